Context: an optimization exercise on an open-source flow, tuned for small area. The choices shown serve that exercise and are no tape-out recipe. Only simulation tests tie the RTL to the original design; equivalence was not proved. The runs stand in the order in which they began. Some may have run side by side, so a run need not build on the results above it, and the first need not be the original design. Some runs may be left out. An edit can pass the tests and still lose a function that they never use. Power figures rest on the tool's default switching activity, not on a simulated workload.

==> flow/design.v <==
module primitive_srlatch (
    input   wire            i_S,
    input   wire            i_R,
    output  reg             o_Q
);
always @(*) begin
    case({i_S, i_R})
        2'b00: o_Q = o_Q;
        2'b01: o_Q = 1'b0;
        2'b10: o_Q = 1'b1;
        2'b11: o_Q = 1'b0;  
    endcase
end
endmodule
module primitive_dlatch #(parameter WIDTH = 8 ) (
    input   wire                    i_EN,
    input   wire    [WIDTH-1:0]     i_D,
    output  reg     [WIDTH-1:0]     o_Q
);
always @(*) begin
    if(i_EN) o_Q = i_D;
    else o_Q = o_Q;
end
endmodule
module primitive_syncsrlatch (
    input   wire            i_EMUCLK,
    input   wire            i_RST_n,
    input   wire            i_S,
    input   wire            i_R,
    output  reg             o_Q
);
always @(posedge i_EMUCLK) begin
    if(!i_RST_n) o_Q <= 1'b0;
    else begin
        case({i_S, i_R})
            2'b00: o_Q <= o_Q;
            2'b01: o_Q <= 1'b0;
            2'b10: o_Q <= 1'b1;
            2'b11: o_Q <= 1'b0;  
        endcase
    end
end
endmodule
module primitive_syncdlatch #(parameter WIDTH = 8 ) (
    input   wire                    i_EMUCLK,
    input   wire                    i_RST_n,
    input   wire                    i_EN,
    input   wire    [WIDTH-1:0]     i_D,
    output  reg     [WIDTH-1:0]     o_Q
);
always @(posedge i_EMUCLK) begin
    if(!i_RST_n) o_Q <= {WIDTH{1'b0}};
    else begin
        if(i_EN) o_Q <= i_D;
        else o_Q <= o_Q;
    end
end
endmodule
module primitive_counter #(parameter WIDTH = 4 ) (
    input   wire                    i_EMUCLK,
    input   wire                    i_PCEN_n,
    input   wire                    i_NCEN_n,
    input   wire                    i_CNT,
    input   wire                    i_LD,
    input   wire                    i_RST,
    input   wire    [WIDTH-1:0]     i_D,
    output  wire    [WIDTH-1:0]     o_Q,
    output  wire                    o_CO
);
localparam COUNTER_MAX = (2**WIDTH) - 1;
reg     [WIDTH-1:0]     counter;
reg                     counter_full;
always @(posedge i_EMUCLK) begin
    if(!i_PCEN_n) begin
        if(i_RST) counter <= {WIDTH{1'b0}};
        else begin
            if(i_LD) counter <= i_D;
            else begin
                if(i_CNT) begin
                    counter <= (counter == COUNTER_MAX) ? {WIDTH{1'b0}} : counter + {{(WIDTH - 1){1'b0}}, 1'b1};
                end
            end
        end
    end
    if(!i_NCEN_n) begin
        counter_full <= counter == COUNTER_MAX;
    end
end
assign  o_CO = counter_full & i_CNT;
assign  o_Q = counter;
endmodule
module primitive_sr #(parameter WIDTH = 1, parameter LENGTH = 32, parameter TAP = 32 ) (
    input   wire                    i_EMUCLK,
    input   wire                    i_CEN_n, 
    input   wire    [WIDTH-1:0]     i_D,
    output  wire    [WIDTH-1:0]     o_Q_TAP,
    output  wire    [WIDTH-1:0]     o_Q_LAST
);
reg     [WIDTH-1:0]     sr[0:LENGTH-1];
always @(posedge i_EMUCLK) begin
    if(!i_CEN_n) begin
        sr[0] <= i_D;
    end
end
genvar stage;
generate
for(stage = 0; stage < LENGTH-1; stage = stage + 1) begin : primitive_sr
    always @(posedge i_EMUCLK) if(!i_CEN_n) begin
        sr[stage + 1] <= sr[stage];
    end
end
endgenerate
assign  o_Q_LAST = sr[LENGTH-1];
assign  o_Q_TAP = (TAP == 0) ? i_D : sr[TAP-1];
endmodule
module primitive_sr_bram #(parameter WIDTH = 1, parameter LENGTH = 32, parameter TAP = 32 ) (
    input   wire                    i_EMUCLK,
    input   wire                    i_CEN_n,
    input   wire                    i_CNTRRST,
    input   wire                    i_WR,
    input   wire    [WIDTH-1:0]     i_D,
    output  reg     [WIDTH-1:0]     o_Q_TAP
);
function integer length_bin (input integer length); 
    integer iter;
begin
    iter = 0;
    while(2**iter < length) begin
        iter = iter + 1;
    end
    length_bin = iter;
end
endfunction
localparam  LENGTH_BIN = length_bin(LENGTH);
localparam  WRCNTR_INIT = 0;
localparam  RDCNTR_INIT = {LENGTH - (TAP - 1)};
reg     [LENGTH_BIN-1:0]    wrcntr;
reg     [LENGTH_BIN-1:0]    rdcntr;
always @(posedge i_EMUCLK) if(!i_CEN_n) begin
    if(i_CNTRRST) begin
        wrcntr <= WRCNTR_INIT[LENGTH_BIN-1:0];
        rdcntr <= RDCNTR_INIT[LENGTH_BIN-1:0];
    end
    else begin
        wrcntr <= (wrcntr < LENGTH - 1) ? wrcntr + {{(LENGTH_BIN - 1){1'b0}}, 1'b1} : {LENGTH_BIN{1'b0}};  
        rdcntr <= (rdcntr < LENGTH - 1) ? rdcntr + {{(LENGTH_BIN - 1){1'b0}}, 1'b1} : {LENGTH_BIN{1'b0}};
    end
end
reg     [WIDTH-1:0]     sr_bram[0:LENGTH-1];
always @(posedge i_EMUCLK) if(!i_CEN_n) begin
    if(i_WR) sr_bram[wrcntr] <= i_D;
end
always @(posedge i_EMUCLK) if(!i_CEN_n) begin
    o_Q_TAP <= sr_bram[rdcntr];
end
endmodule
module IKAOPM_timinggen #(parameter FULLY_SYNCHRONOUS = 1, parameter FAST_RESET = 0) (
    input   wire            i_EMUCLK,  
    input   wire            i_IC_n,
    output  wire            o_MRST_n,  
    input   wire            i_phiM_PCEN_n,  
    output  wire            o_phi1,  
    output  wire            o_phi1_PCEN_n,  
    output  wire            o_phi1_NCEN_n,  
    output  reg             o_SH1,
    output  reg             o_SH2,
    output  reg             o_CYCLE_01,
    output  reg             o_CYCLE_31,
    output  reg             o_CYCLE_12_28,
    output  reg             o_CYCLE_05_21,
    output  reg             o_CYCLE_BYTE,
    output  reg             o_CYCLE_05,
    output  reg             o_CYCLE_10,
    output  reg             o_CYCLE_03,
    output  reg             o_CYCLE_00_16,
    output  reg             o_CYCLE_01_TO_16,
    output  reg             o_CYCLE_04_12_20_28,
    output  reg             o_CYCLE_12,
    output  reg             o_CYCLE_15_31,
    output  reg             o_CYCLE_29,
    output  reg             o_CYCLE_06_22
);
wire            phi1ncen_n = o_phi1_NCEN_n;
wire            mrst_n = o_MRST_n;
reg             ic_n_negedge;  
reg             synced_mrst_n;  
wire            phi1_init;
generate
if(FAST_RESET == 0) begin : FAST_RESET_0_clock_and_global_rst
    assign  o_MRST_n = synced_mrst_n;
    assign  phi1_init = ic_n_negedge;
end
else begin : FAST_RESET_1_clock_and_global_rst
    assign  o_MRST_n = synced_mrst_n & i_IC_n;
    assign  phi1_init = ic_n_negedge | ~i_IC_n;
end
endgenerate
generate
if(FULLY_SYNCHRONOUS == 0) begin : FULLY_SYNCHRONOUS_0_reset_syncchain
    reg     [1:0]   ic_n_internal;
    always @(posedge i_EMUCLK) if(!i_phiM_PCEN_n) begin 
        ic_n_internal[0] <= i_IC_n; 
        ic_n_internal[1] <= ic_n_internal[0];  
    end
    always @(posedge i_EMUCLK) if(!i_phiM_PCEN_n) begin
        ic_n_negedge <= ~ic_n_internal[0] & ic_n_internal[1];
    end
    always @(posedge i_EMUCLK) if(!phi1ncen_n) begin
        synced_mrst_n <= ic_n_internal[0];
    end
end
else begin : FULLY_SYNCHRONOUS_1_reset_syncchain
    reg     [3:0]   ic_n_internal;
    always @(posedge i_EMUCLK) if(!i_phiM_PCEN_n) begin 
        ic_n_internal[0] <= i_IC_n; 
        ic_n_internal[3:1] <= ic_n_internal[2:0];  
    end
    always @(posedge i_EMUCLK) if(!i_phiM_PCEN_n) begin
        ic_n_negedge <= ~ic_n_internal[2] & ic_n_internal[3];
    end
    always @(posedge i_EMUCLK) if(!phi1ncen_n) begin
        synced_mrst_n <= ic_n_internal[2];
    end
end
endgenerate
reg             phi1p, phi1n;
generate
if(FAST_RESET == 0) begin : FAST_RESET_0_phi1gen
    always @(posedge i_EMUCLK) if(!i_phiM_PCEN_n) begin
        if(phi1_init)   begin phi1p <= 1'b1;   phi1n <= 1'b1;  end  
        else            begin phi1p <= ~phi1p; phi1n <= phi1p; end  
    end
end
else begin : FAST_RESET_1_phi1gen
    always @(posedge i_EMUCLK) if(!(i_phiM_PCEN_n & i_IC_n)) begin
        if(phi1_init)   begin phi1p <= 1'b1;   phi1n <= 1'b1;  end  
        else            begin phi1p <= ~phi1p; phi1n <= phi1p; end  
    end
end
endgenerate
assign  o_phi1 = phi1p;
generate
if(FAST_RESET == 0) begin : FAST_RESET_0_cenout
    assign  o_phi1_PCEN_n = phi1p | i_phiM_PCEN_n;  
    assign  o_phi1_NCEN_n = phi1n | i_phiM_PCEN_n;
end
else begin : FAST_RESET_1_cenout
    assign  o_phi1_PCEN_n = (phi1p | i_phiM_PCEN_n) & i_IC_n;  
    assign  o_phi1_NCEN_n = (phi1n | i_phiM_PCEN_n) & i_IC_n;
end
endgenerate
reg     [4:0]   timinggen_cntr;
always @(posedge i_EMUCLK) if(!phi1ncen_n) begin
    if(!mrst_n) begin
        timinggen_cntr <= 5'h0;
    end
    else begin
        if(timinggen_cntr == 5'h1F) timinggen_cntr <= 5'h0;
        else                        timinggen_cntr <= timinggen_cntr + 5'h1;
    end
end
always @(posedge i_EMUCLK) if(!phi1ncen_n) begin
    o_CYCLE_01          <= timinggen_cntr == 5'd0;
    o_CYCLE_31          <= timinggen_cntr == 5'd30;
    o_CYCLE_12_28 <= (timinggen_cntr == 5'd11) | (timinggen_cntr == 5'd27);
    o_CYCLE_05_21 <= (timinggen_cntr == 5'd4) | (timinggen_cntr == 5'd20);
    o_CYCLE_BYTE  <= (timinggen_cntr[3:1] == 3'b111) |
                     (timinggen_cntr[3:1] == 3'b010) |
                     (timinggen_cntr[3:2] == 2'b00);
    o_CYCLE_05          <= timinggen_cntr == 5'd4;
    o_CYCLE_10          <= timinggen_cntr == 5'd9;
    o_CYCLE_03          <= timinggen_cntr == 5'd2;
    o_CYCLE_00_16       <= (timinggen_cntr == 5'd31) | (timinggen_cntr == 5'd15);
    o_CYCLE_01_TO_16    <= ~timinggen_cntr[4];
    o_CYCLE_04_12_20_28 <= (timinggen_cntr == 5'd3) | (timinggen_cntr == 5'd11) | (timinggen_cntr == 5'd19) | (timinggen_cntr == 5'd27);
    o_CYCLE_29          <= timinggen_cntr == 5'd28;
    o_CYCLE_06_22       <= (timinggen_cntr == 5'd05) | (timinggen_cntr == 5'd21);
    o_CYCLE_12          <= timinggen_cntr == 5'd11;
    o_CYCLE_15_31       <= (timinggen_cntr == 5'd14) | (timinggen_cntr == 5'd30);
end
wire            sh1 = timinggen_cntr[4:3] == 2'b01;  
wire            sh2 = timinggen_cntr[4:3] == 2'b11;  
reg     [4:0]   sh1_sr, sh2_sr;
always @(posedge i_EMUCLK) if(!phi1ncen_n) begin
    sh1_sr[0] <= sh1;
    sh2_sr[0] <= sh2;
    sh1_sr[4:1] <= sh1_sr[3:0];
    sh2_sr[4:1] <= sh2_sr[3:0];
    o_SH1 <= sh1_sr[4] & mrst_n;
    o_SH2 <= sh2_sr[4] & mrst_n;
end
endmodule
module IKAOPM_reg #(parameter USE_BRAM_FOR_D32REG = 0, parameter FULLY_SYNCHRONOUS = 1) (
    input   wire            i_EMUCLK,  
    input   wire            i_MRST_n,
    input   wire            i_phi1_PCEN_n,  
    input   wire            i_phi1_NCEN_n,  
    input   wire            i_CYCLE_01,
    input   wire            i_CYCLE_31,
    input   wire            i_CS_n,
    input   wire            i_RD_n,
    input   wire            i_WR_n,
    input   wire            i_A0,
    input   wire    [7:0]   i_D,
    output  wire    [7:0]   o_D,   
    output  wire            o_D_OE,   
    input   wire            i_TIMERA_OVFL,
    input   wire            i_TIMERA_FLAG,
    input   wire            i_TIMERB_FLAG,
    output  reg     [7:0]   o_TEST,      
    output  reg             o_CT1,
    output  reg             o_CT2,
    output  reg             o_NE,        
    output  reg     [4:0]   o_NFRQ,      
    output  reg     [7:0]   o_CLKA1,         
    output  reg     [1:0]   o_CLKA2,         
    output  reg     [7:0]   o_CLKB,          
    output  wire            o_TIMERA_FRST,   
    output  wire            o_TIMERB_FRST,   
    output  reg             o_TIMERA_RUN,    
    output  reg             o_TIMERB_RUN,    
    output  reg             o_TIMERA_IRQ_EN, 
    output  reg             o_TIMERB_IRQ_EN, 
    output  reg     [7:0]   o_LFRQ,      
    output  reg     [6:0]   o_PMD,       
    output  reg     [6:0]   o_AMD,       
    output  reg     [1:0]   o_W,         
    output  wire            o_LFRQ_UPDATE,
    output  wire    [6:0]   o_KC, 
    output  wire    [5:0]   o_KF, 
    output  wire    [2:0]   o_PMS,
    output  wire    [1:0]   o_DT2,
    output  wire    [2:0]   o_DT1,
    output  wire    [3:0]   o_MUL,
    output  wire            o_KON,
    output  wire    [1:0]   o_KS,
    output  wire    [4:0]   o_AR,
    output  wire    [4:0]   o_D1R,
    output  wire    [4:0]   o_D2R,
    output  wire    [3:0]   o_RR,
    output  wire    [3:0]   o_D1L,
    output  wire    [6:0]   o_TL,
    output  wire    [1:0]   o_AMS,
    output  wire    [2:0]   o_ALG,
    output  wire    [2:0]   o_FL,
    output  wire    [1:0]   o_RL,
    input   wire            i_REG_LFO_CLK,
    input   wire            i_REG_PHASE_CH6_C2,
    input   wire            i_REG_ATTENLEVEL_CH8_C2,
    input   wire    [13:0]  i_REG_OPDATA
);
wire            phi1pcen_n = i_phi1_PCEN_n;
wire            phi1ncen_n = i_phi1_NCEN_n;
wire            mrst_n = i_MRST_n;
reg             cycle_02;
always @(posedge i_EMUCLK) if(!phi1ncen_n) begin
    cycle_02 <= i_CYCLE_01;
end
wire    [7:0]   dbus_inlatch_temp;
wire            dreg_rq_inlatch, areg_rq_inlatch;
reg             dreg_rq_synced0, dreg_rq_synced1, dreg_rq_synced2;
reg             areg_rq_synced0, areg_rq_synced1, areg_rq_synced2;
wire            data_ld = dreg_rq_synced2;
wire            addr_ld = areg_rq_synced2;
always @(posedge i_EMUCLK) begin
    if(!phi1ncen_n) begin
        if(!mrst_n) begin
            dreg_rq_synced0 <= 1'b0;
            dreg_rq_synced2 <= 1'b0;
            areg_rq_synced0 <= 1'b0;
            areg_rq_synced2 <= 1'b0;
        end
        else begin
            dreg_rq_synced0 <= dreg_rq_inlatch;
            dreg_rq_synced2 <= dreg_rq_synced1;
            areg_rq_synced0 <= areg_rq_inlatch;
            areg_rq_synced2 <= areg_rq_synced1;
        end
    end
    if(!phi1pcen_n) begin
        if(!mrst_n) begin
            dreg_rq_synced1 <= 1'b0;
            areg_rq_synced1 <= 1'b0;
        end
        else begin
            dreg_rq_synced1 <= dreg_rq_synced0;
            areg_rq_synced1 <= areg_rq_synced0;
        end
    end
end
reg     [7:0]   dbus_inlatch; 
always @(posedge i_EMUCLK) begin
    if(!phi1ncen_n) begin
        if(!i_MRST_n) begin
            dbus_inlatch <= 8'h00;
        end
        else begin
            if(areg_rq_synced1 | dreg_rq_synced1) dbus_inlatch <= dbus_inlatch_temp;
        end
    end
end
generate
if(FULLY_SYNCHRONOUS == 0) begin : FULLY_SYNCHRONOUS_0_busctrl
    wire            dbus_inlatch_temp_en = ~|{i_CS_n, i_WR_n};
    wire            dreg_req_inlatch_set = ~(|{i_CS_n, i_WR_n, ~i_A0, ~mrst_n} | dreg_rq_synced1);
    wire            dreg_req_inlatch_rst = dreg_rq_synced1 | ~mrst_n;
    wire            areg_req_inlatch_set = ~(|{i_CS_n, i_WR_n,  i_A0, ~mrst_n} | areg_rq_synced1);
    wire            areg_req_inlatch_rst = areg_rq_synced1 | ~mrst_n;
    primitive_dlatch #(.WIDTH(8)) u_dbus_inlatch_temp (
        .i_EN(dbus_inlatch_temp_en), .i_D(i_D), .o_Q(dbus_inlatch_temp)
    );
    primitive_srlatch u_dreg_req_inlatch (
        .i_S(dreg_req_inlatch_set), .i_R(dreg_req_inlatch_rst), .o_Q(dreg_rq_inlatch)
    );
    primitive_srlatch u_areg_req_inlatch (
        .i_S(areg_req_inlatch_set), .i_R(areg_req_inlatch_rst), .o_Q(areg_rq_inlatch)
    );
end
else begin : FULLY_SYNCHRONOUS_1_busctrl
    reg     [7:0]   din_syncchain[0:1];
    reg     [1:0]   cs_n_syncchain, rd_n_syncchain, wr_n_syncchain, a0_syncchain;
    always @(posedge i_EMUCLK) begin
        din_syncchain[0] <= i_D;
        din_syncchain[1] <= din_syncchain[0];
        cs_n_syncchain[0] <= i_CS_n;
        cs_n_syncchain[1] <= cs_n_syncchain[0];
        wr_n_syncchain[0] <= i_WR_n;
        wr_n_syncchain[1] <= wr_n_syncchain[0];
        a0_syncchain[0] <= i_A0;
        a0_syncchain[1] <= a0_syncchain[0];
    end
    wire            cs_n = cs_n_syncchain[1];
    wire            wr_n = wr_n_syncchain[1];
    wire            a0 = a0_syncchain[1];
    wire    [7:0]   din = din_syncchain[1];
    wire            dbus_inlatch_temp_en = ~|{cs_n, wr_n};
    wire            dreg_req_inlatch_set = ~(|{cs_n, wr_n, ~a0, ~mrst_n} | dreg_rq_synced1);
    wire            dreg_req_inlatch_rst = dreg_rq_synced1 | ~mrst_n;
    wire            areg_req_inlatch_set = ~(|{cs_n, wr_n, a0, ~mrst_n} | areg_rq_synced1);
    wire            areg_req_inlatch_rst = areg_rq_synced1 | ~mrst_n;
    primitive_syncdlatch #(.WIDTH(8)) u_dbus_inlatch_temp (
        .i_EMUCLK(i_EMUCLK), .i_RST_n(i_MRST_n),
        .i_EN(dbus_inlatch_temp_en), .i_D(din), .o_Q(dbus_inlatch_temp)
    );
    primitive_syncsrlatch u_dreg_req_inlatch (
        .i_EMUCLK(i_EMUCLK), .i_RST_n(i_MRST_n),
        .i_S(dreg_req_inlatch_set), .i_R(dreg_req_inlatch_rst), .o_Q(dreg_rq_inlatch)
    );
    primitive_syncsrlatch u_areg_req_inlatch (
        .i_EMUCLK(i_EMUCLK), .i_RST_n(i_MRST_n),
        .i_S(areg_req_inlatch_set), .i_R(areg_req_inlatch_rst), .o_Q(areg_rq_inlatch)
    );
end
endgenerate
wire            reg10_en, reg11_en, reg12_en, reg14_en;  
wire            reg01_en;  
wire            reg0f_en;  
wire            reg19_en;  
wire            reg18_en;  
wire            reg1b_en;  
wire            reg08_en;  
assign  o_LFRQ_UPDATE = reg18_en;  
reg_submdl_loreg_decoder #(.TARGET_ADDR(8'h10)) u_reg10 (
    .i_EMUCLK(i_EMUCLK), .i_phi1_NCEN_n(phi1ncen_n),
    .i_ADDR(dbus_inlatch), .i_ADDR_LD(addr_ld), .i_DATA_LD(data_ld), .o_REG_LD(reg10_en)
);
reg_submdl_loreg_decoder #(.TARGET_ADDR(8'h11)) u_reg11 (
    .i_EMUCLK(i_EMUCLK), .i_phi1_NCEN_n(phi1ncen_n),
    .i_ADDR(dbus_inlatch), .i_ADDR_LD(addr_ld), .i_DATA_LD(data_ld), .o_REG_LD(reg11_en)
);
reg_submdl_loreg_decoder #(.TARGET_ADDR(8'h12)) u_reg12 (
    .i_EMUCLK(i_EMUCLK), .i_phi1_NCEN_n(phi1ncen_n),
    .i_ADDR(dbus_inlatch), .i_ADDR_LD(addr_ld), .i_DATA_LD(data_ld), .o_REG_LD(reg12_en)
);
reg_submdl_loreg_decoder #(.TARGET_ADDR(8'h14)) u_reg14 (
    .i_EMUCLK(i_EMUCLK), .i_phi1_NCEN_n(phi1ncen_n),
    .i_ADDR(dbus_inlatch), .i_ADDR_LD(addr_ld), .i_DATA_LD(data_ld), .o_REG_LD(reg14_en)
);
reg_submdl_loreg_decoder #(.TARGET_ADDR(8'h01)) u_reg01 (
    .i_EMUCLK(i_EMUCLK), .i_phi1_NCEN_n(phi1ncen_n),
    .i_ADDR(dbus_inlatch), .i_ADDR_LD(addr_ld), .i_DATA_LD(data_ld), .o_REG_LD(reg01_en)
);
reg_submdl_loreg_decoder #(.TARGET_ADDR(8'h0f)) u_reg0f (
    .i_EMUCLK(i_EMUCLK), .i_phi1_NCEN_n(phi1ncen_n),
    .i_ADDR(dbus_inlatch), .i_ADDR_LD(addr_ld), .i_DATA_LD(data_ld), .o_REG_LD(reg0f_en)
);
reg_submdl_loreg_decoder #(.TARGET_ADDR(8'h19)) u_reg19 (
    .i_EMUCLK(i_EMUCLK), .i_phi1_NCEN_n(phi1ncen_n),
    .i_ADDR(dbus_inlatch), .i_ADDR_LD(addr_ld), .i_DATA_LD(data_ld), .o_REG_LD(reg19_en)
);
reg_submdl_loreg_decoder #(.TARGET_ADDR(8'h18)) u_reg18 (
    .i_EMUCLK(i_EMUCLK), .i_phi1_NCEN_n(phi1ncen_n),
    .i_ADDR(dbus_inlatch), .i_ADDR_LD(addr_ld), .i_DATA_LD(data_ld), .o_REG_LD(reg18_en)
);
reg_submdl_loreg_decoder #(.TARGET_ADDR(8'h1B)) u_reg1b (
    .i_EMUCLK(i_EMUCLK), .i_phi1_NCEN_n(phi1ncen_n),
    .i_ADDR(dbus_inlatch), .i_ADDR_LD(addr_ld), .i_DATA_LD(data_ld), .o_REG_LD(reg1b_en)
);
reg_submdl_loreg_decoder #(.TARGET_ADDR(8'h08)) u_reg08 (
    .i_EMUCLK(i_EMUCLK), .i_phi1_NCEN_n(phi1ncen_n),
    .i_ADDR(dbus_inlatch), .i_ADDR_LD(addr_ld), .i_DATA_LD(data_ld), .o_REG_LD(reg08_en)
);
wire            hireg_addrreg_en = (addr_ld & (dbus_inlatch[7:5] != 3'b000));  
reg     [7:0]   hireg_addr;
always @(posedge i_EMUCLK or negedge mrst_n) begin
    if(!mrst_n) begin
        hireg_addr <= 8'hFF;
    end
    else begin
        if(!phi1pcen_n) begin
            if(hireg_addrreg_en) hireg_addr <= dbus_inlatch;
        end
    end
end
reg             hireg_addr_valid;
always @(posedge i_EMUCLK) begin
    if(!phi1ncen_n) begin
        if(!mrst_n) hireg_addr_valid <= 1'b0;
        else hireg_addr_valid <= hireg_addrreg_en | (hireg_addr_valid & ~addr_ld);
    end
end
wire            hireg_datareg_en = data_ld & hireg_addr_valid;
reg     [7:0]   hireg_data;
always @(posedge i_EMUCLK or negedge mrst_n) begin
    if(!mrst_n) begin
        hireg_data <= 8'hFF;
    end
    else begin
        if(!phi1ncen_n) begin
            if(hireg_datareg_en) hireg_data <= dbus_inlatch;
        end
    end
end
reg             hireg_data_valid;
always @(posedge i_EMUCLK) begin
    if(!phi1pcen_n) begin
        if(!mrst_n) hireg_data_valid <= 1'b0;
        else hireg_data_valid <= hireg_datareg_en | (hireg_data_valid & ~addr_ld);
    end
end
wire    [4:0]   hireg_addrcntr;
primitive_counter #(.WIDTH(5)) u_hireg_addrcntr (
    .i_EMUCLK(i_EMUCLK), .i_PCEN_n(phi1pcen_n), .i_NCEN_n(phi1ncen_n),
    .i_CNT(1'b1), .i_LD(1'b0), .i_RST(i_CYCLE_31 | ~mrst_n),
    .i_D(5'd0), .o_Q(hireg_addrcntr), .o_CO()
);
reg             reg38_3f_en;  
reg             reg30_37_en;  
reg             reg28_2f_en;  
reg             reg20_27_en;  
reg             rege0_ff_en;  
reg             regc0_df_en;  
reg             rega0_bf_en;  
reg             reg80_9f_en;  
reg             reg60_7f_en;  
reg             reg40_5f_en;  
always @(posedge i_EMUCLK) begin
    if(!phi1ncen_n) begin
        reg38_3f_en <= (hireg_addr[7:3] == 5'b00111) & (hireg_addr[2:0] == hireg_addrcntr[2:0]) & hireg_data_valid;
        reg30_37_en <= (hireg_addr[7:3] == 5'b00110) & (hireg_addr[2:0] == hireg_addrcntr[2:0]) & hireg_data_valid;
        reg28_2f_en <= (hireg_addr[7:3] == 5'b00101) & (hireg_addr[2:0] == hireg_addrcntr[2:0]) & hireg_data_valid;
        reg20_27_en <= (hireg_addr[7:3] == 5'b00100) & (hireg_addr[2:0] == hireg_addrcntr[2:0]) & hireg_data_valid;
        rege0_ff_en <= (hireg_addr[7:5] == 3'b111)   & (hireg_addr[4:0] == hireg_addrcntr)      & hireg_data_valid;
        regc0_df_en <= (hireg_addr[7:5] == 3'b110)   & (hireg_addr[4:0] == hireg_addrcntr)      & hireg_data_valid;
        rega0_bf_en <= (hireg_addr[7:5] == 3'b101)   & (hireg_addr[4:0] == hireg_addrcntr)      & hireg_data_valid;
        reg80_9f_en <= (hireg_addr[7:5] == 3'b100)   & (hireg_addr[4:0] == hireg_addrcntr)      & hireg_data_valid;
        reg60_7f_en <= (hireg_addr[7:5] == 3'b011)   & (hireg_addr[4:0] == hireg_addrcntr)      & hireg_data_valid;
        reg40_5f_en <= (hireg_addr[7:5] == 3'b010)   & (hireg_addr[4:0] == hireg_addrcntr)      & hireg_data_valid;
    end
end
reg     [1:0]   ct_reg;  
always @(posedge i_EMUCLK) if(!phi1ncen_n) begin
    o_CT1 <= o_TEST[3] ? i_REG_LFO_CLK : ct_reg[0];   
    o_CT2 <= ct_reg[1];
end
reg             csm_reg;
reg     [6:0]   kon_temp_reg;
assign  o_TIMERA_FRST = (reg14_en & dbus_inlatch[4]) | ~mrst_n;
assign  o_TIMERB_FRST = (reg14_en & dbus_inlatch[5]) | ~mrst_n;
always @(posedge i_EMUCLK) begin
    if(!phi1pcen_n) begin  
        if(!mrst_n) begin
            o_TEST          <= 8'h0;
            ct_reg          <= 2'b00;
            o_NE            <= 1'b0;
            o_NFRQ          <= 5'h00;
            o_CLKA1         <= 8'h0;
            o_CLKA2         <= 2'h0;
            o_CLKB          <= 8'h0;
            o_TIMERA_RUN    <= 1'b0;
            o_TIMERB_RUN    <= 1'b0;
            o_TIMERA_IRQ_EN <= 1'b0;
            o_TIMERB_IRQ_EN <= 1'b0;
            o_LFRQ          <= 8'h00;
            o_PMD           <= 7'h00;
            o_AMD           <= 7'h00;
            o_W             <= 2'd0;
            csm_reg         <= 1'b0;
            kon_temp_reg    <= 7'b0000_000;
        end
        else begin
            o_TEST          <= reg01_en ? dbus_inlatch      : o_TEST;
            ct_reg          <= reg1b_en ? dbus_inlatch[7:6] : ct_reg;
            o_NE            <= reg0f_en ? dbus_inlatch[7]   : o_NE;
            o_NFRQ          <= reg0f_en ? dbus_inlatch[4:0] : o_NFRQ;
            o_CLKA1         <= reg10_en ? dbus_inlatch      : o_CLKA1;
            o_CLKA2         <= reg11_en ? dbus_inlatch[1:0] : o_CLKA2;
            o_CLKB          <= reg12_en ? dbus_inlatch      : o_CLKB;
            o_TIMERA_RUN    <= reg14_en ? dbus_inlatch[0]   : o_TIMERA_RUN;
            o_TIMERB_RUN    <= reg14_en ? dbus_inlatch[1]   : o_TIMERB_RUN;
            o_TIMERA_IRQ_EN <= reg14_en ? dbus_inlatch[2]   : o_TIMERA_IRQ_EN;
            o_TIMERB_IRQ_EN <= reg14_en ? dbus_inlatch[3]   : o_TIMERB_IRQ_EN;
            o_LFRQ          <= reg18_en ? dbus_inlatch      : o_LFRQ;
            o_PMD           <= reg19_en ? (dbus_inlatch[7] == 1'b1) ? dbus_inlatch[6:0] : o_PMD :
                                          o_PMD;
            o_AMD           <= reg19_en ? (dbus_inlatch[7] == 1'b0) ? dbus_inlatch[6:0] : o_AMD :
                                          o_AMD;
            o_W             <= reg1b_en ? dbus_inlatch[1:0] : o_W;
            csm_reg         <= reg14_en ? dbus_inlatch[7]   : csm_reg;
            kon_temp_reg    <= reg08_en ? dbus_inlatch[6:0] : kon_temp_reg;
        end
    end
end
reg             ch_equal, force_kon;
always @(posedge i_EMUCLK) begin
    if(!phi1ncen_n) begin
        ch_equal <= hireg_addrcntr == {2'b00, kon_temp_reg[2:0]};  
        if(!mrst_n) force_kon <= 1'b0;
        else begin if(cycle_02) force_kon <= i_TIMERA_OVFL & csm_reg; end
    end
end
reg             kon_m1, kon_m2, kon_c1, kon_c2;
reg     [7:0]   kon_sr_0_7, kon_sr_8_15, kon_sr_16_23, kon_sr_24_31;
always @(posedge i_EMUCLK) begin
    if(!phi1ncen_n) begin
        kon_m1 <= kon_temp_reg[3]; kon_m2 <= kon_temp_reg[5];
        kon_c1 <= kon_temp_reg[4]; kon_c2 <= kon_temp_reg[6];
        kon_sr_0_7[0] <= ch_equal ? kon_m1 : (kon_sr_24_31[7] & mrst_n);
        kon_sr_0_7[7:1] <= kon_sr_0_7[6:0];
        kon_sr_8_15[0] <= ch_equal ? kon_c2 : kon_sr_0_7[7];
        kon_sr_8_15[7:1] <= kon_sr_8_15[6:0];
        kon_sr_16_23[0] <= ch_equal ? kon_c1 : kon_sr_8_15[7];
        kon_sr_16_23[7:1] <= kon_sr_16_23[6:0];
        kon_sr_24_31[0] <= ch_equal ? kon_m2 : kon_sr_16_23[7];
        kon_sr_24_31[7:1] <= kon_sr_24_31[6:0];
    end
end
assign  o_KON = kon_sr_24_31[5] | force_kon;
wire    [2:0]   pms_out;     
wire    [1:0]   ams_out;     
wire    [5:0]   kf_out;      
wire    [6:0]   kc_out;      
wire    [2:0]   fl_out;      
wire    [2:0]   alg_out;     
wire    [1:0]   rl_out;      
wire    [2:0]   pms_in  = !mrst_n ? 3'd0  : reg38_3f_en ? hireg_data[6:4] : pms_out;
wire    [1:0]   ams_in  = !mrst_n ? 2'd0  : reg38_3f_en ? hireg_data[1:0] : ams_out;
wire    [5:0]   kf_in   = !mrst_n ? 6'd0  : reg30_37_en ? hireg_data[7:2] : kf_out;
wire    [6:0]   kc_in   = !mrst_n ? 7'd0  : reg28_2f_en ? hireg_data[6:0] : kc_out;
wire    [2:0]   fl_in   = !mrst_n ? 3'd0  : reg20_27_en ? hireg_data[5:3] : fl_out;
wire    [2:0]   alg_in  = !mrst_n ? 3'd0  : reg20_27_en ? hireg_data[2:0] : alg_out;
wire    [1:0]   rl_in   = !mrst_n ? 2'b00 : reg20_27_en ? hireg_data[7:6] : rl_out;
primitive_sr #(.WIDTH(3), .LENGTH(8), .TAP(0)) u_pms_reg 
(.i_EMUCLK(i_EMUCLK), .i_CEN_n(phi1ncen_n), .i_D(pms_in), .o_Q_TAP(o_PMS), .o_Q_LAST(pms_out));
primitive_sr #(.WIDTH(2), .LENGTH(8), .TAP(8)) u_ams_reg 
(.i_EMUCLK(i_EMUCLK), .i_CEN_n(phi1ncen_n), .i_D(ams_in), .o_Q_TAP(), .o_Q_LAST(ams_out));
primitive_sr #(.WIDTH(6), .LENGTH(8), .TAP(1)) u_kf_reg 
(.i_EMUCLK(i_EMUCLK), .i_CEN_n(phi1ncen_n), .i_D(kf_in), .o_Q_TAP(o_KF), .o_Q_LAST(kf_out));
primitive_sr #(.WIDTH(7), .LENGTH(8), .TAP(1)) u_kc_reg 
(.i_EMUCLK(i_EMUCLK), .i_CEN_n(phi1ncen_n), .i_D(kc_in), .o_Q_TAP(o_KC), .o_Q_LAST(kc_out));
primitive_sr #(.WIDTH(3), .LENGTH(8), .TAP(7)) u_fl_reg 
(.i_EMUCLK(i_EMUCLK), .i_CEN_n(phi1ncen_n), .i_D(fl_in), .o_Q_TAP(o_FL), .o_Q_LAST(fl_out));
primitive_sr #(.WIDTH(3), .LENGTH(8), .TAP(4)) u_alg_reg 
(.i_EMUCLK(i_EMUCLK), .i_CEN_n(phi1ncen_n), .i_D(alg_in), .o_Q_TAP(o_ALG), .o_Q_LAST(alg_out));
primitive_sr #(.WIDTH(2), .LENGTH(8), .TAP(5)) u_rl_reg 
(.i_EMUCLK(i_EMUCLK), .i_CEN_n(phi1ncen_n), .i_D(rl_in), .o_Q_TAP(o_RL), .o_Q_LAST(rl_out));
wire    [1:0]   dt2_out;     
wire    [2:0]   dt1_out;     
wire    [3:0]   mul_out;     
wire    [4:0]   ar_out;      
wire    [4:0]   d2r_out;     
wire    [4:0]   d1r_out;     
wire    [3:0]   rr_out;      
wire    [3:0]   d1l_out;     
wire            amen_out;    
wire    [1:0]   ks_out;      
wire    [6:0]   tl_out;      
generate
if(USE_BRAM_FOR_D32REG == 0) begin: d32reg_mode_sr
    wire    [1:0]   dt2_in  = !mrst_n ? 2'd0 : regc0_df_en ? hireg_data[7:6] : dt2_out;
    wire    [2:0]   dt1_in  = !mrst_n ? 3'd0 : reg40_5f_en ? hireg_data[6:4] : dt1_out;
    wire    [3:0]   mul_in  = !mrst_n ? 4'd0 : reg40_5f_en ? hireg_data[3:0] : mul_out;
    wire    [4:0]   ar_in   = !mrst_n ? 5'd0 : reg80_9f_en ? hireg_data[4:0] : ar_out;
    wire    [4:0]   d1r_in  = !mrst_n ? 5'd0 : rega0_bf_en ? hireg_data[4:0] : d1r_out;
    wire    [4:0]   d2r_in  = !mrst_n ? 5'd0 : regc0_df_en ? hireg_data[4:0] : d2r_out;
    wire    [3:0]   rr_in   = !mrst_n ? 4'd0 : rege0_ff_en ? hireg_data[3:0] : rr_out;
    wire    [3:0]   d1l_in  = !mrst_n ? 4'd0 : rege0_ff_en ? hireg_data[7:4] : d1l_out;
    wire            amen_in = !mrst_n ? 1'b0 : rega0_bf_en ? hireg_data[7]   : amen_out;
    wire    [1:0]   ks_in   = !mrst_n ? 2'd0 : reg80_9f_en ? hireg_data[7:6] : ks_out; 
    wire    [6:0]   tl_in   = !mrst_n ? 7'd0 : reg60_7f_en ? hireg_data[6:0] : tl_out; 
    primitive_sr #(.WIDTH(2), .LENGTH(32), .TAP(27)) u_dt2_reg 
    (.i_EMUCLK(i_EMUCLK), .i_CEN_n(phi1ncen_n), .i_D(dt2_in), .o_Q_TAP(o_DT2), .o_Q_LAST(dt2_out));
    primitive_sr #(.WIDTH(3), .LENGTH(32), .TAP(32)) u_dt1_reg 
    (.i_EMUCLK(i_EMUCLK), .i_CEN_n(phi1ncen_n), .i_D(dt1_in), .o_Q_TAP(o_DT1), .o_Q_LAST(dt1_out));
    primitive_sr #(.WIDTH(4), .LENGTH(32), .TAP(32)) u_mul_reg 
    (.i_EMUCLK(i_EMUCLK), .i_CEN_n(phi1ncen_n), .i_D(mul_in), .o_Q_TAP(o_MUL), .o_Q_LAST(mul_out));
    primitive_sr #(.WIDTH(5), .LENGTH(32), .TAP(32)) u_ar_reg 
    (.i_EMUCLK(i_EMUCLK), .i_CEN_n(phi1ncen_n), .i_D(ar_in), .o_Q_TAP(o_AR), .o_Q_LAST(ar_out));
    primitive_sr #(.WIDTH(5), .LENGTH(32), .TAP(32)) u_d1r_reg 
    (.i_EMUCLK(i_EMUCLK), .i_CEN_n(phi1ncen_n), .i_D(d1r_in), .o_Q_TAP(o_D1R), .o_Q_LAST(d1r_out));
    primitive_sr #(.WIDTH(5), .LENGTH(32), .TAP(32)) u_d2r_reg 
    (.i_EMUCLK(i_EMUCLK), .i_CEN_n(phi1ncen_n), .i_D(d2r_in), .o_Q_TAP(o_D2R), .o_Q_LAST(d2r_out));
    primitive_sr #(.WIDTH(4), .LENGTH(32), .TAP(32)) u_rr_reg 
    (.i_EMUCLK(i_EMUCLK), .i_CEN_n(phi1ncen_n), .i_D(rr_in), .o_Q_TAP(o_RR), .o_Q_LAST(rr_out));
    primitive_sr #(.WIDTH(4), .LENGTH(32), .TAP(32)) u_d1l_reg 
    (.i_EMUCLK(i_EMUCLK), .i_CEN_n(phi1ncen_n), .i_D(d1l_in), .o_Q_TAP(o_D1L), .o_Q_LAST(d1l_out));
    primitive_sr #(.WIDTH(1), .LENGTH(32), .TAP(32)) u_amen_reg 
    (.i_EMUCLK(i_EMUCLK), .i_CEN_n(phi1ncen_n), .i_D(amen_in), .o_Q_TAP(), .o_Q_LAST(amen_out));
    primitive_sr #(.WIDTH(2), .LENGTH(32), .TAP(32)) u_ks_reg 
    (.i_EMUCLK(i_EMUCLK), .i_CEN_n(phi1ncen_n), .i_D(ks_in), .o_Q_TAP(o_KS), .o_Q_LAST(ks_out));
    primitive_sr #(.WIDTH(7), .LENGTH(32), .TAP(32)) u_tl_reg 
    (.i_EMUCLK(i_EMUCLK), .i_CEN_n(phi1ncen_n), .i_D(tl_in), .o_Q_TAP(o_TL), .o_Q_LAST(tl_out));
    assign  o_AMS = ams_out & {2{amen_out}};
end
else begin: d32reg_mode_bram
    wire    [1:0]   dt2_in  = !mrst_n ? 2'd0 : regc0_df_en ? hireg_data[7:6] : dt2_out;
    wire    [2:0]   dt1_in  = !mrst_n ? 3'd0 : hireg_data[6:4];
    wire    [3:0]   mul_in  = !mrst_n ? 4'd0 : hireg_data[3:0];
    wire    [4:0]   ar_in   = !mrst_n ? 5'd0 : hireg_data[4:0];
    wire    [4:0]   d1r_in  = !mrst_n ? 5'd0 : hireg_data[4:0];
    wire    [4:0]   d2r_in  = !mrst_n ? 5'd0 : hireg_data[4:0];
    wire    [3:0]   rr_in   = !mrst_n ? 4'd0 : hireg_data[3:0];
    wire    [3:0]   d1l_in  = !mrst_n ? 4'd0 : hireg_data[7:4];
    wire            amen_in = !mrst_n ? 1'b0 : hireg_data[7]  ;
    wire    [1:0]   ks_in   = !mrst_n ? 2'd0 : hireg_data[7:6];
    wire    [6:0]   tl_in   = !mrst_n ? 7'd0 : hireg_data[6:0];
    wire            d32reg_cntr_rst = i_CYCLE_31 | ~mrst_n;
    primitive_sr #(.WIDTH(2), .LENGTH(32), .TAP(27)) u_dt2_reg 
    (.i_EMUCLK(i_EMUCLK), .i_CEN_n(phi1ncen_n), .i_D(dt2_in), .o_Q_TAP(o_DT2), .o_Q_LAST(dt2_out));
    primitive_sr_bram #(.WIDTH(3), .LENGTH(32), .TAP(32)) u_dt1_reg 
    (.i_EMUCLK(i_EMUCLK), .i_CEN_n(phi1ncen_n), .i_CNTRRST(d32reg_cntr_rst), .i_WR(reg40_5f_en), .i_D(dt1_in), .o_Q_TAP(o_DT1));
    primitive_sr_bram #(.WIDTH(4), .LENGTH(32), .TAP(32)) u_mul_reg 
    (.i_EMUCLK(i_EMUCLK), .i_CEN_n(phi1ncen_n), .i_CNTRRST(d32reg_cntr_rst), .i_WR(reg40_5f_en), .i_D(mul_in), .o_Q_TAP(o_MUL));
    primitive_sr_bram #(.WIDTH(5), .LENGTH(32), .TAP(32)) u_ar_reg 
    (.i_EMUCLK(i_EMUCLK), .i_CEN_n(phi1ncen_n), .i_CNTRRST(d32reg_cntr_rst), .i_WR(reg80_9f_en), .i_D(ar_in), .o_Q_TAP(o_AR));
    primitive_sr_bram #(.WIDTH(5), .LENGTH(32), .TAP(32)) u_d1r_reg 
    (.i_EMUCLK(i_EMUCLK), .i_CEN_n(phi1ncen_n), .i_CNTRRST(d32reg_cntr_rst), .i_WR(rega0_bf_en), .i_D(d1r_in), .o_Q_TAP(o_D1R));
    primitive_sr_bram #(.WIDTH(5), .LENGTH(32), .TAP(32)) u_d2r_reg 
    (.i_EMUCLK(i_EMUCLK), .i_CEN_n(phi1ncen_n), .i_CNTRRST(d32reg_cntr_rst), .i_WR(regc0_df_en), .i_D(d2r_in), .o_Q_TAP(o_D2R));
    primitive_sr_bram #(.WIDTH(4), .LENGTH(32), .TAP(32)) u_rr_reg 
    (.i_EMUCLK(i_EMUCLK), .i_CEN_n(phi1ncen_n), .i_CNTRRST(d32reg_cntr_rst), .i_WR(rege0_ff_en), .i_D(rr_in), .o_Q_TAP(o_RR));
    primitive_sr_bram #(.WIDTH(4), .LENGTH(32), .TAP(32)) u_d1l_reg 
    (.i_EMUCLK(i_EMUCLK), .i_CEN_n(phi1ncen_n), .i_CNTRRST(d32reg_cntr_rst), .i_WR(rege0_ff_en), .i_D(d1l_in), .o_Q_TAP(o_D1L));
    primitive_sr_bram #(.WIDTH(1), .LENGTH(32), .TAP(32)) u_amen_reg 
    (.i_EMUCLK(i_EMUCLK), .i_CEN_n(phi1ncen_n), .i_CNTRRST(d32reg_cntr_rst), .i_WR(rega0_bf_en), .i_D(amen_in), .o_Q_TAP());
    primitive_sr_bram #(.WIDTH(2), .LENGTH(32), .TAP(32)) u_ks_reg 
    (.i_EMUCLK(i_EMUCLK), .i_CEN_n(phi1ncen_n), .i_CNTRRST(d32reg_cntr_rst), .i_WR(reg80_9f_en), .i_D(ks_in), .o_Q_TAP(o_KS));
    primitive_sr_bram #(.WIDTH(7), .LENGTH(32), .TAP(32)) u_tl_reg 
    (.i_EMUCLK(i_EMUCLK), .i_CEN_n(phi1ncen_n), .i_CNTRRST(d32reg_cntr_rst), .i_WR(reg60_7f_en), .i_D(tl_in), .o_Q_TAP(o_TL));
end
endgenerate
reg             busycntr_cnt;
wire            busycntr_ovfl;
primitive_counter #(.WIDTH(5)) u_busycntr (
    .i_EMUCLK(i_EMUCLK), .i_PCEN_n(phi1pcen_n), .i_NCEN_n(phi1ncen_n),
    .i_CNT(busycntr_cnt), .i_LD(1'b0), .i_RST(~mrst_n),
    .i_D(5'd0), .o_Q(), .o_CO(busycntr_ovfl)
);
reg             write_busy;
always @(posedge i_EMUCLK) begin
    if(!phi1pcen_n) write_busy <= (write_busy & ~(~mrst_n | busycntr_ovfl)) | data_ld;
    if(!phi1ncen_n) busycntr_cnt <= write_busy;
end
wire        [7:0]   internal_data = o_TEST[7] ? {i_REG_PHASE_CH6_C2, i_REG_ATTENLEVEL_CH8_C2, i_REG_OPDATA[13:8]} : i_REG_OPDATA[7:0];
assign  o_D = o_TEST[6] ? internal_data : {write_busy, 5'b00000, i_TIMERB_FLAG, i_TIMERA_FLAG};
assign  o_D_OE = ~|{~mrst_n, i_A0, i_RD_n, i_CS_n};
endmodule
module reg_submdl_loreg_decoder #(parameter TARGET_ADDR = 8'h00 ) (
    input   wire            i_EMUCLK,  
    input   wire            i_phi1_NCEN_n,  
    input   wire    [7:0]   i_ADDR,
    input   wire            i_ADDR_LD,
    input   wire            i_DATA_LD,
    output  wire            o_REG_LD
);
reg             loreg_addr_valid;
always @(posedge i_EMUCLK) begin
    if(!i_phi1_NCEN_n) begin
        loreg_addr_valid <= ((TARGET_ADDR == i_ADDR) & i_ADDR_LD) | (loreg_addr_valid & ~i_ADDR_LD);
    end
end
assign  o_REG_LD = loreg_addr_valid & i_DATA_LD;
endmodule
module IKAOPM_noise (
    input   wire            i_EMUCLK,  
    input   wire            i_MRST_n,
    input   wire            i_phi1_PCEN_n,  
    input   wire            i_phi1_NCEN_n,  
    input   wire            i_CYCLE_12,
    input   wire            i_CYCLE_15_31,
    input   wire    [4:0]   i_NFRQ,
    input   wire            i_NOISE_ATTENLEVEL,
    output  wire    [13:0]  o_ACC_NOISE,
    output  wire            o_LFO_NOISE
);
wire            phi1pcen_n = i_phi1_PCEN_n;
wire            phi1ncen_n = i_phi1_NCEN_n;
wire            mrst_n = i_MRST_n;
wire    [4:0]   noise_freqgen_value;
reg             noise_update, noise_update_z;
always @(posedge i_EMUCLK) if(!phi1ncen_n) begin
    noise_update <= (noise_freqgen_value == ~i_NFRQ);
    noise_update_z <= noise_update;
end
primitive_counter #(.WIDTH(5)) u_noise_freqgen (
    .i_EMUCLK(i_EMUCLK), .i_PCEN_n(phi1pcen_n), .i_NCEN_n(phi1ncen_n),
    .i_CNT(i_CYCLE_15_31), .i_LD(1'b0), .i_RST(~mrst_n | (noise_update & i_CYCLE_15_31)),
    .i_D(5'd0), .o_Q(noise_freqgen_value), .o_CO()
);
reg     [15:0]  noise_lfsr;
reg             xor_flag;
wire            xor_fdbk = (xor_flag ^ noise_lfsr[2]) | (noise_lfsr == 16'h0000 && xor_flag == 1'b0);
always @(posedge i_EMUCLK) if(!phi1ncen_n) begin
    noise_lfsr[15] <= !mrst_n ? 1'b0 : 
                                noise_update_z ? xor_fdbk : noise_lfsr[0];
    noise_lfsr[14:0] <= noise_lfsr[15:1];
    xor_flag  <= !mrst_n ? noise_lfsr[0] :
                           noise_update_z ? noise_lfsr[0] : xor_flag;
end
wire            noise_serial = noise_lfsr[1];
assign  o_LFO_NOISE = noise_serial;
reg             is_attenlevel_max;  
always @(posedge i_EMUCLK) if(!phi1ncen_n) begin
    is_attenlevel_max <= i_CYCLE_12 ? 1'b1 : (i_NOISE_ATTENLEVEL & is_attenlevel_max);
end
reg             noise_sign_z, noise_sign_zz;
reg     [8:0]   noise_sipo_sr;
reg             noise_mute;
reg             noise_sign;
reg             noise_redundant_bit;
reg     [8:0]   noise_parallel;
always @(posedge i_EMUCLK) begin
    if(!phi1ncen_n) begin
        noise_sign_z <= noise_sign;
        noise_sign_zz <= noise_sign_z;
        noise_sipo_sr[0] <= noise_sign_zz ^ ~i_NOISE_ATTENLEVEL;
        noise_sipo_sr[8:1] <= noise_sipo_sr[7:0];
    end
    if(!phi1pcen_n) begin
        if(i_CYCLE_12) begin
            noise_mute <= is_attenlevel_max;  
            noise_sign <= noise_serial;  
            noise_redundant_bit <= noise_sign_z;  
            noise_parallel <= noise_sipo_sr;  
        end
    end    
end
assign  o_ACC_NOISE = noise_mute ? 14'd0 : {{2{noise_redundant_bit}},
                                             noise_parallel,
                                            {3{noise_redundant_bit}}};
endmodule
module IKAOPM_lfo (
    input   wire            i_EMUCLK,  
    input   wire            i_MRST_n,
    input   wire            i_phi1_PCEN_n,  
    input   wire            i_phi1_NCEN_n,  
    input   wire            i_CYCLE_12_28,
    input   wire            i_CYCLE_05_21,
    input   wire            i_CYCLE_BYTE,
    input   wire    [7:0]   i_LFRQ,  
    input   wire    [6:0]   i_AMD,   
    input   wire    [6:0]   i_PMD,   
    input   wire    [1:0]   i_W,     
    input   wire            i_TEST_D1,  
    input   wire            i_TEST_D2,
    input   wire            i_TEST_D3,
    input   wire            i_LFRQ_UPDATE,
    input   wire            i_LFO_NOISE,
    output  wire    [7:0]   o_LFP,
    output  wire    [7:0]   o_LFA,
    output  wire            o_REG_LFO_CLK
);
wire            phi1pcen_n = i_phi1_PCEN_n;
wire            phi1ncen_n = i_phi1_NCEN_n;
wire            mrst_n = i_MRST_n;
reg             cycle_06_22, cycle_13_29, cycle_14_30, cycle_15_31;
always @(posedge i_EMUCLK) if(!phi1ncen_n) begin
    cycle_06_22 <= i_CYCLE_05_21;
    cycle_13_29 <= i_CYCLE_12_28;
    cycle_14_30 <= cycle_13_29;
    cycle_15_31 <= cycle_14_30;
end
wire    [3:0]   prescaler_value;
wire            prescaler_cout;
primitive_counter #(.WIDTH(4)) u_lfo_prescaler (
    .i_EMUCLK(i_EMUCLK), .i_PCEN_n(phi1pcen_n), .i_NCEN_n(phi1ncen_n),
    .i_CNT(i_CYCLE_12_28), .i_LD(1'b0), .i_RST(~mrst_n),
    .i_D(4'd0), .o_Q(prescaler_value), .o_CO(prescaler_cout)
);
reg             prescaler_cycle_2, prescaler_cout_z;
always @(posedge i_EMUCLK) begin
    if(!phi1ncen_n) prescaler_cycle_2 <= prescaler_value == 4'd2;
    if(!phi1ncen_n) prescaler_cout_z <= prescaler_cout;
end
reg     [14:0]  lfolut_dout;
always @(posedge i_EMUCLK) if(!phi1ncen_n) begin
    case(i_LFRQ[7:4])
        4'hF: lfolut_dout <= 15'h7FFF;
        4'hE: lfolut_dout <= 15'h7FFE;
        4'hD: lfolut_dout <= 15'h7FFC;
        4'hC: lfolut_dout <= 15'h7FF8;
        4'hB: lfolut_dout <= 15'h7FF0;
        4'hA: lfolut_dout <= 15'h7FE0;
        4'h9: lfolut_dout <= 15'h7FC0;
        4'h8: lfolut_dout <= 15'h7F80;
        4'h7: lfolut_dout <= 15'h7F00;
        4'h6: lfolut_dout <= 15'h7E00;
        4'h5: lfolut_dout <= 15'h7C00;
        4'h4: lfolut_dout <= 15'h7800;
        4'h3: lfolut_dout <= 15'h7000;
        4'h2: lfolut_dout <= 15'h6000;
        4'h1: lfolut_dout <= 15'h4000;
        4'h0: lfolut_dout <= 15'h1000;
    endcase
end
reg             locntr_cnt;
always @(posedge i_EMUCLK) if(!phi1ncen_n) begin
    locntr_cnt <= prescaler_cout_z | i_TEST_D3;  
end
wire            locntr_cout;
reg             locntr_cout_z, freq_update;
reg             locntr_ld;
always @(posedge i_EMUCLK) if(!phi1ncen_n) begin
    locntr_cout_z <= locntr_cout;
    freq_update <= i_LFRQ_UPDATE;
    locntr_ld <= (locntr_cout_z | freq_update);
end
primitive_counter #(.WIDTH(15)) u_lfo_locntr (
    .i_EMUCLK(i_EMUCLK), .i_PCEN_n(phi1pcen_n), .i_NCEN_n(phi1ncen_n),
    .i_CNT(locntr_cnt), .i_LD(locntr_ld), .i_RST(~mrst_n),
    .i_D(lfolut_dout), .o_Q(), .o_CO(locntr_cout)
);
reg             locntr_cout_step1, locntr_cout_step2;
always @(posedge i_EMUCLK) begin
    if(!phi1pcen_n) begin
        if(!mrst_n) begin
            locntr_cout_step1 <= 1'b0;
            locntr_cout_step2 <= 1'b0;
        end
        else begin
            if(cycle_15_31) locntr_cout_step1 <= locntr_cout_z;
            if(i_CYCLE_05_21) locntr_cout_step2 <= locntr_cout_step1;  
        end
    end
end
reg             hicntr_cnt;
wire            hicntr_decode_en = (cycle_13_29 & locntr_cout_step2);  
always @(posedge i_EMUCLK) if(!phi1ncen_n) begin
    hicntr_cnt <= hicntr_decode_en;
end
wire    [3:0]  hicntr_value;
primitive_counter #(.WIDTH(4)) u_lfo_hicntr (
    .i_EMUCLK(i_EMUCLK), .i_PCEN_n(phi1pcen_n), .i_NCEN_n(phi1ncen_n),
    .i_CNT(hicntr_cnt), .i_LD(1'b0), .i_RST(~mrst_n),
    .i_D(4'd0), .o_Q(hicntr_value), .o_CO()
);
reg             hicntr_complete;  
always @(posedge i_EMUCLK) if(!phi1ncen_n) begin
    if(hicntr_decode_en) begin  
        casez(hicntr_value)
            4'b???0: hicntr_complete <= i_LFRQ[3];
            4'b??01: hicntr_complete <= i_LFRQ[2];
            4'b?011: hicntr_complete <= i_LFRQ[1];
            4'b0111: hicntr_complete <= i_LFRQ[0];
            default: hicntr_complete <= 1'b0;
        endcase
    end
    else hicntr_complete <= 1'b0;  
end
reg             lfo_clk;
assign  o_REG_LFO_CLK = lfo_clk;
always @(posedge i_EMUCLK) if(!phi1ncen_n) begin
    lfo_clk <= |{locntr_cout, hicntr_complete, i_TEST_D2};
end
reg             lfo_clk_latched;  
always @(posedge i_EMUCLK) if(!phi1ncen_n) begin
    if(cycle_14_30) lfo_clk_latched <= |{locntr_cout, hicntr_complete, i_TEST_D2};
end
reg     [1:0]   wfsel;
wire            wfsel_noise = (wfsel == 2'd3);
wire            wfsel_tri   = (wfsel == 2'd2);
always @(posedge i_EMUCLK) if(!phi1ncen_n) begin
    wfsel <= i_W;
end
reg             tst_bit1_latched;
always @(posedge i_EMUCLK) if(!phi1ncen_n) begin
    tst_bit1_latched <= i_TEST_D1;
end
reg     [15:0]  phase_acc;  
wire            phase_acc_lsb = phase_acc[0];
wire    [1:0]   phase_acc_fa;
reg             phase_acc_fa_prev_carry;
always @(posedge i_EMUCLK or negedge mrst_n) begin  
    if(!mrst_n) phase_acc_fa_prev_carry <= 1'b0;
    else begin
        if(!phi1ncen_n) phase_acc_fa_prev_carry <= phase_acc_fa[1];  
    end
end
wire            phase_acc_fa_a   =  &{cycle_15_31, lfo_clk, ~wfsel_noise} &
                                    wfsel_tri;
wire            phase_acc_fa_b   =  mrst_n &
                                   ~tst_bit1_latched &
                                    phase_acc_lsb &
                                   ~(lfo_clk_latched & wfsel_noise);
wire            phase_acc_fa_cin = ~(|{cycle_15_31, ~phase_acc_fa_prev_carry, wfsel_noise} &
                                     ~&{cycle_15_31, lfo_clk, ~wfsel_noise});
assign  phase_acc_fa = phase_acc_fa_a + phase_acc_fa_b + phase_acc_fa_cin;
reg             noise_input_z, noise_stream;
always @(posedge i_EMUCLK) if(!phi1ncen_n) begin
    noise_input_z <= i_LFO_NOISE;
    noise_stream <= lfo_clk_latched & noise_input_z;  
end
wire            phase_acc_input = phase_acc_fa[0] | (wfsel_noise & noise_stream);
always @(posedge i_EMUCLK or negedge mrst_n) begin  
    if(!mrst_n) phase_acc <= 16'h0;
    else begin
        if(!phi1ncen_n) begin
            phase_acc[15] <= phase_acc_input;
            phase_acc[14:0] <= phase_acc[15:1];
        end
    end
end
wire    [3:0]   multiplier_bitselcntr_value;
primitive_counter #(.WIDTH(4)) u_lfo_multiplier_bitselcntr (
    .i_EMUCLK(i_EMUCLK), .i_PCEN_n(phi1pcen_n), .i_NCEN_n(phi1ncen_n),
    .i_CNT(cycle_14_30), .i_LD(1'b0), .i_RST(~mrst_n | (prescaler_cycle_2 & i_CYCLE_12_28)),
    .i_D(4'd0), .o_Q(multiplier_bitselcntr_value), .o_CO()
);
reg     [2:0]   multiplier_bitsel;
always @(posedge i_EMUCLK) if(!phi1ncen_n) begin
    multiplier_bitsel <= multiplier_bitselcntr_value[2:0];  
end
wire            a_np_sel = ~multiplier_bitselcntr_value[3];  
wire            multiplier_bitselcntr_cycle_0_8 = multiplier_bitselcntr_value == 4'd0 | multiplier_bitselcntr_value == 4'd8;
wire            multiplier_bitsel_0 = multiplier_bitsel == 3'd0;
wire            multiplier_bitsel_7 = multiplier_bitsel == 3'd7;
reg             wf_tri_sign, wf_saw_sign;
always @(posedge i_EMUCLK) if(!phi1pcen_n) begin
    if(!mrst_n) begin
        wf_tri_sign <= 1'b0;
        wf_saw_sign <= 1'b0;
    end
    else if(cycle_15_31 & multiplier_bitselcntr_cycle_0_8) begin
        wf_tri_sign <= phase_acc[8];
        wf_saw_sign <= phase_acc[7];
    end
end
reg             a_np_sel_latched;
always @(posedge i_EMUCLK) if(!phi1ncen_n) begin
    a_np_sel_latched <= a_np_sel;
end
wire            noise_value_stream = a_np_sel_latched ? phase_acc_fa_b ^ 1'b1         : (phase_acc_fa_b ^ wf_saw_sign);
wire            tri_value_stream   = a_np_sel_latched ? phase_acc_fa_b ^ ~wf_tri_sign : (phase_acc_fa_b ^ wf_saw_sign);
wire            sq_value_stream    = a_np_sel_latched ?         ~wf_saw_sign          :          cycle_06_22          ;
wire            saw_value_stream   = a_np_sel_latched ? phase_acc_fa_b ^ 1'b1         : (phase_acc_fa_b ^ wf_saw_sign);
reg             base_value_input;
always @(*) begin
    if(i_CYCLE_BYTE) begin
        case(wfsel)
            2'd3: base_value_input = noise_value_stream;
            2'd2: base_value_input = tri_value_stream;  
            2'd1: base_value_input = sq_value_stream;
            2'd0: base_value_input = saw_value_stream;
        endcase
    end
    else base_value_input = 1'b0;
end
reg     [6:0]   base_value_sr;
always @(posedge i_EMUCLK or negedge mrst_n) begin
    if(!mrst_n) base_value_sr <= 7'h00;
    else begin
        if(!phi1ncen_n) begin
            base_value_sr[6] <= base_value_input;
            base_value_sr[5:0] <= base_value_sr[6:1];
        end
    end
end
reg     [6:0]   ap_muxed;
always @(posedge i_EMUCLK) if(!phi1ncen_n) begin
    ap_muxed <= a_np_sel ? i_AMD : i_PMD;
end
reg             multiplier_fa_b;
always @(*) begin
    case(multiplier_bitsel)
        3'b000: multiplier_fa_b = base_value_sr[0] & ap_muxed[6];
        3'b001: multiplier_fa_b = base_value_sr[1] & ap_muxed[5];
        3'b010: multiplier_fa_b = base_value_sr[2] & ap_muxed[4];
        3'b011: multiplier_fa_b = base_value_sr[3] & ap_muxed[3];
        3'b100: multiplier_fa_b = base_value_sr[4] & ap_muxed[2];
        3'b101: multiplier_fa_b = base_value_sr[5] & ap_muxed[1];
        3'b110: multiplier_fa_b = base_value_sr[6] & ap_muxed[0];
        3'b111: multiplier_fa_b = 1'b0;
    endcase 
end
wire    [1:0]   multiplier_fa;
reg     [15:0]  multiplier_sr;
always @(posedge i_EMUCLK or negedge mrst_n) begin
    if(!mrst_n) multiplier_sr <= 16'h0;  
    else begin
        if(!phi1ncen_n) begin
            multiplier_sr[15] <= multiplier_fa[0];
            multiplier_sr[14:0] <= multiplier_sr[15:1];
        end
    end
end
reg             multiplier_prev_carry;
always @(posedge i_EMUCLK or negedge mrst_n) begin
    if(!mrst_n) multiplier_prev_carry <= 1'b0;  
    else begin
        if(!phi1ncen_n) multiplier_prev_carry <= multiplier_fa[1];
    end
end
wire            multiplier_fa_a = ~(~multiplier_sr[0] | multiplier_bitsel_0);
wire            multiplier_fa_cin = multiplier_prev_carry & ~cycle_15_31;
assign  multiplier_fa = multiplier_fa_a + multiplier_fa_b + multiplier_fa_cin;
wire            lfa_reg_ld = &{cycle_15_31, multiplier_bitsel_7, a_np_sel};
wire            lfp_reg_ld = &{cycle_15_31, multiplier_bitsel_7, ~a_np_sel};
reg     [7:0]   lfa_reg, lfp_reg;
assign  o_LFA = lfa_reg;
assign  o_LFP = lfp_reg;
wire            pmd_zero = i_PMD == 7'h00;
wire            lfp_sign_ctrl = wfsel_tri ? wf_tri_sign : wf_saw_sign;  
always @(posedge i_EMUCLK) begin
    if(!phi1ncen_n) begin
        if(!mrst_n) lfa_reg <= 8'd0; 
        else begin
            if(lfa_reg_ld) lfa_reg <= multiplier_sr[15:8];
        end
    end
    if(!phi1pcen_n) begin
        if(!mrst_n) lfp_reg <= 8'd0;
        else begin
            if(lfp_reg_ld) lfp_reg <= (pmd_zero == 1'b1) ? 8'h00 : {~(multiplier_sr[15] ^ ~lfp_sign_ctrl), multiplier_sr[14:8]};
        end
    end
end
endmodule
module IKAOPM_pg #(parameter USE_BRAM_FOR_PHASEREG = 0) (
    input   wire            i_EMUCLK,  
    input   wire            i_MRST_n,
    input   wire            i_phi1_PCEN_n,  
    input   wire            i_phi1_NCEN_n,  
    input   wire            i_CYCLE_05,  
    input   wire            i_CYCLE_10,
    input   wire    [6:0]   i_KC,  
    input   wire    [5:0]   i_KF,  
    input   wire    [2:0]   i_PMS,  
    input   wire    [1:0]   i_DT2,  
    input   wire    [2:0]   i_DT1,  
    input   wire    [3:0]   i_MUL,
    input   wire            i_TEST_D3,  
    input   wire    [7:0]   i_LFP,
    input   wire            i_PG_PHASE_RST,  
    output  wire    [4:0]   o_EG_PDELTA_SHIFT_AMOUNT,  
    output  wire    [9:0]   o_OP_PHASEDATA,  
    output  wire            o_REG_PHASE_CH6_C2  
);
wire            phi1ncen_n = i_phi1_NCEN_n;
wire            mrst_n = i_MRST_n;
wire    [2:0]   cyc0c_ex_lfp_weight0 = (i_PMS == 3'd7) ? i_LFP[6:4]        : {1'b0, i_LFP[6:5]};
wire    [2:0]   cyc0c_ex_lfp_weight1 = (i_PMS == 3'd7) ? {2'b00, i_LFP[6]} : 3'b000;
wire            cyc0c_ex_lfp_weight2 = (i_PMS == 3'd7) ? ((i_LFP[6] & i_LFP[5]) | (i_LFP[5] & i_LFP[4])) : 
                                       (i_PMS == 3'd6) ? (i_LFP[6] & i_LFP[5]) : 1'b0;
wire    [3:0]   cyc0c_ex_lfp_weightsum = cyc0c_ex_lfp_weight0 + cyc0c_ex_lfp_weight1 + cyc0c_ex_lfp_weight2;
reg     [2:0]   cyc0r_pms_level;
reg     [7:0]   cyc0r_ex_lfp;
reg             cyc0r_ex_lfp_sign;
always @(posedge i_EMUCLK) if(!phi1ncen_n) begin
    cyc0r_pms_level <= i_PMS;
    if(i_PMS == 3'd7) cyc0r_ex_lfp <= {cyc0c_ex_lfp_weightsum,      i_LFP[3:0]};
    else              cyc0r_ex_lfp <= {cyc0c_ex_lfp_weightsum[2:0], i_LFP[4:0]};
    cyc0r_ex_lfp_sign <= (i_PMS > 3'd0) & i_LFP[7];
end
reg     [12:0]  cyc1c_lfp_deviance;
always @(*) begin
    case(cyc0r_pms_level)
        3'd0: cyc1c_lfp_deviance = 13'b0;
        3'd1: cyc1c_lfp_deviance = {11'b0, cyc0r_ex_lfp[6:5]      };
        3'd2: cyc1c_lfp_deviance = {10'b0, cyc0r_ex_lfp[6:4]      };
        3'd3: cyc1c_lfp_deviance = {9'b0,  cyc0r_ex_lfp[6:3]      };
        3'd4: cyc1c_lfp_deviance = {8'b0,  cyc0r_ex_lfp[6:2]      };
        3'd5: cyc1c_lfp_deviance = {7'b0,  cyc0r_ex_lfp[6:1]      };
        3'd6: cyc1c_lfp_deviance = {4'b0,  cyc0r_ex_lfp[7:0], 1'b0};
        3'd7: cyc1c_lfp_deviance = {3'b0,  cyc0r_ex_lfp[7:0], 2'b0};
    endcase
end
wire    [6:0]   cyc1c_frac_adder      = i_KF      + (cyc1c_lfp_deviance[5:0]  ^ {6{cyc0r_ex_lfp_sign}}) + cyc0r_ex_lfp_sign; 
wire    [7:0]   cyc1c_int_adder       = i_KC      + (cyc1c_lfp_deviance[12:6] ^ {7{cyc0r_ex_lfp_sign}}) + cyc1c_frac_adder[6];
wire    [2:0]   cyc1c_notegroup_adder = i_KC[1:0] + (cyc1c_lfp_deviance[7:6]  ^ {2{cyc0r_ex_lfp_sign}}) + cyc1c_frac_adder[6];
reg     [12:0]  cyc1r_modded_pitchval;  
reg             cyc1r_modded_pitchval_ovfl;
reg             cyc1r_notegroup_nopitchmod;  
reg             cyc1r_notegroup_ovfl;  
reg             cyc1r_lfp_sign;
always @(posedge i_EMUCLK) if(!phi1ncen_n) begin
    cyc1r_modded_pitchval      <= {cyc1c_int_adder[6:0], cyc1c_frac_adder[5:0]};
    cyc1r_modded_pitchval_ovfl <= cyc1c_int_adder[7];
    cyc1r_notegroup_nopitchmod <= (cyc1c_lfp_deviance[7:6] ^ {2{cyc0r_ex_lfp_sign}}) == 2'b00;
    cyc1r_notegroup_ovfl <= cyc1c_notegroup_adder[2];
    cyc1r_lfp_sign <= cyc0r_ex_lfp_sign; 
end
reg     [7:0]   cyc2c_int_adder;
always @(*) begin
    case({(cyc1r_modded_pitchval[7:6] == 2'd3), cyc1r_notegroup_nopitchmod, cyc1r_notegroup_ovfl, cyc1r_lfp_sign})
        4'b0_0_0_0: cyc2c_int_adder = cyc1r_modded_pitchval[12:6]        ; 
        4'b0_0_0_1: cyc2c_int_adder = cyc1r_modded_pitchval[12:6] + 7'h7F; 
        4'b0_0_1_0: cyc2c_int_adder = cyc1r_modded_pitchval[12:6] + 7'h01; 
        4'b0_0_1_1: cyc2c_int_adder = cyc1r_modded_pitchval[12:6]        ; 
        4'b0_1_0_0: cyc2c_int_adder = cyc1r_modded_pitchval[12:6]        ; 
        4'b0_1_0_1: cyc2c_int_adder = cyc1r_modded_pitchval[12:6]        ; 
        4'b0_1_1_0: cyc2c_int_adder = cyc1r_modded_pitchval[12:6] + 7'h01; 
        4'b0_1_1_1: cyc2c_int_adder = cyc1r_modded_pitchval[12:6]        ; 
        4'b1_0_0_0: cyc2c_int_adder = cyc1r_modded_pitchval[12:6] + 7'h01; 
        4'b1_0_0_1: cyc2c_int_adder = cyc1r_modded_pitchval[12:6] + 7'h7F; 
        4'b1_0_1_0: cyc2c_int_adder = cyc1r_modded_pitchval[12:6] + 7'h01; 
        4'b1_0_1_1: cyc2c_int_adder = cyc1r_modded_pitchval[12:6]        ; 
        4'b1_1_0_0: cyc2c_int_adder = cyc1r_modded_pitchval[12:6] + 7'h01; 
        4'b1_1_0_1: cyc2c_int_adder = cyc1r_modded_pitchval[12:6]        ; 
        4'b1_1_1_0: cyc2c_int_adder = cyc1r_modded_pitchval[12:6] + 7'h01; 
        4'b1_1_1_1: cyc2c_int_adder = cyc1r_modded_pitchval[12:6]        ; 
    endcase
end
reg     [12:0]  cyc2r_rearranged_pitchval;
reg             cyc2r_rearranged_pitchval_ovfl;
reg             cyc2r_modded_pitchval_ovfl;
reg             cyc2r_int_sub1;
reg             cyc2r_lfp_sign;
always @(posedge i_EMUCLK) if(!phi1ncen_n) begin
    cyc2r_rearranged_pitchval <= {cyc2c_int_adder[6:0], cyc1r_modded_pitchval[5:0]};
    cyc2r_rearranged_pitchval_ovfl <= cyc2c_int_adder[7];
    cyc2r_int_sub1 <= ~(cyc1r_notegroup_nopitchmod | cyc1r_notegroup_ovfl | ~cyc1r_lfp_sign);
    cyc2r_modded_pitchval_ovfl <= cyc1r_modded_pitchval_ovfl;
    cyc2r_lfp_sign <= cyc1r_lfp_sign;
end
reg     [12:0]  cyc3r_saturated_pitchval;
reg     [1:0]   cyc3r_dt2;  
always @(posedge i_EMUCLK) if(!phi1ncen_n) begin
    casez({cyc2r_lfp_sign, cyc2r_modded_pitchval_ovfl, cyc2r_int_sub1, cyc2r_rearranged_pitchval_ovfl})
        4'b0000: cyc3r_saturated_pitchval <= cyc2r_rearranged_pitchval;
        4'b00?1: cyc3r_saturated_pitchval <= 13'b111_1110_111111;  
        4'b01?0: cyc3r_saturated_pitchval <= 13'b111_1110_111111;
        4'b01?1: cyc3r_saturated_pitchval <= 13'b111_1110_111111;
        4'b0010: cyc3r_saturated_pitchval <= 13'b000_0000_000000;  
        4'b1000: cyc3r_saturated_pitchval <= 13'b000_0000_000000;  
        4'b1001: cyc3r_saturated_pitchval <= 13'b000_0000_000000;
        4'b1010: cyc3r_saturated_pitchval <= 13'b000_0000_000000;
        4'b1011: cyc3r_saturated_pitchval <= 13'b000_0000_000000;
        4'b1100: cyc3r_saturated_pitchval <= cyc2r_rearranged_pitchval;
        4'b1101: cyc3r_saturated_pitchval <= cyc2r_rearranged_pitchval;
        4'b1110: cyc3r_saturated_pitchval <= 13'b000_0000_000000;
        4'b1111: cyc3r_saturated_pitchval <= cyc2r_rearranged_pitchval;
    endcase
    cyc3r_dt2 <= i_DT2;
end
reg     [6:0]   cyc4r_frac_detuned_pitchval;  
reg     [6:0]   cyc4r_int_pitchval;
reg     [1:0]   cyc4r_dt2;
always @(posedge i_EMUCLK) if(!phi1ncen_n) begin
    case(cyc3r_dt2)
        2'd0: cyc4r_frac_detuned_pitchval <= cyc3r_saturated_pitchval[5:0] + 6'd0  + 1'd0;
        2'd1: cyc4r_frac_detuned_pitchval <= cyc3r_saturated_pitchval[5:0] + 6'd0  + 1'd0;
        2'd2: cyc4r_frac_detuned_pitchval <= cyc3r_saturated_pitchval[5:0] + 6'd52 + 1'd0;  
        2'd3: cyc4r_frac_detuned_pitchval <= cyc3r_saturated_pitchval[5:0] + 6'd32 + 1'd0;  
    endcase
    cyc4r_int_pitchval <= cyc3r_saturated_pitchval[12:6];
    cyc4r_dt2 <= cyc3r_dt2;
end
reg     [5:0]   cyc5r_frac_detuned_pitchval;  
reg     [7:0]   cyc5r_int_detuned_pitchval;  
always @(posedge i_EMUCLK) if(!phi1ncen_n) begin
    casez({cyc4r_dt2, cyc4r_frac_detuned_pitchval[6], cyc4r_int_pitchval[1:0]})
        5'b00_0_00: cyc5r_int_detuned_pitchval <= cyc4r_int_pitchval + 7'd0;
        5'b00_0_01: cyc5r_int_detuned_pitchval <= cyc4r_int_pitchval + 7'd0;
        5'b00_0_10: cyc5r_int_detuned_pitchval <= cyc4r_int_pitchval + 7'd0;
        5'b00_0_11: cyc5r_int_detuned_pitchval <= cyc4r_int_pitchval + 7'd0;
        5'b00_1_00: cyc5r_int_detuned_pitchval <= cyc4r_int_pitchval + 7'd0 + 7'd1;
        5'b00_1_01: cyc5r_int_detuned_pitchval <= cyc4r_int_pitchval + 7'd0 + 7'd1;
        5'b00_1_10: cyc5r_int_detuned_pitchval <= cyc4r_int_pitchval + 7'd0 + 7'd2;
        5'b00_1_11: cyc5r_int_detuned_pitchval <= cyc4r_int_pitchval + 7'd0 + 7'd2;
        5'b01_0_00: cyc5r_int_detuned_pitchval <= cyc4r_int_pitchval + 7'd8;
        5'b01_0_01: cyc5r_int_detuned_pitchval <= cyc4r_int_pitchval + 7'd8;
        5'b01_0_10: cyc5r_int_detuned_pitchval <= cyc4r_int_pitchval + 7'd8;
        5'b01_0_11: cyc5r_int_detuned_pitchval <= cyc4r_int_pitchval + 7'd8;
        5'b01_1_00: cyc5r_int_detuned_pitchval <= cyc4r_int_pitchval + 7'd8 + 7'd1;
        5'b01_1_01: cyc5r_int_detuned_pitchval <= cyc4r_int_pitchval + 7'd8 + 7'd1;
        5'b01_1_10: cyc5r_int_detuned_pitchval <= cyc4r_int_pitchval + 7'd8 + 7'd2;
        5'b01_1_11: cyc5r_int_detuned_pitchval <= cyc4r_int_pitchval + 7'd8 + 7'd2;
        5'b10_0_00: cyc5r_int_detuned_pitchval <= cyc4r_int_pitchval + 7'd9;
        5'b10_0_01: cyc5r_int_detuned_pitchval <= cyc4r_int_pitchval + 7'd9;
        5'b10_0_10: cyc5r_int_detuned_pitchval <= cyc4r_int_pitchval + 7'd9 + 7'd1;
        5'b10_0_11: cyc5r_int_detuned_pitchval <= cyc4r_int_pitchval + 7'd9 + 7'd1;
        5'b10_1_00: cyc5r_int_detuned_pitchval <= cyc4r_int_pitchval + 7'd9 + 7'd1;
        5'b10_1_01: cyc5r_int_detuned_pitchval <= cyc4r_int_pitchval + 7'd9 + 7'd2;
        5'b10_1_10: cyc5r_int_detuned_pitchval <= cyc4r_int_pitchval + 7'd9 + 7'd2;
        5'b10_1_11: cyc5r_int_detuned_pitchval <= cyc4r_int_pitchval + 7'd9 + 7'd2;
        5'b11_0_00: cyc5r_int_detuned_pitchval <= cyc4r_int_pitchval + 7'd12;
        5'b11_0_01: cyc5r_int_detuned_pitchval <= cyc4r_int_pitchval + 7'd12;
        5'b11_0_10: cyc5r_int_detuned_pitchval <= cyc4r_int_pitchval + 7'd12;
        5'b11_0_11: cyc5r_int_detuned_pitchval <= cyc4r_int_pitchval + 7'd12;
        5'b11_1_00: cyc5r_int_detuned_pitchval <= cyc4r_int_pitchval + 7'd12 + 7'd1;
        5'b11_1_01: cyc5r_int_detuned_pitchval <= cyc4r_int_pitchval + 7'd12 + 7'd1;
        5'b11_1_10: cyc5r_int_detuned_pitchval <= cyc4r_int_pitchval + 7'd12 + 7'd2;
        5'b11_1_11: cyc5r_int_detuned_pitchval <= cyc4r_int_pitchval + 7'd12 + 7'd2;
    endcase
    cyc5r_frac_detuned_pitchval <= cyc4r_frac_detuned_pitchval[5:0];  
end
wire   [12:0]  cyc6c_final_pitchval = (cyc5r_int_detuned_pitchval[7] == 1'b1) ? 13'b111_1110_111111 : {cyc5r_int_detuned_pitchval[6:0], cyc5r_frac_detuned_pitchval};
reg     [4:0]   cyc6r_pdelta_shift_amount;
wire    [11:0]  cyc6r_pdelta_base;
wire    [3:0]   cyc6r_pdelta_increment_multiplicand;
reg     [3:0]   cyc6r_pdelta_increment_multiplier;
wire            cyc6r_pdelta_calcmode;
pg_submdl_fnumrom u_cyc6r_fnumrom (
    .i_EMUCLK(i_EMUCLK), .i_CEN_n(phi1ncen_n), .i_ADDR(cyc6c_final_pitchval[9:4]),
    .o_DATA({cyc6r_pdelta_base, cyc6r_pdelta_increment_multiplicand[0], cyc6r_pdelta_increment_multiplicand[3:1], cyc6r_pdelta_calcmode})
);
always @(posedge i_EMUCLK) if(!phi1ncen_n) begin
    cyc6r_pdelta_shift_amount <= cyc6c_final_pitchval[12:8];
    cyc6r_pdelta_increment_multiplier <= cyc6c_final_pitchval[3:0];
end
reg     [4:0]   cyc7r_pdelta_shift_amount;
reg     [11:0]  cyc7r_pdelta_base;
reg     [6:0]   cyc7r_multiplied_increment;
assign  o_EG_PDELTA_SHIFT_AMOUNT = cyc7r_pdelta_shift_amount;
always @(posedge i_EMUCLK) if(!phi1ncen_n) begin
    cyc7r_pdelta_shift_amount <= cyc6r_pdelta_shift_amount;
    cyc7r_pdelta_base <= cyc6r_pdelta_base;
    if(cyc6r_pdelta_calcmode) begin
        cyc7r_multiplied_increment <= ({{1'b1, cyc6r_pdelta_increment_multiplicand} >> 0} & {5{cyc6r_pdelta_increment_multiplier[3]}}) +
                                        ({{1'b1, cyc6r_pdelta_increment_multiplicand} >> 1} & {5{cyc6r_pdelta_increment_multiplier[2]}}) +
                                        ({{1'b1, cyc6r_pdelta_increment_multiplicand} >> 2} & {5{cyc6r_pdelta_increment_multiplier[1]}}) +
                                        ({{1'b1, cyc6r_pdelta_increment_multiplicand} >> 3} & {5{cyc6r_pdelta_increment_multiplier[0]}});
    end
    else begin
        cyc7r_multiplied_increment <= ({{1'b1, cyc6r_pdelta_increment_multiplicand[3:1], 1'b1} >> 0} & {5{cyc6r_pdelta_increment_multiplier[3]}}) +
                                        ({{1'b1, cyc6r_pdelta_increment_multiplicand[3:1], 1'b1} >> 1} & {5{cyc6r_pdelta_increment_multiplier[2]}}) +
                                        ({{1'b1, cyc6r_pdelta_increment_multiplicand[3:1], 1'b1} >> 3} & {5{cyc6r_pdelta_increment_multiplier[0]}}) +
                                        (5'd4 & {5{&{cyc6r_pdelta_increment_multiplier[3:2], ~cyc6r_pdelta_increment_multiplicand[0]}}}) + 
                                        (5'd1 & {5{cyc6r_pdelta_increment_multiplier[3]}}) + 
                                        (5'd8 & {5{cyc6r_pdelta_increment_multiplier[1]}}) + 
                                        (5'd2 & {5{cyc6r_pdelta_increment_multiplier[0]}});
    end
end
reg     [4:0]   cyc8r_pdelta_shift_amount;
reg     [11:0]  cyc8r_pdelta_base;
reg     [2:0]   cyc8r_dt1;
reg     [3:0]   cyc8r_mul;
always @(posedge i_EMUCLK) if(!phi1ncen_n) begin
    cyc8r_pdelta_shift_amount <= cyc7r_pdelta_shift_amount;
    cyc8r_pdelta_base <= cyc7r_pdelta_base + {6'b0, cyc7r_multiplied_increment[6:1]};
    cyc8r_dt1 <= i_DT1;
    cyc8r_mul <= i_MUL;
end
reg     [4:0]   cyc9c_dt1_intensity;  
always @(*) begin
    case(cyc8r_dt1[1:0])
        2'd0: cyc9c_dt1_intensity = {1'b0, cyc8r_pdelta_shift_amount[4:2]} + 4'd0  + 1'd1;  
        2'd1: cyc9c_dt1_intensity = {1'b0, cyc8r_pdelta_shift_amount[4:2]} + 4'd8  + 1'd1;
        2'd2: cyc9c_dt1_intensity = {1'b0, cyc8r_pdelta_shift_amount[4:2]} + 4'd10 + 1'd1;
        2'd3: cyc9c_dt1_intensity = {1'b0, cyc8r_pdelta_shift_amount[4:2]} + 4'd11 + 1'd1;
    endcase
end
wire    [1:0]   cyc9c_dt1_base_sel = (cyc8r_pdelta_shift_amount >= 5'd28) ? 2'd0 : cyc8r_pdelta_shift_amount[1:0];  
reg     [4:0]   cyc9c_dt1_base;
always @(*) begin
    case({cyc9c_dt1_intensity[0], cyc9c_dt1_base_sel})
        3'b0_00: cyc9c_dt1_base = 5'b10000;  
        3'b0_01: cyc9c_dt1_base = 5'b10001;  
        3'b0_10: cyc9c_dt1_base = 5'b10011;  
        3'b0_11: cyc9c_dt1_base = 5'b10100;  
        3'b1_00: cyc9c_dt1_base = 5'b10110;  
        3'b1_01: cyc9c_dt1_base = 5'b11000;  
        3'b1_10: cyc9c_dt1_base = 5'b11011;  
        3'b1_11: cyc9c_dt1_base = 5'b11101;  
    endcase
end
wire    [19:0]  cyc40r_phase_sr_out;  
reg     [19:0]  cyc9r_previous_phase;
reg     [16:0]  cyc9r_shifted_pdelta;
reg     [16:0]  cyc9r_pdelta_detuning_value;
reg     [3:0]   cyc9r_mul;
always @(posedge i_EMUCLK) if(!phi1ncen_n) begin
    case(cyc8r_pdelta_shift_amount[4:2])
        3'd0: cyc9r_shifted_pdelta <= {7'b0000000, cyc8r_pdelta_base[11:2]};  
        3'd1: cyc9r_shifted_pdelta <= {6'b000000, cyc8r_pdelta_base[11:1] };  
        3'd2: cyc9r_shifted_pdelta <= {5'b00000, cyc8r_pdelta_base        };  
        3'd3: cyc9r_shifted_pdelta <= {4'b0000, cyc8r_pdelta_base, 1'b0   };  
        3'd4: cyc9r_shifted_pdelta <= {3'b000, cyc8r_pdelta_base, 2'b00   };  
        3'd5: cyc9r_shifted_pdelta <= {2'b00, cyc8r_pdelta_base, 3'b000   };  
        3'd6: cyc9r_shifted_pdelta <= {1'b0, cyc8r_pdelta_base, 4'b0000   };  
        3'd7: cyc9r_shifted_pdelta <= {     cyc8r_pdelta_base, 5'b00000   };  
    endcase
    case(cyc9c_dt1_intensity[4:1])
        4'b0101: cyc9r_pdelta_detuning_value <= (cyc8r_dt1[2] == 1'b0) ? {16'd0, cyc9c_dt1_base[4]}   : ~{16'd0, cyc9c_dt1_base[4]}   + 1'd1;  
        4'b0110: cyc9r_pdelta_detuning_value <= (cyc8r_dt1[2] == 1'b0) ? {15'd0, cyc9c_dt1_base[4:3]} : ~{15'd0, cyc9c_dt1_base[4:3]} + 1'd1;  
        4'b0111: cyc9r_pdelta_detuning_value <= (cyc8r_dt1[2] == 1'b0) ? {14'd0, cyc9c_dt1_base[4:2]} : ~{14'd0, cyc9c_dt1_base[4:2]} + 1'd1;  
        4'b1000: cyc9r_pdelta_detuning_value <= (cyc8r_dt1[2] == 1'b0) ? {13'd0, cyc9c_dt1_base[4:1]} : ~{13'd0, cyc9c_dt1_base[4:1]} + 1'd1;  
        4'b1001: cyc9r_pdelta_detuning_value <= (cyc8r_dt1[2] == 1'b0) ? {12'd0, cyc9c_dt1_base}      : ~{12'd0, cyc9c_dt1_base}      + 1'd1;  
        default: cyc9r_pdelta_detuning_value <= 17'd0;                                                                                     
    endcase
    cyc9r_mul <= cyc8r_mul;
    cyc9r_previous_phase <= mrst_n ? cyc40r_phase_sr_out : 20'd0;  
end
reg     [19:0]  cyc10r_previous_phase;
reg     [16:0]  cyc10r_detuned_pdelta;  
reg     [3:0]   cyc10r_mul;
reg             cyc10r_phase_rst;
always @(posedge i_EMUCLK) if(!phi1ncen_n) begin
    cyc10r_detuned_pdelta <= cyc9r_shifted_pdelta + cyc9r_pdelta_detuning_value;
    cyc10r_mul <= cyc9r_mul;
    cyc10r_previous_phase <= cyc9r_previous_phase;
    cyc10r_phase_rst <= i_PG_PHASE_RST;
end
reg     [19:0]  cyc11r_previous_phase;
reg     [16:0]  cyc11r_detuned_pdelta;
reg     [3:0]   cyc11r_mul;
reg             cyc11r_phase_rst;
always @(posedge i_EMUCLK) if(!phi1ncen_n) begin
    cyc11r_detuned_pdelta <= cyc10r_detuned_pdelta;
    cyc11r_mul <= cyc10r_mul;
    cyc11r_previous_phase <= cyc10r_previous_phase;
    cyc11r_phase_rst <= cyc10r_phase_rst;
end
reg     [19:0]  cyc12r_previous_phase;
reg     [19:0]  cyc12r_multiplied_pdelta;  
reg             cyc12r_phase_rst;
always @(posedge i_EMUCLK) if(!phi1ncen_n) begin
    if(cyc11r_mul == 4'b0) cyc12r_multiplied_pdelta <= {4'b0000, cyc11r_detuned_pdelta[16:1]};  
    else begin
        cyc12r_multiplied_pdelta <= cyc11r_detuned_pdelta * cyc11r_mul;
    end
    cyc12r_previous_phase <= cyc11r_previous_phase;
    cyc12r_phase_rst <= cyc11r_phase_rst;
end
reg     [19:0]  cyc13r_previous_phase;
reg     [19:0]  cyc13r_multiplied_pdelta;  
reg             cyc13r_phase_rst;
always @(posedge i_EMUCLK) if(!phi1ncen_n) begin
    cyc13r_multiplied_pdelta <= cyc12r_multiplied_pdelta[19:0];
    cyc13r_previous_phase <= cyc12r_previous_phase;
    cyc13r_phase_rst <= cyc12r_phase_rst;
end
reg     [19:0]  cyc14r_previous_phase;
reg     [19:0]  cyc14r_final_pdelta; 
reg             cyc14r_phase_rst;
always @(posedge i_EMUCLK) if(!phi1ncen_n) begin
    cyc14r_final_pdelta <= (cyc13r_phase_rst) ? 20'd0 : cyc13r_multiplied_pdelta;
    cyc14r_previous_phase <= cyc13r_previous_phase;
    cyc14r_phase_rst <= cyc13r_phase_rst;
end
reg     [19:0]  cyc15r_previous_phase;
reg     [19:0]  cyc15r_final_pdelta; 
reg             cyc15r_phase_rst;
always @(posedge i_EMUCLK) if(!phi1ncen_n) begin
    cyc15r_final_pdelta <= cyc14r_final_pdelta;
    cyc15r_previous_phase <= cyc14r_previous_phase;
    cyc15r_phase_rst <= cyc14r_phase_rst;
end
reg     [19:0]  cyc16r_final_pdelta; 
reg     [19:0]  cyc16r_previous_phase;
always @(posedge i_EMUCLK) if(!phi1ncen_n) begin
    cyc16r_final_pdelta <= cyc15r_final_pdelta;
    cyc16r_previous_phase <= (cyc15r_phase_rst | i_TEST_D3) ? 20'd0 : cyc15r_previous_phase;
end
reg     [19:0]  cyc17r_current_phase;  
always @(posedge i_EMUCLK) if(!phi1ncen_n) begin
    cyc17r_current_phase <= cyc16r_previous_phase + cyc16r_final_pdelta;
end
reg     [19:0]  cyc18r_current_phase;
always @(posedge i_EMUCLK) if(!phi1ncen_n) begin
    cyc18r_current_phase <= mrst_n ? cyc17r_current_phase : 20'd0;  
end
generate
if(USE_BRAM_FOR_PHASEREG == 0) begin: phasesr_mode_sr
    primitive_sr #(.WIDTH(20), .LENGTH(22), .TAP(22)) u_cyc19r_cyc40r_phase_sr
    (.i_EMUCLK(i_EMUCLK), .i_CEN_n(phi1ncen_n), .i_D(cyc18r_current_phase), .o_Q_TAP(), .o_Q_LAST(cyc40r_phase_sr_out));
end
else begin: phasesr_mode_bram
    primitive_sr_bram #(.WIDTH(20), .LENGTH(32), .TAP(22)) u_cyc19r_cyc40r_phase_sr
    (.i_EMUCLK(i_EMUCLK), .i_CEN_n(phi1ncen_n), .i_CNTRRST(i_CYCLE_10 | ~mrst_n), .i_WR(1'b1), .i_D(cyc18r_current_phase), .o_Q_TAP(cyc40r_phase_sr_out));
end
endgenerate
assign  o_OP_PHASEDATA = cyc40r_phase_sr_out[19:10];
reg     [8:0]   phase_ch6_c2;
assign  o_REG_PHASE_CH6_C2 = phase_ch6_c2[0];
always @(posedge i_EMUCLK) if(!phi1ncen_n) begin
    if(i_CYCLE_05) phase_ch6_c2 <= cyc15r_previous_phase[8:0];
    else begin 
        phase_ch6_c2[7:0] <= phase_ch6_c2[8:1];
        phase_ch6_c2[8] <= 1'b0;
    end
end
endmodule
module pg_submdl_fnumrom (
    input   wire            i_EMUCLK,  
    input   wire            i_CEN_n,  
    input   wire    [5:0]   i_ADDR,
    output  reg     [16:0]  o_DATA
);
always @(posedge i_EMUCLK) if(!i_CEN_n) begin
    case(i_ADDR)
        6'h00: o_DATA <= 17'b010100_010011_1001_1;
        6'h01: o_DATA <= 17'b010100_100110_1001_1;
        6'h02: o_DATA <= 17'b010100_111001_1001_1;
        6'h03: o_DATA <= 17'b010101_001100_0010_1;
        6'h04: o_DATA <= 17'b010101_100000_0010_1;
        6'h05: o_DATA <= 17'b010101_110100_0010_1;
        6'h06: o_DATA <= 17'b010110_001000_1010_1;
        6'h07: o_DATA <= 17'b010110_011101_0010_1;
        6'h08: o_DATA <= 17'b010110_110010_1010_1;
        6'h09: o_DATA <= 17'b010111_000111_1010_1;
        6'h0A: o_DATA <= 17'b010111_011101_0011_1;
        6'h0B: o_DATA <= 17'b010111_110011_0011_1;
        6'h0C: o_DATA <= 17'b000000_000000_0000_0;
        6'h0D: o_DATA <= 17'b000000_000000_0000_0;
        6'h0E: o_DATA <= 17'b000000_000000_0000_0;
        6'h0F: o_DATA <= 17'b000000_000000_0000_0;
        6'h10: o_DATA <= 17'b011000_001001_0011_1;
        6'h11: o_DATA <= 17'b011000_011111_0011_1;
        6'h12: o_DATA <= 17'b011000_110110_1011_1;
        6'h13: o_DATA <= 17'b011001_001101_1011_1;
        6'h14: o_DATA <= 17'b011001_100101_1011_1;
        6'h15: o_DATA <= 17'b011001_111100_0100_1;
        6'h16: o_DATA <= 17'b011010_010101_0100_1;
        6'h17: o_DATA <= 17'b011010_101101_0100_1;
        6'h18: o_DATA <= 17'b011011_000110_1100_1;
        6'h19: o_DATA <= 17'b011011_011111_1100_1;
        6'h1A: o_DATA <= 17'b011011_111001_0101_1;
        6'h1B: o_DATA <= 17'b011100_010011_0101_1;
        6'h1C: o_DATA <= 17'b000000_000000_0000_0;
        6'h1D: o_DATA <= 17'b000000_000000_0000_0;
        6'h1E: o_DATA <= 17'b000000_000000_0000_0;
        6'h1F: o_DATA <= 17'b000000_000000_0000_0;
        6'h20: o_DATA <= 17'b011100_101101_0101_1;
        6'h21: o_DATA <= 17'b011101_001000_1101_1;
        6'h22: o_DATA <= 17'b011101_100011_1101_1;
        6'h23: o_DATA <= 17'b011101_111110_0110_1;
        6'h24: o_DATA <= 17'b011110_011010_0110_1;
        6'h25: o_DATA <= 17'b011110_110111_0110_1;
        6'h26: o_DATA <= 17'b011111_010011_1110_1;
        6'h27: o_DATA <= 17'b011111_110000_0111_1;
        6'h28: o_DATA <= 17'b100000_001110_0111_1;
        6'h29: o_DATA <= 17'b100000_101100_0111_1;
        6'h2A: o_DATA <= 17'b100001_001010_1111_1;
        6'h2B: o_DATA <= 17'b100001_101001_1111_1;
        6'h2C: o_DATA <= 17'b000000_000000_0000_0;
        6'h2D: o_DATA <= 17'b000000_000000_0000_0;
        6'h2E: o_DATA <= 17'b000000_000000_0000_0;
        6'h2F: o_DATA <= 17'b000000_000000_0000_0;
        6'h30: o_DATA <= 17'b100010_001001_1111_1;
        6'h31: o_DATA <= 17'b100010_101000_1111_0;
        6'h32: o_DATA <= 17'b100011_001001_1111_0;
        6'h33: o_DATA <= 17'b100011_101001_1111_0;
        6'h34: o_DATA <= 17'b100100_001011_1111_0;
        6'h35: o_DATA <= 17'b100100_101100_1111_0;
        6'h36: o_DATA <= 17'b100101_001110_0111_0;
        6'h37: o_DATA <= 17'b100101_110001_0111_0;
        6'h38: o_DATA <= 17'b100110_010100_0111_0;
        6'h39: o_DATA <= 17'b100110_111000_0111_0;
        6'h3A: o_DATA <= 17'b100111_011100_0111_0;
        6'h3B: o_DATA <= 17'b101000_000001_0111_0;
        6'h3C: o_DATA <= 17'b000000_000000_0000_0;
        6'h3D: o_DATA <= 17'b000000_000000_0000_0;
        6'h3E: o_DATA <= 17'b000000_000000_0000_0;
        6'h3F: o_DATA <= 17'b000000_000000_0000_0;
    endcase
end
endmodule
module IKAOPM_eg (
    input   wire            i_EMUCLK,  
    input   wire            i_MRST_n,
    input   wire            i_phi1_PCEN_n,  
    input   wire            i_phi1_NCEN_n,  
    input   wire            i_CYCLE_03,
    input   wire            i_CYCLE_31,
    input   wire            i_CYCLE_00_16,
    input   wire            i_CYCLE_01_TO_16,
    input   wire            i_KON,  
    input   wire    [1:0]   i_KS,   
    input   wire    [4:0]   i_AR,   
    input   wire    [4:0]   i_D1R,  
    input   wire    [4:0]   i_D2R,  
    input   wire    [3:0]   i_RR,   
    input   wire    [3:0]   i_D1L,  
    input   wire    [6:0]   i_TL,   
    input   wire    [1:0]   i_AMS,  
    input   wire    [7:0]   i_LFA,  
    input   wire            i_TEST_D0,  
    input   wire            i_TEST_D5,
    input   wire    [4:0]   i_EG_PDELTA_SHIFT_AMOUNT,
    output  wire            o_PG_PHASE_RST,
    output  wire    [9:0]   o_OP_ATTENLEVEL,  
    output  wire            o_NOISE_ATTENLEVEL,  
    output  wire            o_REG_ATTENLEVEL_CH8_C2  
);
wire            phi1pcen_n = i_phi1_PCEN_n;
wire            phi1ncen_n = i_phi1_NCEN_n;
wire            mrst_n = i_MRST_n;
reg             cycle_01_17;
always @(posedge i_EMUCLK) if(!phi1ncen_n) begin
    cycle_01_17 <= i_CYCLE_00_16;
end
reg             samplecntr_rst;
wire    [1:0]   samplecntr_q;
reg             third_sample;
always @(posedge i_EMUCLK) if(!phi1ncen_n) begin
    samplecntr_rst <= samplecntr_q[1];
    third_sample <= samplecntr_q[1] | i_TEST_D0;
end
primitive_counter #(.WIDTH(2)) u_samplecntr (
    .i_EMUCLK(i_EMUCLK), .i_PCEN_n(phi1pcen_n), .i_NCEN_n(phi1ncen_n),
    .i_CNT(i_CYCLE_31), .i_LD(1'b0), .i_RST((samplecntr_rst & i_CYCLE_31) | ~mrst_n),
    .i_D(2'd0), .o_Q(samplecntr_q), .o_CO()
);
reg             mrst_z;
reg     [1:0]   timecntr_adder;
reg     [14:0]  timecntr_sr;  
reg             onebit_det, mrst_dlyd;
reg     [3:0]   conseczerobitcntr;
always @(posedge i_EMUCLK) if(!phi1ncen_n) begin
    timecntr_adder <= mrst_n ? (((third_sample & i_CYCLE_01_TO_16) & (cycle_01_17 | timecntr_adder[1])) + timecntr_sr[0]) :
                                2'd0;
    timecntr_sr[14] <= timecntr_adder[0];
    timecntr_sr[13:0] <= timecntr_sr[14:1];
    mrst_z <= ~mrst_n;  
    if(mrst_z | cycle_01_17) begin
        onebit_det <= 1'b0;
        conseczerobitcntr <= 4'd1;  
    end
    else begin
        if(!onebit_det) begin
            if(timecntr_adder[0]) begin
                onebit_det <= 1'b1;
                conseczerobitcntr <= conseczerobitcntr;
            end
            else begin
                onebit_det <= 1'b0;
                conseczerobitcntr <= (conseczerobitcntr == 4'd14) ? 4'd0 : conseczerobitcntr + 4'd1;  
            end
        end
    end
end
reg     [1:0]   envcntr;
reg     [3:0]   attenrate;
always @(posedge i_EMUCLK) if(!phi1pcen_n) begin  
    if(third_sample & ~i_CYCLE_01_TO_16 & cycle_01_17) begin
        envcntr <= timecntr_sr[2:1];
        attenrate <= conseczerobitcntr;
    end
end
reg     [3:0]   cyc6r_cyc9r_kon_current_dlyline;  
reg     [27:0]  cyc10r_cyc37r_kon_previous;  
reg     [3:0]   cyc6r_cyc9r_kon_previous;  
wire            cyc9r_kon_current = cyc6r_cyc9r_kon_current_dlyline[3];  
wire            cyc9r_kon_detected = ~cyc6r_cyc9r_kon_previous[3] & cyc9r_kon_current;  
assign  o_PG_PHASE_RST = cyc9r_kon_detected;
always @(posedge i_EMUCLK) if(!phi1ncen_n) begin
    cyc6r_cyc9r_kon_current_dlyline[0] <= i_KON;
    cyc6r_cyc9r_kon_current_dlyline[3:1] <= cyc6r_cyc9r_kon_current_dlyline[2:0];
    cyc10r_cyc37r_kon_previous[0] <= cyc6r_cyc9r_kon_current_dlyline[3];
    cyc10r_cyc37r_kon_previous[27:1] <= cyc10r_cyc37r_kon_previous[26:0];
    cyc6r_cyc9r_kon_previous[0] <= cyc10r_cyc37r_kon_previous[27];
    cyc6r_cyc9r_kon_previous[3:1] <= cyc6r_cyc9r_kon_previous[2:0];
end
localparam ATTACK = 2'd0;
localparam FIRST_DECAY = 2'd1;
localparam SECOND_DECAY = 2'd2;
localparam RELEASE = 2'd3;
wire            cyc10c_first_decay_end;
wire            cyc10c_prevatten_min;
wire            cyc10c_prevatten_max;
reg     [1:0]   cyc6r_cyc9r_envstate_previous[0:3];  
reg     [1:0]   cyc10r_envstate_current;  
wire    [1:0]   cyc37r_envstate_previous;  
wire    [1:0]   cyc9r_envstate_previous = cyc6r_cyc9r_envstate_previous[3];
always @(posedge i_EMUCLK) if(!phi1ncen_n) begin
    cyc6r_cyc9r_envstate_previous[0] <= (~cyc10r_cyc37r_kon_previous[27] & i_KON) ? ATTACK : cyc37r_envstate_previous;
    cyc6r_cyc9r_envstate_previous[1] <= cyc6r_cyc9r_envstate_previous[0];
    cyc6r_cyc9r_envstate_previous[2] <= cyc6r_cyc9r_envstate_previous[1];
    cyc6r_cyc9r_envstate_previous[3] <= cyc6r_cyc9r_envstate_previous[2];
end
primitive_sr #(.WIDTH(2), .LENGTH(27), .TAP(27)) u_cyc11r_cyc37r_envstate_sr
(.i_EMUCLK(i_EMUCLK), .i_CEN_n(phi1ncen_n), .i_D(cyc10r_envstate_current), .o_Q_TAP(), .o_Q_LAST(cyc37r_envstate_previous));
always @(posedge i_EMUCLK) if(!phi1ncen_n) begin
    if(!mrst_n) begin
        cyc10r_envstate_current <= RELEASE;
    end
    else begin
        if(cyc9r_kon_detected) begin
            cyc10r_envstate_current <= ATTACK;  
        end
        else begin
            if(cyc9r_kon_current) begin
                case(cyc9r_envstate_previous)
                    2'd0: begin
                        if(cyc10c_prevatten_min) begin
                            cyc10r_envstate_current <= FIRST_DECAY;  
                        end
                        else begin
                            cyc10r_envstate_current <= ATTACK;  
                        end
                    end
                    2'd1: begin
                        if(cyc10c_prevatten_max) begin
                            cyc10r_envstate_current <= RELEASE;  
                        end
                        else begin
                            if(cyc10c_first_decay_end) begin
                                cyc10r_envstate_current <= SECOND_DECAY;  
                            end
                            else begin
                                cyc10r_envstate_current <= FIRST_DECAY;  
                            end
                        end
                    end 
                    2'd2: begin
                        if(cyc10c_prevatten_max) begin
                            cyc10r_envstate_current <= RELEASE;  
                        end
                        else begin
                            cyc10r_envstate_current <= SECOND_DECAY;  
                        end
                    end
                    2'd3: begin
                        cyc10r_envstate_current <= RELEASE;  
                    end
                endcase                    
            end
            else begin
                cyc10r_envstate_current <= RELEASE;  
            end
        end
    end
end
reg     [4:0]   cyc8c_egparam;
always @(*) begin
    if(!mrst_n) begin
        cyc8c_egparam = 5'd31;
    end
    else begin
        case(cyc6r_cyc9r_envstate_previous[1])
            ATTACK:         cyc8c_egparam = i_AR;
            FIRST_DECAY:    cyc8c_egparam = i_D1R;
            SECOND_DECAY:   cyc8c_egparam = i_D2R;
            RELEASE:        cyc8c_egparam = {i_RR, 1'b1};
        endcase
    end
end
reg     [4:0]   cyc8r_egparam;
reg             cyc8r_egparam_zero;
reg     [3:0]   cyc8r_d1l;
reg     [4:0]   cyc8r_keyscale;
always @(posedge i_EMUCLK) if(!phi1ncen_n) begin
    cyc8r_egparam <= cyc8c_egparam;
    cyc8r_egparam_zero <= cyc8c_egparam == 5'd0;
    cyc8r_d1l <= i_D1L;
    case(i_KS)
        2'd0: cyc8r_keyscale <= (cyc8c_egparam == 5'd0) ? 5'd0 : {3'b000, i_EG_PDELTA_SHIFT_AMOUNT[4:3]};
        2'd1: cyc8r_keyscale <= {2'b00, i_EG_PDELTA_SHIFT_AMOUNT[4:2]};
        2'd2: cyc8r_keyscale <= {1'b0, i_EG_PDELTA_SHIFT_AMOUNT[4:1]};
        2'd3: cyc8r_keyscale <= i_EG_PDELTA_SHIFT_AMOUNT;
    endcase
end
wire    [6:0]   cyc9c_egparam_scaled_adder = {cyc8r_egparam, 1'b0} + {1'b0, cyc8r_keyscale};
wire    [9:0]   cyc40r_attenlevel_previous;  
reg             cyc9r_egparam_zero;
reg     [5:0]   cyc9r_egparam_scaled;
reg             cyc9r_egparam_scaled_fullrate;
reg     [3:0]   cyc9r_d1l;
reg             cyc9r_third_sample;
reg     [1:0]   cyc9r_envcntr;
reg     [3:0]   cyc9r_attenrate;
reg     [9:0]   cyc9r_attenlevel_previous;
always @(posedge i_EMUCLK) if(!phi1ncen_n) begin
    cyc9r_egparam_zero <= cyc8r_egparam_zero;
    cyc9r_egparam_scaled <= cyc9c_egparam_scaled_adder[6] ? 6'd63 : cyc9c_egparam_scaled_adder[5:0];  
    cyc9r_egparam_scaled_fullrate <= cyc9c_egparam_scaled_adder[5:1] == 5'b11111;  
    cyc9r_d1l <= cyc8r_d1l;
    cyc9r_third_sample <= third_sample;
    cyc9r_envcntr <= envcntr;
    cyc9r_attenrate <= attenrate;
    cyc9r_attenlevel_previous <= cyc40r_attenlevel_previous;
end
reg             cyc10c_envdeltaweight_intensity;  
always @(*) begin
    case({cyc9r_egparam_scaled[1:0], cyc9r_envcntr})
        4'b00_00: cyc10c_envdeltaweight_intensity = 1'b0;
        4'b00_01: cyc10c_envdeltaweight_intensity = 1'b0;
        4'b00_10: cyc10c_envdeltaweight_intensity = 1'b0;
        4'b00_11: cyc10c_envdeltaweight_intensity = 1'b0;
        4'b01_00: cyc10c_envdeltaweight_intensity = 1'b1;
        4'b01_01: cyc10c_envdeltaweight_intensity = 1'b0;
        4'b01_10: cyc10c_envdeltaweight_intensity = 1'b0;
        4'b01_11: cyc10c_envdeltaweight_intensity = 1'b0;
        4'b10_00: cyc10c_envdeltaweight_intensity = 1'b1;
        4'b10_01: cyc10c_envdeltaweight_intensity = 1'b0;
        4'b10_10: cyc10c_envdeltaweight_intensity = 1'b1;
        4'b10_11: cyc10c_envdeltaweight_intensity = 1'b0;
        4'b11_00: cyc10c_envdeltaweight_intensity = 1'b1;
        4'b11_01: cyc10c_envdeltaweight_intensity = 1'b1;
        4'b11_10: cyc10c_envdeltaweight_intensity = 1'b1;
        4'b11_11: cyc10c_envdeltaweight_intensity = 1'b0;
    endcase
end
wire    [5:0]   cyc10c_egparam_rateapplied = cyc9r_egparam_scaled + {cyc9r_attenrate, 2'b00};  
assign  cyc10c_first_decay_end =  cyc9r_attenlevel_previous[9:4] == {(cyc9r_d1l == 4'd15), cyc9r_d1l, 1'b0};  
assign  cyc10c_prevatten_min = cyc9r_attenlevel_previous == 10'd0;
assign  cyc10c_prevatten_max = cyc9r_attenlevel_previous >= 10'd1008;  
reg     [3:0]   cyc10r_envdeltaweight;  
always @(posedge i_EMUCLK) if(!phi1ncen_n) begin
    if(cyc9r_third_sample) begin
        if     (cyc9r_egparam_scaled[5:2] == 4'b1111) cyc10r_envdeltaweight <= cyc10c_envdeltaweight_intensity ? 4'b1000 : 4'b1000;
        else if(cyc9r_egparam_scaled[5:2] == 4'b1110) cyc10r_envdeltaweight <= cyc10c_envdeltaweight_intensity ? 4'b1000 : 4'b0100;
        else if(cyc9r_egparam_scaled[5:2] == 4'b1101) cyc10r_envdeltaweight <= cyc10c_envdeltaweight_intensity ? 4'b0100 : 4'b0010;
        else if(cyc9r_egparam_scaled[5:2] == 4'b1100) cyc10r_envdeltaweight <= cyc10c_envdeltaweight_intensity ? 4'b0010 : 4'b0001;
        else begin
            if(cyc9r_egparam_zero) begin
                cyc10r_envdeltaweight <= 4'b0000;
            end
            else begin
                if(cyc9r_egparam_scaled != 6'd0 & 
                    |{cyc10c_egparam_rateapplied == 6'd59, cyc10c_egparam_rateapplied == 6'd57,
                        cyc10c_egparam_rateapplied == 6'd55, cyc10c_egparam_rateapplied == 6'd54,
                        cyc10c_egparam_rateapplied == 6'd51, cyc10c_egparam_rateapplied == 6'd50,
                        cyc10c_egparam_rateapplied == 6'd49, cyc10c_egparam_rateapplied == 6'd48}) begin
                    cyc10r_envdeltaweight <= 4'b0001;
                end
                else begin
                    cyc10r_envdeltaweight <= 4'b0000;
                end
            end
        end
    end
    else begin
        cyc10r_envdeltaweight <= 4'b0000;
    end
end
reg             cyc10r_atten_inc;  
reg             cyc10r_atten_dec;  
reg             cyc10r_fix_prevatten_max;  
reg             cyc10r_enable_prevatten;  
always @(posedge i_EMUCLK) if(!phi1ncen_n) begin
    if(!mrst_n) begin
        cyc10r_atten_inc <= 1'b0;
        cyc10r_atten_dec <= 1'b0;
    end
    else begin
        cyc10r_atten_inc     <= ( cyc9r_envstate_previous == FIRST_DECAY &
                                ~cyc9r_kon_detected &
                                ~cyc10c_first_decay_end &
                                ~cyc10c_prevatten_max ) |
                                ((cyc9r_envstate_previous == SECOND_DECAY | cyc9r_envstate_previous == RELEASE) &
                                ~cyc9r_kon_detected &
                                ~cyc10c_prevatten_max );
        cyc10r_atten_dec      <= ( cyc9r_envstate_previous == ATTACK &
                                cyc9r_kon_current &
                                ~cyc10c_prevatten_min &
                                ~cyc9r_egparam_scaled_fullrate );
    end
    cyc10r_fix_prevatten_max <= ( cyc9r_envstate_previous != ATTACK ) & ~cyc9r_kon_detected & cyc10c_prevatten_max;
    cyc10r_enable_prevatten  <= (~cyc9r_kon_detected &
                                    cyc9r_egparam_scaled_fullrate) |
                                    ~cyc9r_egparam_scaled_fullrate;
end
reg     [9:0]   cyc10r_attenlevel_previous;
always @(posedge i_EMUCLK) if(!phi1ncen_n) begin
    cyc10r_attenlevel_previous <= cyc9r_attenlevel_previous;
end
reg     [9:0]   cyc11r_attenlevel_previous_gated;  
reg     [9:0]   cyc11r_attenlevel_weighted_delta;
always @(posedge i_EMUCLK) if(!phi1ncen_n) begin
    if(cyc10r_fix_prevatten_max | ~mrst_n) cyc11r_attenlevel_previous_gated <= 10'd1023;
    else begin
        if(cyc10r_enable_prevatten) cyc11r_attenlevel_previous_gated <= cyc10r_attenlevel_previous;
        else                        cyc11r_attenlevel_previous_gated <= 10'd0;
    end
    case({cyc10r_atten_dec, cyc10r_atten_inc})
        2'b00: cyc11r_attenlevel_weighted_delta <= 10'd0;
        2'b01: cyc11r_attenlevel_weighted_delta <= {6'b000000, cyc10r_envdeltaweight};
        2'b10: begin
            case(cyc10r_envdeltaweight)
                4'b0001: cyc11r_attenlevel_weighted_delta <= {4'b1111, ~cyc10r_attenlevel_previous[9:5], ~cyc10r_attenlevel_previous[3]};
                4'b0010: cyc11r_attenlevel_weighted_delta <= {3'b111, ~cyc10r_attenlevel_previous[9:5], ~cyc10r_attenlevel_previous[3], ~cyc10r_attenlevel_previous[1]};
                4'b0100: cyc11r_attenlevel_weighted_delta <= {2'b11, ~cyc10r_attenlevel_previous[9:5], ~cyc10r_attenlevel_previous[3], {2{~cyc10r_attenlevel_previous[2]}}};
                4'b1000: cyc11r_attenlevel_weighted_delta <= {1'b1, ~cyc10r_attenlevel_previous[9:5], {4{~cyc10r_attenlevel_previous[4]}}};
                default: cyc11r_attenlevel_weighted_delta <= 10'd0;
            endcase
        end
        2'b11: cyc11r_attenlevel_weighted_delta <= 10'd1023;
    endcase
end
reg     [9:0]   cyc12r_attenlevel_current;
always @(posedge i_EMUCLK) if(!phi1ncen_n) begin
    cyc12r_attenlevel_current <= cyc11r_attenlevel_previous_gated + cyc11r_attenlevel_weighted_delta;  
end
primitive_sr #(.WIDTH(10), .LENGTH(28), .TAP(28)) u_cyc13r_cyc40r_attenlevel_sr
(.i_EMUCLK(i_EMUCLK), .i_CEN_n(phi1ncen_n), .i_D(cyc12r_attenlevel_current), .o_Q_TAP(), .o_Q_LAST(cyc40r_attenlevel_previous));
reg     [9:0]   cyc40r_lfa_shifted;
reg             cyc40r_force_no_atten;
reg     [6:0]   cyc40r_tl;
always @(posedge i_EMUCLK) if(!phi1ncen_n) begin
    case(i_AMS)
        2'd0: cyc40r_lfa_shifted <= {10'd0};
        2'd1: cyc40r_lfa_shifted <= {2'b00, i_LFA};
        2'd2: cyc40r_lfa_shifted <= {1'b0, i_LFA, 1'b0};
        2'd3: cyc40r_lfa_shifted <= {i_LFA, 2'b00};
    endcase
    cyc40r_force_no_atten <= i_TEST_D5;
    cyc40r_tl <= i_TL;
end
wire    [10:0]  cyc41c_attenlevel_mod_adder = cyc40r_attenlevel_previous + cyc40r_lfa_shifted;
reg     [9:0]   cyc41r_attenlevel_mod;
reg             cyc41r_force_no_atten;
reg     [6:0]   cyc41r_tl;
always @(posedge i_EMUCLK) if(!phi1ncen_n) begin
    cyc41r_attenlevel_mod <= cyc41c_attenlevel_mod_adder[10] ? 10'd1023 : cyc41c_attenlevel_mod_adder[9:0];  
    cyc41r_force_no_atten <= cyc40r_force_no_atten;
    cyc41r_tl <= cyc40r_tl;
end
wire    [10:0]  cyc42c_attenlevel_tl_adder = cyc41r_attenlevel_mod + {cyc41r_tl, 3'b000};  
reg     [9:0]   cyc42r_attenlevel_tl;
reg             cyc42r_force_no_atten;
always @(posedge i_EMUCLK) if(!phi1ncen_n) begin
    cyc42r_attenlevel_tl <= cyc42c_attenlevel_tl_adder[10] ? 10'd1023 : cyc42c_attenlevel_tl_adder[9:0];  
    cyc42r_force_no_atten <= cyc41r_force_no_atten;
end
reg     [9:0]   cyc43r_attenlevel_final;
always @(posedge i_EMUCLK) if(!phi1ncen_n) begin
    cyc43r_attenlevel_final <= cyc42r_force_no_atten ? 10'd0 : cyc42r_attenlevel_tl;  
end
assign  o_OP_ATTENLEVEL = cyc43r_attenlevel_final;
reg     [9:0]   noise_attenlevel;
assign  o_NOISE_ATTENLEVEL = noise_attenlevel[9];
assign  o_REG_ATTENLEVEL_CH8_C2 = noise_attenlevel[9];
always @(posedge i_EMUCLK) if(!phi1ncen_n) begin
    if(i_CYCLE_03) noise_attenlevel <= cyc43r_attenlevel_final;
    else begin 
        noise_attenlevel[9:1] <= noise_attenlevel[8:0];
        noise_attenlevel[0] <= 1'b1;
    end
end
endmodule
module IKAOPM_op (
    input   wire            i_EMUCLK,  
    input   wire            i_MRST_n,
    input   wire            i_phi1_PCEN_n,  
    input   wire            i_phi1_NCEN_n,  
    input   wire            i_CYCLE_03,
    input   wire            i_CYCLE_12,
    input   wire            i_CYCLE_04_12_20_28,
    input   wire    [2:0]   i_ALG,
    input   wire    [2:0]   i_FL,
    input   wire            i_TEST_D4,  
    input   wire    [9:0]   i_OP_PHASEDATA,
    input   wire    [9:0]   i_OP_ATTENLEVEL,
    output  wire            o_ACC_SNDADD,
    output  wire    [13:0]  o_ACC_OPDATA
);
wire            phi1pcen_n = i_phi1_PCEN_n;
wire            phi1ncen_n = i_phi1_NCEN_n;
wire            mrst_n = i_MRST_n;
wire    [1:0]   algst_cntr;
primitive_counter #(.WIDTH(2)) u_op_algst_cntr (
    .i_EMUCLK(i_EMUCLK), .i_PCEN_n(phi1pcen_n), .i_NCEN_n(phi1ncen_n),
    .i_CNT(i_CYCLE_04_12_20_28), .i_LD(1'b0), .i_RST(i_CYCLE_12 | ~mrst_n),
    .i_D(2'd0), .o_Q(algst_cntr), .o_CO()
);
reg     [9:0]   cyc56r_phasemod_value;  
wire    [10:0]  cyc41c_modded_phase_adder = !mrst_n ? 10'd0 : i_OP_PHASEDATA + cyc56r_phasemod_value;
reg     [7:0]   cyc41r_logsinrom_phase;
reg             cyc41r_level_fp_sign;
always @(posedge i_EMUCLK) if(!phi1ncen_n) begin
    cyc41r_logsinrom_phase <= cyc41c_modded_phase_adder[8] ?  cyc41c_modded_phase_adder[7:0] : 
                                                             ~cyc41c_modded_phase_adder[7:0];
    cyc41r_level_fp_sign <= cyc41c_modded_phase_adder[9];  
end
wire    [45:0]  cyc42r_logsinrom_out;
op_submdl_logsinrom u_cyc42r_logsinrom (
    .i_EMUCLK(i_EMUCLK), .i_CEN_n(phi1ncen_n), .i_ADDR(cyc41r_logsinrom_phase[5:1]), .o_DATA(cyc42r_logsinrom_out)
);
reg             cyc42r_logsinrom_phase_odd;
reg     [1:0]   cyc42r_logsinrom_bitsel;
reg             cyc42r_level_fp_sign;
always @(posedge i_EMUCLK) if(!phi1ncen_n) begin
    cyc42r_logsinrom_phase_odd <= cyc41r_logsinrom_phase[0];
    cyc42r_logsinrom_bitsel <= cyc41r_logsinrom_phase[7:6];
    cyc42r_level_fp_sign <= cyc41r_level_fp_sign;
end
wire    [45:0]  ls = cyc42r_logsinrom_out;  
wire            odd = cyc42r_logsinrom_phase_odd;  
reg     [10:0]  cyc43c_logsinrom_addend0, cyc43c_logsinrom_addend1;
always @(*) begin
    case(cyc42r_logsinrom_bitsel)
        2'd0: cyc43c_logsinrom_addend0 = {  1'b0,   1'b0,   1'b0,   1'b0,   1'b0,   1'b0, ls[29], ls[25], ls[18], ls[14],  ls[3]};
        2'd1: cyc43c_logsinrom_addend0 = {  1'b0,   1'b0,   1'b0,   1'b0, ls[37], ls[34], ls[28], ls[24], ls[17], ls[13],  ls[2]};
        2'd2: cyc43c_logsinrom_addend0 = {  1'b0,   1'b0, ls[43], ls[41], ls[36], ls[33], ls[27], ls[23], ls[16], ls[12],  ls[1]};
        2'd3: cyc43c_logsinrom_addend0 = {ls[45], ls[44], ls[42], ls[40], ls[35], ls[32], ls[26], ls[22], ls[15], ls[11],  ls[0]};
    endcase
    case(cyc42r_logsinrom_bitsel)
        2'd0: cyc43c_logsinrom_addend1 = {  1'b0,   1'b0,   1'b0,   1'b0,   1'b0,   1'b0,   1'b0,   1'b0,   1'b0,   1'b0,  ls[7]} & {2'b00, {9{odd}}};
        2'd1: cyc43c_logsinrom_addend1 = {  1'b0,   1'b0,   1'b0,   1'b0,   1'b0,   1'b0,   1'b0,   1'b0,   1'b0, ls[10],  ls[6]} & {2'b00, {9{odd}}};
        2'd2: cyc43c_logsinrom_addend1 = {  1'b0,   1'b0,   1'b0,   1'b0,   1'b0,   1'b0,   1'b0,   1'b0, ls[20],  ls[9],  ls[5]} & {2'b00, {9{odd}}};
        2'd3: cyc43c_logsinrom_addend1 = {  1'b0,   1'b0, ls[39], ls[39], ls[38], ls[31], ls[30], ls[21], ls[19],  ls[8],  ls[4]} & {2'b00, {9{odd}}};
    endcase 
end
reg     [11:0]  cyc43r_logsin_raw;
reg             cyc43r_level_fp_sign;
always @(posedge i_EMUCLK) if(!phi1ncen_n) begin
    cyc43r_logsin_raw <= cyc43c_logsinrom_addend0 + cyc43c_logsinrom_addend1;
    cyc43r_level_fp_sign <= cyc42r_level_fp_sign;
end
reg     [12:0]  cyc44r_logsin_attenuated;
reg             cyc44r_level_fp_sign;
always @(posedge i_EMUCLK) if(!phi1ncen_n) begin
    cyc44r_logsin_attenuated <= cyc43r_logsin_raw + {i_OP_ATTENLEVEL, 2'b00};
    cyc44r_level_fp_sign <= cyc43r_level_fp_sign;
end
reg     [11:0]  cyc45r_logsin_saturated;
reg             cyc45r_level_fp_sign;
always @(posedge i_EMUCLK) if(!phi1ncen_n) begin
    cyc45r_logsin_saturated <= cyc44r_logsin_attenuated[12] ? 12'd4095 : cyc44r_logsin_attenuated[11:0];  
    cyc45r_level_fp_sign <= cyc44r_level_fp_sign;
end
wire    [44:0]  cyc46r_exprom_out;
op_submdl_exprom u_cyc46r_exprom (
    .i_EMUCLK(i_EMUCLK), .i_CEN_n(phi1ncen_n), .i_ADDR(cyc45r_logsin_saturated[5:1]), .o_DATA(cyc46r_exprom_out)
);
reg             cyc46r_logsin_even;
reg     [1:0]   cyc46r_exprom_bitsel;
reg     [3:0]   cyc46r_level_fp_exp;
reg             cyc46r_level_fp_sign;
always @(posedge i_EMUCLK) if(!phi1ncen_n) begin
    cyc46r_logsin_even <= ~cyc45r_logsin_saturated[0];  
    cyc46r_exprom_bitsel <= cyc45r_logsin_saturated[7:6];
    cyc46r_level_fp_exp <= ~cyc45r_logsin_saturated[11:8];  
    cyc46r_level_fp_sign <= cyc45r_level_fp_sign;
end
wire    [44:0]  e = cyc46r_exprom_out;  
wire            even = cyc46r_logsin_even;  
reg     [9:0]  cyc47c_exprom_addend0, cyc47c_exprom_addend1;
always @(*) begin
    case(cyc46r_exprom_bitsel)
        2'd0: cyc47c_exprom_addend0 = {  1'b1,  e[43],  e[40],  e[36],  e[32],  e[28],  e[24],  e[18],  e[14],   e[3]};
        2'd1: cyc47c_exprom_addend0 = { e[44],  e[42],  e[39],  e[35],  e[31],  e[27],  e[23],  e[17],  e[13],   e[2]};
        2'd2: cyc47c_exprom_addend0 = {  1'b0,  e[41],  e[38],  e[34],  e[30],  e[26],  e[22],  e[16],  e[12],   e[1]};
        2'd3: cyc47c_exprom_addend0 = {  1'b0,   1'b0,  e[37],  e[33],  e[29],  e[25],  e[21],  e[15],  e[11],   e[0]};
    endcase
    case(cyc46r_exprom_bitsel)
        2'd0: cyc47c_exprom_addend1 = {  1'b0,   1'b0,   1'b0,   1'b0,   1'b0,   1'b0,   1'b0,   1'b1,  e[10],   e[7]} & {7'b0000000, {3{even}}};
        2'd1: cyc47c_exprom_addend1 = {  1'b0,   1'b0,   1'b0,   1'b0,   1'b0,   1'b0,   1'b0,   1'b1,   1'b0,   e[6]} & {7'b0000000, {3{even}}};
        2'd2: cyc47c_exprom_addend1 = {  1'b0,   1'b0,   1'b0,   1'b0,   1'b0,   1'b0,   1'b0,  e[19],   e[9],   e[5]} & {7'b0000000, {3{even}}};
        2'd3: cyc47c_exprom_addend1 = {  1'b0,   1'b0,   1'b0,   1'b0,   1'b0,   1'b0,   1'b0,  e[20],   e[8],   e[4]} & {7'b0000000, {3{even}}};
    endcase 
end
reg     [9:0]   cyc47r_level_fp_mant;
reg     [3:0]   cyc47r_level_fp_exp;
reg             cyc47r_level_fp_sign;
reg             cyc47r_level_negate;
always @(posedge i_EMUCLK) if(!phi1ncen_n) begin
    cyc47r_level_fp_mant <= cyc47c_exprom_addend0 + cyc47c_exprom_addend1;  
    cyc47r_level_fp_exp <= cyc46r_level_fp_exp;
    cyc47r_level_fp_sign <= cyc46r_level_fp_sign;
    cyc47r_level_negate <= i_TEST_D4;
end
reg     [12:0]  cyc48c_shifter0, cyc48c_shifter1;
always @(*) begin
    case(cyc47r_level_fp_exp[1:0])
        2'b00: cyc48c_shifter0 = {3'b000, 1'b1, cyc47r_level_fp_mant[9:1]};
        2'b01: cyc48c_shifter0 = {2'b00, 1'b1, cyc47r_level_fp_mant      };
        2'b10: cyc48c_shifter0 = {1'b0, 1'b1, cyc47r_level_fp_mant, 1'b0 };
        2'b11: cyc48c_shifter0 = {     1'b1, cyc47r_level_fp_mant, 2'b00 };
    endcase
    case(cyc47r_level_fp_exp[3:2])
        2'b00: cyc48c_shifter1 = {12'b0, cyc48c_shifter0[12]  };
        2'b01: cyc48c_shifter1 = { 8'b0, cyc48c_shifter0[12:8]};
        2'b10: cyc48c_shifter1 = { 4'b0, cyc48c_shifter0[12:4]};
        2'b11: cyc48c_shifter1 = cyc48c_shifter0;
    endcase
end
reg             cyc48r_level_negate;
reg             cyc48r_level_sign;
reg     [12:0]  cyc48r_level_magnitude;
always @(posedge i_EMUCLK) if(!phi1ncen_n) begin
    cyc48r_level_negate <= cyc47r_level_negate;
    cyc48r_level_sign <= cyc47r_level_fp_sign;
    cyc48r_level_magnitude <= cyc48c_shifter1;
end
reg     [13:0]  cyc49r_level_signed;
always @(posedge i_EMUCLK) if(!phi1ncen_n) begin
    cyc49r_level_signed <= cyc48r_level_sign ? (~{cyc48r_level_negate, cyc48r_level_magnitude} + 14'd1) : 
                                                 {cyc48r_level_negate, cyc48r_level_magnitude};
end
reg     [13:0]  cyc50r_level_signed;
always @(posedge i_EMUCLK) if(!phi1ncen_n) begin
    cyc50r_level_signed <= cyc49r_level_signed;
end
reg     [13:0]  cyc51r_level_signed;
always @(posedge i_EMUCLK) if(!phi1ncen_n) begin
    cyc51r_level_signed <= cyc50r_level_signed;
end
reg     [1:0]   cyc52r_algst;
reg     [2:0]   cyc52r_algtype;
reg     [13:0]  cyc52r_level_signed;
always @(posedge i_EMUCLK) if(!phi1ncen_n) begin
    cyc52r_algst <= algst_cntr;  
    cyc52r_algtype <= i_ALG;  
    cyc52r_level_signed <= cyc51r_level_signed;
end
assign  o_ACC_OPDATA = cyc52r_level_signed;  
reg             cyc53c_accumulation_en;
assign  o_ACC_SNDADD = cyc53c_accumulation_en;
always @(*) begin
    case(cyc52r_algst)
        2'd0: cyc53c_accumulation_en = cyc52r_algtype == 3'd7;  
        2'd1: cyc53c_accumulation_en = cyc52r_algtype == 3'd7 || cyc52r_algtype == 3'd6 || cyc52r_algtype == 3'd5;  
        2'd2: cyc53c_accumulation_en = cyc52r_algtype == 3'd7 || cyc52r_algtype == 3'd6 || cyc52r_algtype == 3'd5 || cyc52r_algtype == 3'd4;  
        2'd3: cyc53c_accumulation_en = 1'b1;  
    endcase
end
reg     [1:0]   cyc53r_algst;
reg     [2:0]   cyc53r_algtype;
reg     [13:0]  cyc53r_OP_current;
always @(posedge i_EMUCLK) if(!phi1ncen_n) begin
    cyc53r_algst <= cyc52r_algst;
    cyc53r_algtype <= cyc52r_algtype;
    cyc53r_OP_current <= cyc52r_level_signed;
end
reg             cyc53r_M1_z_ld, cyc53r_M1_zz_ld;  
reg             cyc53r_C1_z_ld;  
always @(posedge i_EMUCLK) if(!phi1ncen_n) begin
    cyc53r_M1_z_ld <= cyc52r_algst == 2'd0;
    cyc53r_M1_zz_ld <= cyc52r_algst == 2'd0;
    cyc53r_C1_z_ld <= cyc52r_algst == 2'd2;
end
wire    [13:0]  cyc53r_M1_z_reg_out, cyc53r_M1_zz_reg_out, cyc53r_C1_z_reg_out;
wire    [13:0]  cyc46c_M1_z_reg_in  = !mrst_n ? 14'd0 : 
                                                cyc53r_M1_z_ld ? cyc53r_OP_current: cyc53r_M1_z_reg_out;
wire    [13:0]  cyc46c_M1_zz_reg_in = !mrst_n ? 14'd0 : 
                                                cyc53r_M1_zz_ld ? cyc53r_M1_z_reg_out : cyc53r_M1_zz_reg_out;
wire    [13:0]  cyc46c_C1_z_reg_in  = !mrst_n ? 14'd0 : 
                                                cyc53r_C1_z_ld ? cyc53r_OP_current : cyc53r_C1_z_reg_out;
primitive_sr #(.WIDTH(14), .LENGTH(8), .TAP(8)) u_cyc46r_cyc53r_M1_z
(.i_EMUCLK(i_EMUCLK), .i_CEN_n(phi1ncen_n), .i_D(cyc46c_M1_z_reg_in), .o_Q_TAP(), .o_Q_LAST(cyc53r_M1_z_reg_out));
primitive_sr #(.WIDTH(14), .LENGTH(8), .TAP(8)) u_cyc46r_cyc53r_M1_zz
(.i_EMUCLK(i_EMUCLK), .i_CEN_n(phi1ncen_n), .i_D(cyc46c_M1_zz_reg_in), .o_Q_TAP(), .o_Q_LAST(cyc53r_M1_zz_reg_out));
primitive_sr #(.WIDTH(14), .LENGTH(8), .TAP(8)) u_cyc46r_cyc53r_C1_z
(.i_EMUCLK(i_EMUCLK), .i_CEN_n(phi1ncen_n), .i_D(cyc46c_C1_z_reg_in), .o_Q_TAP(), .o_Q_LAST(cyc53r_C1_z_reg_out));
reg             cyc53r_self_fdbk_en;
always @(posedge i_EMUCLK) if(!phi1ncen_n) begin
    cyc53r_self_fdbk_en <= cyc52r_algst == 2'd2;
end
wire    [13:0]  M1    = cyc53r_OP_current;
wire    [13:0]  M2    = cyc53r_OP_current;
wire    [13:0]  M1_z  = cyc53r_M1_z_reg_out;
wire    [13:0]  M1_zz = cyc53r_M1_zz_reg_out;
wire    [13:0]  C1_z  = cyc53r_C1_z_reg_out;
reg     [13:0]  cyc54r_op_addend0, cyc54r_op_addend1;
reg             cyc54r_self_fdbk_en;
always @(posedge i_EMUCLK) if(!phi1ncen_n) begin
    case({cyc53r_algtype, cyc53r_algst})
        5'b000_10: begin cyc54r_op_addend0 <= M1_z ; cyc54r_op_addend1 <= M1_zz; end  
        5'b000_11: begin cyc54r_op_addend0 <= 14'd0; cyc54r_op_addend1 <= C1_z ; end  
        5'b000_00: begin cyc54r_op_addend0 <= M1   ; cyc54r_op_addend1 <= 14'd0; end  
        5'b000_01: begin cyc54r_op_addend0 <= M2   ; cyc54r_op_addend1 <= 14'd0; end  
        5'b001_10: begin cyc54r_op_addend0 <= M1_z ; cyc54r_op_addend1 <= M1_zz; end  
        5'b001_11: begin cyc54r_op_addend0 <= M1_z ; cyc54r_op_addend1 <= C1_z ; end  
        5'b001_00: begin cyc54r_op_addend0 <= 14'd0; cyc54r_op_addend1 <= 14'd0; end  
        5'b001_01: begin cyc54r_op_addend0 <= M2   ; cyc54r_op_addend1 <= 14'd0; end  
        5'b010_10: begin cyc54r_op_addend0 <= M1_z ; cyc54r_op_addend1 <= M1_zz; end  
        5'b010_11: begin cyc54r_op_addend0 <= 14'd0; cyc54r_op_addend1 <= C1_z ; end  
        5'b010_00: begin cyc54r_op_addend0 <= 14'd0; cyc54r_op_addend1 <= 14'd0; end  
        5'b010_01: begin cyc54r_op_addend0 <= M1_z ; cyc54r_op_addend1 <= M2   ; end  
        5'b011_10: begin cyc54r_op_addend0 <= M1_z ; cyc54r_op_addend1 <= M1_zz; end  
        5'b011_11: begin cyc54r_op_addend0 <= 14'd0; cyc54r_op_addend1 <= 14'd0; end  
        5'b011_00: begin cyc54r_op_addend0 <= M1   ; cyc54r_op_addend1 <= 14'd0; end  
        5'b011_01: begin cyc54r_op_addend0 <= M2   ; cyc54r_op_addend1 <= C1_z ; end  
        5'b100_10: begin cyc54r_op_addend0 <= M1_z ; cyc54r_op_addend1 <= M1_zz; end  
        5'b100_11: begin cyc54r_op_addend0 <= 14'd0; cyc54r_op_addend1 <= 14'd0; end  
        5'b100_00: begin cyc54r_op_addend0 <= M1   ; cyc54r_op_addend1 <= 14'd0; end  
        5'b100_01: begin cyc54r_op_addend0 <= M2   ; cyc54r_op_addend1 <= 14'd0; end  
        5'b101_10: begin cyc54r_op_addend0 <= M1_z ; cyc54r_op_addend1 <= M1_zz; end  
        5'b101_11: begin cyc54r_op_addend0 <= M1_z ; cyc54r_op_addend1 <= 14'd0; end  
        5'b101_00: begin cyc54r_op_addend0 <= M1   ; cyc54r_op_addend1 <= 14'd0; end  
        5'b101_01: begin cyc54r_op_addend0 <= M1_z ; cyc54r_op_addend1 <= 14'd0; end  
        5'b110_10: begin cyc54r_op_addend0 <= M1_z ; cyc54r_op_addend1 <= M1_zz; end  
        5'b110_11: begin cyc54r_op_addend0 <= 14'd0; cyc54r_op_addend1 <= 14'd0; end  
        5'b110_00: begin cyc54r_op_addend0 <= M1   ; cyc54r_op_addend1 <= 14'd0; end  
        5'b110_01: begin cyc54r_op_addend0 <= 14'd0; cyc54r_op_addend1 <= 14'd0; end  
        5'b111_10: begin cyc54r_op_addend0 <= M1_z ; cyc54r_op_addend1 <= M1_zz; end  
        5'b111_11: begin cyc54r_op_addend0 <= 14'd0; cyc54r_op_addend1 <= 14'd0; end  
        5'b111_00: begin cyc54r_op_addend0 <= 14'd0; cyc54r_op_addend1 <= 14'd0; end  
        5'b111_01: begin cyc54r_op_addend0 <= 14'd0; cyc54r_op_addend1 <= 14'd0; end  
    endcase
    cyc54r_self_fdbk_en <= cyc53r_self_fdbk_en;
end
reg             cyc55r_self_fdbk_en;
reg     [2:0]   cyc55r_fl;
reg     [14:0]  cyc55r_op_sum;
always @(posedge i_EMUCLK) if(!phi1ncen_n) begin
    cyc55r_self_fdbk_en <= cyc54r_self_fdbk_en;
    cyc55r_fl <= cyc54r_self_fdbk_en ? i_FL : 3'd0;
    cyc55r_op_sum <= {cyc54r_op_addend0[13], cyc54r_op_addend0} + {cyc54r_op_addend1[13], cyc54r_op_addend1};  
end
always @(posedge i_EMUCLK) if(!phi1ncen_n) begin
    if(cyc55r_self_fdbk_en) begin
        case(cyc55r_fl)
            3'd0: cyc56r_phasemod_value <= 10'd0;
            3'd1: cyc56r_phasemod_value <= {{4{cyc55r_op_sum[14]}}, cyc55r_op_sum[14:9]};
            3'd2: cyc56r_phasemod_value <= {{3{cyc55r_op_sum[14]}}, cyc55r_op_sum[14:8]};
            3'd3: cyc56r_phasemod_value <= {{2{cyc55r_op_sum[14]}}, cyc55r_op_sum[14:7]};
            3'd4: cyc56r_phasemod_value <= {{1{cyc55r_op_sum[14]}}, cyc55r_op_sum[14:6]};
            3'd5: cyc56r_phasemod_value <= cyc55r_op_sum[14:5];
            3'd6: cyc56r_phasemod_value <= cyc55r_op_sum[13:4];
            3'd7: cyc56r_phasemod_value <= cyc55r_op_sum[12:3];
        endcase
    end
    else cyc56r_phasemod_value <= cyc55r_op_sum[10:1];
end
endmodule
module op_submdl_logsinrom (
    input   wire            i_EMUCLK,  
    input   wire            i_CEN_n,  
    input   wire    [4:0]   i_ADDR,
    output  reg     [45:0]  o_DATA
);
always @(posedge i_EMUCLK) if(!i_CEN_n) begin
    case(i_ADDR)
        5'd0 : o_DATA <= 46'b000110000010010001000100_0010101010101001010010;
        5'd1 : o_DATA <= 46'b000110000011010000010000_0010010001001101000001;
        5'd2 : o_DATA <= 46'b000110000011010000010011_0010001011001101100000;
        5'd3 : o_DATA <= 46'b000111000001000000000011_0010110001001101110010;
        5'd4 : o_DATA <= 46'b000111000001000000110000_0010111010001101101001;
        5'd5 : o_DATA <= 46'b000111000001010000100110_0010000000101101111010;
        5'd6 : o_DATA <= 46'b000111000001010000110110_0010010011001101011010;
        5'd7 : o_DATA <= 46'b000111000001110000010101_0010111000101111111100;
        5'd8 : o_DATA <= 46'b000111000011100000000111_0010101110001101110111;
        5'd9 : o_DATA <= 46'b000111000011100001010011_1000011101011010100110;
        5'd10: o_DATA <= 46'b000111000011110001100001_1000111100001001111010;
        5'd11: o_DATA <= 46'b000111000011110001110011_1001101011001001110111;
        5'd12: o_DATA <= 46'b010010000101000001000101_1001001000111010110111;
        5'd13: o_DATA <= 46'b010010000101010001000100_1001110001111100101010;
        5'd14: o_DATA <= 46'b010010000101010001010110_1101111110100101000110;
        5'd15: o_DATA <= 46'b010010001110000000100001_1001010110101101111001;
        5'd16: o_DATA <= 46'b010010001110010000100010_1011100101001011101111;
        5'd17: o_DATA <= 46'b010010001110110000011101_1010000001011010110001;
        5'd18: o_DATA <= 46'b010011001100100000011110_1010000010111010111111;
        5'd19: o_DATA <= 46'b010011001100110000101101_1110101110110110000001;
        5'd20: o_DATA <= 46'b010011001110100001101011_1011001010001101110001;
        5'd21: o_DATA <= 46'b010011001110110101101011_0101111001010100001111;
        5'd22: o_DATA <= 46'b011100001000000101011100_0101010101010110010111;
        5'd23: o_DATA <= 46'b011100001000010101011111_0111110101010010111011;
        5'd24: o_DATA <= 46'b011100001011010110100010_1100001000010000011001;
        5'd25: o_DATA <= 46'b011101001001100110010001_1110100100010010010010;
        5'd26: o_DATA <= 46'b011101001011101010010110_0101000000110100100011;
        5'd27: o_DATA <= 46'b101000001001101010110101_1101100001110010011010;
        5'd28: o_DATA <= 46'b101000001011111111110010_0111010100010000111001;
        5'd29: o_DATA <= 46'b101001011111010011001000_1100111001010110100000;
        5'd30: o_DATA <= 46'b101101011101001111101101_1110000100110010100001;
        5'd31: o_DATA <= 46'b111001101111000111101110_0111100001110110100111;
    endcase
end
endmodule
module op_submdl_exprom (
    input   wire            i_EMUCLK,  
    input   wire            i_CEN_n,  
    input   wire    [4:0]   i_ADDR,
    output  reg     [44:0]  o_DATA
);
always @(posedge i_EMUCLK) if(!i_CEN_n) begin
    case(i_ADDR)
        5'd0 : o_DATA <= 45'b110111111000111111010001_011000000100110011101;
        5'd1 : o_DATA <= 45'b110111111000110100111110_000001100001110110011;
        5'd2 : o_DATA <= 45'b110111111000000111101101_011101110100111011010;
        5'd3 : o_DATA <= 45'b110111111000000111000011_011100000010101010110;
        5'd4 : o_DATA <= 45'b110111111000000100001100_010100000010101011011;
        5'd5 : o_DATA <= 45'b110111010010101010111011_011000111100111011101;
        5'd6 : o_DATA <= 45'b110110010110111011110100_111001011000011000000;
        5'd7 : o_DATA <= 45'b110110010110111001001011_010001001100111011110;
        5'd8 : o_DATA <= 45'b110110010110011010001101_011000101000111011010;
        5'd9 : o_DATA <= 45'b110110010110000011100110_011110010100111010100;
        5'd10: o_DATA <= 45'b110110000111000101111001_010110110100110010101;
        5'd11: o_DATA <= 45'b110100001111100110011110_011111110000110011011;
        5'd12: o_DATA <= 45'b110100001111100110000001_001111001101110111101;
        5'd13: o_DATA <= 45'b110100001001111101101111_010110101010101010001;
        5'd14: o_DATA <= 45'b110100001001111101100000_010110001100110010011;
        5'd15: o_DATA <= 45'b110100001001011010110101_011001110000111010101;
        5'd16: o_DATA <= 45'b110100001001011000011010_001001010101110110111;
        5'd17: o_DATA <= 45'b110100001001001001010100_000000111001110110001;
        5'd18: o_DATA <= 45'b110100000001100011101011_000000011101110110011;
        5'd19: o_DATA <= 45'b110100000001100000101100_001011100001111110101;
        5'd20: o_DATA <= 45'b110100000000100100010011_011011000100110010101;
        5'd21: o_DATA <= 45'b011101000100010111011101_000010101001110110101;
        5'd22: o_DATA <= 45'b011001100110011111110010_000010001101111110011;
        5'd23: o_DATA <= 45'b011001100110011100100111_001001100001110110001;
        5'd24: o_DATA <= 45'b001011101110111110101001_001000000001110101010;
        5'd25: o_DATA <= 45'b001011101110101111000110_000000101101110111000;
        5'd26: o_DATA <= 45'b001011101110101001011001_010001001000110011010;
        5'd27: o_DATA <= 45'b001011101110100000110110_010011000100110010000;
        5'd28: o_DATA <= 45'b001011101110000010110000_001010101001110110001;
        5'd29: o_DATA <= 45'b001011101010010001001111_001010001101110111011;
        5'd30: o_DATA <= 45'b001011101010010001000010_011001000100100000000;
        5'd31: o_DATA <= 45'b001011100010110010001100_000000101001110110000;
    endcase
end
endmodule
module IKAOPM_acc (
    input   wire            i_EMUCLK,  
    input   wire            i_MRST_n,
    input   wire            i_phi1_PCEN_n,  
    input   wire            i_phi1_NCEN_n,  
    input   wire            i_CYCLE_12,
    input   wire            i_CYCLE_29,
    input   wire            i_CYCLE_00_16,
    input   wire            i_CYCLE_06_22,
    input   wire            i_CYCLE_01_TO_16,
    input   wire            i_NE,
    input   wire    [1:0]   i_RL,
    input   wire            i_ACC_SNDADD,
    input   wire    [13:0]  i_ACC_OPDATA,
    input   wire    [13:0]  i_ACC_NOISE,
    output  reg             o_SO,
    output  reg             o_EMU_R_SAMPLE, o_EMU_L_SAMPLE,
    output  reg signed      [15:0]  o_EMU_R_EX, o_EMU_L_EX,
    output  reg signed      [15:0]  o_EMU_R, o_EMU_L
);
wire            phi1ncen_n = i_phi1_NCEN_n;
wire            mrst_n = i_MRST_n;
reg             cycle_13, cycle_01_17, cycle_02_to_17;
always @(posedge i_EMUCLK) if(!phi1ncen_n) begin
    cycle_13 <= i_CYCLE_12;
    cycle_01_17 <= i_CYCLE_00_16;
    cycle_02_to_17 <= i_CYCLE_01_TO_16;
end
reg     [13:0]  sound_inlatch;
reg             r_add, l_add;
always @(posedge i_EMUCLK) if(!phi1ncen_n) begin
    sound_inlatch <= (i_NE & i_CYCLE_12) ? i_ACC_NOISE : i_ACC_OPDATA;
    r_add <= i_ACC_SNDADD & i_RL[1];
    l_add <= i_ACC_SNDADD & i_RL[0];
end
reg     [17:0]  r_accumulator, l_accumulator;
always @(posedge i_EMUCLK) if(!phi1ncen_n) begin
    if(!mrst_n) begin
        r_accumulator <= 18'd0;  
        l_accumulator <= 18'd0;
    end
    else begin
        if(cycle_13)   r_accumulator <= r_add ? {{4{sound_inlatch[13]}}, sound_inlatch}                 : 17'd0;          
        else           r_accumulator <= r_add ? {{4{sound_inlatch[13]}}, sound_inlatch} + r_accumulator : r_accumulator;  
        if(i_CYCLE_29) l_accumulator <= l_add ? {{4{sound_inlatch[13]}}, sound_inlatch}                 : 17'd0;          
        else           l_accumulator <= l_add ? {{4{sound_inlatch[13]}}, sound_inlatch} + l_accumulator : l_accumulator;  
    end
end
reg     [15:0]  mcyc14_r_piso, mcyc30_l_piso;
reg     [2:0]   mcyc14_r_saturation_ctrl, mcyc30_l_saturation_ctrl;
always @(posedge i_EMUCLK) if(!phi1ncen_n) begin
    if(cycle_13) begin
        mcyc14_r_piso <= {~r_accumulator[17], r_accumulator[14:0]};  
        mcyc14_r_saturation_ctrl <= r_accumulator[17:15];
    end
    else begin
        mcyc14_r_piso[14:0] <= mcyc14_r_piso[15:1];  
    end
    if(i_CYCLE_29) begin
        mcyc30_l_piso <= {~l_accumulator[17], l_accumulator[14:0]};  
        mcyc30_l_saturation_ctrl <= l_accumulator[17:15];
    end
    else begin
        mcyc30_l_piso[14:0] <= mcyc30_l_piso[15:1];  
    end
end
localparam  SAMPLE_STROBE_LENGTH = 1;  
reg     [SAMPLE_STROBE_LENGTH+1:0]   r_sample_det, l_sample_det;
always @(posedge i_EMUCLK) begin
    if(!i_MRST_n) begin
        r_sample_det[0] <= 1'b0;
        l_sample_det[0] <= 1'b0;
    end
    else begin
        r_sample_det[0] <= cycle_13;
        l_sample_det[0] <= i_CYCLE_29;
    end
    r_sample_det[SAMPLE_STROBE_LENGTH+1:1] <= r_sample_det[SAMPLE_STROBE_LENGTH:0];
    l_sample_det[SAMPLE_STROBE_LENGTH+1:1] <= l_sample_det[SAMPLE_STROBE_LENGTH:0];
    o_EMU_R_SAMPLE <= {|{r_sample_det[SAMPLE_STROBE_LENGTH+1:2]}, r_sample_det[1]} == 2'b10;
    o_EMU_L_SAMPLE <= {|{l_sample_det[SAMPLE_STROBE_LENGTH+1:2]}, l_sample_det[1]} == 2'b10;
end
reg signed  [15:0]  r_parallel, l_parallel, r_parallel_extended, l_parallel_extended;  
reg         [2:0]   r_parallel_saturation_ctrl, l_parallel_saturation_ctrl;  
always @(posedge i_EMUCLK) if(!phi1ncen_n) begin
    if(!i_MRST_n) begin
        r_parallel_saturation_ctrl <= 3'b000;
        r_parallel_extended <= 16'sd0;
        r_parallel <= 16'sd0;
        l_parallel_saturation_ctrl <= 3'b000;
        l_parallel_extended <= 16'sd0;
        l_parallel <= 16'sd0;
    end
    else begin
        if(cycle_13) begin
            r_parallel_saturation_ctrl <= r_accumulator[17:15];
            r_parallel_extended <= {r_accumulator[17], r_accumulator[14:0]};  
            casez(r_accumulator[14:9] ^ {6{r_accumulator[17]}})
                6'b000000: r_parallel <= {r_accumulator[17], r_accumulator[14:6], r_accumulator[5:0]};  
                6'b000001: r_parallel <= {r_accumulator[17], r_accumulator[14:6], r_accumulator[17] ? r_accumulator[5:0] | 6'b000001 : r_accumulator[5:0] & 6'b111110};
                6'b00001?: r_parallel <= {r_accumulator[17], r_accumulator[14:6], r_accumulator[17] ? r_accumulator[5:0] | 6'b000011 : r_accumulator[5:0] & 6'b111100};
                6'b0001??: r_parallel <= {r_accumulator[17], r_accumulator[14:6], r_accumulator[17] ? r_accumulator[5:0] | 6'b000111 : r_accumulator[5:0] & 6'b111000};
                6'b001???: r_parallel <= {r_accumulator[17], r_accumulator[14:6], r_accumulator[17] ? r_accumulator[5:0] | 6'b001111 : r_accumulator[5:0] & 6'b110000};
                6'b01????: r_parallel <= {r_accumulator[17], r_accumulator[14:6], r_accumulator[17] ? r_accumulator[5:0] | 6'b011111 : r_accumulator[5:0] & 6'b100000};
                6'b1?????: r_parallel <= {r_accumulator[17], r_accumulator[14:6], r_accumulator[17] ? r_accumulator[5:0] | 6'b111111 : r_accumulator[5:0] & 6'b000000};  
                default:   r_parallel <= {r_accumulator[17], r_accumulator[14:6], r_accumulator[5:0]};
            endcase
        end
        if(i_CYCLE_29) begin
            l_parallel_saturation_ctrl <= l_accumulator[17:15];
            l_parallel_extended <= {l_accumulator[17], l_accumulator[14:0]};  
            casez(l_accumulator[14:9] ^ {6{l_accumulator[17]}})
                6'b000000: l_parallel <= {l_accumulator[17], l_accumulator[14:6], l_accumulator[5:0]};  
                6'b000001: l_parallel <= {l_accumulator[17], l_accumulator[14:6], l_accumulator[17] ? l_accumulator[5:0] | 6'b000001 : l_accumulator[5:0] & 6'b111110};
                6'b00001?: l_parallel <= {l_accumulator[17], l_accumulator[14:6], l_accumulator[17] ? l_accumulator[5:0] | 6'b000011 : l_accumulator[5:0] & 6'b111100};
                6'b0001??: l_parallel <= {l_accumulator[17], l_accumulator[14:6], l_accumulator[17] ? l_accumulator[5:0] | 6'b000111 : l_accumulator[5:0] & 6'b111000};
                6'b001???: l_parallel <= {l_accumulator[17], l_accumulator[14:6], l_accumulator[17] ? l_accumulator[5:0] | 6'b001111 : l_accumulator[5:0] & 6'b110000};
                6'b01????: l_parallel <= {l_accumulator[17], l_accumulator[14:6], l_accumulator[17] ? l_accumulator[5:0] | 6'b011111 : l_accumulator[5:0] & 6'b100000};
                6'b1?????: l_parallel <= {l_accumulator[17], l_accumulator[14:6], l_accumulator[17] ? l_accumulator[5:0] | 6'b111111 : l_accumulator[5:0] & 6'b000000};  
                default:   l_parallel <= {l_accumulator[17], l_accumulator[14:6], l_accumulator[5:0]};
            endcase
        end
    end
end
always @(posedge i_EMUCLK) begin
    if(!i_MRST_n) begin
        o_EMU_R <= 16'sd0;
        o_EMU_R_EX <= 16'sd0;
        o_EMU_L <= 16'sd0;
        o_EMU_L_EX <= 16'sd0;
    end
    else begin
        case(r_parallel_saturation_ctrl)
            3'b000: begin o_EMU_R <= r_parallel; o_EMU_R_EX <= r_parallel_extended; end
            3'b001: begin o_EMU_R <= 16'h7FFF;   o_EMU_R_EX <= 16'h7FFF; end  
            3'b010: begin o_EMU_R <= 16'h7FFF;   o_EMU_R_EX <= 16'h7FFF; end
            3'b011: begin o_EMU_R <= 16'h7FFF;   o_EMU_R_EX <= 16'h7FFF; end
            3'b100: begin o_EMU_R <= 16'h8000;   o_EMU_R_EX <= 16'h8000; end  
            3'b101: begin o_EMU_R <= 16'h8000;   o_EMU_R_EX <= 16'h8000; end
            3'b110: begin o_EMU_R <= 16'h8000;   o_EMU_R_EX <= 16'h8000; end
            3'b111: begin o_EMU_R <= r_parallel; o_EMU_R_EX <= r_parallel_extended; end
        endcase
        case(l_parallel_saturation_ctrl)
            3'b000: begin o_EMU_L <= l_parallel; o_EMU_L_EX <= l_parallel_extended; end
            3'b001: begin o_EMU_L <= 16'h7FFF;   o_EMU_L_EX <= 16'h7FFF; end  
            3'b010: begin o_EMU_L <= 16'h7FFF;   o_EMU_L_EX <= 16'h7FFF; end
            3'b011: begin o_EMU_L <= 16'h7FFF;   o_EMU_L_EX <= 16'h7FFF; end
            3'b100: begin o_EMU_L <= 16'h8000;   o_EMU_L_EX <= 16'h8000; end  
            3'b101: begin o_EMU_L <= 16'h8000;   o_EMU_L_EX <= 16'h8000; end
            3'b110: begin o_EMU_L <= 16'h8000;   o_EMU_L_EX <= 16'h8000; end
            3'b111: begin o_EMU_L <= l_parallel; o_EMU_L_EX <= l_parallel_extended; end
        endcase
    end
end
reg             mcyc15_r_stream, mcyc31_l_stream;
always @(posedge i_EMUCLK) if(!phi1ncen_n) begin
    case(mcyc14_r_saturation_ctrl)
        3'b000: mcyc15_r_stream <= mcyc14_r_piso[0];
        3'b001: mcyc15_r_stream <= 1'b1;  
        3'b010: mcyc15_r_stream <= 1'b1;
        3'b011: mcyc15_r_stream <= 1'b1;
        3'b100: mcyc15_r_stream <= 1'b0;  
        3'b101: mcyc15_r_stream <= 1'b0;
        3'b110: mcyc15_r_stream <= 1'b0;
        3'b111: mcyc15_r_stream <= mcyc14_r_piso[0];
    endcase
    case(mcyc30_l_saturation_ctrl)
        3'b000: mcyc31_l_stream <= mcyc30_l_piso[0];
        3'b001: mcyc31_l_stream <= 1'b1;  
        3'b010: mcyc31_l_stream <= 1'b1;
        3'b011: mcyc31_l_stream <= 1'b1;
        3'b100: mcyc31_l_stream <= 1'b0;  
        3'b101: mcyc31_l_stream <= 1'b0;
        3'b110: mcyc31_l_stream <= 1'b0;
        3'b111: mcyc31_l_stream <= mcyc30_l_piso[0];
    endcase
end
reg             mcyc16_r_stream_z, mcyc17_r_stream_zz, mcyc18_r_stream_zzz;
reg             mcyc00_l_stream_z, mcyc01_l_stream_zz, mcyc02_l_stream_zzz;
always @(posedge i_EMUCLK) if(!phi1ncen_n) begin
    mcyc16_r_stream_z <= mcyc15_r_stream;
    mcyc00_l_stream_z <= mcyc31_l_stream;
    mcyc17_r_stream_zz <= mcyc16_r_stream_z;
    mcyc01_l_stream_zz <= mcyc00_l_stream_z;
    mcyc18_r_stream_zzz <= mcyc17_r_stream_zz;
    mcyc02_l_stream_zzz <= mcyc01_l_stream_zz;
end
wire            sound_data_lookaround_register_input_stream = cycle_02_to_17 ? mcyc02_l_stream_zzz : mcyc18_r_stream_zzz;
reg     [20:0]  sound_data_lookaround_register;
reg     [6:0]   sound_data_bit_15_9;
always @(posedge i_EMUCLK) if(!phi1ncen_n) begin
    sound_data_lookaround_register[20] <= sound_data_lookaround_register_input_stream;  
    sound_data_lookaround_register[19:0] <= sound_data_lookaround_register[20:1];
    if(cycle_01_17) sound_data_bit_15_9 <= {sound_data_lookaround_register_input_stream, sound_data_lookaround_register[20:15]};
end
reg     [3:0]   outmux_sel_cntr;
always @(posedge i_EMUCLK) if(!phi1ncen_n) begin
    if(i_CYCLE_06_22) outmux_sel_cntr <= 4'd1;
    else outmux_sel_cntr <= (outmux_sel_cntr == 4'd15) ? 4'd0 : outmux_sel_cntr + 4'd1;
end
wire    [5:0]   sound_data_magnitude = sound_data_bit_15_9[6] ? sound_data_bit_15_9[5:0] : ~sound_data_bit_15_9[5:0];
reg             sound_data_sign;
reg     [2:0]   sound_data_shift_amount;
reg     [4:0]   sound_data_output_tap;
always @(posedge i_EMUCLK) if(!phi1ncen_n) begin
    if(i_CYCLE_06_22) begin
        sound_data_sign <= sound_data_bit_15_9[6];
        casez(sound_data_magnitude)
            6'b000000: begin sound_data_output_tap <= 5'd0; sound_data_shift_amount <= 3'd1; end  
            6'b000001: begin sound_data_output_tap <= 5'd1; sound_data_shift_amount <= 3'd2; end
            6'b00001?: begin sound_data_output_tap <= 5'd2; sound_data_shift_amount <= 3'd3; end
            6'b0001??: begin sound_data_output_tap <= 5'd3; sound_data_shift_amount <= 3'd4; end
            6'b001???: begin sound_data_output_tap <= 5'd4; sound_data_shift_amount <= 3'd5; end
            6'b01????: begin sound_data_output_tap <= 5'd5; sound_data_shift_amount <= 3'd6; end
            6'b1?????: begin sound_data_output_tap <= 5'd6; sound_data_shift_amount <= 3'd7; end  
            default:   begin sound_data_output_tap <= 5'd0; sound_data_shift_amount <= 3'd1; end
        endcase
    end
end
reg             floating_sound_data;
always @(posedge i_EMUCLK) if(!phi1ncen_n) begin
    if(outmux_sel_cntr >= 4'd1 && outmux_sel_cntr < 4'd10)  floating_sound_data <= sound_data_lookaround_register[sound_data_output_tap];
    else if(outmux_sel_cntr == 4'd10)                       floating_sound_data <= sound_data_sign;
    else if(outmux_sel_cntr == 4'd11)                       floating_sound_data <= sound_data_shift_amount[0];
    else if(outmux_sel_cntr == 4'd12)                       floating_sound_data <= sound_data_shift_amount[1];
    else if(outmux_sel_cntr == 4'd13)                       floating_sound_data <= sound_data_shift_amount[2];
    else                                                    floating_sound_data <= sound_data_lookaround_register[sound_data_output_tap];
    o_SO <= floating_sound_data;
end
endmodule
module IKAOPM_timer (
    input   wire            i_EMUCLK,  
    input   wire            i_MRST_n,
    input   wire            i_phi1_PCEN_n,  
    input   wire            i_phi1_NCEN_n,  
    input   wire            i_CYCLE_31,
    input   wire    [7:0]   i_CLKA1,
    input   wire    [1:0]   i_CLKA2,
    input   wire    [7:0]   i_CLKB,
    input   wire            i_TIMERA_RUN,
    input   wire            i_TIMERB_RUN,
    input   wire            i_TIMERA_IRQ_EN,
    input   wire            i_TIMERB_IRQ_EN,
    input   wire            i_TIMERA_FRST,
    input   wire            i_TIMERB_FRST,
    input   wire            i_TEST_D2,  
    output  wire            o_TIMERA_OVFL,
    output  reg             o_TIMERA_FLAG,
    output  reg             o_TIMERB_FLAG,
    output  reg             o_IRQ_n
);
wire            phi1pcen_n = i_phi1_PCEN_n;
wire            phi1ncen_n = i_phi1_NCEN_n;
wire            mrst_n = i_MRST_n;
reg             timera_cnt, timera_ld, timera_rst, timera_ovfl_z;
wire            timera_ovfl;
always @(posedge i_EMUCLK) if(!phi1ncen_n) begin
    timera_cnt <= (i_CYCLE_31 & i_TIMERA_RUN) | i_TEST_D2;
    timera_ld  <= (i_TIMERA_RUN & timera_rst) | timera_ovfl_z;  
    timera_rst <= ~i_TIMERA_RUN;
    timera_ovfl_z <= timera_ovfl;
end
primitive_counter #(.WIDTH(10)) u_timera (
    .i_EMUCLK(i_EMUCLK), .i_PCEN_n(phi1pcen_n), .i_NCEN_n(phi1ncen_n),
    .i_CNT(timera_cnt), .i_LD(timera_ld), .i_RST(~mrst_n | timera_rst),
    .i_D({i_CLKA1, i_CLKA2}), .o_Q(), .o_CO(timera_ovfl)
);
assign  o_TIMERA_OVFL = timera_ld;  
reg             timerb_prescaler_cnt, timerb_prescaler_ovfl_z;
wire            timerb_prescaler_ovfl;
always @(posedge i_EMUCLK) if(!phi1ncen_n) begin
    timerb_prescaler_ovfl_z <= timerb_prescaler_ovfl;  
    timerb_prescaler_cnt <= i_CYCLE_31;
end
primitive_counter #(.WIDTH(4)) u_timerb_prescaler (
    .i_EMUCLK(i_EMUCLK), .i_PCEN_n(phi1pcen_n), .i_NCEN_n(phi1ncen_n),
    .i_CNT(timerb_prescaler_cnt), .i_LD(1'b0), .i_RST(~mrst_n),
    .i_D(4'd0), .o_Q(), .o_CO(timerb_prescaler_ovfl)
);
reg             timerb_cnt, timerb_ld, timerb_rst, timerb_ovfl_z;
wire            timerb_ovfl;
always @(posedge i_EMUCLK) if(!phi1ncen_n) begin
    timerb_cnt <= (timerb_prescaler_ovfl_z & i_TIMERB_RUN) | i_TEST_D2;
    timerb_ld  <= (i_TIMERB_RUN & timerb_rst) | timerb_ovfl_z;  
    timerb_rst <= ~i_TIMERB_RUN;
    timerb_ovfl_z <= timerb_ovfl;
end
primitive_counter #(.WIDTH(8)) u_timerb (
    .i_EMUCLK(i_EMUCLK), .i_PCEN_n(phi1pcen_n), .i_NCEN_n(phi1ncen_n),
    .i_CNT(timerb_cnt), .i_LD(timerb_ld), .i_RST(~mrst_n | timerb_rst),
    .i_D(i_CLKB), .o_Q(), .o_CO(timerb_ovfl)
);
always @(posedge i_EMUCLK) if(!phi1ncen_n) begin
    if(~mrst_n || i_TIMERA_FRST) begin
        o_TIMERA_FLAG <= 1'b0;
    end
    else begin
        if(i_TIMERA_IRQ_EN) o_TIMERA_FLAG <= timera_ovfl_z | o_TIMERA_FLAG;
        else o_TIMERA_FLAG <= 1'b0;
    end
    if(~mrst_n || i_TIMERB_FRST) begin
        o_TIMERB_FLAG <= 1'b0;
    end
    else begin
        if(i_TIMERB_IRQ_EN) o_TIMERB_FLAG <= timerb_ovfl_z | o_TIMERB_FLAG;
        else o_TIMERB_FLAG <= 1'b0;
    end
    o_IRQ_n <= ~(o_TIMERA_FLAG | o_TIMERB_FLAG);
end
endmodule
module IKAOPM #(parameter FULLY_SYNCHRONOUS = 1, parameter FAST_RESET = 0) (
    input   wire            i_EMUCLK,  
    input   wire            i_phiM_PCEN_n,  
    input   wire            i_IC_n,    
    output  wire            o_phi1,
    input   wire            i_CS_n,
    input   wire            i_RD_n,
    input   wire            i_WR_n,
    input   wire            i_A0,
    input   wire    [7:0]   i_D,
    output  wire    [7:0]   o_D,
    output  wire            o_D_OE,
    output  wire            o_CT2,  
    output  wire            o_CT1,  
    output  wire            o_IRQ_n,
    output  wire            o_SH1,
    output  wire            o_SH2,
    output  wire            o_SO,
    output  wire            o_EMU_R_SAMPLE, o_EMU_L_SAMPLE,
    output  wire signed     [15:0]  o_EMU_R_EX, o_EMU_L_EX,
    output  wire signed     [15:0]  o_EMU_R, o_EMU_L
);
wire            phi1pcen_n, phi1ncen_n;
wire            mrst_n;
wire            cycle_31, cycle_01;                      
wire            cycle_12_28, cycle_05_21, cycle_byte;    
wire            cycle_05, cycle_10;                      
wire            cycle_03, cycle_00_16, cycle_01_to_16;   
wire            cycle_04_12_20_28;                       
wire            cycle_29, cycle_06_22;                   
wire            cycle_12, cycle_15_31;                   
wire    [4:0]   nfrq;
wire            lfo_noise;
wire            noise_attenlevel;
wire    [7:0]   lfrq;
wire    [6:0]   pmd, amd;
wire    [1:0]   w;
wire            lfrq_update;
wire    [7:0]   lfa, lfp;
wire    [6:0]   kc;
wire    [5:0]   kf;
wire    [2:0]   pms;
wire    [1:0]   dt2;
wire    [2:0]   dt1;
wire    [3:0]   mul;
wire    [4:0]   pdelta_shamt;
wire            phase_rst;
wire            kon;
wire    [1:0]   ks;
wire    [4:0]   ar;
wire    [4:0]   d1r;
wire    [4:0]   d2r;
wire    [3:0]   rr;
wire    [3:0]   d1l;
wire    [6:0]   tl;
wire    [1:0]   ams;
wire    [9:0]   op_attenlevel, op_phasedata;
wire    [2:0]   alg, fl;
wire            ne;
wire    [1:0]   rl;
wire            acc_snd_add;
wire    [13:0]  acc_noise;
wire    [13:0]  acc_opdata;
wire    [7:0]   clka1, clkb;
wire    [1:0]   clka2;
wire    [5:0]   timerctrl;
wire            timera_flag, timerb_flag, timera_ovfl;
wire    [7:0]   test;
wire            reg_phase_ch6_c2, reg_attenlevel_ch8_c2, reg_lfo_clk;
IKAOPM_timinggen #(
    .FULLY_SYNCHRONOUS          (FULLY_SYNCHRONOUS          ),
    .FAST_RESET                 (FAST_RESET                 )
) TIMINGGEN (
    .i_EMUCLK                   (i_EMUCLK                   ),
    .i_IC_n                     (i_IC_n                     ),
    .o_MRST_n                   (mrst_n                     ),
    .i_phiM_PCEN_n              (i_phiM_PCEN_n              ),
    .o_phi1                     (o_phi1                     ),
    .o_phi1_PCEN_n              (phi1pcen_n                 ),
    .o_phi1_NCEN_n              (phi1ncen_n                 ),
    .o_SH1                      (o_SH1                      ),
    .o_SH2                      (o_SH2                      ),
    .o_CYCLE_01                 (cycle_01                   ),
    .o_CYCLE_31                 (cycle_31                   ),
    .o_CYCLE_12_28              (cycle_12_28                ),
    .o_CYCLE_05_21              (cycle_05_21                ),
    .o_CYCLE_BYTE               (cycle_byte                 ),
    .o_CYCLE_05                 (cycle_05                   ),
    .o_CYCLE_10                 (cycle_10                   ),
    .o_CYCLE_03                 (cycle_03                   ),
    .o_CYCLE_00_16              (cycle_00_16                ),
    .o_CYCLE_01_TO_16           (cycle_01_to_16             ),
    .o_CYCLE_04_12_20_28        (cycle_04_12_20_28          ),
    .o_CYCLE_12                 (cycle_12                   ),
    .o_CYCLE_15_31              (cycle_15_31                ),
    .o_CYCLE_29                 (cycle_29                   ),
    .o_CYCLE_06_22              (cycle_06_22                )
);
IKAOPM_reg #(
    .USE_BRAM_FOR_D32REG        (0                          ),
    .FULLY_SYNCHRONOUS          (FULLY_SYNCHRONOUS          )
) REG (
    .i_EMUCLK                   (i_EMUCLK                   ),
    .i_MRST_n                   (mrst_n                     ),
    .i_phi1_PCEN_n              (phi1pcen_n                 ),
    .i_phi1_NCEN_n              (phi1ncen_n                 ),
    .i_CYCLE_01                 (cycle_01                   ),
    .i_CYCLE_31                 (cycle_31                   ),
    .i_CS_n                     (i_CS_n                     ),
    .i_RD_n                     (i_RD_n                     ),
    .i_WR_n                     (i_WR_n                     ),
    .i_A0                       (i_A0                       ),
    .i_D                        (i_D                        ),
    .o_D                        (o_D                        ),
    .o_D_OE                     (o_D_OE                     ),
    .i_TIMERA_OVFL              (timera_ovfl                ),
    .i_TIMERA_FLAG              (timera_flag                ),
    .i_TIMERB_FLAG              (timerb_flag                ),
    .o_TEST                     (test                       ),
    .o_CT1                      (o_CT1                      ),
    .o_CT2                      (o_CT2                      ),
    .o_NE                       (ne                         ),
    .o_NFRQ                     (nfrq                       ),
    .o_CLKA1                    (clka1                      ),
    .o_CLKA2                    (clka2                      ),
    .o_CLKB                     (clkb                       ),       
    .o_TIMERA_RUN               (timerctrl[0]               ),
    .o_TIMERB_RUN               (timerctrl[1]               ),
    .o_TIMERA_IRQ_EN            (timerctrl[2]               ),
    .o_TIMERB_IRQ_EN            (timerctrl[3]               ),
    .o_TIMERA_FRST              (timerctrl[4]               ),
    .o_TIMERB_FRST              (timerctrl[5]               ),
    .o_LFRQ                     (lfrq                       ),
    .o_PMD                      (pmd                        ),
    .o_AMD                      (amd                        ),
    .o_W                        (w                          ),
    .o_LFRQ_UPDATE              (lfrq_update                ),
    .o_KC                       (kc                         ),
    .o_KF                       (kf                         ),
    .o_PMS                      (pms                        ),
    .o_DT2                      (dt2                        ),
    .o_DT1                      (dt1                        ),
    .o_MUL                      (mul                        ),
    .o_KON                      (kon                        ),
    .o_KS                       (ks                         ),
    .o_AR                       (ar                         ),
    .o_D1R                      (d1r                        ),
    .o_D2R                      (d2r                        ),
    .o_RR                       (rr                         ),
    .o_D1L                      (d1l                        ),
    .o_TL                       (tl                         ),
    .o_AMS                      (ams                        ),
    .o_ALG                      (alg                        ),
    .o_FL                       (fl                         ),
    .o_RL                       (rl                         ),
    .i_REG_LFO_CLK              (reg_lfo_clk                ),
    .i_REG_PHASE_CH6_C2         (reg_phase_ch6_c2           ),
    .i_REG_ATTENLEVEL_CH8_C2    (reg_attenlevel_ch8_c2      ),
    .i_REG_OPDATA               (acc_opdata                 )
);
IKAOPM_noise NOISE (
    .i_EMUCLK                   (i_EMUCLK                   ),
    .i_MRST_n                   (mrst_n                     ),
    .i_phi1_PCEN_n              (phi1pcen_n                 ),
    .i_phi1_NCEN_n              (phi1ncen_n                 ),
    .i_CYCLE_12                 (cycle_12                   ),
    .i_CYCLE_15_31              (cycle_15_31                ),
    .i_NFRQ                     (nfrq                       ),
    .i_NOISE_ATTENLEVEL         (noise_attenlevel           ),
    .o_ACC_NOISE                (acc_noise                  ),
    .o_LFO_NOISE                (lfo_noise                  )
);
IKAOPM_lfo LFO (
    .i_EMUCLK                   (i_EMUCLK                   ),
    .i_MRST_n                   (mrst_n                     ),
    .i_phi1_PCEN_n              (phi1pcen_n                 ),
    .i_phi1_NCEN_n              (phi1ncen_n                 ),
    .i_CYCLE_12_28              (cycle_12_28                ),
    .i_CYCLE_05_21              (cycle_05_21                ),
    .i_CYCLE_BYTE               (cycle_byte                 ),
    .i_LFRQ                     (lfrq                       ),
    .i_PMD                      (pmd                        ),
    .i_AMD                      (amd                        ),
    .i_W                        (w                          ),
    .i_TEST_D1                  (test[1]                    ),
    .i_TEST_D2                  (test[2]                    ),
    .i_TEST_D3                  (test[3]                    ),
    .i_LFRQ_UPDATE              (lfrq_update                ),
    .i_LFO_NOISE                (lfo_noise                  ),
    .o_LFA                      (lfa                        ),
    .o_LFP                      (lfp                        ),
    .o_REG_LFO_CLK              (reg_lfo_clk                )
);
IKAOPM_pg #(
    .USE_BRAM_FOR_PHASEREG      (0                          )
) PG (
    .i_EMUCLK                   (i_EMUCLK                   ),
    .i_MRST_n                   (mrst_n                     ),
    .i_phi1_PCEN_n              (phi1pcen_n                 ),
    .i_phi1_NCEN_n              (phi1ncen_n                 ),
    .i_CYCLE_05                 (cycle_05                   ),
    .i_CYCLE_10                 (cycle_10                   ),
    .i_KC                       (kc                         ),
    .i_KF                       (kf                         ),
    .i_PMS                      (pms                        ),
    .i_DT2                      (dt2                        ),
    .i_DT1                      (dt1                        ),
    .i_MUL                      (mul                        ),
    .i_TEST_D3                  (test[3]                    ),
    .i_LFP                      (lfp                        ),
    .i_PG_PHASE_RST             (phase_rst                  ),
    .o_EG_PDELTA_SHIFT_AMOUNT   (pdelta_shamt               ),
    .o_OP_PHASEDATA             (op_phasedata               ),
    .o_REG_PHASE_CH6_C2         (reg_phase_ch6_c2           )
);
IKAOPM_eg EG (
    .i_EMUCLK                   (i_EMUCLK                   ),
    .i_MRST_n                   (mrst_n                     ),
    .i_phi1_PCEN_n              (phi1pcen_n                 ),
    .i_phi1_NCEN_n              (phi1ncen_n                 ),
    .i_CYCLE_03                 (cycle_03                   ),
    .i_CYCLE_31                 (cycle_31                   ),
    .i_CYCLE_00_16              (cycle_00_16                ),
    .i_CYCLE_01_TO_16           (cycle_01_to_16             ),
    .i_KON                      (kon                        ),
    .i_KS                       (ks                         ),
    .i_AR                       (ar                         ),
    .i_D1R                      (d1r                        ),
    .i_D2R                      (d2r                        ),
    .i_RR                       (rr                         ),
    .i_D1L                      (d1l                        ),
    .i_TL                       (tl                         ),
    .i_AMS                      (ams                        ),
    .i_LFA                      (lfa                        ),
    .i_TEST_D0                  (test[0]                    ),
    .i_TEST_D5                  (test[5]                    ),
    .i_EG_PDELTA_SHIFT_AMOUNT   (pdelta_shamt               ),
    .o_PG_PHASE_RST             (phase_rst                  ),
    .o_OP_ATTENLEVEL            (op_attenlevel              ),
    .o_NOISE_ATTENLEVEL         (noise_attenlevel           ),
    .o_REG_ATTENLEVEL_CH8_C2    (reg_attenlevel_ch8_c2      )
);
IKAOPM_op OP (
    .i_EMUCLK                   (i_EMUCLK                   ),
    .i_MRST_n                   (mrst_n                     ),
    .i_phi1_PCEN_n              (phi1pcen_n                 ),
    .i_phi1_NCEN_n              (phi1ncen_n                 ),
    .i_CYCLE_03                 (cycle_03                   ),
    .i_CYCLE_12                 (cycle_12                   ),
    .i_CYCLE_04_12_20_28        (cycle_04_12_20_28          ),
    .i_ALG                      (alg                        ),
    .i_FL                       (fl                         ),
    .i_TEST_D4                  (test[4]                    ),
    .i_OP_PHASEDATA             (op_phasedata               ),
    .i_OP_ATTENLEVEL            (op_attenlevel              ),
    .o_ACC_SNDADD               (acc_snd_add                ),
    .o_ACC_OPDATA               (acc_opdata                 )
);
IKAOPM_acc ACC (
    .i_EMUCLK                   (i_EMUCLK                   ),
    .i_MRST_n                   (mrst_n                     ),
    .i_phi1_PCEN_n              (phi1pcen_n                 ),
    .i_phi1_NCEN_n              (phi1ncen_n                 ),
    .i_CYCLE_12                 (cycle_12                   ),
    .i_CYCLE_29                 (cycle_29                   ),
    .i_CYCLE_00_16              (cycle_00_16                ),
    .i_CYCLE_06_22              (cycle_06_22                ),
    .i_CYCLE_01_TO_16           (cycle_01_to_16             ),
    .i_NE                       (ne                         ),
    .i_RL                       (rl                         ),
    .i_ACC_SNDADD               (acc_snd_add                ),
    .i_ACC_OPDATA               (acc_opdata                 ),
    .i_ACC_NOISE                (acc_noise                  ),
    .o_SO                       (o_SO                       ),
    .o_EMU_R_SAMPLE             (o_EMU_R_SAMPLE             ),
    .o_EMU_R_EX                 (o_EMU_R_EX                 ),
    .o_EMU_R                    (o_EMU_R                    ),
    .o_EMU_L_SAMPLE             (o_EMU_L_SAMPLE             ),
    .o_EMU_L_EX                 (o_EMU_L_EX                 ),
    .o_EMU_L                    (o_EMU_L                    )
);
IKAOPM_timer TIMER (
    .i_EMUCLK                   (i_EMUCLK                   ),
    .i_MRST_n                   (mrst_n                     ),
    .i_phi1_PCEN_n              (phi1pcen_n                 ),
    .i_phi1_NCEN_n              (phi1ncen_n                 ),
    .i_CYCLE_31                 (cycle_31                   ),
    .i_CLKA1                    (clka1                      ),
    .i_CLKA2                    (clka2                      ),
    .i_CLKB                     (clkb                       ),
    .i_TIMERA_RUN               (timerctrl[0]               ),
    .i_TIMERB_RUN               (timerctrl[1]               ),
    .i_TIMERA_IRQ_EN            (timerctrl[2]               ),
    .i_TIMERB_IRQ_EN            (timerctrl[3]               ),
    .i_TIMERA_FRST              (timerctrl[4]               ),
    .i_TIMERB_FRST              (timerctrl[5]               ),
    .i_TEST_D2                  (test[2]                    ),
    .o_TIMERA_OVFL              (timera_ovfl                ),
    .o_TIMERA_FLAG              (timera_flag                ),
    .o_TIMERB_FLAG              (timerb_flag                ),
    .o_IRQ_n                    (o_IRQ_n                    )
);
endmodule 
==> flow/run.sh <==
#!/bin/bash
# synth_recipe.tcl (not shown) runs the flow's synth.tcl, then flattens the netlist and writes it again
# the make line also repeats each setting of config.mk as NAME=value (left out here)
make -C /OpenROAD-flow-scripts/flow DESIGN_CONFIG=/design/flow/config.mk WORK_HOME=/design/flow/orfs CLKGATE_MAP_FILE= SYNTH_SCRIPT=/design/flow/synth_recipe.tcl finish
==> flow/config.mk <==
export PLATFORM = sky130hd
export DESIGN_NAME = IKAOPM
export DESIGN_NICKNAME = IKAOPM
export VERILOG_FILES = /design/flow/design.v
export SDC_FILE = /design/flow/constraint.sdc
export NUM_CORES = 4
export LEC_CHECK = 0
export CAP_MARGIN = 20
export CORE_MARGIN = 2
export CORE_UTILIZATION = 40
export PLACE_DENSITY = 0.6
export SLEW_MARGIN = 20
==> flow/constraint.sdc <==
create_clock -name core_clock -period 10.0 [get_ports {i_EMUCLK}]
set_input_delay 2.0000 -clock core_clock [delete_from_list [all_inputs] [get_ports {i_EMUCLK}]]
set_output_delay 2.0000 -clock core_clock [all_outputs]
set_load 0.01 [all_outputs]
==> results of run 1 <==
## worst max path at each step
stage	slack, ns	endpoint	start	cells past startpoint
floorplan	-2.72	NOISE.xor_flag	i_phiM_PCEN_n	5
global route	4.65	o_D_OE	i_CS_n	3
CTS	4.70	o_D_OE	i_CS_n	3
finish	4.72	o_D_OE	i_CS_n	3
detailed placement	4.44	REG.d32reg_mode_sr.u_d1l_reg.sr[1][3]	i_phiM_PCEN_n	5
global placement	4.54	REG.d32reg_mode_sr.u_d1l_reg.sr[5][2]	i_phiM_PCEN_n	5
## placed cells by master (no fill, tap or decap), types with 44 or more instances in the layout
master	instances
sky130_fd_sc_hd__mux2_2	108
sky130_fd_sc_hd__a21oi_1	388
sky130_fd_sc_hd__clkdlybuf4s50_1	96
sky130_fd_sc_hd__nand2_1	580
sky130_fd_sc_hd__nor2_1	627
sky130_fd_sc_hd__a31oi_1	45
sky130_fd_sc_hd__xor2_1	113
sky130_fd_sc_hd__buf_4	44
sky130_fd_sc_hd__fa_1	62
sky130_fd_sc_hd__mux2i_1	186
sky130_fd_sc_hd__clkbuf_16	421
sky130_fd_sc_hd__ha_1	314
sky130_fd_sc_hd__a21o_1	87
sky130_fd_sc_hd__xnor2_1	172
sky130_fd_sc_hd__o21a_1	55
sky130_fd_sc_hd__o21ai_0	270
sky130_fd_sc_hd__nor2b_1	108
sky130_fd_sc_hd__and2_1	214
sky130_fd_sc_hd__nand3_1	85
sky130_fd_sc_hd__nand2b_1	93
sky130_fd_sc_hd__inv_1	258
sky130_fd_sc_hd__nor3_1	73
sky130_fd_sc_hd__clkbuf_1	95
sky130_fd_sc_hd__dfxtp_1	84
sky130_fd_sc_hd__clkinv_1	77
sky130_fd_sc_hd__edfxtp_1	4326
sky130_fd_sc_hd__clkinv_2	83
## per-layer routing
| metal | GRT usage | wire, um | vias up |
|---|---|---|---|
| met2 | 0.197 | 126000 | 1757 |
| met4 | 0.0441 | 8460 | 2 |
| met1 | 0.203 | 137000 | 38398 |
| met5 | 0 | 13 | - |
| met3 | 0.0212 | 14300 | 517 |
| li1 | - | - | 35494 |
## worst reg2reg max path, stage by stage, from the launching register on
cell,delay [ns]
sky130_fd_sc_hd__edfxtp_1,0.70
sky130_fd_sc_hd__nand3b_1,0.19
sky130_fd_sc_hd__o21ai_0,0.13
sky130_fd_sc_hd__o21ai_0,0.27
sky130_fd_sc_hd__o21ai_0,0.20
sky130_fd_sc_hd__xor2_1,0.19
sky130_fd_sc_hd__ha_1,0.37
sky130_fd_sc_hd__a21oi_1,0.17
sky130_fd_sc_hd__o21bai_1,0.11
sky130_fd_sc_hd__a21o_1,0.19
sky130_fd_sc_hd__a21o_1,0.19
sky130_fd_sc_hd__fa_1,0.44
sky130_fd_sc_hd__fa_1,0.46
sky130_fd_sc_hd__a21oi_1,0.16
sky130_fd_sc_hd__nor2_1,0.05
sky130_fd_sc_hd__nor2_1,0.15
sky130_fd_sc_hd__o21bai_1,0.09
sky130_fd_sc_hd__a21oi_1,0.18
sky130_fd_sc_hd__xnor2_1,0.09
## per-stage QoR
stage / instance area (sq um) / std cells / power (mW) / setup slack [ns] / hold WS (ns)
2_1_floorplan: 164000 / 9248 / 22.7 / -2.72 / 0.310
3_3_place_gp: 171000 / 14546 / 22.9 / 4.54 / 0.268
3_5_place_dp: 171000 / 14548 / 23.0 / 4.44 / 0.265
4_1_cts: 185000 / 15323 / 38.8 / 4.70 / 0.280
5_1_grt: 185000 / 15326 / 39.7 / 4.65 / 0.285
6_report: 185000 / 15328 / 38.4 / 4.72 / 0.278
## cell families (layout without fill, tap and decap cells)
family                     count (synthesis)  in the layout  share of synthesized area
DFF                                     4467           4467                      0.812
adders and majority gates                377            377                     0.0316
other                                      0              3                          0
and+or+nand+nor                         1989           1989                     0.0572
muxes                                    321            321                     0.0225
AOI/OAI and AO/OA                       1230           1230                     0.0475
buffers and inverters                    577           1203                     0.0140
xor gates and xnor gates                 287            287                     0.0154
## power by group through the flow
stage / Combinational [mW] / Sequential, mW / Clock (mW)
2_1_floorplan: 0.885 / 21.9 / 0
3_3_place_gp: 1.14 / 21.8 / 0
3_5_place_dp: 1.17 / 21.8 / 0
4_1_cts: 1.18 / 21.4 / 16.2
5_1_grt: 1.31 / 21.5 / 17.0
6_report: 1.17 / 21.4 / 15.8
## cell type report
| type | count | area (sq um) | area share |
|---|---|---|---|
| Clock buffer | 528 | 11100 | 0.0598 |
| Inverter | 266 | 1020 | 0.00551 |
| Tap cell | 5451 | 6820 | 0.0369 |
| Sequential cell | 4467 | 133000 | 0.719 |
| Antenna cell | 3 | 7.51 | 0.0000406 |
| Multi-Input combinational cell | 4204 | 28600 | 0.155 |
| Timing Repair Buffer | 162 | 1740 | 0.00940 |
| Clock inverter | 247 | 2690 | 0.0145 |
==> results.toml, run 1 <==
[synth]
async_reset_ff_frac = 0.0128
synth_largest_type_area_fraction = 0.793
synth-main-ff-cell = "sky130_fd_sc_hd__edfxtp_1"
ys_types = 103
synthesis.yosys.warnings = 68
post-synth-top-count-cell = "sky130_fd_sc_hd__edfxtp_1"
synth.ff_latch_count = 4467
synth_common_cells = "sky130_fd_sc_hd__edfxtp_1 (4326), sky130_fd_sc_hd__nor2_1 (628), sky130_fd_sc_hd__nand2_1 (580)"
synthesis.area_per_instance_sq_um = 17.7
synth_area_leaders = "sky130_fd_sc_hd__edfxtp_1 (79%), sky130_fd_sc_hd__ha_1 (2.4%), sky130_fd_sc_hd__nor2_1 (1.4%)"
synthesis.area_sq_mm = 0.164
synth_top_area_cell = "sky130_fd_sc_hd__edfxtp_1"
synth_seq_area_share = 0.812
synth_edf_count = 4326
synth_nets = 9639
synthCells = 9248

[finish]
largest_register_ff_count = 440
drive_above_1_share = 0.0921
final_util = 0.453
design.final.nets = 9910
largest_reg_by_ff_count = "PG.phasesr_mode_sr.u_cyc19r_cyc40r_phase_sr.sr"
layout_stage_area_growth_over_the_synthesis_result_pct = 12.9
biggestRegsByFlops = "PG.phasesr_mode_sr.u_cyc19r_cyc40r_phase_sr.sr x440, EG.u_cyc13r_cyc40r_attenlevel_sr.sr x280, REG.d32reg_mode_sr.u_tl_reg.sr x224"
fillCellCount = 34695

[clock_tree]
cts_root_buffer = "sky130_fd_sc_hd__clkbuf_16"
cts_tree = "done"
cts_max_level = 5
cts-buffers-inserted = 418
postCtsSetupRepairBufs = 0
clkTransAtPathRegs_ns = 0.06
clock_latency_ns = 0.98
clkSinkCount = 4467
post_cts_hold_buffer_count = 0
post_cts.resized_instances = 0
cts_max_path_buffers = 4

[sta]
setup_viol = 0
final_hold_viol_count = 0
fin_crit_ns = 5.28
post-route-period-util = 0.528
fin_worst_skew_ns = 0.0670
slew_violations = 0
fmax_mhz = 189
fin_tns_setup_ns = 0
slew_headroom = 0.241
max_slew.worst_pin.slew_ns = 1.14
grt_setup_unrepaired = "no"

[global_routing]
grt.total_usage = 0.134
grt-ovfl-total = 0
global_route_wire_length_before_repair_mm = 441
grt_pass1_vias = 74653
initial_antenna_violation_count = 12
grt_start_max_net_pins = 229

[setup_path]
critical_path.endpoint_type = "output port"
critical_path_required_ns = 8.00
critPathMaxStageDelay_ns = 0.58
setup.worst_path.start_class = "input port"
cpMostUsedCell = "sky130_fd_sc_hd__clkdlybuf4s50_1"
cell_with_the_largest_stage_delay_on_the_worst_path = "sky130_fd_sc_hd__clkdlybuf4s50_1"
crit-reg2reg-capture = "PG.cyc1r_modded_pitchval[12]"
arrival_ns = 3.28
r2r.worst_path.cells = 18
timing_worst_setup_path_type = "in -> out"
worstReg2RegStart = "PG.cyc0r_pms_level[1]"
r2r_setup_slack_ns = 5.42
critical_path.n_buffers_inverters = 2
critical_path.cell_chain = "clkdlybuf4s50_1 > nor4_1 > clkdlybuf4s50_1"
path_delay_family = "buffers and inverters"
worst-path-max-fanout = 2

[outcome]
run_status = "complete, no violations"

[floorplan]
die_h_um = 644
starting_density = 0.401
rows = 235
core_area_sq_mm = 0.409
fp.dieW_um = 644
ios = 97
fp.dieArea_sq_mm = 0.415

[power_and_ir_drop]
pwr_density_cell_mw_per_mm2 = 207
power.net_switching_mw = 7.94
power_frac_seq = 0.558
power_switching_share = 0.207
pwr-share-clk = 0.411
comb_power_share = 0.031
peak_supply_drop_mv = 0.157
power.static_leakage_nw = 62.7
intPower_mw = 30.4

[route]
antenna_violating_nets_post_route = 0
remaining_drc_errors = 0
via_count = 76168
first_iter_violations = 7539
wl_mm = 286
route.detailed.vias_per_inst = 4.97
wire_per_inst_um = 18.7
detail_route.first_pass.iterations = 8

[placed_design]
place_congestion = 0.852
dp_hpwl_mm = 174
port-buffer-count = 96

[run]
maxCapViolations = 0

[min_path]
min-delay-path-class = "reg -> async"
==> inputs of run 2 (changes only) <==
--- a/flow/config.mk
+++ b/flow/config.mk
@@ -7,6 +7,9 @@
 export LEC_CHECK = 0
 export CAP_MARGIN = 20
 export CORE_MARGIN = 2
-export CORE_UTILIZATION = 40
-export PLACE_DENSITY = 0.6
+export CORE_UTILIZATION = 65
+export CTS_BUF_LIST = sky130_fd_sc_hd__clkbuf_16
+export CTS_CLUSTER_DIAMETER = 50
+export CTS_CLUSTER_SIZE = 30
+export PLACE_DENSITY = 0.75
 export SLEW_MARGIN = 20
==> results.toml, run 2 <==
[sta]
fin_tns_setup_ns = 0
fmax_mhz = 188
post-route-period-util = 0.533
max_slew.worst_pin.slew_ns = 1.24
slew_headroom = 0.176
grt_setup_unrepaired = "no"
fin_worst_skew_ns = 0.0946
slew_violations = 0
final_hold_viol_count = 0
fin_crit_ns = 5.33
setup_viol = 0

[global_routing]
grt_pass1_vias = 75506
grt_start_max_net_pins = 212
grt.total_usage = 0.223
grt-ovfl-total = 0
initial_antenna_violation_count = 4
global_route_wire_length_before_repair_mm = 441

[route]
antenna_violating_nets_post_route = 0
remaining_drc_errors = 0
wire_per_inst_um = 21.9
detail_route.first_pass.iterations = 8
wl_mm = 287
via_count = 76689
first_iter_violations = 8642
route.detailed.vias_per_inst = 5.86

[synth]
synth_area_leaders = "sky130_fd_sc_hd__edfxtp_1 (79%), sky130_fd_sc_hd__ha_1 (2.4%), sky130_fd_sc_hd__nor2_1 (1.4%)"
synth_common_cells = "sky130_fd_sc_hd__edfxtp_1 (4326), sky130_fd_sc_hd__nor2_1 (628), sky130_fd_sc_hd__nand2_1 (580)"
async_reset_ff_frac = 0.0128
synth_edf_count = 4326
synthesis.yosys.warnings = 68
post-synth-top-count-cell = "sky130_fd_sc_hd__edfxtp_1"
synth_nets = 9639
synthesis.area_sq_mm = 0.164
synth_top_area_cell = "sky130_fd_sc_hd__edfxtp_1"
synth.ff_latch_count = 4467
ys_types = 103
synth_largest_type_area_fraction = 0.793
synth-main-ff-cell = "sky130_fd_sc_hd__edfxtp_1"
synth_seq_area_share = 0.812
synthesis.area_per_instance_sq_um = 17.7
synthCells = 9248

[clock_tree]
cts_root_buffer = "sky130_fd_sc_hd__clkbuf_16"
cts_max_path_buffers = 4
post_cts.resized_instances = 0
post_cts_hold_buffer_count = 0
cts-buffers-inserted = 363
cts_tree = "done"
clkSinkCount = 4467
postCtsSetupRepairBufs = 0
clkTransAtPathRegs_ns = 0.08
clock_latency_ns = 1.00
cts_max_level = 5

[finish]
layout.cell_area.non_filler_sq_mm = 0.182
layout_stage_area_growth_over_the_synthesis_result_pct = 10.9
drive_above_1_share = 0.0956
biggestRegsByFlops = "PG.phasesr_mode_sr.u_cyc19r_cyc40r_phase_sr.sr x440, EG.u_cyc13r_cyc40r_attenlevel_sr.sr x280, REG.d32reg_mode_sr.u_tl_reg.sr x224"
largest_reg_by_ff_count = "PG.phasesr_mode_sr.u_cyc19r_cyc40r_phase_sr.sr"
mostFrequentLayoutCells = "sky130_fd_sc_hd__edfxtp_1 (4326), sky130_fd_sc_hd__nor2_1 (624), sky130_fd_sc_hd__nand2_1 (580), sky130_fd_sc_hd__a21oi_1 (388), sky130_fd_sc_hd__clkbuf_16 (366)"
fin_cells = 13094
largest_register_ff_count = 440
design.final.nets = 9846
final_common_cell = "sky130_fd_sc_hd__edfxtp_1"

[setup_path]
setup.worst_path.start_class = "input port"
cpMostUsedCell = "sky130_fd_sc_hd__clkdlybuf4s50_1"
critical_path.endpoint_type = "output port"
critPathMaxStageDelay_ns = 0.59
worstReg2RegStart = "PG.cyc0r_pms_level[0]"
critical_path.n_buffers_inverters = 2
critical_path.cell_chain = "clkdlybuf4s50_1 > nor4_1 > clkdlybuf4s50_1"
cell_with_the_largest_stage_delay_on_the_worst_path = "sky130_fd_sc_hd__clkdlybuf4s50_1"
timing_worst_setup_path_type = "in -> out"
crit_start = "i_CS_n"
path_delay_family = "buffers and inverters"
critical_path_required_ns = 8.00
worst-path-max-fanout = 2
arrival_ns = 3.33

[placed_design]
place_congestion = 0.860
dp_cells = 12437
port-buffer-count = 96
place_area_sq_mm = 0.168
dp_hpwl_mm = 166

[floorplan]
core_area_sq_mm = 0.251
ios = 97
starting_density = 0.653
die_h_um = 506
fp.dieW_um = 506
fp.dieArea_sq_mm = 0.256
rows = 184

[min_path]
min-delay-path-class = "reg -> reg"
worstHoldStart = "ACC.l_sample_det[0]"

[power_and_ir_drop]
power.static_leakage_nw = 62.3
pwr_density_cell_mw_per_mm2 = 209
overall_power_consumption_mw = 38.0
peak_supply_drop_mv = 0.217

[run]
maxCapViolations = 0

[outcome]
run_status = "complete, no violations"
## run 2: cell types whose count changed in the layout (fill, tap and decap cells not counted), moves of 29 or more
cell	change
sky130_fd_sc_hd__bufinv_16	-29
sky130_fd_sc_hd__clkbuf_1	-95
sky130_fd_sc_hd__clkbuf_16	-55
sky130_fd_sc_hd__clkinv_1	-63
sky130_fd_sc_hd__clkinv_2	-72
sky130_fd_sc_hd__clkinv_8	+49
sky130_fd_sc_hd__inv_12	+48
sky130_fd_sc_hd__inv_16	+35
sky130_fd_sc_hd__inv_8	+45
## run 2: stage by stage
step	setup WS, ns	hold slack, ns	utilization
final	4.67	0.333	0.724
after global routing	4.63	0.338	0.724
after CTS	4.67	0.334	0.724
after detailed placement	4.42	0.312	0.671
after global placement	4.54	0.313	0.671
after floorplan	-2.72	0.310	-
## run 2: final cells by class
cell class / instances / area [sq um]
Multi-Input combinational cell: 4204 / 28600
Clock inverter: 286 / 4090
Antenna cell: 4 / 10.0
Tap cell: 3348 / 4190
Inverter: 266 / 1020
Sequential cell: 4467 / 133000
Fill cell: 14613 / 69200
Timing Repair Buffer: 153 / 1670
Clock buffer: 366 / 9160
## run 2: kinds of logic after synthesis
family / Yosys count / synth area share
buffers and inverters: 577 / 0.0140
XOR/XNOR: 287 / 0.0154
adder cells (fa/ha/maj): 377 / 0.0316
AND/OR/NAND/NOR: 1989 / 0.0572
flip-flops: 4467 / 0.812
AO/OA/AOI/OAI: 1230 / 0.0475
multiplexers: 321 / 0.0225
## run 2: layer usage
layer | routed length (um) | up-vias | GRT usage | part of all wire
li1 | - | 35336 | - | -
met1 | 124000 | 38412 | 0.329 | 0.43
met2 | 139000 | 2457 | 0.356 | 0.48
met3 | 17400 | 482 | 0.0346 | 0.061
met4 | 6390 | 2 | 0.0555 | 0.022
met5 | 13 | - | 0 | 0.000045
## run 2: worst register-to-register path, delay by kind of cell, from the launching register on
family,cells,cell delay (ns)
AO/OA/AOI/OAI,8,1.31
buffers and inverters,1,0.05
flip-flops,1,0.77
multiplexers,3,0.80
adder cells (fa/ha/maj),3,1.19
XOR/XNOR,1,0.09
AND/OR/NAND/NOR,2,0.22
## run 2: worst paths after layout
path	end	slack, ns	cells past startpoint
setup / recovery	o_D_OE	4.67	3
hold / removal	ACC.l_sample_det[1]	0.33	0
setup reg to reg	PG.cyc1r_modded_pitchval[12]	5.35	18
hold reg to reg	ACC.l_sample_det[1]	0.33	0
max in group asynchronous	REG.hireg_addr[6]	8.22	3
min in group asynchronous	LFO.phase_acc[3]	0.39	1
## run 2: power breakdown
group          switching (mW)  internal (mW)
logic                   0.761          0.410
clock network            7.76           7.69
registers               0.324           21.1
==> inputs of run 3 (changes only) <==
--- a/flow/config.mk
+++ b/flow/config.mk
@@ -8,8 +8,8 @@
 export CAP_MARGIN = 20
 export CORE_MARGIN = 2
 export CORE_UTILIZATION = 65
-export CTS_BUF_LIST = sky130_fd_sc_hd__clkbuf_16
-export CTS_CLUSTER_DIAMETER = 50
-export CTS_CLUSTER_SIZE = 30
+export CTS_BUF_LIST = sky130_fd_sc_hd__clkbuf_8
+export CTS_CLUSTER_DIAMETER = 40
+export CTS_CLUSTER_SIZE = 18
 export PLACE_DENSITY = 0.75
 export SLEW_MARGIN = 20
==> results.toml, run 3 <==
[outcome]
run_status = "complete, no violations"

[placed_design]
port-buffer-count = 96
dp_hpwl_mm = 166
dp_cells = 12437
place_area_sq_mm = 0.168
place_ws_ns = 4.42
place_congestion = 0.860

[clock_tree]
cts_max_path_buffers = 4
cts_max_level = 5
clkTransAtPathRegs_ns = 0.10
post_cts.resized_instances = 0
cts-buffers-inserted = 485
cts_tree = "done"
clkSinkCount = 4467
clock_latency_ns = 1.11
cts_root_buffer = "sky130_fd_sc_hd__clkbuf_8"
post_cts_hold_buffer_count = 0
postCtsSetupRepairBufs = 0

[power_and_ir_drop]
pwr-share-clk = 0.373
power.net_switching_mw = 8.12
overall_power_consumption_mw = 35.9
power_frac_seq = 0.595
intPower_mw = 27.8
power.static_leakage_nw = 61.7
comb_power_share = 0.032
peak_supply_drop_mv = 0.208
pwr_density_cell_mw_per_mm2 = 200
power_switching_share = 0.226

[sta]
fmax_mhz = 189
fin_tns_setup_ns = 0
slew_violations = 0
setup_viol = 0
fin_crit_ns = 5.30
max_slew.worst_pin.slew_ns = 1.09
hold_ws_ns = 0.314
post-route-period-util = 0.530
layout_setup_ws_ns = 4.70
fin_worst_skew_ns = 0.0832
slew_headroom = 0.273
grt_setup_unrepaired = "no"
final_hold_viol_count = 0

[finish]
mostFrequentLayoutCells = "sky130_fd_sc_hd__edfxtp_1 (4326), sky130_fd_sc_hd__nor2_1 (624), sky130_fd_sc_hd__nand2_1 (580), sky130_fd_sc_hd__clkbuf_8 (499), sky130_fd_sc_hd__a21oi_1 (388)"
largest_register_ff_count = 440
largest_reg_by_ff_count = "PG.phasesr_mode_sr.u_cyc19r_cyc40r_phase_sr.sr"
layout.cell_area.non_filler_sq_mm = 0.180
final_common_cell = "sky130_fd_sc_hd__edfxtp_1"
final_util = 0.717
design.final.nets = 9968
layout_stage_area_growth_over_the_synthesis_result_pct = 9.74
fillCellCount = 14782
drive_above_1_share = 0.114
biggestRegsByFlops = "PG.phasesr_mode_sr.u_cyc19r_cyc40r_phase_sr.sr x440, EG.u_cyc13r_cyc40r_attenlevel_sr.sr x280, REG.d32reg_mode_sr.u_tl_reg.sr x224"
fin_cells = 13339

[synth]
synth.ff_latch_count = 4467
ys_types = 103
synth_edf_count = 4326
synth_nets = 9639
synth_seq_area_share = 0.812
synth-main-ff-cell = "sky130_fd_sc_hd__edfxtp_1"
synth_top_area_cell = "sky130_fd_sc_hd__edfxtp_1"
synthCells = 9248
synthesis.area_sq_mm = 0.164
synthesis.yosys.warnings = 68
async_reset_ff_frac = 0.0128
post-synth-top-count-cell = "sky130_fd_sc_hd__edfxtp_1"
synth_common_cells = "sky130_fd_sc_hd__edfxtp_1 (4326), sky130_fd_sc_hd__nor2_1 (628), sky130_fd_sc_hd__nand2_1 (580)"
synth_largest_type_area_fraction = 0.793
synthesis.area_per_instance_sq_um = 17.7
synth_area_leaders = "sky130_fd_sc_hd__edfxtp_1 (79%), sky130_fd_sc_hd__ha_1 (2.4%), sky130_fd_sc_hd__nor2_1 (1.4%)"

[setup_path]
setup.worst_path.start_class = "input port"
r2r.worst_path.cells = 18
timing_worst_setup_path_type = "in -> out"
worst-path-max-fanout = 2
crit-reg2reg-capture = "PG.cyc1r_modded_pitchval[12]"
worstReg2RegStart = "PG.cyc0r_pms_level[0]"
cpMostUsedCell = "sky130_fd_sc_hd__clkdlybuf4s50_1"
critical_path.cell_chain = "clkdlybuf4s50_1 > nor4_1 > clkdlybuf4s50_1"
critPathMaxStageDelay_ns = 0.59
r2r_setup_slack_ns = 5.42
cell_with_the_largest_stage_delay_on_the_worst_path = "sky130_fd_sc_hd__clkdlybuf4s50_1"
arrival_ns = 3.30
critical_path.endpoint_type = "output port"
critical_path_required_ns = 8.00

[run]
maxCapViolations = 0

[route]
via_count = 76848
wire_per_inst_um = 20.8
antenna_violating_nets_post_route = 0
first_iter_violations = 8621
remaining_drc_errors = 0
route.detailed.vias_per_inst = 5.76
wl_mm = 277
detail_route.first_pass.iterations = 9

[floorplan]
core_area_sq_mm = 0.251
starting_density = 0.653
rows = 184
ios = 97
fp.dieArea_sq_mm = 0.256
fp.dieW_um = 506
die_h_um = 506

[min_path]
worstHoldStart = "REG.FULLY_SYNCHRONOUS_1_busctrl.cs_n_syncchain[0]"
min-delay-path-class = "reg -> reg"
min_delay_path_depth = 0
worstHoldEndpoint = "REG.FULLY_SYNCHRONOUS_1_busctrl.cs_n_syncchain[1]"

[global_routing]
grt_pass1_vias = 75108
grt_start_max_net_pins = 212
global_route_wire_length_before_repair_mm = 427
grt.total_usage = 0.214
grt-ovfl-total = 0
initial_antenna_violation_count = 7
-- run 3: cells by family (layout without fill, tap and decap cells) --
logic type,count (synthesis),after routing,synth area share
xor gates and xnor gates,287,287,0.0154
DFF,4467,4467,0.812
AOI/OAI and AO/OA,1230,1230,0.0475
and+or+nand+nor,1989,1989,0.0572
muxes,321,321,0.0225
other,0,3,0
buffers and inverters,577,1317,0.0140
adders and majority gates,377,377,0.0316
-- run 3: cell type report --
| cell class | count | area (sq um) | area share |
|---|---|---|---|
| sequential | 4467 | 133000 | 0.740 |
| multi-input combinational | 4204 | 28600 | 0.159 |
| clock buffer | 499 | 6870 | 0.0382 |
| clock inverter | 399 | 4460 | 0.0248 |
| tap | 3348 | 4190 | 0.0233 |
| timing repair buffer | 153 | 1670 | 0.00929 |
| inverter | 266 | 1020 | 0.00568 |
| antenna | 3 | 7.51 | 0.0000417 |
-- run 3: worst max path at each step --
stage,startpoint,cells after the start,slack (ns),to
final,i_CS_n,3,4.70,o_D_OE
after global routing,i_CS_n,3,4.66,o_D_OE
after CTS,i_CS_n,3,4.69,o_D_OE
after detailed placement,i_phiM_PCEN_n,5,4.42,PG.cyc15r_previous_phase[17]
after global placement,i_phiM_PCEN_n,5,4.54,flop
after floorplan,i_phiM_PCEN_n,5,-2.72,NOISE.xor_flag
-- run 3: worst max-delay path, delay by kind of cell --
kind | cells | cell delay [ns]
buf+inv | 2 | 1.01
simple gates | 1 | 0.29
-- run 3: routing by layer --
| metal | share of wire | GRT usage | up-vias |
|---|---|---|---|
| met5 | 0.000047 | 0 | - |
| met4 | 0.025 | 0.0618 | 2 |
| met3 | 0.058 | 0.0327 | 540 |
| met2 | 0.47 | 0.330 | 2352 |
| met1 | 0.45 | 0.325 | 38330 |
| li1 | - | - | 35624 |
-- run 3: power groups by stage --
| stage | Combinational, mW | Sequential (mW) | Clock (mW) |
|---|---|---|---|
| 2_1_floorplan | 0.885 | 21.9 | 0 |
| 4_1_cts | 1.16 | 21.4 | 13.7 |
| 6_report | 1.17 | 21.4 | 13.4 |
| 3_3_place_gp | 1.12 | 21.8 | 0 |
| 3_5_place_dp | 1.16 | 21.8 | 0 |
| 5_1_grt | 1.30 | 21.4 | 14.4 |
==> inputs of run 4 (changes only) <==
--- a/flow/design.v
+++ b/flow/design.v
@@ -164,21 +164,21 @@
     output  wire            o_phi1_NCEN_n,  
     output  reg             o_SH1,
     output  reg             o_SH2,
-    output  reg             o_CYCLE_01,
-    output  reg             o_CYCLE_31,
-    output  reg             o_CYCLE_12_28,
-    output  reg             o_CYCLE_05_21,
-    output  reg             o_CYCLE_BYTE,
-    output  reg             o_CYCLE_05,
-    output  reg             o_CYCLE_10,
-    output  reg             o_CYCLE_03,
-    output  reg             o_CYCLE_00_16,
-    output  reg             o_CYCLE_01_TO_16,
-    output  reg             o_CYCLE_04_12_20_28,
-    output  reg             o_CYCLE_12,
-    output  reg             o_CYCLE_15_31,
-    output  reg             o_CYCLE_29,
-    output  reg             o_CYCLE_06_22
+    output  wire            o_CYCLE_01,
+    output  wire            o_CYCLE_31,
+    output  wire            o_CYCLE_12_28,
+    output  wire            o_CYCLE_05_21,
+    output  wire            o_CYCLE_BYTE,
+    output  wire            o_CYCLE_05,
+    output  wire            o_CYCLE_10,
+    output  wire            o_CYCLE_03,
+    output  wire            o_CYCLE_00_16,
+    output  wire            o_CYCLE_01_TO_16,
+    output  wire            o_CYCLE_04_12_20_28,
+    output  wire            o_CYCLE_12,
+    output  wire            o_CYCLE_15_31,
+    output  wire            o_CYCLE_29,
+    output  wire            o_CYCLE_06_22
 );
 wire            phi1ncen_n = o_phi1_NCEN_n;
 wire            mrst_n = o_MRST_n;
@@ -249,43 +249,37 @@
     assign  o_phi1_NCEN_n = (phi1n | i_phiM_PCEN_n) & i_IC_n;
 end
 endgenerate
-reg     [4:0]   timinggen_cntr;
+reg     [4:0]   timinggen_cntr_prev;
+reg             timinggen_cntr_run;
+wire    [4:0]   timinggen_cntr = timinggen_cntr_run ? timinggen_cntr_prev + 5'h1 : 5'h0;
+always @(posedge i_EMUCLK) if(!phi1ncen_n) begin
+    timinggen_cntr_prev <= timinggen_cntr;
+    timinggen_cntr_run <= mrst_n;
+end
+wire    [4:0]   pc = timinggen_cntr_prev;
+assign  o_CYCLE_01          = pc == 5'd0;
+assign  o_CYCLE_31          = pc == 5'd30;
+assign  o_CYCLE_12_28       = (pc == 5'd11) | (pc == 5'd27);
+assign  o_CYCLE_05_21       = (pc == 5'd4) | (pc == 5'd20);
+assign  o_CYCLE_BYTE        = (pc[3:1] == 3'b111) |
+                              (pc[3:1] == 3'b010) |
+                              (pc[3:2] == 2'b00);
+assign  o_CYCLE_05          = pc == 5'd4;
+assign  o_CYCLE_10          = pc == 5'd9;
+assign  o_CYCLE_03          = pc == 5'd2;
+assign  o_CYCLE_00_16       = (pc == 5'd31) | (pc == 5'd15);
+assign  o_CYCLE_01_TO_16    = ~pc[4];
+assign  o_CYCLE_04_12_20_28 = (pc == 5'd3) | (pc == 5'd11) | (pc == 5'd19) | (pc == 5'd27);
+assign  o_CYCLE_29          = pc == 5'd28;
+assign  o_CYCLE_06_22       = (pc == 5'd05) | (pc == 5'd21);
+assign  o_CYCLE_12          = pc == 5'd11;
+assign  o_CYCLE_15_31       = (pc == 5'd14) | (pc == 5'd30);
+wire            sh1_sr0 = pc[4:3] == 2'b01;  
+wire            sh2_sr0 = pc[4:3] == 2'b11;  
+reg     [4:1]   sh1_sr, sh2_sr;
 always @(posedge i_EMUCLK) if(!phi1ncen_n) begin
-    if(!mrst_n) begin
-        timinggen_cntr <= 5'h0;
-    end
-    else begin
-        if(timinggen_cntr == 5'h1F) timinggen_cntr <= 5'h0;
-        else                        timinggen_cntr <= timinggen_cntr + 5'h1;
-    end
-end
-always @(posedge i_EMUCLK) if(!phi1ncen_n) begin
-    o_CYCLE_01          <= timinggen_cntr == 5'd0;
-    o_CYCLE_31          <= timinggen_cntr == 5'd30;
-    o_CYCLE_12_28 <= (timinggen_cntr == 5'd11) | (timinggen_cntr == 5'd27);
-    o_CYCLE_05_21 <= (timinggen_cntr == 5'd4) | (timinggen_cntr == 5'd20);
-    o_CYCLE_BYTE  <= (timinggen_cntr[3:1] == 3'b111) |
-                     (timinggen_cntr[3:1] == 3'b010) |
-                     (timinggen_cntr[3:2] == 2'b00);
-    o_CYCLE_05          <= timinggen_cntr == 5'd4;
-    o_CYCLE_10          <= timinggen_cntr == 5'd9;
-    o_CYCLE_03          <= timinggen_cntr == 5'd2;
-    o_CYCLE_00_16       <= (timinggen_cntr == 5'd31) | (timinggen_cntr == 5'd15);
-    o_CYCLE_01_TO_16    <= ~timinggen_cntr[4];
-    o_CYCLE_04_12_20_28 <= (timinggen_cntr == 5'd3) | (timinggen_cntr == 5'd11) | (timinggen_cntr == 5'd19) | (timinggen_cntr == 5'd27);
-    o_CYCLE_29          <= timinggen_cntr == 5'd28;
-    o_CYCLE_06_22       <= (timinggen_cntr == 5'd05) | (timinggen_cntr == 5'd21);
-    o_CYCLE_12          <= timinggen_cntr == 5'd11;
-    o_CYCLE_15_31       <= (timinggen_cntr == 5'd14) | (timinggen_cntr == 5'd30);
-end
-wire            sh1 = timinggen_cntr[4:3] == 2'b01;  
-wire            sh2 = timinggen_cntr[4:3] == 2'b11;  
-reg     [4:0]   sh1_sr, sh2_sr;
-always @(posedge i_EMUCLK) if(!phi1ncen_n) begin
-    sh1_sr[0] <= sh1;
-    sh2_sr[0] <= sh2;
-    sh1_sr[4:1] <= sh1_sr[3:0];
-    sh2_sr[4:1] <= sh2_sr[3:0];
+    sh1_sr[4:1] <= {sh1_sr[3:1], sh1_sr0};
+    sh2_sr[4:1] <= {sh2_sr[3:1], sh2_sr0};
     o_SH1 <= sh1_sr[4] & mrst_n;
     o_SH2 <= sh2_sr[4] & mrst_n;
 end
@@ -902,27 +896,10 @@
     if(!phi1ncen_n) prescaler_cycle_2 <= prescaler_value == 4'd2;
     if(!phi1ncen_n) prescaler_cout_z <= prescaler_cout;
 end
-reg     [14:0]  lfolut_dout;
-always @(posedge i_EMUCLK) if(!phi1ncen_n) begin
-    case(i_LFRQ[7:4])
-        4'hF: lfolut_dout <= 15'h7FFF;
-        4'hE: lfolut_dout <= 15'h7FFE;
-        4'hD: lfolut_dout <= 15'h7FFC;
-        4'hC: lfolut_dout <= 15'h7FF8;
-        4'hB: lfolut_dout <= 15'h7FF0;
-        4'hA: lfolut_dout <= 15'h7FE0;
-        4'h9: lfolut_dout <= 15'h7FC0;
-        4'h8: lfolut_dout <= 15'h7F80;
-        4'h7: lfolut_dout <= 15'h7F00;
-        4'h6: lfolut_dout <= 15'h7E00;
-        4'h5: lfolut_dout <= 15'h7C00;
-        4'h4: lfolut_dout <= 15'h7800;
-        4'h3: lfolut_dout <= 15'h7000;
-        4'h2: lfolut_dout <= 15'h6000;
-        4'h1: lfolut_dout <= 15'h4000;
-        4'h0: lfolut_dout <= 15'h1000;
-    endcase
-end
+reg     [3:0]   lfolut_addr;
+always @(posedge i_EMUCLK) if(!phi1ncen_n) lfolut_addr <= i_LFRQ[7:4];
+localparam [239:0] LFOLUT_DATA = 240'hfffffffbffe7ff8ffe1ff83fe07f80fe01f803e007800e00180020001000;
+wire    [14:0]  lfolut_dout = LFOLUT_DATA[lfolut_addr*15 +: 15];
 reg             locntr_cnt;
 always @(posedge i_EMUCLK) if(!phi1ncen_n) begin
     locntr_cnt <= prescaler_cout_z | i_TEST_D3;  
@@ -1316,39 +1293,45 @@
 end
 wire   [12:0]  cyc6c_final_pitchval = (cyc5r_int_detuned_pitchval[7] == 1'b1) ? 13'b111_1110_111111 : {cyc5r_int_detuned_pitchval[6:0], cyc5r_frac_detuned_pitchval};
 reg     [4:0]   cyc6r_pdelta_shift_amount;
-wire    [11:0]  cyc6r_pdelta_base;
-wire    [3:0]   cyc6r_pdelta_increment_multiplicand;
+reg     [5:0]   cyc6r_fnumrom_addr;
 reg     [3:0]   cyc6r_pdelta_increment_multiplier;
-wire            cyc6r_pdelta_calcmode;
-pg_submdl_fnumrom u_cyc6r_fnumrom (
-    .i_EMUCLK(i_EMUCLK), .i_CEN_n(phi1ncen_n), .i_ADDR(cyc6c_final_pitchval[9:4]),
-    .o_DATA({cyc6r_pdelta_base, cyc6r_pdelta_increment_multiplicand[0], cyc6r_pdelta_increment_multiplicand[3:1], cyc6r_pdelta_calcmode})
-);
 always @(posedge i_EMUCLK) if(!phi1ncen_n) begin
     cyc6r_pdelta_shift_amount <= cyc6c_final_pitchval[12:8];
+    cyc6r_fnumrom_addr <= cyc6c_final_pitchval[9:4];
     cyc6r_pdelta_increment_multiplier <= cyc6c_final_pitchval[3:0];
 end
 reg     [4:0]   cyc7r_pdelta_shift_amount;
-reg     [11:0]  cyc7r_pdelta_base;
-reg     [6:0]   cyc7r_multiplied_increment;
+reg     [5:0]   cyc7r_fnumrom_addr;
+reg     [3:0]   cyc7r_pdelta_increment_multiplier;
 assign  o_EG_PDELTA_SHIFT_AMOUNT = cyc7r_pdelta_shift_amount;
 always @(posedge i_EMUCLK) if(!phi1ncen_n) begin
     cyc7r_pdelta_shift_amount <= cyc6r_pdelta_shift_amount;
-    cyc7r_pdelta_base <= cyc6r_pdelta_base;
-    if(cyc6r_pdelta_calcmode) begin
-        cyc7r_multiplied_increment <= ({{1'b1, cyc6r_pdelta_increment_multiplicand} >> 0} & {5{cyc6r_pdelta_increment_multiplier[3]}}) +
-                                        ({{1'b1, cyc6r_pdelta_increment_multiplicand} >> 1} & {5{cyc6r_pdelta_increment_multiplier[2]}}) +
-                                        ({{1'b1, cyc6r_pdelta_increment_multiplicand} >> 2} & {5{cyc6r_pdelta_increment_multiplier[1]}}) +
-                                        ({{1'b1, cyc6r_pdelta_increment_multiplicand} >> 3} & {5{cyc6r_pdelta_increment_multiplier[0]}});
+    cyc7r_fnumrom_addr <= cyc6r_fnumrom_addr;
+    cyc7r_pdelta_increment_multiplier <= cyc6r_pdelta_increment_multiplier;
+end
+wire    [11:0]  cyc7c_pdelta_base;
+wire    [3:0]   cyc7c_pdelta_increment_multiplicand;
+wire            cyc7c_pdelta_calcmode;
+pg_submdl_fnumrom u_cyc7c_fnumrom (
+    .i_ADDR(cyc7r_fnumrom_addr),
+    .o_DATA({cyc7c_pdelta_base, cyc7c_pdelta_increment_multiplicand[0], cyc7c_pdelta_increment_multiplicand[3:1], cyc7c_pdelta_calcmode})
+);
+reg     [6:0]   cyc7c_multiplied_increment;
+always @(*) begin
+    if(cyc7c_pdelta_calcmode) begin
+        cyc7c_multiplied_increment = ({{1'b1, cyc7c_pdelta_increment_multiplicand} >> 0} & {5{cyc7r_pdelta_increment_multiplier[3]}}) +
+                                        ({{1'b1, cyc7c_pdelta_increment_multiplicand} >> 1} & {5{cyc7r_pdelta_increment_multiplier[2]}}) +
+                                        ({{1'b1, cyc7c_pdelta_increment_multiplicand} >> 2} & {5{cyc7r_pdelta_increment_multiplier[1]}}) +
+                                        ({{1'b1, cyc7c_pdelta_increment_multiplicand} >> 3} & {5{cyc7r_pdelta_increment_multiplier[0]}});
     end
     else begin
-        cyc7r_multiplied_increment <= ({{1'b1, cyc6r_pdelta_increment_multiplicand[3:1], 1'b1} >> 0} & {5{cyc6r_pdelta_increment_multiplier[3]}}) +
-                                        ({{1'b1, cyc6r_pdelta_increment_multiplicand[3:1], 1'b1} >> 1} & {5{cyc6r_pdelta_increment_multiplier[2]}}) +
-                                        ({{1'b1, cyc6r_pdelta_increment_multiplicand[3:1], 1'b1} >> 3} & {5{cyc6r_pdelta_increment_multiplier[0]}}) +
-                                        (5'd4 & {5{&{cyc6r_pdelta_increment_multiplier[3:2], ~cyc6r_pdelta_increment_multiplicand[0]}}}) + 
-                                        (5'd1 & {5{cyc6r_pdelta_increment_multiplier[3]}}) + 
-                                        (5'd8 & {5{cyc6r_pdelta_increment_multiplier[1]}}) + 
-                                        (5'd2 & {5{cyc6r_pdelta_increment_multiplier[0]}});
+        cyc7c_multiplied_increment = ({{1'b1, cyc7c_pdelta_increment_multiplicand[3:1], 1'b1} >> 0} & {5{cyc7r_pdelta_increment_multiplier[3]}}) +
+                                        ({{1'b1, cyc7c_pdelta_increment_multiplicand[3:1], 1'b1} >> 1} & {5{cyc7r_pdelta_increment_multiplier[2]}}) +
+                                        ({{1'b1, cyc7c_pdelta_increment_multiplicand[3:1], 1'b1} >> 3} & {5{cyc7r_pdelta_increment_multiplier[0]}}) +
+                                        (5'd4 & {5{&{cyc7r_pdelta_increment_multiplier[3:2], ~cyc7c_pdelta_increment_multiplicand[0]}}}) + 
+                                        (5'd1 & {5{cyc7r_pdelta_increment_multiplier[3]}}) + 
+                                        (5'd8 & {5{cyc7r_pdelta_increment_multiplier[1]}}) + 
+                                        (5'd2 & {5{cyc7r_pdelta_increment_multiplier[0]}});
     end
 end
 reg     [4:0]   cyc8r_pdelta_shift_amount;
@@ -1357,7 +1340,7 @@
 reg     [3:0]   cyc8r_mul;
 always @(posedge i_EMUCLK) if(!phi1ncen_n) begin
     cyc8r_pdelta_shift_amount <= cyc7r_pdelta_shift_amount;
-    cyc8r_pdelta_base <= cyc7r_pdelta_base + {6'b0, cyc7r_multiplied_increment[6:1]};
+    cyc8r_pdelta_base <= cyc7c_pdelta_base + {6'b0, cyc7c_multiplied_increment[6:1]};
     cyc8r_dt1 <= i_DT1;
     cyc8r_mul <= i_MUL;
 end
@@ -1502,78 +1485,12 @@
 end
 endmodule
 module pg_submdl_fnumrom (
-    input   wire            i_EMUCLK,  
-    input   wire            i_CEN_n,  
     input   wire    [5:0]   i_ADDR,
     output  reg     [16:0]  o_DATA
 );
-always @(posedge i_EMUCLK) if(!i_CEN_n) begin
-    case(i_ADDR)
-        6'h00: o_DATA <= 17'b010100_010011_1001_1;
-        6'h01: o_DATA <= 17'b010100_100110_1001_1;
-        6'h02: o_DATA <= 17'b010100_111001_1001_1;
-        6'h03: o_DATA <= 17'b010101_001100_0010_1;
-        6'h04: o_DATA <= 17'b010101_100000_0010_1;
-        6'h05: o_DATA <= 17'b010101_110100_0010_1;
-        6'h06: o_DATA <= 17'b010110_001000_1010_1;
-        6'h07: o_DATA <= 17'b010110_011101_0010_1;
-        6'h08: o_DATA <= 17'b010110_110010_1010_1;
-        6'h09: o_DATA <= 17'b010111_000111_1010_1;
-        6'h0A: o_DATA <= 17'b010111_011101_0011_1;
-        6'h0B: o_DATA <= 17'b010111_110011_0011_1;
-        6'h0C: o_DATA <= 17'b000000_000000_0000_0;
-        6'h0D: o_DATA <= 17'b000000_000000_0000_0;
-        6'h0E: o_DATA <= 17'b000000_000000_0000_0;
-        6'h0F: o_DATA <= 17'b000000_000000_0000_0;
-        6'h10: o_DATA <= 17'b011000_001001_0011_1;
-        6'h11: o_DATA <= 17'b011000_011111_0011_1;
-        6'h12: o_DATA <= 17'b011000_110110_1011_1;
-        6'h13: o_DATA <= 17'b011001_001101_1011_1;
-        6'h14: o_DATA <= 17'b011001_100101_1011_1;
-        6'h15: o_DATA <= 17'b011001_111100_0100_1;
-        6'h16: o_DATA <= 17'b011010_010101_0100_1;
-        6'h17: o_DATA <= 17'b011010_101101_0100_1;
-        6'h18: o_DATA <= 17'b011011_000110_1100_1;
-        6'h19: o_DATA <= 17'b011011_011111_1100_1;
-        6'h1A: o_DATA <= 17'b011011_111001_0101_1;
-        6'h1B: o_DATA <= 17'b011100_010011_0101_1;
-        6'h1C: o_DATA <= 17'b000000_000000_0000_0;
-        6'h1D: o_DATA <= 17'b000000_000000_0000_0;
-        6'h1E: o_DATA <= 17'b000000_000000_0000_0;
-        6'h1F: o_DATA <= 17'b000000_000000_0000_0;
-        6'h20: o_DATA <= 17'b011100_101101_0101_1;
-        6'h21: o_DATA <= 17'b011101_001000_1101_1;
-        6'h22: o_DATA <= 17'b011101_100011_1101_1;
-        6'h23: o_DATA <= 17'b011101_111110_0110_1;
-        6'h24: o_DATA <= 17'b011110_011010_0110_1;
-        6'h25: o_DATA <= 17'b011110_110111_0110_1;
-        6'h26: o_DATA <= 17'b011111_010011_1110_1;
-        6'h27: o_DATA <= 17'b011111_110000_0111_1;
-        6'h28: o_DATA <= 17'b100000_001110_0111_1;
-        6'h29: o_DATA <= 17'b100000_101100_0111_1;
-        6'h2A: o_DATA <= 17'b100001_001010_1111_1;
-        6'h2B: o_DATA <= 17'b100001_101001_1111_1;
-        6'h2C: o_DATA <= 17'b000000_000000_0000_0;
-        6'h2D: o_DATA <= 17'b000000_000000_0000_0;
-        6'h2E: o_DATA <= 17'b000000_000000_0000_0;
-        6'h2F: o_DATA <= 17'b000000_000000_0000_0;
-        6'h30: o_DATA <= 17'b100010_001001_1111_1;
-        6'h31: o_DATA <= 17'b100010_101000_1111_0;
-        6'h32: o_DATA <= 17'b100011_001001_1111_0;
-        6'h33: o_DATA <= 17'b100011_101001_1111_0;
-        6'h34: o_DATA <= 17'b100100_001011_1111_0;
-        6'h35: o_DATA <= 17'b100100_101100_1111_0;
-        6'h36: o_DATA <= 17'b100101_001110_0111_0;
-        6'h37: o_DATA <= 17'b100101_110001_0111_0;
-        6'h38: o_DATA <= 17'b100110_010100_0111_0;
-        6'h39: o_DATA <= 17'b100110_111000_0111_0;
-        6'h3A: o_DATA <= 17'b100111_011100_0111_0;
-        6'h3B: o_DATA <= 17'b101000_000001_0111_0;
-        6'h3C: o_DATA <= 17'b000000_000000_0000_0;
-        6'h3D: o_DATA <= 17'b000000_000000_0000_0;
-        6'h3E: o_DATA <= 17'b000000_000000_0000_0;
-        6'h3F: o_DATA <= 17'b000000_000000_0000_0;
-    endcase
+localparam [1087:0] ROM_DATA = 1088'ha0174ee3a6e1d328e97174a73a4b3d217e8e9f464fa2a3d113f00000000000000000869fc257e0b1f01cf7f07be9f5eddaf34d77e6bb1edd236e5ab000000000000000007135b7cadb7f2d8d96ad4b4aa59f12ccb764dbb1b5d87cec127000000000000000005f33aee9d71eab65559d2ac4555d0aac0554c2a9ccd49a6a273;
+always @(*) begin
+    o_DATA = ROM_DATA[i_ADDR*17 +: 17];
 end
 endmodule
 module IKAOPM_eg (
@@ -2135,13 +2052,9 @@
     cyc53r_algtype <= cyc52r_algtype;
     cyc53r_OP_current <= cyc52r_level_signed;
 end
-reg             cyc53r_M1_z_ld, cyc53r_M1_zz_ld;  
-reg             cyc53r_C1_z_ld;  
-always @(posedge i_EMUCLK) if(!phi1ncen_n) begin
-    cyc53r_M1_z_ld <= cyc52r_algst == 2'd0;
-    cyc53r_M1_zz_ld <= cyc52r_algst == 2'd0;
-    cyc53r_C1_z_ld <= cyc52r_algst == 2'd2;
-end
+wire            cyc53r_M1_z_ld = cyc53r_algst == 2'd0;
+wire            cyc53r_M1_zz_ld = cyc53r_algst == 2'd0;
+wire            cyc53r_C1_z_ld = cyc53r_algst == 2'd2;
 wire    [13:0]  cyc53r_M1_z_reg_out, cyc53r_M1_zz_reg_out, cyc53r_C1_z_reg_out;
 wire    [13:0]  cyc46c_M1_z_reg_in  = !mrst_n ? 14'd0 : 
                                                 cyc53r_M1_z_ld ? cyc53r_OP_current: cyc53r_M1_z_reg_out;
@@ -2155,10 +2068,7 @@
 (.i_EMUCLK(i_EMUCLK), .i_CEN_n(phi1ncen_n), .i_D(cyc46c_M1_zz_reg_in), .o_Q_TAP(), .o_Q_LAST(cyc53r_M1_zz_reg_out));
 primitive_sr #(.WIDTH(14), .LENGTH(8), .TAP(8)) u_cyc46r_cyc53r_C1_z
 (.i_EMUCLK(i_EMUCLK), .i_CEN_n(phi1ncen_n), .i_D(cyc46c_C1_z_reg_in), .o_Q_TAP(), .o_Q_LAST(cyc53r_C1_z_reg_out));
-reg             cyc53r_self_fdbk_en;
-always @(posedge i_EMUCLK) if(!phi1ncen_n) begin
-    cyc53r_self_fdbk_en <= cyc52r_algst == 2'd2;
-end
+wire            cyc53r_self_fdbk_en = cyc53r_algst == 2'd2;
 wire    [13:0]  M1    = cyc53r_OP_current;
 wire    [13:0]  M2    = cyc53r_OP_current;
 wire    [13:0]  M1_z  = cyc53r_M1_z_reg_out;
@@ -2233,41 +2143,11 @@
     input   wire    [4:0]   i_ADDR,
     output  reg     [45:0]  o_DATA
 );
-always @(posedge i_EMUCLK) if(!i_CEN_n) begin
-    case(i_ADDR)
-        5'd0 : o_DATA <= 46'b000110000010010001000100_0010101010101001010010;
-        5'd1 : o_DATA <= 46'b000110000011010000010000_0010010001001101000001;
-        5'd2 : o_DATA <= 46'b000110000011010000010011_0010001011001101100000;
-        5'd3 : o_DATA <= 46'b000111000001000000000011_0010110001001101110010;
-        5'd4 : o_DATA <= 46'b000111000001000000110000_0010111010001101101001;
-        5'd5 : o_DATA <= 46'b000111000001010000100110_0010000000101101111010;
-        5'd6 : o_DATA <= 46'b000111000001010000110110_0010010011001101011010;
-        5'd7 : o_DATA <= 46'b000111000001110000010101_0010111000101111111100;
-        5'd8 : o_DATA <= 46'b000111000011100000000111_0010101110001101110111;
-        5'd9 : o_DATA <= 46'b000111000011100001010011_1000011101011010100110;
-        5'd10: o_DATA <= 46'b000111000011110001100001_1000111100001001111010;
-        5'd11: o_DATA <= 46'b000111000011110001110011_1001101011001001110111;
-        5'd12: o_DATA <= 46'b010010000101000001000101_1001001000111010110111;
-        5'd13: o_DATA <= 46'b010010000101010001000100_1001110001111100101010;
-        5'd14: o_DATA <= 46'b010010000101010001010110_1101111110100101000110;
-        5'd15: o_DATA <= 46'b010010001110000000100001_1001010110101101111001;
-        5'd16: o_DATA <= 46'b010010001110010000100010_1011100101001011101111;
-        5'd17: o_DATA <= 46'b010010001110110000011101_1010000001011010110001;
-        5'd18: o_DATA <= 46'b010011001100100000011110_1010000010111010111111;
-        5'd19: o_DATA <= 46'b010011001100110000101101_1110101110110110000001;
-        5'd20: o_DATA <= 46'b010011001110100001101011_1011001010001101110001;
-        5'd21: o_DATA <= 46'b010011001110110101101011_0101111001010100001111;
-        5'd22: o_DATA <= 46'b011100001000000101011100_0101010101010110010111;
-        5'd23: o_DATA <= 46'b011100001000010101011111_0111110101010010111011;
-        5'd24: o_DATA <= 46'b011100001011010110100010_1100001000010000011001;
-        5'd25: o_DATA <= 46'b011101001001100110010001_1110100100010010010010;
-        5'd26: o_DATA <= 46'b011101001011101010010110_0101000000110100100011;
-        5'd27: o_DATA <= 46'b101000001001101010110101_1101100001110010011010;
-        5'd28: o_DATA <= 46'b101000001011111111110010_0111010100010000111001;
-        5'd29: o_DATA <= 46'b101001011111010011001000_1100111001010110100000;
-        5'd30: o_DATA <= 46'b101101011101001111101101_1110000100110010100001;
-        5'd31: o_DATA <= 46'b111001101111000111101110_0111100001110110100111;
-    endcase
+reg     [4:0]   addr_r;
+always @(posedge i_EMUCLK) if(!i_CEN_n) addr_r <= i_ADDR;
+localparam [1471:0] ROM_DATA = 1472'he6f1ee78769ed74fb784ca1a5f4c8ce568282ffc9d4439a09ab5d87269d2ea5940d23749991e91249c2d68b0841970855f7d52edc20571555974ced6b5e543d33a1aeca3714ccc2debb60533207a82ebf48ec1da05ac523908ae52ef48e02195ade521515b7e9464854449c7ca921411648eb71c3c739ac9dc70f1863c27a1c3853875a9870e01cae3771c1c152e2ff07050d89335a1c1426202de87040c0ba3691c10032c4dc860d04c8b360183410244d04609110aaa52;
+always @(*) begin
+    o_DATA = ROM_DATA[addr_r*46 +: 46];
 end
 endmodule
 module op_submdl_exprom (
@@ -2276,41 +2156,11 @@
     input   wire    [4:0]   i_ADDR,
     output  reg     [44:0]  o_DATA
 );
-always @(posedge i_EMUCLK) if(!i_CEN_n) begin
-    case(i_ADDR)
-        5'd0 : o_DATA <= 45'b110111111000111111010001_011000000100110011101;
-        5'd1 : o_DATA <= 45'b110111111000110100111110_000001100001110110011;
-        5'd2 : o_DATA <= 45'b110111111000000111101101_011101110100111011010;
-        5'd3 : o_DATA <= 45'b110111111000000111000011_011100000010101010110;
-        5'd4 : o_DATA <= 45'b110111111000000100001100_010100000010101011011;
-        5'd5 : o_DATA <= 45'b110111010010101010111011_011000111100111011101;
-        5'd6 : o_DATA <= 45'b110110010110111011110100_111001011000011000000;
-        5'd7 : o_DATA <= 45'b110110010110111001001011_010001001100111011110;
-        5'd8 : o_DATA <= 45'b110110010110011010001101_011000101000111011010;
-        5'd9 : o_DATA <= 45'b110110010110000011100110_011110010100111010100;
-        5'd10: o_DATA <= 45'b110110000111000101111001_010110110100110010101;
-        5'd11: o_DATA <= 45'b110100001111100110011110_011111110000110011011;
-        5'd12: o_DATA <= 45'b110100001111100110000001_001111001101110111101;
-        5'd13: o_DATA <= 45'b110100001001111101101111_010110101010101010001;
-        5'd14: o_DATA <= 45'b110100001001111101100000_010110001100110010011;
-        5'd15: o_DATA <= 45'b110100001001011010110101_011001110000111010101;
-        5'd16: o_DATA <= 45'b110100001001011000011010_001001010101110110111;
-        5'd17: o_DATA <= 45'b110100001001001001010100_000000111001110110001;
-        5'd18: o_DATA <= 45'b110100000001100011101011_000000011101110110011;
-        5'd19: o_DATA <= 45'b110100000001100000101100_001011100001111110101;
-        5'd20: o_DATA <= 45'b110100000000100100010011_011011000100110010101;
-        5'd21: o_DATA <= 45'b011101000100010111011101_000010101001110110101;
-        5'd22: o_DATA <= 45'b011001100110011111110010_000010001101111110011;
-        5'd23: o_DATA <= 45'b011001100110011100100111_001001100001110110001;
-        5'd24: o_DATA <= 45'b001011101110111110101001_001000000001110101010;
-        5'd25: o_DATA <= 45'b001011101110101111000110_000000101101110111000;
-        5'd26: o_DATA <= 45'b001011101110101001011001_010001001000110011010;
-        5'd27: o_DATA <= 45'b001011101110100000110110_010011000100110010000;
-        5'd28: o_DATA <= 45'b001011101110000010110000_001010101001110110001;
-        5'd29: o_DATA <= 45'b001011101010010001001111_001010001101110111011;
-        5'd30: o_DATA <= 45'b001011101010010001000010_011001000100100000000;
-        5'd31: o_DATA <= 45'b001011100010110010001100_000000101001110110000;
-    endcase
+reg     [4:0]   addr_r;
+always @(posedge i_EMUCLK) if(!i_CEN_n) addr_r <= i_ADDR;
+localparam [1439:0] ROM_DATA = 1440'h2e2c8c029d8175221322400ba913ca37765dc160553b12ee8364c4c817752ca24668bbaf180b7705ddf52403aa666727261d8b333f9046fcdd117742a76ba01226d8995d0182c2e1fae80c7580eecf4249500e763a12c344abb7d096b5670eae84fb02c664f427dbd6aaa3a1f30279bbdd0f99e7f0cdec38bcada657658399e53a9b2cd1ac51dad96e4b44cef6cb77a72c30374aaed8f3bbbf0218a055bdf81c3702ab6fc0f6bba76b7e34f818767bf1fa2c099d;
+always @(*) begin
+    o_DATA = ROM_DATA[addr_r*45 +: 45];
 end
 endmodule
 module IKAOPM_acc (
@@ -2331,7 +2181,7 @@
     output  reg             o_SO,
     output  reg             o_EMU_R_SAMPLE, o_EMU_L_SAMPLE,
     output  reg signed      [15:0]  o_EMU_R_EX, o_EMU_L_EX,
-    output  reg signed      [15:0]  o_EMU_R, o_EMU_L
+    output  wire signed     [15:0]  o_EMU_R, o_EMU_L
 );
 wire            phi1ncen_n = i_phi1_NCEN_n;
 wire            mrst_n = i_MRST_n;
@@ -2362,18 +2212,18 @@
     end
 end
 reg     [15:0]  mcyc14_r_piso, mcyc30_l_piso;
-reg     [2:0]   mcyc14_r_saturation_ctrl, mcyc30_l_saturation_ctrl;
+reg     [1:0]   mcyc14_r_saturation_ctrl, mcyc30_l_saturation_ctrl;  
 always @(posedge i_EMUCLK) if(!phi1ncen_n) begin
     if(cycle_13) begin
         mcyc14_r_piso <= {~r_accumulator[17], r_accumulator[14:0]};  
-        mcyc14_r_saturation_ctrl <= r_accumulator[17:15];
+        mcyc14_r_saturation_ctrl <= {(r_accumulator[17:15] != 3'b000) & (r_accumulator[17:15] != 3'b111), r_accumulator[17]};
     end
     else begin
         mcyc14_r_piso[14:0] <= mcyc14_r_piso[15:1];  
     end
     if(i_CYCLE_29) begin
         mcyc30_l_piso <= {~l_accumulator[17], l_accumulator[14:0]};  
-        mcyc30_l_saturation_ctrl <= l_accumulator[17:15];
+        mcyc30_l_saturation_ctrl <= {(l_accumulator[17:15] != 3'b000) & (l_accumulator[17:15] != 3'b111), l_accumulator[17]};
     end
     else begin
         mcyc30_l_piso[14:0] <= mcyc30_l_piso[15:1];  
@@ -2395,100 +2245,65 @@
     o_EMU_R_SAMPLE <= {|{r_sample_det[SAMPLE_STROBE_LENGTH+1:2]}, r_sample_det[1]} == 2'b10;
     o_EMU_L_SAMPLE <= {|{l_sample_det[SAMPLE_STROBE_LENGTH+1:2]}, l_sample_det[1]} == 2'b10;
 end
-reg signed  [15:0]  r_parallel, l_parallel, r_parallel_extended, l_parallel_extended;  
-reg         [2:0]   r_parallel_saturation_ctrl, l_parallel_saturation_ctrl;  
+reg signed  [15:0]  r_parallel_extended, l_parallel_extended;  
+reg                 r_parallel_saturated, l_parallel_saturated;  
 always @(posedge i_EMUCLK) if(!phi1ncen_n) begin
     if(!i_MRST_n) begin
-        r_parallel_saturation_ctrl <= 3'b000;
+        r_parallel_saturated <= 1'b0;
         r_parallel_extended <= 16'sd0;
-        r_parallel <= 16'sd0;
-        l_parallel_saturation_ctrl <= 3'b000;
+        l_parallel_saturated <= 1'b0;
         l_parallel_extended <= 16'sd0;
-        l_parallel <= 16'sd0;
     end
     else begin
         if(cycle_13) begin
-            r_parallel_saturation_ctrl <= r_accumulator[17:15];
+            r_parallel_saturated <= (r_accumulator[17:15] != 3'b000) & (r_accumulator[17:15] != 3'b111);
             r_parallel_extended <= {r_accumulator[17], r_accumulator[14:0]};  
-            casez(r_accumulator[14:9] ^ {6{r_accumulator[17]}})
-                6'b000000: r_parallel <= {r_accumulator[17], r_accumulator[14:6], r_accumulator[5:0]};  
-                6'b000001: r_parallel <= {r_accumulator[17], r_accumulator[14:6], r_accumulator[17] ? r_accumulator[5:0] | 6'b000001 : r_accumulator[5:0] & 6'b111110};
-                6'b00001?: r_parallel <= {r_accumulator[17], r_accumulator[14:6], r_accumulator[17] ? r_accumulator[5:0] | 6'b000011 : r_accumulator[5:0] & 6'b111100};
-                6'b0001??: r_parallel <= {r_accumulator[17], r_accumulator[14:6], r_accumulator[17] ? r_accumulator[5:0] | 6'b000111 : r_accumulator[5:0] & 6'b111000};
-                6'b001???: r_parallel <= {r_accumulator[17], r_accumulator[14:6], r_accumulator[17] ? r_accumulator[5:0] | 6'b001111 : r_accumulator[5:0] & 6'b110000};
-                6'b01????: r_parallel <= {r_accumulator[17], r_accumulator[14:6], r_accumulator[17] ? r_accumulator[5:0] | 6'b011111 : r_accumulator[5:0] & 6'b100000};
-                6'b1?????: r_parallel <= {r_accumulator[17], r_accumulator[14:6], r_accumulator[17] ? r_accumulator[5:0] | 6'b111111 : r_accumulator[5:0] & 6'b000000};  
-                default:   r_parallel <= {r_accumulator[17], r_accumulator[14:6], r_accumulator[5:0]};
-            endcase
         end
         if(i_CYCLE_29) begin
-            l_parallel_saturation_ctrl <= l_accumulator[17:15];
-            l_parallel_extended <= {l_accumulator[17], l_accumulator[14:0]};  
-            casez(l_accumulator[14:9] ^ {6{l_accumulator[17]}})
-                6'b000000: l_parallel <= {l_accumulator[17], l_accumulator[14:6], l_accumulator[5:0]};  
-                6'b000001: l_parallel <= {l_accumulator[17], l_accumulator[14:6], l_accumulator[17] ? l_accumulator[5:0] | 6'b000001 : l_accumulator[5:0] & 6'b111110};
-                6'b00001?: l_parallel <= {l_accumulator[17], l_accumulator[14:6], l_accumulator[17] ? l_accumulator[5:0] | 6'b000011 : l_accumulator[5:0] & 6'b111100};
-                6'b0001??: l_parallel <= {l_accumulator[17], l_accumulator[14:6], l_accumulator[17] ? l_accumulator[5:0] | 6'b000111 : l_accumulator[5:0] & 6'b111000};
-                6'b001???: l_parallel <= {l_accumulator[17], l_accumulator[14:6], l_accumulator[17] ? l_accumulator[5:0] | 6'b001111 : l_accumulator[5:0] & 6'b110000};
-                6'b01????: l_parallel <= {l_accumulator[17], l_accumulator[14:6], l_accumulator[17] ? l_accumulator[5:0] | 6'b011111 : l_accumulator[5:0] & 6'b100000};
-                6'b1?????: l_parallel <= {l_accumulator[17], l_accumulator[14:6], l_accumulator[17] ? l_accumulator[5:0] | 6'b111111 : l_accumulator[5:0] & 6'b000000};  
-                default:   l_parallel <= {l_accumulator[17], l_accumulator[14:6], l_accumulator[5:0]};
-            endcase
+            l_parallel_saturated <= (l_accumulator[17:15] != 3'b000) & (l_accumulator[17:15] != 3'b111);
+            l_parallel_extended <= {l_accumulator[17], l_accumulator[14:0]};
         end
     end
 end
+function [5:0] acc_lowbits;
+    input   [15:0]  x;
+    reg     [5:0]   mag;
+    reg     [5:0]   m;
+    begin
+        mag = x[14:9] ^ {6{x[15]}};
+        casez(mag)
+            6'b000000: m = 6'b000000;
+            6'b000001: m = 6'b000001;
+            6'b00001?: m = 6'b000011;
+            6'b0001??: m = 6'b000111;
+            6'b001???: m = 6'b001111;
+            6'b01????: m = 6'b011111;
+            default:   m = 6'b111111;
+        endcase
+        acc_lowbits = x[15] ? (x[5:0] | m) : (x[5:0] & ~m);
+    end
+endfunction
+reg                 r_out_saturated, l_out_saturated;
 always @(posedge i_EMUCLK) begin
     if(!i_MRST_n) begin
-        o_EMU_R <= 16'sd0;
         o_EMU_R_EX <= 16'sd0;
-        o_EMU_L <= 16'sd0;
         o_EMU_L_EX <= 16'sd0;
+        r_out_saturated <= 1'b0;
+        l_out_saturated <= 1'b0;
     end
     else begin
-        case(r_parallel_saturation_ctrl)
-            3'b000: begin o_EMU_R <= r_parallel; o_EMU_R_EX <= r_parallel_extended; end
-            3'b001: begin o_EMU_R <= 16'h7FFF;   o_EMU_R_EX <= 16'h7FFF; end  
-            3'b010: begin o_EMU_R <= 16'h7FFF;   o_EMU_R_EX <= 16'h7FFF; end
-            3'b011: begin o_EMU_R <= 16'h7FFF;   o_EMU_R_EX <= 16'h7FFF; end
-            3'b100: begin o_EMU_R <= 16'h8000;   o_EMU_R_EX <= 16'h8000; end  
-            3'b101: begin o_EMU_R <= 16'h8000;   o_EMU_R_EX <= 16'h8000; end
-            3'b110: begin o_EMU_R <= 16'h8000;   o_EMU_R_EX <= 16'h8000; end
-            3'b111: begin o_EMU_R <= r_parallel; o_EMU_R_EX <= r_parallel_extended; end
-        endcase
-        case(l_parallel_saturation_ctrl)
-            3'b000: begin o_EMU_L <= l_parallel; o_EMU_L_EX <= l_parallel_extended; end
-            3'b001: begin o_EMU_L <= 16'h7FFF;   o_EMU_L_EX <= 16'h7FFF; end  
-            3'b010: begin o_EMU_L <= 16'h7FFF;   o_EMU_L_EX <= 16'h7FFF; end
-            3'b011: begin o_EMU_L <= 16'h7FFF;   o_EMU_L_EX <= 16'h7FFF; end
-            3'b100: begin o_EMU_L <= 16'h8000;   o_EMU_L_EX <= 16'h8000; end  
-            3'b101: begin o_EMU_L <= 16'h8000;   o_EMU_L_EX <= 16'h8000; end
-            3'b110: begin o_EMU_L <= 16'h8000;   o_EMU_L_EX <= 16'h8000; end
-            3'b111: begin o_EMU_L <= l_parallel; o_EMU_L_EX <= l_parallel_extended; end
-        endcase
+        r_out_saturated <= r_parallel_saturated;
+        l_out_saturated <= l_parallel_saturated;
+        o_EMU_R_EX <= r_parallel_saturated ? (r_parallel_extended[15] ? 16'h8000 : 16'h7FFF) : r_parallel_extended;
+        o_EMU_L_EX <= l_parallel_saturated ? (l_parallel_extended[15] ? 16'h8000 : 16'h7FFF) : l_parallel_extended;
     end
 end
+assign  o_EMU_R = {o_EMU_R_EX[15:6], r_out_saturated ? o_EMU_R_EX[5:0] : acc_lowbits(o_EMU_R_EX)};
+assign  o_EMU_L = {o_EMU_L_EX[15:6], l_out_saturated ? o_EMU_L_EX[5:0] : acc_lowbits(o_EMU_L_EX)};
 reg             mcyc15_r_stream, mcyc31_l_stream;
 always @(posedge i_EMUCLK) if(!phi1ncen_n) begin
-    case(mcyc14_r_saturation_ctrl)
-        3'b000: mcyc15_r_stream <= mcyc14_r_piso[0];
-        3'b001: mcyc15_r_stream <= 1'b1;  
-        3'b010: mcyc15_r_stream <= 1'b1;
-        3'b011: mcyc15_r_stream <= 1'b1;
-        3'b100: mcyc15_r_stream <= 1'b0;  
-        3'b101: mcyc15_r_stream <= 1'b0;
-        3'b110: mcyc15_r_stream <= 1'b0;
-        3'b111: mcyc15_r_stream <= mcyc14_r_piso[0];
-    endcase
-    case(mcyc30_l_saturation_ctrl)
-        3'b000: mcyc31_l_stream <= mcyc30_l_piso[0];
-        3'b001: mcyc31_l_stream <= 1'b1;  
-        3'b010: mcyc31_l_stream <= 1'b1;
-        3'b011: mcyc31_l_stream <= 1'b1;
-        3'b100: mcyc31_l_stream <= 1'b0;  
-        3'b101: mcyc31_l_stream <= 1'b0;
-        3'b110: mcyc31_l_stream <= 1'b0;
-        3'b111: mcyc31_l_stream <= mcyc30_l_piso[0];
-    endcase
+    mcyc15_r_stream <= mcyc14_r_saturation_ctrl[1] ? ~mcyc14_r_saturation_ctrl[0] : mcyc14_r_piso[0];
+    mcyc31_l_stream <= mcyc30_l_saturation_ctrl[1] ? ~mcyc30_l_saturation_ctrl[0] : mcyc30_l_piso[0];
 end
 reg             mcyc16_r_stream_z, mcyc17_r_stream_zz, mcyc18_r_stream_zzz;
 reg             mcyc00_l_stream_z, mcyc01_l_stream_zz, mcyc02_l_stream_zzz;
--- a/flow/config.mk
+++ b/flow/config.mk
@@ -8,8 +8,8 @@
 export CAP_MARGIN = 20
 export CORE_MARGIN = 2
 export CORE_UTILIZATION = 65
-export CTS_BUF_LIST = sky130_fd_sc_hd__clkbuf_8
-export CTS_CLUSTER_DIAMETER = 40
-export CTS_CLUSTER_SIZE = 18
+export CTS_BUF_LIST = sky130_fd_sc_hd__clkbuf_16
+export CTS_CLUSTER_DIAMETER = 100
+export CTS_CLUSTER_SIZE = 26
 export PLACE_DENSITY = 0.75
 export SLEW_MARGIN = 20
==> results.toml, run 4 <==
[power_and_ir_drop]
intPower_mw = 24.3
peak_supply_drop_mv = 0.200
pwr_density_cell_mw_per_mm2 = 181
power.net_switching_mw = 6.25
comb_power_share = 0.037
power.static_leakage_nw = 57.2
pwr-share-clk = 0.287
power_frac_seq = 0.676
power_switching_share = 0.205

[sta]
final_hold_viol_count = 0
setup_viol = 0
post-route-period-util = 0.656
fmax_mhz = 152
fin_crit_ns = 6.56
grt_setup_unrepaired = "no"
fin_worst_skew_ns = 0.0523
max_slew.worst_pin.slew_ns = 1.17
slew_violations = 0
slew_headroom = 0.220
layout_setup_ws_ns = 3.44

[synth]
synth_nets = 9481
synth_edf_count = 4179
synthesis.yosys.warnings = 68
synth_common_cells = "sky130_fd_sc_hd__edfxtp_1 (4179), sky130_fd_sc_hd__nand2_1 (681), sky130_fd_sc_hd__nor2_1 (502)"
synth_area_leaders = "sky130_fd_sc_hd__edfxtp_1 (79%), sky130_fd_sc_hd__ha_1 (2.4%), sky130_fd_sc_hd__nand2_1 (1.6%)"
synthesis.area_sq_mm = 0.159
ys_types = 102
post-synth-top-count-cell = "sky130_fd_sc_hd__edfxtp_1"
synth-main-ff-cell = "sky130_fd_sc_hd__edfxtp_1"
synthesis.area_per_instance_sq_um = 17.4
synth_top_area_cell = "sky130_fd_sc_hd__edfxtp_1"
async_reset_ff_frac = 0.0132
synth.ff_latch_count = 4310
synthCells = 9103
synth_seq_area_share = 0.809
synth_largest_type_area_fraction = 0.791

[global_routing]
grt.total_usage = 0.215
grt_start_max_net_pins = 255
grt-ovfl-total = 0
global_route_wire_length_before_repair_mm = 412
initial_antenna_violation_count = 3
grt_pass1_vias = 70507

[route]
via_count = 73243
first_iter_violations = 7938
wire_per_inst_um = 21.7
route.detailed.vias_per_inst = 5.88
antenna_violating_nets_post_route = 0
detail_route.first_pass.iterations = 14
remaining_drc_errors = 0
wl_mm = 270

[clock_tree]
post_cts.resized_instances = 0
cts_max_level = 4
cts_tree = "done"
cts-buffers-inserted = 187
post_cts_hold_buffer_count = 0
clkSinkCount = 4310
cts_max_path_buffers = 3
cts_root_buffer = "sky130_fd_sc_hd__clkbuf_16"
postCtsSetupRepairBufs = 0
clkTransAtPathRegs_ns = 0.10
clock_latency_ns = 0.87

[outcome]
run_status = "complete, no violations"

[placed_design]
place_ws_ns = 3.48
port-buffer-count = 96
dp_hpwl_mm = 166
dp_cells = 12165
place_congestion = 0.868

[finish]
biggestRegsByFlops = "PG.phasesr_mode_sr.u_cyc19r_cyc40r_phase_sr.sr x440, EG.u_cyc13r_cyc40r_attenlevel_sr.sr x280, REG.d32reg_mode_sr.u_tl_reg.sr x224"
design.final.nets = 9534
largest_reg_by_ff_count = "PG.phasesr_mode_sr.u_cyc19r_cyc40r_phase_sr.sr"
mostFrequentLayoutCells = "sky130_fd_sc_hd__edfxtp_1 (4179), sky130_fd_sc_hd__nand2_1 (681), sky130_fd_sc_hd__nor2_1 (499), sky130_fd_sc_hd__a21oi_1 (444), sky130_fd_sc_hd__inv_1 (346)"
layout_stage_area_growth_over_the_synthesis_result_pct = 6.34
largest_register_ff_count = 440
drive_above_1_share = 0.0535
fin_cells = 12453
final_common_cell = "sky130_fd_sc_hd__edfxtp_1"

[setup_path]
critical_path.n_buffers_inverters = 5
critPathMaxStageDelay_ns = 0.61
cpMostUsedCell = "sky130_fd_sc_hd__inv_1"
setup.worst_path.start_class = "flop"
crit-reg2reg-capture = "PG.cyc8r_pdelta_base[10]"
arrival_ns = 7.15
worst-path-max-fanout = 12
timing_worst_setup_path_type = "reg -> reg"
critical_path_required_ns = 10.59
r2r.worst_path.cells = 27
critical_path.endpoint_type = "flop"
worstReg2RegStart = "PG.cyc7r_fnumrom_addr[1]"
path_delay_family = "adder cells"
r2r_setup_slack_ns = 3.44
cell_with_the_largest_stage_delay_on_the_worst_path = "sky130_fd_sc_hd__edfxtp_1"

[floorplan]
starting_density = 0.653
rows = 181
ios = 97
fp.dieArea_sq_mm = 0.248
fp.dieW_um = 498
die_h_um = 498
core_area_sq_mm = 0.243

[run]
maxCapViolations = 0

[min_path]
worstHoldStart = "REG.FULLY_SYNCHRONOUS_1_busctrl.wr_n_syncchain[0]"
min-delay-path-class = "reg -> reg"
min_delay_path_depth = 0
worstHoldEndpoint = "REG.FULLY_SYNCHRONOUS_1_busctrl.wr_n_syncchain[1]"
[run 4: kinds of logic (layout without fill, tap and decap cells)]
kind of cell,Yosys count,count (layout),synth area share
flops,4310,4310,0.809
xor+xnor,279,279,0.0154
mux,236,236,0.0170
simple gates,2006,2006,0.0600
compound gates,1319,1319,0.0523
fa+ha+maj,363,363,0.0315
buf+inv,590,735,0.0147
other cells,0,3,0
[run 4: area by class of cell]
class	count	area, sq um
repair buffers	167	1770
flip-flops and latches	4310	128000
diodes	3	7.51
fillers	15083	74200
well taps	3202	4010
inverters	287	1110
multi-input cells	4203	28000
clock buffers	190	4750
clock inverters	91	728
[run 4: worst max-delay path by stage]
stage | startpoint | to | slack, ns | cells past startpoint
final | PG.cyc7r_fnumrom_addr[1] | PG.cyc8r_pdelta_base[10] | 3.44 | 27
after global routing | PG.cyc7r_fnumrom_addr[1] | PG.cyc8r_pdelta_base[10] | 2.92 | 27
after CTS | PG.cyc7r_fnumrom_addr[1] | PG.cyc8r_pdelta_base[10] | 3.44 | 27
after detailed placement | PG.cyc7r_fnumrom_addr[1] | PG.cyc8r_pdelta_base[10] | 3.48 | 27
after global placement | PG.cyc7r_fnumrom_addr[1] | PG.cyc8r_pdelta_base[10] | 3.44 | 27
after floorplan | i_phiM_PCEN_n | NOISE.xor_flag | -2.42 | 5
[run 4: metal layers]
| layer | share of wire | global-route usage | vias to the layer above | wire length [um] |
|---|---|---|---|---|
| li1 | - | - | 34159 | - |
| met1 | 0.45 | 0.325 | 36783 | 122000 |
| met2 | 0.47 | 0.335 | 1898 | 127000 |
| met3 | 0.047 | 0.0265 | 401 | 12700 |
| met4 | 0.030 | 0.0634 | 2 | 8100 |
| met5 | 0.000059 | 0 | - | 16 |
[run 4: power groups by stage]
stage | sequential (mW) | clock [mW] | combinational, mW
after floorplan | 21.1 | 0 | 0.864
after global placement | 21.0 | 0 | 1.10
after detailed placement | 21.0 | 0 | 1.13
after CTS | 20.6 | 9.00 | 1.14
after global routing | 20.7 | 9.52 | 1.28
final | 20.6 | 8.75 | 1.14
[run 4: stage by stage]
step                      setup TNS, ns  utilization  power (mW)  area, sq um  hold slack, ns
after detailed placement              0        0.672        22.2       163000           0.315
after global placement                0        0.672        22.1       163000           0.310
after CTS                             0        0.694        30.8       169000           0.337
after floorplan                -8817.42            -        21.9       159000           0.310
after global routing                  0        0.695        31.5       169000           0.341
final                                 0        0.695        30.5       169000           0.336
==> inputs of run 5 (changes only) <==
--- a/flow/config.mk
+++ b/flow/config.mk
@@ -8,8 +8,8 @@
 export CAP_MARGIN = 20
 export CORE_MARGIN = 2
 export CORE_UTILIZATION = 65
-export CTS_BUF_LIST = sky130_fd_sc_hd__clkbuf_16
-export CTS_CLUSTER_DIAMETER = 100
-export CTS_CLUSTER_SIZE = 26
+export CTS_BUF_LIST = sky130_fd_sc_hd__clkbuf_8
+export CTS_CLUSTER_DIAMETER = 60
+export CTS_CLUSTER_SIZE = 15
 export PLACE_DENSITY = 0.75
 export SLEW_MARGIN = 20
==> results.toml, run 5 <==
[synth]
synth_nets = 9481
synthesis.yosys.warnings = 68
synthCells = 9103
async_reset_ff_frac = 0.0132
synth_seq_area_share = 0.809
synth-main-ff-cell = "sky130_fd_sc_hd__edfxtp_1"
synth_top_area_cell = "sky130_fd_sc_hd__edfxtp_1"
synth_area_leaders = "sky130_fd_sc_hd__edfxtp_1 (79%), sky130_fd_sc_hd__ha_1 (2.4%), sky130_fd_sc_hd__nand2_1 (1.6%)"
synth.ff_latch_count = 4310
synth_edf_count = 4179
synth_largest_type_area_fraction = 0.791
ys_types = 102
synth_common_cells = "sky130_fd_sc_hd__edfxtp_1 (4179), sky130_fd_sc_hd__nand2_1 (681), sky130_fd_sc_hd__nor2_1 (502)"
synthesis.area_per_instance_sq_um = 17.4
post-synth-top-count-cell = "sky130_fd_sc_hd__edfxtp_1"
synthesis.area_sq_mm = 0.159

[sta]
max_slew.worst_pin.slew_ns = 1.10
post-route-period-util = 0.650
slew_violations = 0
setup_viol = 0
final_hold_viol_count = 0
fmax_mhz = 154
fin_worst_skew_ns = 0.114
hold_ws_ns = 0.335
fin_crit_ns = 6.50
slew_headroom = 0.267
grt_setup_unrepaired = "no"

[setup_path]
critical_path.endpoint_type = "flop"
r2r_setup_slack_ns = 3.50
critical_path_required_ns = 10.83
timing_worst_setup_path_type = "reg -> reg"
worst-path-max-fanout = 12
critPathMaxStageDelay_ns = 0.62
critical_path.n_buffers_inverters = 5
cell_with_the_largest_stage_delay_on_the_worst_path = "sky130_fd_sc_hd__edfxtp_1"
cpMostUsedCell = "sky130_fd_sc_hd__inv_1"
arrival_ns = 7.33
path_delay_family = "adder cells"
setup.worst_path.start_class = "flop"

[power_and_ir_drop]
pwr_density_cell_mw_per_mm2 = 180
peak_supply_drop_mv = 0.138
overall_power_consumption_mw = 30.3
power.static_leakage_nw = 57.4

[finish]
largest_reg_by_ff_count = "PG.phasesr_mode_sr.u_cyc19r_cyc40r_phase_sr.sr"
fin_cells = 12644
largest_register_ff_count = 440
drive_above_1_share = 0.0700
layout_stage_area_growth_over_the_synthesis_result_pct = 6.35
fillCellCount = 14987
final_common_cell = "sky130_fd_sc_hd__edfxtp_1"
design.final.nets = 9693
biggestRegsByFlops = "PG.phasesr_mode_sr.u_cyc19r_cyc40r_phase_sr.sr x440, EG.u_cyc13r_cyc40r_attenlevel_sr.sr x280, REG.d32reg_mode_sr.u_tl_reg.sr x224"
multi_input_comb_area_sq_mm = 0.0280
mostFrequentLayoutCells = "sky130_fd_sc_hd__edfxtp_1 (4179), sky130_fd_sc_hd__nand2_1 (681), sky130_fd_sc_hd__nor2_1 (499), sky130_fd_sc_hd__a21oi_1 (444), sky130_fd_sc_hd__inv_1 (366)"
seq_area_sq_mm = 0.128

[clock_tree]
cts_max_level = 5
post_cts.resized_instances = 0
cts_max_path_buffers = 4
post_cts_hold_buffer_count = 0
cts_root_buffer = "sky130_fd_sc_hd__clkbuf_8"
clkSinkCount = 4310
clkTransAtPathRegs_ns = 0.08
postCtsSetupRepairBufs = 0
cts-buffers-inserted = 346
clock_latency_ns = 1.16
cts_tree = "done"

[global_routing]
grt-ovfl-total = 0
global_route_wire_length_before_repair_mm = 413
grt_start_max_net_pins = 255
grt_pass1_vias = 71707
initial_antenna_violation_count = 4
grt.total_usage = 0.215

[floorplan]
fp.dieArea_sq_mm = 0.248
core_area_sq_mm = 0.243
die_h_um = 498
fp.dieW_um = 498
rows = 181
starting_density = 0.653
ios = 97

[placed_design]
dp_cells = 12165
place_congestion = 0.868
port-buffer-count = 96
dp_hpwl_mm = 166

[route]
wl_mm = 269
route.detailed.vias_per_inst = 5.85
detail_route.first_pass.iterations = 8
antenna_violating_nets_post_route = 0
first_iter_violations = 7085
via_count = 73998
remaining_drc_errors = 0
wire_per_inst_um = 21.3

[outcome]
run_status = "complete, no violations"

[min_path]
min-delay-path-class = "reg -> reg"

[run]
maxCapViolations = 0
run 5: final timing paths:
kind                                     startpoint                       end  cells after the start
setup / recovery           PG.cyc7r_fnumrom_addr[1]  PG.cyc8r_pdelta_base[10]                     27
hold / removal                  ACC.l_sample_det[0]       ACC.l_sample_det[1]                      0
setup reg to reg           PG.cyc7r_fnumrom_addr[1]  PG.cyc8r_pdelta_base[10]                     27
hold reg to reg                 ACC.l_sample_det[0]       ACC.l_sample_det[1]                      0
max in group asynchronous   TIMINGGEN.synced_mrst_n         LFO.phase_acc[10]                      2
min in group asynchronous   TIMINGGEN.synced_mrst_n         REG.hireg_addr[2]                      1
run 5: per-layer routing:
layer | GRT usage | part of all wire | vias to the layer above
li1 | - | - | 34467
met1 | 0.326 | 0.45 | 36905
met2 | 0.328 | 0.47 | 2164
met3 | 0.0348 | 0.056 | 462
met4 | 0.0643 | 0.027 | 0
met5 | 0 | 0 | -
run 5: kinds of logic (layout without fill, tap and decap cells):
logic type | Yosys count | count (layout) | share of synthesized area
adders and majority gates | 363 | 363 | 0.0315
buffers and inverters | 590 | 920 | 0.0147
other | 0 | 9 | 0
AOI/OAI and AO/OA | 1319 | 1319 | 0.0523
muxes | 236 | 236 | 0.0170
xor gates and xnor gates | 279 | 279 | 0.0154
DFF | 4310 | 4310 | 0.809
and+or+nand+nor | 2006 | 2006 | 0.0600
run 5: where the power goes:
part | internal, mW | total, mW | switching, mW
clock | 3.32 | 8.57 | 5.25
sequential | 20.3 | 20.6 | 0.304
combinational | 0.403 | 1.14 | 0.736
total | 24.0 | 30.3 | 6.29
run 5: final cells by class:
| class | count | share of cell area |
|---|---|---|
| Clock inverter | 115 | 0.00385 |
| Tap cell | 3202 | 0.0237 |
| Antenna cell | 9 | 0.000133 |
| Timing Repair Buffer | 167 | 0.0105 |
| Multi-Input combinational cell | 4203 | 0.166 |
| Sequential cell | 4310 | 0.761 |
| Clock buffer | 351 | 0.0286 |
| Inverter | 287 | 0.00658 |
run 5: stage by stage:
step / TNS (ns) / utilization / worst slack [ns] / area [sq um]
2_1_floorplan: -8817.42 / - / -2.42 / 159000
3_3_place_gp: 0 / 0.672 / 3.44 / 163000
3_5_place_dp: 0 / 0.672 / 3.48 / 163000
4_1_cts: 0 / 0.694 / 3.51 / 169000
5_1_grt: 0 / 0.695 / 2.99 / 169000
6_report: 0 / 0.695 / 3.50 / 169000
==> inputs of run 6 (changes only) <==
--- a/flow/design.v
+++ b/flow/design.v
@@ -89,11 +89,12 @@
 assign  o_CO = counter_full & i_CNT;
 assign  o_Q = counter;
 endmodule
-module primitive_sr #(parameter WIDTH = 1, parameter LENGTH = 32, parameter TAP = 32 ) (
+module primitive_sr #(parameter WIDTH = 1, parameter LENGTH = 32, parameter TAP = 32, parameter TAP2 = 32 ) (
     input   wire                    i_EMUCLK,
     input   wire                    i_CEN_n, 
     input   wire    [WIDTH-1:0]     i_D,
     output  wire    [WIDTH-1:0]     o_Q_TAP,
+    output  wire    [WIDTH-1:0]     o_Q_TAP2,
     output  wire    [WIDTH-1:0]     o_Q_LAST
 );
 reg     [WIDTH-1:0]     sr[0:LENGTH-1];
@@ -112,6 +113,7 @@
 endgenerate
 assign  o_Q_LAST = sr[LENGTH-1];
 assign  o_Q_TAP = (TAP == 0) ? i_D : sr[TAP-1];
+assign  o_Q_TAP2 = (TAP2 == 0) ? i_D : sr[TAP2-1];
 endmodule
 module primitive_sr_bram #(parameter WIDTH = 1, parameter LENGTH = 32, parameter TAP = 32 ) (
     input   wire                    i_EMUCLK,
@@ -323,7 +325,9 @@
     output  wire    [6:0]   o_KC, 
     output  wire    [5:0]   o_KF, 
     output  wire    [2:0]   o_PMS,
-    output  wire    [1:0]   o_DT2,
+    output  wire    [2:0]   o_PMS_T1,   
+    output  wire    [1:0]   o_DT2_T28,  
+    output  wire    [1:0]   o_DT2_T29,  
     output  wire    [2:0]   o_DT1,
     output  wire    [3:0]   o_MUL,
     output  wire            o_KON,
@@ -335,7 +339,8 @@
     output  wire    [3:0]   o_D1L,
     output  wire    [6:0]   o_TL,
     output  wire    [1:0]   o_AMS,
-    output  wire    [2:0]   o_ALG,
+    output  wire    [2:0]   o_ALG_T5,
+    output  wire    [2:0]   o_ALG_T6,
     output  wire    [2:0]   o_FL,
     output  wire    [1:0]   o_RL,
     input   wire            i_REG_LFO_CLK,
@@ -654,18 +659,30 @@
 wire    [2:0]   fl_in   = !mrst_n ? 3'd0  : reg20_27_en ? hireg_data[5:3] : fl_out;
 wire    [2:0]   alg_in  = !mrst_n ? 3'd0  : reg20_27_en ? hireg_data[2:0] : alg_out;
 wire    [1:0]   rl_in   = !mrst_n ? 2'b00 : reg20_27_en ? hireg_data[7:6] : rl_out;
-primitive_sr #(.WIDTH(3), .LENGTH(8), .TAP(0)) u_pms_reg 
-(.i_EMUCLK(i_EMUCLK), .i_CEN_n(phi1ncen_n), .i_D(pms_in), .o_Q_TAP(o_PMS), .o_Q_LAST(pms_out));
+primitive_sr #(.WIDTH(3), .LENGTH(8), .TAP(0), .TAP2(1)) u_pms_reg 
+(.i_EMUCLK(i_EMUCLK), .i_CEN_n(phi1ncen_n), .i_D(pms_in), .o_Q_TAP(o_PMS), .o_Q_TAP2(o_PMS_T1), .o_Q_LAST(pms_out));
 primitive_sr #(.WIDTH(2), .LENGTH(8), .TAP(8)) u_ams_reg 
 (.i_EMUCLK(i_EMUCLK), .i_CEN_n(phi1ncen_n), .i_D(ams_in), .o_Q_TAP(), .o_Q_LAST(ams_out));
 primitive_sr #(.WIDTH(6), .LENGTH(8), .TAP(1)) u_kf_reg 
 (.i_EMUCLK(i_EMUCLK), .i_CEN_n(phi1ncen_n), .i_D(kf_in), .o_Q_TAP(o_KF), .o_Q_LAST(kf_out));
 primitive_sr #(.WIDTH(7), .LENGTH(8), .TAP(1)) u_kc_reg 
 (.i_EMUCLK(i_EMUCLK), .i_CEN_n(phi1ncen_n), .i_D(kc_in), .o_Q_TAP(o_KC), .o_Q_LAST(kc_out));
-primitive_sr #(.WIDTH(3), .LENGTH(8), .TAP(7)) u_fl_reg 
+primitive_sr #(.WIDTH(3), .LENGTH(8), .TAP(6)) u_fl_reg 
 (.i_EMUCLK(i_EMUCLK), .i_CEN_n(phi1ncen_n), .i_D(fl_in), .o_Q_TAP(o_FL), .o_Q_LAST(fl_out));
-primitive_sr #(.WIDTH(3), .LENGTH(8), .TAP(4)) u_alg_reg 
-(.i_EMUCLK(i_EMUCLK), .i_CEN_n(phi1ncen_n), .i_D(alg_in), .o_Q_TAP(o_ALG), .o_Q_LAST(alg_out));
+reg     [2:0]   alg_sr[0:7];
+always @(posedge i_EMUCLK) if(!phi1ncen_n) begin
+    alg_sr[0] <= alg_in;
+    alg_sr[1] <= alg_sr[0];
+    alg_sr[2] <= alg_sr[1];
+    alg_sr[3] <= alg_sr[2];
+    alg_sr[4] <= alg_sr[3];
+    alg_sr[5] <= alg_sr[4];
+    alg_sr[6] <= alg_sr[5];
+    alg_sr[7] <= alg_sr[6];
+end
+assign  alg_out = alg_sr[7];
+assign  o_ALG_T5 = alg_sr[4];
+assign  o_ALG_T6 = alg_sr[5];
 primitive_sr #(.WIDTH(2), .LENGTH(8), .TAP(5)) u_rl_reg 
 (.i_EMUCLK(i_EMUCLK), .i_CEN_n(phi1ncen_n), .i_D(rl_in), .o_Q_TAP(o_RL), .o_Q_LAST(rl_out));
 wire    [1:0]   dt2_out;     
@@ -692,8 +709,8 @@
     wire            amen_in = !mrst_n ? 1'b0 : rega0_bf_en ? hireg_data[7]   : amen_out;
     wire    [1:0]   ks_in   = !mrst_n ? 2'd0 : reg80_9f_en ? hireg_data[7:6] : ks_out; 
     wire    [6:0]   tl_in   = !mrst_n ? 7'd0 : reg60_7f_en ? hireg_data[6:0] : tl_out; 
-    primitive_sr #(.WIDTH(2), .LENGTH(32), .TAP(27)) u_dt2_reg 
-    (.i_EMUCLK(i_EMUCLK), .i_CEN_n(phi1ncen_n), .i_D(dt2_in), .o_Q_TAP(o_DT2), .o_Q_LAST(dt2_out));
+    primitive_sr #(.WIDTH(2), .LENGTH(32), .TAP(28), .TAP2(29)) u_dt2_reg 
+    (.i_EMUCLK(i_EMUCLK), .i_CEN_n(phi1ncen_n), .i_D(dt2_in), .o_Q_TAP(o_DT2_T28), .o_Q_TAP2(o_DT2_T29), .o_Q_LAST(dt2_out));
     primitive_sr #(.WIDTH(3), .LENGTH(32), .TAP(32)) u_dt1_reg 
     (.i_EMUCLK(i_EMUCLK), .i_CEN_n(phi1ncen_n), .i_D(dt1_in), .o_Q_TAP(o_DT1), .o_Q_LAST(dt1_out));
     primitive_sr #(.WIDTH(4), .LENGTH(32), .TAP(32)) u_mul_reg 
@@ -729,8 +746,8 @@
     wire    [1:0]   ks_in   = !mrst_n ? 2'd0 : hireg_data[7:6];
     wire    [6:0]   tl_in   = !mrst_n ? 7'd0 : hireg_data[6:0];
     wire            d32reg_cntr_rst = i_CYCLE_31 | ~mrst_n;
-    primitive_sr #(.WIDTH(2), .LENGTH(32), .TAP(27)) u_dt2_reg 
-    (.i_EMUCLK(i_EMUCLK), .i_CEN_n(phi1ncen_n), .i_D(dt2_in), .o_Q_TAP(o_DT2), .o_Q_LAST(dt2_out));
+    primitive_sr #(.WIDTH(2), .LENGTH(32), .TAP(28), .TAP2(29)) u_dt2_reg 
+    (.i_EMUCLK(i_EMUCLK), .i_CEN_n(phi1ncen_n), .i_D(dt2_in), .o_Q_TAP(o_DT2_T28), .o_Q_TAP2(o_DT2_T29), .o_Q_LAST(dt2_out));
     primitive_sr_bram #(.WIDTH(3), .LENGTH(32), .TAP(32)) u_dt1_reg 
     (.i_EMUCLK(i_EMUCLK), .i_CEN_n(phi1ncen_n), .i_CNTRRST(d32reg_cntr_rst), .i_WR(reg40_5f_en), .i_D(dt1_in), .o_Q_TAP(o_DT1));
     primitive_sr_bram #(.WIDTH(4), .LENGTH(32), .TAP(32)) u_mul_reg 
@@ -1132,7 +1149,9 @@
     input   wire    [6:0]   i_KC,  
     input   wire    [5:0]   i_KF,  
     input   wire    [2:0]   i_PMS,  
-    input   wire    [1:0]   i_DT2,  
+    input   wire    [2:0]   i_PMS_T1,  
+    input   wire    [1:0]   i_DT2_T28,  
+    input   wire    [1:0]   i_DT2_T29,  
     input   wire    [2:0]   i_DT1,  
     input   wire    [3:0]   i_MUL,
     input   wire            i_TEST_D3,  
@@ -1149,11 +1168,10 @@
 wire            cyc0c_ex_lfp_weight2 = (i_PMS == 3'd7) ? ((i_LFP[6] & i_LFP[5]) | (i_LFP[5] & i_LFP[4])) : 
                                        (i_PMS == 3'd6) ? (i_LFP[6] & i_LFP[5]) : 1'b0;
 wire    [3:0]   cyc0c_ex_lfp_weightsum = cyc0c_ex_lfp_weight0 + cyc0c_ex_lfp_weight1 + cyc0c_ex_lfp_weight2;
-reg     [2:0]   cyc0r_pms_level;
+wire    [2:0]   cyc0r_pms_level = i_PMS_T1;  
 reg     [7:0]   cyc0r_ex_lfp;
 reg             cyc0r_ex_lfp_sign;
 always @(posedge i_EMUCLK) if(!phi1ncen_n) begin
-    cyc0r_pms_level <= i_PMS;
     if(i_PMS == 3'd7) cyc0r_ex_lfp <= {cyc0c_ex_lfp_weightsum,      i_LFP[3:0]};
     else              cyc0r_ex_lfp <= {cyc0c_ex_lfp_weightsum[2:0], i_LFP[4:0]};
     cyc0r_ex_lfp_sign <= (i_PMS > 3'd0) & i_LFP[7];
@@ -1174,74 +1192,79 @@
 wire    [6:0]   cyc1c_frac_adder      = i_KF      + (cyc1c_lfp_deviance[5:0]  ^ {6{cyc0r_ex_lfp_sign}}) + cyc0r_ex_lfp_sign; 
 wire    [7:0]   cyc1c_int_adder       = i_KC      + (cyc1c_lfp_deviance[12:6] ^ {7{cyc0r_ex_lfp_sign}}) + cyc1c_frac_adder[6];
 wire    [2:0]   cyc1c_notegroup_adder = i_KC[1:0] + (cyc1c_lfp_deviance[7:6]  ^ {2{cyc0r_ex_lfp_sign}}) + cyc1c_frac_adder[6];
-reg     [12:0]  cyc1r_modded_pitchval;  
-reg             cyc1r_modded_pitchval_ovfl;
-reg             cyc1r_notegroup_nopitchmod;  
-reg             cyc1r_notegroup_ovfl;  
-reg             cyc1r_lfp_sign;
-always @(posedge i_EMUCLK) if(!phi1ncen_n) begin
-    cyc1r_modded_pitchval      <= {cyc1c_int_adder[6:0], cyc1c_frac_adder[5:0]};
-    cyc1r_modded_pitchval_ovfl <= cyc1c_int_adder[7];
-    cyc1r_notegroup_nopitchmod <= (cyc1c_lfp_deviance[7:6] ^ {2{cyc0r_ex_lfp_sign}}) == 2'b00;
-    cyc1r_notegroup_ovfl <= cyc1c_notegroup_adder[2];
-    cyc1r_lfp_sign <= cyc0r_ex_lfp_sign; 
+reg     [12:0]  cyc1q_modded_pitchval;  
+reg             cyc1q_modded_pitchval_ovfl;
+reg             cyc1q_notegroup_nopitchmod;  
+reg             cyc1q_notegroup_ovfl;  
+reg             cyc1q_lfp_sign;
+always @(*) begin
+    cyc1q_modded_pitchval      = {cyc1c_int_adder[6:0], cyc1c_frac_adder[5:0]};
+    cyc1q_modded_pitchval_ovfl = cyc1c_int_adder[7];
+    cyc1q_notegroup_nopitchmod = (cyc1c_lfp_deviance[7:6] ^ {2{cyc0r_ex_lfp_sign}}) == 2'b00;
+    cyc1q_notegroup_ovfl = cyc1c_notegroup_adder[2];
+    cyc1q_lfp_sign = cyc0r_ex_lfp_sign; 
 end
 reg     [7:0]   cyc2c_int_adder;
 always @(*) begin
-    case({(cyc1r_modded_pitchval[7:6] == 2'd3), cyc1r_notegroup_nopitchmod, cyc1r_notegroup_ovfl, cyc1r_lfp_sign})
-        4'b0_0_0_0: cyc2c_int_adder = cyc1r_modded_pitchval[12:6]        ; 
-        4'b0_0_0_1: cyc2c_int_adder = cyc1r_modded_pitchval[12:6] + 7'h7F; 
-        4'b0_0_1_0: cyc2c_int_adder = cyc1r_modded_pitchval[12:6] + 7'h01; 
-        4'b0_0_1_1: cyc2c_int_adder = cyc1r_modded_pitchval[12:6]        ; 
-        4'b0_1_0_0: cyc2c_int_adder = cyc1r_modded_pitchval[12:6]        ; 
-        4'b0_1_0_1: cyc2c_int_adder = cyc1r_modded_pitchval[12:6]        ; 
-        4'b0_1_1_0: cyc2c_int_adder = cyc1r_modded_pitchval[12:6] + 7'h01; 
-        4'b0_1_1_1: cyc2c_int_adder = cyc1r_modded_pitchval[12:6]        ; 
-        4'b1_0_0_0: cyc2c_int_adder = cyc1r_modded_pitchval[12:6] + 7'h01; 
-        4'b1_0_0_1: cyc2c_int_adder = cyc1r_modded_pitchval[12:6] + 7'h7F; 
-        4'b1_0_1_0: cyc2c_int_adder = cyc1r_modded_pitchval[12:6] + 7'h01; 
-        4'b1_0_1_1: cyc2c_int_adder = cyc1r_modded_pitchval[12:6]        ; 
-        4'b1_1_0_0: cyc2c_int_adder = cyc1r_modded_pitchval[12:6] + 7'h01; 
-        4'b1_1_0_1: cyc2c_int_adder = cyc1r_modded_pitchval[12:6]        ; 
-        4'b1_1_1_0: cyc2c_int_adder = cyc1r_modded_pitchval[12:6] + 7'h01; 
-        4'b1_1_1_1: cyc2c_int_adder = cyc1r_modded_pitchval[12:6]        ; 
+    case({(cyc1q_modded_pitchval[7:6] == 2'd3), cyc1q_notegroup_nopitchmod, cyc1q_notegroup_ovfl, cyc1q_lfp_sign})
+        4'b0_0_0_0: cyc2c_int_adder = cyc1q_modded_pitchval[12:6]        ; 
+        4'b0_0_0_1: cyc2c_int_adder = cyc1q_modded_pitchval[12:6] + 7'h7F; 
+        4'b0_0_1_0: cyc2c_int_adder = cyc1q_modded_pitchval[12:6] + 7'h01; 
+        4'b0_0_1_1: cyc2c_int_adder = cyc1q_modded_pitchval[12:6]        ; 
+        4'b0_1_0_0: cyc2c_int_adder = cyc1q_modded_pitchval[12:6]        ; 
+        4'b0_1_0_1: cyc2c_int_adder = cyc1q_modded_pitchval[12:6]        ; 
+        4'b0_1_1_0: cyc2c_int_adder = cyc1q_modded_pitchval[12:6] + 7'h01; 
+        4'b0_1_1_1: cyc2c_int_adder = cyc1q_modded_pitchval[12:6]        ; 
+        4'b1_0_0_0: cyc2c_int_adder = cyc1q_modded_pitchval[12:6] + 7'h01; 
+        4'b1_0_0_1: cyc2c_int_adder = cyc1q_modded_pitchval[12:6] + 7'h7F; 
+        4'b1_0_1_0: cyc2c_int_adder = cyc1q_modded_pitchval[12:6] + 7'h01; 
+        4'b1_0_1_1: cyc2c_int_adder = cyc1q_modded_pitchval[12:6]        ; 
+        4'b1_1_0_0: cyc2c_int_adder = cyc1q_modded_pitchval[12:6] + 7'h01; 
+        4'b1_1_0_1: cyc2c_int_adder = cyc1q_modded_pitchval[12:6]        ; 
+        4'b1_1_1_0: cyc2c_int_adder = cyc1q_modded_pitchval[12:6] + 7'h01; 
+        4'b1_1_1_1: cyc2c_int_adder = cyc1q_modded_pitchval[12:6]        ; 
     endcase
 end
-reg     [12:0]  cyc2r_rearranged_pitchval;
-reg             cyc2r_rearranged_pitchval_ovfl;
-reg             cyc2r_modded_pitchval_ovfl;
-reg             cyc2r_int_sub1;
-reg             cyc2r_lfp_sign;
-always @(posedge i_EMUCLK) if(!phi1ncen_n) begin
-    cyc2r_rearranged_pitchval <= {cyc2c_int_adder[6:0], cyc1r_modded_pitchval[5:0]};
-    cyc2r_rearranged_pitchval_ovfl <= cyc2c_int_adder[7];
-    cyc2r_int_sub1 <= ~(cyc1r_notegroup_nopitchmod | cyc1r_notegroup_ovfl | ~cyc1r_lfp_sign);
-    cyc2r_modded_pitchval_ovfl <= cyc1r_modded_pitchval_ovfl;
-    cyc2r_lfp_sign <= cyc1r_lfp_sign;
+reg     [12:0]  cyc2q_rearranged_pitchval;
+reg             cyc2q_rearranged_pitchval_ovfl;
+reg             cyc2q_modded_pitchval_ovfl;
+reg             cyc2q_int_sub1;
+reg             cyc2q_lfp_sign;
+always @(*) begin
+    cyc2q_rearranged_pitchval = {cyc2c_int_adder[6:0], cyc1q_modded_pitchval[5:0]};
+    cyc2q_rearranged_pitchval_ovfl = cyc2c_int_adder[7];
+    cyc2q_int_sub1 = ~(cyc1q_notegroup_nopitchmod | cyc1q_notegroup_ovfl | ~cyc1q_lfp_sign);
+    cyc2q_modded_pitchval_ovfl = cyc1q_modded_pitchval_ovfl;
+    cyc2q_lfp_sign = cyc1q_lfp_sign;
+end
+reg     [12:0]  cyc1r_saturated_pitchval;  
+wire    [1:0]   cyc3r_dt2 = i_DT2_T28;  
+always @(posedge i_EMUCLK) if(!phi1ncen_n) begin
+    casez({cyc2q_lfp_sign, cyc2q_modded_pitchval_ovfl, cyc2q_int_sub1, cyc2q_rearranged_pitchval_ovfl})
+        4'b0000: cyc1r_saturated_pitchval <= cyc2q_rearranged_pitchval;
+        4'b00?1: cyc1r_saturated_pitchval <= 13'b111_1110_111111;  
+        4'b01?0: cyc1r_saturated_pitchval <= 13'b111_1110_111111;
+        4'b01?1: cyc1r_saturated_pitchval <= 13'b111_1110_111111;
+        4'b0010: cyc1r_saturated_pitchval <= 13'b000_0000_000000;  
+        4'b1000: cyc1r_saturated_pitchval <= 13'b000_0000_000000;  
+        4'b1001: cyc1r_saturated_pitchval <= 13'b000_0000_000000;
+        4'b1010: cyc1r_saturated_pitchval <= 13'b000_0000_000000;
+        4'b1011: cyc1r_saturated_pitchval <= 13'b000_0000_000000;
+        4'b1100: cyc1r_saturated_pitchval <= cyc2q_rearranged_pitchval;
+        4'b1101: cyc1r_saturated_pitchval <= cyc2q_rearranged_pitchval;
+        4'b1110: cyc1r_saturated_pitchval <= 13'b000_0000_000000;
+        4'b1111: cyc1r_saturated_pitchval <= cyc2q_rearranged_pitchval;
+    endcase
 end
+reg     [12:0]  cyc2r_saturated_pitchval;
 reg     [12:0]  cyc3r_saturated_pitchval;
-reg     [1:0]   cyc3r_dt2;  
 always @(posedge i_EMUCLK) if(!phi1ncen_n) begin
-    casez({cyc2r_lfp_sign, cyc2r_modded_pitchval_ovfl, cyc2r_int_sub1, cyc2r_rearranged_pitchval_ovfl})
-        4'b0000: cyc3r_saturated_pitchval <= cyc2r_rearranged_pitchval;
-        4'b00?1: cyc3r_saturated_pitchval <= 13'b111_1110_111111;  
-        4'b01?0: cyc3r_saturated_pitchval <= 13'b111_1110_111111;
-        4'b01?1: cyc3r_saturated_pitchval <= 13'b111_1110_111111;
-        4'b0010: cyc3r_saturated_pitchval <= 13'b000_0000_000000;  
-        4'b1000: cyc3r_saturated_pitchval <= 13'b000_0000_000000;  
-        4'b1001: cyc3r_saturated_pitchval <= 13'b000_0000_000000;
-        4'b1010: cyc3r_saturated_pitchval <= 13'b000_0000_000000;
-        4'b1011: cyc3r_saturated_pitchval <= 13'b000_0000_000000;
-        4'b1100: cyc3r_saturated_pitchval <= cyc2r_rearranged_pitchval;
-        4'b1101: cyc3r_saturated_pitchval <= cyc2r_rearranged_pitchval;
-        4'b1110: cyc3r_saturated_pitchval <= 13'b000_0000_000000;
-        4'b1111: cyc3r_saturated_pitchval <= cyc2r_rearranged_pitchval;
-    endcase
-    cyc3r_dt2 <= i_DT2;
+    cyc2r_saturated_pitchval <= cyc1r_saturated_pitchval;
+    cyc3r_saturated_pitchval <= cyc2r_saturated_pitchval;
 end
 reg     [6:0]   cyc4r_frac_detuned_pitchval;  
 reg     [6:0]   cyc4r_int_pitchval;
-reg     [1:0]   cyc4r_dt2;
+wire    [1:0]   cyc4r_dt2 = i_DT2_T29;
 always @(posedge i_EMUCLK) if(!phi1ncen_n) begin
     case(cyc3r_dt2)
         2'd0: cyc4r_frac_detuned_pitchval <= cyc3r_saturated_pitchval[5:0] + 6'd0  + 1'd0;
@@ -1250,7 +1273,6 @@
         2'd3: cyc4r_frac_detuned_pitchval <= cyc3r_saturated_pitchval[5:0] + 6'd32 + 1'd0;  
     endcase
     cyc4r_int_pitchval <= cyc3r_saturated_pitchval[12:6];
-    cyc4r_dt2 <= cyc3r_dt2;
 end
 reg     [5:0]   cyc5r_frac_detuned_pitchval;  
 reg     [7:0]   cyc5r_int_detuned_pitchval;  
@@ -1369,28 +1391,32 @@
 end
 wire    [19:0]  cyc40r_phase_sr_out;  
 reg     [19:0]  cyc9r_previous_phase;
-reg     [16:0]  cyc9r_shifted_pdelta;
-reg     [16:0]  cyc9r_pdelta_detuning_value;
-reg     [3:0]   cyc9r_mul;
-always @(posedge i_EMUCLK) if(!phi1ncen_n) begin
+reg     [16:0]  cyc9c_shifted_pdelta;
+reg     [16:0]  cyc9c_pdelta_detuning_value;
+always @(*) begin
     case(cyc8r_pdelta_shift_amount[4:2])
-        3'd0: cyc9r_shifted_pdelta <= {7'b0000000, cyc8r_pdelta_base[11:2]};  
-        3'd1: cyc9r_shifted_pdelta <= {6'b000000, cyc8r_pdelta_base[11:1] };  
-        3'd2: cyc9r_shifted_pdelta <= {5'b00000, cyc8r_pdelta_base        };  
-        3'd3: cyc9r_shifted_pdelta <= {4'b0000, cyc8r_pdelta_base, 1'b0   };  
-        3'd4: cyc9r_shifted_pdelta <= {3'b000, cyc8r_pdelta_base, 2'b00   };  
-        3'd5: cyc9r_shifted_pdelta <= {2'b00, cyc8r_pdelta_base, 3'b000   };  
-        3'd6: cyc9r_shifted_pdelta <= {1'b0, cyc8r_pdelta_base, 4'b0000   };  
-        3'd7: cyc9r_shifted_pdelta <= {     cyc8r_pdelta_base, 5'b00000   };  
+        3'd0: cyc9c_shifted_pdelta = {7'b0000000, cyc8r_pdelta_base[11:2]};  
+        3'd1: cyc9c_shifted_pdelta = {6'b000000, cyc8r_pdelta_base[11:1] };  
+        3'd2: cyc9c_shifted_pdelta = {5'b00000, cyc8r_pdelta_base        };  
+        3'd3: cyc9c_shifted_pdelta = {4'b0000, cyc8r_pdelta_base, 1'b0   };  
+        3'd4: cyc9c_shifted_pdelta = {3'b000, cyc8r_pdelta_base, 2'b00   };  
+        3'd5: cyc9c_shifted_pdelta = {2'b00, cyc8r_pdelta_base, 3'b000   };  
+        3'd6: cyc9c_shifted_pdelta = {1'b0, cyc8r_pdelta_base, 4'b0000   };  
+        3'd7: cyc9c_shifted_pdelta = {     cyc8r_pdelta_base, 5'b00000   };  
     endcase
     case(cyc9c_dt1_intensity[4:1])
-        4'b0101: cyc9r_pdelta_detuning_value <= (cyc8r_dt1[2] == 1'b0) ? {16'd0, cyc9c_dt1_base[4]}   : ~{16'd0, cyc9c_dt1_base[4]}   + 1'd1;  
-        4'b0110: cyc9r_pdelta_detuning_value <= (cyc8r_dt1[2] == 1'b0) ? {15'd0, cyc9c_dt1_base[4:3]} : ~{15'd0, cyc9c_dt1_base[4:3]} + 1'd1;  
-        4'b0111: cyc9r_pdelta_detuning_value <= (cyc8r_dt1[2] == 1'b0) ? {14'd0, cyc9c_dt1_base[4:2]} : ~{14'd0, cyc9c_dt1_base[4:2]} + 1'd1;  
-        4'b1000: cyc9r_pdelta_detuning_value <= (cyc8r_dt1[2] == 1'b0) ? {13'd0, cyc9c_dt1_base[4:1]} : ~{13'd0, cyc9c_dt1_base[4:1]} + 1'd1;  
-        4'b1001: cyc9r_pdelta_detuning_value <= (cyc8r_dt1[2] == 1'b0) ? {12'd0, cyc9c_dt1_base}      : ~{12'd0, cyc9c_dt1_base}      + 1'd1;  
-        default: cyc9r_pdelta_detuning_value <= 17'd0;                                                                                     
+        4'b0101: cyc9c_pdelta_detuning_value = (cyc8r_dt1[2] == 1'b0) ? {16'd0, cyc9c_dt1_base[4]}   : ~{16'd0, cyc9c_dt1_base[4]}   + 1'd1;  
+        4'b0110: cyc9c_pdelta_detuning_value = (cyc8r_dt1[2] == 1'b0) ? {15'd0, cyc9c_dt1_base[4:3]} : ~{15'd0, cyc9c_dt1_base[4:3]} + 1'd1;  
+        4'b0111: cyc9c_pdelta_detuning_value = (cyc8r_dt1[2] == 1'b0) ? {14'd0, cyc9c_dt1_base[4:2]} : ~{14'd0, cyc9c_dt1_base[4:2]} + 1'd1;  
+        4'b1000: cyc9c_pdelta_detuning_value = (cyc8r_dt1[2] == 1'b0) ? {13'd0, cyc9c_dt1_base[4:1]} : ~{13'd0, cyc9c_dt1_base[4:1]} + 1'd1;  
+        4'b1001: cyc9c_pdelta_detuning_value = (cyc8r_dt1[2] == 1'b0) ? {12'd0, cyc9c_dt1_base}      : ~{12'd0, cyc9c_dt1_base}      + 1'd1;  
+        default: cyc9c_pdelta_detuning_value = 17'd0;                                                                                     
     endcase
+end
+reg     [16:0]  cyc9r_detuned_pdelta;  
+reg     [3:0]   cyc9r_mul;
+always @(posedge i_EMUCLK) if(!phi1ncen_n) begin
+    cyc9r_detuned_pdelta <= cyc9c_shifted_pdelta + cyc9c_pdelta_detuning_value;
     cyc9r_mul <= cyc8r_mul;
     cyc9r_previous_phase <= mrst_n ? cyc40r_phase_sr_out : 20'd0;  
 end
@@ -1399,7 +1425,7 @@
 reg     [3:0]   cyc10r_mul;
 reg             cyc10r_phase_rst;
 always @(posedge i_EMUCLK) if(!phi1ncen_n) begin
-    cyc10r_detuned_pdelta <= cyc9r_shifted_pdelta + cyc9r_pdelta_detuning_value;
+    cyc10r_detuned_pdelta <= cyc9r_detuned_pdelta;
     cyc10r_mul <= cyc9r_mul;
     cyc10r_previous_phase <= cyc9r_previous_phase;
     cyc10r_phase_rst <= i_PG_PHASE_RST;
@@ -1793,67 +1819,62 @@
 always @(posedge i_EMUCLK) if(!phi1ncen_n) begin
     cyc10r_attenlevel_previous <= cyc9r_attenlevel_previous;
 end
-reg     [9:0]   cyc11r_attenlevel_previous_gated;  
-reg     [9:0]   cyc11r_attenlevel_weighted_delta;
-always @(posedge i_EMUCLK) if(!phi1ncen_n) begin
-    if(cyc10r_fix_prevatten_max | ~mrst_n) cyc11r_attenlevel_previous_gated <= 10'd1023;
+reg     [9:0]   cyc11c_attenlevel_previous_gated;  
+reg     [9:0]   cyc11c_attenlevel_weighted_delta;
+always @(*) begin
+    if(cyc10r_fix_prevatten_max | ~mrst_n) cyc11c_attenlevel_previous_gated = 10'd1023;
     else begin
-        if(cyc10r_enable_prevatten) cyc11r_attenlevel_previous_gated <= cyc10r_attenlevel_previous;
-        else                        cyc11r_attenlevel_previous_gated <= 10'd0;
+        if(cyc10r_enable_prevatten) cyc11c_attenlevel_previous_gated = cyc10r_attenlevel_previous;
+        else                        cyc11c_attenlevel_previous_gated = 10'd0;
     end
     case({cyc10r_atten_dec, cyc10r_atten_inc})
-        2'b00: cyc11r_attenlevel_weighted_delta <= 10'd0;
-        2'b01: cyc11r_attenlevel_weighted_delta <= {6'b000000, cyc10r_envdeltaweight};
+        2'b00: cyc11c_attenlevel_weighted_delta = 10'd0;
+        2'b01: cyc11c_attenlevel_weighted_delta = {6'b000000, cyc10r_envdeltaweight};
         2'b10: begin
             case(cyc10r_envdeltaweight)
-                4'b0001: cyc11r_attenlevel_weighted_delta <= {4'b1111, ~cyc10r_attenlevel_previous[9:5], ~cyc10r_attenlevel_previous[3]};
-                4'b0010: cyc11r_attenlevel_weighted_delta <= {3'b111, ~cyc10r_attenlevel_previous[9:5], ~cyc10r_attenlevel_previous[3], ~cyc10r_attenlevel_previous[1]};
-                4'b0100: cyc11r_attenlevel_weighted_delta <= {2'b11, ~cyc10r_attenlevel_previous[9:5], ~cyc10r_attenlevel_previous[3], {2{~cyc10r_attenlevel_previous[2]}}};
-                4'b1000: cyc11r_attenlevel_weighted_delta <= {1'b1, ~cyc10r_attenlevel_previous[9:5], {4{~cyc10r_attenlevel_previous[4]}}};
-                default: cyc11r_attenlevel_weighted_delta <= 10'd0;
+                4'b0001: cyc11c_attenlevel_weighted_delta = {4'b1111, ~cyc10r_attenlevel_previous[9:5], ~cyc10r_attenlevel_previous[3]};
+                4'b0010: cyc11c_attenlevel_weighted_delta = {3'b111, ~cyc10r_attenlevel_previous[9:5], ~cyc10r_attenlevel_previous[3], ~cyc10r_attenlevel_previous[1]};
+                4'b0100: cyc11c_attenlevel_weighted_delta = {2'b11, ~cyc10r_attenlevel_previous[9:5], ~cyc10r_attenlevel_previous[3], {2{~cyc10r_attenlevel_previous[2]}}};
+                4'b1000: cyc11c_attenlevel_weighted_delta = {1'b1, ~cyc10r_attenlevel_previous[9:5], {4{~cyc10r_attenlevel_previous[4]}}};
+                default: cyc11c_attenlevel_weighted_delta = 10'd0;
             endcase
         end
-        2'b11: cyc11r_attenlevel_weighted_delta <= 10'd1023;
+        2'b11: cyc11c_attenlevel_weighted_delta = 10'd1023;
     endcase
 end
-reg     [9:0]   cyc12r_attenlevel_current;
+reg     [9:0]   cyc11r_attenlevel_current;
 always @(posedge i_EMUCLK) if(!phi1ncen_n) begin
-    cyc12r_attenlevel_current <= cyc11r_attenlevel_previous_gated + cyc11r_attenlevel_weighted_delta;  
+    cyc11r_attenlevel_current <= cyc11c_attenlevel_previous_gated + cyc11c_attenlevel_weighted_delta;  
 end
-primitive_sr #(.WIDTH(10), .LENGTH(28), .TAP(28)) u_cyc13r_cyc40r_attenlevel_sr
-(.i_EMUCLK(i_EMUCLK), .i_CEN_n(phi1ncen_n), .i_D(cyc12r_attenlevel_current), .o_Q_TAP(), .o_Q_LAST(cyc40r_attenlevel_previous));
-reg     [9:0]   cyc40r_lfa_shifted;
-reg             cyc40r_force_no_atten;
-reg     [6:0]   cyc40r_tl;
+reg     [9:0]   cyc12r_attenlevel_current;
 always @(posedge i_EMUCLK) if(!phi1ncen_n) begin
+    cyc12r_attenlevel_current <= cyc11r_attenlevel_current;
+end
+wire    [9:0]   cyc39r_attenlevel_previous;  
+primitive_sr #(.WIDTH(10), .LENGTH(28), .TAP(27)) u_cyc13r_cyc40r_attenlevel_sr
+(.i_EMUCLK(i_EMUCLK), .i_CEN_n(phi1ncen_n), .i_D(cyc12r_attenlevel_current), .o_Q_TAP(cyc39r_attenlevel_previous), .o_Q_LAST(cyc40r_attenlevel_previous));
+reg     [9:0]   cyc40c_lfa_shifted;
+always @(*) begin
     case(i_AMS)
-        2'd0: cyc40r_lfa_shifted <= {10'd0};
-        2'd1: cyc40r_lfa_shifted <= {2'b00, i_LFA};
-        2'd2: cyc40r_lfa_shifted <= {1'b0, i_LFA, 1'b0};
-        2'd3: cyc40r_lfa_shifted <= {i_LFA, 2'b00};
+        2'd0: cyc40c_lfa_shifted = {10'd0};
+        2'd1: cyc40c_lfa_shifted = {2'b00, i_LFA};
+        2'd2: cyc40c_lfa_shifted = {1'b0, i_LFA, 1'b0};
+        2'd3: cyc40c_lfa_shifted = {i_LFA, 2'b00};
     endcase
-    cyc40r_force_no_atten <= i_TEST_D5;
-    cyc40r_tl <= i_TL;
-end
-wire    [10:0]  cyc41c_attenlevel_mod_adder = cyc40r_attenlevel_previous + cyc40r_lfa_shifted;
-reg     [9:0]   cyc41r_attenlevel_mod;
-reg             cyc41r_force_no_atten;
-reg     [6:0]   cyc41r_tl;
-always @(posedge i_EMUCLK) if(!phi1ncen_n) begin
-    cyc41r_attenlevel_mod <= cyc41c_attenlevel_mod_adder[10] ? 10'd1023 : cyc41c_attenlevel_mod_adder[9:0];  
-    cyc41r_force_no_atten <= cyc40r_force_no_atten;
-    cyc41r_tl <= cyc40r_tl;
-end
-wire    [10:0]  cyc42c_attenlevel_tl_adder = cyc41r_attenlevel_mod + {cyc41r_tl, 3'b000};  
-reg     [9:0]   cyc42r_attenlevel_tl;
-reg             cyc42r_force_no_atten;
-always @(posedge i_EMUCLK) if(!phi1ncen_n) begin
-    cyc42r_attenlevel_tl <= cyc42c_attenlevel_tl_adder[10] ? 10'd1023 : cyc42c_attenlevel_tl_adder[9:0];  
-    cyc42r_force_no_atten <= cyc41r_force_no_atten;
 end
+wire    [10:0]  cyc40c_attenlevel_mod_adder = cyc39r_attenlevel_previous + cyc40c_lfa_shifted;
+wire    [9:0]   cyc40c_attenlevel_mod = cyc40c_attenlevel_mod_adder[10] ? 10'd1023 : cyc40c_attenlevel_mod_adder[9:0];  
+wire    [10:0]  cyc40c_attenlevel_tl_adder = cyc40c_attenlevel_mod + {i_TL, 3'b000};  
+wire    [9:0]   cyc40c_attenlevel_tl = cyc40c_attenlevel_tl_adder[10] ? 10'd1023 : cyc40c_attenlevel_tl_adder[9:0];  
+reg     [9:0]   cyc40r_attenlevel_final;
+reg     [9:0]   cyc41r_attenlevel_final;
+reg     [9:0]   cyc42r_attenlevel_final;
 reg     [9:0]   cyc43r_attenlevel_final;
 always @(posedge i_EMUCLK) if(!phi1ncen_n) begin
-    cyc43r_attenlevel_final <= cyc42r_force_no_atten ? 10'd0 : cyc42r_attenlevel_tl;  
+    cyc40r_attenlevel_final <= i_TEST_D5 ? 10'd0 : cyc40c_attenlevel_tl;  
+    cyc41r_attenlevel_final <= cyc40r_attenlevel_final;
+    cyc42r_attenlevel_final <= cyc41r_attenlevel_final;
+    cyc43r_attenlevel_final <= cyc42r_attenlevel_final;
 end
 assign  o_OP_ATTENLEVEL = cyc43r_attenlevel_final;
 reg     [9:0]   noise_attenlevel;
@@ -1875,8 +1896,9 @@
     input   wire            i_CYCLE_03,
     input   wire            i_CYCLE_12,
     input   wire            i_CYCLE_04_12_20_28,
-    input   wire    [2:0]   i_ALG,
-    input   wire    [2:0]   i_FL,
+    input   wire    [2:0]   i_ALG_T5,  
+    input   wire    [2:0]   i_ALG_T6,  
+    input   wire    [2:0]   i_FL_T6,  
     input   wire            i_TEST_D4,  
     input   wire    [9:0]   i_OP_PHASEDATA,
     input   wire    [9:0]   i_OP_ATTENLEVEL,
@@ -2026,11 +2048,10 @@
     cyc51r_level_signed <= cyc50r_level_signed;
 end
 reg     [1:0]   cyc52r_algst;
-reg     [2:0]   cyc52r_algtype;
+wire    [2:0]   cyc52r_algtype = i_ALG_T5;  
 reg     [13:0]  cyc52r_level_signed;
 always @(posedge i_EMUCLK) if(!phi1ncen_n) begin
     cyc52r_algst <= algst_cntr;  
-    cyc52r_algtype <= i_ALG;  
     cyc52r_level_signed <= cyc51r_level_signed;
 end
 assign  o_ACC_OPDATA = cyc52r_level_signed;  
@@ -2045,11 +2066,10 @@
     endcase
 end
 reg     [1:0]   cyc53r_algst;
-reg     [2:0]   cyc53r_algtype;
+wire    [2:0]   cyc53r_algtype = i_ALG_T6;
 reg     [13:0]  cyc53r_OP_current;
 always @(posedge i_EMUCLK) if(!phi1ncen_n) begin
     cyc53r_algst <= cyc52r_algst;
-    cyc53r_algtype <= cyc52r_algtype;
     cyc53r_OP_current <= cyc52r_level_signed;
 end
 wire            cyc53r_M1_z_ld = cyc53r_algst == 2'd0;
@@ -2074,67 +2094,65 @@
 wire    [13:0]  M1_z  = cyc53r_M1_z_reg_out;
 wire    [13:0]  M1_zz = cyc53r_M1_zz_reg_out;
 wire    [13:0]  C1_z  = cyc53r_C1_z_reg_out;
-reg     [13:0]  cyc54r_op_addend0, cyc54r_op_addend1;
-reg             cyc54r_self_fdbk_en;
-always @(posedge i_EMUCLK) if(!phi1ncen_n) begin
+reg     [13:0]  cyc53c_op_addend0, cyc53c_op_addend1;
+always @(*) begin
     case({cyc53r_algtype, cyc53r_algst})
-        5'b000_10: begin cyc54r_op_addend0 <= M1_z ; cyc54r_op_addend1 <= M1_zz; end  
-        5'b000_11: begin cyc54r_op_addend0 <= 14'd0; cyc54r_op_addend1 <= C1_z ; end  
-        5'b000_00: begin cyc54r_op_addend0 <= M1   ; cyc54r_op_addend1 <= 14'd0; end  
-        5'b000_01: begin cyc54r_op_addend0 <= M2   ; cyc54r_op_addend1 <= 14'd0; end  
-        5'b001_10: begin cyc54r_op_addend0 <= M1_z ; cyc54r_op_addend1 <= M1_zz; end  
-        5'b001_11: begin cyc54r_op_addend0 <= M1_z ; cyc54r_op_addend1 <= C1_z ; end  
-        5'b001_00: begin cyc54r_op_addend0 <= 14'd0; cyc54r_op_addend1 <= 14'd0; end  
-        5'b001_01: begin cyc54r_op_addend0 <= M2   ; cyc54r_op_addend1 <= 14'd0; end  
-        5'b010_10: begin cyc54r_op_addend0 <= M1_z ; cyc54r_op_addend1 <= M1_zz; end  
-        5'b010_11: begin cyc54r_op_addend0 <= 14'd0; cyc54r_op_addend1 <= C1_z ; end  
-        5'b010_00: begin cyc54r_op_addend0 <= 14'd0; cyc54r_op_addend1 <= 14'd0; end  
-        5'b010_01: begin cyc54r_op_addend0 <= M1_z ; cyc54r_op_addend1 <= M2   ; end  
-        5'b011_10: begin cyc54r_op_addend0 <= M1_z ; cyc54r_op_addend1 <= M1_zz; end  
-        5'b011_11: begin cyc54r_op_addend0 <= 14'd0; cyc54r_op_addend1 <= 14'd0; end  
-        5'b011_00: begin cyc54r_op_addend0 <= M1   ; cyc54r_op_addend1 <= 14'd0; end  
-        5'b011_01: begin cyc54r_op_addend0 <= M2   ; cyc54r_op_addend1 <= C1_z ; end  
-        5'b100_10: begin cyc54r_op_addend0 <= M1_z ; cyc54r_op_addend1 <= M1_zz; end  
-        5'b100_11: begin cyc54r_op_addend0 <= 14'd0; cyc54r_op_addend1 <= 14'd0; end  
-        5'b100_00: begin cyc54r_op_addend0 <= M1   ; cyc54r_op_addend1 <= 14'd0; end  
-        5'b100_01: begin cyc54r_op_addend0 <= M2   ; cyc54r_op_addend1 <= 14'd0; end  
-        5'b101_10: begin cyc54r_op_addend0 <= M1_z ; cyc54r_op_addend1 <= M1_zz; end  
-        5'b101_11: begin cyc54r_op_addend0 <= M1_z ; cyc54r_op_addend1 <= 14'd0; end  
-        5'b101_00: begin cyc54r_op_addend0 <= M1   ; cyc54r_op_addend1 <= 14'd0; end  
-        5'b101_01: begin cyc54r_op_addend0 <= M1_z ; cyc54r_op_addend1 <= 14'd0; end  
-        5'b110_10: begin cyc54r_op_addend0 <= M1_z ; cyc54r_op_addend1 <= M1_zz; end  
-        5'b110_11: begin cyc54r_op_addend0 <= 14'd0; cyc54r_op_addend1 <= 14'd0; end  
-        5'b110_00: begin cyc54r_op_addend0 <= M1   ; cyc54r_op_addend1 <= 14'd0; end  
-        5'b110_01: begin cyc54r_op_addend0 <= 14'd0; cyc54r_op_addend1 <= 14'd0; end  
-        5'b111_10: begin cyc54r_op_addend0 <= M1_z ; cyc54r_op_addend1 <= M1_zz; end  
-        5'b111_11: begin cyc54r_op_addend0 <= 14'd0; cyc54r_op_addend1 <= 14'd0; end  
-        5'b111_00: begin cyc54r_op_addend0 <= 14'd0; cyc54r_op_addend1 <= 14'd0; end  
-        5'b111_01: begin cyc54r_op_addend0 <= 14'd0; cyc54r_op_addend1 <= 14'd0; end  
+        5'b000_10: begin cyc53c_op_addend0 = M1_z ; cyc53c_op_addend1 = M1_zz; end  
+        5'b000_11: begin cyc53c_op_addend0 = 14'd0; cyc53c_op_addend1 = C1_z ; end  
+        5'b000_00: begin cyc53c_op_addend0 = M1   ; cyc53c_op_addend1 = 14'd0; end  
+        5'b000_01: begin cyc53c_op_addend0 = M2   ; cyc53c_op_addend1 = 14'd0; end  
+        5'b001_10: begin cyc53c_op_addend0 = M1_z ; cyc53c_op_addend1 = M1_zz; end  
+        5'b001_11: begin cyc53c_op_addend0 = M1_z ; cyc53c_op_addend1 = C1_z ; end  
+        5'b001_00: begin cyc53c_op_addend0 = 14'd0; cyc53c_op_addend1 = 14'd0; end  
+        5'b001_01: begin cyc53c_op_addend0 = M2   ; cyc53c_op_addend1 = 14'd0; end  
+        5'b010_10: begin cyc53c_op_addend0 = M1_z ; cyc53c_op_addend1 = M1_zz; end  
+        5'b010_11: begin cyc53c_op_addend0 = 14'd0; cyc53c_op_addend1 = C1_z ; end  
+        5'b010_00: begin cyc53c_op_addend0 = 14'd0; cyc53c_op_addend1 = 14'd0; end  
+        5'b010_01: begin cyc53c_op_addend0 = M1_z ; cyc53c_op_addend1 = M2   ; end  
+        5'b011_10: begin cyc53c_op_addend0 = M1_z ; cyc53c_op_addend1 = M1_zz; end  
+        5'b011_11: begin cyc53c_op_addend0 = 14'd0; cyc53c_op_addend1 = 14'd0; end  
+        5'b011_00: begin cyc53c_op_addend0 = M1   ; cyc53c_op_addend1 = 14'd0; end  
+        5'b011_01: begin cyc53c_op_addend0 = M2   ; cyc53c_op_addend1 = C1_z ; end  
+        5'b100_10: begin cyc53c_op_addend0 = M1_z ; cyc53c_op_addend1 = M1_zz; end  
+        5'b100_11: begin cyc53c_op_addend0 = 14'd0; cyc53c_op_addend1 = 14'd0; end  
+        5'b100_00: begin cyc53c_op_addend0 = M1   ; cyc53c_op_addend1 = 14'd0; end  
+        5'b100_01: begin cyc53c_op_addend0 = M2   ; cyc53c_op_addend1 = 14'd0; end  
+        5'b101_10: begin cyc53c_op_addend0 = M1_z ; cyc53c_op_addend1 = M1_zz; end  
+        5'b101_11: begin cyc53c_op_addend0 = M1_z ; cyc53c_op_addend1 = 14'd0; end  
+        5'b101_00: begin cyc53c_op_addend0 = M1   ; cyc53c_op_addend1 = 14'd0; end  
+        5'b101_01: begin cyc53c_op_addend0 = M1_z ; cyc53c_op_addend1 = 14'd0; end  
+        5'b110_10: begin cyc53c_op_addend0 = M1_z ; cyc53c_op_addend1 = M1_zz; end  
+        5'b110_11: begin cyc53c_op_addend0 = 14'd0; cyc53c_op_addend1 = 14'd0; end  
+        5'b110_00: begin cyc53c_op_addend0 = M1   ; cyc53c_op_addend1 = 14'd0; end  
+        5'b110_01: begin cyc53c_op_addend0 = 14'd0; cyc53c_op_addend1 = 14'd0; end  
+        5'b111_10: begin cyc53c_op_addend0 = M1_z ; cyc53c_op_addend1 = M1_zz; end  
+        5'b111_11: begin cyc53c_op_addend0 = 14'd0; cyc53c_op_addend1 = 14'd0; end  
+        5'b111_00: begin cyc53c_op_addend0 = 14'd0; cyc53c_op_addend1 = 14'd0; end  
+        5'b111_01: begin cyc53c_op_addend0 = 14'd0; cyc53c_op_addend1 = 14'd0; end  
     endcase
-    cyc54r_self_fdbk_en <= cyc53r_self_fdbk_en;
 end
-reg             cyc55r_self_fdbk_en;
-reg     [2:0]   cyc55r_fl;
-reg     [14:0]  cyc55r_op_sum;
-always @(posedge i_EMUCLK) if(!phi1ncen_n) begin
-    cyc55r_self_fdbk_en <= cyc54r_self_fdbk_en;
-    cyc55r_fl <= cyc54r_self_fdbk_en ? i_FL : 3'd0;
-    cyc55r_op_sum <= {cyc54r_op_addend0[13], cyc54r_op_addend0} + {cyc54r_op_addend1[13], cyc54r_op_addend1};  
-end
-always @(posedge i_EMUCLK) if(!phi1ncen_n) begin
-    if(cyc55r_self_fdbk_en) begin
-        case(cyc55r_fl)
-            3'd0: cyc56r_phasemod_value <= 10'd0;
-            3'd1: cyc56r_phasemod_value <= {{4{cyc55r_op_sum[14]}}, cyc55r_op_sum[14:9]};
-            3'd2: cyc56r_phasemod_value <= {{3{cyc55r_op_sum[14]}}, cyc55r_op_sum[14:8]};
-            3'd3: cyc56r_phasemod_value <= {{2{cyc55r_op_sum[14]}}, cyc55r_op_sum[14:7]};
-            3'd4: cyc56r_phasemod_value <= {{1{cyc55r_op_sum[14]}}, cyc55r_op_sum[14:6]};
-            3'd5: cyc56r_phasemod_value <= cyc55r_op_sum[14:5];
-            3'd6: cyc56r_phasemod_value <= cyc55r_op_sum[13:4];
-            3'd7: cyc56r_phasemod_value <= cyc55r_op_sum[12:3];
+wire    [14:0]  cyc53c_op_sum = {cyc53c_op_addend0[13], cyc53c_op_addend0} + {cyc53c_op_addend1[13], cyc53c_op_addend1};  
+reg     [9:0]   cyc53c_phasemod_value;
+always @(*) begin
+    if(cyc53r_self_fdbk_en) begin
+        case(i_FL_T6)
+            3'd0: cyc53c_phasemod_value = 10'd0;
+            3'd1: cyc53c_phasemod_value = {{4{cyc53c_op_sum[14]}}, cyc53c_op_sum[14:9]};
+            3'd2: cyc53c_phasemod_value = {{3{cyc53c_op_sum[14]}}, cyc53c_op_sum[14:8]};
+            3'd3: cyc53c_phasemod_value = {{2{cyc53c_op_sum[14]}}, cyc53c_op_sum[14:7]};
+            3'd4: cyc53c_phasemod_value = {{1{cyc53c_op_sum[14]}}, cyc53c_op_sum[14:6]};
+            3'd5: cyc53c_phasemod_value = cyc53c_op_sum[14:5];
+            3'd6: cyc53c_phasemod_value = cyc53c_op_sum[13:4];
+            3'd7: cyc53c_phasemod_value = cyc53c_op_sum[12:3];
         endcase
     end
-    else cyc56r_phasemod_value <= cyc55r_op_sum[10:1];
+    else cyc53c_phasemod_value = cyc53c_op_sum[10:1];
+end
+reg     [9:0]   cyc54r_phasemod_value, cyc55r_phasemod_value;
+always @(posedge i_EMUCLK) if(!phi1ncen_n) begin
+    cyc54r_phasemod_value <= cyc53c_phasemod_value;
+    cyc55r_phasemod_value <= cyc54r_phasemod_value;
+    cyc56r_phasemod_value <= cyc55r_phasemod_value;
 end
 endmodule
 module op_submdl_logsinrom (
@@ -2479,8 +2497,8 @@
 wire    [7:0]   lfa, lfp;
 wire    [6:0]   kc;
 wire    [5:0]   kf;
-wire    [2:0]   pms;
-wire    [1:0]   dt2;
+wire    [2:0]   pms, pms_t1;
+wire    [1:0]   dt2_t28, dt2_t29;
 wire    [2:0]   dt1;
 wire    [3:0]   mul;
 wire    [4:0]   pdelta_shamt;
@@ -2495,7 +2513,7 @@
 wire    [6:0]   tl;
 wire    [1:0]   ams;
 wire    [9:0]   op_attenlevel, op_phasedata;
-wire    [2:0]   alg, fl;
+wire    [2:0]   alg_t5, alg_t6, fl_t6;
 wire            ne;
 wire    [1:0]   rl;
 wire            acc_snd_add;
@@ -2578,7 +2596,9 @@
     .o_KC                       (kc                         ),
     .o_KF                       (kf                         ),
     .o_PMS                      (pms                        ),
-    .o_DT2                      (dt2                        ),
+    .o_PMS_T1                   (pms_t1                     ),
+    .o_DT2_T28                  (dt2_t28                    ),
+    .o_DT2_T29                  (dt2_t29                    ),
     .o_DT1                      (dt1                        ),
     .o_MUL                      (mul                        ),
     .o_KON                      (kon                        ),
@@ -2590,8 +2610,9 @@
     .o_D1L                      (d1l                        ),
     .o_TL                       (tl                         ),
     .o_AMS                      (ams                        ),
-    .o_ALG                      (alg                        ),
-    .o_FL                       (fl                         ),
+    .o_ALG_T5                   (alg_t5                     ),
+    .o_ALG_T6                   (alg_t6                     ),
+    .o_FL                       (fl_t6                      ),
     .o_RL                       (rl                         ),
     .i_REG_LFO_CLK              (reg_lfo_clk                ),
     .i_REG_PHASE_CH6_C2         (reg_phase_ch6_c2           ),
@@ -2643,7 +2664,9 @@
     .i_KC                       (kc                         ),
     .i_KF                       (kf                         ),
     .i_PMS                      (pms                        ),
-    .i_DT2                      (dt2                        ),
+    .i_PMS_T1                   (pms_t1                     ),
+    .i_DT2_T28                  (dt2_t28                    ),
+    .i_DT2_T29                  (dt2_t29                    ),
     .i_DT1                      (dt1                        ),
     .i_MUL                      (mul                        ),
     .i_TEST_D3                  (test[3]                    ),
@@ -2688,8 +2711,9 @@
     .i_CYCLE_03                 (cycle_03                   ),
     .i_CYCLE_12                 (cycle_12                   ),
     .i_CYCLE_04_12_20_28        (cycle_04_12_20_28          ),
-    .i_ALG                      (alg                        ),
-    .i_FL                       (fl                         ),
+    .i_ALG_T5                   (alg_t5                     ),
+    .i_ALG_T6                   (alg_t6                     ),
+    .i_FL_T6                    (fl_t6                      ),
     .i_TEST_D4                  (test[4]                    ),
     .i_OP_PHASEDATA             (op_phasedata               ),
     .i_OP_ATTENLEVEL            (op_attenlevel              ),
--- a/flow/config.mk
+++ b/flow/config.mk
@@ -7,9 +7,9 @@
 export LEC_CHECK = 0
 export CAP_MARGIN = 20
 export CORE_MARGIN = 2
-export CORE_UTILIZATION = 65
+export CORE_UTILIZATION = 72
 export CTS_BUF_LIST = sky130_fd_sc_hd__clkbuf_8
 export CTS_CLUSTER_DIAMETER = 60
 export CTS_CLUSTER_SIZE = 15
-export PLACE_DENSITY = 0.75
+export PLACE_DENSITY = 0.82
 export SLEW_MARGIN = 20
==> results.toml, run 6 <==
[route]
route.detailed.vias_per_inst = 6.12
detail_route.first_pass.iterations = 9
first_iter_violations = 8294
wl_mm = 282
wire_per_inst_um = 23.0
via_count = 74914
antenna_violating_nets_post_route = 0
remaining_drc_errors = 0

[sta]
setup_viol = 0
fin_worst_skew_ns = 0.0916
max_slew.worst_pin.slew_ns = 1.15
slew_violations = 0
grt_setup_unrepaired = "no"
hold_ws_ns = 0.300
post-route-period-util = 0.693
fin_crit_ns = 6.93
layout_setup_ws_ns = 3.07
fmax_mhz = 144
slew_headroom = 0.235
final_hold_viol_count = 0

[synth]
post-synth-top-count-cell = "sky130_fd_sc_hd__edfxtp_1"
synth_common_cells = "sky130_fd_sc_hd__edfxtp_1 (4111), sky130_fd_sc_hd__nand2_1 (693), sky130_fd_sc_hd__nor2_1 (484)"
synth_seq_area_share = 0.806
synth_edf_count = 4111
synthCells = 9049
synthesis.yosys.warnings = 67
synth_nets = 9426
synth.ff_latch_count = 4242
async_reset_ff_frac = 0.0134
synth_area_leaders = "sky130_fd_sc_hd__edfxtp_1 (79%), sky130_fd_sc_hd__ha_1 (2.4%), sky130_fd_sc_hd__nand2_1 (1.7%)"
synthesis.area_per_instance_sq_um = 17.3
synth_top_area_cell = "sky130_fd_sc_hd__edfxtp_1"
synth_largest_type_area_fraction = 0.788
ys_types = 95
synthesis.area_sq_mm = 0.157
synth-main-ff-cell = "sky130_fd_sc_hd__edfxtp_1"

[finish]
biggestRegsByFlops = "PG.phasesr_mode_sr.u_cyc19r_cyc40r_phase_sr.sr x440, EG.u_cyc13r_cyc40r_attenlevel_sr.sr x280, REG.d32reg_mode_sr.u_tl_reg.sr x224"
fin_cells = 12238
layout_stage_area_growth_over_the_synthesis_result_pct = 6.04
largest_register_ff_count = 440
design.final.nets = 9620
mostFrequentLayoutCells = "sky130_fd_sc_hd__edfxtp_1 (4111), sky130_fd_sc_hd__nand2_1 (693), sky130_fd_sc_hd__nor2_1 (482), sky130_fd_sc_hd__a21oi_1 (438), sky130_fd_sc_hd__inv_1 (346)"
largest_reg_by_ff_count = "PG.phasesr_mode_sr.u_cyc19r_cyc40r_phase_sr.sr"
drive_above_1_share = 0.0689
final_common_cell = "sky130_fd_sc_hd__edfxtp_1"

[clock_tree]
clock_latency_ns = 1.11
post_cts_hold_buffer_count = 0
post_cts.resized_instances = 0
cts_max_level = 5
clkSinkCount = 4242
cts_max_path_buffers = 4
cts-buffers-inserted = 339
cts_root_buffer = "sky130_fd_sc_hd__clkbuf_8"
cts_tree = "done"
postCtsSetupRepairBufs = 0
clkTransAtPathRegs_ns = 0.11

[setup_path]
path_delay_family = "compound AO/OA/AOI/OAI gates"
critical_path_required_ns = 10.76
critical_path_cell_count = 27
worst-path-max-fanout = 20
critPathMaxStageDelay_ns = 0.81
critical_path.n_buffers_inverters = 2
timing_worst_setup_path_type = "reg -> reg"
arrival_ns = 7.69
cell_with_the_largest_stage_delay_on_the_worst_path = "sky130_fd_sc_hd__edfxtp_1"
setup.worst_path.start_class = "flop"
r2r.worst_path.cells = 27
cpMostUsedCell = "sky130_fd_sc_hd__a21oi_1"
critical_path.endpoint_type = "flop"

[global_routing]
grt.total_usage = 0.253
initial_antenna_violation_count = 8
grt_pass1_vias = 72976
grt_start_max_net_pins = 224
global_route_wire_length_before_repair_mm = 428
grt-ovfl-total = 0

[floorplan]
fp.dieArea_sq_mm = 0.221
die_h_um = 471
fp.dieW_um = 471
rows = 171
ios = 97
starting_density = 0.723
core_area_sq_mm = 0.217

[placed_design]
place_congestion = 0.854
dp_hpwl_mm = 175
dp_cells = 11756
port-buffer-count = 96
place_ws_ns = 2.80

[min_path]
min_delay_path_depth = 0
min-delay-path-class = "reg -> reg"

[run]
maxCapViolations = 0

[power_and_ir_drop]
power.static_leakage_nw = 56.6
overall_power_consumption_mw = 29.9
pwr_density_cell_mw_per_mm2 = 180
peak_supply_drop_mv = 0.158

[outcome]
run_status = "complete, no violations"
run 6: changes by cell type in the layout (fill, tap and decap cells not counted), moves of 12 or more:
cell	delta
sky130_fd_sc_hd__buf_4	+15
sky130_fd_sc_hd__edfxtp_1	-68
sky130_fd_sc_hd__a221oi_1	-12
sky130_fd_sc_hd__nand2_1	+12
sky130_fd_sc_hd__nor3_1	+19
sky130_fd_sc_hd__inv_1	-20
sky130_fd_sc_hd__nor2_1	-17
run 6: logic make-up (layout without fill, tap and decap cells):
family | count (synthesis) | in the layout | share of synthesized area
buffers and inverters | 574 | 901 | 0.0144
flip-flops | 4242 | 4242 | 0.806
adder cells (fa/ha/maj) | 362 | 362 | 0.0319
other | 0 | 8 | 0
multiplexers | 236 | 236 | 0.0167
AND/OR/NAND/NOR | 2027 | 2027 | 0.0612
AO/OA/AOI/OAI | 1331 | 1331 | 0.0542
XOR/XNOR | 277 | 277 | 0.0155
run 6: through the flow:
stage | cell area [sq um] | utilization | TNS [ns]
CTS | 166000 | 0.767 | 0
global route | 166000 | 0.767 | 0
finish | 166000 | 0.767 | 0
detailed placement | 161000 | 0.742 | 0
floorplan | 157000 | - | -8036.98
global placement | 161000 | 0.742 | 0
run 6: worst register-to-register path: stages (launching register included):
cell                       delay [ns]
sky130_fd_sc_hd__edfxtp_1        0.81
sky130_fd_sc_hd__mux2i_1         0.26
sky130_fd_sc_hd__a211oi_1        0.10
sky130_fd_sc_hd__a21oi_1         0.28
sky130_fd_sc_hd__mux2_2          0.41
sky130_fd_sc_hd__fa_1            0.42
sky130_fd_sc_hd__a21oi_1         0.18
sky130_fd_sc_hd__nor2_1          0.06
sky130_fd_sc_hd__nor2_1          0.16
sky130_fd_sc_hd__nor2b_1         0.07
sky130_fd_sc_hd__o21ai_0         0.19
sky130_fd_sc_hd__nand2b_1        0.10
sky130_fd_sc_hd__fa_1            0.42
sky130_fd_sc_hd__inv_1           0.09
sky130_fd_sc_hd__fa_1            0.44
sky130_fd_sc_hd__inv_1           0.13
sky130_fd_sc_hd__nand2_1         0.06
sky130_fd_sc_hd__a21o_1          0.29
sky130_fd_sc_hd__ha_1            0.32
sky130_fd_sc_hd__a21o_1          0.18
sky130_fd_sc_hd__a21oi_1         0.23
sky130_fd_sc_hd__o21bai_1        0.10
sky130_fd_sc_hd__a21oi_1         0.23
sky130_fd_sc_hd__nor2b_1         0.07
sky130_fd_sc_hd__o21ai_0         0.19
sky130_fd_sc_hd__nand2b_1        0.12
sky130_fd_sc_hd__o21ai_1         0.54
sky130_fd_sc_hd__o21ai_0         0.22
run 6: area by class of cell:
cell class	count	area (sq um)
inverters	251	976
multi-input cells	4233	28200
fillers	11256	50500
clock inverters	131	641
repair buffers	176	1750
clock buffers	343	4720
flip-flops and latches	4242	126000
well taps	2854	3570
diodes	8	20.0
run 6: worst paths after layout:
check	startpoint	to	slack [ns]
worst min register to register	REG.FULLY_SYNCHRONOUS_1_busctrl.din_syncchain[0][1]	REG.FULLY_SYNCHRONOUS_1_busctrl.din_syncchain[1][1]	0.30
worst min-delay path	REG.FULLY_SYNCHRONOUS_1_busctrl.din_syncchain[0][1]	REG.FULLY_SYNCHRONOUS_1_busctrl.din_syncchain[1][1]	0.30
worst max register to register	REG.u_pms_reg.sr[0][0]	PG.cyc1r_saturated_pitchval[2]	3.07
max in group asynchronous	TIMINGGEN.synced_mrst_n	LFO.multiplier_sr[13]	8.26
min in group asynchronous	TIMINGGEN.synced_mrst_n	REG.hireg_addr[3]	0.78
worst max-delay path	REG.u_pms_reg.sr[0][0]	PG.cyc1r_saturated_pitchval[2]	3.07
run 6: report_power, final:
group | internal [mW] | switching (mW)
Clock | 3.20 | 5.20
Combinational | 0.430 | 0.805
Sequential | 20.0 | 0.311
Total | 23.6 | 6.31
run 6: metal layers:
| layer | share of wire | vias to the layer above | global-route usage |
|---|---|---|---|
| met4 | 0.032 | 2 | 0.0792 |
| met2 | 0.48 | 2787 | 0.403 |
| met3 | 0.060 | 555 | 0.0330 |
| met5 | 0.000046 | - | 0 |
| li1 | - | 34334 | - |
| met1 | 0.42 | 37236 | 0.373 |
==> inputs of run 7 (changes only) <==
--- a/flow/design.v
+++ b/flow/design.v
@@ -1699,22 +1699,26 @@
         endcase
     end
 end
-reg     [4:0]   cyc8r_egparam;
+reg     [4:0]   cyc8c_keyscale;
+always @(*) begin
+    case(i_KS)
+        2'd0: cyc8c_keyscale = (cyc8c_egparam == 5'd0) ? 5'd0 : {3'b000, i_EG_PDELTA_SHIFT_AMOUNT[4:3]};
+        2'd1: cyc8c_keyscale = {2'b00, i_EG_PDELTA_SHIFT_AMOUNT[4:2]};
+        2'd2: cyc8c_keyscale = {1'b0, i_EG_PDELTA_SHIFT_AMOUNT[4:1]};
+        2'd3: cyc8c_keyscale = i_EG_PDELTA_SHIFT_AMOUNT;
+    endcase
+end
+wire    [6:0]   cyc8c_egparam_scaled_adder = {cyc8c_egparam, 1'b0} + {1'b0, cyc8c_keyscale};
 reg             cyc8r_egparam_zero;
+reg     [5:0]   cyc8r_egparam_scaled;
+reg             cyc8r_egparam_scaled_fullrate;
 reg     [3:0]   cyc8r_d1l;
-reg     [4:0]   cyc8r_keyscale;
 always @(posedge i_EMUCLK) if(!phi1ncen_n) begin
-    cyc8r_egparam <= cyc8c_egparam;
     cyc8r_egparam_zero <= cyc8c_egparam == 5'd0;
+    cyc8r_egparam_scaled <= cyc8c_egparam_scaled_adder[6] ? 6'd63 : cyc8c_egparam_scaled_adder[5:0];  
+    cyc8r_egparam_scaled_fullrate <= cyc8c_egparam_scaled_adder[5:1] == 5'b11111;  
     cyc8r_d1l <= i_D1L;
-    case(i_KS)
-        2'd0: cyc8r_keyscale <= (cyc8c_egparam == 5'd0) ? 5'd0 : {3'b000, i_EG_PDELTA_SHIFT_AMOUNT[4:3]};
-        2'd1: cyc8r_keyscale <= {2'b00, i_EG_PDELTA_SHIFT_AMOUNT[4:2]};
-        2'd2: cyc8r_keyscale <= {1'b0, i_EG_PDELTA_SHIFT_AMOUNT[4:1]};
-        2'd3: cyc8r_keyscale <= i_EG_PDELTA_SHIFT_AMOUNT;
-    endcase
 end
-wire    [6:0]   cyc9c_egparam_scaled_adder = {cyc8r_egparam, 1'b0} + {1'b0, cyc8r_keyscale};
 wire    [9:0]   cyc40r_attenlevel_previous;  
 reg             cyc9r_egparam_zero;
 reg     [5:0]   cyc9r_egparam_scaled;
@@ -1726,8 +1730,8 @@
 reg     [9:0]   cyc9r_attenlevel_previous;
 always @(posedge i_EMUCLK) if(!phi1ncen_n) begin
     cyc9r_egparam_zero <= cyc8r_egparam_zero;
-    cyc9r_egparam_scaled <= cyc9c_egparam_scaled_adder[6] ? 6'd63 : cyc9c_egparam_scaled_adder[5:0];  
-    cyc9r_egparam_scaled_fullrate <= cyc9c_egparam_scaled_adder[5:1] == 5'b11111;  
+    cyc9r_egparam_scaled <= cyc8r_egparam_scaled;
+    cyc9r_egparam_scaled_fullrate <= cyc8r_egparam_scaled_fullrate;
     cyc9r_d1l <= cyc8r_d1l;
     cyc9r_third_sample <= third_sample;
     cyc9r_envcntr <= envcntr;
@@ -1903,6 +1907,7 @@
     input   wire    [9:0]   i_OP_PHASEDATA,
     input   wire    [9:0]   i_OP_ATTENLEVEL,
     output  wire            o_ACC_SNDADD,
+    output  wire    [13:0]  o_ACC_OPDATA_Z,
     output  wire    [13:0]  o_ACC_OPDATA
 );
 wire            phi1pcen_n = i_phi1_PCEN_n;
@@ -1923,20 +1928,20 @@
                                                              ~cyc41c_modded_phase_adder[7:0];
     cyc41r_level_fp_sign <= cyc41c_modded_phase_adder[9];  
 end
-wire    [45:0]  cyc42r_logsinrom_out;
-op_submdl_logsinrom u_cyc42r_logsinrom (
-    .i_EMUCLK(i_EMUCLK), .i_CEN_n(phi1ncen_n), .i_ADDR(cyc41r_logsinrom_phase[5:1]), .o_DATA(cyc42r_logsinrom_out)
-);
-reg             cyc42r_logsinrom_phase_odd;
-reg     [1:0]   cyc42r_logsinrom_bitsel;
+reg     [7:0]   cyc42r_logsinrom_phase, cyc43r_logsinrom_phase;
 reg             cyc42r_level_fp_sign;
 always @(posedge i_EMUCLK) if(!phi1ncen_n) begin
-    cyc42r_logsinrom_phase_odd <= cyc41r_logsinrom_phase[0];
-    cyc42r_logsinrom_bitsel <= cyc41r_logsinrom_phase[7:6];
+    cyc42r_logsinrom_phase <= cyc41r_logsinrom_phase;
+    cyc43r_logsinrom_phase <= cyc42r_logsinrom_phase;
     cyc42r_level_fp_sign <= cyc41r_level_fp_sign;
 end
-wire    [45:0]  ls = cyc42r_logsinrom_out;  
-wire            odd = cyc42r_logsinrom_phase_odd;  
+wire    [45:0]  cyc43c_logsinrom_out;
+op_submdl_logsinrom u_cyc43c_logsinrom (
+    .i_ADDR(cyc43r_logsinrom_phase[5:1]), .o_DATA(cyc43c_logsinrom_out)
+);
+wire    [45:0]  ls = cyc43c_logsinrom_out;  
+wire            odd = cyc43r_logsinrom_phase[0];  
+wire    [1:0]   cyc42r_logsinrom_bitsel = cyc43r_logsinrom_phase[7:6];  
 reg     [10:0]  cyc43c_logsinrom_addend0, cyc43c_logsinrom_addend1;
 always @(*) begin
     case(cyc42r_logsinrom_bitsel)
@@ -1952,22 +1957,18 @@
         2'd3: cyc43c_logsinrom_addend1 = {  1'b0,   1'b0, ls[39], ls[39], ls[38], ls[31], ls[30], ls[21], ls[19],  ls[8],  ls[4]} & {2'b00, {9{odd}}};
     endcase 
 end
-reg     [11:0]  cyc43r_logsin_raw;
+wire    [11:0]  cyc43c_logsin_raw = cyc43c_logsinrom_addend0 + cyc43c_logsinrom_addend1;
+wire    [12:0]  cyc43c_logsin_attenuated = cyc43c_logsin_raw + {i_OP_ATTENLEVEL, 2'b00};
 reg             cyc43r_level_fp_sign;
-always @(posedge i_EMUCLK) if(!phi1ncen_n) begin
-    cyc43r_logsin_raw <= cyc43c_logsinrom_addend0 + cyc43c_logsinrom_addend1;
-    cyc43r_level_fp_sign <= cyc42r_level_fp_sign;
-end
-reg     [12:0]  cyc44r_logsin_attenuated;
+reg     [11:0]  cyc44r_logsin_saturated;
 reg             cyc44r_level_fp_sign;
-always @(posedge i_EMUCLK) if(!phi1ncen_n) begin
-    cyc44r_logsin_attenuated <= cyc43r_logsin_raw + {i_OP_ATTENLEVEL, 2'b00};
-    cyc44r_level_fp_sign <= cyc43r_level_fp_sign;
-end
 reg     [11:0]  cyc45r_logsin_saturated;
 reg             cyc45r_level_fp_sign;
 always @(posedge i_EMUCLK) if(!phi1ncen_n) begin
-    cyc45r_logsin_saturated <= cyc44r_logsin_attenuated[12] ? 12'd4095 : cyc44r_logsin_attenuated[11:0];  
+    cyc43r_level_fp_sign <= cyc42r_level_fp_sign;
+    cyc44r_logsin_saturated <= cyc43c_logsin_attenuated[12] ? 12'd4095 : cyc43c_logsin_attenuated[11:0];  
+    cyc44r_level_fp_sign <= cyc43r_level_fp_sign;
+    cyc45r_logsin_saturated <= cyc44r_logsin_saturated;
     cyc45r_level_fp_sign <= cyc44r_level_fp_sign;
 end
 wire    [44:0]  cyc46r_exprom_out;
@@ -2068,6 +2069,7 @@
 reg     [1:0]   cyc53r_algst;
 wire    [2:0]   cyc53r_algtype = i_ALG_T6;
 reg     [13:0]  cyc53r_OP_current;
+assign  o_ACC_OPDATA_Z = cyc53r_OP_current;
 always @(posedge i_EMUCLK) if(!phi1ncen_n) begin
     cyc53r_algst <= cyc52r_algst;
     cyc53r_OP_current <= cyc52r_level_signed;
@@ -2156,16 +2158,12 @@
 end
 endmodule
 module op_submdl_logsinrom (
-    input   wire            i_EMUCLK,  
-    input   wire            i_CEN_n,  
     input   wire    [4:0]   i_ADDR,
     output  reg     [45:0]  o_DATA
 );
-reg     [4:0]   addr_r;
-always @(posedge i_EMUCLK) if(!i_CEN_n) addr_r <= i_ADDR;
 localparam [1471:0] ROM_DATA = 1472'he6f1ee78769ed74fb784ca1a5f4c8ce568282ffc9d4439a09ab5d87269d2ea5940d23749991e91249c2d68b0841970855f7d52edc20571555974ced6b5e543d33a1aeca3714ccc2debb60533207a82ebf48ec1da05ac523908ae52ef48e02195ade521515b7e9464854449c7ca921411648eb71c3c739ac9dc70f1863c27a1c3853875a9870e01cae3771c1c152e2ff07050d89335a1c1426202de87040c0ba3691c10032c4dc860d04c8b360183410244d04609110aaa52;
 always @(*) begin
-    o_DATA = ROM_DATA[addr_r*46 +: 46];
+    o_DATA = ROM_DATA[i_ADDR*46 +: 46];
 end
 endmodule
 module op_submdl_exprom (
@@ -2195,6 +2193,7 @@
     input   wire    [1:0]   i_RL,
     input   wire            i_ACC_SNDADD,
     input   wire    [13:0]  i_ACC_OPDATA,
+    input   wire    [13:0]  i_ACC_OPDATA_Z,  
     input   wire    [13:0]  i_ACC_NOISE,
     output  reg             o_SO,
     output  reg             o_EMU_R_SAMPLE, o_EMU_L_SAMPLE,
@@ -2209,10 +2208,11 @@
     cycle_01_17 <= i_CYCLE_00_16;
     cycle_02_to_17 <= i_CYCLE_01_TO_16;
 end
-reg     [13:0]  sound_inlatch;
+reg             sound_inlatch_noise_sel;
+wire    [13:0]  sound_inlatch = sound_inlatch_noise_sel ? i_ACC_NOISE : i_ACC_OPDATA_Z;
 reg             r_add, l_add;
 always @(posedge i_EMUCLK) if(!phi1ncen_n) begin
-    sound_inlatch <= (i_NE & i_CYCLE_12) ? i_ACC_NOISE : i_ACC_OPDATA;
+    sound_inlatch_noise_sel <= i_NE & i_CYCLE_12;
     r_add <= i_ACC_SNDADD & i_RL[1];
     l_add <= i_ACC_SNDADD & i_RL[0];
 end
@@ -2518,7 +2518,7 @@
 wire    [1:0]   rl;
 wire            acc_snd_add;
 wire    [13:0]  acc_noise;
-wire    [13:0]  acc_opdata;
+wire    [13:0]  acc_opdata, acc_opdata_z;
 wire    [7:0]   clka1, clkb;
 wire    [1:0]   clka2;
 wire    [5:0]   timerctrl;
@@ -2718,6 +2718,7 @@
     .i_OP_PHASEDATA             (op_phasedata               ),
     .i_OP_ATTENLEVEL            (op_attenlevel              ),
     .o_ACC_SNDADD               (acc_snd_add                ),
+    .o_ACC_OPDATA_Z             (acc_opdata_z               ),
     .o_ACC_OPDATA               (acc_opdata                 )
 );
 IKAOPM_acc ACC (
@@ -2734,6 +2735,7 @@
     .i_RL                       (rl                         ),
     .i_ACC_SNDADD               (acc_snd_add                ),
     .i_ACC_OPDATA               (acc_opdata                 ),
+    .i_ACC_OPDATA_Z             (acc_opdata_z               ),
     .i_ACC_NOISE                (acc_noise                  ),
     .o_SO                       (o_SO                       ),
     .o_EMU_R_SAMPLE             (o_EMU_R_SAMPLE             ),
==> results.toml, run 7 <==
[outcome]
run_status = "complete, no violations"

[finish]
design.final.nets = 9584
fillCellCount = 11113
largest_register_ff_count = 440
largest_reg_by_ff_count = "PG.phasesr_mode_sr.u_cyc19r_cyc40r_phase_sr.sr"
layout_stage_area_growth_over_the_synthesis_result_pct = 6.25
final_common_cell = "sky130_fd_sc_hd__edfxtp_1"
biggestRegsByFlops = "PG.phasesr_mode_sr.u_cyc19r_cyc40r_phase_sr.sr x440, EG.u_cyc13r_cyc40r_attenlevel_sr.sr x280, REG.d32reg_mode_sr.u_tl_reg.sr x224"
seq_area_sq_mm = 0.126
drive_above_1_share = 0.0697
multi_input_comb_area_sq_mm = 0.0280
final_util = 0.771
mostFrequentLayoutCells = "sky130_fd_sc_hd__edfxtp_1 (4090), sky130_fd_sc_hd__nand2_1 (686), sky130_fd_sc_hd__nor2_1 (505), sky130_fd_sc_hd__a21oi_1 (447), sky130_fd_sc_hd__inv_1 (359)"

[placed_design]
dp_hpwl_mm = 180
place_congestion = 0.885
port-buffer-count = 96

[synth]
synthesis.area_per_instance_sq_um = 17.4
synthesis.yosys.warnings = 67
async_reset_ff_frac = 0.0135
synth-main-ff-cell = "sky130_fd_sc_hd__edfxtp_1"
synth_common_cells = "sky130_fd_sc_hd__edfxtp_1 (4090), sky130_fd_sc_hd__nand2_1 (686), sky130_fd_sc_hd__nor2_1 (506)"
synth.ff_latch_count = 4222
post-synth-top-count-cell = "sky130_fd_sc_hd__edfxtp_1"
ys_types = 97
synthesis.area_sq_mm = 0.156
synth_top_area_cell = "sky130_fd_sc_hd__edfxtp_1"
synth_area_leaders = "sky130_fd_sc_hd__edfxtp_1 (79%), sky130_fd_sc_hd__ha_1 (2.5%), sky130_fd_sc_hd__nand2_1 (1.7%)"
synth_nets = 9362
synth_largest_type_area_fraction = 0.787
synth_seq_area_share = 0.806
synth_edf_count = 4090
synthCells = 8968

[floorplan]
core_area_sq_mm = 0.215
starting_density = 0.725
fp.dieW_um = 469
fp.dieArea_sq_mm = 0.220
rows = 170
ios = 97
die_h_um = 469

[clock_tree]
cts_max_level = 5
post_cts.resized_instances = 0
cts_root_buffer = "sky130_fd_sc_hd__clkbuf_8"
cts-buffers-inserted = 341
cts_max_path_buffers = 4
postCtsSetupRepairBufs = 0
clkTransAtPathRegs_ns = 0.10
clkSinkCount = 4222
post_cts_hold_buffer_count = 0
cts_tree = "done"
clock_latency_ns = 1.12

[setup_path]
setup.worst_path.start_class = "flop"
critPathMaxStageDelay_ns = 0.83
cell_with_the_largest_stage_delay_on_the_worst_path = "sky130_fd_sc_hd__edfxtp_1"
arrival_ns = 7.98
timing_worst_setup_path_type = "reg -> reg"
critical_path.endpoint_type = "flop"
worst-path-max-fanout = 20
critical_path_required_ns = 10.72

[power_and_ir_drop]
power.static_leakage_nw = 56.7
pwr-share-clk = 0.285
power_frac_seq = 0.674
peak_supply_drop_mv = 0.201
intPower_mw = 23.6
pwr_density_cell_mw_per_mm2 = 181
power.net_switching_mw = 6.42
power_switching_share = 0.214
comb_power_share = 0.041
overall_power_consumption_mw = 30.0

[route]
remaining_drc_errors = 0
wl_mm = 289
route.detailed.vias_per_inst = 6.15
wire_per_inst_um = 23.8
via_count = 74923
first_iter_violations = 7968
antenna_violating_nets_post_route = 0
detail_route.first_pass.iterations = 6

[global_routing]
global_route_wire_length_before_repair_mm = 436
initial_antenna_violation_count = 7
grt.total_usage = 0.260
grt-ovfl-total = 0
grt_pass1_vias = 74147
grt_start_max_net_pins = 269

[min_path]
min-delay-path-class = "reg -> reg"

[sta]
post-route-period-util = 0.726
fmax_mhz = 138
fin_crit_ns = 7.26
setup_viol = 0
final_hold_viol_count = 0
fin_worst_skew_ns = 0.135
max_slew.worst_pin.slew_ns = 1.13
slew_headroom = 0.246
slew_violations = 0
grt_setup_unrepaired = "no"
hold_ws_ns = 0.306

[run]
maxCapViolations = 0
[run 7: per-stage QoR]
stage                     instance area [sq um]  std cells  worst slack, ns  setup TNS (ns)
after CTS                                166000      12170             2.77               0
after detailed placement                 160000      11683             2.80               0
after global routing                     166000      12176             2.21               0
final                                    166000      12176             2.74               0
after global placement                   160000      11683             2.63               0
after floorplan                          156000       8968            -2.19        -7717.36
[run 7: cells by family (layout without fill, tap and decap cells)]
| logic type | Yosys count | count (layout) | synth area share |
|---|---|---|---|
| DFF | 4222 | 4222 | 0.806 |
| other | 0 | 4 | 0 |
| AOI/OAI and AO/OA | 1287 | 1287 | 0.0525 |
| xor gates and xnor gates | 287 | 287 | 0.0162 |
| and+or+nand+nor | 1984 | 1984 | 0.0598 |
| muxes | 237 | 237 | 0.0170 |
| buffers and inverters | 568 | 934 | 0.0142 |
| adders and majority gates | 383 | 383 | 0.0339 |
[run 7: cell type report]
class                      count  area share
clock inverter               142     0.00456
antenna                        4   0.0000604
inverter                     260     0.00609
timing repair buffer         187      0.0113
sequential                  4222       0.759
clock buffer                 345      0.0287
multi-input combinational   4178       0.169
tap                         2838      0.0214
[run 7: routing by layer]
metal / vias to the layer above / track usage / share of wire
met5: - / 0 / 0.000038
met4: 2 / 0.0872 / 0.034
met3: 596 / 0.0319 / 0.057
met2: 2899 / 0.429 / 0.50
met1: 37380 / 0.369 / 0.41
li1: 34046 / - / -
[run 7: worst max-delay path: cells and delay by family (launching register included)]
kind	cells	cell delay [ns]
AO/OA/AOI/OAI	9	2.20
adder cells (fa/ha/maj)	5	1.98
flip-flops	1	0.83
multiplexers	3	0.78
AND/OR/NAND/NOR	7	0.64
buffers and inverters	3	0.54
[run 7: worst paths after layout]
| path | slack (ns) | endpoint | depth (start not counted) | from |
|---|---|---|---|---|
| max | 2.74 | PG.cyc1r_saturated_pitchval[2] | 27 | REG.u_pms_reg.sr[0][0] |
| min | 0.31 | REG.FULLY_SYNCHRONOUS_1_busctrl.a0_syncchain[1] | 0 | REG.FULLY_SYNCHRONOUS_1_busctrl.a0_syncchain[0] |
| max reg2reg | 2.74 | PG.cyc1r_saturated_pitchval[2] | 27 | REG.u_pms_reg.sr[0][0] |
| min reg2reg | 0.31 | REG.FULLY_SYNCHRONOUS_1_busctrl.a0_syncchain[1] | 0 | REG.FULLY_SYNCHRONOUS_1_busctrl.a0_syncchain[0] |
| max in group asynchronous | 6.81 | LFO.phase_acc[10] | 4 | TIMINGGEN.synced_mrst_n |
| min in group asynchronous | 0.73 | REG.hireg_addr[6] | 0 | TIMINGGEN.synced_mrst_n |
[run 7: power by group through the flow]
stage	registers [mW]	logic, mW	clock network (mW)
floorplan	20.6	0.924	0
global placement	20.6	1.18	0
detailed placement	20.6	1.23	0
CTS	20.2	1.24	8.70
global route	20.3	1.38	9.27
finish	20.2	1.24	8.55
==> inputs of run 8 (changes only) <==
--- a/flow/design.v
+++ b/flow/design.v
@@ -89,7 +89,7 @@
 assign  o_CO = counter_full & i_CNT;
 assign  o_Q = counter;
 endmodule
-module primitive_sr #(parameter WIDTH = 1, parameter LENGTH = 32, parameter TAP = 32, parameter TAP2 = 32 ) (
+module primitive_sr #(parameter WIDTH = 1, parameter LENGTH = 32, parameter TAP = 32, parameter TAP2 = 0 ) (
     input   wire                    i_EMUCLK,
     input   wire                    i_CEN_n, 
     input   wire    [WIDTH-1:0]     i_D,
@@ -113,7 +113,14 @@
 endgenerate
 assign  o_Q_LAST = sr[LENGTH-1];
 assign  o_Q_TAP = (TAP == 0) ? i_D : sr[TAP-1];
-assign  o_Q_TAP2 = (TAP2 == 0) ? i_D : sr[TAP2-1];
+generate
+if(TAP2 == 0) begin : tap2_input
+    assign  o_Q_TAP2 = i_D;
+end
+else begin : tap2_stage
+    assign  o_Q_TAP2 = sr[TAP2-1];
+end
+endgenerate
 endmodule
 module primitive_sr_bram #(parameter WIDTH = 1, parameter LENGTH = 32, parameter TAP = 32 ) (
     input   wire                    i_EMUCLK,
@@ -459,46 +466,36 @@
 wire            reg1b_en;  
 wire            reg08_en;  
 assign  o_LFRQ_UPDATE = reg18_en;  
-reg_submdl_loreg_decoder #(.TARGET_ADDR(8'h10)) u_reg10 (
-    .i_EMUCLK(i_EMUCLK), .i_phi1_NCEN_n(phi1ncen_n),
-    .i_ADDR(dbus_inlatch), .i_ADDR_LD(addr_ld), .i_DATA_LD(data_ld), .o_REG_LD(reg10_en)
-);
-reg_submdl_loreg_decoder #(.TARGET_ADDR(8'h11)) u_reg11 (
-    .i_EMUCLK(i_EMUCLK), .i_phi1_NCEN_n(phi1ncen_n),
-    .i_ADDR(dbus_inlatch), .i_ADDR_LD(addr_ld), .i_DATA_LD(data_ld), .o_REG_LD(reg11_en)
-);
-reg_submdl_loreg_decoder #(.TARGET_ADDR(8'h12)) u_reg12 (
-    .i_EMUCLK(i_EMUCLK), .i_phi1_NCEN_n(phi1ncen_n),
-    .i_ADDR(dbus_inlatch), .i_ADDR_LD(addr_ld), .i_DATA_LD(data_ld), .o_REG_LD(reg12_en)
-);
-reg_submdl_loreg_decoder #(.TARGET_ADDR(8'h14)) u_reg14 (
-    .i_EMUCLK(i_EMUCLK), .i_phi1_NCEN_n(phi1ncen_n),
-    .i_ADDR(dbus_inlatch), .i_ADDR_LD(addr_ld), .i_DATA_LD(data_ld), .o_REG_LD(reg14_en)
-);
-reg_submdl_loreg_decoder #(.TARGET_ADDR(8'h01)) u_reg01 (
-    .i_EMUCLK(i_EMUCLK), .i_phi1_NCEN_n(phi1ncen_n),
-    .i_ADDR(dbus_inlatch), .i_ADDR_LD(addr_ld), .i_DATA_LD(data_ld), .o_REG_LD(reg01_en)
-);
-reg_submdl_loreg_decoder #(.TARGET_ADDR(8'h0f)) u_reg0f (
-    .i_EMUCLK(i_EMUCLK), .i_phi1_NCEN_n(phi1ncen_n),
-    .i_ADDR(dbus_inlatch), .i_ADDR_LD(addr_ld), .i_DATA_LD(data_ld), .o_REG_LD(reg0f_en)
-);
-reg_submdl_loreg_decoder #(.TARGET_ADDR(8'h19)) u_reg19 (
-    .i_EMUCLK(i_EMUCLK), .i_phi1_NCEN_n(phi1ncen_n),
-    .i_ADDR(dbus_inlatch), .i_ADDR_LD(addr_ld), .i_DATA_LD(data_ld), .o_REG_LD(reg19_en)
-);
-reg_submdl_loreg_decoder #(.TARGET_ADDR(8'h18)) u_reg18 (
-    .i_EMUCLK(i_EMUCLK), .i_phi1_NCEN_n(phi1ncen_n),
-    .i_ADDR(dbus_inlatch), .i_ADDR_LD(addr_ld), .i_DATA_LD(data_ld), .o_REG_LD(reg18_en)
-);
-reg_submdl_loreg_decoder #(.TARGET_ADDR(8'h1B)) u_reg1b (
-    .i_EMUCLK(i_EMUCLK), .i_phi1_NCEN_n(phi1ncen_n),
-    .i_ADDR(dbus_inlatch), .i_ADDR_LD(addr_ld), .i_DATA_LD(data_ld), .o_REG_LD(reg1b_en)
-);
-reg_submdl_loreg_decoder #(.TARGET_ADDR(8'h08)) u_reg08 (
-    .i_EMUCLK(i_EMUCLK), .i_phi1_NCEN_n(phi1ncen_n),
-    .i_ADDR(dbus_inlatch), .i_ADDR_LD(addr_ld), .i_DATA_LD(data_ld), .o_REG_LD(reg08_en)
-);
+reg     [3:0]   loreg_addr_code;
+always @(posedge i_EMUCLK) begin
+    if(!phi1ncen_n) begin
+        if(addr_ld) begin
+            case(dbus_inlatch)
+                8'h10: loreg_addr_code <= 4'd1;
+                8'h11: loreg_addr_code <= 4'd2;
+                8'h12: loreg_addr_code <= 4'd3;
+                8'h14: loreg_addr_code <= 4'd4;
+                8'h01: loreg_addr_code <= 4'd5;
+                8'h0f: loreg_addr_code <= 4'd6;
+                8'h19: loreg_addr_code <= 4'd7;
+                8'h18: loreg_addr_code <= 4'd8;
+                8'h1B: loreg_addr_code <= 4'd9;
+                8'h08: loreg_addr_code <= 4'd10;
+                default: loreg_addr_code <= 4'd0;
+            endcase
+        end
+    end
+end
+assign  reg10_en = (loreg_addr_code == 4'd1) & data_ld;
+assign  reg11_en = (loreg_addr_code == 4'd2) & data_ld;
+assign  reg12_en = (loreg_addr_code == 4'd3) & data_ld;
+assign  reg14_en = (loreg_addr_code == 4'd4) & data_ld;
+assign  reg01_en = (loreg_addr_code == 4'd5) & data_ld;
+assign  reg0f_en = (loreg_addr_code == 4'd6) & data_ld;
+assign  reg19_en = (loreg_addr_code == 4'd7) & data_ld;
+assign  reg18_en = (loreg_addr_code == 4'd8) & data_ld;
+assign  reg1b_en = (loreg_addr_code == 4'd9) & data_ld;
+assign  reg08_en = (loreg_addr_code == 4'd10) & data_ld;
 wire            hireg_addrreg_en = (addr_ld & (dbus_inlatch[7:5] != 3'b000));  
 reg     [7:0]   hireg_addr;
 always @(posedge i_EMUCLK or negedge mrst_n) begin
==> results.toml, run 8 <==
[placed_design]
dp_hpwl_mm = 176
dp_cells = 11745
place_congestion = 0.880
port-buffer-count = 96
place_ws_ns = 3.13

[power_and_ir_drop]
intPower_mw = 23.5
pwr-share-clk = 0.282
power.net_switching_mw = 6.28
pwr_density_cell_mw_per_mm2 = 180
power_frac_seq = 0.676
power_switching_share = 0.210
comb_power_share = 0.042
peak_supply_drop_mv = 0.157
power.static_leakage_nw = 56.6

[synth]
synth_edf_count = 4084
synth_area_leaders = "sky130_fd_sc_hd__edfxtp_1 (79%), sky130_fd_sc_hd__ha_1 (2.4%), sky130_fd_sc_hd__nand2_1 (1.7%)"
synth.ff_latch_count = 4216
post-synth-top-count-cell = "sky130_fd_sc_hd__edfxtp_1"
synthesis.yosys.warnings = 57
synth_top_area_cell = "sky130_fd_sc_hd__edfxtp_1"
synth_largest_type_area_fraction = 0.786
synth_seq_area_share = 0.805
synthesis.area_per_instance_sq_um = 17.2
synthCells = 9052
ys_types = 95
async_reset_ff_frac = 0.0135
synth_common_cells = "sky130_fd_sc_hd__edfxtp_1 (4084), sky130_fd_sc_hd__nand2_1 (688), sky130_fd_sc_hd__nor2_1 (537)"
synth-main-ff-cell = "sky130_fd_sc_hd__edfxtp_1"
synthesis.area_sq_mm = 0.156
synth_nets = 9436

[finish]
multi_input_comb_area_sq_mm = 0.0282
largest_reg_by_ff_count = "PG.phasesr_mode_sr.u_cyc19r_cyc40r_phase_sr.sr"
final_common_cell = "sky130_fd_sc_hd__edfxtp_1"
biggestRegsByFlops = "PG.phasesr_mode_sr.u_cyc19r_cyc40r_phase_sr.sr x440, EG.u_cyc13r_cyc40r_attenlevel_sr.sr x280, REG.d32reg_mode_sr.u_tl_reg.sr x224"
final_util = 0.770
design.final.nets = 9635
largest_register_ff_count = 440
fillCellCount = 11140
mostFrequentLayoutCells = "sky130_fd_sc_hd__edfxtp_1 (4084), sky130_fd_sc_hd__nand2_1 (688), sky130_fd_sc_hd__nor2_1 (533), sky130_fd_sc_hd__a21oi_1 (476), sky130_fd_sc_hd__inv_1 (360)"
drive_above_1_share = 0.0678
fin_cells = 12227
seq_area_sq_mm = 0.126
layout_stage_area_growth_over_the_synthesis_result_pct = 6.15

[clock_tree]
post_cts_hold_buffer_count = 0
cts_max_level = 5
post_cts.resized_instances = 0
clkSinkCount = 4216
cts_max_path_buffers = 4
cts_tree = "done"
cts-buffers-inserted = 342
clock_latency_ns = 1.10
postCtsSetupRepairBufs = 0
cts_root_buffer = "sky130_fd_sc_hd__clkbuf_8"
clkTransAtPathRegs_ns = 0.11

[global_routing]
initial_antenna_violation_count = 6
grt.total_usage = 0.250
grt_pass1_vias = 73432
grt_start_max_net_pins = 279
grt-ovfl-total = 0
global_route_wire_length_before_repair_mm = 424

[outcome]
run_status = "complete, no violations"

[sta]
post-route-period-util = 0.688
fin_worst_skew_ns = 0.107
slew_violations = 0
hold_ws_ns = 0.341
fmax_mhz = 145
grt_setup_unrepaired = "no"
fin_crit_ns = 6.88
max_slew.worst_pin.slew_ns = 1.15
final_hold_viol_count = 0
layout_setup_ws_ns = 3.12
slew_headroom = 0.231
setup_viol = 0

[min_path]
min-delay-path-class = "reg -> reg"
min_delay_path_depth = 0
worstHoldEndpoint = "REG.FULLY_SYNCHRONOUS_1_busctrl.din_syncchain[1][1]"
worstHoldStart = "REG.FULLY_SYNCHRONOUS_1_busctrl.din_syncchain[0][1]"

[setup_path]
worstReg2RegStart = "REG.u_pms_reg.sr[0][0]"
critical_path.endpoint_type = "flop"
timing_worst_setup_path_type = "reg -> reg"
crit-reg2reg-capture = "PG.cyc1r_saturated_pitchval[4]"
critPathMaxStageDelay_ns = 0.83
worst-path-max-fanout = 22
setup.worst_path.start_class = "flop"
cpMostUsedCell = "sky130_fd_sc_hd__a21o_1"
r2r_setup_slack_ns = 3.12
critical_path_required_ns = 10.76
crit_start = "REG.u_pms_reg.sr[0][0]"
r2r.worst_path.cells = 25
cell_with_the_largest_stage_delay_on_the_worst_path = "sky130_fd_sc_hd__edfxtp_1"
arrival_ns = 7.64

[route]
via_count = 75028
wl_mm = 277
remaining_drc_errors = 0
wire_per_inst_um = 22.7
antenna_violating_nets_post_route = 0
detail_route.first_pass.iterations = 7
route.detailed.vias_per_inst = 6.14
first_iter_violations = 8644

[floorplan]
die_h_um = 470
fp.dieW_um = 470
core_area_sq_mm = 0.215
rows = 170
ios = 97
starting_density = 0.726
fp.dieArea_sq_mm = 0.221

[run]
maxCapViolations = 0
==> run 8: changes by cell type after synthesis, moves of 9 or more <==
cell,delta
sky130_fd_sc_hd__a31oi_1,-13
sky130_fd_sc_hd__inv_1,+12
sky130_fd_sc_hd__o22ai_1,-10
sky130_fd_sc_hd__a21oi_1,+29
sky130_fd_sc_hd__o21ai_0,+25
sky130_fd_sc_hd__a21o_1,+10
sky130_fd_sc_hd__a211oi_1,+13
sky130_fd_sc_hd__nor2_1,+31
sky130_fd_sc_hd__nor4_1,-9
sky130_fd_sc_hd__ha_1,-10
sky130_fd_sc_hd__a22oi_1,-10
sky130_fd_sc_hd__buf_1,+10
==> run 8: layout make-up <==
class,instances,area share
diodes,5,0.0000755
clock buffers,347,0.0288
clock inverters,130,0.00428
inverters,268,0.00628
multi-input cells,4249,0.170
flip-flops and latches,4216,0.758
well taps,2838,0.0214
repair buffers,174,0.0107
==> run 8: routing by layer <==
metal	vias up	GRT usage	routed length (um)
met5	-	0	13
met2	2798	0.400	134000
met3	591	0.0333	16000
li1	34300	-	-
met1	37337	0.367	118000
met4	2	0.0817	8980
==> run 8: logic make-up (layout without fill, tap and decap cells) <==
logic type | after synthesis | after routing | share of synthesized area
flip-flops | 4216 | 4216 | 0.805
AND/OR/NAND/NOR | 2008 | 2008 | 0.0602
AO/OA/AOI/OAI | 1345 | 1345 | 0.0547
buffers and inverters | 587 | 919 | 0.0148
adder cells (fa/ha/maj) | 372 | 372 | 0.0330
XOR/XNOR | 287 | 287 | 0.0162
multiplexers | 237 | 237 | 0.0165
other | 0 | 5 | 0
==> run 8: how the worst max path moves through the flow <==
| stage | to | slack (ns) |
|---|---|---|
| detailed placement | PG.cyc1r_saturated_pitchval[4] | 3.13 |
| CTS | PG.cyc1r_saturated_pitchval[4] | 3.12 |
| finish | PG.cyc1r_saturated_pitchval[4] | 3.12 |
| floorplan | NOISE.xor_flag | -2.19 |
| global placement | PG.cyc1r_saturated_pitchval[7] | 3.21 |
| global route | PG.cyc1r_saturated_pitchval[4] | 2.50 |
==> run 8: per-stage QoR <==
stage               setup TNS [ns]  area (sq um)  power [mW]
CTS                              0        166000        30.0
detailed placement               0        160000        21.8
floorplan                 -7717.36        156000        21.5
global route                     0        166000        30.8
global placement                 0        160000        21.7
finish                           0        166000        29.8
==> run 8: power groups by stage <==
stage               Sequential [mW]  Combinational [mW]  Clock [mW]
floorplan                      20.6               0.930           0
global placement               20.5                1.19           0
detailed placement             20.6                1.23           0
CTS                            20.2                1.24        8.62
global route                   20.2                1.38        9.19
finish                         20.2                1.24        8.42
==> run 8: worst max-delay path: cells and delay by family, from the launching register on <==
| family | cells | cell delay, ns |
|---|---|---|
| flip-flops | 1 | 0.83 |
| adder cells (fa/ha/maj) | 4 | 1.57 |
| AND/OR/NAND/NOR | 6 | 0.70 |
| multiplexers | 2 | 0.81 |
| buffers and inverters | 2 | 0.23 |
| AO/OA/AOI/OAI | 11 | 2.47 |
==> inputs of run 9 (changes only) <==
--- a/flow/design.v
+++ b/flow/design.v
@@ -2226,24 +2226,31 @@
         else           l_accumulator <= l_add ? {{4{sound_inlatch[13]}}, sound_inlatch} + l_accumulator : l_accumulator;  
     end
 end
-reg     [15:0]  mcyc14_r_piso, mcyc30_l_piso;
+reg     [15:0]  mcyc_piso;
 reg     [1:0]   mcyc14_r_saturation_ctrl, mcyc30_l_saturation_ctrl;  
+reg             mcyc_piso_holds_r;
+reg             mcyc_r_loaded_z;
+reg             mcyc_l_next;
 always @(posedge i_EMUCLK) if(!phi1ncen_n) begin
     if(cycle_13) begin
-        mcyc14_r_piso <= {~r_accumulator[17], r_accumulator[14:0]};  
+        mcyc_piso <= {~r_accumulator[17], r_accumulator[14:0]};  
         mcyc14_r_saturation_ctrl <= {(r_accumulator[17:15] != 3'b000) & (r_accumulator[17:15] != 3'b111), r_accumulator[17]};
+        mcyc_piso_holds_r <= 1'b1;
+        mcyc_l_next <= mcyc_piso_holds_r ? ~mcyc30_l_saturation_ctrl[0] : mcyc_piso[1];
     end
-    else begin
-        mcyc14_r_piso[14:0] <= mcyc14_r_piso[15:1];  
-    end
-    if(i_CYCLE_29) begin
-        mcyc30_l_piso <= {~l_accumulator[17], l_accumulator[14:0]};  
+    else if(i_CYCLE_29) begin
+        mcyc_piso <= {~l_accumulator[17], l_accumulator[14:0]};  
         mcyc30_l_saturation_ctrl <= {(l_accumulator[17:15] != 3'b000) & (l_accumulator[17:15] != 3'b111), l_accumulator[17]};
+        mcyc_piso_holds_r <= 1'b0;
     end
     else begin
-        mcyc30_l_piso[14:0] <= mcyc30_l_piso[15:1];  
+        mcyc_piso[14:0] <= mcyc_piso[15:1];  
     end
+    mcyc_r_loaded_z <= cycle_13;
 end
+wire            mcyc14_r_piso_0 = mcyc_piso_holds_r ? mcyc_piso[0] : ~mcyc14_r_saturation_ctrl[0];
+wire            mcyc30_l_piso_0 = ~mcyc_piso_holds_r ? mcyc_piso[0] :
+                                  mcyc_r_loaded_z ? mcyc_l_next : ~mcyc30_l_saturation_ctrl[0];
 localparam  SAMPLE_STROBE_LENGTH = 1;  
 reg     [SAMPLE_STROBE_LENGTH+1:0]   r_sample_det, l_sample_det;
 always @(posedge i_EMUCLK) begin
@@ -2317,8 +2324,8 @@
 assign  o_EMU_L = {o_EMU_L_EX[15:6], l_out_saturated ? o_EMU_L_EX[5:0] : acc_lowbits(o_EMU_L_EX)};
 reg             mcyc15_r_stream, mcyc31_l_stream;
 always @(posedge i_EMUCLK) if(!phi1ncen_n) begin
-    mcyc15_r_stream <= mcyc14_r_saturation_ctrl[1] ? ~mcyc14_r_saturation_ctrl[0] : mcyc14_r_piso[0];
-    mcyc31_l_stream <= mcyc30_l_saturation_ctrl[1] ? ~mcyc30_l_saturation_ctrl[0] : mcyc30_l_piso[0];
+    mcyc15_r_stream <= mcyc14_r_saturation_ctrl[1] ? ~mcyc14_r_saturation_ctrl[0] : mcyc14_r_piso_0;
+    mcyc31_l_stream <= mcyc30_l_saturation_ctrl[1] ? ~mcyc30_l_saturation_ctrl[0] : mcyc30_l_piso_0;
 end
 reg             mcyc16_r_stream_z, mcyc17_r_stream_zz, mcyc18_r_stream_zzz;
 reg             mcyc00_l_stream_z, mcyc01_l_stream_zz, mcyc02_l_stream_zzz;
==> results.toml, run 9 <==
[clock_tree]
post_cts_hold_buffer_count = 0
clkSinkCount = 4203
postCtsSetupRepairBufs = 0
cts_root_buffer = "sky130_fd_sc_hd__clkbuf_8"
cts_max_path_buffers = 4
clock_latency_ns = 1.11
cts-buffers-inserted = 338
post_cts.resized_instances = 0
cts_tree = "done"
clkTransAtPathRegs_ns = 0.10
cts_max_level = 5

[power_and_ir_drop]
peak_supply_drop_mv = 0.156
power.static_leakage_nw = 56.2
pwr_density_cell_mw_per_mm2 = 180

[placed_design]
place_congestion = 0.909
dp_hpwl_mm = 178
port-buffer-count = 96

[synth]
async_reset_ff_frac = 0.0136
synthesis.area_per_instance_sq_um = 17.3
synth_top_area_cell = "sky130_fd_sc_hd__edfxtp_1"
ys_types = 101
synth_compound_gate_area_share = 0.0544
synth_largest_type_area_fraction = 0.786
synth-main-ff-cell = "sky130_fd_sc_hd__edfxtp_1"
synthMuxAreaShare = 0.0164
post-synth-top-count-cell = "sky130_fd_sc_hd__edfxtp_1"
synth.ff_latch_count = 4203
synthesis.area_sq_mm = 0.156
synth_edf_count = 4071
synthCells = 8965
synth_simple_gate_area_frac = 0.0602
synth_top_family_by_area = "simple AND/OR/NAND/NOR gates"
synthesized_area_fraction_occupied_by_adder_cells = 0.0334
synthesis.yosys.warnings = 57
synth_seq_area_share = 0.805
synth_xor_xnor_area_share = 0.0164
synth_common_cells = "sky130_fd_sc_hd__edfxtp_1 (4071), sky130_fd_sc_hd__nand2_1 (651), sky130_fd_sc_hd__nor2_1 (496)"
synth_nets = 9353
synth_area_leaders = "sky130_fd_sc_hd__edfxtp_1 (79%), sky130_fd_sc_hd__ha_1 (2.5%), sky130_fd_sc_hd__nand2_1 (1.6%)"

[finish]
layout_stage_area_growth_over_the_synthesis_result_pct = 6.11
largest_reg_by_ff_count = "PG.phasesr_mode_sr.u_cyc19r_cyc40r_phase_sr.sr"
drive_above_1_share = 0.0661
mostFrequentLayoutCells = "sky130_fd_sc_hd__edfxtp_1 (4071), sky130_fd_sc_hd__nand2_1 (651), sky130_fd_sc_hd__nor2_1 (493), sky130_fd_sc_hd__a21oi_1 (455), sky130_fd_sc_hd__clkbuf_8 (345)"
final_common_cell = "sky130_fd_sc_hd__edfxtp_1"
final_util = 0.769
largest_register_ff_count = 440
biggestRegsByFlops = "PG.phasesr_mode_sr.u_cyc19r_cyc40r_phase_sr.sr x440, EG.u_cyc13r_cyc40r_attenlevel_sr.sr x280, REG.d32reg_mode_sr.u_tl_reg.sr x224"
design.final.nets = 9545

[outcome]
run_status = "complete, but fails checks"
violations = "antenna rules"

[sta]
post-route-period-util = 0.746
fmax_mhz = 134
max_slew.worst_pin.slew_ns = 1.16
fin_worst_skew_ns = 0.0783
slew_headroom = 0.226
final_hold_viol_count = 0
slew_violations = 0
grt_setup_unrepaired = "no"
fin_crit_ns = 7.46
setup_viol = 0
hold_ws_ns = 0.266

[setup_path]
timing_worst_setup_path_type = "reg -> reg"
setup.worst_path.start_class = "flop"
critical_path_required_ns = 10.91
worst-path-max-fanout = 23
arrival_ns = 8.36
critical_path.endpoint_type = "flop"

[floorplan]
ios = 97
starting_density = 0.725
rows = 170
fp.dieArea_sq_mm = 0.220
core_area_sq_mm = 0.215
fp.dieW_um = 469
die_h_um = 469

[route]
first_iter_violations = 8454
route.detailed.vias_per_inst = 6.14
antenna_violating_nets_post_route = 1
wire_per_inst_um = 23.3
wl_mm = 282
detail_route.first_pass.iterations = 8
remaining_drc_errors = 0
via_count = 74558

[global_routing]
grt_start_max_net_pins = 271
grt.total_usage = 0.255
grt_pass1_vias = 72115
grt-ovfl-total = 0
initial_antenna_violation_count = 14
global_route_wire_length_before_repair_mm = 423

[min_path]
min-delay-path-class = "reg -> reg"

[run]
maxCapViolations = 0
-- run 9: cells by family (layout without fill, tap and decap cells) --
kind of cell,Yosys count,after routing
AO/OA/AOI/OAI,1334,1334
buffers and inverters,561,882
flip-flops,4203,4203
XOR/XNOR,290,290
multiplexers,232,232
other,0,15
AND/OR/NAND/NOR,1971,1971
adder cells (fa/ha/maj),374,374
-- run 9: per-layer routing --
metal,global-route usage,vias up,routed length (um)
met5,0,-,0
met4,0.0937,0,10700
met3,0.0308,602,16400
met2,0.405,2825,136000
met1,0.372,37105,119000
li1,-,34026,-
-- run 9: cell type report --
cell class | count | area [sq um]
inverter | 244 | 950
antenna | 15 | 37.5
clock buffer | 345 | 4750
clock inverter | 124 | 647
tap | 2838 | 3550
fill | 11100 | 49600
multi-input combinational | 4201 | 28100
sequential | 4203 | 125000
timing repair buffer | 169 | 1760
-- run 9: final timing paths --
path	start	endpoint	slack, ns	cells after the start
max reg2reg	REG.u_pms_reg.sr[0][0]	PG.cyc1r_saturated_pitchval[1]	2.54	25
max in group asynchronous	TIMINGGEN.synced_mrst_n	LFO.phase_acc[10]	8.47	2
min reg2reg	REG.FULLY_SYNCHRONOUS_1_busctrl.wr_n_syncchain[0]	REG.FULLY_SYNCHRONOUS_1_busctrl.wr_n_syncchain[1]	0.27	0
min	REG.FULLY_SYNCHRONOUS_1_busctrl.wr_n_syncchain[0]	REG.FULLY_SYNCHRONOUS_1_busctrl.wr_n_syncchain[1]	0.27	0
min in group asynchronous	TIMINGGEN.synced_mrst_n	LFO.multiplier_sr[9]	0.59	1
max	REG.u_pms_reg.sr[0][0]	PG.cyc1r_saturated_pitchval[1]	2.54	25
-- run 9: report_power, final --
part           switching (mW)  leakage [nW]  total, mW  internal, mW
Clock                    5.12          3.12       8.36          3.24
Sequential              0.316          39.1       20.1          19.8
Combinational           0.817          13.9       1.25         0.435
Total                    6.25          56.2       29.7          23.5
-- run 9: per-stage QoR --
stage / std cells / setup slack [ns] / cell area (sq um) / power (mW) / TNS, ns
6_report: 12139 / 2.54 / 165000 / 29.7 / 0
5_1_grt: 12129 / 1.96 / 165000 / 30.7 / 0
4_1_cts: 12122 / 2.56 / 165000 / 29.9 / 0
3_5_place_dp: 11653 / 2.60 / 160000 / 21.8 / 0
3_3_place_gp: 11653 / 2.58 / 160000 / 21.7 / 0
2_1_floorplan: 8965 / -2.16 / 156000 / 21.5 / -7571.11
-- run 9: worst max-delay path, cell delays in order (launching register included) --
cell                       delay (ns)
sky130_fd_sc_hd__edfxtp_1        0.86
sky130_fd_sc_hd__mux2i_1         0.27
sky130_fd_sc_hd__mux2i_1         0.09
sky130_fd_sc_hd__o21ai_1         0.26
sky130_fd_sc_hd__mux2_1          0.40
sky130_fd_sc_hd__fa_1            0.45
sky130_fd_sc_hd__a21o_1          0.18
sky130_fd_sc_hd__a21oi_1         0.22
sky130_fd_sc_hd__nor2b_1         0.07
sky130_fd_sc_hd__o21ai_0         0.14
sky130_fd_sc_hd__nand2b_1        0.10
sky130_fd_sc_hd__fa_1            0.42
sky130_fd_sc_hd__inv_1           0.09
sky130_fd_sc_hd__fa_1            0.45
sky130_fd_sc_hd__o21ai_0         0.23
sky130_fd_sc_hd__nand2b_1        0.28
sky130_fd_sc_hd__ha_1            0.37
sky130_fd_sc_hd__a21o_1          0.18
sky130_fd_sc_hd__a21o_1          0.20
sky130_fd_sc_hd__a21o_1          0.17
sky130_fd_sc_hd__a21oi_1         0.26
sky130_fd_sc_hd__o21ai_0         0.16
sky130_fd_sc_hd__nor2b_1         0.15
sky130_fd_sc_hd__o21bai_1        0.56
sky130_fd_sc_hd__nand2_1         0.40
sky130_fd_sc_hd__o21ai_0         0.32
==> inputs of run 10 (changes only) <==
--- a/flow/config.mk
+++ b/flow/config.mk
@@ -7,7 +7,7 @@
 export LEC_CHECK = 0
 export CAP_MARGIN = 20
 export CORE_MARGIN = 2
-export CORE_UTILIZATION = 72
+export CORE_UTILIZATION = 70
 export CTS_BUF_LIST = sky130_fd_sc_hd__clkbuf_8
 export CTS_CLUSTER_DIAMETER = 60
 export CTS_CLUSTER_SIZE = 15
==> results.toml, run 10 <==
[outcome]
run_status = "complete, no violations"

[synth]
synth_seq_area_share = 0.805
synth_top_area_cell = "sky130_fd_sc_hd__edfxtp_1"
synthesis.yosys.warnings = 57
synth_largest_type_area_fraction = 0.786
synth-main-ff-cell = "sky130_fd_sc_hd__edfxtp_1"
synth_area_leaders = "sky130_fd_sc_hd__edfxtp_1 (79%), sky130_fd_sc_hd__ha_1 (2.5%), sky130_fd_sc_hd__nand2_1 (1.6%)"
synth_nets = 9353
synth_common_cells = "sky130_fd_sc_hd__edfxtp_1 (4071), sky130_fd_sc_hd__nand2_1 (651), sky130_fd_sc_hd__nor2_1 (496)"
async_reset_ff_frac = 0.0136
synthCells = 8965
synthesis.area_per_instance_sq_um = 17.3
post-synth-top-count-cell = "sky130_fd_sc_hd__edfxtp_1"
synth_edf_count = 4071
ys_types = 101
synthesis.area_sq_mm = 0.156
synth.ff_latch_count = 4203

[route]
route.detailed.vias_per_inst = 6.02
remaining_drc_errors = 0
antenna_violating_nets_post_route = 0
wire_per_inst_um = 22.6
wl_mm = 278
detail_route.first_pass.iterations = 8
via_count = 73954
first_iter_violations = 7642

[clock_tree]
post_cts_hold_buffer_count = 0
cts_max_path_buffers = 4
clkTransAtPathRegs_ns = 0.10
cts_tree = "done"
post_cts.resized_instances = 0
clkSinkCount = 4203
cts_root_buffer = "sky130_fd_sc_hd__clkbuf_8"
postCtsSetupRepairBufs = 0
cts_max_level = 5
clock_latency_ns = 1.09
cts-buffers-inserted = 341

[setup_path]
arrival_ns = 8.38
worst-path-max-fanout = 23
worstReg2RegStart = "REG.u_pms_reg.sr[0][0]"
critical_path.endpoint_type = "flop"
setup.worst_path.start_class = "flop"
cell_with_the_largest_stage_delay_on_the_worst_path = "sky130_fd_sc_hd__edfxtp_1"
timing_worst_setup_path_type = "reg -> reg"
crit-reg2reg-capture = "PG.cyc1r_saturated_pitchval[3]"
r2r_setup_slack_ns = 2.54
worstSetupEndpoint = "PG.cyc1r_saturated_pitchval[3]"
critPathMaxStageDelay_ns = 0.88
critical_path_required_ns = 10.92
crit_start = "REG.u_pms_reg.sr[0][0]"
r2r.worst_path.cells = 25

[sta]
slew_violations = 0
grt_setup_unrepaired = "no"
layout_setup_ws_ns = 2.54
final_hold_viol_count = 0
max_slew.worst_pin.slew_ns = 1.25
slew_headroom = 0.169
fin_worst_skew_ns = 0.0991
fin_crit_ns = 7.46
fmax_mhz = 134
setup_viol = 0
post-route-period-util = 0.746

[global_routing]
grt_most_used_layer = "met2"
grt_pass1_vias = 72212
met1_usage = 0.365
grt_start_max_net_pins = 250
grt.total_usage = 0.245
global_route_wire_length_before_repair_mm = 421
initial_antenna_violation_count = 7
grt-ovfl-total = 0
grt_use_met3 = 0.0283
global_route.usage.met2 = 0.385

[floorplan]
ios = 97
core_area_sq_mm = 0.222
fp.dieArea_sq_mm = 0.226
rows = 173
die_h_um = 475
fp.dieW_um = 475
starting_density = 0.702

[finish]
layout_stage_area_growth_over_the_synthesis_result_pct = 6.30
largest_register_ff_count = 440
final_common_cell = "sky130_fd_sc_hd__edfxtp_1"
seq_area_sq_mm = 0.125
fin_cells = 12288
fillCellCount = 12304
design.final.nets = 9565
mostFrequentLayoutCells = "sky130_fd_sc_hd__edfxtp_1 (4071), sky130_fd_sc_hd__nand2_1 (651), sky130_fd_sc_hd__nor2_1 (494), sky130_fd_sc_hd__a21oi_1 (455), sky130_fd_sc_hd__clkbuf_8 (350)"
multi_input_comb_area_sq_mm = 0.0281
drive_above_1_share = 0.0685
largest_reg_by_ff_count = "PG.phasesr_mode_sr.u_cyc19r_cyc40r_phase_sr.sr"
biggestRegsByFlops = "PG.phasesr_mode_sr.u_cyc19r_cyc40r_phase_sr.sr x440, EG.u_cyc13r_cyc40r_attenlevel_sr.sr x280, REG.d32reg_mode_sr.u_tl_reg.sr x224"

[power_and_ir_drop]
peak_supply_drop_mv = 0.154
power.static_leakage_nw = 56.2
overall_power_consumption_mw = 29.8
pwr_density_cell_mw_per_mm2 = 180

[placed_design]
dp_hpwl_mm = 176
dp_cells = 11808
place_ws_ns = 2.43
place_congestion = 0.874
port-buffer-count = 96

[min_path]
min-delay-path-class = "reg -> reg"
min_delay_path_depth = 0

[run]
maxCapViolations = 0
[run 10: kinds of logic (layout without fill, tap and decap cells)]
family	Yosys count	in the layout	share of synthesized area
AO/OA/AOI/OAI	1334	1334	0.0544
flip-flops	4203	4203	0.805
buffers and inverters	561	902	0.0143
other	0	7	0
XOR/XNOR	290	290	0.0164
multiplexers	232	232	0.0164
adder cells (fa/ha/maj)	374	374	0.0334
AND/OR/NAND/NOR	1971	1971	0.0602
[run 10: layout make-up]
class                      count  area share
tap                         2975      0.0225
timing repair buffer         186      0.0109
clock inverter               122     0.00418
multi-input combinational   4201       0.170
antenna                        7    0.000106
clock buffer                 350      0.0291
sequential                  4203       0.757
inverter                     244     0.00574
[run 10: critical path: cells and delay by family, from the launching register on]
kind / cells / cell delay, ns
buf+inv: 1 / 0.09
simple gates: 5 / 0.99
compound gates: 12 / 2.91
fa+ha+maj: 4 / 1.67
mux: 3 / 0.76
flops: 1 / 0.88
[run 10: routing by layer]
layer  vias to the layer above  share of wire
met5                         -              0
met3                       563          0.053
met2                      2615           0.47
met1                     36709           0.44
li1                      34067              -
met4                         0          0.036
[run 10: stage by stage]
step	setup TNS (ns)	hold slack [ns]	instance area [sq um]	utilization
after detailed placement	0	0.313	160000	0.721
after global routing	0	0.337	165000	0.746
after CTS	0	0.332	165000	0.746
final	0	0.331	165000	0.746
after global placement	0	0.312	160000	0.721
after floorplan	-7571.11	0.310	156000	-
[run 10: worst min-delay path by stage]
stage,startpoint,to
3_3_place_gp,REG.FULLY_SYNCHRONOUS_1_busctrl.din_syncchain[0][6],REG.FULLY_SYNCHRONOUS_1_busctrl.din_syncchain[1][6]
4_1_cts,REG.FULLY_SYNCHRONOUS_1_busctrl.din_syncchain[0][1],REG.FULLY_SYNCHRONOUS_1_busctrl.din_syncchain[1][1]
6_report,REG.FULLY_SYNCHRONOUS_1_busctrl.din_syncchain[0][1],REG.FULLY_SYNCHRONOUS_1_busctrl.din_syncchain[1][1]
2_1_floorplan,ACC.l_sample_det[0],ACC.l_sample_det[1]
3_5_place_dp,REG.FULLY_SYNCHRONOUS_1_busctrl.din_syncchain[0][1],REG.FULLY_SYNCHRONOUS_1_busctrl.din_syncchain[1][1]
5_1_grt,REG.FULLY_SYNCHRONOUS_1_busctrl.din_syncchain[0][1],REG.FULLY_SYNCHRONOUS_1_busctrl.din_syncchain[1][1]
[run 10: power by group]
group	switching [mW]	internal, mW
clock	5.15	3.29
sequential	0.292	19.8
combinational	0.817	0.434
==> inputs of run 11 (changes only) <==
--- a/flow/config.mk
+++ b/flow/config.mk
@@ -10,6 +10,6 @@
 export CORE_UTILIZATION = 70
 export CTS_BUF_LIST = sky130_fd_sc_hd__clkbuf_8
 export CTS_CLUSTER_DIAMETER = 60
-export CTS_CLUSTER_SIZE = 15
+export CTS_CLUSTER_SIZE = 18
 export PLACE_DENSITY = 0.82
 export SLEW_MARGIN = 20
==> results.toml, run 11 <==
[outcome]
run_status = "complete, no violations"

[finish]
largest_reg_by_ff_count = "PG.phasesr_mode_sr.u_cyc19r_cyc40r_phase_sr.sr"
design.final.nets = 9522
multi_input_comb_area_sq_mm = 0.0281
final_common_cell = "sky130_fd_sc_hd__edfxtp_1"
fillCellCount = 12410
largest_register_ff_count = 440
drive_above_1_share = 0.0651
layout_stage_area_growth_over_the_synthesis_result_pct = 5.90
mostFrequentLayoutCells = "sky130_fd_sc_hd__edfxtp_1 (4071), sky130_fd_sc_hd__nand2_1 (651), sky130_fd_sc_hd__nor2_1 (494), sky130_fd_sc_hd__a21oi_1 (455), sky130_fd_sc_hd__inv_1 (308)"
biggestRegsByFlops = "PG.phasesr_mode_sr.u_cyc19r_cyc40r_phase_sr.sr x440, EG.u_cyc13r_cyc40r_attenlevel_sr.sr x280, REG.d32reg_mode_sr.u_tl_reg.sr x224"
seq_area_sq_mm = 0.125
final_util = 0.743

[floorplan]
core_area_sq_mm = 0.222
starting_density = 0.702
rows = 173
fp.dieW_um = 475
fp.dieArea_sq_mm = 0.226
ios = 97
die_h_um = 475

[setup_path]
critical_path.n_buffers_inverters = 1
timing_worst_setup_path_type = "reg -> reg"
critical_path_required_ns = 10.90
r2r_setup_slack_ns = 2.52
setup.worst_path.start_class = "flop"
worstReg2RegStart = "REG.u_pms_reg.sr[0][0]"
arrival_ns = 8.37
cell_with_the_largest_stage_delay_on_the_worst_path = "sky130_fd_sc_hd__edfxtp_1"
critPathMaxStageDelay_ns = 0.88
worst-path-max-fanout = 23
crit_start = "REG.u_pms_reg.sr[0][0]"
critical_path.endpoint_type = "flop"
path_delay_family = "compound AO/OA/AOI/OAI gates"

[route]
via_count = 73771
antenna_violating_nets_post_route = 0
remaining_drc_errors = 0
wire_per_inst_um = 22.6
wl_mm = 276
first_iter_violations = 7502
route.detailed.vias_per_inst = 6.03
detail_route.first_pass.iterations = 9

[global_routing]
grt-ovfl-total = 0
global_route_wire_length_before_repair_mm = 419
grt.total_usage = 0.244
initial_antenna_violation_count = 7
grt_pass1_vias = 71690
grt_start_max_net_pins = 250

[clock_tree]
cts_root_buffer = "sky130_fd_sc_hd__clkbuf_8"
post_cts_hold_buffer_count = 0
clkSinkCount = 4203
cts-buffers-inserted = 298
postCtsSetupRepairBufs = 0
post_cts.resized_instances = 0
cts_max_level = 5
cts_max_path_buffers = 4
clock_latency_ns = 1.08
cts_tree = "done"
clkTransAtPathRegs_ns = 0.11

[power_and_ir_drop]
peak_supply_drop_mv = 0.175
power_frac_seq = 0.686
intPower_mw = 23.1
overall_power_consumption_mw = 29.3
pwr-share-clk = 0.271
power.static_leakage_nw = 55.8
comb_power_share = 0.043
pwr_density_cell_mw_per_mm2 = 178
power.net_switching_mw = 6.16
power_switching_share = 0.210

[sta]
final_hold_viol_count = 0
fin_crit_ns = 7.48
slew_violations = 0
fin_worst_skew_ns = 0.0982
max_slew.worst_pin.slew_ns = 1.20
setup_viol = 0
slew_headroom = 0.201
fmax_mhz = 134
post-route-period-util = 0.748
grt_setup_unrepaired = "no"

[synth]
synthesis.yosys.warnings = 57
synth_xor_xnor_area_share = 0.0164
ys_types = 101
synth_simple_gate_area_frac = 0.0602
synth-main-ff-cell = "sky130_fd_sc_hd__edfxtp_1"
synth_compound_gate_area_share = 0.0544
async_reset_ff_frac = 0.0136
synth_seq_area_share = 0.805
synth_area_leaders = "sky130_fd_sc_hd__edfxtp_1 (79%), sky130_fd_sc_hd__ha_1 (2.5%), sky130_fd_sc_hd__nand2_1 (1.6%)"
synth_largest_type_area_fraction = 0.786
synthesized_area_fraction_occupied_by_adder_cells = 0.0334
synth_top_family_by_area = "simple AND/OR/NAND/NOR gates"
synthesis.area_per_instance_sq_um = 17.3
post-synth-top-count-cell = "sky130_fd_sc_hd__edfxtp_1"
synth.ff_latch_count = 4203
synthMuxAreaShare = 0.0164
synthCells = 8965
synthesis.area_sq_mm = 0.156
synth_edf_count = 4071
synth_nets = 9353
synth_top_area_cell = "sky130_fd_sc_hd__edfxtp_1"
synth_common_cells = "sky130_fd_sc_hd__edfxtp_1 (4071), sky130_fd_sc_hd__nand2_1 (651), sky130_fd_sc_hd__nor2_1 (496)"

[run]
maxCapViolations = 0

[placed_design]
port-buffer-count = 96
place_congestion = 0.874
dp_hpwl_mm = 176

[min_path]
worstHoldStart = "REG.FULLY_SYNCHRONOUS_1_busctrl.din_syncchain[0][1]"
min-delay-path-class = "reg -> reg"
run 11: changes by cell type in the layout (fill, tap and decap cells not counted), sizes merged:
cell	before	now
inv	340	330
clkinv	18	16
clkinvlp	6	10
bufinv	2	0
diode	7	8
clkbuf	350	306
run 11: final cells by class:
cell class	instances	share of cell area
Sequential cell	4203	0.760
Multi-Input combinational cell	4201	0.171
Clock buffer	306	0.0256
Tap cell	2975	0.0226
Timing Repair Buffer	186	0.0110
Inverter	244	0.00577
Clock inverter	112	0.00403
Antenna cell	8	0.000122
run 11: final timing paths:
path | cells after the start | endpoint
setup / recovery | 25 | PG.cyc1r_saturated_pitchval[3]
hold / removal | 0 | REG.FULLY_SYNCHRONOUS_1_busctrl.din_syncchain[1][1]
setup reg to reg | 25 | PG.cyc1r_saturated_pitchval[3]
hold reg to reg | 0 | REG.FULLY_SYNCHRONOUS_1_busctrl.din_syncchain[1][1]
max in group asynchronous | 2 | LFO.multiplier_sr[13]
min in group asynchronous | 1 | LFO.multiplier_sr[6]
run 11: stage by stage:
| stage | setup slack, ns | area (sq um) | setup TNS (ns) | hold WS, ns | instances |
|---|---|---|---|---|---|
| floorplan | -2.16 | 156000 | -7571.11 | 0.310 | 8965 |
| global placement | 2.53 | 160000 | 0 | 0.312 | 11808 |
| detailed placement | 2.43 | 160000 | 0 | 0.313 | 11808 |
| CTS | 2.42 | 165000 | 0 | 0.336 | 12226 |
| global route | 1.85 | 165000 | 0 | 0.341 | 12233 |
| finish | 2.52 | 165000 | 0 | 0.335 | 12235 |
run 11: kinds of logic after synthesis:
family / after synthesis
AOI/OAI and AO/OA: 1334
and+or+nand+nor: 1971
xor gates and xnor gates: 290
muxes: 232
buffers and inverters: 561
DFF: 4203
adders and majority gates: 374
run 11: power by group through the flow:
| stage | clock [mW] | combinational, mW | sequential [mW] |
|---|---|---|---|
| after floorplan | 0 | 0.926 | 20.5 |
| after CTS | 8.14 | 1.25 | 20.1 |
| after detailed placement | 0 | 1.24 | 20.5 |
| final | 7.94 | 1.25 | 20.1 |
| after global routing | 8.70 | 1.39 | 20.1 |
| after global placement | 0 | 1.20 | 20.5 |
run 11: worst reg2reg max path: stages (launching register included):
cell and delay [ns]:
sky130_fd_sc_hd__edfxtp_1 0.88, sky130_fd_sc_hd__mux2i_1 0.27, sky130_fd_sc_hd__mux2i_1 0.10, sky130_fd_sc_hd__o21ai_1 0.25
sky130_fd_sc_hd__mux2_1 0.39, sky130_fd_sc_hd__fa_1 0.44, sky130_fd_sc_hd__a21o_1 0.17, sky130_fd_sc_hd__a21oi_1 0.23
sky130_fd_sc_hd__nor2b_1 0.07, sky130_fd_sc_hd__o21ai_0 0.15, sky130_fd_sc_hd__nand2b_1 0.09, sky130_fd_sc_hd__fa_1 0.43
sky130_fd_sc_hd__inv_1 0.09, sky130_fd_sc_hd__fa_1 0.45, sky130_fd_sc_hd__o21ai_0 0.22, sky130_fd_sc_hd__nand2b_1 0.26
sky130_fd_sc_hd__ha_1 0.36, sky130_fd_sc_hd__a21o_1 0.18, sky130_fd_sc_hd__a21o_1 0.20, sky130_fd_sc_hd__a21o_1 0.18
sky130_fd_sc_hd__a21oi_1 0.23, sky130_fd_sc_hd__o21ai_0 0.18, sky130_fd_sc_hd__nor2b_1 0.16, sky130_fd_sc_hd__o21bai_1 0.57
sky130_fd_sc_hd__nand2_1 0.41, sky130_fd_sc_hd__o21ai_0 0.34
run 11: layer usage:
layer / global-route usage / share of wire / up-vias
li1: - / - / 33985
met5: 0 / 0 / -
met4: 0.0813 / 0.033 / 0
met3: 0.0282 / 0.052 / 528
met2: 0.385 / 0.48 / 2409
met1: 0.362 / 0.44 / 36849
==> inputs of run 12 (changes only) <==
--- a/flow/config.mk
+++ b/flow/config.mk
@@ -9,7 +9,7 @@
 export CORE_MARGIN = 2
 export CORE_UTILIZATION = 70
 export CTS_BUF_LIST = sky130_fd_sc_hd__clkbuf_8
-export CTS_CLUSTER_DIAMETER = 60
-export CTS_CLUSTER_SIZE = 18
+export CTS_CLUSTER_DIAMETER = 70
+export CTS_CLUSTER_SIZE = 17
 export PLACE_DENSITY = 0.82
 export SLEW_MARGIN = 20
==> results.toml, run 12 <==
[outcome]
run_status = "complete, no violations"

[placed_design]
dp_hpwl_mm = 176
port-buffer-count = 96
place_congestion = 0.874
place_ws_ns = 2.43

[sta]
fin_crit_ns = 7.51
slew_violations = 0
final_hold_viol_count = 0
fin_tns_setup_ns = 0
fin_worst_skew_ns = 0.0861
hold_ws_ns = 0.336
setup_viol = 0
slew_headroom = 0.242
fmax_mhz = 133
grt_setup_unrepaired = "no"
layout_setup_ws_ns = 2.49
max_slew.worst_pin.slew_ns = 1.14
post-route-period-util = 0.751

[floorplan]
fp.dieArea_sq_mm = 0.226
fp.dieW_um = 475
starting_density = 0.702
ios = 97
rows = 173
core_area_sq_mm = 0.222
die_h_um = 475

[synth]
synth_common_cells = "sky130_fd_sc_hd__edfxtp_1 (4071), sky130_fd_sc_hd__nand2_1 (651), sky130_fd_sc_hd__nor2_1 (496)"
synthCells = 8965
synth_seq_area_share = 0.805
synth_nets = 9353
synth_edf_count = 4071
synth_area_leaders = "sky130_fd_sc_hd__edfxtp_1 (79%), sky130_fd_sc_hd__ha_1 (2.5%), sky130_fd_sc_hd__nand2_1 (1.6%)"
synth_largest_type_area_fraction = 0.786
post-synth-top-count-cell = "sky130_fd_sc_hd__edfxtp_1"
ys_types = 101
synth.ff_latch_count = 4203
async_reset_ff_frac = 0.0136
synthesis.area_per_instance_sq_um = 17.3
synthesis.yosys.warnings = 57
synth-main-ff-cell = "sky130_fd_sc_hd__edfxtp_1"
synthesis.area_sq_mm = 0.156
synth_top_area_cell = "sky130_fd_sc_hd__edfxtp_1"

[power_and_ir_drop]
peak_supply_drop_mv = 0.146
overall_power_consumption_mw = 29.4
power.static_leakage_nw = 55.9
pwr_density_cell_mw_per_mm2 = 178

[clock_tree]
post_cts.resized_instances = 0
clock_latency_ns = 1.07
post_cts_hold_buffer_count = 0
clkSinkCount = 4203
cts-buffers-inserted = 305
postCtsSetupRepairBufs = 0
clkTransAtPathRegs_ns = 0.10
cts_max_path_buffers = 4
cts_root_buffer = "sky130_fd_sc_hd__clkbuf_8"
cts_max_level = 5
cts_tree = "done"

[finish]
largest_reg_by_ff_count = "PG.phasesr_mode_sr.u_cyc19r_cyc40r_phase_sr.sr"
final_common_cell = "sky130_fd_sc_hd__edfxtp_1"
design.final.nets = 9529
drive_above_1_share = 0.0643
biggestRegsByFlops = "PG.phasesr_mode_sr.u_cyc19r_cyc40r_phase_sr.sr x440, EG.u_cyc13r_cyc40r_attenlevel_sr.sr x280, REG.d32reg_mode_sr.u_tl_reg.sr x224"
final_util = 0.743
layout_stage_area_growth_over_the_synthesis_result_pct = 5.92
mostFrequentLayoutCells = "sky130_fd_sc_hd__edfxtp_1 (4071), sky130_fd_sc_hd__nand2_1 (651), sky130_fd_sc_hd__nor2_1 (494), sky130_fd_sc_hd__a21oi_1 (455), sky130_fd_sc_hd__inv_1 (315)"
largest_register_ff_count = 440

[min_path]
min_delay_path_depth = 0
worstHoldEndpoint = "REG.FULLY_SYNCHRONOUS_1_busctrl.wr_n_syncchain[1]"
worstHoldStart = "REG.FULLY_SYNCHRONOUS_1_busctrl.wr_n_syncchain[0]"
min-delay-path-class = "reg -> reg"

[global_routing]
grt_start_max_net_pins = 250
grt-ovfl-total = 0
grt_pass1_vias = 71965
global_route_wire_length_before_repair_mm = 421
grt.total_usage = 0.245
initial_antenna_violation_count = 8

[setup_path]
worst-path-max-fanout = 23
critical_path.endpoint_type = "flop"
timing_worst_setup_path_type = "reg -> reg"
worstReg2RegStart = "REG.u_pms_reg.sr[0][0]"
setup.worst_path.start_class = "flop"
critical_path_required_ns = 10.88
r2r_setup_slack_ns = 2.49
arrival_ns = 8.39
r2r.worst_path.cells = 25
crit-reg2reg-capture = "PG.cyc1r_saturated_pitchval[3]"

[route]
remaining_drc_errors = 0
wl_mm = 278
detail_route.first_pass.iterations = 9
antenna_violating_nets_post_route = 0
route.detailed.vias_per_inst = 6.03
via_count = 73815
first_iter_violations = 7804
wire_per_inst_um = 22.8

[run]
maxCapViolations = 0
==> run 12: cells by family (layout without fill, tap and decap cells) <==
family,after synthesis,in the layout,share of synthesized area
XOR/XNOR,290,290,0.0164
AND/OR/NAND/NOR,1971,1971,0.0602
other,0,8,0
multiplexers,232,232,0.0164
adder cells (fa/ha/maj),374,374,0.0334
buffers and inverters,561,848,0.0143
AO/OA/AOI/OAI,1334,1334,0.0544
flip-flops,4203,4203,0.805
==> run 12: area by class of cell <==
cell class,instances,area (sq um)
clock buffers,308,4240
flip-flops and latches,4203,125000
repair buffers,186,1810
well taps,2975,3720
clock inverters,110,672
inverters,244,950
diodes,8,20.0
fillers,12392,56900
multi-input cells,4201,28100
==> run 12: stage by stage <==
stage	cells	area (sq um)
final	12235	165000
after global routing	12232	165000
after CTS	12226	165000
after detailed placement	11808	160000
after global placement	11808	160000
after floorplan	8965	156000
==> run 12: per-layer routing <==
metal	vias up	wire (um)	global-route usage
met5	-	8	0
met4	2	9750	0.0818
met3	535	14600	0.0272
met2	2429	133000	0.388
met1	36883	121000	0.365
li1	33966	-	-
==> run 12: worst max-delay path, stage by stage (launching register included) <==
cell and delay (ns):
sky130_fd_sc_hd__edfxtp_1 0.89, sky130_fd_sc_hd__mux2i_1 0.27, sky130_fd_sc_hd__mux2i_1 0.10, sky130_fd_sc_hd__o21ai_1 0.25
sky130_fd_sc_hd__mux2_1 0.39, sky130_fd_sc_hd__fa_1 0.44, sky130_fd_sc_hd__a21o_1 0.17, sky130_fd_sc_hd__a21oi_1 0.23
sky130_fd_sc_hd__nor2b_1 0.07, sky130_fd_sc_hd__o21ai_0 0.15, sky130_fd_sc_hd__nand2b_1 0.10, sky130_fd_sc_hd__fa_1 0.43
sky130_fd_sc_hd__inv_1 0.09, sky130_fd_sc_hd__fa_1 0.45, sky130_fd_sc_hd__o21ai_0 0.22, sky130_fd_sc_hd__nand2b_1 0.27
sky130_fd_sc_hd__ha_1 0.36, sky130_fd_sc_hd__a21o_1 0.18, sky130_fd_sc_hd__a21o_1 0.20, sky130_fd_sc_hd__a21o_1 0.18
sky130_fd_sc_hd__a21oi_1 0.23, sky130_fd_sc_hd__o21ai_0 0.18, sky130_fd_sc_hd__nor2b_1 0.16, sky130_fd_sc_hd__o21bai_1 0.57
sky130_fd_sc_hd__nand2_1 0.42, sky130_fd_sc_hd__o21ai_0 0.34
==> run 12: how the worst max path moves through the flow <==
stage / to / startpoint
floorplan: NOISE.xor_flag / i_phiM_PCEN_n
CTS: PG.cyc1r_saturated_pitchval[3] / REG.u_pms_reg.sr[0][0]
global placement: PG.cyc1r_saturated_pitchval[1] / REG.u_pms_reg.sr[0][0]
finish: PG.cyc1r_saturated_pitchval[3] / REG.u_pms_reg.sr[0][0]
global route: PG.cyc1r_saturated_pitchval[2] / REG.u_pms_reg.sr[0][0]
detailed placement: PG.cyc1r_saturated_pitchval[3] / REG.u_pms_reg.sr[0][0]
==> run 12: report_power, final <==
part	internal, mW	switching [mW]
sequential	19.8	0.293
clock	2.98	5.05
combinational	0.433	0.817
total	23.2	6.16
==> inputs of run 13 (changes only) <==
--- a/flow/config.mk
+++ b/flow/config.mk
@@ -9,7 +9,7 @@
 export CORE_MARGIN = 2
 export CORE_UTILIZATION = 70
 export CTS_BUF_LIST = sky130_fd_sc_hd__clkbuf_8
-export CTS_CLUSTER_DIAMETER = 70
-export CTS_CLUSTER_SIZE = 17
+export CTS_CLUSTER_DIAMETER = 55
+export CTS_CLUSTER_SIZE = 20
 export PLACE_DENSITY = 0.82
 export SLEW_MARGIN = 20
==> results.toml, run 13 <==
[clock_tree]
clkTransAtPathRegs_ns = 0.11
cts_max_level = 5
post_cts.resized_instances = 0
clock_latency_ns = 1.08
clkSinkCount = 4203
cts_root_buffer = "sky130_fd_sc_hd__clkbuf_8"
postCtsSetupRepairBufs = 0
post_cts_hold_buffer_count = 0
cts_tree = "done"
cts-buffers-inserted = 284
cts_max_path_buffers = 4

[synth]
synth.ff_latch_count = 4203
synth_area_leaders = "sky130_fd_sc_hd__edfxtp_1 (79%), sky130_fd_sc_hd__ha_1 (2.5%), sky130_fd_sc_hd__nand2_1 (1.6%)"
synthesis.area_sq_mm = 0.156
synthCells = 8965
synth_largest_type_area_fraction = 0.786
synthesis.area_per_instance_sq_um = 17.3
synthesis.yosys.warnings = 57
synth_nets = 9353
post-synth-top-count-cell = "sky130_fd_sc_hd__edfxtp_1"
synth-main-ff-cell = "sky130_fd_sc_hd__edfxtp_1"
synth_top_area_cell = "sky130_fd_sc_hd__edfxtp_1"
synth_common_cells = "sky130_fd_sc_hd__edfxtp_1 (4071), sky130_fd_sc_hd__nand2_1 (651), sky130_fd_sc_hd__nor2_1 (496)"
async_reset_ff_frac = 0.0136
ys_types = 101
synth_seq_area_share = 0.805
synth_edf_count = 4071

[sta]
fin_crit_ns = 7.48
setup_viol = 0
grt_setup_unrepaired = "no"
slew_violations = 0
post-route-period-util = 0.748
max_slew.worst_pin.slew_ns = 1.13
layout_setup_ws_ns = 2.52
slew_headroom = 0.247
fin_worst_skew_ns = 0.105
fmax_mhz = 134
final_hold_viol_count = 0

[finish]
layout_stage_area_growth_over_the_synthesis_result_pct = 6.03
design.final.nets = 9508
largest_reg_by_ff_count = "PG.phasesr_mode_sr.u_cyc19r_cyc40r_phase_sr.sr"
drive_above_1_share = 0.0663
largest_register_ff_count = 440
biggestRegsByFlops = "PG.phasesr_mode_sr.u_cyc19r_cyc40r_phase_sr.sr x440, EG.u_cyc13r_cyc40r_attenlevel_sr.sr x280, REG.d32reg_mode_sr.u_tl_reg.sr x224"
mostFrequentLayoutCells = "sky130_fd_sc_hd__edfxtp_1 (4071), sky130_fd_sc_hd__nand2_1 (651), sky130_fd_sc_hd__nor2_1 (494), sky130_fd_sc_hd__a21oi_1 (455), sky130_fd_sc_hd__ha_1 (305)"
final_common_cell = "sky130_fd_sc_hd__edfxtp_1"
final_util = 0.744

[global_routing]
grt_use_met3 = 0.0265
grt.total_usage = 0.244
met1_usage = 0.363
grt_most_used_layer = "met2"
grt-ovfl-total = 0
initial_antenna_violation_count = 4
global_route_wire_length_before_repair_mm = 420
grt_start_max_net_pins = 250
grt_pass1_vias = 71816
global_route.usage.met2 = 0.388

[min_path]
min-delay-path-class = "reg -> reg"
worstHoldStart = "REG.FULLY_SYNCHRONOUS_1_busctrl.din_syncchain[0][2]"

[setup_path]
arrival_ns = 8.37
timing_worst_setup_path_type = "reg -> reg"
worstReg2RegStart = "REG.u_pms_reg.sr[0][0]"
path_delay_family = "compound AO/OA/AOI/OAI gates"
setup.worst_path.start_class = "flop"
crit_start = "REG.u_pms_reg.sr[0][0]"
critPathMaxStageDelay_ns = 0.87
cell_with_the_largest_stage_delay_on_the_worst_path = "sky130_fd_sc_hd__edfxtp_1"
critical_path.endpoint_type = "flop"
critical_path_required_ns = 10.89
critical_path.n_buffers_inverters = 1
worst-path-max-fanout = 23

[placed_design]
place_congestion = 0.874
dp_hpwl_mm = 176
place_ws_ns = 2.43
port-buffer-count = 96

[power_and_ir_drop]
peak_supply_drop_mv = 0.152
pwr_density_cell_mw_per_mm2 = 179
power.static_leakage_nw = 55.9
overall_power_consumption_mw = 29.5

[route]
first_iter_violations = 7820
route.detailed.vias_per_inst = 6.05
antenna_violating_nets_post_route = 0
detail_route.first_pass.iterations = 9
remaining_drc_errors = 0
wl_mm = 276
via_count = 73873
wire_per_inst_um = 22.6

[floorplan]
rows = 173
core_area_sq_mm = 0.222
starting_density = 0.702
fp.dieW_um = 475
ios = 97
die_h_um = 475
fp.dieArea_sq_mm = 0.226

[run]
maxCapViolations = 0

[outcome]
run_status = "complete, no violations"
==> run 13: cell counts after synthesis <==
Identical to the previous run, type by type.
==> run 13: cell families (layout without fill, tap and decap cells) <==
| kind of cell | Yosys count | count (layout) | synth area share |
|---|---|---|---|
| adder cells (fa/ha/maj) | 374 | 374 | 0.0334 |
| buffers and inverters | 561 | 839 | 0.0143 |
| AO/OA/AOI/OAI | 1334 | 1334 | 0.0544 |
| multiplexers | 232 | 232 | 0.0164 |
| flip-flops | 4203 | 4203 | 0.805 |
| other | 0 | 2 | 0 |
| AND/OR/NAND/NOR | 1971 | 1971 | 0.0602 |
| XOR/XNOR | 290 | 290 | 0.0164 |
==> run 13: metal layers <==
metal | vias to the layer above | wire length, um
met5 | - | 0
met4 | 0 | 9330
met3 | 546 | 14700
met2 | 2547 | 132000
met1 | 36834 | 120000
li1 | 33946 | -
==> run 13: path summary, 6_finish.rpt <==
| check | endpoint | cells after the start | slack, ns |
|---|---|---|---|
| max | PG.cyc1r_saturated_pitchval[3] | 25 | 2.52 |
| min | REG.FULLY_SYNCHRONOUS_1_busctrl.din_syncchain[1][2] | 0 | 0.34 |
| max reg2reg | PG.cyc1r_saturated_pitchval[3] | 25 | 2.52 |
| min reg2reg | REG.FULLY_SYNCHRONOUS_1_busctrl.din_syncchain[1][2] | 0 | 0.34 |
| max in group asynchronous | LFO.multiplier_sr[13] | 2 | 8.41 |
| min in group asynchronous | LFO.multiplier_sr[6] | 1 | 0.61 |
==> run 13: worst register-to-register path, delay by kind of cell, from the launching register on <==
kind            cells  cell delay [ns]
compound gates     12             2.90
fa+ha+maj           4             1.68
buf+inv             1             0.09
flops               1             0.87
mux                 3             0.77
simple gates        5             1.01
==> run 13: final cells by class <==
cell class	count	area, sq um
Tap cell	2975	3720
Multi-Input combinational cell	4201	28100
Timing Repair Buffer	186	1810
Inverter	244	950
Antenna cell	2	5.00
Clock inverter	117	1070
Sequential cell	4203	125000
Clock buffer	292	4020
Fill cell	12389	56800
==> run 13: stage by stage <==
step	hold slack, ns	cells	cell area, sq um	setup TNS (ns)
global route	0.338	12219	165000	0
global placement	0.312	11808	160000	0
finish	0.337	12220	165000	0
CTS	0.335	12217	165000	0
detailed placement	0.313	11808	160000	0
floorplan	0.310	8965	156000	-7571.11
==> run 13: report_power, final <==
| part | internal (mW) | switching [mW] | total (mW) |
|---|---|---|---|
| logic | 0.433 | 0.816 | 1.25 |
| clock network | 3.09 | 5.10 | 8.19 |
| registers | 19.8 | 0.292 | 20.1 |

[separate check: timing with driven ports]
How much do the figures lean on ideal ports? The routed layouts below were timed once more, with nothing changed but the port constraints.
Step 1: set_driving_cell puts a clkbuf_16 on i_EMUCLK and a buf_2 on each other input, an assumption about the parent block.
Step 2 also shifts input and output timing later by t, the mid clock arrival at the registers, as if the neighbouring blocks saw the same clock.
a / b / c = ideal / step 1 / step 2; a / b = the first two.
| run | t (ns) | setup WS [ns] | hold WS [ns] | pins driven straight from the clock port |
|---|---|---|---|---|
| run 1 | 1.055 | 4.723 / 4.702 / 4.457 | 0.278 / 0.278 / 0.278 | 1 |
| run 2 | 1.064 | 4.673 / 4.651 / 4.294 | 0.333 / 0.333 / 0.333 | 1 |
| run 3 | 1.173 | 4.702 / 4.679 / 4.379 | 0.314 / 0.314 / 0.314 | 1 |
| run 4 | 0.949 | 3.441 / 3.441 / 3.441 | 0.336 / 0.336 / 0.336 | 1 |
| run 5 | 1.192 | 3.496 / 3.496 / 3.496 | 0.335 / 0.335 / 0.335 | 1 |
| run 6 | 1.139 | 3.067 / 3.067 / 3.067 | 0.300 / 0.300 / 0.300 | 1 |
| run 7 | 1.136 | 2.737 / 2.737 / 2.737 | 0.306 / 0.306 / 0.306 | 1 |
| run 8 | 1.127 | 3.121 / 3.121 / 3.121 | 0.341 / 0.341 / 0.341 | 1 |
| run 9 | 1.152 | 2.543 / 2.543 / 2.543 | 0.266 / 0.266 / 0.266 | 1 |
| run 10 | 1.125 | 2.537 / 2.537 / 2.537 | 0.331 / 0.331 / 0.331 | 1 |
| run 11 | 1.131 | 2.525 / 2.525 / 2.525 | 0.335 / 0.335 / 0.335 | 1 |
| run 12 | 1.119 | 2.491 / 2.491 / 2.491 | 0.336 / 0.336 / 0.336 | 1 |
| run 13 | 1.115 | 2.524 / 2.524 / 2.524 | 0.337 / 0.337 / 0.337 | 1 |
The setup slack of run 2, which loses most, moves by -0.022 ns with the drivers and by -0.379 ns with both steps.
